Source: an optimization exercise on an open RTL-to-GDS flow (aim: small area, a short achievable clock period and few clock cycles per item). Production flows keep margins and buffers that such runs may drop.
Where RTL was checked, it was by simulation tests only, not by an equivalence proof against the original.
Order is by start time. A run may have started before the one above it ended, and the first run may already hold edits.
Not every run is shown, and edits may drop behaviour that the tests do not exercise.
No functional check of the RTL was part of runs 4, 6, 10, 11, 13 and 27.
Power figures rest on the tool's default switching activity, not on a simulated workload.

File: design/flow/run.sh
#!/bin/bash
# synth_recipe.tcl (not shown) runs the flow's synth.tcl, then flattens the netlist and writes it again
# the make line also repeats each setting of config.mk as NAME=value (left out here)
make -C /OpenROAD-flow-scripts/flow DESIGN_CONFIG=/design/flow/config.mk WORK_HOME=/design/flow/orfs CLKGATE_MAP_FILE= SYNTH_SCRIPT=/design/flow/synth_recipe.tcl finish
File: design/flow/config.mk
export PLATFORM = sky130hd
export DESIGN_NAME = matrix2x2_mult
export DESIGN_NICKNAME = matrix2x2_mult
export VERILOG_FILES = /design/flow/design.v
export SDC_FILE = /design/flow/constraint.sdc
export NUM_CORES = 4
export LEC_CHECK = 0
export CAP_MARGIN = 20
export CORE_MARGIN = 2
export CORE_UTILIZATION = 40
export SLEW_MARGIN = 20
File: design/flow/constraint.sdc
create_clock -name core_clock -period 7.0 [get_ports {clk}]
set_input_delay 1.4000 -clock core_clock [delete_from_list [all_inputs] [get_ports {clk}]]
set_output_delay 1.4000 -clock core_clock [all_outputs]
set_load 0.01 [all_outputs]
File: design/flow/design.v
`timescale 1ns / 1ps
module matrix2x2_mult (
    input       clk,
    input       rst,
    input       start,
    input [7:0]  a00, a01,
    input [7:0]  a10, a11,
    input [7:0]  b00, b01,
    input [7:0]  b10, b11,
    output reg [16:0] c00, c01,
    output reg [16:0] c10, c11,
    output reg done
);
always@(posedge clk, posedge rst)
begin
    if(rst) begin
        c00 <= 0;
        c01 <= 0;
        c10 <= 0;
        c11 <= 0;
        done <= 0;
    end
    else    begin
        if(start)   begin
            c00 <= (a00 * b00) + (a01 * b10);
            c01 <= (a00 * b01) + (a01 * b11);
            c10 <= (a10 * b00) + (a11 * b10);
            c11 <= (a10 * b01) + (a11 * b11);
            done <= 1'b1;
        end
        else    begin
            c00 <= 0;
            c01 <= 0;
            c10 <= 0;
            c11 <= 0;
            done <= 0;    
        end
    end
end
endmodule
==> results of run 1 <==
[critical path: cells and delay by family]
family                     cells  cell delay, ns
adders and majority gates      7            3.33
and+or+nand+nor                6            1.05
buffers and inverters          7            0.94
AOI/OAI and AO/OA              1            0.25
[metrics by stage]
stage	worst slack [ns]	hold slack (ns)	cell area, sq um	std cells	setup TNS [ns]
CTS	0.304	1.52	23600	3049	0
global placement	0.00123	1.93	23300	3033	0
finish	0.309	1.52	23600	3052	0
floorplan	0.611	1.43	19800	2167	0
detailed placement	-0.0848	1.93	23300	3033	-0.265
global route	0.0260	1.55	23600	3049	0
[worst min-delay path by stage]
stage	startpoint	end	slack [ns]	cells after the start
2_1_floorplan	start	done$_DFF_PP0_	1.43	0
4_1_cts	start	done$_DFF_PP0_	1.52	2
3_5_place_dp	start	done$_DFF_PP0_	1.93	2
6_report	rst	c00[1]$_DFF_PP0_	1.52	3
3_3_place_gp	start	done$_DFF_PP0_	1.93	2
5_1_grt	start	done$_DFF_PP0_	1.55	2
[logic make-up after synthesis]
logic type,count (synthesis),share of synthesized area [%]
AOI/OAI and AO/OA,137,4.57
adders and majority gates,648,55.5
DFF,69,8.70
xor gates and xnor gates,30,1.32
and+or+nand+nor,677,18.1
muxes,8,0.404
buffers and inverters,598,11.3
[cells in the mapped netlist (2+ instances only)]
cell type  count  area share (%)
a41oi_1        2           0.088
ha_1         260              16
a211oi_1      11            0.42
mux2i_1        8            0.40
and2_1       357              11
nor2_1        50            0.95
o31ai_1        5            0.19
and3_4         2            0.11
buf_1          2           0.038
nand2b_1      10            0.32
nand2_1      200             3.8
or2_2          3           0.095
a21o_1        11            0.42
a31oi_1        2           0.063
or3_1          4            0.13
and3_1         6            0.19
nor2b_1       12            0.38
fa_1         388              39
xor2_1        15            0.66
a31o_2         2           0.088
nand3_1       11            0.28
dfrtp_1       69             8.7
o21ai_1        4            0.10
o21a_1        12            0.45
xnor2_1       15            0.66
o21bai_1       5            0.19
nor4_1         2           0.063
nor3_1        10            0.25
clkbuf_1      71             1.3
o21ai_0       25            0.63
inv_1        524             9.9
o31a_1         3            0.13
a21oi_1       40             1.0
nand4_1        6            0.19
[cells in the final DEF, fill, tap and decap left out, types with 11 or more instances in the layout]
cell type,n
nor2b_1,12
clkdlybuf4s50_1,133
o21ai_0,25
xor2_1,15
a211oi_1,11
a21oi_1,40
buf_4,101
nand3_1,11
nor2_1,50
xnor2_1,15
o21a_1,12
nand2_1,200
buf_12,39
inv_1,522
a21o_1,11
fa_1,388
and2_1,357
ha_1,260
dfrtp_1,69
[final cells by class]
class / instances / area, sq um / share of cell area, %
repair buffers: 276 / 2900 / 12.3
well taps: 664 / 831 / 3.52
diodes: 3 / 7.51 / 0.0318
flip-flops and latches: 69 / 1730 / 7.32
clock buffers: 9 / 225 / 0.955
multi-input cells: 1500 / 15900 / 67.3
clock inverters: 7 / 51.3 / 0.218
inverters: 524 / 1970 / 8.35
[where the power goes]
| part | total (mW) | switching (mW) | internal (mW) |
|---|---|---|---|
| Sequential | 0.649 | 0.0433 | 0.606 |
| Clock | 0.453 | 0.213 | 0.241 |
| Combinational | 10.6 | 5.52 | 5.13 |
[flip-flops by register name, indices dropped and copies added (netlist names)]
| name | flops |
|---|---|
| done | 1 |
| c10 | 17 |
| c00 | 17 |
| c01 | 17 |
| c11 | 17 |
[layer usage]
| metal | global-route usage (%) | wire (um) | vias up | share of wire, % |
|---|---|---|---|---|
| li1 | - | - | 6864 | - |
| met3 | 2.67 | 2220 | 56 | 4.6 |
| met1 | 26.1 | 20700 | 7662 | 43 |
| met2 | 36.7 | 24500 | 317 | 51 |
| met4 | 6.01 | 1120 | 0 | 2.3 |
| met5 | 0 | 0 | - | 0 |
==> flow_metrics.tcl, run 1 <==
set metrics [dict create \
    ys_seq_area_share_pct 8.70 \
    grt_remaining_overflow 0 \
    rsz0062_at_grt "no" \
    synth_edf_count 0 \
    antenna_left 0 \
    path_common_cell "fa_1" \
    ir_drop_mv 0.438 \
    crit_path_max_incr_delay_ns 0.54 \
    hp-class "in2async" \
    port_buffers 135 \
    clk_path_buf_depth 2 \
    netlist_area_sq_um 19800 \
    ys_warn_count 1 \
    track_usage_pct 20.6 \
    period_share_pct 95.6 \
    cts_tree "done" \
    core_sq_um 49000 \
    drc_errors 0 \
    rows 81 \
    cpMaxStageDelayCell "fa_1" \
    synth-async-reset-ratio_pct 100 \
    path_class "in2reg" \
    critical_path.cell_chain "clkdlybuf4s50_1, buf_4, buf_4, and2_1, fa_1, inv_1, fa_1, inv_1, fa_1, fa_1, fa_1, inv_1, fa_1, inv_1, ha_1, nand4_1, nor4_1, nor2_1, a21oi_1, nor3_1, nor3_1" \
    fill_cells 4755 \
    critPathLaunch "b11[5]" \
    post_cts_buffers 0 \
    wl_um 48500 \
    hold_viol_final 0 \
    cts_made_buffers 9 \
    worstPathRequired_ns 7.28 \
    avgSynthCellArea_sq_um 9.16 \
    cts_resized 0 \
    layout.nets 3095 \
    ys_seq_elements 69 \
    root_buffer "clkbuf_16" \
    max_slew_margin_pct 40.7 \
    die_w_um 227 \
    cp-endpoint "c01[15]$_DFF_PP0_" \
    p_leak_nw 12.3 \
    critPathLaunchType "primary input" \
    clk_pin_slew_ns 0.06 \
    status "timing/DRC/antenna clean" \
    dieArea_sq_um 51400 \
    dieHeight_um 227 \
    fin_crit_ns 6.69 \
    power_density_nw_per_um2 498 \
    grt_pass1_vias 16900 \
    ios 136 \
    setup_violations 0 \
    antenna_found_initial 0 \
    gp_congestion 0.864 \
    slew_viol_final 0 \
    power.total_mw 11.8 \
    synth_cells 2167 \
    routed_via_density 4.88 \
    initial_core_util_pct 40.5 \
    crit_fanout 10 \
    synth_nets 2882 \
    tightestPinTransition_ns 0.889 \
    areaGrowthSynthToFinish_pct 18.8 \
    drive_above_1_share_pct 7.34 \
    ys.flop_type "dfrtp_1" \
    utilization_pct 48.2 \
    crit_arrival_ns 6.97 \
    grt_pass1_wl_um 82500 \
    grt_max_degree 70 \
    cts.sinks 69 \
    htree_levels 3 \
    dp_hpwl_um 40400 \
    vias 14900 \
    clock.fmax_mhz 149 \
    synth_cell_type_count 54 \
    end_kind "register" \
    maxCapViolations 0 \
    drtPass1Iterations 5 \
    wl_per_cell_um 15.9 \
    ctsHoldBuffers 0 \
    first_iter_violations 651 \
]
Testbench counts, summed over its fixed seeds: cycles 16,000, items 16,000.
==> inputs of run 2 (changes only) <==
==> design/flow/design.v (replaced) <==
`timescale 1ns / 1ps
module matrix2x2_mult (
    input       clk,
    input       rst,
    input       start,
    input [7:0]  a00, a01,
    input [7:0]  a10, a11,
    input [7:0]  b00, b01,
    input [7:0]  b10, b11,
    output [16:0] c00, c01,
    output [16:0] c10, c11,
    output done
);
reg [7:0] ra00, ra01, ra10, ra11, rb00, rb01, rb10, rb11;
reg v1, v2;
always @(posedge clk) begin
    ra00 <= a00; ra01 <= a01; ra10 <= a10; ra11 <= a11;
    rb00 <= b00; rb01 <= b01; rb10 <= b10; rb11 <= b11;
end
always @(posedge clk, posedge rst) begin
    if (rst) begin
        v1 <= 1'b0;
        v2 <= 1'b0;
    end else begin
        v1 <= start;
        v2 <= v1;
    end
end
wire [26:0] s00, s01, s10, s11;
mm_dot_s1 d00 (.x0(ra00), .y0(rb00), .x1(ra01), .y1(rb10), .s(s00));
mm_dot_s1 d01 (.x0(ra00), .y0(rb01), .x1(ra01), .y1(rb11), .s(s01));
mm_dot_s1 d10 (.x0(ra10), .y0(rb00), .x1(ra11), .y1(rb10), .s(s10));
mm_dot_s1 d11 (.x0(ra10), .y0(rb01), .x1(ra11), .y1(rb11), .s(s11));
reg [26:0] q00, q01, q10, q11;
always @(posedge clk) begin
    q00 <= s00; q01 <= s01; q10 <= s10; q11 <= s11;
end
mm_dot_s2 e00 (.s(q00), .c(c00));
mm_dot_s2 e01 (.s(q01), .c(c01));
mm_dot_s2 e10 (.s(q10), .c(c10));
mm_dot_s2 e11 (.s(q11), .c(c11));
assign done = v2;
endmodule
module mm_dot_s1 (
  input  [7:0] x0, y0, x1, y1,
  output [26:0] s
);
  wire p_x0_0_0;
  mm_nand n_x0_0_0 (.a(x0[0]), .b(y0[0]), .y(p_x0_0_0));
  wire p_x0_0_1;
  mm_nand n_x0_0_1 (.a(x0[0]), .b(y0[1]), .y(p_x0_0_1));
  wire p_x0_0_2;
  mm_nand n_x0_0_2 (.a(x0[0]), .b(y0[2]), .y(p_x0_0_2));
  wire p_x0_0_3;
  mm_nand n_x0_0_3 (.a(x0[0]), .b(y0[3]), .y(p_x0_0_3));
  wire p_x0_0_4;
  mm_nand n_x0_0_4 (.a(x0[0]), .b(y0[4]), .y(p_x0_0_4));
  wire p_x0_0_5;
  mm_nand n_x0_0_5 (.a(x0[0]), .b(y0[5]), .y(p_x0_0_5));
  wire p_x0_0_6;
  mm_nand n_x0_0_6 (.a(x0[0]), .b(y0[6]), .y(p_x0_0_6));
  wire p_x0_0_7;
  mm_nand n_x0_0_7 (.a(x0[0]), .b(y0[7]), .y(p_x0_0_7));
  wire p_x0_1_0;
  mm_nand n_x0_1_0 (.a(x0[1]), .b(y0[0]), .y(p_x0_1_0));
  wire p_x0_1_1;
  mm_nand n_x0_1_1 (.a(x0[1]), .b(y0[1]), .y(p_x0_1_1));
  wire p_x0_1_2;
  mm_nand n_x0_1_2 (.a(x0[1]), .b(y0[2]), .y(p_x0_1_2));
  wire p_x0_1_3;
  mm_nand n_x0_1_3 (.a(x0[1]), .b(y0[3]), .y(p_x0_1_3));
  wire p_x0_1_4;
  mm_nand n_x0_1_4 (.a(x0[1]), .b(y0[4]), .y(p_x0_1_4));
  wire p_x0_1_5;
  mm_nand n_x0_1_5 (.a(x0[1]), .b(y0[5]), .y(p_x0_1_5));
  wire p_x0_1_6;
  mm_nand n_x0_1_6 (.a(x0[1]), .b(y0[6]), .y(p_x0_1_6));
  wire p_x0_1_7;
  mm_nand n_x0_1_7 (.a(x0[1]), .b(y0[7]), .y(p_x0_1_7));
  wire p_x0_2_0;
  mm_nand n_x0_2_0 (.a(x0[2]), .b(y0[0]), .y(p_x0_2_0));
  wire p_x0_2_1;
  mm_nand n_x0_2_1 (.a(x0[2]), .b(y0[1]), .y(p_x0_2_1));
  wire p_x0_2_2;
  mm_nand n_x0_2_2 (.a(x0[2]), .b(y0[2]), .y(p_x0_2_2));
  wire p_x0_2_3;
  mm_nand n_x0_2_3 (.a(x0[2]), .b(y0[3]), .y(p_x0_2_3));
  wire p_x0_2_4;
  mm_nand n_x0_2_4 (.a(x0[2]), .b(y0[4]), .y(p_x0_2_4));
  wire p_x0_2_5;
  mm_nand n_x0_2_5 (.a(x0[2]), .b(y0[5]), .y(p_x0_2_5));
  wire p_x0_2_6;
  mm_nand n_x0_2_6 (.a(x0[2]), .b(y0[6]), .y(p_x0_2_6));
  wire p_x0_2_7;
  mm_nand n_x0_2_7 (.a(x0[2]), .b(y0[7]), .y(p_x0_2_7));
  wire p_x0_3_0;
  mm_nand n_x0_3_0 (.a(x0[3]), .b(y0[0]), .y(p_x0_3_0));
  wire p_x0_3_1;
  mm_nand n_x0_3_1 (.a(x0[3]), .b(y0[1]), .y(p_x0_3_1));
  wire p_x0_3_2;
  mm_nand n_x0_3_2 (.a(x0[3]), .b(y0[2]), .y(p_x0_3_2));
  wire p_x0_3_3;
  mm_nand n_x0_3_3 (.a(x0[3]), .b(y0[3]), .y(p_x0_3_3));
  wire p_x0_3_4;
  mm_nand n_x0_3_4 (.a(x0[3]), .b(y0[4]), .y(p_x0_3_4));
  wire p_x0_3_5;
  mm_nand n_x0_3_5 (.a(x0[3]), .b(y0[5]), .y(p_x0_3_5));
  wire p_x0_3_6;
  mm_nand n_x0_3_6 (.a(x0[3]), .b(y0[6]), .y(p_x0_3_6));
  wire p_x0_3_7;
  mm_nand n_x0_3_7 (.a(x0[3]), .b(y0[7]), .y(p_x0_3_7));
  wire p_x0_4_0;
  mm_nand n_x0_4_0 (.a(x0[4]), .b(y0[0]), .y(p_x0_4_0));
  wire p_x0_4_1;
  mm_nand n_x0_4_1 (.a(x0[4]), .b(y0[1]), .y(p_x0_4_1));
  wire p_x0_4_2;
  mm_nand n_x0_4_2 (.a(x0[4]), .b(y0[2]), .y(p_x0_4_2));
  wire p_x0_4_3;
  mm_nand n_x0_4_3 (.a(x0[4]), .b(y0[3]), .y(p_x0_4_3));
  wire p_x0_4_4;
  mm_nand n_x0_4_4 (.a(x0[4]), .b(y0[4]), .y(p_x0_4_4));
  wire p_x0_4_5;
  mm_nand n_x0_4_5 (.a(x0[4]), .b(y0[5]), .y(p_x0_4_5));
  wire p_x0_4_6;
  mm_nand n_x0_4_6 (.a(x0[4]), .b(y0[6]), .y(p_x0_4_6));
  wire p_x0_4_7;
  mm_nand n_x0_4_7 (.a(x0[4]), .b(y0[7]), .y(p_x0_4_7));
  wire p_x0_5_0;
  mm_nand n_x0_5_0 (.a(x0[5]), .b(y0[0]), .y(p_x0_5_0));
  wire p_x0_5_1;
  mm_nand n_x0_5_1 (.a(x0[5]), .b(y0[1]), .y(p_x0_5_1));
  wire p_x0_5_2;
  mm_nand n_x0_5_2 (.a(x0[5]), .b(y0[2]), .y(p_x0_5_2));
  wire p_x0_5_3;
  mm_nand n_x0_5_3 (.a(x0[5]), .b(y0[3]), .y(p_x0_5_3));
  wire p_x0_5_4;
  mm_nand n_x0_5_4 (.a(x0[5]), .b(y0[4]), .y(p_x0_5_4));
  wire p_x0_5_5;
  mm_nand n_x0_5_5 (.a(x0[5]), .b(y0[5]), .y(p_x0_5_5));
  wire p_x0_5_6;
  mm_nand n_x0_5_6 (.a(x0[5]), .b(y0[6]), .y(p_x0_5_6));
  wire p_x0_5_7;
  mm_nand n_x0_5_7 (.a(x0[5]), .b(y0[7]), .y(p_x0_5_7));
  wire p_x0_6_0;
  mm_nand n_x0_6_0 (.a(x0[6]), .b(y0[0]), .y(p_x0_6_0));
  wire p_x0_6_1;
  mm_nand n_x0_6_1 (.a(x0[6]), .b(y0[1]), .y(p_x0_6_1));
  wire p_x0_6_2;
  mm_nand n_x0_6_2 (.a(x0[6]), .b(y0[2]), .y(p_x0_6_2));
  wire p_x0_6_3;
  mm_nand n_x0_6_3 (.a(x0[6]), .b(y0[3]), .y(p_x0_6_3));
  wire p_x0_6_4;
  mm_nand n_x0_6_4 (.a(x0[6]), .b(y0[4]), .y(p_x0_6_4));
  wire p_x0_6_5;
  mm_nand n_x0_6_5 (.a(x0[6]), .b(y0[5]), .y(p_x0_6_5));
  wire p_x0_6_6;
  mm_nand n_x0_6_6 (.a(x0[6]), .b(y0[6]), .y(p_x0_6_6));
  wire p_x0_6_7;
  mm_nand n_x0_6_7 (.a(x0[6]), .b(y0[7]), .y(p_x0_6_7));
  wire p_x0_7_0;
  mm_nand n_x0_7_0 (.a(x0[7]), .b(y0[0]), .y(p_x0_7_0));
  wire p_x0_7_1;
  mm_nand n_x0_7_1 (.a(x0[7]), .b(y0[1]), .y(p_x0_7_1));
  wire p_x0_7_2;
  mm_nand n_x0_7_2 (.a(x0[7]), .b(y0[2]), .y(p_x0_7_2));
  wire p_x0_7_3;
  mm_nand n_x0_7_3 (.a(x0[7]), .b(y0[3]), .y(p_x0_7_3));
  wire p_x0_7_4;
  mm_nand n_x0_7_4 (.a(x0[7]), .b(y0[4]), .y(p_x0_7_4));
  wire p_x0_7_5;
  mm_nand n_x0_7_5 (.a(x0[7]), .b(y0[5]), .y(p_x0_7_5));
  wire p_x0_7_6;
  mm_nand n_x0_7_6 (.a(x0[7]), .b(y0[6]), .y(p_x0_7_6));
  wire p_x0_7_7;
  mm_nand n_x0_7_7 (.a(x0[7]), .b(y0[7]), .y(p_x0_7_7));
  wire p_x1_0_0;
  mm_nand n_x1_0_0 (.a(x1[0]), .b(y1[0]), .y(p_x1_0_0));
  wire p_x1_0_1;
  mm_nand n_x1_0_1 (.a(x1[0]), .b(y1[1]), .y(p_x1_0_1));
  wire p_x1_0_2;
  mm_nand n_x1_0_2 (.a(x1[0]), .b(y1[2]), .y(p_x1_0_2));
  wire p_x1_0_3;
  mm_nand n_x1_0_3 (.a(x1[0]), .b(y1[3]), .y(p_x1_0_3));
  wire p_x1_0_4;
  mm_nand n_x1_0_4 (.a(x1[0]), .b(y1[4]), .y(p_x1_0_4));
  wire p_x1_0_5;
  mm_nand n_x1_0_5 (.a(x1[0]), .b(y1[5]), .y(p_x1_0_5));
  wire p_x1_0_6;
  mm_nand n_x1_0_6 (.a(x1[0]), .b(y1[6]), .y(p_x1_0_6));
  wire p_x1_0_7;
  mm_nand n_x1_0_7 (.a(x1[0]), .b(y1[7]), .y(p_x1_0_7));
  wire p_x1_1_0;
  mm_nand n_x1_1_0 (.a(x1[1]), .b(y1[0]), .y(p_x1_1_0));
  wire p_x1_1_1;
  mm_nand n_x1_1_1 (.a(x1[1]), .b(y1[1]), .y(p_x1_1_1));
  wire p_x1_1_2;
  mm_nand n_x1_1_2 (.a(x1[1]), .b(y1[2]), .y(p_x1_1_2));
  wire p_x1_1_3;
  mm_nand n_x1_1_3 (.a(x1[1]), .b(y1[3]), .y(p_x1_1_3));
  wire p_x1_1_4;
  mm_nand n_x1_1_4 (.a(x1[1]), .b(y1[4]), .y(p_x1_1_4));
  wire p_x1_1_5;
  mm_nand n_x1_1_5 (.a(x1[1]), .b(y1[5]), .y(p_x1_1_5));
  wire p_x1_1_6;
  mm_nand n_x1_1_6 (.a(x1[1]), .b(y1[6]), .y(p_x1_1_6));
  wire p_x1_1_7;
  mm_nand n_x1_1_7 (.a(x1[1]), .b(y1[7]), .y(p_x1_1_7));
  wire p_x1_2_0;
  mm_nand n_x1_2_0 (.a(x1[2]), .b(y1[0]), .y(p_x1_2_0));
  wire p_x1_2_1;
  mm_nand n_x1_2_1 (.a(x1[2]), .b(y1[1]), .y(p_x1_2_1));
  wire p_x1_2_2;
  mm_nand n_x1_2_2 (.a(x1[2]), .b(y1[2]), .y(p_x1_2_2));
  wire p_x1_2_3;
  mm_nand n_x1_2_3 (.a(x1[2]), .b(y1[3]), .y(p_x1_2_3));
  wire p_x1_2_4;
  mm_nand n_x1_2_4 (.a(x1[2]), .b(y1[4]), .y(p_x1_2_4));
  wire p_x1_2_5;
  mm_nand n_x1_2_5 (.a(x1[2]), .b(y1[5]), .y(p_x1_2_5));
  wire p_x1_2_6;
  mm_nand n_x1_2_6 (.a(x1[2]), .b(y1[6]), .y(p_x1_2_6));
  wire p_x1_2_7;
  mm_nand n_x1_2_7 (.a(x1[2]), .b(y1[7]), .y(p_x1_2_7));
  wire p_x1_3_0;
  mm_nand n_x1_3_0 (.a(x1[3]), .b(y1[0]), .y(p_x1_3_0));
  wire p_x1_3_1;
  mm_nand n_x1_3_1 (.a(x1[3]), .b(y1[1]), .y(p_x1_3_1));
  wire p_x1_3_2;
  mm_nand n_x1_3_2 (.a(x1[3]), .b(y1[2]), .y(p_x1_3_2));
  wire p_x1_3_3;
  mm_nand n_x1_3_3 (.a(x1[3]), .b(y1[3]), .y(p_x1_3_3));
  wire p_x1_3_4;
  mm_nand n_x1_3_4 (.a(x1[3]), .b(y1[4]), .y(p_x1_3_4));
  wire p_x1_3_5;
  mm_nand n_x1_3_5 (.a(x1[3]), .b(y1[5]), .y(p_x1_3_5));
  wire p_x1_3_6;
  mm_nand n_x1_3_6 (.a(x1[3]), .b(y1[6]), .y(p_x1_3_6));
  wire p_x1_3_7;
  mm_nand n_x1_3_7 (.a(x1[3]), .b(y1[7]), .y(p_x1_3_7));
  wire p_x1_4_0;
  mm_nand n_x1_4_0 (.a(x1[4]), .b(y1[0]), .y(p_x1_4_0));
  wire p_x1_4_1;
  mm_nand n_x1_4_1 (.a(x1[4]), .b(y1[1]), .y(p_x1_4_1));
  wire p_x1_4_2;
  mm_nand n_x1_4_2 (.a(x1[4]), .b(y1[2]), .y(p_x1_4_2));
  wire p_x1_4_3;
  mm_nand n_x1_4_3 (.a(x1[4]), .b(y1[3]), .y(p_x1_4_3));
  wire p_x1_4_4;
  mm_nand n_x1_4_4 (.a(x1[4]), .b(y1[4]), .y(p_x1_4_4));
  wire p_x1_4_5;
  mm_nand n_x1_4_5 (.a(x1[4]), .b(y1[5]), .y(p_x1_4_5));
  wire p_x1_4_6;
  mm_nand n_x1_4_6 (.a(x1[4]), .b(y1[6]), .y(p_x1_4_6));
  wire p_x1_4_7;
  mm_nand n_x1_4_7 (.a(x1[4]), .b(y1[7]), .y(p_x1_4_7));
  wire p_x1_5_0;
  mm_nand n_x1_5_0 (.a(x1[5]), .b(y1[0]), .y(p_x1_5_0));
  wire p_x1_5_1;
  mm_nand n_x1_5_1 (.a(x1[5]), .b(y1[1]), .y(p_x1_5_1));
  wire p_x1_5_2;
  mm_nand n_x1_5_2 (.a(x1[5]), .b(y1[2]), .y(p_x1_5_2));
  wire p_x1_5_3;
  mm_nand n_x1_5_3 (.a(x1[5]), .b(y1[3]), .y(p_x1_5_3));
  wire p_x1_5_4;
  mm_nand n_x1_5_4 (.a(x1[5]), .b(y1[4]), .y(p_x1_5_4));
  wire p_x1_5_5;
  mm_nand n_x1_5_5 (.a(x1[5]), .b(y1[5]), .y(p_x1_5_5));
  wire p_x1_5_6;
  mm_nand n_x1_5_6 (.a(x1[5]), .b(y1[6]), .y(p_x1_5_6));
  wire p_x1_5_7;
  mm_nand n_x1_5_7 (.a(x1[5]), .b(y1[7]), .y(p_x1_5_7));
  wire p_x1_6_0;
  mm_nand n_x1_6_0 (.a(x1[6]), .b(y1[0]), .y(p_x1_6_0));
  wire p_x1_6_1;
  mm_nand n_x1_6_1 (.a(x1[6]), .b(y1[1]), .y(p_x1_6_1));
  wire p_x1_6_2;
  mm_nand n_x1_6_2 (.a(x1[6]), .b(y1[2]), .y(p_x1_6_2));
  wire p_x1_6_3;
  mm_nand n_x1_6_3 (.a(x1[6]), .b(y1[3]), .y(p_x1_6_3));
  wire p_x1_6_4;
  mm_nand n_x1_6_4 (.a(x1[6]), .b(y1[4]), .y(p_x1_6_4));
  wire p_x1_6_5;
  mm_nand n_x1_6_5 (.a(x1[6]), .b(y1[5]), .y(p_x1_6_5));
  wire p_x1_6_6;
  mm_nand n_x1_6_6 (.a(x1[6]), .b(y1[6]), .y(p_x1_6_6));
  wire p_x1_6_7;
  mm_nand n_x1_6_7 (.a(x1[6]), .b(y1[7]), .y(p_x1_6_7));
  wire p_x1_7_0;
  mm_nand n_x1_7_0 (.a(x1[7]), .b(y1[0]), .y(p_x1_7_0));
  wire p_x1_7_1;
  mm_nand n_x1_7_1 (.a(x1[7]), .b(y1[1]), .y(p_x1_7_1));
  wire p_x1_7_2;
  mm_nand n_x1_7_2 (.a(x1[7]), .b(y1[2]), .y(p_x1_7_2));
  wire p_x1_7_3;
  mm_nand n_x1_7_3 (.a(x1[7]), .b(y1[3]), .y(p_x1_7_3));
  wire p_x1_7_4;
  mm_nand n_x1_7_4 (.a(x1[7]), .b(y1[4]), .y(p_x1_7_4));
  wire p_x1_7_5;
  mm_nand n_x1_7_5 (.a(x1[7]), .b(y1[5]), .y(p_x1_7_5));
  wire p_x1_7_6;
  mm_nand n_x1_7_6 (.a(x1[7]), .b(y1[6]), .y(p_x1_7_6));
  wire p_x1_7_7;
  mm_nand n_x1_7_7 (.a(x1[7]), .b(y1[7]), .y(p_x1_7_7));
  wire c2;
  mm_xnor xn1 (.a(p_x0_0_0), .b(p_x1_0_0), .y(s[0]));
  mm_or or1 (.a(p_x0_0_0), .b(p_x1_0_0), .y(c2));
  wire s3, c4;
  mm_fa fa3 (.a(p_x0_0_1), .b(p_x0_1_0), .c(p_x1_0_1), .s(s3), .co(c4));
  wire c6;
  mm_fa fa5 (.a(p_x1_1_0), .b(c2), .c(s3), .s(s[1]), .co(c6));
  wire s7, c8;
  mm_fa fa7 (.a(p_x0_0_2), .b(p_x0_1_1), .c(p_x0_2_0), .s(s7), .co(c8));
  wire s9, c10;
  mm_fa fa9 (.a(p_x1_0_2), .b(p_x1_1_1), .c(p_x1_2_0), .s(s9), .co(c10));
  wire s11, c12;
  mm_fa fa11 (.a(c4), .b(s7), .c(s9), .s(s11), .co(c12));
  wire c14;
  mm_xnor xn13 (.a(c6), .b(s11), .y(s[2]));
  mm_or or13 (.a(c6), .b(s11), .y(c14));
  wire s15, c16;
  mm_fa fa15 (.a(p_x0_0_3), .b(p_x0_1_2), .c(p_x0_2_1), .s(s15), .co(c16));
  wire s17, c18;
  mm_fa fa17 (.a(p_x0_3_0), .b(p_x1_0_3), .c(p_x1_1_2), .s(s17), .co(c18));
  wire s19, c20;
  mm_fa fa19 (.a(p_x1_2_1), .b(p_x1_3_0), .c(c10), .s(s19), .co(c20));
  wire s21, c22;
  mm_fa fa21 (.a(c8), .b(s15), .c(s17), .s(s21), .co(c22));
  wire s23, c24;
  mm_fa fa23 (.a(s19), .b(c12), .c(s21), .s(s23), .co(c24));
  wire c26;
  mm_xnor xn25 (.a(c14), .b(s23), .y(s[3]));
  mm_or or25 (.a(c14), .b(s23), .y(c26));
  wire s27, c28;
  mm_fa fa27 (.a(p_x0_0_4), .b(p_x0_1_3), .c(p_x0_2_2), .s(s27), .co(c28));
  wire s29, c30;
  mm_fa fa29 (.a(p_x0_3_1), .b(p_x0_4_0), .c(p_x1_0_4), .s(s29), .co(c30));
  wire s31, c32;
  mm_fa fa31 (.a(p_x1_1_3), .b(p_x1_2_2), .c(p_x1_3_1), .s(s31), .co(c32));
  wire s33, c34;
  mm_fa fa33 (.a(p_x1_4_0), .b(c16), .c(c18), .s(s33), .co(c34));
  wire s35, c36;
  mm_fa fa35 (.a(s27), .b(s29), .c(s31), .s(s35), .co(c36));
  wire s37, c38;
  mm_fa fa37 (.a(c20), .b(s33), .c(c22), .s(s37), .co(c38));
  wire s39, c40;
  mm_fa fa39 (.a(s35), .b(c24), .c(s37), .s(s39), .co(c40));
  mm_xnor xn41 (.a(c26), .b(s39), .y(s[4]));
  mm_or or41 (.a(c26), .b(s39), .y(s[5]));
  wire s43, c44;
  mm_fa fa43 (.a(p_x0_0_5), .b(p_x0_1_4), .c(p_x0_2_3), .s(s43), .co(c44));
  wire s45, c46;
  mm_fa fa45 (.a(p_x0_3_2), .b(p_x0_4_1), .c(p_x0_5_0), .s(s45), .co(c46));
  wire s47, c48;
  mm_fa fa47 (.a(p_x1_0_5), .b(p_x1_1_4), .c(p_x1_2_3), .s(s47), .co(c48));
  wire s49, c50;
  mm_fa fa49 (.a(p_x1_3_2), .b(p_x1_4_1), .c(p_x1_5_0), .s(s49), .co(c50));
  wire s51, c52;
  mm_fa fa51 (.a(c28), .b(c30), .c(c32), .s(s51), .co(c52));
  wire s53, c54;
  mm_fa fa53 (.a(s43), .b(s45), .c(s47), .s(s53), .co(c54));
  wire s55, c56;
  mm_fa fa55 (.a(s49), .b(c34), .c(s51), .s(s55), .co(c56));
  wire s57, c58;
  mm_fa fa57 (.a(c36), .b(s53), .c(c38), .s(s57), .co(c58));
  mm_fa fa59 (.a(s55), .b(c40), .c(s57), .s(s[6]), .co(s[8]));
  wire s61, c62;
  mm_fa fa61 (.a(p_x0_0_6), .b(p_x0_1_5), .c(p_x0_2_4), .s(s61), .co(c62));
  wire s63, c64;
  mm_fa fa63 (.a(p_x0_3_3), .b(p_x0_4_2), .c(p_x0_5_1), .s(s63), .co(c64));
  wire s65, c66;
  mm_fa fa65 (.a(p_x0_6_0), .b(p_x1_0_6), .c(p_x1_1_5), .s(s65), .co(c66));
  wire s67, c68;
  mm_fa fa67 (.a(p_x1_2_4), .b(p_x1_3_3), .c(p_x1_4_2), .s(s67), .co(c68));
  wire s69, c70;
  mm_fa fa69 (.a(p_x1_5_1), .b(p_x1_6_0), .c(c44), .s(s69), .co(c70));
  wire s71, c72;
  mm_fa fa71 (.a(c46), .b(c48), .c(c50), .s(s71), .co(c72));
  wire s73, c74;
  mm_fa fa73 (.a(s61), .b(s63), .c(s65), .s(s73), .co(c74));
  wire s75, c76;
  mm_fa fa75 (.a(s67), .b(c52), .c(s69), .s(s75), .co(c76));
  wire s77, c78;
  mm_fa fa77 (.a(s71), .b(c54), .c(s73), .s(s77), .co(c78));
  wire s79, c80;
  mm_fa fa79 (.a(c56), .b(s75), .c(s77), .s(s79), .co(c80));
  wire c82;
  mm_xnor xn81 (.a(c58), .b(s79), .y(s[7]));
  mm_or or81 (.a(c58), .b(s79), .y(c82));
  wire s83, c84;
  mm_fa fa83 (.a(p_x0_0_7), .b(p_x0_1_6), .c(p_x0_2_5), .s(s83), .co(c84));
  wire s85, c86;
  mm_fa fa85 (.a(p_x0_3_4), .b(p_x0_4_3), .c(p_x0_5_2), .s(s85), .co(c86));
  wire s87, c88;
  mm_fa fa87 (.a(p_x0_6_1), .b(p_x0_7_0), .c(p_x1_0_7), .s(s87), .co(c88));
  wire s89, c90;
  mm_fa fa89 (.a(p_x1_1_6), .b(p_x1_2_5), .c(p_x1_3_4), .s(s89), .co(c90));
  wire s91, c92;
  mm_fa fa91 (.a(p_x1_4_3), .b(p_x1_5_2), .c(p_x1_6_1), .s(s91), .co(c92));
  wire s93, c94;
  mm_fa fa93 (.a(p_x1_7_0), .b(c62), .c(c64), .s(s93), .co(c94));
  wire s95, c96;
  mm_fa fa95 (.a(c66), .b(c68), .c(s83), .s(s95), .co(c96));
  wire s97, c98;
  mm_fa fa97 (.a(s85), .b(s87), .c(s89), .s(s97), .co(c98));
  wire s99, c100;
  mm_fa fa99 (.a(s91), .b(c70), .c(c72), .s(s99), .co(c100));
  wire s101, c102;
  mm_fa fa101 (.a(s93), .b(c74), .c(s95), .s(s101), .co(c102));
  wire s103, c104;
  mm_fa fa103 (.a(s97), .b(c76), .c(s99), .s(s103), .co(c104));
  wire c106;
  mm_fa fa105 (.a(c78), .b(s101), .c(s103), .s(s[9]), .co(c106));
  mm_xnor xn107 (.a(c80), .b(c82), .y(s[10]));
  mm_or or107 (.a(c80), .b(c82), .y(s[11]));
  wire s109, c110;
  mm_fa fa109 (.a(p_x0_1_7), .b(p_x0_2_6), .c(p_x0_3_5), .s(s109), .co(c110));
  wire s111, c112;
  mm_fa fa111 (.a(p_x0_4_4), .b(p_x0_5_3), .c(p_x0_6_2), .s(s111), .co(c112));
  wire s113, c114;
  mm_fa fa113 (.a(p_x0_7_1), .b(p_x1_1_7), .c(p_x1_2_6), .s(s113), .co(c114));
  wire s115, c116;
  mm_fa fa115 (.a(p_x1_3_5), .b(p_x1_4_4), .c(p_x1_5_3), .s(s115), .co(c116));
  wire s117, c118;
  mm_fa fa117 (.a(p_x1_6_2), .b(p_x1_7_1), .c(c84), .s(s117), .co(c118));
  wire s119, c120;
  mm_fa fa119 (.a(c86), .b(c88), .c(c90), .s(s119), .co(c120));
  wire s121, c122;
  mm_fa fa121 (.a(c92), .b(s109), .c(s111), .s(s121), .co(c122));
  wire s123, c124;
  mm_fa fa123 (.a(s113), .b(s115), .c(c94), .s(s123), .co(c124));
  wire s125, c126;
  mm_fa fa125 (.a(s117), .b(s119), .c(c96), .s(s125), .co(c126));
  wire s127, c128;
  mm_fa fa127 (.a(c98), .b(s121), .c(c100), .s(s127), .co(c128));
  wire s129, c130;
  mm_fa fa129 (.a(s123), .b(c102), .c(s125), .s(s129), .co(c130));
  wire s131, c132;
  mm_fa fa131 (.a(c104), .b(s127), .c(s129), .s(s131), .co(c132));
  wire c134;
  mm_xnor xn133 (.a(c106), .b(s131), .y(s[12]));
  mm_or or133 (.a(c106), .b(s131), .y(c134));
  wire s135, c136;
  mm_fa fa135 (.a(p_x0_2_7), .b(p_x0_3_6), .c(p_x0_4_5), .s(s135), .co(c136));
  wire s137, c138;
  mm_fa fa137 (.a(p_x0_5_4), .b(p_x0_6_3), .c(p_x0_7_2), .s(s137), .co(c138));
  wire s139, c140;
  mm_fa fa139 (.a(p_x1_2_7), .b(p_x1_3_6), .c(p_x1_4_5), .s(s139), .co(c140));
  wire s141, c142;
  mm_fa fa141 (.a(p_x1_5_4), .b(p_x1_6_3), .c(p_x1_7_2), .s(s141), .co(c142));
  wire s143, c144;
  mm_fa fa143 (.a(c110), .b(c112), .c(c114), .s(s143), .co(c144));
  wire s145, c146;
  mm_fa fa145 (.a(c116), .b(s135), .c(s137), .s(s145), .co(c146));
  wire s147, c148;
  mm_fa fa147 (.a(s139), .b(s141), .c(c118), .s(s147), .co(c148));
  wire s149, c150;
  mm_fa fa149 (.a(c120), .b(s143), .c(c122), .s(s149), .co(c150));
  wire s151, c152;
  mm_fa fa151 (.a(s145), .b(c124), .c(c126), .s(s151), .co(c152));
  wire s153, c154;
  mm_fa fa153 (.a(s147), .b(s149), .c(c128), .s(s153), .co(c154));
  wire c156;
  mm_fa fa155 (.a(c130), .b(s151), .c(s153), .s(s[13]), .co(c156));
  mm_xnor xn157 (.a(c132), .b(c134), .y(s[14]));
  mm_or or157 (.a(c132), .b(c134), .y(s[15]));
  wire s159, c160;
  mm_fa fa159 (.a(p_x0_3_7), .b(p_x0_4_6), .c(p_x0_5_5), .s(s159), .co(c160));
  wire s161, c162;
  mm_fa fa161 (.a(p_x0_6_4), .b(p_x0_7_3), .c(p_x1_3_7), .s(s161), .co(c162));
  wire s163, c164;
  mm_fa fa163 (.a(p_x1_4_6), .b(p_x1_5_5), .c(p_x1_6_4), .s(s163), .co(c164));
  wire s165, c166;
  mm_fa fa165 (.a(p_x1_7_3), .b(c136), .c(c138), .s(s165), .co(c166));
  wire s167, c168;
  mm_fa fa167 (.a(c140), .b(c142), .c(s159), .s(s167), .co(c168));
  wire s169, c170;
  mm_fa fa169 (.a(s161), .b(s163), .c(c144), .s(s169), .co(c170));
  wire s171, c172;
  mm_fa fa171 (.a(s165), .b(c146), .c(s167), .s(s171), .co(c172));
  wire s173, c174;
  mm_fa fa173 (.a(c148), .b(c150), .c(s169), .s(s173), .co(c174));
  wire s175, c176;
  mm_fa fa175 (.a(s171), .b(c152), .c(s173), .s(s175), .co(c176));
  mm_fa fa177 (.a(c154), .b(s175), .c(c156), .s(s[16]), .co(s[18]));
  wire s179, c180;
  mm_fa fa179 (.a(p_x0_4_7), .b(p_x0_5_6), .c(p_x0_6_5), .s(s179), .co(c180));
  wire s181, c182;
  mm_fa fa181 (.a(p_x0_7_4), .b(p_x1_4_7), .c(p_x1_5_6), .s(s181), .co(c182));
  wire s183, c184;
  mm_fa fa183 (.a(p_x1_6_5), .b(p_x1_7_4), .c(c160), .s(s183), .co(c184));
  wire s185, c186;
  mm_fa fa185 (.a(c162), .b(c164), .c(s179), .s(s185), .co(c186));
  wire s187, c188;
  mm_fa fa187 (.a(s181), .b(c166), .c(s183), .s(s187), .co(c188));
  wire s189, c190;
  mm_fa fa189 (.a(c168), .b(s185), .c(c170), .s(s189), .co(c190));
  wire s191, c192;
  mm_fa fa191 (.a(s187), .b(c172), .c(c174), .s(s191), .co(c192));
  mm_fa fa193 (.a(s189), .b(c176), .c(s191), .s(s[17]), .co(s[19]));
  wire s195, c196;
  mm_fa fa195 (.a(p_x0_5_7), .b(p_x0_6_6), .c(p_x0_7_5), .s(s195), .co(c196));
  wire s197, c198;
  mm_fa fa197 (.a(p_x1_5_7), .b(p_x1_6_6), .c(p_x1_7_5), .s(s197), .co(c198));
  wire s199, c200;
  mm_fa fa199 (.a(c180), .b(c182), .c(s195), .s(s199), .co(c200));
  wire s201, c202;
  mm_fa fa201 (.a(s197), .b(c184), .c(c186), .s(s201), .co(c202));
  wire s203, c204;
  mm_fa fa203 (.a(s199), .b(c188), .c(s201), .s(s203), .co(c204));
  mm_fa fa205 (.a(c190), .b(s203), .c(c192), .s(s[20]), .co(s[22]));
  wire s207, c208;
  mm_fa fa207 (.a(p_x0_6_7), .b(p_x0_7_6), .c(p_x1_6_7), .s(s207), .co(c208));
  wire s209, c210;
  mm_fa fa209 (.a(p_x1_7_6), .b(c196), .c(c198), .s(s209), .co(c210));
  wire s211, c212;
  mm_fa fa211 (.a(s207), .b(s209), .c(c200), .s(s211), .co(c212));
  mm_fa fa213 (.a(c202), .b(s211), .c(c204), .s(s[21]), .co(s[24]));
  wire s215;
  mm_fa fa215 (.a(p_x0_7_7), .b(p_x1_7_7), .c(c208), .s(s215), .co(s[25]));
  mm_fa fa217 (.a(c210), .b(s215), .c(c212), .s(s[23]), .co(s[26]));
endmodule
module mm_dot_s2 (
  input  [26:0] s,
  output [16:0] c
);
  mm_inv u1 (.a(s[0]), .y(c[0]));
  mm_inv u2 (.a(s[1]), .y(c[1]));
  mm_inv u3 (.a(s[2]), .y(c[2]));
  mm_inv u4 (.a(s[3]), .y(c[3]));
  mm_inv u5 (.a(s[4]), .y(c[4]));
  wire g6;
  mm_nor u6 (.a(s[5]), .b(s[6]), .y(g6));
  mm_xor u7 (.a(s[5]), .b(s[6]), .y(c[5]));
  wire g8;
  mm_nor u8 (.a(s[7]), .b(s[8]), .y(g8));
  wire g9;
  mm_xor u9 (.a(s[7]), .b(s[8]), .y(g9));
  wire g10;
  mm_nor u10 (.a(s[9]), .b(s[10]), .y(g10));
  wire g11;
  mm_xor u11 (.a(s[9]), .b(s[10]), .y(g11));
  wire g12;
  mm_nor u12 (.a(s[11]), .b(s[12]), .y(g12));
  wire g13;
  mm_xor u13 (.a(s[11]), .b(s[12]), .y(g13));
  wire g14;
  mm_nor u14 (.a(s[13]), .b(s[14]), .y(g14));
  wire g15;
  mm_xor u15 (.a(s[13]), .b(s[14]), .y(g15));
  wire g16;
  mm_nor u16 (.a(s[15]), .b(s[16]), .y(g16));
  wire g17;
  mm_xor u17 (.a(s[15]), .b(s[16]), .y(g17));
  wire g18;
  mm_nor u18 (.a(s[17]), .b(s[18]), .y(g18));
  wire g19;
  mm_xor u19 (.a(s[17]), .b(s[18]), .y(g19));
  wire g20;
  mm_nor u20 (.a(s[19]), .b(s[20]), .y(g20));
  wire g21;
  mm_xor u21 (.a(s[19]), .b(s[20]), .y(g21));
  wire g22;
  mm_nor u22 (.a(s[21]), .b(s[22]), .y(g22));
  wire g23;
  mm_xor u23 (.a(s[21]), .b(s[22]), .y(g23));
  wire g24;
  mm_nor u24 (.a(s[23]), .b(s[24]), .y(g24));
  wire g25;
  mm_xor u25 (.a(s[23]), .b(s[24]), .y(g25));
  wire g26;
  mm_nor u26 (.a(s[25]), .b(s[26]), .y(g26));
  wire g27;
  mm_xor u27 (.a(s[25]), .b(s[26]), .y(g27));
  wire g28;
  mm_a21oi u28 (.a(g9), .b(g6), .c(g8), .y(g28));
  wire g29;
  mm_a21oi u29 (.a(g13), .b(g10), .c(g12), .y(g29));
  wire g30;
  mm_nand u30 (.a(g13), .b(g11), .y(g30));
  wire g31;
  mm_a21oi u31 (.a(g17), .b(g14), .c(g16), .y(g31));
  wire g32;
  mm_nand u32 (.a(g17), .b(g15), .y(g32));
  wire g33;
  mm_a21oi u33 (.a(g21), .b(g18), .c(g20), .y(g33));
  wire g34;
  mm_nand u34 (.a(g21), .b(g19), .y(g34));
  wire g35;
  mm_a21oi u35 (.a(g25), .b(g22), .c(g24), .y(g35));
  wire g36;
  mm_nand u36 (.a(g25), .b(g23), .y(g36));
  wire g37;
  mm_inv u37 (.a(g10), .y(g37));
  wire g38;
  mm_inv u38 (.a(g11), .y(g38));
  wire g39;
  mm_o21ai u39 (.a(g38), .b(g28), .c(g37), .y(g39));
  wire g40;
  mm_o21ai u40 (.a(g30), .b(g28), .c(g29), .y(g40));
  wire g41;
  mm_inv u41 (.a(g18), .y(g41));
  wire g42;
  mm_inv u42 (.a(g19), .y(g42));
  wire g43;
  mm_o21ai u43 (.a(g42), .b(g31), .c(g41), .y(g43));
  wire g44;
  mm_inv u44 (.a(g19), .y(g44));
  wire g45;
  mm_nor u45 (.a(g44), .b(g32), .y(g45));
  wire g46;
  mm_o21ai u46 (.a(g34), .b(g31), .c(g33), .y(g46));
  wire g47;
  mm_nor u47 (.a(g34), .b(g32), .y(g47));
  wire g48;
  mm_inv u48 (.a(g26), .y(g48));
  wire g49;
  mm_inv u49 (.a(g27), .y(g49));
  wire g50;
  mm_o21ai u50 (.a(g49), .b(g35), .c(g48), .y(g50));
  wire g51;
  mm_inv u51 (.a(g27), .y(g51));
  wire g52;
  mm_nor u52 (.a(g51), .b(g36), .y(g52));
  wire g53;
  mm_a21oi u53 (.a(g15), .b(g40), .c(g14), .y(g53));
  wire g54;
  mm_inv u54 (.a(g31), .y(g54));
  wire g55;
  mm_inv u55 (.a(g32), .y(g55));
  wire g56;
  mm_a21oi u56 (.a(g55), .b(g40), .c(g54), .y(g56));
  wire g57;
  mm_a21oi u57 (.a(g45), .b(g40), .c(g43), .y(g57));
  wire g58;
  mm_a21oi u58 (.a(g47), .b(g40), .c(g46), .y(g58));
  wire g59;
  mm_inv u59 (.a(g22), .y(g59));
  wire g60;
  mm_inv u60 (.a(g23), .y(g60));
  wire g61;
  mm_o21ai u61 (.a(g60), .b(g58), .c(g59), .y(g61));
  wire g62;
  mm_o21ai u62 (.a(g36), .b(g58), .c(g35), .y(g62));
  wire g63;
  mm_inv u63 (.a(g50), .y(g63));
  wire g64;
  mm_inv u64 (.a(g52), .y(g64));
  mm_o21ai u65 (.a(g64), .b(g58), .c(g63), .y(c[16]));
  mm_xor u66 (.a(g9), .b(g6), .y(c[6]));
  mm_xnor u67 (.a(g11), .b(g28), .y(c[7]));
  mm_xor u68 (.a(g13), .b(g39), .y(c[8]));
  mm_xor u69 (.a(g15), .b(g40), .y(c[9]));
  mm_xnor u70 (.a(g17), .b(g53), .y(c[10]));
  mm_xnor u71 (.a(g19), .b(g56), .y(c[11]));
  mm_xnor u72 (.a(g21), .b(g57), .y(c[12]));
  mm_xnor u73 (.a(g23), .b(g58), .y(c[13]));
  mm_xor u74 (.a(g25), .b(g61), .y(c[14]));
  mm_xor u75 (.a(g27), .b(g62), .y(c[15]));
endmodule
module mm_nand (input a, b, output y); assign y = ~(a & b); endmodule
module mm_nor (input a, b, output y); assign y = ~(a | b); endmodule
module mm_xor (input a, b, output y); assign y = a ^ b; endmodule
module mm_inv (input a, output y); assign y = ~a; endmodule
module mm_a21oi (input a, b, c, output y); assign y = ~((a & b) | c); endmodule
module mm_o21ai (input a, b, c, output y); assign y = ~((a | b) & c); endmodule
module mm_fa (
  input  a, b, c,
  output s, co
);
  assign s = a ^ b ^ c;
  assign co = (a & b) | (a & c) | (b & c);
endmodule
module mm_xnor (
  input  a, b,
  output y
);
  assign y = ~(a ^ b);
endmodule
module mm_or (
  input  a, b,
  output y
);
  assign y = a | b;
endmodule
--- a/design/flow/config.mk
+++ b/design/flow/config.mk
@@ -11 +11,3 @@
 export SLEW_MARGIN = 20
+export SYNTH_HIERARCHICAL = 1
+export SYNTH_MINIMUM_KEEP_SIZE = 0
==> run 2 against run 1 <==
Against the previous run:
- still clean on timing, DRC and antenna
- power fell by 42%
- hold slack got worse by 1.2 ns
- via count fell by 28%
- fmax rose by 50%
- critical path depth fell by 14
- critical endpoint is now c11[14]
==> flow_metrics.tcl, run 2 <==
set metrics [dict create \
    utilization_pct 47.4 \
    comb_power_share_pct 62.1 \
    path_buf_inv 1 \
    ir_drop_mv 0.398 \
    dp_hpwl_um 28500 \
    cts_resized 0 \
    wl_per_cell_um 18.2 \
    critPathLaunchType "register" \
    synth_common_cells "528 x nand2_1, 404 x fa_1, 172 x dfxtp_1" \
    period_share_pct 63.9 \
    ys_seq_area_share_pct 22.2 \
    synth_top_area_share_pct 51.3 \
    layout.nets 2083 \
    grt_max_degree 19 \
    ctsHoldBuffers 0 \
    die_w_um 202 \
    drtPass1Iterations 7 \
    cts.sinks 174 \
    netlist_area_sq_um 15800 \
    worstPathRequired_ns 5.60 \
    synth_cell_type_count 11 \
    hp-class "reg2reg" \
    final_cell_mix "528 x nand2_1, 404 x fa_1, 172 x dfxtp_1" \
    intPower_mw 3.96 \
    synth_nets 1926 \
    setup_tns_ns 0 \
    cts_tree "done" \
    initial_core_util_pct 40.7 \
    antenna_found_initial 1 \
    ys.flop_type "dfxtp_1" \
    clk_pin_slew_ns 0.08 \
    synth_cells 1455 \
    post_cts_buffers 0 \
    critical-path-top-delay-family "compound AO/OA/AOI/OAI gates" \
    slew_viol_final 0 \
    ys_warn_count 7 \
    clock.fmax_mhz 224 \
    end_kind "output pin" \
    routed_via_density 4.98 \
    clkLatencyLatePin_ns 0.46 \
    hold_viol_final 0 \
    rsz0062_at_grt "no" \
    synthTopCellsByArea "fa_1 51%, dfxtp_1 22%, nand2_1 13%" \
    avgSynthCellArea_sq_um 10.8 \
    power.share.clock_pct 14.3 \
    gp_congestion 0.857 \
    ys_seq_elements 174 \
    yosysMostFrequentCell "nand2_1" \
    areaGrowthSynthToFinish_pct 16.6 \
    dieHeight_um 202 \
    antenna_left 0 \
    crit_fanout 5 \
    fin_crit_ns 4.47 \
    first_iter_violations 834 \
    drc_errors 0 \
    p_leak_nw 6.59 \
    path_class "reg2out" \
    grt_remaining_overflow 0 \
    clk_path_buf_depth 2 \
    track_usage_pct 20.5 \
    cpMaxStageDelayCell "o21ai_1" \
    power_density_nw_per_um2 369 \
    grt_pass1_wl_um 64600 \
    antenna_cells 0 \
    tightestPinTransition_ns 0.929 \
    rows 72 \
    vias 10700 \
    synth_edf_count 0 \
    status "timing/DRC/antenna clean" \
    crit_path_max_incr_delay_ns 0.68 \
    root_buffer "clkbuf_16" \
    netSwitchingFraction_pct 41.6 \
    htree_levels 4 \
    seq_power_share_pct 23.6 \
    critical_path.cell_chain "xor2_1, a21oi_2, o21ai_1, a21oi_2, o21ai_1, xor2_1, clkdlybuf4s50_1" \
    port_buffers 135 \
    core_sq_um 38700 \
    max_slew_margin_pct 38.0 \
    drive_above_1_share_pct 4.37 \
    dieArea_sq_um 41000 \
    fin_skew_ns 0.0120 \
    grt_pass1_vias 12000 \
    setup_violations 0 \
    cts_made_buffers 17 \
    synth-async-reset-ratio_pct 1.15 \
    fill_cells 3621 \
    yosys.area.top_type "fa_1" \
    maxCapViolations 0 \
    power_switching_mw 2.82 \
    wl_um 39000 \
    ios 136 \
    final_common_cell "nand2_1" \
    crit_arrival_ns 3.07 \
]
run 2: worst register-to-register path: cells and delay by family (launching register included):
| family | cells | cell delay, ns |
|---|---|---|
| fa+ha+maj | 7 | 3.01 |
| flops | 1 | 0.90 |
| simple gates | 1 | 0.17 |
run 2: stage by stage:
step / total power, mW / cell area [sq um] / instances / hold WS (ns) / setup WS, ns
CTS: 6.91 / 18400 / 2143 / 0.361 / 2.56
floorplan: 4.29 / 15800 / 1455 / 0.331 / 3.32
finish: 6.78 / 18400 / 2143 / 0.358 / 2.53
global placement: 5.83 / 17800 / 2111 / 0.341 / 2.91
detailed placement: 5.91 / 17800 / 2111 / 0.338 / 2.83
global route: 7.45 / 18400 / 2143 / 0.373 / 2.35
run 2: cells by family (layout without fill, tap and decap cells):
family | count (synthesis) | count (layout) | synth area share [%]
fa+ha+maj | 404 | 404 | 51.3
xor+xnor | 116 | 116 | 6.45
simple gates | 616 | 616 | 15.2
flops | 174 | 174 | 22.2
buf+inv | 77 | 247 | 1.83
compound gates | 68 | 68 | 3.02
run 2: final timing paths:
kind / startpoint / end / slack, ns / cells after the start
max in group asynchronous: rst / v2$_DFF_PP0_ / 5.80 / 2
worst min-delay path: v1$_DFF_PP0_ / v2$_DFF_PP0_ / 0.36 / 0
worst min register to register: v1$_DFF_PP0_ / v2$_DFF_PP0_ / 0.36 / 0
worst max-delay path: q11[8]$_DFF_P_ / c11[14] / 2.53 / 7
min in group asynchronous: rst / v1$_DFF_PP0_ / 1.09 / 2
worst max register to register: rb01[4]$_DFF_P_ / q11[16]$_DFF_P_ / 2.80 / 8
run 2: final cells by class:
cell class	instances	area (sq um)	share of cell area, %
Clock buffer	19	453	2.47
Clock inverter	13	134	0.729
Inverter	77	289	1.57
Multi-Input combinational cell	1204	12000	65.2
Sequential cell	174	3490	19.0
Tap cell	518	648	3.53
Timing Repair Buffer	138	1370	7.48
run 2: power groups by stage:
stage | logic (mW) | registers, mW | clock network [mW]
floorplan | 2.76 | 1.53 | 0
global placement | 4.22 | 1.61 | 0
detailed placement | 4.30 | 1.62 | 0
CTS | 4.32 | 1.60 | 1.00
global route | 4.77 | 1.64 | 1.04
finish | 4.21 | 1.60 | 0.970
run 2: routing by layer:
metal,share of wire (%),track usage (%)
met1,46,30.5
met2,43,30.1
met3,9.1,4.94
met4,1.4,5.16
met5,0,0.357
run 2: modules after synthesis, one instance, submodules excluded, a selection:
module / copies in the design / cells / flops+latches
matrix2x2_mult: 1 / 175 / 174
mm_a21oi: 36 / 1 / 0
mm_fa: 404 / 1 / 0
mm_inv: 76 / 1 / 0
mm_nand: 528 / 1 / 0
mm_nor: 56 / 1 / 0
mm_o21ai: 32 / 1 / 0
mm_or: 32 / 1 / 0
mm_xnor: 52 / 1 / 0
mm_xor: 64 / 1 / 0
Testbench counts for the RTL of run 2, summed over its fixed seeds: cycles 16,008, items 16,000.
==> inputs of run 3 (changes only) <==
--- a/design/flow/config.mk
+++ b/design/flow/config.mk
@@ -10,2 +10,3 @@
 export CORE_UTILIZATION = 40
+export SETUP_SLACK_MARGIN = 3.3
 export SLEW_MARGIN = 20
==> run 3 against run 2 <==
Against the previous run:
- still clean on timing, DRC and antenna
- via count is 9.4% higher
- die area stayed put
- cell area is 12% higher
- hold slack hardly changed
- global-route usage is 1.8 points higher
- power is 6.6% higher
- routed wire length is 13% higher
- register-to-register slack better by 0.51 ns
- largest cell class unchanged
- largest power group unchanged
==> flow_metrics.tcl, run 3 <==
set metrics [dict create \
    status "timing/DRC/antenna clean" \
    critical-path-top-delay-family "adder cells" \
    clkLatencyLatePin_ns 0.46 \
    netlist_area_sq_um 15800 \
    wl_per_cell_um 18.9 \
    synth_cell_type_count 11 \
    synth_xor_area_share_pct 6.45 \
    ys_seq_elements 174 \
    wl_um 44100 \
    synth_common_cells "528 x nand2_1, 404 x fa_1, 172 x dfxtp_1" \
    rows 72 \
    place_ws_ns 2.83 \
    vias 11700 \
    root_buffer "clkbuf_16" \
    dieArea_sq_um 41000 \
    clock.fmax_mhz 271 \
    synth_cells 1455 \
    gp_congestion 0.857 \
    critical_path.cell_chain "clkbuf_4, buf_4, nand2_1, fa_1, fa_1, fa_1, fa_1, fa_1, or2_1, or2_1" \
    synth_nets 1926 \
    timing.final.ws_setup_ns 3.31 \
    period_share_pct 52.7 \
    crit_fanout 6 \
    tightestPinTransition_ns 0.467 \
    p_leak_nw 7.79 \
    track_usage_pct 22.2 \
    antenna_cells 0 \
    hp-class "reg2reg" \
    grt_pass1_vias 12800 \
    ys_warn_count 7 \
    dieHeight_um 202 \
    placed_cells 2111 \
    worstHoldStart "v1$_DFF_PP0_" \
    avgSynthCellArea_sq_um 10.8 \
    clk_path_buf_depth 2 \
    cts_tree "done" \
    power.total_mw 7.23 \
    areaGrowthSynthToFinish_pct 30.9 \
    hold_viol_final 0 \
    path_common_cell "fa_1" \
    maxCapViolations 0 \
    layout.nets 2269 \
    setup_violations 0 \
    synth_top_family_by_area "adder cells" \
    place_area_sq_um 17800 \
    stdcell_count 2329 \
    drtPass1Iterations 5 \
    rsz0062_at_grt "yes" \
    initial_core_util_pct 40.7 \
    utilization_pct 53.2 \
    critPathLaunchType "register" \
    grt_max_degree 19 \
    core_sq_um 38700 \
    antenna_found_initial 1 \
    dp_hpwl_um 28500 \
    die_w_um 202 \
    power_density_nw_per_um2 351 \
    worstPathRequired_ns 7.34 \
    ir_drop_mv 0.274 \
    path_buf_inv 2 \
    slew_viol_final 0 \
    critPathLaunch "ra00[4]$_DFF_P_" \
    grt_remaining_overflow 0 \
    synth-compound-area-share_pct 3.02 \
    fin_area_sq_um 20600 \
    antenna_left 0 \
    yosysMostFrequentCell "nand2_1" \
    cpMaxStageDelayCell "fa_1" \
    first_iter_violations 855 \
    ys_seq_area_share_pct 22.2 \
    final_cell_mix "524 x nand2_1, 383 x fa_1, 157 x buf_4" \
    crit_arrival_ns 4.03 \
    synthMuxAreaShare_pct 0 \
    routed_via_density 5.02 \
    synth_edf_count 0 \
    max_slew_margin_pct 68.9 \
    fin_skew_ns 0.0143 \
    final_common_cell "nand2_1" \
    htree_levels 4 \
    hold_ws_ns 0.358 \
    worst_r2r_startpoint "ra00[4]$_DFF_P_" \
    synth_top_area_share_pct 51.3 \
    ys.flop_type "dfxtp_1" \
    synth_fa_ha_area_share_pct 51.3 \
    yosys.area.top_type "fa_1" \
    grt_pass1_wl_um 69400 \
    drc_errors 0 \
    drive_above_1_share_pct 22.0 \
    ios 136 \
    synth-async-reset-ratio_pct 1.15 \
    port_buffers 135 \
    fin_crit_ns 3.69 \
    crit_path_max_incr_delay_ns 0.57 \
    end_kind "register" \
    setup_tns_ns 0 \
    cts_made_buffers 17 \
    path_class "reg2reg" \
    synth-simple-area-share_pct 15.2 \
    cts.sinks 174 \
    synthTopCellsByArea "fa_1 51%, dfxtp_1 22%, nand2_1 13%" \
    clk_pin_slew_ns 0.08 \
]
-- run 3: cells by family (layout without fill, tap and decap cells) --
logic type / after synthesis / count (layout)
AND/OR/NAND/NOR: 616 / 616
flip-flops: 174 / 174
AO/OA/AOI/OAI: 68 / 68
buffers and inverters: 77 / 433
adder cells (fa/ha/maj): 404 / 404
XOR/XNOR: 116 / 116
-- run 3: final timing paths --
kind	endpoint	slack [ns]	depth (start not counted)
setup / recovery	q01[15]$_DFF_P_	3.31	10
hold / removal	v2$_DFF_PP0_	0.36	0
setup reg to reg	q01[15]$_DFF_P_	3.31	10
hold reg to reg	v2$_DFF_PP0_	0.36	0
max in group asynchronous	v2$_DFF_PP0_	5.80	2
min in group asynchronous	v1$_DFF_PP0_	1.09	2
-- run 3: area by class of cell --
cell class | count | area [sq um]
inverter | 77 | 289
sequential | 174 | 3720
clock inverter | 13 | 134
multi-input combinational | 1204 | 12400
fill | 3419 | 18100
clock buffer | 19 | 453
tap | 518 | 648
timing repair buffer | 324 | 2970
-- run 3: layer usage --
metal	track usage (%)	part of all wire [%]	up-vias	wire, um
met5	0.714	0	-	0
met4	5.55	1.7	0	766
met3	7.19	11	47	4980
met2	32.6	44	613	19300
met1	32.0	43	5962	19000
li1	-	-	5060	-
-- run 3: power by group --
group	switching (mW)	leakage [nW]	internal, mW	total (mW)
Sequential	0.300	1.49	1.32	1.62
Clock	0.479	0.292	0.496	0.975
Combinational	2.30	6.01	2.33	4.63
Total	3.08	7.79	4.15	7.23
-- run 3: what timing repair did --
action | in CTS | in global routing
gates resized for setup | 193 | 74
setup endpoints to repair | 73 | 34
setup buffers | 114 | 72
pin swaps | 16 | 31
hold buffers | 0 | 0
-- run 3: Yosys stat by module, one instance, submodules excluded, a selection --
module / cell area (sq um) / flops+latches / cells / copies in the design
mm_xnor: 8.76 / 0 / 1 / 52
mm_o21ai: 5.00 / 0 / 1 / 32
mm_nor: 3.75 / 0 / 1 / 56
mm_inv: 3.75 / 0 / 1 / 76
mm_fa: 20.0 / 0 / 1 / 404
mm_xor: 8.76 / 0 / 1 / 64
matrix2x2_mult: 3500 / 174 / 175 / 1
mm_nand: 3.75 / 0 / 1 / 528
mm_a21oi: 8.76 / 0 / 1 / 36
mm_or: 6.26 / 0 / 1 / 32
==> inputs of run 4 (changes only) <==
==> design/flow/design.v (replaced) <==
`timescale 1ns / 1ps
module matrix2x2_mult (
    input       clk,
    input       rst,
    input       start,
    input [7:0]  a00, a01,
    input [7:0]  a10, a11,
    input [7:0]  b00, b01,
    input [7:0]  b10, b11,
    output [16:0] c00, c01,
    output [16:0] c10, c11,
    output done
);
reg [7:0] ra00, ra01, ra10, ra11, rb00, rb01, rb10, rb11;
always @(posedge clk) begin
    ra00 <= a00; ra01 <= a01; ra10 <= a10; ra11 <= a11;
    rb00 <= b00; rb01 <= b01; rb10 <= b10; rb11 <= b11;
end
reg [3:0] v;
always @(posedge clk, posedge rst) begin
    if (rst)
        v <= 4'd0;
    else
        v <= {v[2:0], start};
end
assign done = v[3];
wire [38:0] t1_00;
mm_t1 s1_00 (.x0(ra00), .y0(rb00), .x1(ra01), .y1(rb10), .o(t1_00));
wire [38:0] t1_01;
mm_t1 s1_01 (.x0(ra00), .y0(rb01), .x1(ra01), .y1(rb11), .o(t1_01));
wire [38:0] t1_10;
mm_t1 s1_10 (.x0(ra10), .y0(rb00), .x1(ra11), .y1(rb10), .o(t1_10));
wire [38:0] t1_11;
mm_t1 s1_11 (.x0(ra10), .y0(rb01), .x1(ra11), .y1(rb11), .o(t1_11));
reg [38:0] q1_00, q1_01, q1_10, q1_11;
always @(posedge clk) begin
    q1_00 <= t1_00;
    q1_01 <= t1_01;
    q1_10 <= t1_10;
    q1_11 <= t1_11;
end
wire [22:0] t2_00;
mm_t2 s2_00 (.i(q1_00), .o(t2_00));
wire [22:0] t2_01;
mm_t2 s2_01 (.i(q1_01), .o(t2_01));
wire [22:0] t2_10;
mm_t2 s2_10 (.i(q1_10), .o(t2_10));
wire [22:0] t2_11;
mm_t2 s2_11 (.i(q1_11), .o(t2_11));
reg [22:0] q2_00, q2_01, q2_10, q2_11;
always @(posedge clk) begin
    q2_00 <= t2_00;
    q2_01 <= t2_01;
    q2_10 <= t2_10;
    q2_11 <= t2_11;
end
wire [16:0] s_00;
mm_cpa a_00 (.i(q2_00), .c(s_00));
wire [16:0] s_01;
mm_cpa a_01 (.i(q2_01), .c(s_01));
wire [16:0] s_10;
mm_cpa a_10 (.i(q2_10), .c(s_10));
wire [16:0] s_11;
mm_cpa a_11 (.i(q2_11), .c(s_11));
reg [16:0] r00, r01, r10, r11;
always @(posedge clk) begin
    r00 <= s_00;
    r01 <= s_01;
    r10 <= s_10;
    r11 <= s_11;
end
assign c00 = r00;
assign c01 = r01;
assign c10 = r10;
assign c11 = r11;
endmodule
module mm_t1 (
  input  [7:0] x0, y0, x1, y1,
  output [38:0] o
);
  mm_nand u1 (.a(x0[0]), .b(y0[0]), .y(o[0]));
  wire w2_0;
  mm_nand u2 (.a(x0[0]), .b(y0[1]), .y(w2_0));
  wire w3_0;
  mm_nand u3 (.a(x0[0]), .b(y0[2]), .y(w3_0));
  wire w4_0;
  mm_nand u4 (.a(x0[0]), .b(y0[3]), .y(w4_0));
  wire w5_0;
  mm_nand u5 (.a(x0[0]), .b(y0[4]), .y(w5_0));
  wire w6_0;
  mm_nand u6 (.a(x0[0]), .b(y0[5]), .y(w6_0));
  wire w7_0;
  mm_nand u7 (.a(x0[0]), .b(y0[6]), .y(w7_0));
  wire w8_0;
  mm_nand u8 (.a(x0[0]), .b(y0[7]), .y(w8_0));
  mm_nand u9 (.a(x0[1]), .b(y0[0]), .y(o[2]));
  wire w10_0;
  mm_nand u10 (.a(x0[1]), .b(y0[1]), .y(w10_0));
  wire w11_0;
  mm_nand u11 (.a(x0[1]), .b(y0[2]), .y(w11_0));
  wire w12_0;
  mm_nand u12 (.a(x0[1]), .b(y0[3]), .y(w12_0));
  wire w13_0;
  mm_nand u13 (.a(x0[1]), .b(y0[4]), .y(w13_0));
  wire w14_0;
  mm_nand u14 (.a(x0[1]), .b(y0[5]), .y(w14_0));
  wire w15_0;
  mm_nand u15 (.a(x0[1]), .b(y0[6]), .y(w15_0));
  wire w16_0;
  mm_nand u16 (.a(x0[1]), .b(y0[7]), .y(w16_0));
  wire w17_0;
  mm_nand u17 (.a(x0[2]), .b(y0[0]), .y(w17_0));
  wire w18_0;
  mm_nand u18 (.a(x0[2]), .b(y0[1]), .y(w18_0));
  wire w19_0;
  mm_nand u19 (.a(x0[2]), .b(y0[2]), .y(w19_0));
  wire w20_0;
  mm_nand u20 (.a(x0[2]), .b(y0[3]), .y(w20_0));
  wire w21_0;
  mm_nand u21 (.a(x0[2]), .b(y0[4]), .y(w21_0));
  wire w22_0;
  mm_nand u22 (.a(x0[2]), .b(y0[5]), .y(w22_0));
  wire w23_0;
  mm_nand u23 (.a(x0[2]), .b(y0[6]), .y(w23_0));
  wire w24_0;
  mm_nand u24 (.a(x0[2]), .b(y0[7]), .y(w24_0));
  wire w25_0;
  mm_nand u25 (.a(x0[3]), .b(y0[0]), .y(w25_0));
  wire w26_0;
  mm_nand u26 (.a(x0[3]), .b(y0[1]), .y(w26_0));
  wire w27_0;
  mm_nand u27 (.a(x0[3]), .b(y0[2]), .y(w27_0));
  wire w28_0;
  mm_nand u28 (.a(x0[3]), .b(y0[3]), .y(w28_0));
  wire w29_0;
  mm_nand u29 (.a(x0[3]), .b(y0[4]), .y(w29_0));
  wire w30_0;
  mm_nand u30 (.a(x0[3]), .b(y0[5]), .y(w30_0));
  wire w31_0;
  mm_nand u31 (.a(x0[3]), .b(y0[6]), .y(w31_0));
  wire w32_0;
  mm_nand u32 (.a(x0[3]), .b(y0[7]), .y(w32_0));
  wire w33_0;
  mm_nand u33 (.a(x0[4]), .b(y0[0]), .y(w33_0));
  wire w34_0;
  mm_nand u34 (.a(x0[4]), .b(y0[1]), .y(w34_0));
  wire w35_0;
  mm_nand u35 (.a(x0[4]), .b(y0[2]), .y(w35_0));
  wire w36_0;
  mm_nand u36 (.a(x0[4]), .b(y0[3]), .y(w36_0));
  wire w37_0;
  mm_nand u37 (.a(x0[4]), .b(y0[4]), .y(w37_0));
  wire w38_0;
  mm_nand u38 (.a(x0[4]), .b(y0[5]), .y(w38_0));
  wire w39_0;
  mm_nand u39 (.a(x0[4]), .b(y0[6]), .y(w39_0));
  wire w40_0;
  mm_nand u40 (.a(x0[4]), .b(y0[7]), .y(w40_0));
  wire w41_0;
  mm_nand u41 (.a(x0[5]), .b(y0[0]), .y(w41_0));
  wire w42_0;
  mm_nand u42 (.a(x0[5]), .b(y0[1]), .y(w42_0));
  wire w43_0;
  mm_nand u43 (.a(x0[5]), .b(y0[2]), .y(w43_0));
  wire w44_0;
  mm_nand u44 (.a(x0[5]), .b(y0[3]), .y(w44_0));
  wire w45_0;
  mm_nand u45 (.a(x0[5]), .b(y0[4]), .y(w45_0));
  wire w46_0;
  mm_nand u46 (.a(x0[5]), .b(y0[5]), .y(w46_0));
  wire w47_0;
  mm_nand u47 (.a(x0[5]), .b(y0[6]), .y(w47_0));
  wire w48_0;
  mm_nand u48 (.a(x0[5]), .b(y0[7]), .y(w48_0));
  wire w49_0;
  mm_nand u49 (.a(x0[6]), .b(y0[0]), .y(w49_0));
  wire w50_0;
  mm_nand u50 (.a(x0[6]), .b(y0[1]), .y(w50_0));
  wire w51_0;
  mm_nand u51 (.a(x0[6]), .b(y0[2]), .y(w51_0));
  wire w52_0;
  mm_nand u52 (.a(x0[6]), .b(y0[3]), .y(w52_0));
  wire w53_0;
  mm_nand u53 (.a(x0[6]), .b(y0[4]), .y(w53_0));
  wire w54_0;
  mm_nand u54 (.a(x0[6]), .b(y0[5]), .y(w54_0));
  wire w55_0;
  mm_nand u55 (.a(x0[6]), .b(y0[6]), .y(w55_0));
  wire w56_0;
  mm_nand u56 (.a(x0[6]), .b(y0[7]), .y(w56_0));
  wire w57_0;
  mm_nand u57 (.a(x0[7]), .b(y0[0]), .y(w57_0));
  wire w58_0;
  mm_nand u58 (.a(x0[7]), .b(y0[1]), .y(w58_0));
  wire w59_0;
  mm_nand u59 (.a(x0[7]), .b(y0[2]), .y(w59_0));
  wire w60_0;
  mm_nand u60 (.a(x0[7]), .b(y0[3]), .y(w60_0));
  wire w61_0;
  mm_nand u61 (.a(x0[7]), .b(y0[4]), .y(w61_0));
  wire w62_0;
  mm_nand u62 (.a(x0[7]), .b(y0[5]), .y(w62_0));
  wire w63_0;
  mm_nand u63 (.a(x0[7]), .b(y0[6]), .y(w63_0));
  wire w64_0;
  mm_nand u64 (.a(x0[7]), .b(y0[7]), .y(w64_0));
  mm_nand u65 (.a(x1[0]), .b(y1[0]), .y(o[1]));
  wire w66_0;
  mm_nand u66 (.a(x1[0]), .b(y1[1]), .y(w66_0));
  wire w67_0;
  mm_nand u67 (.a(x1[0]), .b(y1[2]), .y(w67_0));
  wire w68_0;
  mm_nand u68 (.a(x1[0]), .b(y1[3]), .y(w68_0));
  wire w69_0;
  mm_nand u69 (.a(x1[0]), .b(y1[4]), .y(w69_0));
  wire w70_0;
  mm_nand u70 (.a(x1[0]), .b(y1[5]), .y(w70_0));
  wire w71_0;
  mm_nand u71 (.a(x1[0]), .b(y1[6]), .y(w71_0));
  wire w72_0;
  mm_nand u72 (.a(x1[0]), .b(y1[7]), .y(w72_0));
  wire w73_0;
  mm_nand u73 (.a(x1[1]), .b(y1[0]), .y(w73_0));
  wire w74_0;
  mm_nand u74 (.a(x1[1]), .b(y1[1]), .y(w74_0));
  wire w75_0;
  mm_nand u75 (.a(x1[1]), .b(y1[2]), .y(w75_0));
  wire w76_0;
  mm_nand u76 (.a(x1[1]), .b(y1[3]), .y(w76_0));
  wire w77_0;
  mm_nand u77 (.a(x1[1]), .b(y1[4]), .y(w77_0));
  wire w78_0;
  mm_nand u78 (.a(x1[1]), .b(y1[5]), .y(w78_0));
  wire w79_0;
  mm_nand u79 (.a(x1[1]), .b(y1[6]), .y(w79_0));
  wire w80_0;
  mm_nand u80 (.a(x1[1]), .b(y1[7]), .y(w80_0));
  wire w81_0;
  mm_nand u81 (.a(x1[2]), .b(y1[0]), .y(w81_0));
  wire w82_0;
  mm_nand u82 (.a(x1[2]), .b(y1[1]), .y(w82_0));
  wire w83_0;
  mm_nand u83 (.a(x1[2]), .b(y1[2]), .y(w83_0));
  wire w84_0;
  mm_nand u84 (.a(x1[2]), .b(y1[3]), .y(w84_0));
  wire w85_0;
  mm_nand u85 (.a(x1[2]), .b(y1[4]), .y(w85_0));
  wire w86_0;
  mm_nand u86 (.a(x1[2]), .b(y1[5]), .y(w86_0));
  wire w87_0;
  mm_nand u87 (.a(x1[2]), .b(y1[6]), .y(w87_0));
  wire w88_0;
  mm_nand u88 (.a(x1[2]), .b(y1[7]), .y(w88_0));
  wire w89_0;
  mm_nand u89 (.a(x1[3]), .b(y1[0]), .y(w89_0));
  wire w90_0;
  mm_nand u90 (.a(x1[3]), .b(y1[1]), .y(w90_0));
  wire w91_0;
  mm_nand u91 (.a(x1[3]), .b(y1[2]), .y(w91_0));
  wire w92_0;
  mm_nand u92 (.a(x1[3]), .b(y1[3]), .y(w92_0));
  wire w93_0;
  mm_nand u93 (.a(x1[3]), .b(y1[4]), .y(w93_0));
  wire w94_0;
  mm_nand u94 (.a(x1[3]), .b(y1[5]), .y(w94_0));
  wire w95_0;
  mm_nand u95 (.a(x1[3]), .b(y1[6]), .y(w95_0));
  wire w96_0;
  mm_nand u96 (.a(x1[3]), .b(y1[7]), .y(w96_0));
  wire w97_0;
  mm_nand u97 (.a(x1[4]), .b(y1[0]), .y(w97_0));
  wire w98_0;
  mm_nand u98 (.a(x1[4]), .b(y1[1]), .y(w98_0));
  wire w99_0;
  mm_nand u99 (.a(x1[4]), .b(y1[2]), .y(w99_0));
  wire w100_0;
  mm_nand u100 (.a(x1[4]), .b(y1[3]), .y(w100_0));
  wire w101_0;
  mm_nand u101 (.a(x1[4]), .b(y1[4]), .y(w101_0));
  wire w102_0;
  mm_nand u102 (.a(x1[4]), .b(y1[5]), .y(w102_0));
  wire w103_0;
  mm_nand u103 (.a(x1[4]), .b(y1[6]), .y(w103_0));
  wire w104_0;
  mm_nand u104 (.a(x1[4]), .b(y1[7]), .y(w104_0));
  wire w105_0;
  mm_nand u105 (.a(x1[5]), .b(y1[0]), .y(w105_0));
  wire w106_0;
  mm_nand u106 (.a(x1[5]), .b(y1[1]), .y(w106_0));
  wire w107_0;
  mm_nand u107 (.a(x1[5]), .b(y1[2]), .y(w107_0));
  wire w108_0;
  mm_nand u108 (.a(x1[5]), .b(y1[3]), .y(w108_0));
  wire w109_0;
  mm_nand u109 (.a(x1[5]), .b(y1[4]), .y(w109_0));
  wire w110_0;
  mm_nand u110 (.a(x1[5]), .b(y1[5]), .y(w110_0));
  wire w111_0;
  mm_nand u111 (.a(x1[5]), .b(y1[6]), .y(w111_0));
  wire w112_0;
  mm_nand u112 (.a(x1[5]), .b(y1[7]), .y(w112_0));
  wire w113_0;
  mm_nand u113 (.a(x1[6]), .b(y1[0]), .y(w113_0));
  wire w114_0;
  mm_nand u114 (.a(x1[6]), .b(y1[1]), .y(w114_0));
  wire w115_0;
  mm_nand u115 (.a(x1[6]), .b(y1[2]), .y(w115_0));
  wire w116_0;
  mm_nand u116 (.a(x1[6]), .b(y1[3]), .y(w116_0));
  wire w117_0;
  mm_nand u117 (.a(x1[6]), .b(y1[4]), .y(w117_0));
  wire w118_0;
  mm_nand u118 (.a(x1[6]), .b(y1[5]), .y(w118_0));
  wire w119_0;
  mm_nand u119 (.a(x1[6]), .b(y1[6]), .y(w119_0));
  wire w120_0;
  mm_nand u120 (.a(x1[6]), .b(y1[7]), .y(w120_0));
  wire w121_0;
  mm_nand u121 (.a(x1[7]), .b(y1[0]), .y(w121_0));
  wire w122_0;
  mm_nand u122 (.a(x1[7]), .b(y1[1]), .y(w122_0));
  wire w123_0;
  mm_nand u123 (.a(x1[7]), .b(y1[2]), .y(w123_0));
  wire w124_0;
  mm_nand u124 (.a(x1[7]), .b(y1[3]), .y(w124_0));
  wire w125_0;
  mm_nand u125 (.a(x1[7]), .b(y1[4]), .y(w125_0));
  wire w126_0;
  mm_nand u126 (.a(x1[7]), .b(y1[5]), .y(w126_0));
  wire w127_0;
  mm_nand u127 (.a(x1[7]), .b(y1[6]), .y(w127_0));
  wire w128_0;
  mm_nand u128 (.a(x1[7]), .b(y1[7]), .y(w128_0));
  wire w129_1;
  mm_fa u129 (.a(w2_0), .b(w66_0), .c(w73_0), .s(o[3]), .co(w129_1));
  wire w130_0, w130_1;
  mm_fa u130 (.a(w10_0), .b(w17_0), .c(w3_0), .s(w130_0), .co(w130_1));
  wire w131_0, w131_1;
  mm_fa u131 (.a(w67_0), .b(w74_0), .c(w81_0), .s(w131_0), .co(w131_1));
  wire w132_1;
  mm_fa u132 (.a(w129_1), .b(w130_0), .c(w131_0), .s(o[4]), .co(w132_1));
  wire w133_0, w133_1;
  mm_fa u133 (.a(w11_0), .b(w18_0), .c(w25_0), .s(w133_0), .co(w133_1));
  wire w134_0, w134_1;
  mm_fa u134 (.a(w4_0), .b(w68_0), .c(w75_0), .s(w134_0), .co(w134_1));
  wire w135_0, w135_1;
  mm_fa u135 (.a(w82_0), .b(w89_0), .c(w130_1), .s(w135_0), .co(w135_1));
  wire w136_0, w136_1;
  mm_fa u136 (.a(w131_1), .b(w133_0), .c(w134_0), .s(w136_0), .co(w136_1));
  wire w137_1;
  mm_fa u137 (.a(w132_1), .b(w135_0), .c(w136_0), .s(o[5]), .co(w137_1));
  wire w138_0, w138_1;
  mm_fa u138 (.a(w12_0), .b(w19_0), .c(w26_0), .s(w138_0), .co(w138_1));
  wire w139_0, w139_1;
  mm_fa u139 (.a(w33_0), .b(w5_0), .c(w69_0), .s(w139_0), .co(w139_1));
  wire w140_0, w140_1;
  mm_fa u140 (.a(w76_0), .b(w83_0), .c(w90_0), .s(w140_0), .co(w140_1));
  wire w141_0, w141_1;
  mm_fa u141 (.a(w97_0), .b(w133_1), .c(w134_1), .s(w141_0), .co(w141_1));
  wire w142_0, w142_1;
  mm_fa u142 (.a(w138_0), .b(w139_0), .c(w140_0), .s(w142_0), .co(w142_1));
  wire w143_0, w143_1;
  mm_fa u143 (.a(w135_1), .b(w136_1), .c(w141_0), .s(w143_0), .co(w143_1));
  mm_fa u144 (.a(w142_0), .b(w137_1), .c(w143_0), .s(o[6]), .co(o[8]));
  wire w145_0, w145_1;
  mm_fa u145 (.a(w105_0), .b(w13_0), .c(w20_0), .s(w145_0), .co(w145_1));
  wire w146_0, w146_1;
  mm_fa u146 (.a(w27_0), .b(w34_0), .c(w41_0), .s(w146_0), .co(w146_1));
  wire w147_0, w147_1;
  mm_fa u147 (.a(w6_0), .b(w70_0), .c(w77_0), .s(w147_0), .co(w147_1));
  wire w148_0, w148_1;
  mm_fa u148 (.a(w84_0), .b(w91_0), .c(w98_0), .s(w148_0), .co(w148_1));
  wire w149_0, w149_1;
  mm_fa u149 (.a(w138_1), .b(w139_1), .c(w140_1), .s(w149_0), .co(w149_1));
  wire w150_0, w150_1;
  mm_fa u150 (.a(w145_0), .b(w146_0), .c(w147_0), .s(w150_0), .co(w150_1));
  wire w151_1;
  mm_fa u151 (.a(w148_0), .b(w141_1), .c(w142_1), .s(o[7]), .co(w151_1));
  mm_fa u152 (.a(w149_0), .b(w150_0), .c(w143_1), .s(o[9]), .co(o[10]));
  wire w153_0, w153_1;
  mm_fa u153 (.a(w106_0), .b(w113_0), .c(w14_0), .s(w153_0), .co(w153_1));
  wire w154_0, w154_1;
  mm_fa u154 (.a(w21_0), .b(w28_0), .c(w35_0), .s(w154_0), .co(w154_1));
  wire w155_0, w155_1;
  mm_fa u155 (.a(w42_0), .b(w49_0), .c(w71_0), .s(w155_0), .co(w155_1));
  wire w156_0, w156_1;
  mm_fa u156 (.a(w78_0), .b(w7_0), .c(w85_0), .s(w156_0), .co(w156_1));
  wire w157_0, w157_1;
  mm_fa u157 (.a(w92_0), .b(w99_0), .c(w145_1), .s(w157_0), .co(w157_1));
  wire w158_0, w158_1;
  mm_fa u158 (.a(w146_1), .b(w147_1), .c(w148_1), .s(w158_0), .co(w158_1));
  wire w159_0, w159_1;
  mm_fa u159 (.a(w153_0), .b(w154_0), .c(w155_0), .s(w159_0), .co(w159_1));
  wire w160_0, w160_1;
  mm_fa u160 (.a(w156_0), .b(w149_1), .c(w150_1), .s(w160_0), .co(w160_1));
  wire w161_0;
  mm_fa u161 (.a(w157_0), .b(w158_0), .c(w159_0), .s(w161_0), .co(o[12]));
  mm_fa u162 (.a(w151_1), .b(w160_0), .c(w161_0), .s(o[11]), .co(o[15]));
  wire w163_0, w163_1;
  mm_fa u163 (.a(w100_0), .b(w107_0), .c(w114_0), .s(w163_0), .co(w163_1));
  wire w164_0, w164_1;
  mm_fa u164 (.a(w121_0), .b(w15_0), .c(w22_0), .s(w164_0), .co(w164_1));
  wire w165_0, w165_1;
  mm_fa u165 (.a(w29_0), .b(w36_0), .c(w43_0), .s(w165_0), .co(w165_1));
  wire w166_0, w166_1;
  mm_fa u166 (.a(w50_0), .b(w57_0), .c(w72_0), .s(w166_0), .co(w166_1));
  wire w167_0, w167_1;
  mm_fa u167 (.a(w79_0), .b(w86_0), .c(w8_0), .s(w167_0), .co(w167_1));
  wire w168_0, w168_1;
  mm_fa u168 (.a(w93_0), .b(w153_1), .c(w154_1), .s(w168_0), .co(w168_1));
  wire w169_0, w169_1;
  mm_fa u169 (.a(w155_1), .b(w156_1), .c(w163_0), .s(w169_0), .co(w169_1));
  wire w170_0, w170_1;
  mm_fa u170 (.a(w164_0), .b(w165_0), .c(w166_0), .s(w170_0), .co(w170_1));
  wire w171_0, w171_1;
  mm_fa u171 (.a(w167_0), .b(w157_1), .c(w158_1), .s(w171_0), .co(w171_1));
  wire w172_1;
  mm_fa u172 (.a(w159_1), .b(w168_0), .c(w169_0), .s(o[13]), .co(w172_1));
  mm_fa u173 (.a(w170_0), .b(w160_1), .c(w171_0), .s(o[14]), .co(o[16]));
  wire w174_0, w174_1;
  mm_fa u174 (.a(w101_0), .b(w108_0), .c(w115_0), .s(w174_0), .co(w174_1));
  wire w175_0, w175_1;
  mm_fa u175 (.a(w122_0), .b(w16_0), .c(w23_0), .s(w175_0), .co(w175_1));
  wire w176_0, w176_1;
  mm_fa u176 (.a(w30_0), .b(w37_0), .c(w44_0), .s(w176_0), .co(w176_1));
  wire w177_0, w177_1;
  mm_fa u177 (.a(w51_0), .b(w58_0), .c(w80_0), .s(w177_0), .co(w177_1));
  wire w178_0, w178_1;
  mm_fa u178 (.a(w87_0), .b(w94_0), .c(w163_1), .s(w178_0), .co(w178_1));
  wire w179_0, w179_1;
  mm_fa u179 (.a(w164_1), .b(w165_1), .c(w166_1), .s(w179_0), .co(w179_1));
  wire w180_0, w180_1;
  mm_fa u180 (.a(w167_1), .b(w174_0), .c(w175_0), .s(w180_0), .co(w180_1));
  wire w181_0, w181_1;
  mm_fa u181 (.a(w176_0), .b(w177_0), .c(w168_1), .s(w181_0), .co(w181_1));
  wire w182_0, w182_1;
  mm_fa u182 (.a(w169_1), .b(w170_1), .c(w178_0), .s(w182_0), .co(w182_1));
  mm_fa u183 (.a(w179_0), .b(w180_0), .c(w171_1), .s(o[17]), .co(o[21]));
  mm_fa u184 (.a(w181_0), .b(w172_1), .c(w182_0), .s(o[18]), .co(o[22]));
  wire w185_0, w185_1;
  mm_fa u185 (.a(w102_0), .b(w109_0), .c(w116_0), .s(w185_0), .co(w185_1));
  wire w186_0, w186_1;
  mm_fa u186 (.a(w123_0), .b(w24_0), .c(w31_0), .s(w186_0), .co(w186_1));
  wire w187_0, w187_1;
  mm_fa u187 (.a(w38_0), .b(w45_0), .c(w52_0), .s(w187_0), .co(w187_1));
  wire w188_0, w188_1;
  mm_fa u188 (.a(w59_0), .b(w88_0), .c(w95_0), .s(w188_0), .co(w188_1));
  wire w189_0, w189_1;
  mm_fa u189 (.a(w174_1), .b(w175_1), .c(w176_1), .s(w189_0), .co(w189_1));
  wire w190_0, w190_1;
  mm_fa u190 (.a(w177_1), .b(w185_0), .c(w186_0), .s(w190_0), .co(w190_1));
  wire w191_1;
  mm_fa u191 (.a(w187_0), .b(w188_0), .c(w178_1), .s(o[19]), .co(w191_1));
  wire w192_1;
  mm_fa u192 (.a(w179_1), .b(w180_1), .c(w189_0), .s(o[20]), .co(w192_1));
  mm_fa u193 (.a(w190_0), .b(w181_1), .c(w182_1), .s(o[23]), .co(o[25]));
  wire w194_0, w194_1;
  mm_fa u194 (.a(w103_0), .b(w110_0), .c(w117_0), .s(w194_0), .co(w194_1));
  wire w195_0, w195_1;
  mm_fa u195 (.a(w124_0), .b(w32_0), .c(w39_0), .s(w195_0), .co(w195_1));
  wire w196_0, w196_1;
  mm_fa u196 (.a(w46_0), .b(w53_0), .c(w60_0), .s(w196_0), .co(w196_1));
  wire w197_0, w197_1;
  mm_fa u197 (.a(w96_0), .b(w185_1), .c(w186_1), .s(w197_0), .co(w197_1));
  wire w198_0, w198_1;
  mm_fa u198 (.a(w187_1), .b(w188_1), .c(w194_0), .s(w198_0), .co(w198_1));
  wire w199_0, w199_1;
  mm_fa u199 (.a(w195_0), .b(w196_0), .c(w189_1), .s(w199_0), .co(w199_1));
  mm_fa u200 (.a(w190_1), .b(w197_0), .c(w198_0), .s(o[24]), .co(o[27]));
  mm_fa u201 (.a(w191_1), .b(w192_1), .c(w199_0), .s(o[26]), .co(o[29]));
  wire w202_0, w202_1;
  mm_fa u202 (.a(w104_0), .b(w111_0), .c(w118_0), .s(w202_0), .co(w202_1));
  wire w203_0, w203_1;
  mm_fa u203 (.a(w125_0), .b(w40_0), .c(w47_0), .s(w203_0), .co(w203_1));
  wire w204_0, w204_1;
  mm_fa u204 (.a(w54_0), .b(w61_0), .c(w194_1), .s(w204_0), .co(w204_1));
  wire w205_0, w205_1;
  mm_fa u205 (.a(w195_1), .b(w196_1), .c(w202_0), .s(w205_0), .co(w205_1));
  wire w206_1;
  mm_fa u206 (.a(w203_0), .b(w197_1), .c(w198_1), .s(o[28]), .co(w206_1));
  mm_fa u207 (.a(w204_0), .b(w205_0), .c(w199_1), .s(o[30]), .co(o[31]));
  wire w208_0, w208_1;
  mm_fa u208 (.a(w112_0), .b(w119_0), .c(w126_0), .s(w208_0), .co(w208_1));
  wire w209_0, w209_1;
  mm_fa u209 (.a(w48_0), .b(w55_0), .c(w62_0), .s(w209_0), .co(w209_1));
  wire w210_0, w210_1;
  mm_fa u210 (.a(w202_1), .b(w203_1), .c(w208_0), .s(w210_0), .co(w210_1));
  wire w211_0;
  mm_fa u211 (.a(w209_0), .b(w204_1), .c(w205_1), .s(w211_0), .co(o[33]));
  mm_fa u212 (.a(w210_0), .b(w206_1), .c(w211_0), .s(o[32]), .co(o[35]));
  wire w213_0, w213_1;
  mm_fa u213 (.a(w120_0), .b(w127_0), .c(w56_0), .s(w213_0), .co(w213_1));
  wire w214_0, w214_1;
  mm_fa u214 (.a(w63_0), .b(w208_1), .c(w209_1), .s(w214_0), .co(w214_1));
  wire w215_1;
  mm_fa u215 (.a(w213_0), .b(w210_1), .c(w214_0), .s(o[34]), .co(w215_1));
  wire w216_0;
  mm_fa u216 (.a(w128_0), .b(w64_0), .c(w213_1), .s(w216_0), .co(o[37]));
  mm_fa u217 (.a(w214_1), .b(w216_0), .c(w215_1), .s(o[36]), .co(o[38]));
endmodule
module mm_t2 (
  input  [38:0] i,
  output [22:0] o
);
  mm_xnor u1 (.a(i[0]), .b(i[1]), .y(o[0]));
  wire w2_0;
  mm_or u2 (.a(i[0]), .b(i[1]), .y(w2_0));
  wire w3_1;
  mm_fa u3 (.a(i[2]), .b(i[3]), .c(w2_0), .s(o[1]), .co(w3_1));
  mm_xnor u4 (.a(i[4]), .b(w3_1), .y(o[2]));
  wire w5_0;
  mm_or u5 (.a(i[4]), .b(w3_1), .y(w5_0));
  mm_xnor u6 (.a(i[5]), .b(w5_0), .y(o[3]));
  wire w7_0;
  mm_or u7 (.a(i[5]), .b(w5_0), .y(w7_0));
  mm_xnor u8 (.a(i[6]), .b(w7_0), .y(o[4]));
  wire w9_0;
  mm_or u9 (.a(i[6]), .b(w7_0), .y(w9_0));
  wire w10_0, w10_1;
  mm_fa u10 (.a(i[7]), .b(i[8]), .c(i[9]), .s(w10_0), .co(w10_1));
  mm_xnor u11 (.a(w10_0), .b(w9_0), .y(o[5]));
  wire w12_0;
  mm_or u12 (.a(w10_0), .b(w9_0), .y(w12_0));
  wire w13_0, w13_1;
  mm_fa u13 (.a(i[10]), .b(i[11]), .c(w10_1), .s(w13_0), .co(w13_1));
  mm_xnor u14 (.a(w13_0), .b(w12_0), .y(o[6]));
  wire w15_0;
  mm_or u15 (.a(w13_0), .b(w12_0), .y(w15_0));
  wire w16_0, w16_1;
  mm_fa u16 (.a(i[12]), .b(i[13]), .c(i[14]), .s(w16_0), .co(w16_1));
  wire w17_0, w17_1;
  mm_fa u17 (.a(i[15]), .b(w16_0), .c(w13_1), .s(w17_0), .co(w17_1));
  mm_xnor u18 (.a(w17_0), .b(w15_0), .y(o[7]));
  wire w19_0;
  mm_or u19 (.a(w17_0), .b(w15_0), .y(w19_0));
  wire w20_0, w20_1;
  mm_fa u20 (.a(i[16]), .b(i[17]), .c(i[18]), .s(w20_0), .co(w20_1));
  wire w21_0, w21_1;
  mm_fa u21 (.a(w16_1), .b(w20_0), .c(w17_1), .s(w21_0), .co(w21_1));
  mm_xnor u22 (.a(w21_0), .b(w19_0), .y(o[8]));
  mm_or u23 (.a(w21_0), .b(w19_0), .y(o[10]));
  wire w24_0, w24_1;
  mm_fa u24 (.a(i[19]), .b(i[20]), .c(i[21]), .s(w24_0), .co(w24_1));
  wire w25_0, w25_1;
  mm_fa u25 (.a(i[22]), .b(i[23]), .c(w20_1), .s(w25_0), .co(w25_1));
  mm_fa u26 (.a(w24_0), .b(w25_0), .c(w21_1), .s(o[9]), .co(o[12]));
  wire w27_0, w27_1;
  mm_fa u27 (.a(i[24]), .b(i[25]), .c(i[26]), .s(w27_0), .co(w27_1));
  mm_fa u28 (.a(w24_1), .b(w27_0), .c(w25_1), .s(o[11]), .co(o[14]));
  wire w29_0, w29_1;
  mm_fa u29 (.a(i[27]), .b(i[28]), .c(i[29]), .s(w29_0), .co(w29_1));
  mm_fa u30 (.a(i[30]), .b(w27_1), .c(w29_0), .s(o[13]), .co(o[15]));
  mm_fa u31 (.a(i[31]), .b(i[32]), .c(w29_1), .s(o[16]), .co(o[18]));
  mm_fa u32 (.a(i[33]), .b(i[34]), .c(i[35]), .s(o[17]), .co(o[20]));
  assign o[19] = i[36];
  assign o[21] = i[37];
  assign o[22] = i[38];
endmodule
module mm_cpa (
  input  [22:0] i,
  output [16:0] c
);
  mm_inv u1 (.a(i[0]), .y(c[0]));
  mm_inv u2 (.a(i[1]), .y(c[1]));
  mm_inv u3 (.a(i[2]), .y(c[2]));
  mm_inv u4 (.a(i[3]), .y(c[3]));
  mm_inv u5 (.a(i[4]), .y(c[4]));
  mm_inv u6 (.a(i[5]), .y(c[5]));
  mm_inv u7 (.a(i[6]), .y(c[6]));
  mm_inv u8 (.a(i[7]), .y(c[7]));
  mm_inv u9 (.a(i[8]), .y(c[8]));
  wire w10_0;
  mm_nor u10 (.a(i[9]), .b(i[10]), .y(w10_0));
  mm_xor u11 (.a(i[9]), .b(i[10]), .y(c[9]));
  wire w12_0;
  mm_nor u12 (.a(i[11]), .b(i[12]), .y(w12_0));
  wire w13_0;
  mm_xor u13 (.a(i[11]), .b(i[12]), .y(w13_0));
  wire w14_0;
  mm_nor u14 (.a(i[13]), .b(i[14]), .y(w14_0));
  wire w15_0;
  mm_xor u15 (.a(i[13]), .b(i[14]), .y(w15_0));
  wire w16_0;
  mm_nor u16 (.a(i[15]), .b(i[16]), .y(w16_0));
  wire w17_0;
  mm_xor u17 (.a(i[15]), .b(i[16]), .y(w17_0));
  wire w18_0;
  mm_nor u18 (.a(i[17]), .b(i[18]), .y(w18_0));
  wire w19_0;
  mm_xor u19 (.a(i[17]), .b(i[18]), .y(w19_0));
  wire w20_0;
  mm_nor u20 (.a(i[19]), .b(i[20]), .y(w20_0));
  wire w21_0;
  mm_xor u21 (.a(i[19]), .b(i[20]), .y(w21_0));
  wire w22_0;
  mm_nor u22 (.a(i[21]), .b(i[22]), .y(w22_0));
  wire w23_0;
  mm_xor u23 (.a(i[21]), .b(i[22]), .y(w23_0));
  wire w24_0;
  mm_a21oi u24 (.a(w13_0), .b(w10_0), .c(w12_0), .y(w24_0));
  wire w25_0;
  mm_a21oi u25 (.a(w17_0), .b(w14_0), .c(w16_0), .y(w25_0));
  wire w26_0;
  mm_nand u26 (.a(w17_0), .b(w15_0), .y(w26_0));
  wire w27_0;
  mm_a21oi u27 (.a(w21_0), .b(w18_0), .c(w20_0), .y(w27_0));
  wire w28_0;
  mm_nand u28 (.a(w21_0), .b(w19_0), .y(w28_0));
  wire w29_0;
  mm_inv u29 (.a(w14_0), .y(w29_0));
  wire w30_0;
  mm_inv u30 (.a(w15_0), .y(w30_0));
  wire w31_0;
  mm_o21ai u31 (.a(w30_0), .b(w24_0), .c(w29_0), .y(w31_0));
  wire w32_0;
  mm_o21ai u32 (.a(w26_0), .b(w24_0), .c(w25_0), .y(w32_0));
  wire w33_0;
  mm_inv u33 (.a(w22_0), .y(w33_0));
  wire w34_0;
  mm_inv u34 (.a(w23_0), .y(w34_0));
  wire w35_0;
  mm_o21ai u35 (.a(w34_0), .b(w27_0), .c(w33_0), .y(w35_0));
  wire w36_0;
  mm_inv u36 (.a(w23_0), .y(w36_0));
  wire w37_0;
  mm_nor u37 (.a(w36_0), .b(w28_0), .y(w37_0));
  wire w38_0;
  mm_a21oi u38 (.a(w19_0), .b(w32_0), .c(w18_0), .y(w38_0));
  wire w39_0;
  mm_inv u39 (.a(w27_0), .y(w39_0));
  wire w40_0;
  mm_inv u40 (.a(w28_0), .y(w40_0));
  wire w41_0;
  mm_a21oi u41 (.a(w40_0), .b(w32_0), .c(w39_0), .y(w41_0));
  wire w42_0;
  mm_a21oi u42 (.a(w37_0), .b(w32_0), .c(w35_0), .y(w42_0));
  mm_xor u43 (.a(w13_0), .b(w10_0), .y(c[10]));
  mm_xnor u44 (.a(w15_0), .b(w24_0), .y(c[11]));
  mm_xor u45 (.a(w17_0), .b(w31_0), .y(c[12]));
  mm_xor u46 (.a(w19_0), .b(w32_0), .y(c[13]));
  mm_xnor u47 (.a(w21_0), .b(w38_0), .y(c[14]));
  mm_xnor u48 (.a(w23_0), .b(w41_0), .y(c[15]));
  mm_inv u49 (.a(w42_0), .y(c[16]));
endmodule
module mm_nand (input a, b, output y); assign y = ~(a & b); endmodule
module mm_nor (input a, b, output y); assign y = ~(a | b); endmodule
module mm_or (input a, b, output y); assign y = a | b; endmodule
module mm_xor (input a, b, output y); assign y = a ^ b; endmodule
module mm_xnor (input a, b, output y); assign y = ~(a ^ b); endmodule
module mm_inv (input a, output y); assign y = ~a; endmodule
module mm_a21oi (input a, b, c, output y); assign y = ~((a & b) | c); endmodule
module mm_o21ai (input a, b, c, output y); assign y = ~((a | b) & c); endmodule
module mm_fa (
  input  a, b, c,
  output s, co
);
  assign s = a ^ b ^ c;
  assign co = (a & b) | (a & c) | (b & c);
endmodule
--- a/design/flow/config.mk
+++ b/design/flow/config.mk
@@ -10,3 +10,3 @@
 export CORE_UTILIZATION = 40
-export SETUP_SLACK_MARGIN = 3.3
+export SETUP_SLACK_MARGIN = 4.1
 export SLEW_MARGIN = 20
==> run 4 against run 3 <==
Against the previous run:
- area after synthesis increased by 25%
- routed wire length increased by 2.7%
- utilization decreased by 4.9 points
- largest cell class unchanged
==> flow_metrics.tcl, run 4 <==
set metrics [dict create \
    status "timing/DRC/antenna clean" \
    tightestPinTransition_ns 0.733 \
    utilization_pct 48.3 \
    hold_viol_final 0 \
    ys_warn_count 7 \
    core_sq_um 48800 \
    hp-class "reg2reg" \
    drtPass1Iterations 5 \
    die_w_um 226 \
    clkLatencyLatePin_ns 0.57 \
    ir_drop_mv 0.199 \
    clk_pin_slew_ns 0.07 \
    ys.flop_type "dfxtp_1" \
    path_class "reg2reg" \
    end_kind "register" \
    synth_nets 2076 \
    grt_max_degree 17 \
    slew_viol_final 0 \
    antenna_found_initial 1 \
    track_usage_pct 18.9 \
    max_slew_margin_pct 50.8 \
    netlist_area_sq_um 19700 \
    crit_fanout 16 \
    synth_cells 1589 \
    clk_path_buf_depth 3 \
    maxCapViolations 0 \
    fin_area_sq_um 23600 \
    yosys.area.top_type "fa_1" \
    synth_cell_type_count 12 \
    gp_congestion 0.822 \
    wl_um 45300 \
    ios 136 \
    grt_pass1_wl_um 73100 \
    synthTopCellsByArea "fa_1 43%, dfxtp_1 39%, nand2_1 9.9%" \
    yosysMostFrequentCell "nand2_1" \
    period_share_pct 40.6 \
    port_buffers 135 \
    avgSynthCellArea_sq_um 12.4 \
    first_iter_violations 927 \
    wl_per_cell_um 18.4 \
    power_density_nw_per_um2 383 \
    fin_skew_ns 0.0222 \
    setup_violations 0 \
    power.total_mw 9.05 \
    p_leak_nw 8.74 \
    routed_via_density 4.83 \
    critPathLaunchType "register" \
    cts_made_buffers 44 \
    cts.sinks 384 \
    dieArea_sq_um 51200 \
    grt_remaining_overflow 0 \
    synth_top_area_share_pct 42.6 \
    final_common_cell "nand2_1" \
    ys_seq_elements 384 \
    vias 11900 \
    initial_core_util_pct 40.4 \
    antenna_cells 0 \
    crit_arrival_ns 3.29 \
    dp_hpwl_um 31700 \
    ys_seq_area_share_pct 39.0 \
    layout.nets 2247 \
    cts_tree "done" \
    ctsHoldBuffers 0 \
    synth_common_cells "520 x nand2_1, 420 x fa_1, 380 x dfxtp_1" \
    final_cell_mix "520 x nand2_1, 417 x fa_1, 317 x dfxtp_1" \
    synth_edf_count 0 \
    dieHeight_um 226 \
    rows 81 \
    worstPathRequired_ns 7.45 \
    antenna_left 0 \
    grt_pass1_vias 13800 \
    rsz0062_at_grt "yes" \
    htree_levels 2 \
    root_buffer "clkbuf_16" \
    areaGrowthSynthToFinish_pct 19.5 \
    setup_tns_ns 0 \
    drc_errors 0 \
    place_area_sq_um 21800 \
    drive_above_1_share_pct 9.69 \
    clock.fmax_mhz 352 \
    fin_crit_ns 2.84 \
    synth-async-reset-ratio_pct 1.04 \
]
-- run 4: cell count changes in the layout (fill, tap and decap cells not counted), moves of 16 or more --
cell and delta:
buf_12 -16, buf_4 -155, clkbuf_16 +29, clkdlybuf4s50_1 +33, dfxtp_1 +212, dfxtp_2 +20, dfxtp_4 -24, dlygate4sd2_1 -21
fa_1 +34, fa_2 -18, nor2_1 -21, xor2_2 -28
-- run 4: timing repair --
item	CTS	global route
endpoints found under the setup margin	89	26
pin swaps	1	5
resized for setup	64	42
setup buffers	0	1
-- run 4: critical path: stages (launching register included) --
cell	delay [ns]
dfxtp_2	0.58
nand2_1	0.16
fa_1	0.60
fa_1	0.44
fa_1	0.51
fa_1	0.42
-- run 4: area by class of cell --
type,instances,area (sq um)
fillers,4426,25300
multi-input cells,1124,11700
flip-flops and latches,384,7870
repair buffers,137,1370
clock buffers,60,1280
well taps,664,831
clock inverters,21,278
inverters,69,259
-- run 4: layer usage --
| layer | up-vias | part of all wire (%) | global-route usage [%] |
|---|---|---|---|
| li1 | 5116 | - | - |
| met1 | 6112 | 40 | 24.1 |
| met2 | 536 | 48 | 30.6 |
| met3 | 107 | 8.9 | 4.87 |
| met4 | 2 | 3.6 | 7.70 |
| met5 | - | 0.024 | 0 |
-- run 4: cells by family after synthesis --
logic type	synth area share, %
AO/OA/AOI/OAI	1.37
XOR/XNOR	3.73
adder cells (fa/ha/maj)	42.6
buffers and inverters	1.77
flip-flops	39.0
AND/OR/NAND/NOR	11.5
-- run 4: where the power goes --
part / total (mW) / switching (mW) / internal, mW
Combinational: 3.10 / 1.51 / 1.59
Sequential: 3.51 / 0.466 / 3.04
Clock: 2.44 / 0.931 / 1.51
Total: 9.05 / 2.91 / 6.14
-- run 4: Yosys stat by module (local to each module, per instance), excerpt --
module	flops+latches	cell area (sq um)	times used
mm_o21ai	0	5.00	12
matrix2x2_mult	384	7710	1
mm_xnor	0	8.76	44
mm_nand	0	3.75	520
mm_t2	0	22.5	4
mm_or	0	6.26	32
mm_xor	0	8.76	40
mm_inv	0	3.75	68
mm_a21oi	0	8.76	24
mm_fa	0	20.0	420
mm_nor	0	3.75	32
-- run 4: worst paths after layout --
| check | start | end | slack [ns] | cells past startpoint |
|---|---|---|---|---|
| max | rb00[4]$_DFF_P_ | q1_00[11]$_DFF_P_ | 4.16 | 5 |
| min reg2reg | q1_10[38]$_DFF_P_ | q2_10[22]$_DFF_P_ | 0.32 | 0 |
| min in group asynchronous | rst | v[3]$_DFF_PP0_ | 1.01 | 2 |
| min | q1_10[38]$_DFF_P_ | q2_10[22]$_DFF_P_ | 0.32 | 0 |
| max reg2reg | rb00[4]$_DFF_P_ | q1_00[11]$_DFF_P_ | 4.16 | 5 |
| max in group asynchronous | rst | v[0]$_DFF_PP0_ | 5.85 | 2 |
-- run 4: through the flow --
step           worst slack (ns)  std cells  hold slack (ns)
3_3_place_gp               3.80       2377            0.315
6_report                   4.16       2459            0.322
5_1_grt                    4.08       2459            0.334
4_1_cts                    4.10       2458            0.323
2_1_floorplan              4.28       1589            0.331
3_5_place_dp               3.77       2377            0.312
==> inputs of run 5 (changes only) <==
--- a/design/flow/design.v
+++ b/design/flow/design.v
@@ -18,10 +18,10 @@
 end
-reg [3:0] v;
+reg [2:0] v;
 always @(posedge clk, posedge rst) begin
     if (rst)
-        v <= 4'd0;
+        v <= 3'd0;
     else
-        v <= {v[2:0], start};
+        v <= {v[1:0], start};
 end
-assign done = v[3];
+assign done = v[2];
 wire [38:0] t1_00;
@@ -41,25 +41,10 @@
 end
-wire [22:0] t2_00;
-mm_t2 s2_00 (.i(q1_00), .o(t2_00));
-wire [22:0] t2_01;
-mm_t2 s2_01 (.i(q1_01), .o(t2_01));
-wire [22:0] t2_10;
-mm_t2 s2_10 (.i(q1_10), .o(t2_10));
-wire [22:0] t2_11;
-mm_t2 s2_11 (.i(q1_11), .o(t2_11));
-reg [22:0] q2_00, q2_01, q2_10, q2_11;
-always @(posedge clk) begin
-    q2_00 <= t2_00;
-    q2_01 <= t2_01;
-    q2_10 <= t2_10;
-    q2_11 <= t2_11;
-end
 wire [16:0] s_00;
-mm_cpa a_00 (.i(q2_00), .c(s_00));
+mm_cpa a_00 (.i(q1_00), .c(s_00));
 wire [16:0] s_01;
-mm_cpa a_01 (.i(q2_01), .c(s_01));
+mm_cpa a_01 (.i(q1_01), .c(s_01));
 wire [16:0] s_10;
-mm_cpa a_10 (.i(q2_10), .c(s_10));
+mm_cpa a_10 (.i(q1_10), .c(s_10));
 wire [16:0] s_11;
-mm_cpa a_11 (.i(q2_11), .c(s_11));
+mm_cpa a_11 (.i(q1_11), .c(s_11));
 reg [16:0] r00, r01, r10, r11;
@@ -500,145 +485,217 @@
 endmodule
-module mm_t2 (
+module mm_cpa (
   input  [38:0] i,
-  output [22:0] o
+  output [16:0] c
 );
-  mm_xnor u1 (.a(i[0]), .b(i[1]), .y(o[0]));
+  wire w1_0;
+  mm_xnor u1 (.a(i[0]), .b(i[1]), .y(w1_0));
   wire w2_0;
   mm_or u2 (.a(i[0]), .b(i[1]), .y(w2_0));
-  wire w3_1;
-  mm_fa u3 (.a(i[2]), .b(i[3]), .c(w2_0), .s(o[1]), .co(w3_1));
-  mm_xnor u4 (.a(i[4]), .b(w3_1), .y(o[2]));
+  wire w3_0, w3_1;
+  mm_fa u3 (.a(i[2]), .b(i[3]), .c(w2_0), .s(w3_0), .co(w3_1));
+  wire w4_0, w4_1;
+  mm_fa u4 (.a(i[7]), .b(i[8]), .c(i[9]), .s(w4_0), .co(w4_1));
   wire w5_0;
-  mm_or u5 (.a(i[4]), .b(w3_1), .y(w5_0));
-  mm_xnor u6 (.a(i[5]), .b(w5_0), .y(o[3]));
-  wire w7_0;
-  mm_or u7 (.a(i[5]), .b(w5_0), .y(w7_0));
-  mm_xnor u8 (.a(i[6]), .b(w7_0), .y(o[4]));
+  mm_xnor u5 (.a(i[10]), .b(i[11]), .y(w5_0));
+  wire w6_0;
+  mm_or u6 (.a(i[10]), .b(i[11]), .y(w6_0));
+  wire w7_0, w7_1;
+  mm_fa u7 (.a(i[12]), .b(i[13]), .c(i[14]), .s(w7_0), .co(w7_1));
+  wire w8_0;
+  mm_xnor u8 (.a(i[15]), .b(w6_0), .y(w8_0));
   wire w9_0;
-  mm_or u9 (.a(i[6]), .b(w7_0), .y(w9_0));
+  mm_or u9 (.a(i[15]), .b(w6_0), .y(w9_0));
   wire w10_0, w10_1;
-  mm_fa u10 (.a(i[7]), .b(i[8]), .c(i[9]), .s(w10_0), .co(w10_1));
-  mm_xnor u11 (.a(w10_0), .b(w9_0), .y(o[5]));
+  mm_fa u10 (.a(i[16]), .b(i[17]), .c(i[18]), .s(w10_0), .co(w10_1));
+  wire w11_0;
+  mm_xnor u11 (.a(w7_1), .b(w9_0), .y(w11_0));
   wire w12_0;
-  mm_or u12 (.a(w10_0), .b(w9_0), .y(w12_0));
+  mm_or u12 (.a(w7_1), .b(w9_0), .y(w12_0));
   wire w13_0, w13_1;
-  mm_fa u13 (.a(i[10]), .b(i[11]), .c(w10_1), .s(w13_0), .co(w13_1));
-  mm_xnor u14 (.a(w13_0), .b(w12_0), .y(o[6]));
+  mm_fa u13 (.a(i[19]), .b(i[20]), .c(i[21]), .s(w13_0), .co(w13_1));
+  wire w14_0, w14_1;
+  mm_fa u14 (.a(i[22]), .b(i[23]), .c(w10_1), .s(w14_0), .co(w14_1));
   wire w15_0;
-  mm_or u15 (.a(w13_0), .b(w12_0), .y(w15_0));
-  wire w16_0, w16_1;
-  mm_fa u16 (.a(i[12]), .b(i[13]), .c(i[14]), .s(w16_0), .co(w16_1));
+  mm_xnor u15 (.a(w13_0), .b(w12_0), .y(w15_0));
+  wire w16_0;
+  mm_or u16 (.a(w13_0), .b(w12_0), .y(w16_0));
   wire w17_0, w17_1;
-  mm_fa u17 (.a(i[15]), .b(w16_0), .c(w13_1), .s(w17_0), .co(w17_1));
-  mm_xnor u18 (.a(w17_0), .b(w15_0), .y(o[7]));
-  wire w19_0;
-  mm_or u19 (.a(w17_0), .b(w15_0), .y(w19_0));
+  mm_fa u17 (.a(i[24]), .b(i[25]), .c(i[26]), .s(w17_0), .co(w17_1));
+  wire w18_0, w18_1;
+  mm_fa u18 (.a(w13_1), .b(w17_0), .c(w14_1), .s(w18_0), .co(w18_1));
+  wire w19_0, w19_1;
+  mm_fa u19 (.a(i[27]), .b(i[28]), .c(i[29]), .s(w19_0), .co(w19_1));
   wire w20_0, w20_1;
-  mm_fa u20 (.a(i[16]), .b(i[17]), .c(i[18]), .s(w20_0), .co(w20_1));
+  mm_fa u20 (.a(i[30]), .b(w17_1), .c(w19_0), .s(w20_0), .co(w20_1));
   wire w21_0, w21_1;
-  mm_fa u21 (.a(w16_1), .b(w20_0), .c(w17_1), .s(w21_0), .co(w21_1));
-  mm_xnor u22 (.a(w21_0), .b(w19_0), .y(o[8]));
-  mm_or u23 (.a(w21_0), .b(w19_0), .y(o[10]));
-  wire w24_0, w24_1;
-  mm_fa u24 (.a(i[19]), .b(i[20]), .c(i[21]), .s(w24_0), .co(w24_1));
-  wire w25_0, w25_1;
-  mm_fa u25 (.a(i[22]), .b(i[23]), .c(w20_1), .s(w25_0), .co(w25_1));
-  mm_fa u26 (.a(w24_0), .b(w25_0), .c(w21_1), .s(o[9]), .co(o[12]));
-  wire w27_0, w27_1;
-  mm_fa u27 (.a(i[24]), .b(i[25]), .c(i[26]), .s(w27_0), .co(w27_1));
-  mm_fa u28 (.a(w24_1), .b(w27_0), .c(w25_1), .s(o[11]), .co(o[14]));
-  wire w29_0, w29_1;
-  mm_fa u29 (.a(i[27]), .b(i[28]), .c(i[29]), .s(w29_0), .co(w29_1));
-  mm_fa u30 (.a(i[30]), .b(w27_1), .c(w29_0), .s(o[13]), .co(o[15]));
-  mm_fa u31 (.a(i[31]), .b(i[32]), .c(w29_1), .s(o[16]), .co(o[18]));
-  mm_fa u32 (.a(i[33]), .b(i[34]), .c(i[35]), .s(o[17]), .co(o[20]));
-  assign o[19] = i[36];
-  assign o[21] = i[37];
-  assign o[22] = i[38];
-endmodule
-module mm_cpa (
-  input  [22:0] i,
-  output [16:0] c
-);
-  mm_inv u1 (.a(i[0]), .y(c[0]));
-  mm_inv u2 (.a(i[1]), .y(c[1]));
-  mm_inv u3 (.a(i[2]), .y(c[2]));
-  mm_inv u4 (.a(i[3]), .y(c[3]));
-  mm_inv u5 (.a(i[4]), .y(c[4]));
-  mm_inv u6 (.a(i[5]), .y(c[5]));
-  mm_inv u7 (.a(i[6]), .y(c[6]));
-  mm_inv u8 (.a(i[7]), .y(c[7]));
-  mm_inv u9 (.a(i[8]), .y(c[8]));
-  wire w10_0;
-  mm_nor u10 (.a(i[9]), .b(i[10]), .y(w10_0));
-  mm_xor u11 (.a(i[9]), .b(i[10]), .y(c[9]));
-  wire w12_0;
-  mm_nor u12 (.a(i[11]), .b(i[12]), .y(w12_0));
-  wire w13_0;
-  mm_xor u13 (.a(i[11]), .b(i[12]), .y(w13_0));
-  wire w14_0;
-  mm_nor u14 (.a(i[13]), .b(i[14]), .y(w14_0));
-  wire w15_0;
-  mm_xor u15 (.a(i[13]), .b(i[14]), .y(w15_0));
-  wire w16_0;
-  mm_nor u16 (.a(i[15]), .b(i[16]), .y(w16_0));
-  wire w17_0;
-  mm_xor u17 (.a(i[15]), .b(i[16]), .y(w17_0));
-  wire w18_0;
-  mm_nor u18 (.a(i[17]), .b(i[18]), .y(w18_0));
-  wire w19_0;
-  mm_xor u19 (.a(i[17]), .b(i[18]), .y(w19_0));
-  wire w20_0;
-  mm_nor u20 (.a(i[19]), .b(i[20]), .y(w20_0));
-  wire w21_0;
-  mm_xor u21 (.a(i[19]), .b(i[20]), .y(w21_0));
-  wire w22_0;
-  mm_nor u22 (.a(i[21]), .b(i[22]), .y(w22_0));
-  wire w23_0;
-  mm_xor u23 (.a(i[21]), .b(i[22]), .y(w23_0));
-  wire w24_0;
-  mm_a21oi u24 (.a(w13_0), .b(w10_0), .c(w12_0), .y(w24_0));
+  mm_fa u21 (.a(i[31]), .b(i[32]), .c(w19_1), .s(w21_0), .co(w21_1));
+  wire w22_0, w22_1;
+  mm_fa u22 (.a(i[33]), .b(i[34]), .c(i[35]), .s(w22_0), .co(w22_1));
+  mm_inv u23 (.a(w1_0), .y(c[0]));
+  mm_inv u24 (.a(w3_0), .y(c[1]));
   wire w25_0;
-  mm_a21oi u25 (.a(w17_0), .b(w14_0), .c(w16_0), .y(w25_0));
-  wire w26_0;
-  mm_nand u26 (.a(w17_0), .b(w15_0), .y(w26_0));
+  mm_nor u25 (.a(i[4]), .b(w3_1), .y(w25_0));
+  mm_xor u26 (.a(i[4]), .b(w3_1), .y(c[2]));
   wire w27_0;
-  mm_a21oi u27 (.a(w21_0), .b(w18_0), .c(w20_0), .y(w27_0));
+  mm_nor u27 (.a(w5_0), .b(w4_1), .y(w27_0));
   wire w28_0;
-  mm_nand u28 (.a(w21_0), .b(w19_0), .y(w28_0));
+  mm_xor u28 (.a(w5_0), .b(w4_1), .y(w28_0));
   wire w29_0;
-  mm_inv u29 (.a(w14_0), .y(w29_0));
+  mm_nor u29 (.a(w8_0), .b(w7_0), .y(w29_0));
   wire w30_0;
-  mm_inv u30 (.a(w15_0), .y(w30_0));
+  mm_xor u30 (.a(w8_0), .b(w7_0), .y(w30_0));
   wire w31_0;
-  mm_o21ai u31 (.a(w30_0), .b(w24_0), .c(w29_0), .y(w31_0));
+  mm_nor u31 (.a(w10_0), .b(w11_0), .y(w31_0));
   wire w32_0;
-  mm_o21ai u32 (.a(w26_0), .b(w24_0), .c(w25_0), .y(w32_0));
+  mm_xor u32 (.a(w10_0), .b(w11_0), .y(w32_0));
   wire w33_0;
-  mm_inv u33 (.a(w22_0), .y(w33_0));
+  mm_nor u33 (.a(w15_0), .b(w14_0), .y(w33_0));
   wire w34_0;
-  mm_inv u34 (.a(w23_0), .y(w34_0));
+  mm_xor u34 (.a(w15_0), .b(w14_0), .y(w34_0));
   wire w35_0;
-  mm_o21ai u35 (.a(w34_0), .b(w27_0), .c(w33_0), .y(w35_0));
+  mm_nor u35 (.a(w16_0), .b(w18_0), .y(w35_0));
   wire w36_0;
-  mm_inv u36 (.a(w23_0), .y(w36_0));
+  mm_xor u36 (.a(w16_0), .b(w18_0), .y(w36_0));
   wire w37_0;
-  mm_nor u37 (.a(w36_0), .b(w28_0), .y(w37_0));
+  mm_nor u37 (.a(w20_0), .b(w18_1), .y(w37_0));
   wire w38_0;
-  mm_a21oi u38 (.a(w19_0), .b(w32_0), .c(w18_0), .y(w38_0));
+  mm_xor u38 (.a(w20_0), .b(w18_1), .y(w38_0));
   wire w39_0;
-  mm_inv u39 (.a(w27_0), .y(w39_0));
+  mm_nor u39 (.a(w20_1), .b(w21_0), .y(w39_0));
   wire w40_0;
-  mm_inv u40 (.a(w28_0), .y(w40_0));
+  mm_xor u40 (.a(w20_1), .b(w21_0), .y(w40_0));
   wire w41_0;
-  mm_a21oi u41 (.a(w40_0), .b(w32_0), .c(w39_0), .y(w41_0));
+  mm_nor u41 (.a(w22_0), .b(w21_1), .y(w41_0));
   wire w42_0;
-  mm_a21oi u42 (.a(w37_0), .b(w32_0), .c(w35_0), .y(w42_0));
-  mm_xor u43 (.a(w13_0), .b(w10_0), .y(c[10]));
-  mm_xnor u44 (.a(w15_0), .b(w24_0), .y(c[11]));
-  mm_xor u45 (.a(w17_0), .b(w31_0), .y(c[12]));
-  mm_xor u46 (.a(w19_0), .b(w32_0), .y(c[13]));
-  mm_xnor u47 (.a(w21_0), .b(w38_0), .y(c[14]));
-  mm_xnor u48 (.a(w23_0), .b(w41_0), .y(c[15]));
-  mm_inv u49 (.a(w42_0), .y(c[16]));
+  mm_xor u42 (.a(w22_0), .b(w21_1), .y(w42_0));
+  wire w43_0;
+  mm_nor u43 (.a(i[36]), .b(w22_1), .y(w43_0));
+  wire w44_0;
+  mm_xor u44 (.a(i[36]), .b(w22_1), .y(w44_0));
+  wire w45_0;
+  mm_nor u45 (.a(i[37]), .b(i[38]), .y(w45_0));
+  wire w46_0;
+  mm_xor u46 (.a(i[37]), .b(i[38]), .y(w46_0));
+  wire w47_0;
+  mm_inv u47 (.a(i[5]), .y(w47_0));
+  wire w48_0;
+  mm_nand u48 (.a(w47_0), .b(w25_0), .y(w48_0));
+  wire w49_0;
+  mm_nor u49 (.a(w4_0), .b(i[6]), .y(w49_0));
+  wire w50_0;
+  mm_a21oi u50 (.a(w30_0), .b(w27_0), .c(w29_0), .y(w50_0));
+  wire w51_0;
+  mm_nand u51 (.a(w30_0), .b(w28_0), .y(w51_0));
+  wire w52_0;
+  mm_a21oi u52 (.a(w34_0), .b(w31_0), .c(w33_0), .y(w52_0));
+  wire w53_0;
+  mm_nand u53 (.a(w34_0), .b(w32_0), .y(w53_0));
+  wire w54_0;
+  mm_a21oi u54 (.a(w38_0), .b(w35_0), .c(w37_0), .y(w54_0));
+  wire w55_0;
+  mm_nand u55 (.a(w38_0), .b(w36_0), .y(w55_0));
+  wire w56_0;
+  mm_a21oi u56 (.a(w42_0), .b(w39_0), .c(w41_0), .y(w56_0));
+  wire w57_0;
+  mm_nand u57 (.a(w42_0), .b(w40_0), .y(w57_0));
+  wire w58_0;
+  mm_a21oi u58 (.a(w46_0), .b(w43_0), .c(w45_0), .y(w58_0));
+  wire w59_0;
+  mm_nand u59 (.a(w46_0), .b(w44_0), .y(w59_0));
+  wire w60_0;
+  mm_nor u60 (.a(i[6]), .b(w48_0), .y(w60_0));
+  wire w61_0;
+  mm_inv u61 (.a(w49_0), .y(w61_0));
+  wire w62_0;
+  mm_nor u62 (.a(w61_0), .b(w48_0), .y(w62_0));
+  wire w63_0;
+  mm_inv u63 (.a(w31_0), .y(w63_0));
+  wire w64_0;
+  mm_inv u64 (.a(w32_0), .y(w64_0));
+  wire w65_0;
+  mm_o21ai u65 (.a(w64_0), .b(w50_0), .c(w63_0), .y(w65_0));
+  wire w66_0;
+  mm_inv u66 (.a(w32_0), .y(w66_0));
+  wire w67_0;
+  mm_nor u67 (.a(w66_0), .b(w51_0), .y(w67_0));
+  wire w68_0;
+  mm_o21ai u68 (.a(w53_0), .b(w50_0), .c(w52_0), .y(w68_0));
+  wire w69_0;
+  mm_nor u69 (.a(w53_0), .b(w51_0), .y(w69_0));
+  wire w70_0;
+  mm_inv u70 (.a(w39_0), .y(w70_0));
+  wire w71_0;
+  mm_inv u71 (.a(w40_0), .y(w71_0));
+  wire w72_0;
+  mm_o21ai u72 (.a(w71_0), .b(w54_0), .c(w70_0), .y(w72_0));
+  wire w73_0;
+  mm_inv u73 (.a(w40_0), .y(w73_0));
+  wire w74_0;
+  mm_nor u74 (.a(w73_0), .b(w55_0), .y(w74_0));
+  wire w75_0;
+  mm_o21ai u75 (.a(w57_0), .b(w54_0), .c(w56_0), .y(w75_0));
+  wire w76_0;
+  mm_nor u76 (.a(w57_0), .b(w55_0), .y(w76_0));
+  wire w77_0;
+  mm_a21oi u77 (.a(w28_0), .b(w62_0), .c(w27_0), .y(w77_0));
+  wire w78_0;
+  mm_inv u78 (.a(w50_0), .y(w78_0));
+  wire w79_0;
+  mm_inv u79 (.a(w51_0), .y(w79_0));
+  wire w80_0;
+  mm_a21oi u80 (.a(w79_0), .b(w62_0), .c(w78_0), .y(w80_0));
+  wire w81_0;
+  mm_a21oi u81 (.a(w67_0), .b(w62_0), .c(w65_0), .y(w81_0));
+  wire w82_0;
+  mm_a21oi u82 (.a(w69_0), .b(w62_0), .c(w68_0), .y(w82_0));
+  wire w83_0;
+  mm_a21oi u83 (.a(w44_0), .b(w75_0), .c(w43_0), .y(w83_0));
+  wire w84_0;
+  mm_nand u84 (.a(w44_0), .b(w76_0), .y(w84_0));
+  wire w85_0;
+  mm_inv u85 (.a(w58_0), .y(w85_0));
+  wire w86_0;
+  mm_inv u86 (.a(w59_0), .y(w86_0));
+  wire w87_0;
+  mm_a21oi u87 (.a(w86_0), .b(w75_0), .c(w85_0), .y(w87_0));
+  wire w88_0;
+  mm_inv u88 (.a(w59_0), .y(w88_0));
+  wire w89_0;
+  mm_nand u89 (.a(w88_0), .b(w76_0), .y(w89_0));
+  wire w90_0;
+  mm_inv u90 (.a(w35_0), .y(w90_0));
+  wire w91_0;
+  mm_inv u91 (.a(w36_0), .y(w91_0));
+  wire w92_0;
+  mm_o21ai u92 (.a(w91_0), .b(w82_0), .c(w90_0), .y(w92_0));
+  wire w93_0;
+  mm_o21ai u93 (.a(w55_0), .b(w82_0), .c(w54_0), .y(w93_0));
+  wire w94_0;
+  mm_inv u94 (.a(w72_0), .y(w94_0));
+  wire w95_0;
+  mm_inv u95 (.a(w74_0), .y(w95_0));
+  wire w96_0;
+  mm_o21ai u96 (.a(w95_0), .b(w82_0), .c(w94_0), .y(w96_0));
+  wire w97_0;
+  mm_inv u97 (.a(w75_0), .y(w97_0));
+  wire w98_0;
+  mm_inv u98 (.a(w76_0), .y(w98_0));
+  wire w99_0;
+  mm_o21ai u99 (.a(w98_0), .b(w82_0), .c(w97_0), .y(w99_0));
+  wire w100_0;
+  mm_o21ai u100 (.a(w84_0), .b(w82_0), .c(w83_0), .y(w100_0));
+  mm_o21ai u101 (.a(w89_0), .b(w82_0), .c(w87_0), .y(c[16]));
+  mm_xnor u102 (.a(i[5]), .b(w25_0), .y(c[3]));
+  mm_xor u103 (.a(i[6]), .b(w48_0), .y(c[4]));
+  mm_xnor u104 (.a(w4_0), .b(w60_0), .y(c[5]));
+  mm_xor u105 (.a(w28_0), .b(w62_0), .y(c[6]));
+  mm_xnor u106 (.a(w30_0), .b(w77_0), .y(c[7]));
+  mm_xnor u107 (.a(w32_0), .b(w80_0), .y(c[8]));
+  mm_xnor u108 (.a(w34_0), .b(w81_0), .y(c[9]));
+  mm_xnor u109 (.a(w36_0), .b(w82_0), .y(c[10]));
+  mm_xor u110 (.a(w38_0), .b(w92_0), .y(c[11]));
+  mm_xor u111 (.a(w40_0), .b(w93_0), .y(c[12]));
+  mm_xor u112 (.a(w42_0), .b(w96_0), .y(c[13]));
+  mm_xor u113 (.a(w44_0), .b(w99_0), .y(c[14]));
+  mm_xor u114 (.a(w46_0), .b(w100_0), .y(c[15]));
 endmodule
--- a/design/flow/config.mk
+++ b/design/flow/config.mk
@@ -9,3 +9,4 @@
 export CORE_MARGIN = 2
-export CORE_UTILIZATION = 40
+export CORE_UTILIZATION = 60
+export CTS_BUF_LIST = sky130_fd_sc_hd__clkbuf_4 sky130_fd_sc_hd__clkbuf_8
 export SETUP_SLACK_MARGIN = 4.1
==> run 5 against run 4 <==
Against the previous run:
- critical endpoint unchanged
- largest cell class unchanged
- clock-buffer cell count rose by 15
- die area decreased by 38%
- routed wire length is 6.6% lower
- sequential power fell by 24%
- synthesized cell count increased by 1.7%
- combinational power up 76%
- flip-flop and latch count down 93
- first-iteration DRC count down 4.9%
- still clean
- clock skew shrank 0.0030 ns
==> flow_metrics.tcl, run 5 <==
set metrics [dict create \
    cpMaxStageDelayCell "dfxtp_2" \
    rsz0062_at_grt "yes" \
    synthMuxAreaShare_pct 0 \
    synth_top_family_by_area "adder cells" \
    clkLatencyLatePin_ns 0.57 \
    grt_max_degree 17 \
    synth_cell_type_count 11 \
    track_usage_pct 28.4 \
    ios 136 \
    cts_tree "done" \
    hp-class "reg2reg" \
    setup_tns_ns 0 \
    fin_crit_ns 2.87 \
    cts.sinks 291 \
    end_kind "register" \
    stdcell_count 2225 \
    max_slew_margin_pct 63.5 \
    final_common_cell "nand2_1" \
    maxCapViolations 0 \
    grt_pass1_vias 13400 \
    yosysMostFrequentCell "nand2_1" \
    critical-path-top-delay-family "adder cells" \
    htree_levels 2 \
    core_sq_um 29800 \
    slew_viol_final 0 \
    p_leak_nw 7.99 \
    ys.flop_type "dfxtp_1" \
    hold_viol_final 0 \
    initial_core_util_pct 61.4 \
    period_share_pct 41.0 \
    grt_pass1_wl_um 68800 \
    hold_ws_ns 0.354 \
    synth_cells 1616 \
    dp_hpwl_um 28800 \
    path_buf_inv 0 \
    cts_made_buffers 49 \
    clk_pin_slew_ns 0.06 \
    critical_path.cell_chain "nand2_1, fa_1, fa_1, fa_1, fa_1" \
    utilization_pct 71.8 \
    synth-compound-area-share_pct 3.20 \
    drive_above_1_share_pct 11.3 \
    avgSynthCellArea_sq_um 11.3 \
    worstHoldStart "v[1]$_DFF_PP0_" \
    wl_um 42300 \
    die_w_um 179 \
    tightestPinTransition_ns 0.548 \
    r2r_setup_slack_ns 4.13 \
    first_iter_violations 882 \
    areaGrowthSynthToFinish_pct 17.0 \
    layout.nets 2276 \
    ys_seq_area_share_pct 31.9 \
    power_density_nw_per_um2 453 \
    r2r_end "q1_00[11]$_DFF_P_" \
    root_buffer "clkbuf_8" \
    drc_errors 0 \
    final_cell_mix "543 x nand2_1, 404 x fa_1, 224 x dfxtp_1" \
    place_area_sq_um 20100 \
    clk_path_buf_depth 3 \
    crit_fanout 16 \
    ys_seq_elements 291 \
    clock.fmax_mhz 349 \
    rows 63 \
    antenna_found_initial 0 \
    ir_drop_mv 0.352 \
    port_buffers 135 \
    path_class "reg2reg" \
    ff2ff_path_depth 5 \
    placed_cells 2141 \
    critPathLaunchType "register" \
    gp_congestion 0.846 \
    crit_arrival_ns 3.30 \
    synth_top_area_share_pct 44.2 \
    antenna_cells 0 \
    wl_per_cell_um 19.0 \
    whs_path_depth 0 \
    dieArea_sq_um 31900 \
    crit_path_max_incr_delay_ns 0.58 \
    fin_area_sq_um 21400 \
    grt_remaining_overflow 0 \
    synthTopCellsByArea "fa_1 44%, dfxtp_1 32%, nand2_1 11%" \
    worstPathRequired_ns 7.44 \
    drtPass1Iterations 5 \
    antenna_left 0 \
    vias 12200 \
    ctsHoldBuffers 0 \
    synth-async-reset-ratio_pct 1.03 \
    dieHeight_um 179 \
    setup_violations 0 \
    ys_warn_count 7 \
    synth_common_cells "544 x nand2_1, 404 x fa_1, 288 x dfxtp_1" \
    routed_via_density 5.48 \
    synth_xor_area_share_pct 5.56 \
    path_common_cell "fa_1" \
    yosys.area.top_type "fa_1" \
    synth_nets 2087 \
    holdPathEnd "v[2]$_DFF_PP0_" \
    synth_edf_count 0 \
    netlist_area_sq_um 18300 \
    worst_r2r_startpoint "ra01[5]$_DFF_P_" \
    fin_skew_ns 0.0192 \
    synth-simple-area-share_pct 13.3 \
    synth_fa_ha_area_share_pct 44.2 \
    status "timing/DRC/antenna clean" \
]
## run 5: cell count changes after synthesis, sizes merged, moves of 20 or more
| cell | previous run | this run |
|---|---|---|
| dfxtp | 380 | 288 |
| nor2 | 32 | 72 |
| nand2 | 520 | 544 |
| a21oi | 24 | 44 |
| o21ai | 12 | 40 |
| xor2 | 40 | 72 |
## run 5: worst max path at each step
stage                       from           endpoint  cells past startpoint
5_1_grt        q1_11[16]$_DFF_P_    r11[15]$_DFF_P_                      9
2_1_floorplan    ra01[5]$_DFF_P_  q1_00[11]$_DFF_P_                      5
4_1_cts        q1_01[16]$_DFF_P_    r01[15]$_DFF_P_                      9
3_5_place_dp     rb10[1]$_DFF_P_  q1_00[11]$_DFF_P_                      5
6_report         ra01[5]$_DFF_P_  q1_00[11]$_DFF_P_                      5
3_3_place_gp     rb10[1]$_DFF_P_  q1_00[11]$_DFF_P_                      5
## run 5: modules after synthesis (local to each module, per instance), excerpt
module | flip-flops and latches | copies in the design | area [sq um] | cells inside
mm_a21oi | 0 | 44 | 8.76 | 1
mm_fa | 0 | 404 | 20.0 | 1
mm_xor | 0 | 72 | 8.76 | 1
mm_inv | 0 | 84 | 3.75 | 1
mm_nand | 0 | 544 | 3.75 | 1
mm_o21ai | 0 | 40 | 5.00 | 1
mm_or | 0 | 20 | 6.26 | 1
matrix2x2_mult | 291 | 1 | 5840 | 292
mm_nor | 0 | 72 | 3.75 | 1
mm_xnor | 0 | 44 | 8.76 | 1
## run 5: metal layers
metal	routed length, um	global-route usage [%]
met3	5110	8.91
met2	18700	42.0
met5	0	0
met4	936	7.83
met1	17500	41.0
## run 5: repair_timing
item	4_1_cts	5_1_grt
pin swaps	0	3
setup buffers	0	3
endpoints found under the setup margin	79	24
gates resized for setup	64	45
## run 5: layout make-up
type | count | area (sq um)
Tap cell | 390 | 488
Clock buffer | 75 | 951
Inverter | 85 | 319
Fill cell | 2139 | 8410
Clock inverter | 6 | 57.6
Timing Repair Buffer | 138 | 1370
Multi-Input combinational cell | 1240 | 12200
Sequential cell | 291 | 6000
## run 5: logic make-up after synthesis
group	after synthesis
AO/OA/AOI/OAI	84
XOR/XNOR	116
adder cells (fa/ha/maj)	404
buffers and inverters	85
flip-flops	291
AND/OR/NAND/NOR	636
## run 5: worst register-to-register path: stages, from the launching register on
cell and delay, ns:
dfxtp_2 0.58, nand2_1 0.17, fa_1 0.54, fa_1 0.59, fa_1 0.45, fa_1 0.43
## run 5: stage by stage
stage               setup slack [ns]  total power, mW
detailed placement              3.83             7.97
global placement                3.87             7.79
CTS                             4.11             9.59
finish                          4.13             9.68
global route                    4.05             10.6
floorplan                       4.31             6.48
## run 5: where the power goes
part           switching, mW  leakage [nW]  internal (mW)  total (mW)
combinational           3.07          4.98           2.38        5.45
clock                  0.655         0.536          0.892        1.55
sequential             0.370          2.47           2.31        2.68
total                   4.10          7.99           5.59        9.68
Testbench counts for the RTL of run 5, summed over its fixed seeds: cycles 16,016, items 16,000.
==> inputs of run 6 (changes only) <==
--- a/design/flow/design.v
+++ b/design/flow/design.v
@@ -26,11 +26,11 @@
 assign done = v[2];
-wire [38:0] t1_00;
+wire [37:0] t1_00;
 mm_t1 s1_00 (.x0(ra00), .y0(rb00), .x1(ra01), .y1(rb10), .o(t1_00));
-wire [38:0] t1_01;
+wire [37:0] t1_01;
 mm_t1 s1_01 (.x0(ra00), .y0(rb01), .x1(ra01), .y1(rb11), .o(t1_01));
-wire [38:0] t1_10;
+wire [37:0] t1_10;
 mm_t1 s1_10 (.x0(ra10), .y0(rb00), .x1(ra11), .y1(rb10), .o(t1_10));
-wire [38:0] t1_11;
+wire [37:0] t1_11;
 mm_t1 s1_11 (.x0(ra10), .y0(rb01), .x1(ra11), .y1(rb11), .o(t1_11));
-reg [38:0] q1_00, q1_01, q1_10, q1_11;
+reg [37:0] q1_00, q1_01, q1_10, q1_11;
 always @(posedge clk) begin
@@ -63,3 +63,3 @@
   input  [7:0] x0, y0, x1, y1,
-  output [38:0] o
+  output [37:0] o
 );
@@ -422,4 +422,5 @@
   mm_fa u182 (.a(w169_1), .b(w170_1), .c(w178_0), .s(w182_0), .co(w182_1));
-  mm_fa u183 (.a(w179_0), .b(w180_0), .c(w171_1), .s(o[17]), .co(o[21]));
-  mm_fa u184 (.a(w181_0), .b(w172_1), .c(w182_0), .s(o[18]), .co(o[22]));
+  wire w183_1;
+  mm_fa u183 (.a(w179_0), .b(w180_0), .c(w171_1), .s(o[17]), .co(w183_1));
+  mm_fa u184 (.a(w181_0), .b(w172_1), .c(w182_0), .s(o[18]), .co(o[19]));
   wire w185_0, w185_1;
@@ -436,53 +437,54 @@
   mm_fa u190 (.a(w177_1), .b(w185_0), .c(w186_0), .s(w190_0), .co(w190_1));
-  wire w191_1;
-  mm_fa u191 (.a(w187_0), .b(w188_0), .c(w178_1), .s(o[19]), .co(w191_1));
-  wire w192_1;
-  mm_fa u192 (.a(w179_1), .b(w180_1), .c(w189_0), .s(o[20]), .co(w192_1));
-  mm_fa u193 (.a(w190_0), .b(w181_1), .c(w182_1), .s(o[23]), .co(o[25]));
-  wire w194_0, w194_1;
-  mm_fa u194 (.a(w103_0), .b(w110_0), .c(w117_0), .s(w194_0), .co(w194_1));
+  wire w191_0, w191_1;
+  mm_fa u191 (.a(w187_0), .b(w188_0), .c(w178_1), .s(w191_0), .co(w191_1));
+  wire w192_0, w192_1;
+  mm_fa u192 (.a(w179_1), .b(w180_1), .c(w189_0), .s(w192_0), .co(w192_1));
+  mm_fa u193 (.a(w190_0), .b(w181_1), .c(w182_1), .s(o[20]), .co(o[23]));
+  mm_fa u194 (.a(w191_0), .b(w192_0), .c(w183_1), .s(o[21]), .co(o[25]));
   wire w195_0, w195_1;
-  mm_fa u195 (.a(w124_0), .b(w32_0), .c(w39_0), .s(w195_0), .co(w195_1));
+  mm_fa u195 (.a(w103_0), .b(w110_0), .c(w117_0), .s(w195_0), .co(w195_1));
   wire w196_0, w196_1;
-  mm_fa u196 (.a(w46_0), .b(w53_0), .c(w60_0), .s(w196_0), .co(w196_1));
+  mm_fa u196 (.a(w124_0), .b(w32_0), .c(w39_0), .s(w196_0), .co(w196_1));
   wire w197_0, w197_1;
-  mm_fa u197 (.a(w96_0), .b(w185_1), .c(w186_1), .s(w197_0), .co(w197_1));
+  mm_fa u197 (.a(w46_0), .b(w53_0), .c(w60_0), .s(w197_0), .co(w197_1));
   wire w198_0, w198_1;
-  mm_fa u198 (.a(w187_1), .b(w188_1), .c(w194_0), .s(w198_0), .co(w198_1));
+  mm_fa u198 (.a(w96_0), .b(w185_1), .c(w186_1), .s(w198_0), .co(w198_1));
   wire w199_0, w199_1;
-  mm_fa u199 (.a(w195_0), .b(w196_0), .c(w189_1), .s(w199_0), .co(w199_1));
-  mm_fa u200 (.a(w190_1), .b(w197_0), .c(w198_0), .s(o[24]), .co(o[27]));
-  mm_fa u201 (.a(w191_1), .b(w192_1), .c(w199_0), .s(o[26]), .co(o[29]));
-  wire w202_0, w202_1;
-  mm_fa u202 (.a(w104_0), .b(w111_0), .c(w118_0), .s(w202_0), .co(w202_1));
+  mm_fa u199 (.a(w187_1), .b(w188_1), .c(w195_0), .s(w199_0), .co(w199_1));
+  wire w200_0, w200_1;
+  mm_fa u200 (.a(w196_0), .b(w197_0), .c(w189_1), .s(w200_0), .co(w200_1));
+  mm_fa u201 (.a(w190_1), .b(w198_0), .c(w199_0), .s(o[22]), .co(o[26]));
+  mm_fa u202 (.a(w191_1), .b(w192_1), .c(w200_0), .s(o[24]), .co(o[28]));
   wire w203_0, w203_1;
-  mm_fa u203 (.a(w125_0), .b(w40_0), .c(w47_0), .s(w203_0), .co(w203_1));
+  mm_fa u203 (.a(w104_0), .b(w111_0), .c(w118_0), .s(w203_0), .co(w203_1));
   wire w204_0, w204_1;
-  mm_fa u204 (.a(w54_0), .b(w61_0), .c(w194_1), .s(w204_0), .co(w204_1));
+  mm_fa u204 (.a(w125_0), .b(w40_0), .c(w47_0), .s(w204_0), .co(w204_1));
   wire w205_0, w205_1;
-  mm_fa u205 (.a(w195_1), .b(w196_1), .c(w202_0), .s(w205_0), .co(w205_1));
-  wire w206_1;
-  mm_fa u206 (.a(w203_0), .b(w197_1), .c(w198_1), .s(o[28]), .co(w206_1));
-  mm_fa u207 (.a(w204_0), .b(w205_0), .c(w199_1), .s(o[30]), .co(o[31]));
-  wire w208_0, w208_1;
-  mm_fa u208 (.a(w112_0), .b(w119_0), .c(w126_0), .s(w208_0), .co(w208_1));
+  mm_fa u205 (.a(w54_0), .b(w61_0), .c(w195_1), .s(w205_0), .co(w205_1));
+  wire w206_0, w206_1;
+  mm_fa u206 (.a(w196_1), .b(w197_1), .c(w203_0), .s(w206_0), .co(w206_1));
+  wire w207_1;
+  mm_fa u207 (.a(w204_0), .b(w198_1), .c(w199_1), .s(o[27]), .co(w207_1));
+  mm_fa u208 (.a(w205_0), .b(w206_0), .c(w200_1), .s(o[29]), .co(o[30]));
   wire w209_0, w209_1;
-  mm_fa u209 (.a(w48_0), .b(w55_0), .c(w62_0), .s(w209_0), .co(w209_1));
+  mm_fa u209 (.a(w112_0), .b(w119_0), .c(w126_0), .s(w209_0), .co(w209_1));
   wire w210_0, w210_1;
-  mm_fa u210 (.a(w202_1), .b(w203_1), .c(w208_0), .s(w210_0), .co(w210_1));
-  wire w211_0;
-  mm_fa u211 (.a(w209_0), .b(w204_1), .c(w205_1), .s(w211_0), .co(o[33]));
-  mm_fa u212 (.a(w210_0), .b(w206_1), .c(w211_0), .s(o[32]), .co(o[35]));
-  wire w213_0, w213_1;
-  mm_fa u213 (.a(w120_0), .b(w127_0), .c(w56_0), .s(w213_0), .co(w213_1));
+  mm_fa u210 (.a(w48_0), .b(w55_0), .c(w62_0), .s(w210_0), .co(w210_1));
+  wire w211_0, w211_1;
+  mm_fa u211 (.a(w203_1), .b(w204_1), .c(w209_0), .s(w211_0), .co(w211_1));
+  wire w212_0;
+  mm_fa u212 (.a(w210_0), .b(w205_1), .c(w206_1), .s(w212_0), .co(o[32]));
+  mm_fa u213 (.a(w211_0), .b(w207_1), .c(w212_0), .s(o[31]), .co(o[34]));
   wire w214_0, w214_1;
-  mm_fa u214 (.a(w63_0), .b(w208_1), .c(w209_1), .s(w214_0), .co(w214_1));
-  wire w215_1;
-  mm_fa u215 (.a(w213_0), .b(w210_1), .c(w214_0), .s(o[34]), .co(w215_1));
-  wire w216_0;
-  mm_fa u216 (.a(w128_0), .b(w64_0), .c(w213_1), .s(w216_0), .co(o[37]));
-  mm_fa u217 (.a(w214_1), .b(w216_0), .c(w215_1), .s(o[36]), .co(o[38]));
+  mm_fa u214 (.a(w120_0), .b(w127_0), .c(w56_0), .s(w214_0), .co(w214_1));
+  wire w215_0, w215_1;
+  mm_fa u215 (.a(w63_0), .b(w209_1), .c(w210_1), .s(w215_0), .co(w215_1));
+  wire w216_1;
+  mm_fa u216 (.a(w214_0), .b(w211_1), .c(w215_0), .s(o[33]), .co(w216_1));
+  wire w217_0;
+  mm_fa u217 (.a(w128_0), .b(w64_0), .c(w214_1), .s(w217_0), .co(o[36]));
+  mm_fa u218 (.a(w215_1), .b(w217_0), .c(w216_1), .s(o[35]), .co(o[37]));
 endmodule
 module mm_cpa (
-  input  [38:0] i,
+  input  [37:0] i,
   output [16:0] c
@@ -515,97 +517,97 @@
   mm_fa u13 (.a(i[19]), .b(i[20]), .c(i[21]), .s(w13_0), .co(w13_1));
-  wire w14_0, w14_1;
-  mm_fa u14 (.a(i[22]), .b(i[23]), .c(w10_1), .s(w14_0), .co(w14_1));
+  wire w14_0;
+  mm_xnor u14 (.a(w10_1), .b(w13_0), .y(w14_0));
   wire w15_0;
-  mm_xnor u15 (.a(w13_0), .b(w12_0), .y(w15_0));
-  wire w16_0;
-  mm_or u16 (.a(w13_0), .b(w12_0), .y(w16_0));
+  mm_or u15 (.a(w10_1), .b(w13_0), .y(w15_0));
+  wire w16_0, w16_1;
+  mm_fa u16 (.a(i[22]), .b(i[23]), .c(i[24]), .s(w16_0), .co(w16_1));
   wire w17_0, w17_1;
-  mm_fa u17 (.a(i[24]), .b(i[25]), .c(i[26]), .s(w17_0), .co(w17_1));
+  mm_fa u17 (.a(i[25]), .b(w13_1), .c(w16_0), .s(w17_0), .co(w17_1));
   wire w18_0, w18_1;
-  mm_fa u18 (.a(w13_1), .b(w17_0), .c(w14_1), .s(w18_0), .co(w18_1));
+  mm_fa u18 (.a(i[26]), .b(i[27]), .c(i[28]), .s(w18_0), .co(w18_1));
   wire w19_0, w19_1;
-  mm_fa u19 (.a(i[27]), .b(i[28]), .c(i[29]), .s(w19_0), .co(w19_1));
+  mm_fa u19 (.a(i[29]), .b(w16_1), .c(w18_0), .s(w19_0), .co(w19_1));
   wire w20_0, w20_1;
-  mm_fa u20 (.a(i[30]), .b(w17_1), .c(w19_0), .s(w20_0), .co(w20_1));
+  mm_fa u20 (.a(i[30]), .b(i[31]), .c(w18_1), .s(w20_0), .co(w20_1));
   wire w21_0, w21_1;
-  mm_fa u21 (.a(i[31]), .b(i[32]), .c(w19_1), .s(w21_0), .co(w21_1));
-  wire w22_0, w22_1;
-  mm_fa u22 (.a(i[33]), .b(i[34]), .c(i[35]), .s(w22_0), .co(w22_1));
-  mm_inv u23 (.a(w1_0), .y(c[0]));
-  mm_inv u24 (.a(w3_0), .y(c[1]));
-  wire w25_0;
-  mm_nor u25 (.a(i[4]), .b(w3_1), .y(w25_0));
-  mm_xor u26 (.a(i[4]), .b(w3_1), .y(c[2]));
+  mm_fa u21 (.a(i[32]), .b(i[33]), .c(i[34]), .s(w21_0), .co(w21_1));
+  mm_inv u22 (.a(w1_0), .y(c[0]));
+  mm_inv u23 (.a(w3_0), .y(c[1]));
+  wire w24_0;
+  mm_nor u24 (.a(i[4]), .b(w3_1), .y(w24_0));
+  mm_xor u25 (.a(i[4]), .b(w3_1), .y(c[2]));
+  wire w26_0;
+  mm_nor u26 (.a(w5_0), .b(w4_1), .y(w26_0));
   wire w27_0;
-  mm_nor u27 (.a(w5_0), .b(w4_1), .y(w27_0));
+  mm_xor u27 (.a(w5_0), .b(w4_1), .y(w27_0));
   wire w28_0;
-  mm_xor u28 (.a(w5_0), .b(w4_1), .y(w28_0));
+  mm_nor u28 (.a(w8_0), .b(w7_0), .y(w28_0));
   wire w29_0;
-  mm_nor u29 (.a(w8_0), .b(w7_0), .y(w29_0));
+  mm_xor u29 (.a(w8_0), .b(w7_0), .y(w29_0));
   wire w30_0;
-  mm_xor u30 (.a(w8_0), .b(w7_0), .y(w30_0));
+  mm_nor u30 (.a(w10_0), .b(w11_0), .y(w30_0));
   wire w31_0;
-  mm_nor u31 (.a(w10_0), .b(w11_0), .y(w31_0));
+  mm_xor u31 (.a(w10_0), .b(w11_0), .y(w31_0));
   wire w32_0;
-  mm_xor u32 (.a(w10_0), .b(w11_0), .y(w32_0));
+  mm_nor u32 (.a(w12_0), .b(w14_0), .y(w32_0));
   wire w33_0;
-  mm_nor u33 (.a(w15_0), .b(w14_0), .y(w33_0));
+  mm_xor u33 (.a(w12_0), .b(w14_0), .y(w33_0));
   wire w34_0;
-  mm_xor u34 (.a(w15_0), .b(w14_0), .y(w34_0));
+  mm_nor u34 (.a(w15_0), .b(w17_0), .y(w34_0));
   wire w35_0;
-  mm_nor u35 (.a(w16_0), .b(w18_0), .y(w35_0));
+  mm_xor u35 (.a(w15_0), .b(w17_0), .y(w35_0));
   wire w36_0;
-  mm_xor u36 (.a(w16_0), .b(w18_0), .y(w36_0));
+  mm_nor u36 (.a(w17_1), .b(w19_0), .y(w36_0));
   wire w37_0;
-  mm_nor u37 (.a(w20_0), .b(w18_1), .y(w37_0));
+  mm_xor u37 (.a(w17_1), .b(w19_0), .y(w37_0));
   wire w38_0;
-  mm_xor u38 (.a(w20_0), .b(w18_1), .y(w38_0));
+  mm_nor u38 (.a(w19_1), .b(w20_0), .y(w38_0));
   wire w39_0;
-  mm_nor u39 (.a(w20_1), .b(w21_0), .y(w39_0));
+  mm_xor u39 (.a(w19_1), .b(w20_0), .y(w39_0));
   wire w40_0;
-  mm_xor u40 (.a(w20_1), .b(w21_0), .y(w40_0));
+  mm_nor u40 (.a(w21_0), .b(w20_1), .y(w40_0));
   wire w41_0;
-  mm_nor u41 (.a(w22_0), .b(w21_1), .y(w41_0));
+  mm_xor u41 (.a(w21_0), .b(w20_1), .y(w41_0));
   wire w42_0;
-  mm_xor u42 (.a(w22_0), .b(w21_1), .y(w42_0));
+  mm_nor u42 (.a(i[35]), .b(w21_1), .y(w42_0));
   wire w43_0;
-  mm_nor u43 (.a(i[36]), .b(w22_1), .y(w43_0));
+  mm_xor u43 (.a(i[35]), .b(w21_1), .y(w43_0));
   wire w44_0;
-  mm_xor u44 (.a(i[36]), .b(w22_1), .y(w44_0));
+  mm_nor u44 (.a(i[36]), .b(i[37]), .y(w44_0));
   wire w45_0;
-  mm_nor u45 (.a(i[37]), .b(i[38]), .y(w45_0));
+  mm_xor u45 (.a(i[36]), .b(i[37]), .y(w45_0));
   wire w46_0;
-  mm_xor u46 (.a(i[37]), .b(i[38]), .y(w46_0));
+  mm_inv u46 (.a(i[5]), .y(w46_0));
   wire w47_0;
-  mm_inv u47 (.a(i[5]), .y(w47_0));
+  mm_nand u47 (.a(w46_0), .b(w24_0), .y(w47_0));
   wire w48_0;
-  mm_nand u48 (.a(w47_0), .b(w25_0), .y(w48_0));
+  mm_nor u48 (.a(w4_0), .b(i[6]), .y(w48_0));
   wire w49_0;
-  mm_nor u49 (.a(w4_0), .b(i[6]), .y(w49_0));
+  mm_a21oi u49 (.a(w29_0), .b(w26_0), .c(w28_0), .y(w49_0));
   wire w50_0;
-  mm_a21oi u50 (.a(w30_0), .b(w27_0), .c(w29_0), .y(w50_0));
+  mm_nand u50 (.a(w29_0), .b(w27_0), .y(w50_0));
   wire w51_0;
-  mm_nand u51 (.a(w30_0), .b(w28_0), .y(w51_0));
+  mm_a21oi u51 (.a(w33_0), .b(w30_0), .c(w32_0), .y(w51_0));
   wire w52_0;
-  mm_a21oi u52 (.a(w34_0), .b(w31_0), .c(w33_0), .y(w52_0));
+  mm_nand u52 (.a(w33_0), .b(w31_0), .y(w52_0));
   wire w53_0;
-  mm_nand u53 (.a(w34_0), .b(w32_0), .y(w53_0));
+  mm_a21oi u53 (.a(w37_0), .b(w34_0), .c(w36_0), .y(w53_0));
   wire w54_0;
-  mm_a21oi u54 (.a(w38_0), .b(w35_0), .c(w37_0), .y(w54_0));
+  mm_nand u54 (.a(w37_0), .b(w35_0), .y(w54_0));
   wire w55_0;
-  mm_nand u55 (.a(w38_0), .b(w36_0), .y(w55_0));
+  mm_a21oi u55 (.a(w41_0), .b(w38_0), .c(w40_0), .y(w55_0));
   wire w56_0;
-  mm_a21oi u56 (.a(w42_0), .b(w39_0), .c(w41_0), .y(w56_0));
+  mm_nand u56 (.a(w41_0), .b(w39_0), .y(w56_0));
   wire w57_0;
-  mm_nand u57 (.a(w42_0), .b(w40_0), .y(w57_0));
+  mm_a21oi u57 (.a(w45_0), .b(w42_0), .c(w44_0), .y(w57_0));
   wire w58_0;
-  mm_a21oi u58 (.a(w46_0), .b(w43_0), .c(w45_0), .y(w58_0));
+  mm_nand u58 (.a(w45_0), .b(w43_0), .y(w58_0));
   wire w59_0;
-  mm_nand u59 (.a(w46_0), .b(w44_0), .y(w59_0));
+  mm_nor u59 (.a(i[6]), .b(w47_0), .y(w59_0));
   wire w60_0;
-  mm_nor u60 (.a(i[6]), .b(w48_0), .y(w60_0));
+  mm_inv u60 (.a(w48_0), .y(w60_0));
   wire w61_0;
-  mm_inv u61 (.a(w49_0), .y(w61_0));
+  mm_nor u61 (.a(w60_0), .b(w47_0), .y(w61_0));
   wire w62_0;
-  mm_nor u62 (.a(w61_0), .b(w48_0), .y(w62_0));
+  mm_inv u62 (.a(w30_0), .y(w62_0));
   wire w63_0;
@@ -613,13 +615,13 @@
   wire w64_0;
-  mm_inv u64 (.a(w32_0), .y(w64_0));
+  mm_o21ai u64 (.a(w63_0), .b(w49_0), .c(w62_0), .y(w64_0));
   wire w65_0;
-  mm_o21ai u65 (.a(w64_0), .b(w50_0), .c(w63_0), .y(w65_0));
+  mm_inv u65 (.a(w31_0), .y(w65_0));
   wire w66_0;
-  mm_inv u66 (.a(w32_0), .y(w66_0));
+  mm_nor u66 (.a(w65_0), .b(w50_0), .y(w66_0));
   wire w67_0;
-  mm_nor u67 (.a(w66_0), .b(w51_0), .y(w67_0));
+  mm_o21ai u67 (.a(w52_0), .b(w49_0), .c(w51_0), .y(w67_0));
   wire w68_0;
-  mm_o21ai u68 (.a(w53_0), .b(w50_0), .c(w52_0), .y(w68_0));
+  mm_nor u68 (.a(w52_0), .b(w50_0), .y(w68_0));
   wire w69_0;
-  mm_nor u69 (.a(w53_0), .b(w51_0), .y(w69_0));
+  mm_inv u69 (.a(w38_0), .y(w69_0));
   wire w70_0;
@@ -627,15 +629,15 @@
   wire w71_0;
-  mm_inv u71 (.a(w40_0), .y(w71_0));
+  mm_o21ai u71 (.a(w70_0), .b(w53_0), .c(w69_0), .y(w71_0));
   wire w72_0;
-  mm_o21ai u72 (.a(w71_0), .b(w54_0), .c(w70_0), .y(w72_0));
+  mm_inv u72 (.a(w39_0), .y(w72_0));
   wire w73_0;
-  mm_inv u73 (.a(w40_0), .y(w73_0));
+  mm_nor u73 (.a(w72_0), .b(w54_0), .y(w73_0));
   wire w74_0;
-  mm_nor u74 (.a(w73_0), .b(w55_0), .y(w74_0));
+  mm_o21ai u74 (.a(w56_0), .b(w53_0), .c(w55_0), .y(w74_0));
   wire w75_0;
-  mm_o21ai u75 (.a(w57_0), .b(w54_0), .c(w56_0), .y(w75_0));
+  mm_nor u75 (.a(w56_0), .b(w54_0), .y(w75_0));
   wire w76_0;
-  mm_nor u76 (.a(w57_0), .b(w55_0), .y(w76_0));
+  mm_a21oi u76 (.a(w27_0), .b(w61_0), .c(w26_0), .y(w76_0));
   wire w77_0;
-  mm_a21oi u77 (.a(w28_0), .b(w62_0), .c(w27_0), .y(w77_0));
+  mm_inv u77 (.a(w49_0), .y(w77_0));
   wire w78_0;
@@ -643,13 +645,13 @@
   wire w79_0;
-  mm_inv u79 (.a(w51_0), .y(w79_0));
+  mm_a21oi u79 (.a(w78_0), .b(w61_0), .c(w77_0), .y(w79_0));
   wire w80_0;
-  mm_a21oi u80 (.a(w79_0), .b(w62_0), .c(w78_0), .y(w80_0));
+  mm_a21oi u80 (.a(w66_0), .b(w61_0), .c(w64_0), .y(w80_0));
   wire w81_0;
-  mm_a21oi u81 (.a(w67_0), .b(w62_0), .c(w65_0), .y(w81_0));
+  mm_a21oi u81 (.a(w68_0), .b(w61_0), .c(w67_0), .y(w81_0));
   wire w82_0;
-  mm_a21oi u82 (.a(w69_0), .b(w62_0), .c(w68_0), .y(w82_0));
+  mm_a21oi u82 (.a(w43_0), .b(w74_0), .c(w42_0), .y(w82_0));
   wire w83_0;
-  mm_a21oi u83 (.a(w44_0), .b(w75_0), .c(w43_0), .y(w83_0));
+  mm_nand u83 (.a(w43_0), .b(w75_0), .y(w83_0));
   wire w84_0;
-  mm_nand u84 (.a(w44_0), .b(w76_0), .y(w84_0));
+  mm_inv u84 (.a(w57_0), .y(w84_0));
   wire w85_0;
@@ -657,9 +659,9 @@
   wire w86_0;
-  mm_inv u86 (.a(w59_0), .y(w86_0));
+  mm_a21oi u86 (.a(w85_0), .b(w74_0), .c(w84_0), .y(w86_0));
   wire w87_0;
-  mm_a21oi u87 (.a(w86_0), .b(w75_0), .c(w85_0), .y(w87_0));
+  mm_inv u87 (.a(w58_0), .y(w87_0));
   wire w88_0;
-  mm_inv u88 (.a(w59_0), .y(w88_0));
+  mm_nand u88 (.a(w87_0), .b(w75_0), .y(w88_0));
   wire w89_0;
-  mm_nand u89 (.a(w88_0), .b(w76_0), .y(w89_0));
+  mm_inv u89 (.a(w34_0), .y(w89_0));
   wire w90_0;
@@ -667,13 +669,13 @@
   wire w91_0;
-  mm_inv u91 (.a(w36_0), .y(w91_0));
+  mm_o21ai u91 (.a(w90_0), .b(w81_0), .c(w89_0), .y(w91_0));
   wire w92_0;
-  mm_o21ai u92 (.a(w91_0), .b(w82_0), .c(w90_0), .y(w92_0));
+  mm_o21ai u92 (.a(w54_0), .b(w81_0), .c(w53_0), .y(w92_0));
   wire w93_0;
-  mm_o21ai u93 (.a(w55_0), .b(w82_0), .c(w54_0), .y(w93_0));
+  mm_inv u93 (.a(w71_0), .y(w93_0));
   wire w94_0;
-  mm_inv u94 (.a(w72_0), .y(w94_0));
+  mm_inv u94 (.a(w73_0), .y(w94_0));
   wire w95_0;
-  mm_inv u95 (.a(w74_0), .y(w95_0));
+  mm_o21ai u95 (.a(w94_0), .b(w81_0), .c(w93_0), .y(w95_0));
   wire w96_0;
-  mm_o21ai u96 (.a(w95_0), .b(w82_0), .c(w94_0), .y(w96_0));
+  mm_inv u96 (.a(w74_0), .y(w96_0));
   wire w97_0;
@@ -681,21 +683,19 @@
   wire w98_0;
-  mm_inv u98 (.a(w76_0), .y(w98_0));
+  mm_o21ai u98 (.a(w97_0), .b(w81_0), .c(w96_0), .y(w98_0));
   wire w99_0;
-  mm_o21ai u99 (.a(w98_0), .b(w82_0), .c(w97_0), .y(w99_0));
-  wire w100_0;
-  mm_o21ai u100 (.a(w84_0), .b(w82_0), .c(w83_0), .y(w100_0));
-  mm_o21ai u101 (.a(w89_0), .b(w82_0), .c(w87_0), .y(c[16]));
-  mm_xnor u102 (.a(i[5]), .b(w25_0), .y(c[3]));
-  mm_xor u103 (.a(i[6]), .b(w48_0), .y(c[4]));
-  mm_xnor u104 (.a(w4_0), .b(w60_0), .y(c[5]));
-  mm_xor u105 (.a(w28_0), .b(w62_0), .y(c[6]));
-  mm_xnor u106 (.a(w30_0), .b(w77_0), .y(c[7]));
-  mm_xnor u107 (.a(w32_0), .b(w80_0), .y(c[8]));
-  mm_xnor u108 (.a(w34_0), .b(w81_0), .y(c[9]));
-  mm_xnor u109 (.a(w36_0), .b(w82_0), .y(c[10]));
-  mm_xor u110 (.a(w38_0), .b(w92_0), .y(c[11]));
-  mm_xor u111 (.a(w40_0), .b(w93_0), .y(c[12]));
-  mm_xor u112 (.a(w42_0), .b(w96_0), .y(c[13]));
-  mm_xor u113 (.a(w44_0), .b(w99_0), .y(c[14]));
-  mm_xor u114 (.a(w46_0), .b(w100_0), .y(c[15]));
+  mm_o21ai u99 (.a(w83_0), .b(w81_0), .c(w82_0), .y(w99_0));
+  mm_o21ai u100 (.a(w88_0), .b(w81_0), .c(w86_0), .y(c[16]));
+  mm_xnor u101 (.a(i[5]), .b(w24_0), .y(c[3]));
+  mm_xor u102 (.a(i[6]), .b(w47_0), .y(c[4]));
+  mm_xnor u103 (.a(w4_0), .b(w59_0), .y(c[5]));
+  mm_xor u104 (.a(w27_0), .b(w61_0), .y(c[6]));
+  mm_xnor u105 (.a(w29_0), .b(w76_0), .y(c[7]));
+  mm_xnor u106 (.a(w31_0), .b(w79_0), .y(c[8]));
+  mm_xnor u107 (.a(w33_0), .b(w80_0), .y(c[9]));
+  mm_xnor u108 (.a(w35_0), .b(w81_0), .y(c[10]));
+  mm_xor u109 (.a(w37_0), .b(w91_0), .y(c[11]));
+  mm_xor u110 (.a(w39_0), .b(w92_0), .y(c[12]));
+  mm_xor u111 (.a(w41_0), .b(w95_0), .y(c[13]));
+  mm_xor u112 (.a(w43_0), .b(w98_0), .y(c[14]));
+  mm_xor u113 (.a(w45_0), .b(w99_0), .y(c[15]));
 endmodule
==> run 6 against run 5 <==
Against the previous run:
- global-route usage grew 0.64 points
- cell area rose by 2.1%
- utilization up 1.5 points
- power hardly changed
- critical path type unchanged
- still clean on timing, DRC and antenna
==> flow_metrics.tcl, run 6 <==
set metrics [dict create \
    layout.nets 2322 \
    place_ws_ns 3.71 \
    met3_usage_pct 7.97 \
    avgSynthCellArea_sq_um 11.3 \
    yosysMostFrequentCell "nand2_1" \
    hold_viol_final 0 \
    rsz0062_at_grt "yes" \
    worstPathRequired_ns 7.45 \
    track_usage_pct 29.0 \
    grt_pass1_wl_um 69700 \
    max_slew_margin_pct 57.5 \
    power.total_mw 9.68 \
    synth-async-reset-ratio_pct 1.05 \
    netlist_area_sq_um 18200 \
    final_cell_mix "544 x nand2_1, 400 x fa_1, 225 x dfxtp_1" \
    rows 63 \
    antenna_found_initial 0 \
    whs_path_depth 0 \
    first_iter_violations 929 \
    yosys.area.top_type "fa_1" \
    critPathLaunchType "register" \
    grtUsageMet1_pct 42.1 \
    die_w_um 178 \
    cts.sinks 287 \
    crit_arrival_ns 3.34 \
    wl_um 43400 \
    initial_core_util_pct 61.1 \
    routed_via_density 5.43 \
    slew_viol_final 0 \
    core_sq_um 29800 \
    root_buffer "clkbuf_8" \
    fin_skew_ns 0.0231 \
    ir_drop_mv 0.353 \
    synth_edf_count 0 \
    areaGrowthSynthToFinish_pct 20.0 \
    ff_latch_area_sq_um 5960 \
    hp-class "reg2reg" \
    clk_pin_slew_ns 0.06 \
    p_leak_nw 8.28 \
    gr-usage-met2_pct 43.6 \
    final_common_cell "nand2_1" \
    synthTopCellsByArea "fa_1 44%, dfxtp_1 31%, nand2_1 11%" \
    clk_path_buf_depth 3 \
    ios 136 \
    tightestPinTransition_ns 0.638 \
    period_share_pct 41.2 \
    vias 12400 \
    path_class "reg2reg" \
    synth_common_cells "544 x nand2_1, 404 x fa_1, 284 x dfxtp_1" \
    htree_levels 2 \
    cts_made_buffers 49 \
    synth_cells 1612 \
    grt_pass1_vias 13400 \
    setup_violations 0 \
    cts_tree "done" \
    gp_congestion 0.865 \
    clock.fmax_mhz 346 \
    antenna_cells 0 \
    drtPass1Iterations 7 \
    drc_errors 0 \
    antenna_left 0 \
    ff2ff_path_depth 6 \
    synth_cell_type_count 11 \
    clkLatencyLatePin_ns 0.58 \
    multi_input_area_sq_um 12100 \
    wl_per_cell_um 19.0 \
    fin_crit_ns 2.89 \
    dp_hpwl_um 29300 \
    grt_busiest_layer "met2" \
    status "timing/DRC/antenna clean" \
    drive_above_1_share_pct 13.3 \
    timing.final.ws_setup_ns 4.11 \
    crit_fanout 16 \
    setup_tns_ns 0 \
    dieArea_sq_um 31800 \
    synth_top_area_share_pct 44.4 \
    end_kind "register" \
    fill_cells 2168 \
    dieHeight_um 178 \
    power_density_nw_per_um2 443 \
    grt_max_degree 17 \
    ys_seq_area_share_pct 31.6 \
    synth_nets 2083 \
    ys_seq_elements 287 \
    grt_remaining_overflow 0 \
    ys_warn_count 7 \
    port_buffers 135 \
    maxCapViolations 0 \
    ys.flop_type "dfxtp_1" \
]
==> run 6: logic make-up after synthesis <==
| group | Yosys count | synth area share (%) |
|---|---|---|
| buffers and inverters | 85 | 1.75 |
| XOR/XNOR | 116 | 5.58 |
| flip-flops | 287 | 31.6 |
| AND/OR/NAND/NOR | 636 | 13.4 |
| adder cells (fa/ha/maj) | 404 | 44.4 |
| AO/OA/AOI/OAI | 84 | 3.22 |
==> run 6: where the power goes <==
group | switching (mW) | internal (mW) | leakage, nW
registers | 0.356 | 2.29 | 2.44
logic | 3.04 | 2.30 | 5.24
clock network | 0.699 | 0.993 | 0.597
==> run 6: timing repair <==
item | in CTS | in global routing
pin swaps | 0 | 0
setup endpoints to repair | 85 | 22
gates resized for setup | 92 | 34
hold buffers | 0 | 0
cloned | 0 | 0
buffers inserted | 0 | 47
endpoints found under the hold margin | 0 | 0
==> run 6: through the flow <==
stage / std cells / instance area (sq um) / util [%] / hold WS [ns]
floorplan: 1612 / 18200 / - / 0.331
global placement: 2143 / 20100 / 67.4 / 0.336
detailed placement: 2143 / 20100 / 67.4 / 0.358
CTS: 2234 / 21400 / 71.7 / 0.379
global route: 2281 / 21800 / 73.3 / 0.385
finish: 2281 / 21800 / 73.3 / 0.367
==> run 6: worst paths after layout <==
kind | from | end | slack, ns
setup / recovery | rb11[3]$_DFF_P_ | q1_01[21]$_DFF_P_ | 4.11
hold / removal | v[1]$_DFF_PP0_ | v[2]$_DFF_PP0_ | 0.37
setup reg to reg | rb11[3]$_DFF_P_ | q1_01[21]$_DFF_P_ | 4.11
hold reg to reg | v[1]$_DFF_PP0_ | v[2]$_DFF_PP0_ | 0.37
max in group asynchronous | rst | v[0]$_DFF_PP0_ | 5.87
min in group asynchronous | rst | v[1]$_DFF_PP0_ | 1.00
==> run 6: worst max-delay path, stage by stage, from the launching register on <==
cell and delay, ns:
dfxtp_4 0.50, nand2_1 0.14, fa_1 0.45, fa_1 0.40, fa_1 0.40, fa_1 0.42
fa_1 0.45
==> run 6: per-layer routing <==
metal	part of all wire (%)	up-vias
met5	0	-
met4	2.7	0
met3	11	103
met2	44	726
met1	42	6167
li1	-	5383
==> run 6: final cells by class <==
class                      instances  share of cell area, %
inverter                          85                   1.46
multi-input combinational       1240                   55.6
tap                              390                   2.23
clock inverter                    20                  0.957
timing repair buffer             188                   8.31
clock buffer                      71                   4.19
sequential                       287                   27.3
==> run 6: per-module statistics from Yosys, one instance, submodules excluded, a selection <==
module | times used | cells
mm_or | 20 | 1
mm_nor | 72 | 1
mm_nand | 544 | 1
mm_xnor | 44 | 1
mm_inv | 84 | 1
mm_fa | 404 | 1
mm_xor | 72 | 1
matrix2x2_mult | 1 | 288
mm_a21oi | 44 | 1
mm_o21ai | 40 | 1
==> inputs of run 7 (changes only) <==
==> design/flow/design.v: back to that of run 5 <==
==> design/flow/flow/run.sh (new file) <==
#!/bin/bash
# The standard layout, with plain buffers (buf_2) on the ports instead of the
# delay buffer buffer_ports picks by default.
set -euo pipefail
bash standard.sh "BUFFER_PORTS_ARGS=-buffer_cell sky130_fd_sc_hd__buf_2" finish > standard_flow.log 2>&1
==> design/flow/standard.sh (new file) <==
#!/bin/bash
# synth_recipe.tcl (not shown) runs the flow's synth.tcl, then flattens the netlist and writes it again
# the make line also repeats each setting of config.mk as NAME=value (left out here)
make -C /OpenROAD-flow-scripts/flow DESIGN_CONFIG=/design/flow/config.mk WORK_HOME=/design/flow/orfs CLKGATE_MAP_FILE= SYNTH_SCRIPT=/design/flow/synth_recipe.tcl "${@:-finish}"
--- a/design/flow/config.mk
+++ b/design/flow/config.mk
@@ -9,5 +9,7 @@
 export CORE_MARGIN = 2
-export CORE_UTILIZATION = 60
-export CTS_BUF_LIST = sky130_fd_sc_hd__clkbuf_4 sky130_fd_sc_hd__clkbuf_8
-export SETUP_SLACK_MARGIN = 4.1
+export CORE_UTILIZATION = 65
+export CTS_BUF_LIST = sky130_fd_sc_hd__clkbuf_8
+export CTS_CLUSTER_DIAMETER = 100
+export CTS_CLUSTER_SIZE = 16
+export SETUP_SLACK_MARGIN = 4.3
 export SLEW_MARGIN = 20
removed: design/flow/run.sh
==> run 7 against run 6 <==
Against the previous run:
- fmax rose by 6.7%
- synthesized cell count grew 0.25%
- power is 2.2% higher
- highest routed layer unchanged
- hold slack got worse by 0.0037 ns
- die area shrank 7.1%
- area after synthesis grew 0.44%
- first-iteration DRC count up 50%
- largest power group unchanged
==> flow_metrics.tcl, run 7 <==
set metrics [dict create \
    ys.flop_type "dfxtp_1" \
    grtUsageMet1_pct 44.0 \
    cts_tree "done" \
    max_slew_margin_pct 55.3 \
    antenna_found_initial 1 \
    synth_top_area_share_pct 44.2 \
    worstHoldStart "v[0]$_DFF_PP0_" \
    crit_arrival_ns 3.18 \
    ff2ff_path_depth 6 \
    utilization_pct 78.8 \
    met3_usage_pct 8.19 \
    p_leak_nw 8.51 \
    fin_skew_ns 0.0442 \
    ys_warn_count 7 \
    ys_seq_elements 291 \
    rsz0062_at_grt "yes" \
    power.total_mw 9.89 \
    drive_above_1_share_pct 24.3 \
    rows 61 \
    netlist_area_sq_um 18300 \
    initial_core_util_pct 66.0 \
    final_cell_mix "540 x nand2_1, 383 x fa_1, 221 x dfxtp_1" \
    ios 136 \
    port_buffers 135 \
    clock.fmax_mhz 369 \
    drc_errors 0 \
    grt_pass1_wl_um 67700 \
    crit_fanout 4 \
    setup_tns_ns 0 \
    antenna_cells 0 \
    whs_path_depth 0 \
    yosysMostFrequentCell "nand2_1" \
    placed_cells 2129 \
    dp_hpwl_um 28500 \
    worstPathRequired_ns 7.48 \
    slew_viol_final 0 \
    routed_via_density 5.70 \
    fin_crit_ns 2.71 \
    cts.sinks 291 \
    areaGrowthSynthToFinish_pct 19.3 \
    dieHeight_um 172 \
    maxCapViolations 0 \
    stdcell_count 2292 \
    status "timing/DRC/antenna clean" \
    antenna_left 0 \
    synth-async-reset-ratio_pct 1.03 \
    synth_cell_type_count 11 \
    critPathLaunch "rb11[0]$_DFF_P_" \
    grt_remaining_overflow 0 \
    r2r_setup_slack_ns 4.29 \
    timing.final.ws_setup_ns 4.29 \
    end_kind "register" \
    final_common_cell "nand2_1" \
    clk_path_buf_depth 3 \
    root_buffer "clkbuf_8" \
    clkLatencyLatePin_ns 0.60 \
    place_ws_ns 3.84 \
    cts_made_buffers 22 \
    period_share_pct 38.7 \
    core_sq_um 27700 \
    die_w_um 172 \
    wl_per_cell_um 21.5 \
    gr-usage-met2_pct 46.0 \
    yosys.area.top_type "fa_1" \
    critPathLaunchType "register" \
    track_usage_pct 30.1 \
    hp-class "reg2reg" \
    hold_viol_final 0 \
    worst_r2r_startpoint "rb11[0]$_DFF_P_" \
    ir_drop_mv 0.388 \
    synthTopCellsByArea "fa_1 44%, dfxtp_1 32%, nand2_1 11%" \
    synth_cells 1616 \
    path_class "reg2reg" \
    layout.nets 2384 \
    gp_congestion 0.864 \
    ys_seq_area_share_pct 31.9 \
    grt_max_degree 18 \
    vias 13100 \
    setup_violations 0 \
    grt_busiest_layer "met2" \
    first_iter_violations 1398 \
    dieArea_sq_um 29500 \
    wl_um 49400 \
    drtPass1Iterations 8 \
    power_density_nw_per_um2 453 \
    htree_levels 1 \
    synth_edf_count 0 \
    grt_pass1_vias 13200 \
    synth_common_cells "544 x nand2_1, 404 x fa_1, 288 x dfxtp_1" \
    clk_pin_slew_ns 0.11 \
    avgSynthCellArea_sq_um 11.3 \
    synth_nets 2087 \
    tightestPinTransition_ns 0.668 \
]
-- run 7: cell count changes in the layout (fill, tap and decap cells not counted), sizes merged --
| cell | change |
|---|---|
| buf | +216 |
| clkdlybuf4s50 | -135 |
| clkbuf | -44 |
| clkinv | -12 |
| bufinv | -4 |
| dfxtp | +4 |
| clkinvlp | -2 |
-- run 7: metrics by stage --
stage,hold slack (ns),area [sq um]
floorplan,0.331,18300
global placement,0.335,19400
detailed placement,0.338,19400
CTS,0.368,20200
global route,0.372,21800
finish,0.364,21800
-- run 7: area by class of cell --
class                           instances  area (sq um)
Multi-Input combinational cell       1240         12400
Sequential cell                       291          6080
Inverter                               85           319
Fill cell                            1756          5890
Clock inverter                          2          20.0
Tap cell                              378           473
Clock buffer                           23           317
Timing Repair Buffer                  273          2160
-- run 7: worst max-delay path: stages (launching register included) --
cell and delay [ns]:
dfxtp_4 0.38, buf_4 0.18, nand2_1 0.09, fa_1 0.51
fa_1 0.46, fa_1 0.53, fa_1 0.43
-- run 7: Yosys stat by module (local to each module, per instance), excerpt --
| module | area (sq um) | cells inside |
|---|---|---|
| matrix2x2_mult | 5840 | 292 |
| mm_a21oi | 8.76 | 1 |
| mm_fa | 20.0 | 1 |
| mm_inv | 3.75 | 1 |
| mm_nand | 3.75 | 1 |
| mm_nor | 3.75 | 1 |
| mm_o21ai | 5.00 | 1 |
| mm_or | 6.26 | 1 |
| mm_xnor | 8.76 | 1 |
| mm_xor | 8.76 | 1 |
-- run 7: what timing repair did --
item,4_1_cts,5_1_grt
pin swaps,14,29
resized for setup,154,62
buffers inserted,10,128
hold buffers,0,0
endpoints found under the setup margin,103,67
cloned,0,0
-- run 7: power by group --
group          leakage, nW  total (mW)  internal, mW  switching [mW]
clock network        0.178       0.838         0.299           0.539
logic                 5.85        6.43          2.81            3.62
registers             2.48        2.63          2.30           0.324
-- run 7: per-layer routing --
metal / part of all wire, % / routed length (um)
met5: 0 / 0
met4: 4.3 / 2150
met3: 13 / 6550
met2: 45 / 22300
met1: 37 / 18400
-- run 7: final timing paths --
path	to
max in group asynchronous	v[0]$_DFF_PP0_
min in group asynchronous	v[1]$_DFF_PP0_
setup reg to reg	q1_11[11]$_DFF_P_
hold reg to reg	v[1]$_DFF_PP0_
setup / recovery	q1_11[11]$_DFF_P_
hold / removal	v[1]$_DFF_PP0_
-- run 7: logic make-up after synthesis --
| kind of cell | Yosys count | synth area share (%) |
|---|---|---|
| buffers and inverters | 85 | 1.74 |
| AOI/OAI and AO/OA | 84 | 3.20 |
| DFF | 291 | 31.9 |
| and+or+nand+nor | 636 | 13.3 |
| adders and majority gates | 404 | 44.2 |
| xor gates and xnor gates | 116 | 5.56 |
Testbench counts for the RTL of run 7, summed over its fixed seeds: cycles 16,016, items 16,000.
==> inputs of run 8 (changes only) <==
--- a/design/flow/config.mk
+++ b/design/flow/config.mk
@@ -10,5 +10,5 @@
 export CORE_UTILIZATION = 65
-export CTS_BUF_LIST = sky130_fd_sc_hd__clkbuf_8
-export CTS_CLUSTER_DIAMETER = 100
-export CTS_CLUSTER_SIZE = 16
+export CTS_BUF_LIST = sky130_fd_sc_hd__clkbuf_16
+export CTS_CLUSTER_DIAMETER = 150
+export CTS_CLUSTER_SIZE = 30
 export SETUP_SLACK_MARGIN = 4.3
==> run 8 against run 7 <==
Against the previous run:
- still clean
- fmax decreased by 1.2%
- register-to-register slack got worse by 0.03 ns
- cell count fell by 1.6%
- routed wire length decreased by 5.2%
- clock-buffer cell count is 10 lower
- highest routed layer is now met5
==> flow_metrics.tcl, run 8 <==
set metrics [dict create \
    status "timing/DRC/antenna clean" \
    layout.nets 2349 \
    grt_remaining_overflow 0 \
    critPathLaunchType "register" \
    drive_above_1_share_pct 22.7 \
    worstPathRequired_ns 7.39 \
    drtPass1Iterations 6 \
    grt_pass1_wl_um 67700 \
    antenna_cells 0 \
    ctsHoldBuffers 0 \
    antenna_found_initial 0 \
    synth-async-reset-ratio_pct 1.03 \
    hp-class "reg2reg" \
    hold_viol_final 0 \
    fill_cells 1826 \
    path_class "reg2reg" \
    synth_edf_count 0 \
    synthTopCellsByArea "fa_1 44%, dfxtp_1 32%, nand2_1 11%" \
    synth_nets 2087 \
    netlist_area_sq_um 18300 \
    slew_viol_final 0 \
    p_leak_nw 8.33 \
    ys_warn_count 7 \
    areaGrowthSynthToFinish_pct 17.4 \
    rows 61 \
    fin_crit_ns 2.74 \
    ys.flop_type "dfxtp_1" \
    yosys.area.top_type "fa_1" \
    yosysMostFrequentCell "nand2_1" \
    initial_core_util_pct 66.0 \
    grt_pass1_vias 13200 \
    dieArea_sq_um 29500 \
    cts_made_buffers 13 \
    final_common_cell "nand2_1" \
    drc_errors 0 \
    placed_cells 2129 \
    avgSynthCellArea_sq_um 11.3 \
    maxCapViolations 0 \
    first_iter_violations 1369 \
    setup_violations 0 \
    port_buffers 135 \
    ios 136 \
    track_usage_pct 30.2 \
    synth_cell_type_count 11 \
    rsz0062_at_grt "yes" \
    synth_cells 1616 \
    cts_tree "done" \
    wl_per_cell_um 20.8 \
    die_w_um 172 \
    grt_max_degree 32 \
    routed_via_density 5.67 \
    max_slew_margin_pct 53.9 \
    final_cell_mix "540 x nand2_1, 391 x fa_1, 219 x dfxtp_1" \
    clk_path_buf_depth 3 \
    synth_common_cells "544 x nand2_1, 404 x fa_1, 288 x dfxtp_1" \
    setup_tns_ns 0 \
    root_buffer "clkbuf_16" \
    tightestPinTransition_ns 0.690 \
    dieHeight_um 172 \
    power_density_nw_per_um2 447 \
    htree_levels 1 \
    antenna_left 0 \
    crit_arrival_ns 3.13 \
    end_kind "register" \
    core_sq_um 27700 \
    period_share_pct 39.1 \
    clk_pin_slew_ns 0.11 \
    ys_seq_area_share_pct 31.9 \
    cts.sinks 291 \
    hold_ws_ns 0.367 \
    crit_fanout 9 \
    ys_seq_elements 291 \
    gp_congestion 0.864 \
    fin_skew_ns 0.0179 \
    ir_drop_mv 0.363 \
    synth_top_area_share_pct 44.2 \
    stdcell_count 2256 \
    wl_um 46800 \
    clock.fmax_mhz 365 \
    clkLatencyLatePin_ns 0.51 \
    vias 12800 \
    dp_hpwl_um 28500 \
]
==> run 8: layer usage <==
layer | wire [um] | vias up | global-route usage (%)
li1 | - | 5394 | -
met1 | 18100 | 6379 | 44.3
met2 | 21200 | 888 | 45.9
met3 | 5830 | 134 | 8.03
met4 | 1590 | 2 | 6.98
met5 | 40 | - | 0
==> run 8: area by class of cell <==
type	count	area (sq um)	share of cell area [%]
clock buffers	13	325	1.52
well taps	378	473	2.20
flip-flops and latches	291	6090	28.4
clock inverters	2	15.0	0.0700
inverters	85	319	1.49
multi-input cells	1240	12400	58.0
repair buffers	247	1800	8.40
==> run 8: final timing paths <==
| kind | startpoint | endpoint | slack [ns] | cells after the start |
|---|---|---|---|---|
| max | rb11[6]$_DFF_P_ | q1_11[32]$_DFF_P_ | 4.26 | 6 |
| min reg2reg | v[0]$_DFF_PP0_ | v[1]$_DFF_PP0_ | 0.37 | 0 |
| max in group asynchronous | rst | v[0]$_DFF_PP0_ | 6.15 | 2 |
| min in group asynchronous | rst | v[1]$_DFF_PP0_ | 0.73 | 2 |
| max reg2reg | rb11[6]$_DFF_P_ | q1_11[32]$_DFF_P_ | 4.26 | 6 |
| min | v[0]$_DFF_PP0_ | v[1]$_DFF_PP0_ | 0.37 | 0 |
==> run 8: stage by stage <==
step,util [%],worst slack [ns],power [mW],area [sq um]
6_report,77.5,4.26,9.60,21500
5_1_grt,77.5,4.20,10.4,21500
4_1_cts,73.2,4.16,9.02,20300
3_5_place_dp,70.1,3.84,7.77,19400
3_3_place_gp,70.1,3.91,7.55,19400
2_1_floorplan,-,4.31,6.48,18300
==> run 8: modules after synthesis, one instance, submodules excluded, excerpt <==
module / cell area (sq um) / cells
mm_fa: 20.0 / 1
mm_xnor: 8.76 / 1
mm_xor: 8.76 / 1
mm_o21ai: 5.00 / 1
mm_nor: 3.75 / 1
mm_inv: 3.75 / 1
==> run 8: critical path, stage by stage, from the launching register on <==
cell	delay (ns)
dfxtp_4	0.50
buf_6	0.21
nand2_1	0.10
fa_1	0.44
fa_1	0.42
fa_1	0.54
fa_1	0.42
==> run 8: repair_timing <==
item / 4_1_cts / 5_1_grt
setup endpoints to repair: 100 / 73
pin swaps: 9 / 26
setup buffers: 23 / 89
gates resized for setup: 146 / 60
==> run 8: logic make-up after synthesis <==
family / Yosys count / share of synthesized area (%)
AO/OA/AOI/OAI: 84 / 3.20
XOR/XNOR: 116 / 5.56
adder cells (fa/ha/maj): 404 / 44.2
buffers and inverters: 85 / 1.74
flip-flops: 291 / 31.9
AND/OR/NAND/NOR: 636 / 13.3
==> run 8: where the power goes <==
group / internal, mW / switching, mW
clock: 0.343 / 0.512
sequential: 2.30 / 0.334
combinational: 2.59 / 3.52
==> inputs of run 9 (changes only) <==
--- a/design/flow/config.mk
+++ b/design/flow/config.mk
@@ -13,3 +13,3 @@
 export CTS_CLUSTER_SIZE = 30
-export SETUP_SLACK_MARGIN = 4.3
+export SETUP_SLACK_MARGIN = 4.0
 export SLEW_MARGIN = 20
==> run 9 against run 8 <==
Against the previous run:
- non-clock buffer count down 112
- largest cell class unchanged
- highest routed layer is now met4
- clock-buffer cell count unchanged
- critical endpoint is now q1_11[11]$_DFF_P_
- register-to-register slack worse by 0.17 ns
- first-iteration DRC count down 25%
- clock skew about the same
==> flow_metrics.tcl, run 9 <==
set metrics [dict create \
    power_density_nw_per_um2 434 \
    antenna_left 0 \
    layout.nets 2237 \
    synth_common_cells "544 x nand2_1, 404 x fa_1, 288 x dfxtp_1" \
    post_cts_buffers 0 \
    power_switching_mw 3.88 \
    dieArea_sq_um 29500 \
    clkLatencyLatePin_ns 0.51 \
    grt_remaining_overflow 0 \
    critical-path-top-delay-family "adder cells" \
    cts_made_buffers 13 \
    htree_levels 1 \
    yosysMostFrequentCell "nand2_1" \
    vias 12000 \
    wl_um 41000 \
    critical_path.cell_chain "nand2_1, fa_1, fa_1, fa_1, fa_1" \
    worst_r2r_startpoint "rb11[1]$_DFF_P_" \
    worstPathRequired_ns 7.39 \
    final_cell_mix "544 x nand2_1, 404 x fa_1, 224 x dfxtp_1" \
    hold_viol_final 0 \
    path_common_cell "fa_1" \
    grt_pass1_wl_um 66500 \
    ios 136 \
    gr-usage-met2_pct 45.4 \
    dieHeight_um 172 \
    end_kind "register" \
    avgSynthCellArea_sq_um 11.3 \
    tightestPinTransition_ns 0.562 \
    hp-class "reg2reg" \
    holdPathEnd "v[1]$_DFF_PP0_" \
    first_iter_violations 1029 \
    clk_path_buf_depth 3 \
    root_buffer "clkbuf_16" \
    netlist_area_sq_um 18300 \
    setup_tns_ns 0 \
    areaGrowthSynthToFinish_pct 8.74 \
    crit_arrival_ns 3.30 \
    port_buffers 135 \
    final_common_cell "nand2_1" \
    ys_seq_elements 291 \
    core_sq_um 27700 \
    ys.flop_type "dfxtp_1" \
    ys_warn_count 7 \
    ff2ff_path_depth 5 \
    dp_hpwl_um 28500 \
    utilization_pct 71.8 \
    ir_drop_mv 0.309 \
    place_ws_ns 3.84 \
    comb_power_share_pct 59.2 \
    cts_tree "done" \
    grtUsageMet1_pct 43.5 \
    drc_errors 0 \
    worstHoldStart "v[0]$_DFF_PP0_" \
    drtPass1Iterations 6 \
    drive_above_1_share_pct 14.8 \
    netSwitchingFraction_pct 44.9 \
    intPower_mw 4.76 \
    path_class "reg2reg" \
    fill_cells 2061 \
    synth_cell_type_count 11 \
    timing.final.ws_setup_ns 4.09 \
    crit_path_max_incr_delay_ns 0.64 \
    synth_edf_count 0 \
    slew_viol_final 0 \
    grt_busiest_layer "met2" \
    maxCapViolations 0 \
    clk_pin_slew_ns 0.11 \
    track_usage_pct 29.5 \
    setup_violations 0 \
    whs_path_depth 0 \
    antenna_cells 0 \
    die_w_um 172 \
    status "timing/DRC/antenna clean" \
    cpMaxStageDelayCell "dfxtp_2" \
    synth-async-reset-ratio_pct 1.03 \
    routed_via_density 5.58 \
    path_buf_inv 0 \
    ys_seq_area_share_pct 31.9 \
    clock.fmax_mhz 343 \
    grt_pass1_vias 13000 \
    met3_usage_pct 7.87 \
    rows 61 \
    fin_skew_ns 0.0179 \
    antenna_found_initial 0 \
    max_slew_margin_pct 62.6 \
    yosys.area.top_type "fa_1" \
    fin_area_sq_um 19900 \
    gp_congestion 0.864 \
    place_area_sq_um 19400 \
    p_leak_nw 7.61 \
    r2r_end "q1_11[11]$_DFF_P_" \
    r2r_setup_slack_ns 4.09 \
    wl_per_cell_um 19.1 \
    initial_core_util_pct 66.0 \
    critPathLaunchType "register" \
    synth_top_area_share_pct 44.2 \
    grt_max_degree 32 \
    cts.sinks 291 \
    synth_cells 1616 \
    synth_nets 2087 \
    rsz0062_at_grt "yes" \
    seq_power_share_pct 31.0 \
    fin_crit_ns 2.91 \
    crit_fanout 16 \
    synthTopCellsByArea "fa_1 44%, dfxtp_1 32%, nand2_1 11%" \
    period_share_pct 41.6 \
    power.share.clock_pct 9.8 \
]
run 9: timing repair:
| item | CTS | global route |
|---|---|---|
| endpoints found under the setup margin | 42 | 37 |
| gates resized for setup | 59 | 9 |
| hold buffers | 0 | 0 |
run 9: Yosys stat by module, one instance, submodules excluded, a selection:
| module | copies in the design | cell area, sq um | cells inside |
|---|---|---|---|
| matrix2x2_mult | 1 | 5840 | 292 |
| mm_nand | 544 | 3.75 | 1 |
| mm_a21oi | 44 | 8.76 | 1 |
| mm_xnor | 44 | 8.76 | 1 |
| mm_or | 20 | 6.26 | 1 |
| mm_nor | 72 | 3.75 | 1 |
| mm_inv | 84 | 3.75 | 1 |
| mm_o21ai | 40 | 5.00 | 1 |
| mm_xor | 72 | 8.76 | 1 |
| mm_fa | 404 | 20.0 | 1 |
run 9: cell type report:
cell class | count | area (sq um) | area share [%]
inverter | 85 | 319 | 1.60
tap | 378 | 473 | 2.38
sequential | 291 | 5920 | 29.8
timing repair buffer | 135 | 676 | 3.40
multi-input combinational | 1240 | 12200 | 61.1
clock inverter | 2 | 15.0 | 0.0755
clock buffer | 13 | 325 | 1.64
run 9: worst reg2reg max path: stages (launching register included):
cell and delay [ns]:
dfxtp_2 0.64, nand2_1 0.15, fa_1 0.54, fa_1 0.57
fa_1 0.45, fa_1 0.45
run 9: metal layers:
layer | vias up | wire, um | part of all wire [%]
li1 | 5169 | - | -
met4 | 0 | 585 | 1.4
met1 | 6046 | 16900 | 41
met3 | 60 | 4780 | 12
met5 | - | 0 | 0
met2 | 698 | 18700 | 46
run 9: worst max path at each step:
stage	from	end	slack, ns	depth (start not counted)
after floorplan	ra01[5]$_DFF_P_	q1_00[11]$_DFF_P_	4.31	5
after CTS	ra01[0]$_DFF_P_	q1_01[11]$_DFF_P_	4.01	5
after global routing	q1_01[16]$_DFF_P_	r01[15]$_DFF_P_	3.92	9
final	rb11[1]$_DFF_P_	q1_11[11]$_DFF_P_	4.09	5
after detailed placement	rb11[1]$_DFF_P_	q1_11[11]$_DFF_P_	3.84	5
after global placement	rb10[1]$_DFF_P_	q1_00[11]$_DFF_P_	3.91	5
run 9: logic make-up after synthesis:
logic type	Yosys count	synth area share [%]
AO/OA/AOI/OAI	84	3.20
XOR/XNOR	116	5.56
adder cells (fa/ha/maj)	404	44.2
buffers and inverters	85	1.74
flip-flops	291	31.9
AND/OR/NAND/NOR	636	13.3
run 9: per-stage QoR:
| step | instances | hold WS (ns) | power (mW) |
|---|---|---|---|
| floorplan | 1616 | 0.331 | 6.48 |
| global placement | 2129 | 0.335 | 7.55 |
| detailed placement | 2129 | 0.338 | 7.77 |
| CTS | 2144 | 0.371 | 8.64 |
| global route | 2144 | 0.375 | 9.47 |
| finish | 2144 | 0.367 | 8.64 |
run 9: power groups by stage:
stage	Sequential (mW)	Clock [mW]	Combinational, mW
after floorplan	2.71	0	3.77
final	2.68	0.848	5.11
after global routing	2.74	0.927	5.80
after global placement	2.69	0	4.86
after detailed placement	2.71	0	5.06
after CTS	2.68	0.869	5.10
--- run 10: outline of the changes from run 9 ---
design/flow/design.v: 716 -> 1353 lines; modules unchanged: 9
  matrix2x2_mult: edited, 60 -> 67 lines
  mm_t1i: new, 424 lines, shown in part
  mm_addi: new, 210 lines
  mm_t1t: new, 424 lines, not shown
  mm_addt: new, 211 lines, not shown
  mm_and: new, 1 line
  removed: mm_t1, mm_cpa
==> module matrix2x2_mult as of run 10 <==
module matrix2x2_mult (
    input       clk,
    input       rst,
    input       start,
    input [7:0]  a00, a01,
    input [7:0]  a10, a11,
    input [7:0]  b00, b01,
    input [7:0]  b10, b11,
    output [16:0] c00, c01,
    output [16:0] c10, c11,
    output done
);
reg [7:0] ta00, ta01, ta10, ta11, tb00, tb01, tb10, tb11;
reg [7:0] na00, na01, na10, na11, nb00, nb01, nb10, nb11;
always @(posedge clk) begin
    ta00 <= a00; ta01 <= a01; ta10 <= a10; ta11 <= a11;
    tb00 <= b00; tb01 <= b01; tb10 <= b10; tb11 <= b11;
    na00 <= ~a00; na01 <= ~a01; na10 <= ~a10; na11 <= ~a11;
    nb00 <= ~b00; nb01 <= ~b01; nb10 <= ~b10; nb11 <= ~b11;
end
reg [2:0] v;
always @(posedge clk, posedge rst) begin
    if (rst)
        v <= 3'd0;
    else
        v <= {v[1:0], start};
end
assign done = v[2];
wire [38:0] t_00;
mm_t1i m1_00 (.x0(ta00), .y0(tb00), .x1(ta01), .y1(tb10), .o(t_00));
wire [38:0] t_01;
mm_t1t m1_01 (.x0(na00), .y0(nb01), .x1(na01), .y1(nb11), .o(t_01));
wire [38:0] t_10;
mm_t1t m1_10 (.x0(na10), .y0(nb00), .x1(na11), .y1(nb10), .o(t_10));
wire [38:0] t_11;
mm_t1i m1_11 (.x0(ta10), .y0(tb01), .x1(ta11), .y1(tb11), .o(t_11));
reg [38:0] q_00, q_01, q_10, q_11;
always @(posedge clk) begin
    q_00 <= t_00;
    q_01 <= t_01;
    q_10 <= t_10;
    q_11 <= t_11;
end
wire [16:0] p_00;
mm_addi m2_00 (.i(q_00), .c(p_00));
wire [16:0] s_00 = {p_00[16], p_00[15], p_00[14], p_00[13], p_00[12], p_00[11], p_00[10], p_00[9], p_00[8], p_00[7], p_00[6], p_00[5], p_00[4], p_00[3], p_00[2], p_00[1], p_00[0]};
wire [16:0] p_01;
mm_addt m2_01 (.i(q_01), .c(p_01));
wire [16:0] s_01 = {p_01[16], p_01[15], p_01[14], p_01[13], p_01[12], p_01[11], p_01[10], p_01[9], p_01[8], p_01[7], p_01[6], p_01[5], p_01[4], p_01[3], p_01[2], p_01[1], p_01[0]};
wire [16:0] p_10;
mm_addt m2_10 (.i(q_10), .c(p_10));
wire [16:0] s_10 = {p_10[16], p_10[15], p_10[14], p_10[13], p_10[12], p_10[11], p_10[10], p_10[9], p_10[8], p_10[7], p_10[6], p_10[5], p_10[4], p_10[3], p_10[2], p_10[1], p_10[0]};
wire [16:0] p_11;
mm_addi m2_11 (.i(q_11), .c(p_11));
wire [16:0] s_11 = {p_11[16], p_11[15], p_11[14], p_11[13], p_11[12], p_11[11], p_11[10], p_11[9], p_11[8], p_11[7], p_11[6], p_11[5], p_11[4], p_11[3], p_11[2], p_11[1], p_11[0]};
reg [16:0] r00, r01, r10, r11;
always @(posedge clk) begin
    r00 <= s_00;
    r01 <= s_01;
    r10 <= s_10;
    r11 <= s_11;
end
assign c00 = r00;
assign c01 = r01;
assign c10 = r10;
assign c11 = r11;
endmodule
==> module mm_t1i as of run 10, first 59 of 424 lines <==
module mm_t1i (
  input  [7:0] x0, y0, x1, y1,
  output [38:0] o
);
  mm_nand u1 (.a(x0[0]), .b(y0[0]), .y(o[0]));
  wire w2_0;
  mm_nand u2 (.a(x0[0]), .b(y0[1]), .y(w2_0));
  wire w3_0;
  mm_nand u3 (.a(x0[0]), .b(y0[2]), .y(w3_0));
  wire w4_0;
  mm_nand u4 (.a(x0[0]), .b(y0[3]), .y(w4_0));
  wire w5_0;
  mm_nand u5 (.a(x0[0]), .b(y0[4]), .y(w5_0));
  wire w6_0;
  mm_nand u6 (.a(x0[0]), .b(y0[5]), .y(w6_0));
  wire w7_0;
  mm_nand u7 (.a(x0[0]), .b(y0[6]), .y(w7_0));
  wire w8_0;
  mm_nand u8 (.a(x0[0]), .b(y0[7]), .y(w8_0));
  mm_nand u9 (.a(x0[1]), .b(y0[0]), .y(o[2]));
  wire w10_0;
  mm_nand u10 (.a(x0[1]), .b(y0[1]), .y(w10_0));
  wire w11_0;
  mm_nand u11 (.a(x0[1]), .b(y0[2]), .y(w11_0));
  wire w12_0;
  mm_nand u12 (.a(x0[1]), .b(y0[3]), .y(w12_0));
  wire w13_0;
  mm_nand u13 (.a(x0[1]), .b(y0[4]), .y(w13_0));
  wire w14_0;
  mm_nand u14 (.a(x0[1]), .b(y0[5]), .y(w14_0));
  wire w15_0;
  mm_nand u15 (.a(x0[1]), .b(y0[6]), .y(w15_0));
  wire w16_0;
  mm_nand u16 (.a(x0[1]), .b(y0[7]), .y(w16_0));
  wire w17_0;
  mm_nand u17 (.a(x0[2]), .b(y0[0]), .y(w17_0));
  wire w18_0;
  mm_nand u18 (.a(x0[2]), .b(y0[1]), .y(w18_0));
  wire w19_0;
  mm_nand u19 (.a(x0[2]), .b(y0[2]), .y(w19_0));
  wire w20_0;
  mm_nand u20 (.a(x0[2]), .b(y0[3]), .y(w20_0));
  wire w21_0;
  mm_nand u21 (.a(x0[2]), .b(y0[4]), .y(w21_0));
  wire w22_0;
  mm_nand u22 (.a(x0[2]), .b(y0[5]), .y(w22_0));
  wire w23_0;
  mm_nand u23 (.a(x0[2]), .b(y0[6]), .y(w23_0));
  wire w24_0;
  mm_nand u24 (.a(x0[2]), .b(y0[7]), .y(w24_0));
  wire w25_0;
  mm_nand u25 (.a(x0[3]), .b(y0[0]), .y(w25_0));
  wire w26_0;
  mm_nand u26 (.a(x0[3]), .b(y0[1]), .y(w26_0));
  wire w27_0;
  mm_nand u27 (.a(x0[3]), .b(y0[2]), .y(w27_0));
  wire w28_0;
  mm_nand u28 (.a(x0[3]), .b(y0[3]), .y(w28_0));
  wire w29_0;
==> module mm_addi as of run 10 <==
module mm_addi (
  input  [38:0] i,
  output [16:0] c
);
  wire w1_0;
  mm_xnor u1 (.a(i[0]), .b(i[1]), .y(w1_0));
  wire w2_0;
  mm_or u2 (.a(i[0]), .b(i[1]), .y(w2_0));
  wire w3_0, w3_1;
  mm_fa u3 (.a(i[2]), .b(i[3]), .c(w2_0), .s(w3_0), .co(w3_1));
  wire w4_0, w4_1;
  mm_fa u4 (.a(i[7]), .b(i[8]), .c(i[9]), .s(w4_0), .co(w4_1));
  wire w5_0;
  mm_xnor u5 (.a(i[10]), .b(i[11]), .y(w5_0));
  wire w6_0;
  mm_or u6 (.a(i[10]), .b(i[11]), .y(w6_0));
  wire w7_0, w7_1;
  mm_fa u7 (.a(i[12]), .b(i[13]), .c(i[14]), .s(w7_0), .co(w7_1));
  wire w8_0;
  mm_xnor u8 (.a(i[15]), .b(w6_0), .y(w8_0));
  wire w9_0;
  mm_or u9 (.a(i[15]), .b(w6_0), .y(w9_0));
  wire w10_0, w10_1;
  mm_fa u10 (.a(i[16]), .b(i[17]), .c(i[18]), .s(w10_0), .co(w10_1));
  wire w11_0;
  mm_xnor u11 (.a(w7_1), .b(w9_0), .y(w11_0));
  wire w12_0;
  mm_or u12 (.a(w7_1), .b(w9_0), .y(w12_0));
  wire w13_0, w13_1;
  mm_fa u13 (.a(i[19]), .b(i[20]), .c(i[21]), .s(w13_0), .co(w13_1));
  wire w14_0, w14_1;
  mm_fa u14 (.a(i[22]), .b(i[23]), .c(w10_1), .s(w14_0), .co(w14_1));
  wire w15_0;
  mm_xnor u15 (.a(w13_0), .b(w12_0), .y(w15_0));
  wire w16_0;
  mm_or u16 (.a(w13_0), .b(w12_0), .y(w16_0));
  wire w17_0, w17_1;
  mm_fa u17 (.a(i[24]), .b(i[25]), .c(i[26]), .s(w17_0), .co(w17_1));
  wire w18_0, w18_1;
  mm_fa u18 (.a(w13_1), .b(w17_0), .c(w14_1), .s(w18_0), .co(w18_1));
  wire w19_0, w19_1;
  mm_fa u19 (.a(i[27]), .b(i[28]), .c(i[29]), .s(w19_0), .co(w19_1));
  wire w20_0, w20_1;
  mm_fa u20 (.a(i[30]), .b(w17_1), .c(w19_0), .s(w20_0), .co(w20_1));
  wire w21_0, w21_1;
  mm_fa u21 (.a(i[31]), .b(i[32]), .c(w19_1), .s(w21_0), .co(w21_1));
  wire w22_0, w22_1;
  mm_fa u22 (.a(i[33]), .b(i[34]), .c(i[35]), .s(w22_0), .co(w22_1));
  wire w23_0;
  mm_nor u23 (.a(i[4]), .b(w3_1), .y(w23_0));
  mm_xor u24 (.a(i[4]), .b(w3_1), .y(c[2]));
  wire w25_0;
  mm_nor u25 (.a(w5_0), .b(w4_1), .y(w25_0));
  wire w26_0;
  mm_xor u26 (.a(w5_0), .b(w4_1), .y(w26_0));
  wire w27_0;
  mm_nor u27 (.a(w8_0), .b(w7_0), .y(w27_0));
  wire w28_0;
  mm_xor u28 (.a(w8_0), .b(w7_0), .y(w28_0));
  wire w29_0;
  mm_nor u29 (.a(w10_0), .b(w11_0), .y(w29_0));
  wire w30_0;
  mm_xor u30 (.a(w10_0), .b(w11_0), .y(w30_0));
  wire w31_0;
  mm_nor u31 (.a(w15_0), .b(w14_0), .y(w31_0));
  wire w32_0;
  mm_xor u32 (.a(w15_0), .b(w14_0), .y(w32_0));
  wire w33_0;
  mm_nor u33 (.a(w16_0), .b(w18_0), .y(w33_0));
  wire w34_0;
  mm_xor u34 (.a(w16_0), .b(w18_0), .y(w34_0));
  wire w35_0;
  mm_nor u35 (.a(w20_0), .b(w18_1), .y(w35_0));
  wire w36_0;
  mm_xor u36 (.a(w20_0), .b(w18_1), .y(w36_0));
  wire w37_0;
  mm_nor u37 (.a(w20_1), .b(w21_0), .y(w37_0));
  wire w38_0;
  mm_xor u38 (.a(w20_1), .b(w21_0), .y(w38_0));
  wire w39_0;
  mm_nor u39 (.a(w22_0), .b(w21_1), .y(w39_0));
  wire w40_0;
  mm_xor u40 (.a(w22_0), .b(w21_1), .y(w40_0));
  wire w41_0;
  mm_nor u41 (.a(i[36]), .b(w22_1), .y(w41_0));
  wire w42_0;
  mm_xor u42 (.a(i[36]), .b(w22_1), .y(w42_0));
  wire w43_0;
  mm_nor u43 (.a(i[37]), .b(i[38]), .y(w43_0));
  wire w44_0;
  mm_xor u44 (.a(i[37]), .b(i[38]), .y(w44_0));
  wire w45_0;
  mm_inv u45 (.a(i[5]), .y(w45_0));
  wire w46_0;
  mm_nand u46 (.a(w45_0), .b(w23_0), .y(w46_0));
  wire w47_0;
  mm_nor u47 (.a(w4_0), .b(i[6]), .y(w47_0));
  wire w48_0;
  mm_a21oi u48 (.a(w28_0), .b(w25_0), .c(w27_0), .y(w48_0));
  wire w49_0;
  mm_nand u49 (.a(w28_0), .b(w26_0), .y(w49_0));
  wire w50_0;
  mm_a21oi u50 (.a(w32_0), .b(w29_0), .c(w31_0), .y(w50_0));
  wire w51_0;
  mm_nand u51 (.a(w32_0), .b(w30_0), .y(w51_0));
  wire w52_0;
  mm_a21oi u52 (.a(w36_0), .b(w33_0), .c(w35_0), .y(w52_0));
  wire w53_0;
  mm_nand u53 (.a(w36_0), .b(w34_0), .y(w53_0));
  wire w54_0;
  mm_a21oi u54 (.a(w40_0), .b(w37_0), .c(w39_0), .y(w54_0));
  wire w55_0;
  mm_nand u55 (.a(w40_0), .b(w38_0), .y(w55_0));
  wire w56_0;
  mm_a21oi u56 (.a(w44_0), .b(w41_0), .c(w43_0), .y(w56_0));
  wire w57_0;
  mm_nand u57 (.a(w44_0), .b(w42_0), .y(w57_0));
  wire w58_0;
  mm_nor u58 (.a(i[6]), .b(w46_0), .y(w58_0));
  wire w59_0;
  mm_inv u59 (.a(w47_0), .y(w59_0));
  wire w60_0;
  mm_nor u60 (.a(w59_0), .b(w46_0), .y(w60_0));
  wire w61_0;
  mm_inv u61 (.a(w29_0), .y(w61_0));
  wire w62_0;
  mm_inv u62 (.a(w30_0), .y(w62_0));
  wire w63_0;
  mm_o21ai u63 (.a(w62_0), .b(w48_0), .c(w61_0), .y(w63_0));
  wire w64_0;
  mm_nor u64 (.a(w62_0), .b(w49_0), .y(w64_0));
  wire w65_0;
  mm_o21ai u65 (.a(w51_0), .b(w48_0), .c(w50_0), .y(w65_0));
  wire w66_0;
  mm_nor u66 (.a(w51_0), .b(w49_0), .y(w66_0));
  wire w67_0;
  mm_inv u67 (.a(w37_0), .y(w67_0));
  wire w68_0;
  mm_inv u68 (.a(w38_0), .y(w68_0));
  wire w69_0;
  mm_o21ai u69 (.a(w68_0), .b(w52_0), .c(w67_0), .y(w69_0));
  wire w70_0;
  mm_nor u70 (.a(w68_0), .b(w53_0), .y(w70_0));
  wire w71_0;
  mm_o21ai u71 (.a(w55_0), .b(w52_0), .c(w54_0), .y(w71_0));
  wire w72_0;
  mm_nor u72 (.a(w55_0), .b(w53_0), .y(w72_0));
  wire w73_0;
  mm_a21oi u73 (.a(w26_0), .b(w60_0), .c(w25_0), .y(w73_0));
  wire w74_0;
  mm_inv u74 (.a(w48_0), .y(w74_0));
  wire w75_0;
  mm_inv u75 (.a(w49_0), .y(w75_0));
  wire w76_0;
  mm_a21oi u76 (.a(w75_0), .b(w60_0), .c(w74_0), .y(w76_0));
  wire w77_0;
  mm_a21oi u77 (.a(w64_0), .b(w60_0), .c(w63_0), .y(w77_0));
  wire w78_0;
  mm_a21oi u78 (.a(w66_0), .b(w60_0), .c(w65_0), .y(w78_0));
  wire w79_0;
  mm_a21oi u79 (.a(w42_0), .b(w71_0), .c(w41_0), .y(w79_0));
  wire w80_0;
  mm_nand u80 (.a(w42_0), .b(w72_0), .y(w80_0));
  wire w81_0;
  mm_inv u81 (.a(w56_0), .y(w81_0));
  wire w82_0;
  mm_inv u82 (.a(w57_0), .y(w82_0));
  wire w83_0;
  mm_a21oi u83 (.a(w82_0), .b(w71_0), .c(w81_0), .y(w83_0));
  wire w84_0;
  mm_nand u84 (.a(w82_0), .b(w72_0), .y(w84_0));
  wire w85_0;
  mm_inv u85 (.a(w33_0), .y(w85_0));
  wire w86_0;
  mm_inv u86 (.a(w34_0), .y(w86_0));
  wire w87_0;
  mm_o21ai u87 (.a(w86_0), .b(w78_0), .c(w85_0), .y(w87_0));
  wire w88_0;
  mm_o21ai u88 (.a(w53_0), .b(w78_0), .c(w52_0), .y(w88_0));
  wire w89_0;
  mm_inv u89 (.a(w69_0), .y(w89_0));
  wire w90_0;
  mm_inv u90 (.a(w70_0), .y(w90_0));
  wire w91_0;
  mm_o21ai u91 (.a(w90_0), .b(w78_0), .c(w89_0), .y(w91_0));
  wire w92_0;
  mm_inv u92 (.a(w71_0), .y(w92_0));
  wire w93_0;
  mm_inv u93 (.a(w72_0), .y(w93_0));
  wire w94_0;
  mm_o21ai u94 (.a(w93_0), .b(w78_0), .c(w92_0), .y(w94_0));
  wire w95_0;
  mm_o21ai u95 (.a(w80_0), .b(w78_0), .c(w79_0), .y(w95_0));
  mm_o21ai u96 (.a(w84_0), .b(w78_0), .c(w83_0), .y(c[16]));
  mm_xnor u97 (.a(i[5]), .b(w23_0), .y(c[3]));
  mm_xor u98 (.a(i[6]), .b(w46_0), .y(c[4]));
  mm_xnor u99 (.a(w4_0), .b(w58_0), .y(c[5]));
  mm_xor u100 (.a(w26_0), .b(w60_0), .y(c[6]));
  mm_xnor u101 (.a(w28_0), .b(w73_0), .y(c[7]));
  mm_xnor u102 (.a(w30_0), .b(w76_0), .y(c[8]));
  mm_xnor u103 (.a(w32_0), .b(w77_0), .y(c[9]));
  mm_xnor u104 (.a(w34_0), .b(w78_0), .y(c[10]));
  mm_xor u105 (.a(w36_0), .b(w87_0), .y(c[11]));
  mm_xor u106 (.a(w38_0), .b(w88_0), .y(c[12]));
  mm_xor u107 (.a(w40_0), .b(w91_0), .y(c[13]));
  mm_xor u108 (.a(w42_0), .b(w94_0), .y(c[14]));
  mm_xor u109 (.a(w44_0), .b(w95_0), .y(c[15]));
  mm_inv u110 (.a(w1_0), .y(c[0]));
  mm_inv u111 (.a(w3_0), .y(c[1]));
endmodule
==> module mm_and as of run 10 <==
module mm_and (input a, b, output y); assign y = a & b; endmodule
==> run 10 against run 9 <==
Against the previous run:
- still clean
- clock-buffer cell count is 2 higher
- cell count is 6.1% higher
- first-iteration DRC count is 21% lower
- area after synthesis is 8.0% higher
- sequential share of layout area is 3.6 points higher
==> flow_metrics.tcl, run 10 <==
set metrics [dict create \
    grt_pass1_wl_um 68700 \
    critPathLaunchType "register" \
    synth_xor_area_share_pct 5.14 \
    antenna_found_initial 0 \
    clk_path_buf_depth 3 \
    ys_seq_area_share_pct 36.1 \
    fin_area_sq_um 21300 \
    dp_hpwl_um 34400 \
    die_w_um 178 \
    hp-class "reg2reg" \
    track_usage_pct 28.8 \
    grt_pass1_vias 13600 \
    drive_above_1_share_pct 10.4 \
    drc_errors 0 \
    post_cts_buffers 0 \
    areaGrowthSynthToFinish_pct 7.90 \
    root_buffer "clkbuf_16" \
    place_area_sq_um 20900 \
    gp_congestion 0.937 \
    synth_cell_type_count 12 \
    fin_crit_ns 2.82 \
    multi_input_area_sq_um 12100 \
    ys_seq_elements 355 \
    antenna_left 0 \
    cts_made_buffers 15 \
    end_kind "register" \
    synth_top_area_share_pct 40.9 \
    dieHeight_um 178 \
    avgSynthCellArea_sq_um 11.4 \
    synthMuxAreaShare_pct 0 \
    clk_pin_slew_ns 0.11 \
    max_slew_margin_pct 45.9 \
    path_class "reg2reg" \
    final_cell_mix "404 x fa_1, 352 x dfxtp_1, 308 x nand2_1, 308 x nor2_1, 138 x inv_1" \
    wl_um 43000 \
    power.total_mw 8.97 \
    wl_per_cell_um 18.9 \
    ys.flop_type "dfxtp_1" \
    final_common_cell "fa_1" \
    fin_skew_ns 0.0129 \
    drtPass1Iterations 8 \
    synth_edf_count 0 \
    p_leak_nw 9.14 \
    grt_max_degree 32 \
    vias 12400 \
    rows 63 \
    cts.sinks 355 \
    synth_top_family_by_area "adder cells" \
    ios 136 \
    hold_ws_ns 0.388 \
    synth-simple-area-share_pct 12.3 \
    status "timing/DRC/antenna clean" \
    synth_fa_ha_area_share_pct 40.9 \
    grt_remaining_overflow 0 \
    slew_viol_final 0 \
    period_share_pct 40.3 \
    hold_viol_final 0 \
    initial_core_util_pct 66.3 \
    setup_violations 0 \
    core_sq_um 29800 \
    crit_path_max_incr_delay_ns 0.63 \
    critical_path.cell_chain "nor2_1, fa_1, fa_1, fa_1, fa_1" \
    synth_cells 1732 \
    netlist_area_sq_um 19800 \
    synth_common_cells "404 x fa_1, 352 x dfxtp_1, 308 x nand2_1, 308 x nor2_1, 137 x inv_1" \
    cpMaxStageDelayCell "dfxtp_1" \
    crit_fanout 8 \
    port_buffers 135 \
    path_buf_inv 0 \
    setup_tns_ns 0 \
    yosysMostFrequentCell "fa_1" \
    first_iter_violations 813 \
    ff_latch_area_sq_um 7120 \
    cts_tree "done" \
    ir_drop_mv 0.478 \
    ys_warn_count 7 \
    dieArea_sq_um 31800 \
    synth-async-reset-ratio_pct 0.845 \
    layout.nets 2355 \
    path_common_cell "fa_1" \
    power_density_nw_per_um2 421 \
    antenna_cells 0 \
    clock.fmax_mhz 354 \
    rsz0062_at_grt "no" \
    maxCapViolations 0 \
    routed_via_density 5.47 \
    synthTopCellsByArea "fa_1 41%, dfxtp_1 36%, nand2_1 5.9%" \
    synth_nets 2203 \
    clkLatencyLatePin_ns 0.51 \
    ctsHoldBuffers 0 \
    yosys.area.top_type "fa_1" \
    htree_levels 1 \
    worstPathRequired_ns 7.41 \
    synth-compound-area-share_pct 2.93 \
    fill_cells 2204 \
    crit_arrival_ns 3.23 \
    tightestPinTransition_ns 0.806 \
    critical-path-top-delay-family "adder cells" \
]
## run 10: per-layer routing
| metal | global-route usage, % | vias up | part of all wire [%] |
|---|---|---|---|
| li1 | - | 5469 | - |
| met1 | 35.9 | 6254 | 37 |
| met2 | 49.8 | 600 | 51 |
| met3 | 6.46 | 123 | 8.8 |
| met4 | 10.3 | 0 | 3.9 |
| met5 | 0 | - | 0 |
## run 10: worst register-to-register path, cell delays in order, from the launching register on
cell and delay (ns):
dfxtp_1 0.63, nor2_1 0.14, fa_1 0.59, fa_1 0.44, fa_1 0.51, fa_1 0.40
## run 10: power by group
part / internal [mW] / switching [mW]
Sequential: 2.69 / 0.346
Clock: 0.392 / 0.600
Combinational: 2.14 / 2.80
Total: 5.23 / 3.75
## run 10: timing repair
item                                   4_1_cts  5_1_grt
gates resized for setup                      0        2
endpoints found under the hold margin        0        0
setup endpoints to repair                    0        5
## run 10: final timing paths
check / start / to / slack (ns) / cells past startpoint
worst max-delay path: nb01[4]$_DFF_P_ / q_01[11]$_DFF_P_ / 4.18 / 5
worst min-delay path: v[0]$_DFF_PP0_ / v[1]$_DFF_PP0_ / 0.39 / 0
worst max register to register: nb01[4]$_DFF_P_ / q_01[11]$_DFF_P_ / 4.18 / 5
worst min register to register: v[0]$_DFF_PP0_ / v[1]$_DFF_PP0_ / 0.39 / 0
max in group asynchronous: rst / v[0]$_DFF_PP0_ / 6.13 / 2
min in group asynchronous: rst / v[1]$_DFF_PP0_ / 0.74 / 2
## run 10: cells by family (layout without fill, tap and decap cells)
| group | Yosys count | after routing |
|---|---|---|
| compound gates | 84 | 84 |
| xor+xnor | 116 | 116 |
| fa+ha+maj | 404 | 404 |
| buf+inv | 137 | 289 |
| simple gates | 636 | 636 |
| flops | 355 | 355 |
## run 10: final cells by class
class / instances / share of cell area, %
Multi-Input combinational cell: 1240 / 56.9
Sequential cell: 355 / 33.4
Timing Repair Buffer: 135 / 3.17
Inverter: 137 / 2.41
Tap cell: 390 / 2.29
Clock buffer: 15 / 1.76
Clock inverter: 2 / 0.0528
## run 10: modules after synthesis (local to each module, per instance), a selection
module	cell area, sq um	times used	cells	flops+latches
mm_fa	20.0	404	1	0
mm_a21oi	8.76	42	1	0
mm_nand	3.75	308	1	0
mm_xnor	8.76	56	1	0
mm_and	6.26	10	1	0
matrix2x2_mult	7370	1	420	355
mm_or	6.26	10	1	0
mm_inv	3.75	72	1	0
mm_nor	3.75	308	1	0
mm_o21ai	5.00	42	1	0
mm_xor	8.76	60	1	0
## run 10: per-stage QoR
stage / cells / setup WS, ns / utilization [%]
after floorplan: 1732 / 4.43 / -
after global placement: 2257 / 4.24 / 70.2
after detailed placement: 2257 / 4.21 / 70.2
after CTS: 2274 / 4.17 / 71.5
after global routing: 2274 / 4.02 / 71.5
final: 2274 / 4.18 / 71.5
==> inputs of run 11 (changes only) <==
--- a/design/flow/config.mk
+++ b/design/flow/config.mk
@@ -13,3 +13,3 @@
 export CTS_CLUSTER_SIZE = 30
-export SETUP_SLACK_MARGIN = 4.0
+export SETUP_SLACK_MARGIN = 4.3
 export SLEW_MARGIN = 20
==> run 11 against run 10 <==
Against the previous run:
- die area unchanged
- critical path depth unchanged
- largest power group unchanged
- via count up 0.30%
- area after synthesis unchanged
- combinational power up 15%
- highest routed layer unchanged
- clock skew up 0.0019 ns
- non-clock buffer count up 9
- first-iteration DRC count down 1.1%
- still clean on timing, DRC and antenna
- global-route usage up 0.16 points
==> flow_metrics.tcl, run 11 <==
set metrics [dict create \
    comb_power_share_pct 58.5 \
    top_layer "met4" \
    dieHeight_um 178 \
    dp_hpwl_um 34400 \
    fin_crit_ns 2.65 \
    die_w_um 178 \
    synth_fa_ha_area_share_pct 40.9 \
    worstPathRequired_ns 7.40 \
    power_switching_mw 4.09 \
    root_buffer "clkbuf_16" \
    grt_pass1_wl_um 69100 \
    maxCapViolations 0 \
    synth-compound-area-share_pct 2.93 \
    intPower_mw 5.64 \
    yosysMostFrequentCell "fa_1" \
    final_common_cell "fa_1" \
    status "timing/DRC/antenna clean" \
    synth_nets 2203 \
    synthTopCellsByArea "fa_1 41%, dfxtp_1 36%, nand2_1 5.9%" \
    avgSynthCellArea_sq_um 11.4 \
    crit_arrival_ns 3.05 \
    wl_met3_um 3630 \
    final_cell_mix "396 x fa_1, 303 x nand2_1, 302 x nor2_1" \
    seq_power_share_pct 31.3 \
    dieArea_sq_um 31800 \
    first_iter_violations 804 \
    rows 63 \
    gp_congestion 0.937 \
    grt_max_degree 32 \
    clkLatencyLatePin_ns 0.52 \
    path_common_cell "fa_1" \
    synth_top_area_share_pct 40.9 \
    clk_path_buf_depth 3 \
    clock.fmax_mhz 377 \
    drtPass1Iterations 5 \
    synth-simple-area-share_pct 12.3 \
    synth_cells 1732 \
    power.share.clock_pct 10.2 \
    synth-async-reset-ratio_pct 0.845 \
    route.met2.wl_um 22300 \
    track_usage_pct 29.0 \
    layout.nets 2364 \
    initial_core_util_pct 66.3 \
    hold_viol_final 0 \
    clk_pin_slew_ns 0.11 \
    cts_made_buffers 15 \
    yosys.area.top_type "fa_1" \
    setup_violations 0 \
    max_slew_margin_pct 60.7 \
    ys_warn_count 7 \
    netSwitchingFraction_pct 42.1 \
    areaGrowthSynthToFinish_pct 10.2 \
    fill_cells 2120 \
    tightestPinTransition_ns 0.587 \
    synth_common_cells "404 x fa_1, 352 x dfxtp_1, 308 x nand2_1, 308 x nor2_1, 137 x inv_1" \
    ys_seq_area_share_pct 36.1 \
    synth_top_family_by_area "adder cells" \
    grt_remaining_overflow 0 \
    utilization_pct 73.1 \
    cpMaxStageDelayCell "fa_1" \
    critical-path-top-delay-family "adder cells" \
    path_class "reg2reg" \
    p_leak_nw 9.23 \
    period_share_pct 37.9 \
    synth_cell_type_count 12 \
    slew_viol_final 0 \
    hp-class "reg2reg" \
    critical_path.cell_chain "nand2_1, fa_1, fa_1, fa_1, fa_1" \
    critPathLaunchType "register" \
    grt_pass1_vias 13600 \
    antenna_cells 0 \
    wl_per_cell_um 19.1 \
    drive_above_1_share_pct 19.1 \
    ir_drop_mv 0.480 \
    hold_ws_ns 0.388 \
    power_density_nw_per_um2 447 \
    netlist_area_sq_um 19800 \
    drc_errors 0 \
    port_buffers 135 \
    crit_fanout 8 \
    synth_xor_area_share_pct 5.14 \
    end_kind "register" \
    path_buf_inv 0 \
    cts_tree "done" \
    rsz0062_at_grt "yes" \
    setup_tns_ns 0 \
    core_sq_um 29800 \
    wl_um 43500 \
    ff_latch_area_sq_um 7290 \
    htree_levels 1 \
    vias 12500 \
    synth_edf_count 0 \
    cts.sinks 355 \
    ys_seq_elements 355 \
    ios 136 \
    crit_path_max_incr_delay_ns 0.58 \
    ys.flop_type "dfxtp_1" \
    multi_input_area_sq_um 12300 \
    fin_skew_ns 0.0148 \
    antenna_found_initial 0 \
    wl_met1_um 16000 \
    routed_via_density 5.47 \
    synthMuxAreaShare_pct 0 \
    antenna_left 0 \
]
-- run 11: what timing repair did --
action,CTS,global route
buffers inserted,1,8
gates resized for setup,75,100
hold buffers,0,0
pin swaps,2,16
endpoints found under the setup margin,34,58
-- run 11: per-module statistics from Yosys, one instance, submodules excluded, excerpt --
| module | cells inside | flops+latches | copies in the design |
|---|---|---|---|
| mm_xnor | 1 | 0 | 56 |
| matrix2x2_mult | 420 | 355 | 1 |
| mm_xor | 1 | 0 | 60 |
| mm_and | 1 | 0 | 10 |
| mm_fa | 1 | 0 | 404 |
| mm_nor | 1 | 0 | 308 |
| mm_a21oi | 1 | 0 | 42 |
| mm_or | 1 | 0 | 10 |
| mm_inv | 1 | 0 | 72 |
| mm_o21ai | 1 | 0 | 42 |
| mm_nand | 1 | 0 | 308 |
-- run 11: stage by stage --
stage	area, sq um	power [mW]	setup slack [ns]	instances
4_1_cts	21500	9.25	4.29	2275
3_5_place_dp	20900	8.06	4.21	2257
2_1_floorplan	19800	6.95	4.43	1732
6_report	21800	9.73	4.35	2283
3_3_place_gp	20900	7.88	4.24	2257
5_1_grt	21800	10.6	4.28	2283
-- run 11: cell type report --
type | instances | share of cell area [%]
Multi-Input combinational cell | 1240 | 56.7
Sequential cell | 355 | 33.5
Timing Repair Buffer | 144 | 3.41
Inverter | 137 | 2.36
Tap cell | 390 | 2.24
Clock buffer | 15 | 1.72
Clock inverter | 2 | 0.0517
-- run 11: final timing paths --
| path | from | end | slack (ns) | depth (start not counted) |
|---|---|---|---|---|
| setup reg to reg | tb10[1]$_DFF_P_ | q_00[11]$_DFF_P_ | 4.35 | 5 |
| min in group asynchronous | rst | v[1]$_DFF_PP0_ | 0.73 | 2 |
| hold / removal | v[0]$_DFF_PP0_ | v[1]$_DFF_PP0_ | 0.39 | 0 |
| hold reg to reg | v[0]$_DFF_PP0_ | v[1]$_DFF_PP0_ | 0.39 | 0 |
| max in group asynchronous | rst | v[0]$_DFF_PP0_ | 6.13 | 2 |
| setup / recovery | tb10[1]$_DFF_P_ | q_00[11]$_DFF_P_ | 4.35 | 5 |
-- run 11: cell families after synthesis --
family / count (synthesis)
simple gates: 636
fa+ha+maj: 404
flops: 355
buf+inv: 137
xor+xnor: 116
compound gates: 84
-- run 11: worst register-to-register path, stage by stage, from the launching register on --
cell	delay, ns
dfxtp_2	0.46
nand2_1	0.12
fa_1	0.51
fa_1	0.58
fa_1	0.44
fa_1	0.44
-- run 11: routing by layer --
layer,track usage [%],up-vias
met5,0,-
met4,9.76,0
met3,5.78,122
met2,50.5,546
met1,36.4,6331
li1,-,5484
-- run 11: power by group through the flow --
stage | combinational (mW) | sequential [mW] | clock (mW)
2_1_floorplan | 3.85 | 3.11 | 0
3_3_place_gp | 4.81 | 3.07 | 0
3_5_place_dp | 4.97 | 3.09 | 0
4_1_cts | 5.18 | 3.05 | 1.02
5_1_grt | 6.42 | 3.12 | 1.08
6_report | 5.69 | 3.05 | 0.994
==> inputs of run 12 (changes only) <==
==> design/flow/design.v: back to that of run 5 <==
==> design/flow/flow/run.sh (replaced) <==
#!/bin/bash
# The standard layout, with plain buffers (buf_1) on the ports instead of the
# delay buffer buffer_ports picks by default.
set -euo pipefail
bash standard.sh "BUFFER_PORTS_ARGS=-buffer_cell sky130_fd_sc_hd__buf_1" finish > standard_flow.log 2>&1
--- a/design/flow/config.mk
+++ b/design/flow/config.mk
@@ -13,3 +13,3 @@
 export CTS_CLUSTER_SIZE = 30
-export SETUP_SLACK_MARGIN = 4.3
+export SETUP_SLACK_MARGIN = 4.0
 export SLEW_MARGIN = 20
==> run 12 against run 11 <==
Against the previous run:
- die area fell by 7.3%
- routed wire length fell by 6.7%
- clock skew rose by 0.0043 ns
- via count fell by 5.0%
- register-to-register slack got worse by 0.27 ns
- synthesized cell count fell by 6.7%
- largest power group unchanged
==> flow_metrics.tcl, run 12 <==
set metrics [dict create \
    status "timing/DRC/antenna clean" \
    synth_top_area_share_pct 44.2 \
    wl_um 40600 \
    grt_pass1_vias 13100 \
    max_slew_margin_pct 59.9 \
    netSwitchingFraction_pct 45.1 \
    ys.flop_type "dfxtp_1" \
    rows 61 \
    clk_pin_slew_ns 0.11 \
    first_iter_violations 1032 \
    dp_hpwl_um 28300 \
    path_buf_inv 0 \
    ys_seq_elements 291 \
    cts_tree "done" \
    drc_errors 0 \
    fin_crit_ns 2.92 \
    power_switching_mw 3.86 \
    root_buffer "clkbuf_16" \
    wl_met3_um 4420 \
    synth_nets 2087 \
    gp_congestion 0.866 \
    worstPathRequired_ns 7.40 \
    power.total_mw 8.56 \
    crit_fanout 16 \
    critical_path.cell_chain "nand2_1, fa_1, fa_1, fa_1, fa_1" \
    dieArea_sq_um 29500 \
    dieHeight_um 172 \
    cts.sinks 291 \
    cpMaxStageDelayCell "dfxtp_2" \
    clkLatencyLatePin_ns 0.51 \
    drive_above_1_share_pct 7.19 \
    timing.final.ws_setup_ns 4.08 \
    wl_per_cell_um 18.9 \
    period_share_pct 41.7 \
    yosys.area.top_type "fa_1" \
    path_class "reg2reg" \
    clk_path_buf_depth 3 \
    port_buffers 135 \
    antenna_left 0 \
    top_layer "met4" \
    netlist_area_sq_um 18300 \
    end_kind "register" \
    crit_arrival_ns 3.31 \
    ys_seq_area_share_pct 31.9 \
    place_ws_ns 3.86 \
    final_cell_mix "544 x nand2_1, 404 x fa_1, 224 x dfxtp_1" \
    cts_resized 56 \
    power_density_nw_per_um2 434 \
    crit_path_max_incr_delay_ns 0.67 \
    track_usage_pct 29.6 \
    synth_cell_type_count 11 \
    hold_viol_final 0 \
    setup_tns_ns 0 \
    cts_made_buffers 13 \
    fin_skew_ns 0.0191 \
    routed_via_density 5.53 \
    areaGrowthSynthToFinish_pct 7.86 \
    synth_cells 1616 \
    critPathLaunchType "register" \
    ys_warn_count 7 \
    setup_violations 0 \
    tightestPinTransition_ns 0.602 \
    antenna_cells 0 \
    place_area_sq_um 19300 \
    critical-path-top-delay-family "adder cells" \
    maxCapViolations 0 \
    post_cts_buffers 0 \
    yosysMostFrequentCell "nand2_1" \
    path_common_cell "fa_1" \
    utilization_pct 71.2 \
    ios 136 \
    synth_common_cells "544 x nand2_1, 404 x fa_1, 288 x dfxtp_1" \
    vias 11900 \
    p_leak_nw 7.23 \
    rsz0062_at_grt "yes" \
    synth_edf_count 0 \
    fin_area_sq_um 19700 \
    die_w_um 172 \
    route.met2.wl_um 18300 \
    synthTopCellsByArea "fa_1 44%, dfxtp_1 32%, nand2_1 11%" \
    comb_power_share_pct 58.8 \
    avgSynthCellArea_sq_um 11.3 \
    synth-async-reset-ratio_pct 1.03 \
    intPower_mw 4.70 \
    clock.fmax_mhz 343 \
    final_common_cell "nand2_1" \
    seq_power_share_pct 31.3 \
    htree_levels 1 \
    grt_remaining_overflow 0 \
    antenna_found_initial 0 \
    layout.nets 2237 \
    grt_pass1_wl_um 66900 \
    power.share.clock_pct 9.9 \
    slew_viol_final 0 \
    initial_core_util_pct 66.0 \
    drtPass1Iterations 5 \
    core_sq_um 27700 \
    hp-class "reg2reg" \
    grt_max_degree 32 \
    wl_met1_um 17100 \
    ir_drop_mv 0.371 \
    ctsHoldBuffers 0 \
]
run 12: changes by cell type in the layout (fill, tap and decap cells not counted), sizes merged:
cell / delta
and2: -10
dfxtp: -64
nand2: +236
xnor2: -12
nor2: -236
inv: -51
clkinvlp: -1
a21oi: +2
buf: -9
o21ai: -2
xor2: +12
clkbuf: -2
or2: +10
run 12: worst paths after layout:
check                                startpoint           endpoint  slack (ns)  depth (start not counted)
worst min-delay path             v[1]$_DFF_PP0_     v[2]$_DFF_PP0_        0.37                          0
worst min register to register   v[1]$_DFF_PP0_     v[2]$_DFF_PP0_        0.37                          0
max in group asynchronous                   rst     v[1]$_DFF_PP0_        6.16                          2
worst max-delay path            ra10[5]$_DFF_P_  q1_10[11]$_DFF_P_        4.08                          5
worst max register to register  ra10[5]$_DFF_P_  q1_10[11]$_DFF_P_        4.08                          5
min in group asynchronous                   rst     v[2]$_DFF_PP0_        0.71                          2
run 12: metal layers:
layer | global-route usage (%) | vias up
met5 | 0 | -
met1 | 43.7 | 5969
li1 | - | 5159
met2 | 45.2 | 673
met3 | 7.46 | 57
met4 | 6.32 | 0
run 12: per-stage QoR:
step           hold slack [ns]  instances
2_1_floorplan            0.331       1616
3_3_place_gp             0.338       2129
3_5_place_dp             0.348       2129
4_1_cts                  0.371       2144
5_1_grt                  0.374       2144
6_report                 0.365       2144
run 12: power by group through the flow:
stage	sequential, mW	combinational [mW]	clock (mW)
global route	2.75	5.72	0.937
finish	2.68	5.04	0.850
global placement	2.70	4.81	0
floorplan	2.71	3.77	0
CTS	2.68	5.00	0.883
detailed placement	2.71	4.97	0
run 12: logic make-up (layout without fill, tap and decap cells):
kind of cell,Yosys count,after routing,share of synthesized area (%)
flops,291,291,31.9
simple gates,636,636,13.3
buf+inv,85,235,1.74
compound gates,84,84,3.20
fa+ha+maj,404,404,44.2
xor+xnor,116,116,5.56
run 12: final cells by class:
cell class | count | area, sq um
Sequential cell | 291 | 5920
Timing Repair Buffer | 135 | 507
Fill cell | 2109 | 7980
Inverter | 85 | 319
Tap cell | 378 | 473
Clock buffer | 13 | 325
Multi-Input combinational cell | 1240 | 12200
Clock inverter | 2 | 15.0
run 12: modules after synthesis, one instance, submodules excluded, a selection:
module   flops+latches  cells inside
mm_fa                0             1
mm_inv               0             1
mm_nand              0             1
mm_nor               0             1
mm_or                0             1
mm_xnor              0             1
Testbench counts for the RTL of run 12, summed over its fixed seeds: cycles 16,016, items 16,000.
==> inputs of run 13 (changes only) <==
==> design/flow/design.v: back to that of run 10 <==
==> design/flow/flow/run.sh (replaced) <==
#!/bin/bash
# The standard layout, with plain buffers (buf_2) on the ports instead of the
# delay buffer buffer_ports picks by default.
set -euo pipefail
bash standard.sh "BUFFER_PORTS_ARGS=-buffer_cell sky130_fd_sc_hd__buf_2" finish > standard_flow.log 2>&1
--- a/design/flow/config.mk
+++ b/design/flow/config.mk
@@ -13,3 +13,3 @@
 export CTS_CLUSTER_SIZE = 30
-export SETUP_SLACK_MARGIN = 4.0
+export SETUP_SLACK_MARGIN = 4.6
 export SLEW_MARGIN = 20
==> run 13 against run 12 <==
Against the previous run:
- clock skew about the same
- clock-buffer cell count is 2 higher
- die area up 7.8%
- highest routed layer is now met5
- non-clock buffer count rose by 182
- synthesized cell count grew 7.2%
- area after synthesis rose by 8.0%
- critical path depth stayed put
- power grew 33%
- sequential power rose by 14%
- fmax grew 11%
- first-iteration DRC count increased by 4.6%
==> flow_metrics.tcl, run 13 <==
set metrics [dict create \
    status "timing/DRC/antenna clean" \
    max_slew_margin_pct 62.7 \
    clkLatencyLatePin_ns 0.52 \
    cp-endpoint "q_11[11]$_DFF_P_" \
    initial_core_util_pct 66.3 \
    grt_max_degree 32 \
    timing.final.ws_setup_ns 4.37 \
    rsz0062_at_grt "yes" \
    cpMaxStageDelayCell "fa_1" \
    r2r_end "q_11[11]$_DFF_P_" \
    drtPass1Iterations 7 \
    ys_seq_area_share_pct 36.1 \
    grt_pass1_wl_um 74200 \
    ys.flop_type "dfxtp_1" \
    drive_above_1_share_pct 44.6 \
    first_iter_violations 1079 \
    crit_fanout 5 \
    synth_cell_type_count 12 \
    tightestPinTransition_ns 0.555 \
    dieHeight_um 178 \
    synth_xor_area_share_pct 5.14 \
    ys_warn_count 7 \
    synthTopCellsByArea "fa_1 41%, dfxtp_1 36%, nand2_1 5.9%" \
    ctsHoldBuffers 0 \
    period_share_pct 37.5 \
    crit_path_max_incr_delay_ns 0.58 \
    synth_cells 1732 \
    synth_common_cells "404 x fa_1, 352 x dfxtp_1, 308 x nand2_1, 308 x nor2_1, 137 x inv_1" \
    clk_pin_slew_ns 0.12 \
    hold_viol_final 0 \
    synth_top_area_share_pct 40.9 \
    netlist_area_sq_um 19800 \
    wl_um 49900 \
    critPathLaunch "tb01[2]$_DFF_P_" \
    port_buffers 135 \
    clk_path_buf_depth 3 \
    grt_pass1_vias 14700 \
    rows 63 \
    final_common_cell "nand2_1" \
    avgSynthCellArea_sq_um 11.4 \
    ir_drop_mv 0.593 \
    yosys.area.top_type "fa_1" \
    path_class "reg2reg" \
    setup_tns_ns 0 \
    fin_area_sq_um 25000 \
    layout.nets 2537 \
    areaGrowthSynthToFinish_pct 26.7 \
    cts_made_buffers 15 \
    slew_viol_final 0 \
    dp_hpwl_um 34600 \
    worstPathRequired_ns 7.39 \
    antenna_left 0 \
    synth-async-reset-ratio_pct 0.845 \
    grt_remaining_overflow 0 \
    dieArea_sq_um 31800 \
    synth-compound-area-share_pct 2.93 \
    ys_seq_elements 355 \
    synth_fa_ha_area_share_pct 40.9 \
    fin_crit_ns 2.63 \
    power_density_nw_per_um2 454 \
    crit_arrival_ns 3.02 \
    final_cell_mix "266 x nand2_1, 215 x nor2_1, 213 x fa_2" \
    p_leak_nw 10.3 \
    path_buf_inv 0 \
    synth_edf_count 0 \
    critical_path.cell_chain "nand2_2, fa_1, fa_2, fa_1, fa_2" \
    critical-path-top-delay-family "adder cells" \
    critPathLaunchType "register" \
    synth_top_family_by_area "adder cells" \
    setup_violations 0 \
    antenna_found_initial 4 \
    cts.sinks 355 \
    synthMuxAreaShare_pct 0 \
    core_sq_um 29800 \
    vias 13700 \
    fin_skew_ns 0.0195 \
    die_w_um 178 \
    antenna_cells 0 \
    wl_per_cell_um 20.3 \
    ios 136 \
    htree_levels 1 \
    power.total_mw 11.4 \
    maxCapViolations 0 \
    track_usage_pct 31.2 \
    crit_cells 5 \
    clock.fmax_mhz 381 \
    cts_tree "done" \
    routed_via_density 5.55 \
    place_ws_ns 4.33 \
    worst_r2r_startpoint "tb01[2]$_DFF_P_" \
    gp_congestion 0.902 \
    root_buffer "clkbuf_16" \
    synth-simple-area-share_pct 12.3 \
    yosysMostFrequentCell "fa_1" \
    drc_errors 0 \
    end_kind "register" \
    ff2ff_path_depth 5 \
    hp-class "reg2reg" \
    utilization_pct 84.0 \
    synth_nets 2203 \
    place_area_sq_um 21200 \
    r2r_setup_slack_ns 4.37 \
]
run 13: changes by cell type after synthesis:
cell	delta
a21oi_2	-2
nor2_1	+236
xor2_1	-12
or2_1	-10
nand2_1	-236
dfxtp_1	+64
and2_1	+10
inv_1	+52
o21ai_1	+2
xnor2_1	+12
run 13: cell families (layout without fill, tap and decap cells):
kind of cell,after synthesis,count (layout)
flip-flops,355,355
AO/OA/AOI/OAI,84,84
XOR/XNOR,116,116
adder cells (fa/ha/maj),404,404
AND/OR/NAND/NOR,636,636
buffers and inverters,137,477
run 13: stage by stage:
| step | hold WS [ns] | cells |
|---|---|---|
| floorplan | 0.331 | 1732 |
| global placement | 0.340 | 2257 |
| detailed placement | 0.353 | 2257 |
| CTS | 0.385 | 2395 |
| global route | 0.391 | 2462 |
| finish | 0.375 | 2462 |
run 13: timing repair:
item,4_1_cts,5_1_grt
pin swaps,142,109
setup endpoints to repair,111,120
setup buffers,115,67
gates resized for setup,378,237
run 13: report_power, final:
group          internal (mW)  switching [mW]
clock                  0.397           0.615
sequential              2.70           0.367
combinational           3.52            3.76
run 13: cell type report:
cell class | instances | area (sq um)
Clock inverter | 8 | 33.8
Multi-Input combinational cell | 1240 | 13500
Inverter | 137 | 514
Fill cell | 1585 | 4770
Tap cell | 390 | 488
Timing Repair Buffer | 317 | 2470
Clock buffer | 15 | 375
Sequential cell | 355 | 7620
run 13: worst min path at each step:
stage | from | to | slack (ns) | cells past startpoint
CTS | v[0]$_DFF_PP0_ | v[1]$_DFF_PP0_ | 0.39 | 0
global route | v[1]$_DFF_PP0_ | v[2]$_DFF_PP0_ | 0.39 | 0
detailed placement | v[0]$_DFF_PP0_ | v[1]$_DFF_PP0_ | 0.35 | 0
finish | v[0]$_DFF_PP0_ | v[1]$_DFF_PP0_ | 0.38 | 0
global placement | v[0]$_DFF_PP0_ | v[1]$_DFF_PP0_ | 0.34 | 0
floorplan | v[0]$_DFF_PP0_ | v[1]$_DFF_PP0_ | 0.33 | 0
run 13: per-module statistics from Yosys, one instance, submodules excluded, a selection:
| module | cells inside | flip-flops and latches | area, sq um | times used |
|---|---|---|---|---|
| mm_a21oi | 1 | 0 | 8.76 | 42 |
| matrix2x2_mult | 420 | 355 | 7370 | 1 |
| mm_inv | 1 | 0 | 3.75 | 72 |
| mm_xor | 1 | 0 | 8.76 | 60 |
| mm_nand | 1 | 0 | 3.75 | 308 |
| mm_xnor | 1 | 0 | 8.76 | 56 |
| mm_and | 1 | 0 | 6.26 | 10 |
| mm_fa | 1 | 0 | 20.0 | 404 |
| mm_o21ai | 1 | 0 | 5.00 | 42 |
| mm_or | 1 | 0 | 6.26 | 10 |
| mm_nor | 1 | 0 | 3.75 | 308 |
run 13: per-layer routing:
metal	vias to the layer above	routed length [um]	track usage [%]
met4	6	2690	15.7
met2	724	26100	54.1
met3	204	4050	5.07
met5	-	62	0
li1	5853	-	-
met1	6883	17100	38.1
run 13: worst register-to-register path: cells and delay by family, from the launching register on:
kind          cells  cell delay [ns]
fa+ha+maj         4             1.99
flops             1             0.43
simple gates      1             0.08
==> inputs of run 14 (changes only) <==
==> design/flow/design.v (replaced) <==
`timescale 1ns / 1ps
module matrix2x2_mult (
    input       clk,
    input       rst,
    input       start,
    input [7:0]  a00, a01,
    input [7:0]  a10, a11,
    input [7:0]  b00, b01,
    input [7:0]  b10, b11,
    output [16:0] c00, c01,
    output [16:0] c10, c11,
    output done
);
reg [7:0] ra00, ra01, ra10, ra11, rb00, rb01, rb10, rb11;
always @(posedge clk) begin
    ra00 <= a00; ra01 <= a01; ra10 <= a10; ra11 <= a11;
    rb00 <= b00; rb01 <= b01; rb10 <= b10; rb11 <= b11;
end
reg [2:0] v;
always @(posedge clk, posedge rst) begin
    if (rst)
        v <= 3'd0;
    else
        v <= {v[1:0], start};
end
assign done = v[2];
wire [38:0] t1_00;
mm_t1 s1_00 (.x0(ra00), .y0(rb00), .x1(ra01), .y1(rb10), .o(t1_00));
wire [38:0] t1_01;
mm_t1 s1_01 (.x0(ra00), .y0(rb01), .x1(ra01), .y1(rb11), .o(t1_01));
wire [38:0] t1_10;
mm_t1 s1_10 (.x0(ra10), .y0(rb00), .x1(ra11), .y1(rb10), .o(t1_10));
wire [38:0] t1_11;
mm_t1 s1_11 (.x0(ra10), .y0(rb01), .x1(ra11), .y1(rb11), .o(t1_11));
reg [38:0] q1_00, q1_01, q1_10, q1_11;
always @(posedge clk) begin
    q1_00 <= t1_00;
    q1_01 <= t1_01;
    q1_10 <= t1_10;
    q1_11 <= t1_11;
end
wire [16:0] s_00;
mm_cpa a_00 (.i(q1_00), .c(s_00));
wire [16:0] s_01;
mm_cpa a_01 (.i(q1_01), .c(s_01));
wire [16:0] s_10;
mm_cpa a_10 (.i(q1_10), .c(s_10));
wire [16:0] s_11;
mm_cpa a_11 (.i(q1_11), .c(s_11));
reg [16:0] r00, r01, r10, r11;
always @(posedge clk) begin
    r00 <= s_00;
    r01 <= s_01;
    r10 <= s_10;
    r11 <= s_11;
end
assign c00 = r00;
assign c01 = r01;
assign c10 = r10;
assign c11 = r11;
endmodule
module mm_t1 (
  input  [7:0] x0, y0, x1, y1,
  output [38:0] o
);
  mm_nand u1 (.a(x0[0]), .b(y0[0]), .y(o[0]));
  wire w2_0;
  mm_nand u2 (.a(x0[0]), .b(y0[1]), .y(w2_0));
  wire w3_0;
  mm_nand u3 (.a(x0[0]), .b(y0[2]), .y(w3_0));
  wire w4_0;
  mm_nand u4 (.a(x0[0]), .b(y0[3]), .y(w4_0));
  wire w5_0;
  mm_nand u5 (.a(x0[0]), .b(y0[4]), .y(w5_0));
  wire w6_0;
  mm_nand u6 (.a(x0[0]), .b(y0[5]), .y(w6_0));
  wire w7_0;
  mm_nand u7 (.a(x0[0]), .b(y0[6]), .y(w7_0));
  wire w8_0;
  mm_nand u8 (.a(x0[0]), .b(y0[7]), .y(w8_0));
  mm_nand u9 (.a(x0[1]), .b(y0[0]), .y(o[2]));
  wire w10_0;
  mm_nand u10 (.a(x0[1]), .b(y0[1]), .y(w10_0));
  wire w11_0;
  mm_nand u11 (.a(x0[1]), .b(y0[2]), .y(w11_0));
  wire w12_0;
  mm_nand u12 (.a(x0[1]), .b(y0[3]), .y(w12_0));
  wire w13_0;
  mm_nand u13 (.a(x0[1]), .b(y0[4]), .y(w13_0));
  wire w14_0;
  mm_nand u14 (.a(x0[1]), .b(y0[5]), .y(w14_0));
  wire w15_0;
  mm_nand u15 (.a(x0[1]), .b(y0[6]), .y(w15_0));
  wire w16_0;
  mm_nand u16 (.a(x0[1]), .b(y0[7]), .y(w16_0));
  wire w17_0;
  mm_nand u17 (.a(x0[2]), .b(y0[0]), .y(w17_0));
  wire w18_0;
  mm_nand u18 (.a(x0[2]), .b(y0[1]), .y(w18_0));
  wire w19_0;
  mm_nand u19 (.a(x0[2]), .b(y0[2]), .y(w19_0));
  wire w20_0;
  mm_nand u20 (.a(x0[2]), .b(y0[3]), .y(w20_0));
  wire w21_0;
  mm_nand u21 (.a(x0[2]), .b(y0[4]), .y(w21_0));
  wire w22_0;
  mm_nand u22 (.a(x0[2]), .b(y0[5]), .y(w22_0));
  wire w23_0;
  mm_nand u23 (.a(x0[2]), .b(y0[6]), .y(w23_0));
  wire w24_0;
  mm_nand u24 (.a(x0[2]), .b(y0[7]), .y(w24_0));
  wire w25_0;
  mm_nand u25 (.a(x0[3]), .b(y0[0]), .y(w25_0));
  wire w26_0;
  mm_nand u26 (.a(x0[3]), .b(y0[1]), .y(w26_0));
  wire w27_0;
  mm_nand u27 (.a(x0[3]), .b(y0[2]), .y(w27_0));
  wire w28_0;
  mm_nand u28 (.a(x0[3]), .b(y0[3]), .y(w28_0));
  wire w29_0;
  mm_nand u29 (.a(x0[3]), .b(y0[4]), .y(w29_0));
  wire w30_0;
  mm_nand u30 (.a(x0[3]), .b(y0[5]), .y(w30_0));
  wire w31_0;
  mm_nand u31 (.a(x0[3]), .b(y0[6]), .y(w31_0));
  wire w32_0;
  mm_nand u32 (.a(x0[3]), .b(y0[7]), .y(w32_0));
  wire w33_0;
  mm_nand u33 (.a(x0[4]), .b(y0[0]), .y(w33_0));
  wire w34_0;
  mm_nand u34 (.a(x0[4]), .b(y0[1]), .y(w34_0));
  wire w35_0;
  mm_nand u35 (.a(x0[4]), .b(y0[2]), .y(w35_0));
  wire w36_0;
  mm_nand u36 (.a(x0[4]), .b(y0[3]), .y(w36_0));
  wire w37_0;
  mm_nand u37 (.a(x0[4]), .b(y0[4]), .y(w37_0));
  wire w38_0;
  mm_nand u38 (.a(x0[4]), .b(y0[5]), .y(w38_0));
  wire w39_0;
  mm_nand u39 (.a(x0[4]), .b(y0[6]), .y(w39_0));
  wire w40_0;
  mm_nand u40 (.a(x0[4]), .b(y0[7]), .y(w40_0));
  wire w41_0;
  mm_nand u41 (.a(x0[5]), .b(y0[0]), .y(w41_0));
  wire w42_0;
  mm_nand u42 (.a(x0[5]), .b(y0[1]), .y(w42_0));
  wire w43_0;
  mm_nand u43 (.a(x0[5]), .b(y0[2]), .y(w43_0));
  wire w44_0;
  mm_nand u44 (.a(x0[5]), .b(y0[3]), .y(w44_0));
  wire w45_0;
  mm_nand u45 (.a(x0[5]), .b(y0[4]), .y(w45_0));
  wire w46_0;
  mm_nand u46 (.a(x0[5]), .b(y0[5]), .y(w46_0));
  wire w47_0;
  mm_nand u47 (.a(x0[5]), .b(y0[6]), .y(w47_0));
  wire w48_0;
  mm_nand u48 (.a(x0[5]), .b(y0[7]), .y(w48_0));
  wire w49_0;
  mm_nand u49 (.a(x0[6]), .b(y0[0]), .y(w49_0));
  wire w50_0;
  mm_nand u50 (.a(x0[6]), .b(y0[1]), .y(w50_0));
  wire w51_0;
  mm_nand u51 (.a(x0[6]), .b(y0[2]), .y(w51_0));
  wire w52_0;
  mm_nand u52 (.a(x0[6]), .b(y0[3]), .y(w52_0));
  wire w53_0;
  mm_nand u53 (.a(x0[6]), .b(y0[4]), .y(w53_0));
  wire w54_0;
  mm_nand u54 (.a(x0[6]), .b(y0[5]), .y(w54_0));
  wire w55_0;
  mm_nand u55 (.a(x0[6]), .b(y0[6]), .y(w55_0));
  wire w56_0;
  mm_nand u56 (.a(x0[6]), .b(y0[7]), .y(w56_0));
  wire w57_0;
  mm_nand u57 (.a(x0[7]), .b(y0[0]), .y(w57_0));
  wire w58_0;
  mm_nand u58 (.a(x0[7]), .b(y0[1]), .y(w58_0));
  wire w59_0;
  mm_nand u59 (.a(x0[7]), .b(y0[2]), .y(w59_0));
  wire w60_0;
  mm_nand u60 (.a(x0[7]), .b(y0[3]), .y(w60_0));
  wire w61_0;
  mm_nand u61 (.a(x0[7]), .b(y0[4]), .y(w61_0));
  wire w62_0;
  mm_nand u62 (.a(x0[7]), .b(y0[5]), .y(w62_0));
  wire w63_0;
  mm_nand u63 (.a(x0[7]), .b(y0[6]), .y(w63_0));
  wire w64_0;
  mm_nand u64 (.a(x0[7]), .b(y0[7]), .y(w64_0));
  mm_nand u65 (.a(x1[0]), .b(y1[0]), .y(o[1]));
  wire w66_0;
  mm_nand u66 (.a(x1[0]), .b(y1[1]), .y(w66_0));
  wire w67_0;
  mm_nand u67 (.a(x1[0]), .b(y1[2]), .y(w67_0));
  wire w68_0;
  mm_nand u68 (.a(x1[0]), .b(y1[3]), .y(w68_0));
  wire w69_0;
  mm_nand u69 (.a(x1[0]), .b(y1[4]), .y(w69_0));
  wire w70_0;
  mm_nand u70 (.a(x1[0]), .b(y1[5]), .y(w70_0));
  wire w71_0;
  mm_nand u71 (.a(x1[0]), .b(y1[6]), .y(w71_0));
  wire w72_0;
  mm_nand u72 (.a(x1[0]), .b(y1[7]), .y(w72_0));
  wire w73_0;
  mm_nand u73 (.a(x1[1]), .b(y1[0]), .y(w73_0));
  wire w74_0;
  mm_nand u74 (.a(x1[1]), .b(y1[1]), .y(w74_0));
  wire w75_0;
  mm_nand u75 (.a(x1[1]), .b(y1[2]), .y(w75_0));
  wire w76_0;
  mm_nand u76 (.a(x1[1]), .b(y1[3]), .y(w76_0));
  wire w77_0;
  mm_nand u77 (.a(x1[1]), .b(y1[4]), .y(w77_0));
  wire w78_0;
  mm_nand u78 (.a(x1[1]), .b(y1[5]), .y(w78_0));
  wire w79_0;
  mm_nand u79 (.a(x1[1]), .b(y1[6]), .y(w79_0));
  wire w80_0;
  mm_nand u80 (.a(x1[1]), .b(y1[7]), .y(w80_0));
  wire w81_0;
  mm_nand u81 (.a(x1[2]), .b(y1[0]), .y(w81_0));
  wire w82_0;
  mm_nand u82 (.a(x1[2]), .b(y1[1]), .y(w82_0));
  wire w83_0;
  mm_nand u83 (.a(x1[2]), .b(y1[2]), .y(w83_0));
  wire w84_0;
  mm_nand u84 (.a(x1[2]), .b(y1[3]), .y(w84_0));
  wire w85_0;
  mm_nand u85 (.a(x1[2]), .b(y1[4]), .y(w85_0));
  wire w86_0;
  mm_nand u86 (.a(x1[2]), .b(y1[5]), .y(w86_0));
  wire w87_0;
  mm_nand u87 (.a(x1[2]), .b(y1[6]), .y(w87_0));
  wire w88_0;
  mm_nand u88 (.a(x1[2]), .b(y1[7]), .y(w88_0));
  wire w89_0;
  mm_nand u89 (.a(x1[3]), .b(y1[0]), .y(w89_0));
  wire w90_0;
  mm_nand u90 (.a(x1[3]), .b(y1[1]), .y(w90_0));
  wire w91_0;
  mm_nand u91 (.a(x1[3]), .b(y1[2]), .y(w91_0));
  wire w92_0;
  mm_nand u92 (.a(x1[3]), .b(y1[3]), .y(w92_0));
  wire w93_0;
  mm_nand u93 (.a(x1[3]), .b(y1[4]), .y(w93_0));
  wire w94_0;
  mm_nand u94 (.a(x1[3]), .b(y1[5]), .y(w94_0));
  wire w95_0;
  mm_nand u95 (.a(x1[3]), .b(y1[6]), .y(w95_0));
  wire w96_0;
  mm_nand u96 (.a(x1[3]), .b(y1[7]), .y(w96_0));
  wire w97_0;
  mm_nand u97 (.a(x1[4]), .b(y1[0]), .y(w97_0));
  wire w98_0;
  mm_nand u98 (.a(x1[4]), .b(y1[1]), .y(w98_0));
  wire w99_0;
  mm_nand u99 (.a(x1[4]), .b(y1[2]), .y(w99_0));
  wire w100_0;
  mm_nand u100 (.a(x1[4]), .b(y1[3]), .y(w100_0));
  wire w101_0;
  mm_nand u101 (.a(x1[4]), .b(y1[4]), .y(w101_0));
  wire w102_0;
  mm_nand u102 (.a(x1[4]), .b(y1[5]), .y(w102_0));
  wire w103_0;
  mm_nand u103 (.a(x1[4]), .b(y1[6]), .y(w103_0));
  wire w104_0;
  mm_nand u104 (.a(x1[4]), .b(y1[7]), .y(w104_0));
  wire w105_0;
  mm_nand u105 (.a(x1[5]), .b(y1[0]), .y(w105_0));
  wire w106_0;
  mm_nand u106 (.a(x1[5]), .b(y1[1]), .y(w106_0));
  wire w107_0;
  mm_nand u107 (.a(x1[5]), .b(y1[2]), .y(w107_0));
  wire w108_0;
  mm_nand u108 (.a(x1[5]), .b(y1[3]), .y(w108_0));
  wire w109_0;
  mm_nand u109 (.a(x1[5]), .b(y1[4]), .y(w109_0));
  wire w110_0;
  mm_nand u110 (.a(x1[5]), .b(y1[5]), .y(w110_0));
  wire w111_0;
  mm_nand u111 (.a(x1[5]), .b(y1[6]), .y(w111_0));
  wire w112_0;
  mm_nand u112 (.a(x1[5]), .b(y1[7]), .y(w112_0));
  wire w113_0;
  mm_nand u113 (.a(x1[6]), .b(y1[0]), .y(w113_0));
  wire w114_0;
  mm_nand u114 (.a(x1[6]), .b(y1[1]), .y(w114_0));
  wire w115_0;
  mm_nand u115 (.a(x1[6]), .b(y1[2]), .y(w115_0));
  wire w116_0;
  mm_nand u116 (.a(x1[6]), .b(y1[3]), .y(w116_0));
  wire w117_0;
  mm_nand u117 (.a(x1[6]), .b(y1[4]), .y(w117_0));
  wire w118_0;
  mm_nand u118 (.a(x1[6]), .b(y1[5]), .y(w118_0));
  wire w119_0;
  mm_nand u119 (.a(x1[6]), .b(y1[6]), .y(w119_0));
  wire w120_0;
  mm_nand u120 (.a(x1[6]), .b(y1[7]), .y(w120_0));
  wire w121_0;
  mm_nand u121 (.a(x1[7]), .b(y1[0]), .y(w121_0));
  wire w122_0;
  mm_nand u122 (.a(x1[7]), .b(y1[1]), .y(w122_0));
  wire w123_0;
  mm_nand u123 (.a(x1[7]), .b(y1[2]), .y(w123_0));
  wire w124_0;
  mm_nand u124 (.a(x1[7]), .b(y1[3]), .y(w124_0));
  wire w125_0;
  mm_nand u125 (.a(x1[7]), .b(y1[4]), .y(w125_0));
  wire w126_0;
  mm_nand u126 (.a(x1[7]), .b(y1[5]), .y(w126_0));
  wire w127_0;
  mm_nand u127 (.a(x1[7]), .b(y1[6]), .y(w127_0));
  wire w128_0;
  mm_nand u128 (.a(x1[7]), .b(y1[7]), .y(w128_0));
  wire w129_1;
  mm_fa u129 (.a(w2_0), .b(w66_0), .c(w73_0), .s(o[3]), .co(w129_1));
  wire w130_0, w130_1;
  mm_fa u130 (.a(w10_0), .b(w17_0), .c(w3_0), .s(w130_0), .co(w130_1));
  wire w131_0, w131_1;
  mm_fa u131 (.a(w67_0), .b(w74_0), .c(w81_0), .s(w131_0), .co(w131_1));
  wire w132_1;
  mm_fa u132 (.a(w129_1), .b(w130_0), .c(w131_0), .s(o[4]), .co(w132_1));
  wire w133_0, w133_1;
  mm_fa u133 (.a(w11_0), .b(w18_0), .c(w25_0), .s(w133_0), .co(w133_1));
  wire w134_0, w134_1;
  mm_fa u134 (.a(w4_0), .b(w68_0), .c(w75_0), .s(w134_0), .co(w134_1));
  wire w135_0, w135_1;
  mm_fa u135 (.a(w82_0), .b(w89_0), .c(w130_1), .s(w135_0), .co(w135_1));
  wire w136_0, w136_1;
  mm_fa u136 (.a(w131_1), .b(w133_0), .c(w134_0), .s(w136_0), .co(w136_1));
  wire w137_1;
  mm_fa u137 (.a(w132_1), .b(w135_0), .c(w136_0), .s(o[5]), .co(w137_1));
  wire w138_0, w138_1;
  mm_fa u138 (.a(w12_0), .b(w19_0), .c(w26_0), .s(w138_0), .co(w138_1));
  wire w139_0, w139_1;
  mm_fa u139 (.a(w33_0), .b(w5_0), .c(w69_0), .s(w139_0), .co(w139_1));
  wire w140_0, w140_1;
  mm_fa u140 (.a(w76_0), .b(w83_0), .c(w90_0), .s(w140_0), .co(w140_1));
  wire w141_0, w141_1;
  mm_fa u141 (.a(w97_0), .b(w133_1), .c(w134_1), .s(w141_0), .co(w141_1));
  wire w142_0, w142_1;
  mm_fa u142 (.a(w138_0), .b(w139_0), .c(w140_0), .s(w142_0), .co(w142_1));
  wire w143_0, w143_1;
  mm_fa u143 (.a(w135_1), .b(w136_1), .c(w141_0), .s(w143_0), .co(w143_1));
  mm_fa u144 (.a(w142_0), .b(w137_1), .c(w143_0), .s(o[6]), .co(o[8]));
  wire w145_0, w145_1;
  mm_fa u145 (.a(w105_0), .b(w13_0), .c(w20_0), .s(w145_0), .co(w145_1));
  wire w146_0, w146_1;
  mm_fa u146 (.a(w27_0), .b(w34_0), .c(w41_0), .s(w146_0), .co(w146_1));
  wire w147_0, w147_1;
  mm_fa u147 (.a(w6_0), .b(w70_0), .c(w77_0), .s(w147_0), .co(w147_1));
  wire w148_0, w148_1;
  mm_fa u148 (.a(w84_0), .b(w91_0), .c(w98_0), .s(w148_0), .co(w148_1));
  wire w149_0, w149_1;
  mm_fa u149 (.a(w138_1), .b(w139_1), .c(w140_1), .s(w149_0), .co(w149_1));
  wire w150_0, w150_1;
  mm_fa u150 (.a(w145_0), .b(w146_0), .c(w147_0), .s(w150_0), .co(w150_1));
  wire w151_1;
  mm_fa u151 (.a(w148_0), .b(w141_1), .c(w142_1), .s(o[7]), .co(w151_1));
  mm_fa u152 (.a(w149_0), .b(w150_0), .c(w143_1), .s(o[9]), .co(o[10]));
  wire w153_0, w153_1;
  mm_fa u153 (.a(w106_0), .b(w113_0), .c(w14_0), .s(w153_0), .co(w153_1));
  wire w154_0, w154_1;
  mm_fa u154 (.a(w21_0), .b(w28_0), .c(w35_0), .s(w154_0), .co(w154_1));
  wire w155_0, w155_1;
  mm_fa u155 (.a(w42_0), .b(w49_0), .c(w71_0), .s(w155_0), .co(w155_1));
  wire w156_0, w156_1;
  mm_fa u156 (.a(w78_0), .b(w7_0), .c(w85_0), .s(w156_0), .co(w156_1));
  wire w157_0, w157_1;
  mm_fa u157 (.a(w92_0), .b(w99_0), .c(w145_1), .s(w157_0), .co(w157_1));
  wire w158_0, w158_1;
  mm_fa u158 (.a(w146_1), .b(w147_1), .c(w148_1), .s(w158_0), .co(w158_1));
  wire w159_0, w159_1;
  mm_fa u159 (.a(w153_0), .b(w154_0), .c(w155_0), .s(w159_0), .co(w159_1));
  wire w160_0, w160_1;
  mm_fa u160 (.a(w156_0), .b(w149_1), .c(w150_1), .s(w160_0), .co(w160_1));
  wire w161_0;
  mm_fa u161 (.a(w157_0), .b(w158_0), .c(w159_0), .s(w161_0), .co(o[12]));
  mm_fa u162 (.a(w151_1), .b(w160_0), .c(w161_0), .s(o[11]), .co(o[15]));
  wire w163_0, w163_1;
  mm_fa u163 (.a(w100_0), .b(w107_0), .c(w114_0), .s(w163_0), .co(w163_1));
  wire w164_0, w164_1;
  mm_fa u164 (.a(w121_0), .b(w15_0), .c(w22_0), .s(w164_0), .co(w164_1));
  wire w165_0, w165_1;
  mm_fa u165 (.a(w29_0), .b(w36_0), .c(w43_0), .s(w165_0), .co(w165_1));
  wire w166_0, w166_1;
  mm_fa u166 (.a(w50_0), .b(w57_0), .c(w72_0), .s(w166_0), .co(w166_1));
  wire w167_0, w167_1;
  mm_fa u167 (.a(w79_0), .b(w86_0), .c(w8_0), .s(w167_0), .co(w167_1));
  wire w168_0, w168_1;
  mm_fa u168 (.a(w93_0), .b(w153_1), .c(w154_1), .s(w168_0), .co(w168_1));
  wire w169_0, w169_1;
  mm_fa u169 (.a(w155_1), .b(w156_1), .c(w163_0), .s(w169_0), .co(w169_1));
  wire w170_0, w170_1;
  mm_fa u170 (.a(w164_0), .b(w165_0), .c(w166_0), .s(w170_0), .co(w170_1));
  wire w171_0, w171_1;
  mm_fa u171 (.a(w167_0), .b(w157_1), .c(w158_1), .s(w171_0), .co(w171_1));
  wire w172_1;
  mm_fa u172 (.a(w159_1), .b(w168_0), .c(w169_0), .s(o[13]), .co(w172_1));
  mm_fa u173 (.a(w170_0), .b(w160_1), .c(w171_0), .s(o[14]), .co(o[16]));
  wire w174_0, w174_1;
  mm_fa u174 (.a(w101_0), .b(w108_0), .c(w115_0), .s(w174_0), .co(w174_1));
  wire w175_0, w175_1;
  mm_fa u175 (.a(w122_0), .b(w16_0), .c(w23_0), .s(w175_0), .co(w175_1));
  wire w176_0, w176_1;
  mm_fa u176 (.a(w30_0), .b(w37_0), .c(w44_0), .s(w176_0), .co(w176_1));
  wire w177_0, w177_1;
  mm_fa u177 (.a(w51_0), .b(w58_0), .c(w80_0), .s(w177_0), .co(w177_1));
  wire w178_0, w178_1;
  mm_fa u178 (.a(w87_0), .b(w94_0), .c(w163_1), .s(w178_0), .co(w178_1));
  wire w179_0, w179_1;
  mm_fa u179 (.a(w164_1), .b(w165_1), .c(w166_1), .s(w179_0), .co(w179_1));
  wire w180_0, w180_1;
  mm_fa u180 (.a(w167_1), .b(w174_0), .c(w175_0), .s(w180_0), .co(w180_1));
  wire w181_0, w181_1;
  mm_fa u181 (.a(w176_0), .b(w177_0), .c(w168_1), .s(w181_0), .co(w181_1));
  wire w182_0, w182_1;
  mm_fa u182 (.a(w169_1), .b(w170_1), .c(w178_0), .s(w182_0), .co(w182_1));
  mm_fa u183 (.a(w179_0), .b(w180_0), .c(w171_1), .s(o[17]), .co(o[21]));
  mm_fa u184 (.a(w181_0), .b(w172_1), .c(w182_0), .s(o[18]), .co(o[22]));
  wire w185_0, w185_1;
  mm_fa u185 (.a(w102_0), .b(w109_0), .c(w116_0), .s(w185_0), .co(w185_1));
  wire w186_0, w186_1;
  mm_fa u186 (.a(w123_0), .b(w24_0), .c(w31_0), .s(w186_0), .co(w186_1));
  wire w187_0, w187_1;
  mm_fa u187 (.a(w38_0), .b(w45_0), .c(w52_0), .s(w187_0), .co(w187_1));
  wire w188_0, w188_1;
  mm_fa u188 (.a(w59_0), .b(w88_0), .c(w95_0), .s(w188_0), .co(w188_1));
  wire w189_0, w189_1;
  mm_fa u189 (.a(w174_1), .b(w175_1), .c(w176_1), .s(w189_0), .co(w189_1));
  wire w190_0, w190_1;
  mm_fa u190 (.a(w177_1), .b(w185_0), .c(w186_0), .s(w190_0), .co(w190_1));
  wire w191_1;
  mm_fa u191 (.a(w187_0), .b(w188_0), .c(w178_1), .s(o[19]), .co(w191_1));
  wire w192_1;
  mm_fa u192 (.a(w179_1), .b(w180_1), .c(w189_0), .s(o[20]), .co(w192_1));
  mm_fa u193 (.a(w190_0), .b(w181_1), .c(w182_1), .s(o[23]), .co(o[25]));
  wire w194_0, w194_1;
  mm_fa u194 (.a(w103_0), .b(w110_0), .c(w117_0), .s(w194_0), .co(w194_1));
  wire w195_0, w195_1;
  mm_fa u195 (.a(w124_0), .b(w32_0), .c(w39_0), .s(w195_0), .co(w195_1));
  wire w196_0, w196_1;
  mm_fa u196 (.a(w46_0), .b(w53_0), .c(w60_0), .s(w196_0), .co(w196_1));
  wire w197_0, w197_1;
  mm_fa u197 (.a(w96_0), .b(w185_1), .c(w186_1), .s(w197_0), .co(w197_1));
  wire w198_0, w198_1;
  mm_fa u198 (.a(w187_1), .b(w188_1), .c(w194_0), .s(w198_0), .co(w198_1));
  wire w199_0, w199_1;
  mm_fa u199 (.a(w195_0), .b(w196_0), .c(w189_1), .s(w199_0), .co(w199_1));
  mm_fa u200 (.a(w190_1), .b(w197_0), .c(w198_0), .s(o[24]), .co(o[27]));
  mm_fa u201 (.a(w191_1), .b(w192_1), .c(w199_0), .s(o[26]), .co(o[29]));
  wire w202_0, w202_1;
  mm_fa u202 (.a(w104_0), .b(w111_0), .c(w118_0), .s(w202_0), .co(w202_1));
  wire w203_0, w203_1;
  mm_fa u203 (.a(w125_0), .b(w40_0), .c(w47_0), .s(w203_0), .co(w203_1));
  wire w204_0, w204_1;
  mm_fa u204 (.a(w54_0), .b(w61_0), .c(w194_1), .s(w204_0), .co(w204_1));
  wire w205_0, w205_1;
  mm_fa u205 (.a(w195_1), .b(w196_1), .c(w202_0), .s(w205_0), .co(w205_1));
  wire w206_1;
  mm_fa u206 (.a(w203_0), .b(w197_1), .c(w198_1), .s(o[28]), .co(w206_1));
  mm_fa u207 (.a(w204_0), .b(w205_0), .c(w199_1), .s(o[30]), .co(o[31]));
  wire w208_0, w208_1;
  mm_fa u208 (.a(w112_0), .b(w119_0), .c(w126_0), .s(w208_0), .co(w208_1));
  wire w209_0, w209_1;
  mm_fa u209 (.a(w48_0), .b(w55_0), .c(w62_0), .s(w209_0), .co(w209_1));
  wire w210_0, w210_1;
  mm_fa u210 (.a(w202_1), .b(w203_1), .c(w208_0), .s(w210_0), .co(w210_1));
  wire w211_0;
  mm_fa u211 (.a(w209_0), .b(w204_1), .c(w205_1), .s(w211_0), .co(o[33]));
  mm_fa u212 (.a(w210_0), .b(w206_1), .c(w211_0), .s(o[32]), .co(o[35]));
  wire w213_0, w213_1;
  mm_fa u213 (.a(w120_0), .b(w127_0), .c(w56_0), .s(w213_0), .co(w213_1));
  wire w214_0, w214_1;
  mm_fa u214 (.a(w63_0), .b(w208_1), .c(w209_1), .s(w214_0), .co(w214_1));
  wire w215_1;
  mm_fa u215 (.a(w213_0), .b(w210_1), .c(w214_0), .s(o[34]), .co(w215_1));
  wire w216_0;
  mm_fa u216 (.a(w128_0), .b(w64_0), .c(w213_1), .s(w216_0), .co(o[37]));
  mm_fa u217 (.a(w214_1), .b(w216_0), .c(w215_1), .s(o[36]), .co(o[38]));
endmodule
module mm_cpa (
  input  [38:0] i,
  output [16:0] c
);
  wire w1_0;
  mm_xnor u1 (.a(i[0]), .b(i[1]), .y(w1_0));
  wire w2_0;
  mm_or u2 (.a(i[0]), .b(i[1]), .y(w2_0));
  wire w3_0, w3_1;
  mm_fa u3 (.a(i[2]), .b(i[3]), .c(w2_0), .s(w3_0), .co(w3_1));
  wire w4_0, w4_1;
  mm_fa u4 (.a(i[7]), .b(i[8]), .c(i[9]), .s(w4_0), .co(w4_1));
  wire w5_0;
  mm_xnor u5 (.a(i[10]), .b(i[11]), .y(w5_0));
  wire w6_0;
  mm_or u6 (.a(i[10]), .b(i[11]), .y(w6_0));
  wire w7_0, w7_1;
  mm_fa u7 (.a(i[12]), .b(i[13]), .c(i[14]), .s(w7_0), .co(w7_1));
  wire w8_0;
  mm_xnor u8 (.a(i[15]), .b(w6_0), .y(w8_0));
  wire w9_0;
  mm_or u9 (.a(i[15]), .b(w6_0), .y(w9_0));
  wire w10_0, w10_1;
  mm_fa u10 (.a(i[16]), .b(i[17]), .c(i[18]), .s(w10_0), .co(w10_1));
  wire w11_0;
  mm_xnor u11 (.a(w7_1), .b(w9_0), .y(w11_0));
  wire w12_0;
  mm_or u12 (.a(w7_1), .b(w9_0), .y(w12_0));
  wire w13_0, w13_1;
  mm_fa u13 (.a(i[19]), .b(i[20]), .c(i[21]), .s(w13_0), .co(w13_1));
  wire w14_0, w14_1;
  mm_fa u14 (.a(i[22]), .b(i[23]), .c(w10_1), .s(w14_0), .co(w14_1));
  wire w15_0;
  mm_xnor u15 (.a(w13_0), .b(w12_0), .y(w15_0));
  wire w16_0;
  mm_or u16 (.a(w13_0), .b(w12_0), .y(w16_0));
  wire w17_0, w17_1;
  mm_fa u17 (.a(i[24]), .b(i[25]), .c(i[26]), .s(w17_0), .co(w17_1));
  wire w18_0, w18_1;
  mm_fa u18 (.a(w13_1), .b(w17_0), .c(w14_1), .s(w18_0), .co(w18_1));
  wire w19_0, w19_1;
  mm_fa u19 (.a(i[27]), .b(i[28]), .c(i[29]), .s(w19_0), .co(w19_1));
  wire w20_0, w20_1;
  mm_fa u20 (.a(i[30]), .b(w17_1), .c(w19_0), .s(w20_0), .co(w20_1));
  wire w21_0, w21_1;
  mm_fa u21 (.a(i[31]), .b(i[32]), .c(w19_1), .s(w21_0), .co(w21_1));
  wire w22_0, w22_1;
  mm_fa u22 (.a(i[33]), .b(i[34]), .c(i[35]), .s(w22_0), .co(w22_1));
  mm_inv u23 (.a(w1_0), .y(c[0]));
  mm_inv u24 (.a(w3_0), .y(c[1]));
  wire w25_0;
  mm_nor u25 (.a(i[4]), .b(w3_1), .y(w25_0));
  mm_xor u26 (.a(i[4]), .b(w3_1), .y(c[2]));
  wire w27_0;
  mm_nor u27 (.a(w5_0), .b(w4_1), .y(w27_0));
  wire w28_0;
  mm_xor u28 (.a(w5_0), .b(w4_1), .y(w28_0));
  wire w29_0;
  mm_nor u29 (.a(w8_0), .b(w7_0), .y(w29_0));
  wire w30_0;
  mm_xor u30 (.a(w8_0), .b(w7_0), .y(w30_0));
  wire w31_0;
  mm_nor u31 (.a(w10_0), .b(w11_0), .y(w31_0));
  wire w32_0;
  mm_xor u32 (.a(w10_0), .b(w11_0), .y(w32_0));
  wire w33_0;
  mm_nor u33 (.a(w15_0), .b(w14_0), .y(w33_0));
  wire w34_0;
  mm_xor u34 (.a(w15_0), .b(w14_0), .y(w34_0));
  wire w35_0;
  mm_nor u35 (.a(w16_0), .b(w18_0), .y(w35_0));
  wire w36_0;
  mm_xor u36 (.a(w16_0), .b(w18_0), .y(w36_0));
  wire w37_0;
  mm_nor u37 (.a(w20_0), .b(w18_1), .y(w37_0));
  wire w38_0;
  mm_xor u38 (.a(w20_0), .b(w18_1), .y(w38_0));
  wire w39_0;
  mm_nor u39 (.a(w20_1), .b(w21_0), .y(w39_0));
  wire w40_0;
  mm_xor u40 (.a(w20_1), .b(w21_0), .y(w40_0));
  wire w41_0;
  mm_nor u41 (.a(w22_0), .b(w21_1), .y(w41_0));
  wire w42_0;
  mm_xor u42 (.a(w22_0), .b(w21_1), .y(w42_0));
  wire w43_0;
  mm_nor u43 (.a(i[36]), .b(w22_1), .y(w43_0));
  wire w44_0;
  mm_xor u44 (.a(i[36]), .b(w22_1), .y(w44_0));
  wire w45_0;
  mm_nor u45 (.a(i[37]), .b(i[38]), .y(w45_0));
  wire w46_0;
  mm_xor u46 (.a(i[37]), .b(i[38]), .y(w46_0));
  wire w47_0;
  mm_inv u47 (.a(i[5]), .y(w47_0));
  wire w48_0;
  mm_nand u48 (.a(w47_0), .b(w25_0), .y(w48_0));
  wire w49_0;
  mm_nor u49 (.a(w4_0), .b(i[6]), .y(w49_0));
  wire w50_0;
  mm_a21oi u50 (.a(w30_0), .b(w27_0), .c(w29_0), .y(w50_0));
  wire w51_0;
  mm_nand u51 (.a(w30_0), .b(w28_0), .y(w51_0));
  wire w52_0;
  mm_a21oi u52 (.a(w34_0), .b(w31_0), .c(w33_0), .y(w52_0));
  wire w53_0;
  mm_nand u53 (.a(w34_0), .b(w32_0), .y(w53_0));
  wire w54_0;
  mm_a21oi u54 (.a(w38_0), .b(w35_0), .c(w37_0), .y(w54_0));
  wire w55_0;
  mm_nand u55 (.a(w38_0), .b(w36_0), .y(w55_0));
  wire w56_0;
  mm_a21oi u56 (.a(w42_0), .b(w39_0), .c(w41_0), .y(w56_0));
  wire w57_0;
  mm_nand u57 (.a(w42_0), .b(w40_0), .y(w57_0));
  wire w58_0;
  mm_a21oi u58 (.a(w46_0), .b(w43_0), .c(w45_0), .y(w58_0));
  wire w59_0;
  mm_nand u59 (.a(w46_0), .b(w44_0), .y(w59_0));
  wire w60_0;
  mm_nor u60 (.a(i[6]), .b(w48_0), .y(w60_0));
  wire w61_0;
  mm_inv u61 (.a(w49_0), .y(w61_0));
  wire w62_0;
  mm_nor u62 (.a(w61_0), .b(w48_0), .y(w62_0));
  wire w63_0;
  mm_inv u63 (.a(w32_0), .y(w63_0));
  wire w64_0;
  mm_o21bai u64 (.a(w63_0), .b(w50_0), .c(w31_0), .y(w64_0));
  wire w65_0;
  mm_nor u65 (.a(w63_0), .b(w51_0), .y(w65_0));
  wire w66_0;
  mm_o21ai u66 (.a(w53_0), .b(w50_0), .c(w52_0), .y(w66_0));
  wire w67_0;
  mm_nor u67 (.a(w53_0), .b(w51_0), .y(w67_0));
  wire w68_0;
  mm_inv u68 (.a(w40_0), .y(w68_0));
  wire w69_0;
  mm_o21bai u69 (.a(w68_0), .b(w54_0), .c(w39_0), .y(w69_0));
  wire w70_0;
  mm_nor u70 (.a(w68_0), .b(w55_0), .y(w70_0));
  wire w71_0;
  mm_o21ai u71 (.a(w57_0), .b(w54_0), .c(w56_0), .y(w71_0));
  wire w72_0;
  mm_nor u72 (.a(w57_0), .b(w55_0), .y(w72_0));
  wire w73_0;
  mm_a21oi u73 (.a(w28_0), .b(w62_0), .c(w27_0), .y(w73_0));
  wire w74_0;
  mm_inv u74 (.a(w51_0), .y(w74_0));
  wire w75_0;
  mm_a21boi u75 (.a(w74_0), .b(w62_0), .c(w50_0), .y(w75_0));
  wire w76_0;
  mm_a21oi u76 (.a(w65_0), .b(w62_0), .c(w64_0), .y(w76_0));
  wire w77_0;
  mm_a21oi u77 (.a(w67_0), .b(w62_0), .c(w66_0), .y(w77_0));
  wire w78_0;
  mm_a21oi u78 (.a(w44_0), .b(w71_0), .c(w43_0), .y(w78_0));
  wire w79_0;
  mm_nand u79 (.a(w44_0), .b(w72_0), .y(w79_0));
  wire w80_0;
  mm_inv u80 (.a(w59_0), .y(w80_0));
  wire w81_0;
  mm_a21boi u81 (.a(w80_0), .b(w71_0), .c(w58_0), .y(w81_0));
  wire w82_0;
  mm_nand u82 (.a(w80_0), .b(w72_0), .y(w82_0));
  wire w83_0;
  mm_inv u83 (.a(w36_0), .y(w83_0));
  wire w84_0;
  mm_o21bai u84 (.a(w83_0), .b(w77_0), .c(w35_0), .y(w84_0));
  wire w85_0;
  mm_o21ai u85 (.a(w55_0), .b(w77_0), .c(w54_0), .y(w85_0));
  wire w86_0;
  mm_inv u86 (.a(w70_0), .y(w86_0));
  wire w87_0;
  mm_o21bai u87 (.a(w86_0), .b(w77_0), .c(w69_0), .y(w87_0));
  wire w88_0;
  mm_inv u88 (.a(w72_0), .y(w88_0));
  wire w89_0;
  mm_o21bai u89 (.a(w88_0), .b(w77_0), .c(w71_0), .y(w89_0));
  wire w90_0;
  mm_o21ai u90 (.a(w79_0), .b(w77_0), .c(w78_0), .y(w90_0));
  mm_o21ai u91 (.a(w82_0), .b(w77_0), .c(w81_0), .y(c[16]));
  mm_xnor u92 (.a(i[5]), .b(w25_0), .y(c[3]));
  mm_xor u93 (.a(i[6]), .b(w48_0), .y(c[4]));
  mm_xnor u94 (.a(w4_0), .b(w60_0), .y(c[5]));
  mm_xor u95 (.a(w28_0), .b(w62_0), .y(c[6]));
  mm_xnor u96 (.a(w30_0), .b(w73_0), .y(c[7]));
  mm_xnor u97 (.a(w32_0), .b(w75_0), .y(c[8]));
  mm_xnor u98 (.a(w34_0), .b(w76_0), .y(c[9]));
  mm_xnor u99 (.a(w36_0), .b(w77_0), .y(c[10]));
  mm_xor u100 (.a(w38_0), .b(w84_0), .y(c[11]));
  mm_xor u101 (.a(w40_0), .b(w85_0), .y(c[12]));
  mm_xor u102 (.a(w42_0), .b(w87_0), .y(c[13]));
  mm_xor u103 (.a(w44_0), .b(w89_0), .y(c[14]));
  mm_xor u104 (.a(w46_0), .b(w90_0), .y(c[15]));
endmodule
module mm_nand (input a, b, output y); assign y = ~(a & b); endmodule
module mm_nor (input a, b, output y); assign y = ~(a | b); endmodule
module mm_or (input a, b, output y); assign y = a | b; endmodule
module mm_xor (input a, b, output y); assign y = a ^ b; endmodule
module mm_xnor (input a, b, output y); assign y = ~(a ^ b); endmodule
module mm_inv (input a, output y); assign y = ~a; endmodule
module mm_a21oi (input a, b, c, output y); assign y = ~((a & b) | c); endmodule
module mm_o21ai (input a, b, c, output y); assign y = ~((a | b) & c); endmodule
module mm_a21boi (input a, b, c, output y); assign y = ~((a & b) | ~c); endmodule
module mm_o21bai (input a, b, c, output y); assign y = ~((a | b) & ~c); endmodule
module mm_nor2b (input a, b, output y); assign y = ~(a | ~b); endmodule
module mm_fa (
  input  a, b, c,
  output s, co
);
  assign s = a ^ b ^ c;
  assign co = (a & b) | (a & c) | (b & c);
endmodule
==> design/flow/flow/run.sh (replaced) <==
#!/bin/bash
# The standard layout, with plain buffers (buf_1) on the ports instead of the
# delay buffer buffer_ports picks by default.
set -euo pipefail
bash standard.sh "BUFFER_PORTS_ARGS=-buffer_cell sky130_fd_sc_hd__buf_1" finish > standard_flow.log 2>&1
--- a/design/flow/config.mk
+++ b/design/flow/config.mk
@@ -13,3 +13,3 @@
 export CTS_CLUSTER_SIZE = 30
-export SETUP_SLACK_MARGIN = 4.6
+export SETUP_SLACK_MARGIN = 4.0
 export SLEW_MARGIN = 20
==> run 14 against run 13 <==
Against the previous run:
- area after synthesis is 7.8% lower
- power is 25% lower
- critical endpoint is now q1_10[11]$_DFF_P_
- combinational power is 32% lower
- via count is 13% lower
- utilization is 13 points lower
==> flow_metrics.tcl, run 14 <==
set metrics [dict create \
    crit_path_max_incr_delay_ns 0.68 \
    synth-async-reset-ratio_pct 1.03 \
    critical-path-top-delay-family "adder cells" \
    tightestPinTransition_ns 0.593 \
    die_w_um 171 \
    period_share_pct 41.6 \
    final_common_cell "nand2_1" \
    setup_tns_ns 0 \
    cts.sinks 291 \
    antenna_left 0 \
    ys_seq_elements 291 \
    dieHeight_um 171 \
    worstPathRequired_ns 7.39 \
    routed_via_density 5.63 \
    synth_edf_count 0 \
    cpMaxStageDelayCell "dfxtp_2" \
    antenna_cells 0 \
    first_iter_violations 1077 \
    antenna_found_initial 0 \
    synth_top_area_share_pct 44.4 \
    synth-simple-area-share_pct 13.4 \
    place_area_sq_um 19200 \
    final_cell_mix "544 x nand2_1, 404 x fa_1, 224 x dfxtp_1" \
    synth_cells 1576 \
    synth_xor_area_share_pct 5.58 \
    ys_seq_area_share_pct 32.1 \
    fin_skew_ns 0.0175 \
    setup_violations 0 \
    cts_made_buffers 13 \
    ys.flop_type "dfxtp_1" \
    hold_viol_final 0 \
    drc_errors 0 \
    rsz0062_at_grt "yes" \
    synth_nets 2047 \
    avgSynthCellArea_sq_um 11.6 \
    clkLatencyLatePin_ns 0.51 \
    netlist_area_sq_um 18200 \
    end_kind "register" \
    synthMuxAreaShare_pct 0 \
    crit_fanout 16 \
    ios 136 \
    vias 11800 \
    dieArea_sq_um 29400 \
    initial_core_util_pct 65.7 \
    grt_pass1_vias 12900 \
    port_buffers 135 \
    timing.final.ws_setup_ns 4.09 \
    maxCapViolations 0 \
    areaGrowthSynthToFinish_pct 7.85 \
    track_usage_pct 29.7 \
    ir_drop_mv 0.321 \
    ys_warn_count 7 \
    path_buf_inv 0 \
    status "timing/DRC/antenna clean" \
    clk_pin_slew_ns 0.11 \
    critPathLaunchType "register" \
    yosysMostFrequentCell "nand2_1" \
    grt_remaining_overflow 0 \
    placed_cells 2089 \
    cts_tree "done" \
    synth_top_family_by_area "adder cells" \
    fill_cells 2098 \
    wl_per_cell_um 19.6 \
    clk_path_buf_depth 3 \
    grt_pass1_wl_um 66700 \
    grt_max_degree 32 \
    fin_crit_ns 2.91 \
    layout.nets 2197 \
    drive_above_1_share_pct 7.30 \
    stdcell_count 2104 \
    gp_congestion 0.846 \
    place_ws_ns 3.83 \
    max_slew_margin_pct 60.5 \
    slew_viol_final 0 \
    synth_common_cells "544 x nand2_1, 404 x fa_1, 288 x dfxtp_1" \
    drtPass1Iterations 7 \
    dp_hpwl_um 28600 \
    fin_area_sq_um 19600 \
    hp-class "reg2reg" \
    p_leak_nw 7.06 \
    rows 61 \
    path_class "reg2reg" \
    wl_um 41200 \
    synthTopCellsByArea "fa_1 44%, dfxtp_1 32%, nand2_1 11%" \
    htree_levels 1 \
    yosys.area.top_type "fa_1" \
    synth_cell_type_count 13 \
    path_common_cell "fa_1" \
    power_density_nw_per_um2 433 \
    crit_arrival_ns 3.31 \
    clock.fmax_mhz 343 \
    ctsHoldBuffers 0 \
    root_buffer "clkbuf_16" \
    synth_fa_ha_area_share_pct 44.4 \
    post_cts_buffers 0 \
    core_sq_um 27700 \
    power.total_mw 8.50 \
    critical_path.cell_chain "nand2_1, fa_1, fa_1, fa_1, fa_1" \
    synth-compound-area-share_pct 3.60 \
]
==> run 14: path summary, 6_finish.rpt <==
kind	from	end	slack (ns)	cells past startpoint
max	ra10[2]$_DFF_P_	q1_10[11]$_DFF_P_	4.09	5
min	v[0]$_DFF_PP0_	v[1]$_DFF_PP0_	0.36	0
max reg2reg	ra10[2]$_DFF_P_	q1_10[11]$_DFF_P_	4.09	5
min reg2reg	v[0]$_DFF_PP0_	v[1]$_DFF_PP0_	0.36	0
max in group asynchronous	rst	v[1]$_DFF_PP0_	6.17	2
min in group asynchronous	rst	v[2]$_DFF_PP0_	0.71	2
==> run 14: area by class of cell <==
type                            instances  area [sq um]  share of cell area, %
Inverter                               45           169                  0.860
Clock inverter                          2          15.0                 0.0765
Sequential cell                       291          5920                   30.2
Tap cell                              378           473                   2.41
Clock buffer                           13           325                   1.66
Timing Repair Buffer                  135           507                   2.58
Multi-Input combinational cell       1240         12200                   62.3
==> run 14: cells by family (layout without fill, tap and decap cells) <==
family / count (synthesis) / after routing
simple gates: 636 / 636
fa+ha+maj: 404 / 404
flops: 291 / 291
xor+xnor: 116 / 116
compound gates: 84 / 84
buf+inv: 45 / 195
==> run 14: power breakdown <==
group | total, mW | leakage (nW) | switching (mW) | internal (mW)
clock network | 0.854 | 0.172 | 0.511 | 0.343
logic | 4.96 | 4.43 | 2.91 | 2.06
registers | 2.68 | 2.46 | 0.370 | 2.31
==> run 14: timing repair <==
| item | 4_1_cts | 5_1_grt |
|---|---|---|
| resized for setup | 57 | 11 |
| endpoints found under the setup margin | 50 | 43 |
| hold endpoints to repair | 0 | 0 |
==> run 14: metrics by stage <==
step                      utilization, %  hold WS [ns]
after floorplan                        -         0.331
after detailed placement            69.2         0.339
after global routing                70.9         0.371
after global placement              69.2         0.335
final                               70.9         0.364
after CTS                           70.7         0.368
==> run 14: layer usage <==
metal | track usage (%) | vias up | wire length (um)
li1 | - | 5091 | -
met1 | 44.2 | 5967 | 17000
met2 | 45.2 | 730 | 18400
met3 | 7.32 | 61 | 4900
met4 | 6.37 | 0 | 940
met5 | 0 | - | 0
==> run 14: per-module statistics from Yosys, one instance, submodules excluded, a selection <==
module | cells | times used
matrix2x2_mult | 292 | 1
mm_fa | 1 | 404
mm_a21boi | 1 | 8
mm_xnor | 1 | 44
mm_xor | 1 | 72
mm_or | 1 | 20
mm_o21ai | 1 | 20
mm_inv | 1 | 44
mm_nand | 1 | 544
Testbench counts for the RTL of run 14, summed over its fixed seeds: cycles 16,016, items 16,000.
==> inputs of run 15 (changes only) <==
--- a/design/flow/design.v
+++ b/design/flow/design.v
@@ -13,6 +13,9 @@
 );
-reg [7:0] ra00, ra01, ra10, ra11, rb00, rb01, rb10, rb11;
+reg [7:0] ta00, ta01, ta10, ta11, tb00, tb01, tb10, tb11;
+reg [7:0] na00, na01, na10, na11, nb00, nb01, nb10, nb11;
 always @(posedge clk) begin
-    ra00 <= a00; ra01 <= a01; ra10 <= a10; ra11 <= a11;
-    rb00 <= b00; rb01 <= b01; rb10 <= b10; rb11 <= b11;
+    ta00 <= a00; ta01 <= a01; ta10 <= a10; ta11 <= a11;
+    tb00 <= b00; tb01 <= b01; tb10 <= b10; tb11 <= b11;
+    na00 <= ~a00; na01 <= ~a01; na10 <= ~a10; na11 <= ~a11;
+    nb00 <= ~b00; nb01 <= ~b01; nb10 <= ~b10; nb11 <= ~b11;
 end
@@ -26,25 +29,29 @@
 assign done = v[2];
-wire [38:0] t1_00;
-mm_t1 s1_00 (.x0(ra00), .y0(rb00), .x1(ra01), .y1(rb10), .o(t1_00));
-wire [38:0] t1_01;
-mm_t1 s1_01 (.x0(ra00), .y0(rb01), .x1(ra01), .y1(rb11), .o(t1_01));
-wire [38:0] t1_10;
-mm_t1 s1_10 (.x0(ra10), .y0(rb00), .x1(ra11), .y1(rb10), .o(t1_10));
-wire [38:0] t1_11;
-mm_t1 s1_11 (.x0(ra10), .y0(rb01), .x1(ra11), .y1(rb11), .o(t1_11));
-reg [38:0] q1_00, q1_01, q1_10, q1_11;
+wire [38:0] t_00;
+mm_t1i m1_00 (.x0(ta00), .y0(tb00), .x1(ta01), .y1(tb10), .o(t_00));
+wire [38:0] t_01;
+mm_t1t m1_01 (.x0(na00), .y0(nb01), .x1(na01), .y1(nb11), .o(t_01));
+wire [38:0] t_10;
+mm_t1t m1_10 (.x0(na10), .y0(nb00), .x1(na11), .y1(nb10), .o(t_10));
+wire [38:0] t_11;
+mm_t1i m1_11 (.x0(ta10), .y0(tb01), .x1(ta11), .y1(tb11), .o(t_11));
+reg [38:0] q_00, q_01, q_10, q_11;
 always @(posedge clk) begin
-    q1_00 <= t1_00;
-    q1_01 <= t1_01;
-    q1_10 <= t1_10;
-    q1_11 <= t1_11;
+    q_00 <= t_00;
+    q_01 <= t_01;
+    q_10 <= t_10;
+    q_11 <= t_11;
 end
-wire [16:0] s_00;
-mm_cpa a_00 (.i(q1_00), .c(s_00));
-wire [16:0] s_01;
-mm_cpa a_01 (.i(q1_01), .c(s_01));
-wire [16:0] s_10;
-mm_cpa a_10 (.i(q1_10), .c(s_10));
-wire [16:0] s_11;
-mm_cpa a_11 (.i(q1_11), .c(s_11));
+wire [16:0] p_00;
+mm_addi m2_00 (.i(q_00), .c(p_00));
+wire [16:0] s_00 = {p_00[16], p_00[15], p_00[14], p_00[13], p_00[12], p_00[11], p_00[10], p_00[9], p_00[8], p_00[7], p_00[6], p_00[5], p_00[4], p_00[3], p_00[2], p_00[1], p_00[0]};
+wire [16:0] p_01;
+mm_addt m2_01 (.i(q_01), .c(p_01));
+wire [16:0] s_01 = {p_01[16], p_01[15], p_01[14], p_01[13], p_01[12], p_01[11], p_01[10], p_01[9], p_01[8], p_01[7], p_01[6], p_01[5], p_01[4], p_01[3], p_01[2], p_01[1], p_01[0]};
+wire [16:0] p_10;
+mm_addt m2_10 (.i(q_10), .c(p_10));
+wire [16:0] s_10 = {p_10[16], p_10[15], p_10[14], p_10[13], p_10[12], p_10[11], p_10[10], p_10[9], p_10[8], p_10[7], p_10[6], p_10[5], p_10[4], p_10[3], p_10[2], p_10[1], p_10[0]};
+wire [16:0] p_11;
+mm_addi m2_11 (.i(q_11), .c(p_11));
+wire [16:0] s_11 = {p_11[16], p_11[15], p_11[14], p_11[13], p_11[12], p_11[11], p_11[10], p_11[9], p_11[8], p_11[7], p_11[6], p_11[5], p_11[4], p_11[3], p_11[2], p_11[1], p_11[0]};
 reg [16:0] r00, r01, r10, r11;
@@ -61,3 +68,3 @@
 endmodule
-module mm_t1 (
+module mm_t1i (
   input  [7:0] x0, y0, x1, y1,
@@ -348,3 +355,3 @@
   mm_fa u143 (.a(w135_1), .b(w136_1), .c(w141_0), .s(w143_0), .co(w143_1));
-  mm_fa u144 (.a(w142_0), .b(w137_1), .c(w143_0), .s(o[6]), .co(o[8]));
+  mm_fa u144 (.a(w142_0), .b(w137_1), .c(w143_0), .s(o[6]), .co(o[9]));
   wire w145_0, w145_1;
@@ -363,3 +370,3 @@
   mm_fa u151 (.a(w148_0), .b(w141_1), .c(w142_1), .s(o[7]), .co(w151_1));
-  mm_fa u152 (.a(w149_0), .b(w150_0), .c(w143_1), .s(o[9]), .co(o[10]));
+  mm_fa u152 (.a(w149_0), .b(w150_0), .c(w143_1), .s(o[8]), .co(o[10]));
   wire w153_0, w153_1;
@@ -423,3 +430,3 @@
   mm_fa u183 (.a(w179_0), .b(w180_0), .c(w171_1), .s(o[17]), .co(o[21]));
-  mm_fa u184 (.a(w181_0), .b(w172_1), .c(w182_0), .s(o[18]), .co(o[22]));
+  mm_fa u184 (.a(w181_0), .b(w172_1), .c(w182_0), .s(o[18]), .co(o[23]));
   wire w185_0, w185_1;
@@ -440,3 +447,3 @@
   mm_fa u192 (.a(w179_1), .b(w180_1), .c(w189_0), .s(o[20]), .co(w192_1));
-  mm_fa u193 (.a(w190_0), .b(w181_1), .c(w182_1), .s(o[23]), .co(o[25]));
+  mm_fa u193 (.a(w190_0), .b(w181_1), .c(w182_1), .s(o[22]), .co(o[25]));
   wire w194_0, w194_1;
@@ -485,3 +492,3 @@
 endmodule
-module mm_cpa (
+module mm_addi (
   input  [38:0] i,
@@ -533,125 +540,127 @@
   mm_fa u22 (.a(i[33]), .b(i[34]), .c(i[35]), .s(w22_0), .co(w22_1));
-  mm_inv u23 (.a(w1_0), .y(c[0]));
-  mm_inv u24 (.a(w3_0), .y(c[1]));
+  wire w23_0;
+  mm_nor u23 (.a(i[4]), .b(w3_1), .y(w23_0));
+  mm_xor u24 (.a(i[4]), .b(w3_1), .y(c[2]));
   wire w25_0;
-  mm_nor u25 (.a(i[4]), .b(w3_1), .y(w25_0));
-  mm_xor u26 (.a(i[4]), .b(w3_1), .y(c[2]));
+  mm_nor u25 (.a(w5_0), .b(w4_1), .y(w25_0));
+  wire w26_0;
+  mm_xor u26 (.a(w5_0), .b(w4_1), .y(w26_0));
   wire w27_0;
-  mm_nor u27 (.a(w5_0), .b(w4_1), .y(w27_0));
+  mm_nor u27 (.a(w8_0), .b(w7_0), .y(w27_0));
   wire w28_0;
-  mm_xor u28 (.a(w5_0), .b(w4_1), .y(w28_0));
+  mm_xor u28 (.a(w8_0), .b(w7_0), .y(w28_0));
   wire w29_0;
-  mm_nor u29 (.a(w8_0), .b(w7_0), .y(w29_0));
+  mm_nor u29 (.a(w10_0), .b(w11_0), .y(w29_0));
   wire w30_0;
-  mm_xor u30 (.a(w8_0), .b(w7_0), .y(w30_0));
+  mm_xor u30 (.a(w10_0), .b(w11_0), .y(w30_0));
   wire w31_0;
-  mm_nor u31 (.a(w10_0), .b(w11_0), .y(w31_0));
+  mm_nor u31 (.a(w15_0), .b(w14_0), .y(w31_0));
   wire w32_0;
-  mm_xor u32 (.a(w10_0), .b(w11_0), .y(w32_0));
+  mm_xor u32 (.a(w15_0), .b(w14_0), .y(w32_0));
   wire w33_0;
-  mm_nor u33 (.a(w15_0), .b(w14_0), .y(w33_0));
+  mm_nor u33 (.a(w16_0), .b(w18_0), .y(w33_0));
   wire w34_0;
-  mm_xor u34 (.a(w15_0), .b(w14_0), .y(w34_0));
+  mm_xor u34 (.a(w16_0), .b(w18_0), .y(w34_0));
   wire w35_0;
-  mm_nor u35 (.a(w16_0), .b(w18_0), .y(w35_0));
+  mm_nor u35 (.a(w20_0), .b(w18_1), .y(w35_0));
   wire w36_0;
-  mm_xor u36 (.a(w16_0), .b(w18_0), .y(w36_0));
+  mm_xor u36 (.a(w20_0), .b(w18_1), .y(w36_0));
   wire w37_0;
-  mm_nor u37 (.a(w20_0), .b(w18_1), .y(w37_0));
+  mm_nor u37 (.a(w20_1), .b(w21_0), .y(w37_0));
   wire w38_0;
-  mm_xor u38 (.a(w20_0), .b(w18_1), .y(w38_0));
+  mm_xor u38 (.a(w20_1), .b(w21_0), .y(w38_0));
   wire w39_0;
-  mm_nor u39 (.a(w20_1), .b(w21_0), .y(w39_0));
+  mm_nor u39 (.a(w22_0), .b(w21_1), .y(w39_0));
   wire w40_0;
-  mm_xor u40 (.a(w20_1), .b(w21_0), .y(w40_0));
+  mm_xor u40 (.a(w22_0), .b(w21_1), .y(w40_0));
   wire w41_0;
-  mm_nor u41 (.a(w22_0), .b(w21_1), .y(w41_0));
+  mm_nor u41 (.a(i[36]), .b(w22_1), .y(w41_0));
   wire w42_0;
-  mm_xor u42 (.a(w22_0), .b(w21_1), .y(w42_0));
+  mm_xor u42 (.a(i[36]), .b(w22_1), .y(w42_0));
   wire w43_0;
-  mm_nor u43 (.a(i[36]), .b(w22_1), .y(w43_0));
+  mm_nor u43 (.a(i[37]), .b(i[38]), .y(w43_0));
   wire w44_0;
-  mm_xor u44 (.a(i[36]), .b(w22_1), .y(w44_0));
+  mm_xor u44 (.a(i[37]), .b(i[38]), .y(w44_0));
   wire w45_0;
-  mm_nor u45 (.a(i[37]), .b(i[38]), .y(w45_0));
+  mm_inv u45 (.a(i[5]), .y(w45_0));
   wire w46_0;
-  mm_xor u46 (.a(i[37]), .b(i[38]), .y(w46_0));
+  mm_nand u46 (.a(w45_0), .b(w23_0), .y(w46_0));
   wire w47_0;
-  mm_inv u47 (.a(i[5]), .y(w47_0));
+  mm_nor u47 (.a(w4_0), .b(i[6]), .y(w47_0));
   wire w48_0;
-  mm_nand u48 (.a(w47_0), .b(w25_0), .y(w48_0));
+  mm_a21oi u48 (.a(w28_0), .b(w25_0), .c(w27_0), .y(w48_0));
   wire w49_0;
-  mm_nor u49 (.a(w4_0), .b(i[6]), .y(w49_0));
+  mm_nand u49 (.a(w28_0), .b(w26_0), .y(w49_0));
   wire w50_0;
-  mm_a21oi u50 (.a(w30_0), .b(w27_0), .c(w29_0), .y(w50_0));
+  mm_a21oi u50 (.a(w32_0), .b(w29_0), .c(w31_0), .y(w50_0));
   wire w51_0;
-  mm_nand u51 (.a(w30_0), .b(w28_0), .y(w51_0));
+  mm_nand u51 (.a(w32_0), .b(w30_0), .y(w51_0));
   wire w52_0;
-  mm_a21oi u52 (.a(w34_0), .b(w31_0), .c(w33_0), .y(w52_0));
+  mm_a21oi u52 (.a(w36_0), .b(w33_0), .c(w35_0), .y(w52_0));
   wire w53_0;
-  mm_nand u53 (.a(w34_0), .b(w32_0), .y(w53_0));
+  mm_nand u53 (.a(w36_0), .b(w34_0), .y(w53_0));
   wire w54_0;
-  mm_a21oi u54 (.a(w38_0), .b(w35_0), .c(w37_0), .y(w54_0));
+  mm_a21oi u54 (.a(w40_0), .b(w37_0), .c(w39_0), .y(w54_0));
   wire w55_0;
-  mm_nand u55 (.a(w38_0), .b(w36_0), .y(w55_0));
+  mm_nand u55 (.a(w40_0), .b(w38_0), .y(w55_0));
   wire w56_0;
-  mm_a21oi u56 (.a(w42_0), .b(w39_0), .c(w41_0), .y(w56_0));
+  mm_a21oi u56 (.a(w44_0), .b(w41_0), .c(w43_0), .y(w56_0));
   wire w57_0;
-  mm_nand u57 (.a(w42_0), .b(w40_0), .y(w57_0));
+  mm_nand u57 (.a(w44_0), .b(w42_0), .y(w57_0));
   wire w58_0;
-  mm_a21oi u58 (.a(w46_0), .b(w43_0), .c(w45_0), .y(w58_0));
+  mm_nor u58 (.a(i[6]), .b(w46_0), .y(w58_0));
   wire w59_0;
-  mm_nand u59 (.a(w46_0), .b(w44_0), .y(w59_0));
+  mm_inv u59 (.a(w47_0), .y(w59_0));
   wire w60_0;
-  mm_nor u60 (.a(i[6]), .b(w48_0), .y(w60_0));
+  mm_nor u60 (.a(w59_0), .b(w46_0), .y(w60_0));
   wire w61_0;
-  mm_inv u61 (.a(w49_0), .y(w61_0));
+  mm_inv u61 (.a(w30_0), .y(w61_0));
   wire w62_0;
-  mm_nor u62 (.a(w61_0), .b(w48_0), .y(w62_0));
+  mm_o21bai u62 (.a(w61_0), .b(w48_0), .c(w29_0), .y(w62_0));
   wire w63_0;
-  mm_inv u63 (.a(w32_0), .y(w63_0));
+  mm_nor u63 (.a(w61_0), .b(w49_0), .y(w63_0));
   wire w64_0;
-  mm_o21bai u64 (.a(w63_0), .b(w50_0), .c(w31_0), .y(w64_0));
+  mm_o21ai u64 (.a(w51_0), .b(w48_0), .c(w50_0), .y(w64_0));
   wire w65_0;
-  mm_nor u65 (.a(w63_0), .b(w51_0), .y(w65_0));
+  mm_nor u65 (.a(w51_0), .b(w49_0), .y(w65_0));
   wire w66_0;
-  mm_o21ai u66 (.a(w53_0), .b(w50_0), .c(w52_0), .y(w66_0));
+  mm_inv u66 (.a(w38_0), .y(w66_0));
   wire w67_0;
-  mm_nor u67 (.a(w53_0), .b(w51_0), .y(w67_0));
+  mm_o21bai u67 (.a(w66_0), .b(w52_0), .c(w37_0), .y(w67_0));
   wire w68_0;
-  mm_inv u68 (.a(w40_0), .y(w68_0));
+  mm_nor u68 (.a(w66_0), .b(w53_0), .y(w68_0));
   wire w69_0;
-  mm_o21bai u69 (.a(w68_0), .b(w54_0), .c(w39_0), .y(w69_0));
+  mm_o21ai u69 (.a(w55_0), .b(w52_0), .c(w54_0), .y(w69_0));
   wire w70_0;
-  mm_nor u70 (.a(w68_0), .b(w55_0), .y(w70_0));
+  mm_nor u70 (.a(w55_0), .b(w53_0), .y(w70_0));
   wire w71_0;
-  mm_o21ai u71 (.a(w57_0), .b(w54_0), .c(w56_0), .y(w71_0));
+  mm_a21oi u71 (.a(w26_0), .b(w60_0), .c(w25_0), .y(w71_0));
   wire w72_0;
-  mm_nor u72 (.a(w57_0), .b(w55_0), .y(w72_0));
+  mm_inv u72 (.a(w49_0), .y(w72_0));
   wire w73_0;
-  mm_a21oi u73 (.a(w28_0), .b(w62_0), .c(w27_0), .y(w73_0));
+  mm_a21boi u73 (.a(w72_0), .b(w60_0), .c(w48_0), .y(w73_0));
   wire w74_0;
-  mm_inv u74 (.a(w51_0), .y(w74_0));
+  mm_a21oi u74 (.a(w63_0), .b(w60_0), .c(w62_0), .y(w74_0));
   wire w75_0;
-  mm_a21boi u75 (.a(w74_0), .b(w62_0), .c(w50_0), .y(w75_0));
+  mm_a21oi u75 (.a(w65_0), .b(w60_0), .c(w64_0), .y(w75_0));
   wire w76_0;
-  mm_a21oi u76 (.a(w65_0), .b(w62_0), .c(w64_0), .y(w76_0));
+  mm_a21oi u76 (.a(w42_0), .b(w69_0), .c(w41_0), .y(w76_0));
   wire w77_0;
-  mm_a21oi u77 (.a(w67_0), .b(w62_0), .c(w66_0), .y(w77_0));
+  mm_nand u77 (.a(w42_0), .b(w70_0), .y(w77_0));
   wire w78_0;
-  mm_a21oi u78 (.a(w44_0), .b(w71_0), .c(w43_0), .y(w78_0));
+  mm_inv u78 (.a(w57_0), .y(w78_0));
   wire w79_0;
-  mm_nand u79 (.a(w44_0), .b(w72_0), .y(w79_0));
+  mm_a21boi u79 (.a(w78_0), .b(w69_0), .c(w56_0), .y(w79_0));
   wire w80_0;
-  mm_inv u80 (.a(w59_0), .y(w80_0));
+  mm_nand u80 (.a(w78_0), .b(w70_0), .y(w80_0));
   wire w81_0;
-  mm_a21boi u81 (.a(w80_0), .b(w71_0), .c(w58_0), .y(w81_0));
+  mm_inv u81 (.a(w34_0), .y(w81_0));
   wire w82_0;
-  mm_nand u82 (.a(w80_0), .b(w72_0), .y(w82_0));
+  mm_o21bai u82 (.a(w81_0), .b(w75_0), .c(w33_0), .y(w82_0));
   wire w83_0;
-  mm_inv u83 (.a(w36_0), .y(w83_0));
+  mm_o21ai u83 (.a(w53_0), .b(w75_0), .c(w52_0), .y(w83_0));
   wire w84_0;
-  mm_o21bai u84 (.a(w83_0), .b(w77_0), .c(w35_0), .y(w84_0));
+  mm_inv u84 (.a(w68_0), .y(w84_0));
   wire w85_0;
-  mm_o21ai u85 (.a(w55_0), .b(w77_0), .c(w54_0), .y(w85_0));
+  mm_o21bai u85 (.a(w84_0), .b(w75_0), .c(w67_0), .y(w85_0));
   wire w86_0;
@@ -659,23 +668,642 @@
   wire w87_0;
-  mm_o21bai u87 (.a(w86_0), .b(w77_0), .c(w69_0), .y(w87_0));
+  mm_o21bai u87 (.a(w86_0), .b(w75_0), .c(w69_0), .y(w87_0));
   wire w88_0;
-  mm_inv u88 (.a(w72_0), .y(w88_0));
+  mm_o21ai u88 (.a(w77_0), .b(w75_0), .c(w76_0), .y(w88_0));
+  mm_o21ai u89 (.a(w80_0), .b(w75_0), .c(w79_0), .y(c[16]));
+  mm_xnor u90 (.a(i[5]), .b(w23_0), .y(c[3]));
+  mm_xor u91 (.a(i[6]), .b(w46_0), .y(c[4]));
+  mm_xnor u92 (.a(w4_0), .b(w58_0), .y(c[5]));
+  mm_xor u93 (.a(w26_0), .b(w60_0), .y(c[6]));
+  mm_xnor u94 (.a(w28_0), .b(w71_0), .y(c[7]));
+  mm_xnor u95 (.a(w30_0), .b(w73_0), .y(c[8]));
+  mm_xnor u96 (.a(w32_0), .b(w74_0), .y(c[9]));
+  mm_xnor u97 (.a(w34_0), .b(w75_0), .y(c[10]));
+  mm_xor u98 (.a(w36_0), .b(w82_0), .y(c[11]));
+  mm_xor u99 (.a(w38_0), .b(w83_0), .y(c[12]));
+  mm_xor u100 (.a(w40_0), .b(w85_0), .y(c[13]));
+  mm_xor u101 (.a(w42_0), .b(w87_0), .y(c[14]));
+  mm_xor u102 (.a(w44_0), .b(w88_0), .y(c[15]));
+  mm_inv u103 (.a(w1_0), .y(c[0]));
+  mm_inv u104 (.a(w3_0), .y(c[1]));
+endmodule
+module mm_t1t (
+  input  [7:0] x0, y0, x1, y1,
+  output [38:0] o
+);
+  mm_nor u1 (.a(x0[0]), .b(y0[0]), .y(o[0]));
+  wire w2_0;
+  mm_nor u2 (.a(x0[0]), .b(y0[1]), .y(w2_0));
+  wire w3_0;
+  mm_nor u3 (.a(x0[0]), .b(y0[2]), .y(w3_0));
+  wire w4_0;
+  mm_nor u4 (.a(x0[0]), .b(y0[3]), .y(w4_0));
+  wire w5_0;
+  mm_nor u5 (.a(x0[0]), .b(y0[4]), .y(w5_0));
+  wire w6_0;
+  mm_nor u6 (.a(x0[0]), .b(y0[5]), .y(w6_0));
+  wire w7_0;
+  mm_nor u7 (.a(x0[0]), .b(y0[6]), .y(w7_0));
+  wire w8_0;
+  mm_nor u8 (.a(x0[0]), .b(y0[7]), .y(w8_0));
+  mm_nor u9 (.a(x0[1]), .b(y0[0]), .y(o[2]));
+  wire w10_0;
+  mm_nor u10 (.a(x0[1]), .b(y0[1]), .y(w10_0));
+  wire w11_0;
+  mm_nor u11 (.a(x0[1]), .b(y0[2]), .y(w11_0));
+  wire w12_0;
+  mm_nor u12 (.a(x0[1]), .b(y0[3]), .y(w12_0));
+  wire w13_0;
+  mm_nor u13 (.a(x0[1]), .b(y0[4]), .y(w13_0));
+  wire w14_0;
+  mm_nor u14 (.a(x0[1]), .b(y0[5]), .y(w14_0));
+  wire w15_0;
+  mm_nor u15 (.a(x0[1]), .b(y0[6]), .y(w15_0));
+  wire w16_0;
+  mm_nor u16 (.a(x0[1]), .b(y0[7]), .y(w16_0));
+  wire w17_0;
+  mm_nor u17 (.a(x0[2]), .b(y0[0]), .y(w17_0));
+  wire w18_0;
+  mm_nor u18 (.a(x0[2]), .b(y0[1]), .y(w18_0));
+  wire w19_0;
+  mm_nor u19 (.a(x0[2]), .b(y0[2]), .y(w19_0));
+  wire w20_0;
+  mm_nor u20 (.a(x0[2]), .b(y0[3]), .y(w20_0));
+  wire w21_0;
+  mm_nor u21 (.a(x0[2]), .b(y0[4]), .y(w21_0));
+  wire w22_0;
+  mm_nor u22 (.a(x0[2]), .b(y0[5]), .y(w22_0));
+  wire w23_0;
+  mm_nor u23 (.a(x0[2]), .b(y0[6]), .y(w23_0));
+  wire w24_0;
+  mm_nor u24 (.a(x0[2]), .b(y0[7]), .y(w24_0));
+  wire w25_0;
+  mm_nor u25 (.a(x0[3]), .b(y0[0]), .y(w25_0));
+  wire w26_0;
+  mm_nor u26 (.a(x0[3]), .b(y0[1]), .y(w26_0));
+  wire w27_0;
+  mm_nor u27 (.a(x0[3]), .b(y0[2]), .y(w27_0));
+  wire w28_0;
+  mm_nor u28 (.a(x0[3]), .b(y0[3]), .y(w28_0));
+  wire w29_0;
+  mm_nor u29 (.a(x0[3]), .b(y0[4]), .y(w29_0));
+  wire w30_0;
+  mm_nor u30 (.a(x0[3]), .b(y0[5]), .y(w30_0));
+  wire w31_0;
+  mm_nor u31 (.a(x0[3]), .b(y0[6]), .y(w31_0));
+  wire w32_0;
+  mm_nor u32 (.a(x0[3]), .b(y0[7]), .y(w32_0));
+  wire w33_0;
+  mm_nor u33 (.a(x0[4]), .b(y0[0]), .y(w33_0));
+  wire w34_0;
+  mm_nor u34 (.a(x0[4]), .b(y0[1]), .y(w34_0));
+  wire w35_0;
+  mm_nor u35 (.a(x0[4]), .b(y0[2]), .y(w35_0));
+  wire w36_0;
+  mm_nor u36 (.a(x0[4]), .b(y0[3]), .y(w36_0));
+  wire w37_0;
+  mm_nor u37 (.a(x0[4]), .b(y0[4]), .y(w37_0));
+  wire w38_0;
+  mm_nor u38 (.a(x0[4]), .b(y0[5]), .y(w38_0));
+  wire w39_0;
+  mm_nor u39 (.a(x0[4]), .b(y0[6]), .y(w39_0));
+  wire w40_0;
+  mm_nor u40 (.a(x0[4]), .b(y0[7]), .y(w40_0));
+  wire w41_0;
+  mm_nor u41 (.a(x0[5]), .b(y0[0]), .y(w41_0));
+  wire w42_0;
+  mm_nor u42 (.a(x0[5]), .b(y0[1]), .y(w42_0));
+  wire w43_0;
+  mm_nor u43 (.a(x0[5]), .b(y0[2]), .y(w43_0));
+  wire w44_0;
+  mm_nor u44 (.a(x0[5]), .b(y0[3]), .y(w44_0));
+  wire w45_0;
+  mm_nor u45 (.a(x0[5]), .b(y0[4]), .y(w45_0));
+  wire w46_0;
+  mm_nor u46 (.a(x0[5]), .b(y0[5]), .y(w46_0));
+  wire w47_0;
+  mm_nor u47 (.a(x0[5]), .b(y0[6]), .y(w47_0));
+  wire w48_0;
+  mm_nor u48 (.a(x0[5]), .b(y0[7]), .y(w48_0));
+  wire w49_0;
+  mm_nor u49 (.a(x0[6]), .b(y0[0]), .y(w49_0));
+  wire w50_0;
+  mm_nor u50 (.a(x0[6]), .b(y0[1]), .y(w50_0));
+  wire w51_0;
+  mm_nor u51 (.a(x0[6]), .b(y0[2]), .y(w51_0));
+  wire w52_0;
+  mm_nor u52 (.a(x0[6]), .b(y0[3]), .y(w52_0));
+  wire w53_0;
+  mm_nor u53 (.a(x0[6]), .b(y0[4]), .y(w53_0));
+  wire w54_0;
+  mm_nor u54 (.a(x0[6]), .b(y0[5]), .y(w54_0));
+  wire w55_0;
+  mm_nor u55 (.a(x0[6]), .b(y0[6]), .y(w55_0));
+  wire w56_0;
+  mm_nor u56 (.a(x0[6]), .b(y0[7]), .y(w56_0));
+  wire w57_0;
+  mm_nor u57 (.a(x0[7]), .b(y0[0]), .y(w57_0));
+  wire w58_0;
+  mm_nor u58 (.a(x0[7]), .b(y0[1]), .y(w58_0));
+  wire w59_0;
+  mm_nor u59 (.a(x0[7]), .b(y0[2]), .y(w59_0));
+  wire w60_0;
+  mm_nor u60 (.a(x0[7]), .b(y0[3]), .y(w60_0));
+  wire w61_0;
+  mm_nor u61 (.a(x0[7]), .b(y0[4]), .y(w61_0));
+  wire w62_0;
+  mm_nor u62 (.a(x0[7]), .b(y0[5]), .y(w62_0));
+  wire w63_0;
+  mm_nor u63 (.a(x0[7]), .b(y0[6]), .y(w63_0));
+  wire w64_0;
+  mm_nor u64 (.a(x0[7]), .b(y0[7]), .y(w64_0));
+  mm_nor u65 (.a(x1[0]), .b(y1[0]), .y(o[1]));
+  wire w66_0;
+  mm_nor u66 (.a(x1[0]), .b(y1[1]), .y(w66_0));
+  wire w67_0;
+  mm_nor u67 (.a(x1[0]), .b(y1[2]), .y(w67_0));
+  wire w68_0;
+  mm_nor u68 (.a(x1[0]), .b(y1[3]), .y(w68_0));
+  wire w69_0;
+  mm_nor u69 (.a(x1[0]), .b(y1[4]), .y(w69_0));
+  wire w70_0;
+  mm_nor u70 (.a(x1[0]), .b(y1[5]), .y(w70_0));
+  wire w71_0;
+  mm_nor u71 (.a(x1[0]), .b(y1[6]), .y(w71_0));
+  wire w72_0;
+  mm_nor u72 (.a(x1[0]), .b(y1[7]), .y(w72_0));
+  wire w73_0;
+  mm_nor u73 (.a(x1[1]), .b(y1[0]), .y(w73_0));
+  wire w74_0;
+  mm_nor u74 (.a(x1[1]), .b(y1[1]), .y(w74_0));
+  wire w75_0;
+  mm_nor u75 (.a(x1[1]), .b(y1[2]), .y(w75_0));
+  wire w76_0;
+  mm_nor u76 (.a(x1[1]), .b(y1[3]), .y(w76_0));
+  wire w77_0;
+  mm_nor u77 (.a(x1[1]), .b(y1[4]), .y(w77_0));
+  wire w78_0;
+  mm_nor u78 (.a(x1[1]), .b(y1[5]), .y(w78_0));
+  wire w79_0;
+  mm_nor u79 (.a(x1[1]), .b(y1[6]), .y(w79_0));
+  wire w80_0;
+  mm_nor u80 (.a(x1[1]), .b(y1[7]), .y(w80_0));
+  wire w81_0;
+  mm_nor u81 (.a(x1[2]), .b(y1[0]), .y(w81_0));
+  wire w82_0;
+  mm_nor u82 (.a(x1[2]), .b(y1[1]), .y(w82_0));
+  wire w83_0;
+  mm_nor u83 (.a(x1[2]), .b(y1[2]), .y(w83_0));
+  wire w84_0;
+  mm_nor u84 (.a(x1[2]), .b(y1[3]), .y(w84_0));
+  wire w85_0;
+  mm_nor u85 (.a(x1[2]), .b(y1[4]), .y(w85_0));
+  wire w86_0;
+  mm_nor u86 (.a(x1[2]), .b(y1[5]), .y(w86_0));
+  wire w87_0;
+  mm_nor u87 (.a(x1[2]), .b(y1[6]), .y(w87_0));
+  wire w88_0;
+  mm_nor u88 (.a(x1[2]), .b(y1[7]), .y(w88_0));
   wire w89_0;
-  mm_o21bai u89 (.a(w88_0), .b(w77_0), .c(w71_0), .y(w89_0));
+  mm_nor u89 (.a(x1[3]), .b(y1[0]), .y(w89_0));
   wire w90_0;
-  mm_o21ai u90 (.a(w79_0), .b(w77_0), .c(w78_0), .y(w90_0));
-  mm_o21ai u91 (.a(w82_0), .b(w77_0), .c(w81_0), .y(c[16]));
-  mm_xnor u92 (.a(i[5]), .b(w25_0), .y(c[3]));
-  mm_xor u93 (.a(i[6]), .b(w48_0), .y(c[4]));
-  mm_xnor u94 (.a(w4_0), .b(w60_0), .y(c[5]));
-  mm_xor u95 (.a(w28_0), .b(w62_0), .y(c[6]));
-  mm_xnor u96 (.a(w30_0), .b(w73_0), .y(c[7]));
-  mm_xnor u97 (.a(w32_0), .b(w75_0), .y(c[8]));
-  mm_xnor u98 (.a(w34_0), .b(w76_0), .y(c[9]));
-  mm_xnor u99 (.a(w36_0), .b(w77_0), .y(c[10]));
-  mm_xor u100 (.a(w38_0), .b(w84_0), .y(c[11]));
-  mm_xor u101 (.a(w40_0), .b(w85_0), .y(c[12]));
-  mm_xor u102 (.a(w42_0), .b(w87_0), .y(c[13]));
-  mm_xor u103 (.a(w44_0), .b(w89_0), .y(c[14]));
-  mm_xor u104 (.a(w46_0), .b(w90_0), .y(c[15]));
+  mm_nor u90 (.a(x1[3]), .b(y1[1]), .y(w90_0));
+  wire w91_0;
+  mm_nor u91 (.a(x1[3]), .b(y1[2]), .y(w91_0));
+  wire w92_0;
+  mm_nor u92 (.a(x1[3]), .b(y1[3]), .y(w92_0));
+  wire w93_0;
+  mm_nor u93 (.a(x1[3]), .b(y1[4]), .y(w93_0));
+  wire w94_0;
+  mm_nor u94 (.a(x1[3]), .b(y1[5]), .y(w94_0));
+  wire w95_0;
+  mm_nor u95 (.a(x1[3]), .b(y1[6]), .y(w95_0));
+  wire w96_0;
+  mm_nor u96 (.a(x1[3]), .b(y1[7]), .y(w96_0));
+  wire w97_0;
+  mm_nor u97 (.a(x1[4]), .b(y1[0]), .y(w97_0));
+  wire w98_0;
+  mm_nor u98 (.a(x1[4]), .b(y1[1]), .y(w98_0));
+  wire w99_0;
+  mm_nor u99 (.a(x1[4]), .b(y1[2]), .y(w99_0));
+  wire w100_0;
+  mm_nor u100 (.a(x1[4]), .b(y1[3]), .y(w100_0));
+  wire w101_0;
+  mm_nor u101 (.a(x1[4]), .b(y1[4]), .y(w101_0));
+  wire w102_0;
+  mm_nor u102 (.a(x1[4]), .b(y1[5]), .y(w102_0));
+  wire w103_0;
+  mm_nor u103 (.a(x1[4]), .b(y1[6]), .y(w103_0));
+  wire w104_0;
+  mm_nor u104 (.a(x1[4]), .b(y1[7]), .y(w104_0));
+  wire w105_0;
+  mm_nor u105 (.a(x1[5]), .b(y1[0]), .y(w105_0));
+  wire w106_0;
+  mm_nor u106 (.a(x1[5]), .b(y1[1]), .y(w106_0));
+  wire w107_0;
+  mm_nor u107 (.a(x1[5]), .b(y1[2]), .y(w107_0));
+  wire w108_0;
+  mm_nor u108 (.a(x1[5]), .b(y1[3]), .y(w108_0));
+  wire w109_0;
+  mm_nor u109 (.a(x1[5]), .b(y1[4]), .y(w109_0));
+  wire w110_0;
+  mm_nor u110 (.a(x1[5]), .b(y1[5]), .y(w110_0));
+  wire w111_0;
+  mm_nor u111 (.a(x1[5]), .b(y1[6]), .y(w111_0));
+  wire w112_0;
+  mm_nor u112 (.a(x1[5]), .b(y1[7]), .y(w112_0));
+  wire w113_0;
+  mm_nor u113 (.a(x1[6]), .b(y1[0]), .y(w113_0));
+  wire w114_0;
+  mm_nor u114 (.a(x1[6]), .b(y1[1]), .y(w114_0));
+  wire w115_0;
+  mm_nor u115 (.a(x1[6]), .b(y1[2]), .y(w115_0));
+  wire w116_0;
+  mm_nor u116 (.a(x1[6]), .b(y1[3]), .y(w116_0));
+  wire w117_0;
+  mm_nor u117 (.a(x1[6]), .b(y1[4]), .y(w117_0));
+  wire w118_0;
+  mm_nor u118 (.a(x1[6]), .b(y1[5]), .y(w118_0));
+  wire w119_0;
+  mm_nor u119 (.a(x1[6]), .b(y1[6]), .y(w119_0));
+  wire w120_0;
+  mm_nor u120 (.a(x1[6]), .b(y1[7]), .y(w120_0));
+  wire w121_0;
+  mm_nor u121 (.a(x1[7]), .b(y1[0]), .y(w121_0));
+  wire w122_0;
+  mm_nor u122 (.a(x1[7]), .b(y1[1]), .y(w122_0));
+  wire w123_0;
+  mm_nor u123 (.a(x1[7]), .b(y1[2]), .y(w123_0));
+  wire w124_0;
+  mm_nor u124 (.a(x1[7]), .b(y1[3]), .y(w124_0));
+  wire w125_0;
+  mm_nor u125 (.a(x1[7]), .b(y1[4]), .y(w125_0));
+  wire w126_0;
+  mm_nor u126 (.a(x1[7]), .b(y1[5]), .y(w126_0));
+  wire w127_0;
+  mm_nor u127 (.a(x1[7]), .b(y1[6]), .y(w127_0));
+  wire w128_0;
+  mm_nor u128 (.a(x1[7]), .b(y1[7]), .y(w128_0));
+  wire w129_1;
+  mm_fa u129 (.a(w2_0), .b(w66_0), .c(w73_0), .s(o[3]), .co(w129_1));
+  wire w130_0, w130_1;
+  mm_fa u130 (.a(w10_0), .b(w17_0), .c(w3_0), .s(w130_0), .co(w130_1));
+  wire w131_0, w131_1;
+  mm_fa u131 (.a(w67_0), .b(w74_0), .c(w81_0), .s(w131_0), .co(w131_1));
+  wire w132_1;
+  mm_fa u132 (.a(w129_1), .b(w130_0), .c(w131_0), .s(o[4]), .co(w132_1));
+  wire w133_0, w133_1;
+  mm_fa u133 (.a(w11_0), .b(w18_0), .c(w25_0), .s(w133_0), .co(w133_1));
+  wire w134_0, w134_1;
+  mm_fa u134 (.a(w4_0), .b(w68_0), .c(w75_0), .s(w134_0), .co(w134_1));
+  wire w135_0, w135_1;
+  mm_fa u135 (.a(w82_0), .b(w89_0), .c(w130_1), .s(w135_0), .co(w135_1));
+  wire w136_0, w136_1;
+  mm_fa u136 (.a(w131_1), .b(w133_0), .c(w134_0), .s(w136_0), .co(w136_1));
+  wire w137_1;
+  mm_fa u137 (.a(w132_1), .b(w135_0), .c(w136_0), .s(o[5]), .co(w137_1));
+  wire w138_0, w138_1;
+  mm_fa u138 (.a(w12_0), .b(w19_0), .c(w26_0), .s(w138_0), .co(w138_1));
+  wire w139_0, w139_1;
+  mm_fa u139 (.a(w33_0), .b(w5_0), .c(w69_0), .s(w139_0), .co(w139_1));
+  wire w140_0, w140_1;
+  mm_fa u140 (.a(w76_0), .b(w83_0), .c(w90_0), .s(w140_0), .co(w140_1));
+  wire w141_0, w141_1;
+  mm_fa u141 (.a(w97_0), .b(w133_1), .c(w134_1), .s(w141_0), .co(w141_1));
+  wire w142_0, w142_1;
+  mm_fa u142 (.a(w138_0), .b(w139_0), .c(w140_0), .s(w142_0), .co(w142_1));
+  wire w143_0, w143_1;
+  mm_fa u143 (.a(w135_1), .b(w136_1), .c(w141_0), .s(w143_0), .co(w143_1));
+  mm_fa u144 (.a(w142_0), .b(w137_1), .c(w143_0), .s(o[6]), .co(o[9]));
+  wire w145_0, w145_1;
+  mm_fa u145 (.a(w105_0), .b(w13_0), .c(w20_0), .s(w145_0), .co(w145_1));
+  wire w146_0, w146_1;
+  mm_fa u146 (.a(w27_0), .b(w34_0), .c(w41_0), .s(w146_0), .co(w146_1));
+  wire w147_0, w147_1;
+  mm_fa u147 (.a(w6_0), .b(w70_0), .c(w77_0), .s(w147_0), .co(w147_1));
+  wire w148_0, w148_1;
+  mm_fa u148 (.a(w84_0), .b(w91_0), .c(w98_0), .s(w148_0), .co(w148_1));
+  wire w149_0, w149_1;
+  mm_fa u149 (.a(w138_1), .b(w139_1), .c(w140_1), .s(w149_0), .co(w149_1));
+  wire w150_0, w150_1;
+  mm_fa u150 (.a(w145_0), .b(w146_0), .c(w147_0), .s(w150_0), .co(w150_1));
+  wire w151_1;
+  mm_fa u151 (.a(w148_0), .b(w141_1), .c(w142_1), .s(o[7]), .co(w151_1));
+  mm_fa u152 (.a(w149_0), .b(w150_0), .c(w143_1), .s(o[8]), .co(o[10]));
+  wire w153_0, w153_1;
+  mm_fa u153 (.a(w106_0), .b(w113_0), .c(w14_0), .s(w153_0), .co(w153_1));
+  wire w154_0, w154_1;
+  mm_fa u154 (.a(w21_0), .b(w28_0), .c(w35_0), .s(w154_0), .co(w154_1));
+  wire w155_0, w155_1;
+  mm_fa u155 (.a(w42_0), .b(w49_0), .c(w71_0), .s(w155_0), .co(w155_1));
+  wire w156_0, w156_1;
+  mm_fa u156 (.a(w78_0), .b(w7_0), .c(w85_0), .s(w156_0), .co(w156_1));
+  wire w157_0, w157_1;
+  mm_fa u157 (.a(w92_0), .b(w99_0), .c(w145_1), .s(w157_0), .co(w157_1));
+  wire w158_0, w158_1;
+  mm_fa u158 (.a(w146_1), .b(w147_1), .c(w148_1), .s(w158_0), .co(w158_1));
+  wire w159_0, w159_1;
+  mm_fa u159 (.a(w153_0), .b(w154_0), .c(w155_0), .s(w159_0), .co(w159_1));
+  wire w160_0, w160_1;
+  mm_fa u160 (.a(w156_0), .b(w149_1), .c(w150_1), .s(w160_0), .co(w160_1));
+  wire w161_0;
+  mm_fa u161 (.a(w157_0), .b(w158_0), .c(w159_0), .s(w161_0), .co(o[12]));
+  mm_fa u162 (.a(w151_1), .b(w160_0), .c(w161_0), .s(o[11]), .co(o[15]));
+  wire w163_0, w163_1;
+  mm_fa u163 (.a(w100_0), .b(w107_0), .c(w114_0), .s(w163_0), .co(w163_1));
+  wire w164_0, w164_1;
+  mm_fa u164 (.a(w121_0), .b(w15_0), .c(w22_0), .s(w164_0), .co(w164_1));
+  wire w165_0, w165_1;
+  mm_fa u165 (.a(w29_0), .b(w36_0), .c(w43_0), .s(w165_0), .co(w165_1));
+  wire w166_0, w166_1;
+  mm_fa u166 (.a(w50_0), .b(w57_0), .c(w72_0), .s(w166_0), .co(w166_1));
+  wire w167_0, w167_1;
+  mm_fa u167 (.a(w79_0), .b(w86_0), .c(w8_0), .s(w167_0), .co(w167_1));
+  wire w168_0, w168_1;
+  mm_fa u168 (.a(w93_0), .b(w153_1), .c(w154_1), .s(w168_0), .co(w168_1));
+  wire w169_0, w169_1;
+  mm_fa u169 (.a(w155_1), .b(w156_1), .c(w163_0), .s(w169_0), .co(w169_1));
+  wire w170_0, w170_1;
+  mm_fa u170 (.a(w164_0), .b(w165_0), .c(w166_0), .s(w170_0), .co(w170_1));
+  wire w171_0, w171_1;
+  mm_fa u171 (.a(w167_0), .b(w157_1), .c(w158_1), .s(w171_0), .co(w171_1));
+  wire w172_1;
+  mm_fa u172 (.a(w159_1), .b(w168_0), .c(w169_0), .s(o[13]), .co(w172_1));
+  mm_fa u173 (.a(w170_0), .b(w160_1), .c(w171_0), .s(o[14]), .co(o[16]));
+  wire w174_0, w174_1;
+  mm_fa u174 (.a(w101_0), .b(w108_0), .c(w115_0), .s(w174_0), .co(w174_1));
+  wire w175_0, w175_1;
+  mm_fa u175 (.a(w122_0), .b(w16_0), .c(w23_0), .s(w175_0), .co(w175_1));
+  wire w176_0, w176_1;
+  mm_fa u176 (.a(w30_0), .b(w37_0), .c(w44_0), .s(w176_0), .co(w176_1));
+  wire w177_0, w177_1;
+  mm_fa u177 (.a(w51_0), .b(w58_0), .c(w80_0), .s(w177_0), .co(w177_1));
+  wire w178_0, w178_1;
+  mm_fa u178 (.a(w87_0), .b(w94_0), .c(w163_1), .s(w178_0), .co(w178_1));
+  wire w179_0, w179_1;
+  mm_fa u179 (.a(w164_1), .b(w165_1), .c(w166_1), .s(w179_0), .co(w179_1));
+  wire w180_0, w180_1;
+  mm_fa u180 (.a(w167_1), .b(w174_0), .c(w175_0), .s(w180_0), .co(w180_1));
+  wire w181_0, w181_1;
+  mm_fa u181 (.a(w176_0), .b(w177_0), .c(w168_1), .s(w181_0), .co(w181_1));
+  wire w182_0, w182_1;
+  mm_fa u182 (.a(w169_1), .b(w170_1), .c(w178_0), .s(w182_0), .co(w182_1));
+  mm_fa u183 (.a(w179_0), .b(w180_0), .c(w171_1), .s(o[17]), .co(o[21]));
+  mm_fa u184 (.a(w181_0), .b(w172_1), .c(w182_0), .s(o[18]), .co(o[23]));
+  wire w185_0, w185_1;
+  mm_fa u185 (.a(w102_0), .b(w109_0), .c(w116_0), .s(w185_0), .co(w185_1));
+  wire w186_0, w186_1;
+  mm_fa u186 (.a(w123_0), .b(w24_0), .c(w31_0), .s(w186_0), .co(w186_1));
+  wire w187_0, w187_1;
+  mm_fa u187 (.a(w38_0), .b(w45_0), .c(w52_0), .s(w187_0), .co(w187_1));
+  wire w188_0, w188_1;
+  mm_fa u188 (.a(w59_0), .b(w88_0), .c(w95_0), .s(w188_0), .co(w188_1));
+  wire w189_0, w189_1;
+  mm_fa u189 (.a(w174_1), .b(w175_1), .c(w176_1), .s(w189_0), .co(w189_1));
+  wire w190_0, w190_1;
+  mm_fa u190 (.a(w177_1), .b(w185_0), .c(w186_0), .s(w190_0), .co(w190_1));
+  wire w191_1;
+  mm_fa u191 (.a(w187_0), .b(w188_0), .c(w178_1), .s(o[19]), .co(w191_1));
+  wire w192_1;
+  mm_fa u192 (.a(w179_1), .b(w180_1), .c(w189_0), .s(o[20]), .co(w192_1));
+  mm_fa u193 (.a(w190_0), .b(w181_1), .c(w182_1), .s(o[22]), .co(o[25]));
+  wire w194_0, w194_1;
+  mm_fa u194 (.a(w103_0), .b(w110_0), .c(w117_0), .s(w194_0), .co(w194_1));
+  wire w195_0, w195_1;
+  mm_fa u195 (.a(w124_0), .b(w32_0), .c(w39_0), .s(w195_0), .co(w195_1));
+  wire w196_0, w196_1;
+  mm_fa u196 (.a(w46_0), .b(w53_0), .c(w60_0), .s(w196_0), .co(w196_1));
+  wire w197_0, w197_1;
+  mm_fa u197 (.a(w96_0), .b(w185_1), .c(w186_1), .s(w197_0), .co(w197_1));
+  wire w198_0, w198_1;
+  mm_fa u198 (.a(w187_1), .b(w188_1), .c(w194_0), .s(w198_0), .co(w198_1));
+  wire w199_0, w199_1;
+  mm_fa u199 (.a(w195_0), .b(w196_0), .c(w189_1), .s(w199_0), .co(w199_1));
+  mm_fa u200 (.a(w190_1), .b(w197_0), .c(w198_0), .s(o[24]), .co(o[27]));
+  mm_fa u201 (.a(w191_1), .b(w192_1), .c(w199_0), .s(o[26]), .co(o[29]));
+  wire w202_0, w202_1;
+  mm_fa u202 (.a(w104_0), .b(w111_0), .c(w118_0), .s(w202_0), .co(w202_1));
+  wire w203_0, w203_1;
+  mm_fa u203 (.a(w125_0), .b(w40_0), .c(w47_0), .s(w203_0), .co(w203_1));
+  wire w204_0, w204_1;
+  mm_fa u204 (.a(w54_0), .b(w61_0), .c(w194_1), .s(w204_0), .co(w204_1));
+  wire w205_0, w205_1;
+  mm_fa u205 (.a(w195_1), .b(w196_1), .c(w202_0), .s(w205_0), .co(w205_1));
+  wire w206_1;
+  mm_fa u206 (.a(w203_0), .b(w197_1), .c(w198_1), .s(o[28]), .co(w206_1));
+  mm_fa u207 (.a(w204_0), .b(w205_0), .c(w199_1), .s(o[30]), .co(o[31]));
+  wire w208_0, w208_1;
+  mm_fa u208 (.a(w112_0), .b(w119_0), .c(w126_0), .s(w208_0), .co(w208_1));
+  wire w209_0, w209_1;
+  mm_fa u209 (.a(w48_0), .b(w55_0), .c(w62_0), .s(w209_0), .co(w209_1));
+  wire w210_0, w210_1;
+  mm_fa u210 (.a(w202_1), .b(w203_1), .c(w208_0), .s(w210_0), .co(w210_1));
+  wire w211_0;
+  mm_fa u211 (.a(w209_0), .b(w204_1), .c(w205_1), .s(w211_0), .co(o[33]));
+  mm_fa u212 (.a(w210_0), .b(w206_1), .c(w211_0), .s(o[32]), .co(o[35]));
+  wire w213_0, w213_1;
+  mm_fa u213 (.a(w120_0), .b(w127_0), .c(w56_0), .s(w213_0), .co(w213_1));
+  wire w214_0, w214_1;
+  mm_fa u214 (.a(w63_0), .b(w208_1), .c(w209_1), .s(w214_0), .co(w214_1));
+  wire w215_1;
+  mm_fa u215 (.a(w213_0), .b(w210_1), .c(w214_0), .s(o[34]), .co(w215_1));
+  wire w216_0;
+  mm_fa u216 (.a(w128_0), .b(w64_0), .c(w213_1), .s(w216_0), .co(o[37]));
+  mm_fa u217 (.a(w214_1), .b(w216_0), .c(w215_1), .s(o[36]), .co(o[38]));
+endmodule
+module mm_addt (
+  input  [38:0] i,
+  output [16:0] c
+);
+  mm_xor u1 (.a(i[0]), .b(i[1]), .y(c[0]));
+  wire w2_0;
+  mm_and u2 (.a(i[0]), .b(i[1]), .y(w2_0));
+  wire w3_1;
+  mm_fa u3 (.a(i[2]), .b(i[3]), .c(w2_0), .s(c[1]), .co(w3_1));
+  wire w4_0, w4_1;
+  mm_fa u4 (.a(i[7]), .b(i[8]), .c(i[9]), .s(w4_0), .co(w4_1));
+  wire w5_0;
+  mm_xor u5 (.a(i[10]), .b(i[11]), .y(w5_0));
+  wire w6_0;
+  mm_and u6 (.a(i[10]), .b(i[11]), .y(w6_0));
+  wire w7_0, w7_1;
+  mm_fa u7 (.a(i[12]), .b(i[13]), .c(i[14]), .s(w7_0), .co(w7_1));
+  wire w8_0;
+  mm_xor u8 (.a(i[15]), .b(w6_0), .y(w8_0));
+  wire w9_0;
+  mm_and u9 (.a(i[15]), .b(w6_0), .y(w9_0));
+  wire w10_0, w10_1;
+  mm_fa u10 (.a(i[16]), .b(i[17]), .c(i[18]), .s(w10_0), .co(w10_1));
+  wire w11_0;
+  mm_xor u11 (.a(w7_1), .b(w9_0), .y(w11_0));
+  wire w12_0;
+  mm_and u12 (.a(w7_1), .b(w9_0), .y(w12_0));
+  wire w13_0, w13_1;
+  mm_fa u13 (.a(i[19]), .b(i[20]), .c(i[21]), .s(w13_0), .co(w13_1));
+  wire w14_0, w14_1;
+  mm_fa u14 (.a(i[22]), .b(i[23]), .c(w10_1), .s(w14_0), .co(w14_1));
+  wire w15_0;
+  mm_xor u15 (.a(w13_0), .b(w12_0), .y(w15_0));
+  wire w16_0;
+  mm_and u16 (.a(w13_0), .b(w12_0), .y(w16_0));
+  wire w17_0, w17_1;
+  mm_fa u17 (.a(i[24]), .b(i[25]), .c(i[26]), .s(w17_0), .co(w17_1));
+  wire w18_0, w18_1;
+  mm_fa u18 (.a(w13_1), .b(w17_0), .c(w14_1), .s(w18_0), .co(w18_1));
+  wire w19_0, w19_1;
+  mm_fa u19 (.a(i[27]), .b(i[28]), .c(i[29]), .s(w19_0), .co(w19_1));
+  wire w20_0, w20_1;
+  mm_fa u20 (.a(i[30]), .b(w17_1), .c(w19_0), .s(w20_0), .co(w20_1));
+  wire w21_0, w21_1;
+  mm_fa u21 (.a(i[31]), .b(i[32]), .c(w19_1), .s(w21_0), .co(w21_1));
+  wire w22_0, w22_1;
+  mm_fa u22 (.a(i[33]), .b(i[34]), .c(i[35]), .s(w22_0), .co(w22_1));
+  wire w23_0;
+  mm_nand u23 (.a(i[4]), .b(w3_1), .y(w23_0));
+  wire w24_0;
+  mm_xnor u24 (.a(i[4]), .b(w3_1), .y(w24_0));
+  wire w25_0;
+  mm_nand u25 (.a(w5_0), .b(w4_1), .y(w25_0));
+  wire w26_0;
+  mm_xnor u26 (.a(w5_0), .b(w4_1), .y(w26_0));
+  wire w27_0;
+  mm_nand u27 (.a(w8_0), .b(w7_0), .y(w27_0));
+  wire w28_0;
+  mm_xnor u28 (.a(w8_0), .b(w7_0), .y(w28_0));
+  wire w29_0;
+  mm_nand u29 (.a(w10_0), .b(w11_0), .y(w29_0));
+  wire w30_0;
+  mm_xnor u30 (.a(w10_0), .b(w11_0), .y(w30_0));
+  wire w31_0;
+  mm_nand u31 (.a(w15_0), .b(w14_0), .y(w31_0));
+  wire w32_0;
+  mm_xnor u32 (.a(w15_0), .b(w14_0), .y(w32_0));
+  wire w33_0;
+  mm_nand u33 (.a(w16_0), .b(w18_0), .y(w33_0));
+  wire w34_0;
+  mm_xnor u34 (.a(w16_0), .b(w18_0), .y(w34_0));
+  wire w35_0;
+  mm_nand u35 (.a(w20_0), .b(w18_1), .y(w35_0));
+  wire w36_0;
+  mm_xnor u36 (.a(w20_0), .b(w18_1), .y(w36_0));
+  wire w37_0;
+  mm_nand u37 (.a(w20_1), .b(w21_0), .y(w37_0));
+  wire w38_0;
+  mm_xnor u38 (.a(w20_1), .b(w21_0), .y(w38_0));
+  wire w39_0;
+  mm_nand u39 (.a(w22_0), .b(w21_1), .y(w39_0));
+  wire w40_0;
+  mm_xnor u40 (.a(w22_0), .b(w21_1), .y(w40_0));
+  wire w41_0;
+  mm_nand u41 (.a(i[36]), .b(w22_1), .y(w41_0));
+  wire w42_0;
+  mm_xnor u42 (.a(i[36]), .b(w22_1), .y(w42_0));
+  wire w43_0;
+  mm_nand u43 (.a(i[37]), .b(i[38]), .y(w43_0));
+  wire w44_0;
+  mm_xnor u44 (.a(i[37]), .b(i[38]), .y(w44_0));
+  wire w45_0;
+  mm_inv u45 (.a(i[5]), .y(w45_0));
+  wire w46_0;
+  mm_nor u46 (.a(w45_0), .b(w23_0), .y(w46_0));
+  wire w47_0;
+  mm_nand u47 (.a(w4_0), .b(i[6]), .y(w47_0));
+  wire w48_0;
+  mm_o21ai u48 (.a(w28_0), .b(w25_0), .c(w27_0), .y(w48_0));
+  wire w49_0;
+  mm_nor u49 (.a(w28_0), .b(w26_0), .y(w49_0));
+  wire w50_0;
+  mm_o21ai u50 (.a(w32_0), .b(w29_0), .c(w31_0), .y(w50_0));
+  wire w51_0;
+  mm_nor u51 (.a(w32_0), .b(w30_0), .y(w51_0));
+  wire w52_0;
+  mm_o21ai u52 (.a(w36_0), .b(w33_0), .c(w35_0), .y(w52_0));
+  wire w53_0;
+  mm_nor u53 (.a(w36_0), .b(w34_0), .y(w53_0));
+  wire w54_0;
+  mm_o21ai u54 (.a(w40_0), .b(w37_0), .c(w39_0), .y(w54_0));
+  wire w55_0;
+  mm_nor u55 (.a(w40_0), .b(w38_0), .y(w55_0));
+  wire w56_0;
+  mm_o21ai u56 (.a(w44_0), .b(w41_0), .c(w43_0), .y(w56_0));
+  wire w57_0;
+  mm_nor u57 (.a(w44_0), .b(w42_0), .y(w57_0));
+  wire w58_0;
+  mm_nand u58 (.a(i[6]), .b(w46_0), .y(w58_0));
+  wire w59_0;
+  mm_inv u59 (.a(w47_0), .y(w59_0));
+  wire w60_0;
+  mm_nand u60 (.a(w59_0), .b(w46_0), .y(w60_0));
+  wire w61_0;
+  mm_inv u61 (.a(w30_0), .y(w61_0));
+  wire w62_0;
+  mm_a21boi u62 (.a(w61_0), .b(w48_0), .c(w29_0), .y(w62_0));
+  wire w63_0;
+  mm_nand u63 (.a(w61_0), .b(w49_0), .y(w63_0));
+  wire w64_0;
+  mm_a21oi u64 (.a(w51_0), .b(w48_0), .c(w50_0), .y(w64_0));
+  wire w65_0;
+  mm_nand u65 (.a(w51_0), .b(w49_0), .y(w65_0));
+  wire w66_0;
+  mm_inv u66 (.a(w38_0), .y(w66_0));
+  wire w67_0;
+  mm_a21boi u67 (.a(w66_0), .b(w52_0), .c(w37_0), .y(w67_0));
+  wire w68_0;
+  mm_nand u68 (.a(w66_0), .b(w53_0), .y(w68_0));
+  wire w69_0;
+  mm_a21oi u69 (.a(w55_0), .b(w52_0), .c(w54_0), .y(w69_0));
+  wire w70_0;
+  mm_nand u70 (.a(w55_0), .b(w53_0), .y(w70_0));
+  wire w71_0;
+  mm_o21ai u71 (.a(w26_0), .b(w60_0), .c(w25_0), .y(w71_0));
+  wire w72_0;
+  mm_inv u72 (.a(w49_0), .y(w72_0));
+  wire w73_0;
+  mm_o21bai u73 (.a(w72_0), .b(w60_0), .c(w48_0), .y(w73_0));
+  wire w74_0;
+  mm_o21ai u74 (.a(w63_0), .b(w60_0), .c(w62_0), .y(w74_0));
+  wire w75_0;
+  mm_o21ai u75 (.a(w65_0), .b(w60_0), .c(w64_0), .y(w75_0));
+  wire w76_0;
+  mm_o21ai u76 (.a(w42_0), .b(w69_0), .c(w41_0), .y(w76_0));
+  wire w77_0;
+  mm_nor u77 (.a(w42_0), .b(w70_0), .y(w77_0));
+  wire w78_0;
+  mm_inv u78 (.a(w57_0), .y(w78_0));
+  wire w79_0;
+  mm_o21bai u79 (.a(w78_0), .b(w69_0), .c(w56_0), .y(w79_0));
+  wire w80_0;
+  mm_nor u80 (.a(w78_0), .b(w70_0), .y(w80_0));
+  wire w81_0;
+  mm_inv u81 (.a(w34_0), .y(w81_0));
+  wire w82_0;
+  mm_a21boi u82 (.a(w81_0), .b(w75_0), .c(w33_0), .y(w82_0));
+  wire w83_0;
+  mm_a21oi u83 (.a(w53_0), .b(w75_0), .c(w52_0), .y(w83_0));
+  wire w84_0;
+  mm_inv u84 (.a(w68_0), .y(w84_0));
+  wire w85_0;
+  mm_a21boi u85 (.a(w84_0), .b(w75_0), .c(w67_0), .y(w85_0));
+  wire w86_0;
+  mm_inv u86 (.a(w70_0), .y(w86_0));
+  wire w87_0;
+  mm_a21boi u87 (.a(w86_0), .b(w75_0), .c(w69_0), .y(w87_0));
+  wire w88_0;
+  mm_a21oi u88 (.a(w77_0), .b(w75_0), .c(w76_0), .y(w88_0));
+  wire w89_0;
+  mm_a21oi u89 (.a(w80_0), .b(w75_0), .c(w79_0), .y(w89_0));
+  mm_xnor u90 (.a(i[5]), .b(w23_0), .y(c[3]));
+  mm_xor u91 (.a(i[6]), .b(w46_0), .y(c[4]));
+  mm_xnor u92 (.a(w4_0), .b(w58_0), .y(c[5]));
+  mm_xor u93 (.a(w26_0), .b(w60_0), .y(c[6]));
+  mm_xnor u94 (.a(w28_0), .b(w71_0), .y(c[7]));
+  mm_xnor u95 (.a(w30_0), .b(w73_0), .y(c[8]));
+  mm_xnor u96 (.a(w32_0), .b(w74_0), .y(c[9]));
+  mm_xnor u97 (.a(w34_0), .b(w75_0), .y(c[10]));
+  mm_xor u98 (.a(w36_0), .b(w82_0), .y(c[11]));
+  mm_xor u99 (.a(w38_0), .b(w83_0), .y(c[12]));
+  mm_xor u100 (.a(w40_0), .b(w85_0), .y(c[13]));
+  mm_xor u101 (.a(w42_0), .b(w87_0), .y(c[14]));
+  mm_xor u102 (.a(w44_0), .b(w88_0), .y(c[15]));
+  mm_inv u103 (.a(w24_0), .y(c[2]));
+  mm_inv u104 (.a(w89_0), .y(c[16]));
 endmodule
@@ -683,2 +1311,3 @@
 module mm_nor (input a, b, output y); assign y = ~(a | b); endmodule
+module mm_and (input a, b, output y); assign y = a & b; endmodule
 module mm_or (input a, b, output y); assign y = a | b; endmodule
--- a/design/flow/config.mk
+++ b/design/flow/config.mk
@@ -13,3 +13,3 @@
 export CTS_CLUSTER_SIZE = 30
-export SETUP_SLACK_MARGIN = 4.0
+export SETUP_SLACK_MARGIN = 4.3
 export SLEW_MARGIN = 20
==> run 15 against run 14 <==
Against the previous run:
- critical path depth is the same
- area after synthesis grew 8.3%
- register-to-register slack gained 0.25 ns
- cell count grew 7.4%
- via count grew 3.2%
==> flow_metrics.tcl, run 15 <==
set metrics [dict create \
    hold_viol_final 0 \
    synth_common_cells "404 x fa_1, 352 x dfxtp_1, 308 x nand2_1, 308 x nor2_1, 109 x inv_1" \
    yosysMostFrequentCell "fa_1" \
    fill_cells 2185 \
    synth_top_area_share_pct 41.0 \
    slew_viol_final 0 \
    wl_um 42600 \
    synth-simple-area-share_pct 12.4 \
    avgSynthCellArea_sq_um 11.6 \
    initial_core_util_pct 66.2 \
    grt_max_degree 32 \
    ys.flop_type "dfxtp_1" \
    synth-async-reset-ratio_pct 0.845 \
    synth_cell_type_count 14 \
    power_density_nw_per_um2 442 \
    clk_path_buf_depth 3 \
    synth_xor_area_share_pct 5.15 \
    netlist_area_sq_um 19700 \
    first_iter_violations 658 \
    ys_warn_count 7 \
    fin_crit_ns 2.66 \
    wl_per_cell_um 18.9 \
    grt_pass1_vias 13500 \
    clk_pin_slew_ns 0.11 \
    ys_seq_elements 355 \
    htree_levels 1 \
    maxCapViolations 0 \
    dp_hpwl_um 34000 \
    period_share_pct 38.0 \
    synth_fa_ha_area_share_pct 41.0 \
    routed_via_density 5.41 \
    status "timing/DRC/antenna clean" \
    setup_tns_ns 0 \
    p_leak_nw 8.76 \
    path_common_cell "fa_1" \
    grt_pass1_wl_um 68400 \
    rows 63 \
    ys_seq_area_share_pct 36.1 \
    synthMuxAreaShare_pct 0 \
    layout.nets 2339 \
    vias 12200 \
    core_sq_um 29800 \
    synth_nets 2175 \
    r2r_setup_slack_ns 4.34 \
    synth_cells 1704 \
    worstPathRequired_ns 7.40 \
    synth-compound-area-share_pct 3.29 \
    fin_skew_ns 0.0111 \
    ctsHoldBuffers 0 \
    drtPass1Iterations 5 \
    die_w_um 178 \
    cts_tree "done" \
    crit_arrival_ns 3.06 \
    clkLatencyLatePin_ns 0.51 \
    yosys.area.top_type "fa_1" \
    dieArea_sq_um 31700 \
    areaGrowthSynthToFinish_pct 9.46 \
    crit_fanout 8 \
    track_usage_pct 28.4 \
    cpMaxStageDelayCell "fa_1" \
    ios 136 \
    cts_made_buffers 15 \
    ir_drop_mv 0.494 \
    antenna_left 0 \
    cts.sinks 355 \
    setup_violations 0 \
    rsz0062_at_grt "no" \
    hp-class "reg2reg" \
    grt_remaining_overflow 0 \
    drc_errors 0 \
    gp_congestion 0.923 \
    path_class "reg2reg" \
    tightestPinTransition_ns 0.607 \
    drive_above_1_share_pct 12.7 \
    root_buffer "clkbuf_16" \
    end_kind "register" \
    dieHeight_um 178 \
    timing.final.ws_setup_ns 4.34 \
    max_slew_margin_pct 59.4 \
    final_cell_mix "394 x fa_1, 304 x nand2_1, 301 x nor2_1" \
    synth_top_family_by_area "adder cells" \
    critPathLaunchType "register" \
    antenna_found_initial 1 \
    place_ws_ns 4.17 \
    port_buffers 135 \
    synth_edf_count 0 \
    crit_path_max_incr_delay_ns 0.56 \
    clock.fmax_mhz 376 \
    critical_path.cell_chain "nor2_1, fa_1, fa_1, fa_1, fa_1" \
    synthTopCellsByArea "fa_1 41%, dfxtp_1 36%, nand2_1 5.9%" \
    final_common_cell "fa_1" \
]
[run 15: changes by cell type in the layout (fill, tap and decap cells not counted), moves of 10 or more]
cell     previous run  this run
nand2_1           544       304
nor2_1             72       301
inv_1              46       110
dfxtp_2            64       114
dfxtp_4             0        13
xor2_1             68        55
buf_4               0        12
a21oi_2            36        26
and2_1              0        10
fa_1              404       394
fa_2                0        10
or2_1              20        10
[run 15: what timing repair did]
| action | 4_1_cts | 5_1_grt |
|---|---|---|
| gates resized for setup | 74 | 111 |
| setup buffers | 0 | 12 |
| pin swaps | 2 | 16 |
| setup endpoints to repair | 43 | 54 |
[run 15: final cells by class]
| cell class | count | area [sq um] | share of cell area, % |
|---|---|---|---|
| Multi-Input combinational cell | 1240 | 12400 | 57.4 |
| Sequential cell | 355 | 7310 | 33.9 |
| Timing Repair Buffer | 147 | 597 | 2.76 |
| Tap cell | 390 | 488 | 2.26 |
| Inverter | 109 | 409 | 1.90 |
| Clock buffer | 15 | 375 | 1.74 |
| Clock inverter | 2 | 11.3 | 0.0522 |
| Antenna cell | 1 | 2.50 | 0.0116 |
[run 15: per-module statistics from Yosys, one instance, submodules excluded, excerpt]
module     cells  flops+latches
mm_xor         1              0
mm_o21bai      1              0
mm_and         1              0
mm_o21ai       1              0
mm_inv         1              0
mm_nor         1              0
[run 15: kinds of logic after synthesis]
logic type                 Yosys count
and+or+nand+nor                    636
AOI/OAI and AO/OA                   84
DFF                                355
xor gates and xnor gates           116
buffers and inverters              109
adders and majority gates          404
[run 15: final timing paths]
check	startpoint	endpoint	cells after the start
setup / recovery	nb11[4]$_DFF_P_	q_01[26]$_DFF_P_	5
hold / removal	v[0]$_DFF_PP0_	v[1]$_DFF_PP0_	0
setup reg to reg	nb11[4]$_DFF_P_	q_01[26]$_DFF_P_	5
hold reg to reg	v[0]$_DFF_PP0_	v[1]$_DFF_PP0_	0
max in group asynchronous	rst	v[0]$_DFF_PP0_	2
min in group asynchronous	rst	v[2]$_DFF_PP0_	2
[run 15: critical path, delay by kind of cell, from the launching register on]
kind          cells  cell delay, ns
simple gates      1            0.11
fa+ha+maj         4            1.92
flops             1            0.50
[run 15: report_power, final]
group	switching (mW)	internal [mW]	leakage [nW]	total, mW
clock	0.594	0.392	0.190	0.986
sequential	0.354	2.70	3.00	3.05
combinational	3.01	2.49	5.56	5.51
[run 15: layer usage]
layer	global-route usage [%]	part of all wire (%)
met4	9.32	3.1
met5	0	0.031
met1	37.1	38
met3	5.26	7.4
met2	48.5	51
[run 15: stage by stage]
step	utilization, %	area, sq um	cells	total power, mW	hold WS, ns
floorplan	-	19700	1704	6.93	0.331
global placement	69.5	20700	2229	7.79	0.336
detailed placement	69.5	20700	2229	7.99	0.343
CTS	71.3	21200	2246	9.12	0.367
global route	72.4	21600	2258	10.4	0.374
finish	72.4	21600	2259	9.55	0.361
Testbench counts for the RTL of run 15, summed over its fixed seeds: cycles 16,016, items 16,000.
==> inputs of run 16 (changes only) <==
--- a/design/flow/config.mk
+++ b/design/flow/config.mk
@@ -9,3 +9,3 @@
 export CORE_MARGIN = 2
-export CORE_UTILIZATION = 65
+export CORE_UTILIZATION = 75
 export CTS_BUF_LIST = sky130_fd_sc_hd__clkbuf_16
==> run 16 against run 15 <==
Against the previous run:
- critical endpoint is now r01[15]$_DFF_P_
- utilization increased by 11 points
- critical path depth increased by 4
- register-to-register slack got worse by 0.06 ns
- via count increased by 7.0%
- largest power group unchanged
- cell count decreased by 2.3%
- die area decreased by 13%
- still clean
==> flow_metrics.tcl, run 16 <==
set metrics [dict create \
    status "timing/DRC/antenna clean" \
    synth_common_cells "404 x fa_1, 352 x dfxtp_1, 308 x nand2_1, 308 x nor2_1, 109 x inv_1" \
    ff2ff_path_depth 9 \
    worst_r2r_startpoint "q_01[16]$_DFF_P_" \
    utilization_pct 83.7 \
    crit_path_max_incr_delay_ns 0.64 \
    path_buf_inv 0 \
    grt_pass1_vias 14900 \
    yosys.area.top_type "fa_1" \
    layout.nets 2344 \
    synth_nets 2175 \
    ios 136 \
    placed_cells 2174 \
    period_share_pct 38.8 \
    clock.fmax_mhz 368 \
    critical-path-top-delay-family "adder cells" \
    cts_made_buffers 15 \
    fin_crit_ns 2.72 \
    rsz0062_at_grt "yes" \
    netlist_area_sq_um 19700 \
    dp_hpwl_um 35300 \
    final_common_cell "fa_1" \
    ys_warn_count 7 \
    worstPathRequired_ns 7.40 \
    ys.flop_type "dfxtp_1" \
    routed_via_density 5.93 \
    critPathLaunchType "register" \
    avgSynthCellArea_sq_um 11.6 \
    ys_seq_area_share_pct 36.1 \
    antenna_left 0 \
    fin_skew_ns 0.0162 \
    fill_cells 1441 \
    rows 59 \
    synth_cells 1704 \
    dieArea_sq_um 27600 \
    r2r_setup_slack_ns 4.28 \
    cpMaxStageDelayCell "fa_2" \
    whs_path_depth 0 \
    synth_top_area_share_pct 41.0 \
    first_iter_violations 1020 \
    dieHeight_um 166 \
    power_density_nw_per_um2 469 \
    max_slew_margin_pct 62.0 \
    setup_violations 0 \
    tightestPinTransition_ns 0.567 \
    drc_errors 0 \
    ir_drop_mv 0.742 \
    crit_arrival_ns 3.12 \
    antenna_found_initial 0 \
    clkLatencyLatePin_ns 0.52 \
    synth-async-reset-ratio_pct 0.845 \
    gp_congestion 1.01 \
    root_buffer "clkbuf_16" \
    grt_pass1_wl_um 75200 \
    critical_path.cell_chain "fa_1, fa_2, fa_2, nand2_2, o21ai_4, a21oi_2, o21ai_2, a21oi_2, xor2_1" \
    wl_per_cell_um 21.6 \
    synthTopCellsByArea "fa_1 41%, dfxtp_1 36%, nand2_1 5.9%" \
    place_ws_ns 4.09 \
    crit_fanout 3 \
    r2r_end "r01[15]$_DFF_P_" \
    yosysMostFrequentCell "fa_1" \
    maxCapViolations 0 \
    ys_seq_elements 355 \
    wl_um 47700 \
    cts_tree "done" \
    cts.sinks 355 \
    die_w_um 166 \
    final_cell_mix "395 x fa_1, 303 x nand2_1, 294 x nor2_1" \
    slew_viol_final 0 \
    track_usage_pct 35.7 \
    p_leak_nw 8.80 \
    setup_tns_ns 0 \
    synth_cell_type_count 14 \
    vias 13100 \
    drive_above_1_share_pct 13.2 \
    hold_viol_final 0 \
    end_kind "register" \
    ctsHoldBuffers 0 \
    antenna_cells 0 \
    grt_remaining_overflow 0 \
    power.total_mw 10.2 \
    timing.final.ws_setup_ns 4.28 \
    path_class "reg2reg" \
    holdPathEnd "v[1]$_DFF_PP0_" \
    grt_max_degree 32 \
    hp-class "reg2reg" \
    core_sq_um 25900 \
    clk_path_buf_depth 3 \
    initial_core_util_pct 76.1 \
    stdcell_count 2208 \
    drtPass1Iterations 6 \
    synth_edf_count 0 \
    port_buffers 135 \
    worstHoldStart "v[0]$_DFF_PP0_" \
    htree_levels 1 \
    clk_pin_slew_ns 0.11 \
    areaGrowthSynthToFinish_pct 10.0 \
]
## run 16: how the worst max path moves through the flow
stage                                   to  cells after the start             start
final                      r01[15]$_DFF_P_                      9  q_01[16]$_DFF_P_
after global routing       r11[14]$_DFF_P_                      9  q_11[16]$_DFF_P_
after CTS                 q_00[11]$_DFF_P_                      5   tb00[1]$_DFF_P_
after detailed placement   r10[14]$_DFF_P_                      8  q_10[16]$_DFF_P_
after global placement    q_01[11]$_DFF_P_                      5   na01[5]$_DFF_P_
after floorplan            r01[15]$_DFF_P_                      9  q_01[16]$_DFF_P_
## run 16: worst register-to-register path, delay by kind of cell, from the launching register on
kind	cells	cell delay, ns
fa+ha+maj	3	1.43
compound gates	4	0.57
flops	1	0.33
xor+xnor	1	0.17
simple gates	1	0.11
## run 16: logic make-up (layout without fill, tap and decap cells)
logic type                 after synthesis  count (layout)  synth area share (%)
AOI/OAI and AO/OA                       84              84                  3.29
xor gates and xnor gates               116             116                  5.15
adders and majority gates              404             404                  41.0
buffers and inverters                  109             278                  2.07
DFF                                    355             355                  36.1
and+or+nand+nor                        636             636                  12.4
## run 16: timing repair
action,CTS,global route
pin swaps,4,22
gates resized for setup,97,124
setup buffers,4,13
hold endpoints to repair,0,0
setup endpoints to repair,42,63
## run 16: per-module statistics from Yosys (local to each module, per instance), a selection
module / copies in the design / cell area [sq um] / flip-flops and latches
matrix2x2_mult: 1 / 7370 / 355
mm_a21boi: 14 / 11.3 / 0
mm_a21oi: 28 / 8.76 / 0
mm_and: 10 / 6.26 / 0
mm_fa: 404 / 20.0 / 0
mm_inv: 44 / 3.75 / 0
mm_nand: 308 / 3.75 / 0
mm_nor: 308 / 3.75 / 0
mm_o21ai: 28 / 5.00 / 0
mm_o21bai: 14 / 7.51 / 0
mm_or: 10 / 6.26 / 0
mm_xnor: 56 / 8.76 / 0
mm_xor: 60 / 8.76 / 0
## run 16: through the flow
step | hold WS [ns] | instance area [sq um]
6_report | 0.367 | 21700
5_1_grt | 0.379 | 21700
4_1_cts | 0.373 | 21200
3_5_place_dp | 0.338 | 20600
3_3_place_gp | 0.344 | 20600
2_1_floorplan | 0.331 | 19700
## run 16: final cells by class
| type | instances | area (sq um) | area share [%] |
|---|---|---|---|
| Clock inverter | 2 | 11.3 | 0.0519 |
| Inverter | 109 | 409 | 1.89 |
| Timing Repair Buffer | 152 | 634 | 2.92 |
| Clock buffer | 15 | 375 | 1.73 |
| Multi-Input combinational cell | 1240 | 12500 | 57.5 |
| Sequential cell | 355 | 7370 | 34.0 |
| Tap cell | 335 | 419 | 1.93 |
## run 16: layer usage
layer / global-route usage [%] / wire length [um] / share of wire, % / vias up
li1: - / - / - / 5452
met1: 41.4 / 15800 / 33 / 6587
met2: 62.3 / 24300 / 51 / 827
met3: 9.41 / 4790 / 10 / 225
met4: 16.7 / 2880 / 6.0 / 0
met5: 0 / 0 / 0 / -
## run 16: power by group
group	leakage (nW)	switching, mW	internal, mW
clock network	0.190	0.613	0.393
registers	3.01	0.366	2.70
logic	5.60	3.41	2.69
total	8.80	4.38	5.78
==> inputs of run 17 (changes only) <==
==> design/flow/design.v: back to that of run 14 <==
--- a/design/flow/config.mk
+++ b/design/flow/config.mk
@@ -9,3 +9,3 @@
 export CORE_MARGIN = 2
-export CORE_UTILIZATION = 75
+export CORE_UTILIZATION = 65
 export CTS_BUF_LIST = sky130_fd_sc_hd__clkbuf_16
@@ -13,3 +13,3 @@
 export CTS_CLUSTER_SIZE = 30
-export SETUP_SLACK_MARGIN = 4.3
+export SETUP_SLACK_MARGIN = 4.1
 export SLEW_MARGIN = 20
==> run 17 against run 16 <==
Against the previous run:
- non-clock buffer count down 14
- cell area down 8.9%
- critical endpoint is now q1_10[11]$_DFF_P_
- sequential share of layout area down 3.7 points
- first-iteration DRC count up 15%
==> flow_metrics.tcl, run 17 <==
set metrics [dict create \
    ff2ff_path_depth 5 \
    dieHeight_um 171 \
    hp-class "reg2reg" \
    fin_crit_ns 2.86 \
    wl_um 41300 \
    yosys.area.top_type "fa_1" \
    cpMaxStageDelayCell "dfxtp_2" \
    critPathLaunchType "register" \
    initial_core_util_pct 65.7 \
    clkLatencyLatePin_ns 0.51 \
    setup_tns_ns 0 \
    synthMuxAreaShare_pct 0 \
    synthTopCellsByArea "fa_1 44%, dfxtp_1 32%, nand2_1 11%" \
    core_sq_um 27700 \
    synth-async-reset-ratio_pct 1.03 \
    ys_seq_area_share_pct 32.1 \
    netlist_area_sq_um 18200 \
    die_w_um 171 \
    routed_via_density 5.63 \
    place_ws_ns 3.83 \
    synth_edf_count 0 \
    ys_warn_count 7 \
    grt_remaining_overflow 0 \
    crit_path_max_incr_delay_ns 0.64 \
    layout.nets 2200 \
    synth_nets 2047 \
    final_common_cell "nand2_1" \
    ios 136 \
    drtPass1Iterations 7 \
    worstPathRequired_ns 7.39 \
    synth_cell_type_count 13 \
    dieArea_sq_um 29400 \
    synth_cells 1576 \
    max_slew_margin_pct 60.8 \
    synth-simple-area-share_pct 13.4 \
    port_buffers 135 \
    ys_seq_elements 291 \
    gp_congestion 0.846 \
    whs_path_depth 0 \
    period_share_pct 40.8 \
    synth_common_cells "544 x nand2_1, 404 x fa_1, 288 x dfxtp_1" \
    synth_fa_ha_area_share_pct 44.4 \
    crit_arrival_ns 3.25 \
    r2r_setup_slack_ns 4.14 \
    worstHoldStart "v[0]$_DFF_PP0_" \
    worst_r2r_startpoint "rb00[5]$_DFF_P_" \
    clk_path_buf_depth 3 \
    path_common_cell "fa_1" \
    cts.sinks 291 \
    clk_pin_slew_ns 0.11 \
    grt_pass1_wl_um 66700 \
    holdPathEnd "v[1]$_DFF_PP0_" \
    yosysMostFrequentCell "nand2_1" \
    grt_pass1_vias 12900 \
    ys.flop_type "dfxtp_1" \
    stdcell_count 2107 \
    rsz0062_at_grt "yes" \
    ir_drop_mv 0.322 \
    vias 11900 \
    rows 61 \
    synth_xor_area_share_pct 5.58 \
    timing.final.ws_setup_ns 4.14 \
    crit_fanout 16 \
    end_kind "register" \
    placed_cells 2089 \
    cts_tree "done" \
    r2r_end "q1_10[11]$_DFF_P_" \
    critical_path.cell_chain "nand2_1, fa_1, fa_1, fa_1, fa_1" \
    maxCapViolations 0 \
    tightestPinTransition_ns 0.586 \
    final_cell_mix "543 x nand2_1, 404 x fa_1, 224 x dfxtp_1" \
    setup_violations 0 \
    antenna_left 0 \
    htree_levels 1 \
    root_buffer "clkbuf_16" \
    fin_skew_ns 0.0188 \
    synth_top_area_share_pct 44.4 \
    slew_viol_final 0 \
    wl_per_cell_um 19.6 \
    drc_errors 0 \
    synth-compound-area-share_pct 3.60 \
    power_density_nw_per_um2 438 \
    avgSynthCellArea_sq_um 11.6 \
    drive_above_1_share_pct 7.98 \
    hold_viol_final 0 \
    path_class "reg2reg" \
    grt_max_degree 32 \
    first_iter_violations 1170 \
    status "timing/DRC/antenna clean" \
    areaGrowthSynthToFinish_pct 8.53 \
    utilization_pct 71.3 \
    cts_made_buffers 13 \
    antenna_cells 0 \
    clock.fmax_mhz 350 \
    hold_ws_ns 0.364 \
    track_usage_pct 29.7 \
    synth_top_family_by_area "adder cells" \
    dp_hpwl_um 28600 \
    p_leak_nw 7.09 \
    antenna_found_initial 0 \
]
[run 17: changes by cell type in the layout (fill, tap and decap cells not counted), sizes merged, moves of 10 or more]
cell,delta
dfxtp,-64
nor2,-236
xnor2,-12
inv,-63
nand2,+236
xor2,+12
and2,-10
or2,+10
buf,-14
[run 17: final cells by class]
type / count / area [sq um]
multi-input cells: 1240 / 12300
fillers: 2086 / 7950
flip-flops and latches: 291 / 5980
repair buffers: 138 / 529
well taps: 378 / 473
clock buffers: 13 / 325
inverters: 45 / 169
clock inverters: 2 / 15.0
[run 17: worst max path at each step]
| stage | end | cells past startpoint | start | slack, ns |
|---|---|---|---|---|
| finish | q1_10[11]$_DFF_P_ | 5 | rb00[5]$_DFF_P_ | 4.14 |
| global placement | q1_11[11]$_DFF_P_ | 5 | ra10[2]$_DFF_P_ | 3.88 |
| detailed placement | q1_10[11]$_DFF_P_ | 5 | ra10[2]$_DFF_P_ | 3.83 |
| floorplan | q1_00[11]$_DFF_P_ | 5 | ra01[5]$_DFF_P_ | 4.31 |
| CTS | r00[15]$_DFF_P_ | 9 | q1_00[16]$_DFF_P_ | 4.11 |
| global route | r00[15]$_DFF_P_ | 9 | q1_00[16]$_DFF_P_ | 4.07 |
[run 17: cells by family after synthesis]
group                      count (synthesis)
DFF                                      291
AOI/OAI and AO/OA                         84
adders and majority gates                404
buffers and inverters                     45
xor gates and xnor gates                 116
and+or+nand+nor                          636
[run 17: report_power, final]
group	switching, mW	internal [mW]
Sequential	0.370	2.31
Clock	0.509	0.343
Combinational	2.98	2.15
Total	3.86	4.80
[run 17: routing by layer]
metal / vias up / wire length, um / global-route usage [%]
met2: 718 / 18600 / 45.2
met5: - / 0 / 0
met3: 57 / 4660 / 7.32
met1: 5991 / 17200 / 44.2
met4: 0 / 859 / 6.37
li1: 5097 / - / -
[run 17: what timing repair did]
item / 4_1_cts / 5_1_grt
endpoints found under the hold margin: 0 / 0
endpoints found under the setup margin: 82 / 25
setup buffers: 0 / 3
cloned: 0 / 0
resized for setup: 64 / 36
hold buffers: 0 / 0
pin swaps: 0 / 5
[run 17: per-stage QoR]
step / area (sq um) / power (mW)
after floorplan: 18200 / 6.44
after CTS: 19600 / 8.50
after detailed placement: 19200 / 7.62
after global routing: 19800 / 9.46
final: 19800 / 8.66
after global placement: 19200 / 7.44
[run 17: critical path, delay by kind of cell (launching register included)]
| family | cells | cell delay, ns |
|---|---|---|
| adders and majority gates | 4 | 1.94 |
| and+or+nand+nor | 1 | 0.18 |
| DFF | 1 | 0.64 |
[run 17: modules after synthesis (local to each module, per instance), a selection]
module          flip-flops and latches  cells inside  times used
mm_fa                                0             1         404
mm_xor                               0             1          72
mm_nor                               0             1          72
mm_o21ai                             0             1          20
mm_a21oi                             0             1          36
mm_inv                               0             1          44
mm_nand                              0             1         544
mm_or                                0             1          20
matrix2x2_mult                     291           292           1
mm_xnor                              0             1          44
Testbench counts for the RTL of run 17, summed over its fixed seeds: cycles 16,016, items 16,000.
==> inputs of run 18 (changes only) <==
==> design/flow/flow/run.sh (replaced) <==
#!/bin/bash
# The standard layout with two changes: plain buf_1 port buffers instead of
# the delay buffer buffer_ports picks by default, and the AOI cells that
# ABC upsized to drive strength 2 during synthesis put back at drive
# strength 1 before placement (timing repair upsizes any that need it).
set -euo pipefail
PB="BUFFER_PORTS_ARGS=-buffer_cell sky130_fd_sc_hd__buf_1"
NET="$PWD/orfs/results/sky130hd/matrix2x2_mult/base/1_2_yosys.v"
bash standard.sh "$PB" "$NET" > synth_flow.log 2>&1
python3 flow/downsize.py "$NET" > downsize.log 2>&1
bash standard.sh "$PB" finish > layout_flow.log 2>&1
==> design/flow/flow/downsize.py (new file) <==
#!/usr/bin/env python3
"""Put the AOI cells that ABC's upsizing left at drive strength 2 back at
drive strength 1 in the synthesized netlist (same function and pins; timing
repair later upsizes any that need it)."""
import re
import sys

path = sys.argv[1]
text = open(path).read()
swaps = {'sky130_fd_sc_hd__a21oi_2': 'sky130_fd_sc_hd__a21oi_1',
         'sky130_fd_sc_hd__a21boi_2': 'sky130_fd_sc_hd__a21boi_1'}
for old, new in swaps.items():
    n = len(re.findall(r'\b%s\b' % old, text))
    text = re.sub(r'\b%s\b' % old, new, text)
    print('%s -> %s: %d' % (old, new, n))
open(path, 'w').write(text)
--- a/design/flow/config.mk
+++ b/design/flow/config.mk
@@ -13,3 +13,3 @@
 export CTS_CLUSTER_SIZE = 30
-export SETUP_SLACK_MARGIN = 4.1
+export SETUP_SLACK_MARGIN = 4.0
 export SLEW_MARGIN = 20
==> run 18 against run 17 <==
Against the previous run:
- clock skew is 0.0012 ns lower
- register-to-register slack worse by 0.08 ns
- routed wire length is 1.8% lower
- critical path depth stayed put
- via count is 0.42% lower
- combinational power is 6.4% lower
- cell area is 1.4% lower
- critical path type unchanged
- largest cell class unchanged
==> flow_metrics.tcl, run 18 <==
set metrics [dict create \
    status "timing/DRC/antenna clean" \
    ys_warn_count 7 \
    crit_path_max_incr_delay_ns 0.66 \
    critical-path-top-delay-family "adder cells" \
    grt_pass1_wl_um 65800 \
    grt_remaining_overflow 0 \
    synth-async-reset-ratio_pct 1.03 \
    track_usage_pct 29.6 \
    path_buf_inv 0 \
    synth_cell_type_count 13 \
    rsz0062_at_grt "no" \
    hold_ws_ns 0.362 \
    synth_cells 1576 \
    antenna_found_initial 0 \
    wl_um 40500 \
    antenna_cells 0 \
    fin_skew_ns 0.0175 \
    initial_core_util_pct 66.6 \
    dp_hpwl_um 28300 \
    grt_max_degree 32 \
    path_class "reg2reg" \
    clk_path_buf_depth 3 \
    gp_congestion 0.833 \
    clk_pin_slew_ns 0.11 \
    crit_fanout 16 \
    slew_viol_final 0 \
    cpMaxStageDelayCell "dfxtp_2" \
    root_buffer "clkbuf_16" \
    stdcell_count 2098 \
    critPathLaunchType "register" \
    worstPathRequired_ns 7.39 \
    grt_pass1_vias 12900 \
    ctsHoldBuffers 0 \
    end_kind "register" \
    ir_drop_mv 0.306 \
    tightestPinTransition_ns 0.569 \
    rows 60 \
    htree_levels 1 \
    final_cell_mix "544 x nand2_1, 404 x fa_1, 224 x dfxtp_1" \
    power_density_nw_per_um2 427 \
    crit_arrival_ns 3.32 \
    vias 11800 \
    ios 136 \
    clock.fmax_mhz 340 \
    synth_nets 2047 \
    wl_per_cell_um 19.3 \
    placed_cells 2083 \
    critical_path.cell_chain "nand2_1, fa_1, fa_1, fa_1, fa_1" \
    synth_top_area_share_pct 44.4 \
    synth_edf_count 0 \
    hold_viol_final 0 \
    p_leak_nw 7.04 \
    fin_crit_ns 2.94 \
    maxCapViolations 0 \
    synth_common_cells "544 x nand2_1, 404 x fa_1, 288 x dfxtp_1" \
    port_buffers 135 \
    drive_above_1_share_pct 5.10 \
    yosys.area.top_type "fa_1" \
    drc_errors 0 \
    routed_via_density 5.63 \
    cts_tree "done" \
    dieHeight_um 171 \
    yosysMostFrequentCell "nand2_1" \
    layout.nets 2197 \
    antenna_left 0 \
    period_share_pct 42.0 \
    setup_violations 0 \
    post_cts_buffers 0 \
    setup_tns_ns 0 \
    yosys_area_sq_um 18200 \
    ys_seq_elements 291 \
    drtPass1Iterations 7 \
    ys_seq_area_share_pct 32.1 \
    dieArea_sq_um 29100 \
    clkLatencyLatePin_ns 0.50 \
    areaGrowthSynthToFinish_pct 8.00 \
    hp-class "reg2reg" \
    cts.sinks 291 \
    core_sq_um 27100 \
    first_iter_violations 931 \
    final_common_cell "nand2_1" \
    max_slew_margin_pct 62.0 \
    netlist_area_sq_um 18000 \
    synthTopCellsByArea "fa_1 44%, dfxtp_1 32%, nand2_1 11%" \
    ys.flop_type "dfxtp_1" \
    die_w_um 171 \
    avgSynthCellArea_sq_um 11.4 \
    path_common_cell "fa_1" \
    cts_made_buffers 13 \
]
==> run 18: cell counts after synthesis <==
No cell type changed its count.
==> run 18: cell type report <==
type | count | area [sq um]
Inverter | 45 | 169
Timing Repair Buffer | 135 | 507
Fill cell | 1935 | 7620
Multi-Input combinational cell | 1240 | 12100
Clock buffer | 13 | 325
Sequential cell | 291 | 5920
Tap cell | 372 | 465
Clock inverter | 2 | 15.0
==> run 18: report_power, final <==
group          internal [mW]  switching (mW)
registers               2.31           0.365
clock network          0.343           0.507
logic                   2.00            2.79
total                   4.65            3.66
==> run 18: per-module statistics from Yosys (local to each module, per instance), a selection <==
module	copies in the design	cell area (sq um)	cells inside
mm_nand	544	3.75	1
mm_o21ai	20	5.00	1
mm_or	20	6.26	1
mm_nor	72	3.75	1
matrix2x2_mult	1	5840	292
mm_xor	72	8.76	1
mm_o21bai	20	7.51	1
mm_a21boi	8	11.3	1
mm_xnor	44	8.76	1
mm_inv	44	3.75	1
==> run 18: routing by layer <==
metal / part of all wire (%) / wire length, um / up-vias / GRT usage [%]
li1: - / - / 5080 / -
met1: 41 / 16800 / 5941 / 43.9
met2: 45 / 18100 / 732 / 44.5
met3: 12 / 4860 / 60 / 7.59
met4: 2.0 / 822 / 0 / 6.80
met5: 0 / 0 / - / 0
==> run 18: cell families after synthesis <==
family | share of synthesized area (%)
simple gates | 13.4
fa+ha+maj | 44.4
buf+inv | 0.928
flops | 32.1
xor+xnor | 5.58
compound gates | 3.60
==> run 18: what timing repair did <==
item | 4_1_cts | 5_1_grt
cloned | 0 | 0
gates resized for setup | 60 | 14
endpoints found under the setup margin | 49 | 45
==> run 18: worst reg2reg max path: cells and delay by family (launching register included) <==
kind / cells / cell delay [ns]
and+or+nand+nor: 1 / 0.19
adders and majority gates: 4 / 1.97
DFF: 1 / 0.66
==> run 18: final timing paths <==
| path | slack [ns] | end | from | cells past startpoint |
|---|---|---|---|---|
| worst max-delay path | 4.06 | q1_10[11]$_DFF_P_ | rb10[1]$_DFF_P_ | 5 |
| worst min-delay path | 0.36 | v[1]$_DFF_PP0_ | v[0]$_DFF_PP0_ | 0 |
| worst max register to register | 4.06 | q1_10[11]$_DFF_P_ | rb10[1]$_DFF_P_ | 5 |
| worst min register to register | 0.36 | v[1]$_DFF_PP0_ | v[0]$_DFF_PP0_ | 0 |
| max in group asynchronous | 6.16 | v[0]$_DFF_PP0_ | rst | 2 |
| min in group asynchronous | 0.72 | v[1]$_DFF_PP0_ | rst | 2 |
==> run 18: through the flow <==
stage               instance area, sq um  util (%)  setup slack [ns]  total power [mW]
CTS                                19400      71.7              3.98              8.26
detailed placement                 19000      70.2              3.85              7.41
global placement                   19000      70.2              3.88              7.22
finish                             19500      71.9              4.06              8.32
global route                       19500      71.9              4.00              9.12
floorplan                          18000         -              4.31              6.21
==> inputs of run 19 (changes only) <==
==> design/flow/flow/run.sh (replaced) <==
#!/bin/bash
# The standard layout, with plain buffers (buf_1) on the ports instead of the
# delay buffer buffer_ports picks by default.
set -euo pipefail
bash standard.sh "BUFFER_PORTS_ARGS=-buffer_cell sky130_fd_sc_hd__buf_1" finish > standard_flow.log 2>&1
--- a/design/flow/config.mk
+++ b/design/flow/config.mk
@@ -13,3 +13,3 @@
 export CTS_CLUSTER_SIZE = 30
-export SETUP_SLACK_MARGIN = 4.0
+export SETUP_SLACK_MARGIN = 4.25
 export SLEW_MARGIN = 20
removed: design/flow/flow/downsize.py
==> run 19 against run 18 <==
Against the previous run:
- utilization rose by 1.9 points
- cell area rose by 5.0%
- non-clock buffer count rose by 45
- via count rose by 2.0%
- clock skew rose by 0.0015 ns
- critical path depth did not move
- still clean on timing, DRC and antenna
- hold slack improved by 0.0020 ns
- register-to-register slack improved by 0.21 ns
- clock-buffer cell count did not move
- critical path type unchanged
- die area rose by 0.89%
- sequential power barely moved
==> flow_metrics.tcl, run 19 <==
set metrics [dict create \
    status "timing/DRC/antenna clean" \
    synth_edf_count 0 \
    power_switching_mw 4.14 \
    synthMuxAreaShare_pct 0 \
    htree_levels 1 \
    grt_pass1_vias 13000 \
    ir_drop_mv 0.328 \
    netlist_area_sq_um 18200 \
    ys.flop_type "dfxtp_1" \
    rsz0062_at_grt "yes" \
    synth_fa_ha_area_share_pct 44.4 \
    gp_congestion 0.846 \
    whs_path_depth 0 \
    crit_arrival_ns 3.13 \
    core_sq_um 27700 \
    root_buffer "clkbuf_16" \
    intPower_mw 5.03 \
    seq_power_share_pct 29.1 \
    power_density_nw_per_um2 448 \
    ys_seq_area_share_pct 32.1 \
    synth_cell_type_count 13 \
    utilization_pct 73.8 \
    period_share_pct 39.0 \
    worstPathRequired_ns 7.40 \
    cts.sinks 291 \
    p_leak_nw 7.37 \
    ctsHoldBuffers 0 \
    synth-compound-area-share_pct 3.60 \
    grt_max_degree 32 \
    drc_errors 0 \
    dp_hpwl_um 28600 \
    antenna_cells 0 \
    track_usage_pct 30.0 \
    dieHeight_um 171 \
    crit_fanout 15 \
    hold_viol_final 0 \
    placed_cells 2089 \
    synth_top_family_by_area "adder cells" \
    yosys.area.top_type "fa_1" \
    layout.nets 2242 \
    ff2ff_path_depth 5 \
    setup_violations 0 \
    hp-class "reg2reg" \
    yosysMostFrequentCell "nand2_1" \
    dieArea_sq_um 29400 \
    die_w_um 171 \
    synth-async-reset-ratio_pct 1.03 \
    port_buffers 135 \
    synth_cells 1576 \
    antenna_found_initial 0 \
    place_area_sq_um 19200 \
    drtPass1Iterations 6 \
    netSwitchingFraction_pct 45.2 \
    power.total_mw 9.17 \
    routed_via_density 5.61 \
    synth_common_cells "544 x nand2_1, 404 x fa_1, 288 x dfxtp_1" \
    grt_remaining_overflow 0 \
    rows 61 \
    vias 12100 \
    fin_skew_ns 0.0190 \
    grt_pass1_wl_um 67100 \
    avgSynthCellArea_sq_um 11.6 \
    final_common_cell "nand2_1" \
    path_class "reg2reg" \
    maxCapViolations 0 \
    fin_area_sq_um 20500 \
    critPathLaunchType "register" \
    tightestPinTransition_ns 0.649 \
    synth_xor_area_share_pct 5.58 \
    first_iter_violations 1194 \
    power.share.clock_pct 9.3 \
    wl_um 43000 \
    synthTopCellsByArea "fa_1 44%, dfxtp_1 32%, nand2_1 11%" \
    synth_top_area_share_pct 44.4 \
    slew_viol_final 0 \
    areaGrowthSynthToFinish_pct 12.4 \
    drive_above_1_share_pct 12.3 \
    ys_seq_elements 291 \
    clkLatencyLatePin_ns 0.51 \
    stdcell_count 2149 \
    comb_power_share_pct 61.6 \
    fin_crit_ns 2.73 \
    setup_tns_ns 0 \
    antenna_left 0 \
    ys_warn_count 7 \
    synth-simple-area-share_pct 13.4 \
    wl_per_cell_um 20.0 \
    initial_core_util_pct 65.7 \
    end_kind "register" \
    clk_pin_slew_ns 0.11 \
    synth_nets 2047 \
    ios 136 \
    final_cell_mix "539 x nand2_1, 393 x fa_1, 220 x dfxtp_1" \
    max_slew_margin_pct 56.5 \
    cts_tree "done" \
    cts_made_buffers 13 \
    clock.fmax_mhz 366 \
    clk_path_buf_depth 3 \
]
-- run 19: path summary, 6_finish.rpt --
path,from,endpoint,slack (ns)
max in group asynchronous,rst,v[1]$_DFF_PP0_,6.17
min in group asynchronous,rst,v[2]$_DFF_PP0_,0.71
worst max-delay path,rb10[1]$_DFF_P_,q1_10[11]$_DFF_P_,4.27
worst min-delay path,v[0]$_DFF_PP0_,v[1]$_DFF_PP0_,0.36
worst min register to register,v[0]$_DFF_PP0_,v[1]$_DFF_PP0_,0.36
worst max register to register,rb10[1]$_DFF_P_,q1_10[11]$_DFF_P_,4.27
-- run 19: cells by family after synthesis --
| logic type | count (synthesis) |
|---|---|
| xor gates and xnor gates | 116 |
| adders and majority gates | 404 |
| and+or+nand+nor | 636 |
| AOI/OAI and AO/OA | 84 |
| DFF | 291 |
| buffers and inverters | 45 |
-- run 19: metrics by stage --
step                      setup slack, ns  hold slack [ns]
after detailed placement             3.83            0.339
final                                4.27            0.364
after global placement               3.88            0.335
after CTS                            4.20            0.368
after global routing                 4.18            0.371
after floorplan                      4.31            0.331
-- run 19: power by group through the flow --
stage          Clock [mW]  Sequential [mW]  Combinational (mW)
2_1_floorplan           0             2.71                3.72
3_3_place_gp            0             2.70                4.74
3_5_place_dp            0             2.72                4.90
4_1_cts             0.880             2.68                5.20
5_1_grt             0.934             2.73                6.32
6_report            0.857             2.67                5.64
-- run 19: layout make-up --
cell class,instances,area (sq um)
Clock buffer,13,325
Clock inverter,2,15.0
Fill cell,1983,7250
Inverter,45,169
Multi-Input combinational cell,1240,12500
Sequential cell,291,6090
Tap cell,378,473
Timing Repair Buffer,180,901
-- run 19: critical path, cell delays in order (launching register included) --
cell	delay, ns
dfxtp_4	0.51
nand2_1	0.13
fa_1	0.53
fa_1	0.58
fa_1	0.44
fa_1	0.43
-- run 19: layer usage --
metal	wire [um]	vias up	part of all wire (%)	global-route usage [%]
met5	0	-	0	0
met4	1160	0	2.7	5.71
met3	4950	81	12	7.11
met2	19400	759	45	46.0
met1	17600	6038	41	44.7
li1	-	5177	-	-
-- run 19: timing repair --
item / in CTS / in global routing
setup buffers: 3 / 42
gates resized for setup: 132 / 64
endpoints found under the setup margin: 98 / 66
pin swaps: 6 / 21
-- run 19: Yosys stat by module (local to each module, per instance), excerpt --
module | times used | area (sq um) | cells
matrix2x2_mult | 1 | 5840 | 292
mm_fa | 404 | 20.0 | 1
mm_a21boi | 8 | 11.3 | 1
mm_a21oi | 36 | 8.76 | 1
mm_xnor | 44 | 8.76 | 1
mm_xor | 72 | 8.76 | 1
mm_o21bai | 20 | 7.51 | 1
mm_or | 20 | 6.26 | 1
mm_o21ai | 20 | 5.00 | 1
mm_inv | 44 | 3.75 | 1
mm_nand | 544 | 3.75 | 1
mm_nor | 72 | 3.75 | 1
==> inputs of run 20 (changes only) <==
--- a/design/flow/config.mk
+++ b/design/flow/config.mk
@@ -13,3 +13,3 @@
 export CTS_CLUSTER_SIZE = 30
-export SETUP_SLACK_MARGIN = 4.25
+export SETUP_SLACK_MARGIN = 4.3
 export SLEW_MARGIN = 20
==> run 20 against run 19 <==
Against the previous run:
- still clean
- utilization up 3.3 points
- non-clock buffer count up 76
- die area unchanged
- routed wire length up 9.1%
- clock power about the same
- register-to-register slack about the same
- setup slack better by 0.0072 ns
- largest power group unchanged
==> flow_metrics.tcl, run 20 <==
set metrics [dict create \
    status "timing/DRC/antenna clean" \
    ff2ff_path_depth 7 \
    antenna_found_initial 1 \
    die_w_um 171 \
    cts.sinks 291 \
    worstPathRequired_ns 7.40 \
    hold_ws_ns 0.364 \
    dieHeight_um 171 \
    slew_viol_final 0 \
    grt_pass1_wl_um 67900 \
    worst_r2r_startpoint "ra10[2]$_DFF_P_" \
    root_buffer "clkbuf_16" \
    r2r_setup_slack_ns 4.28 \
    fin_area_sq_um 21400 \
    period_share_pct 38.9 \
    synth_cells 1576 \
    htree_levels 1 \
    final_cell_mix "539 x nand2_1, 380 x fa_1, 218 x dfxtp_1" \
    ios 136 \
    crit_fanout 7 \
    ys_seq_elements 291 \
    track_usage_pct 30.3 \
    clock.fmax_mhz 367 \
    drtPass1Iterations 5 \
    core_sq_um 27700 \
    drive_above_1_share_pct 16.9 \
    rsz0062_at_grt "yes" \
    holdPathEnd "v[1]$_DFF_PP0_" \
    gp_congestion 0.846 \
    final_common_cell "nand2_1" \
    routed_via_density 5.70 \
    ys.flop_type "dfxtp_1" \
    critical-path-top-delay-family "adder cells" \
    first_iter_violations 1347 \
    path_buf_inv 2 \
    antenna_cells 0 \
    avgSynthCellArea_sq_um 11.6 \
    end_kind "register" \
    synth-async-reset-ratio_pct 1.03 \
    clk_pin_slew_ns 0.12 \
    ir_drop_mv 0.347 \
    worstHoldStart "v[0]$_DFF_PP0_" \
    drc_errors 0 \
    cts_made_buffers 13 \
    ys_warn_count 7 \
    netlist_area_sq_um 18200 \
    dp_hpwl_um 28600 \
    path_common_cell "fa_1" \
    grt_remaining_overflow 0 \
    tightestPinTransition_ns 0.646 \
    utilization_pct 77.2 \
    max_slew_margin_pct 56.8 \
    grt_max_degree 32 \
    areaGrowthSynthToFinish_pct 17.4 \
    grt_pass1_vias 13200 \
    yosysMostFrequentCell "nand2_1" \
    port_buffers 135 \
    clk_path_buf_depth 3 \
    antenna_left 0 \
    clkLatencyLatePin_ns 0.51 \
    ys_seq_area_share_pct 32.1 \
    wl_per_cell_um 21.1 \
    hold_viol_final 0 \
    path_class "reg2reg" \
    cts_tree "done" \
    synth_nets 2047 \
    crit_arrival_ns 3.12 \
    synth_cell_type_count 13 \
    fin_crit_ns 2.72 \
    dieArea_sq_um 29400 \
    rows 61 \
    fin_skew_ns 0.0189 \
    crit_path_max_incr_delay_ns 0.53 \
    wl_um 46900 \
    layout.nets 2318 \
    setup_violations 0 \
    place_area_sq_um 19200 \
    initial_core_util_pct 65.7 \
    maxCapViolations 0 \
    critical_path.cell_chain "buf_4, buf_4, nand2_1, fa_1, fa_1, fa_1, fa_1" \
    whs_path_depth 0 \
    hp-class "reg2reg" \
    r2r_end "q1_10[26]$_DFF_P_" \
    synth_edf_count 0 \
    cpMaxStageDelayCell "fa_1" \
    critPathLaunchType "register" \
    synthTopCellsByArea "fa_1 44%, dfxtp_1 32%, nand2_1 11%" \
    p_leak_nw 7.84 \
    setup_tns_ns 0 \
    yosys.area.top_type "fa_1" \
    vias 12700 \
    power_density_nw_per_um2 443 \
    power.total_mw 9.46 \
    synth_top_area_share_pct 44.4 \
    synth_common_cells "544 x nand2_1, 404 x fa_1, 288 x dfxtp_1" \
]
run 20: layer usage:
metal	up-vias	GRT usage, %	share of wire, %
met5	-	0	0.028
met4	2	6.41	3.5
met3	124	7.46	13
met2	856	46.4	45
met1	6367	44.9	38
li1	5328	-	-
run 20: how the worst max path moves through the flow:
stage / start / end / slack [ns] / depth (start not counted)
final: ra10[2]$_DFF_P_ / q1_10[26]$_DFF_P_ / 4.28 / 7
after CTS: ra10[3]$_DFF_P_ / q1_10[11]$_DFF_P_ / 4.29 / 5
after global routing: q1_01[1]$_DFF_P_ / r01[13]$_DFF_P_ / 4.23 / 8
after floorplan: ra01[5]$_DFF_P_ / q1_00[11]$_DFF_P_ / 4.31 / 5
after detailed placement: ra10[2]$_DFF_P_ / q1_10[11]$_DFF_P_ / 3.83 / 5
after global placement: ra10[2]$_DFF_P_ / q1_11[11]$_DFF_P_ / 3.88 / 5
run 20: timing repair:
item                                    CTS  global route
hold buffers                              0             0
pin swaps                                15            30
resized for setup                       158            63
endpoints found under the setup margin  103            59
buffers inserted                         16           105
run 20: per-module statistics from Yosys (local to each module, per instance), excerpt:
| module | cell area (sq um) | copies in the design |
|---|---|---|
| mm_nand | 3.75 | 544 |
| mm_xor | 8.76 | 72 |
| mm_or | 6.26 | 20 |
| mm_o21ai | 5.00 | 20 |
| mm_o21bai | 7.51 | 20 |
| mm_fa | 20.0 | 404 |
| mm_xnor | 8.76 | 44 |
| mm_a21boi | 11.3 | 8 |
| mm_inv | 3.75 | 44 |
| matrix2x2_mult | 5840 | 1 |
| mm_a21oi | 8.76 | 36 |
| mm_nor | 3.75 | 72 |
run 20: final cells by class:
class | instances | area [sq um]
Timing Repair Buffer | 256 | 1780
Fill cell | 1822 | 6330
Tap cell | 378 | 473
Clock inverter | 2 | 15.0
Clock buffer | 13 | 325
Multi-Input combinational cell | 1240 | 12500
Sequential cell | 291 | 6090
Inverter | 45 | 169
run 20: where the power goes:
| group | internal (mW) | leakage [nW] | switching, mW | total (mW) |
|---|---|---|---|---|
| Clock | 0.343 | 0.172 | 0.514 | 0.857 |
| Combinational | 2.55 | 5.19 | 3.41 | 5.96 |
| Sequential | 2.30 | 2.48 | 0.339 | 2.64 |
run 20: kinds of logic (layout without fill, tap and decap cells):
kind of cell	count (synthesis)	in the layout	share of synthesized area (%)
xor+xnor	116	116	5.58
fa+ha+maj	404	404	44.4
simple gates	636	636	13.4
flops	291	291	32.1
buf+inv	45	316	0.928
compound gates	84	84	3.60
run 20: per-stage QoR:
stage / setup slack, ns / cells
floorplan: 4.31 / 1576
global placement: 3.88 / 2089
detailed placement: 3.83 / 2089
CTS: 4.29 / 2120
global route: 4.23 / 2225
finish: 4.28 / 2225
run 20: worst register-to-register path, cell delays in order, from the launching register on:
cell	delay [ns]
dfxtp_4	0.39
buf_4	0.21
buf_4	0.15
nand2_1	0.07
fa_1	0.41
fa_1	0.44
fa_1	0.53
fa_1	0.42
==> inputs of run 21 (changes only) <==
--- a/design/flow/config.mk
+++ b/design/flow/config.mk
@@ -13,3 +13,3 @@
 export CTS_CLUSTER_SIZE = 30
-export SETUP_SLACK_MARGIN = 4.3
+export SETUP_SLACK_MARGIN = 4.2
 export SLEW_MARGIN = 20
==> run 21 against run 20 <==
Against the previous run:
- still clean
- cell count decreased by 5.0%
- register-to-register slack worse by 0.02 ns
- global-route usage fell by 0.50 points
- first-iteration DRC count shrank 13%
- cell area fell by 6.3%
- critical endpoint is now q1_10[18]$_DFF_P_
- largest power group unchanged
- highest routed layer is now met4
==> flow_metrics.tcl, run 21 <==
set metrics [dict create \
    status "timing/DRC/antenna clean" \
    slew_viol_final 0 \
    fill_cells 2025 \
    areaGrowthSynthToFinish_pct 10.0 \
    clkLatencyLatePin_ns 0.51 \
    dieHeight_um 171 \
    critical_path.cell_chain "nand2_1, fa_1, fa_1, fa_1, fa_1" \
    multi_input_area_sq_um 12400 \
    utilization_pct 72.3 \
    p_leak_nw 7.15 \
    wl_per_cell_um 19.7 \
    synthTopCellsByArea "fa_1 44%, dfxtp_1 32%, nand2_1 11%" \
    power_density_nw_per_um2 447 \
    ios 136 \
    final_common_cell "nand2_1" \
    root_buffer "clkbuf_16" \
    die_w_um 171 \
    antenna_found_initial 0 \
    final_cell_mix "540 x nand2_1, 394 x fa_1, 224 x dfxtp_1" \
    routed_via_density 5.62 \
    fin_skew_ns 0.0198 \
    cts_tree "done" \
    synth_top_area_share_pct 44.4 \
    synth_edf_count 0 \
    crit_fanout 16 \
    cts_made_buffers 13 \
    dp_hpwl_um 28600 \
    antenna_cells 0 \
    grt_max_degree 32 \
    clk_path_buf_depth 3 \
    dieArea_sq_um 29400 \
    initial_core_util_pct 65.7 \
    synth-async-reset-ratio_pct 1.03 \
    cpMaxStageDelayCell "dfxtp_2" \
    antenna_left 0 \
    route.met2.wl_um 18900 \
    fin_crit_ns 2.74 \
    ys_seq_elements 291 \
    ys_seq_area_share_pct 32.1 \
    path_class "reg2reg" \
    worstPathRequired_ns 7.39 \
    ff_latch_area_sq_um 6080 \
    hold_viol_final 0 \
    drive_above_1_share_pct 9.57 \
    ys.flop_type "dfxtp_1" \
    maxCapViolations 0 \
    ctsHoldBuffers 0 \
    grt_remaining_overflow 0 \
    grt_pass1_wl_um 66800 \
    setup_violations 0 \
    synth_nets 2047 \
    hp-class "reg2reg" \
    tightestPinTransition_ns 0.649 \
    wl_met3_um 4390 \
    drc_errors 0 \
    crit_path_max_incr_delay_ns 0.62 \
    grt_pass1_vias 13000 \
    setup_tns_ns 0 \
    clock.fmax_mhz 365 \
    synth_cells 1576 \
    clk_pin_slew_ns 0.12 \
    ir_drop_mv 0.322 \
    yosysMostFrequentCell "nand2_1" \
    critPathLaunchType "register" \
    wl_met1_um 17400 \
    avgSynthCellArea_sq_um 11.6 \
    period_share_pct 39.2 \
    synth_common_cells "544 x nand2_1, 404 x fa_1, 288 x dfxtp_1" \
    core_sq_um 27700 \
    layout.nets 2206 \
    crit_arrival_ns 3.13 \
    ys_warn_count 7 \
    synth_cell_type_count 13 \
    gp_congestion 0.846 \
    end_kind "register" \
    first_iter_violations 1174 \
    htree_levels 1 \
    rows 61 \
    drtPass1Iterations 6 \
    track_usage_pct 29.8 \
    port_buffers 135 \
    top_layer "met4" \
    vias 11900 \
    rsz0062_at_grt "no" \
    critical-path-top-delay-family "adder cells" \
    cts.sinks 291 \
    wl_um 41500 \
    path_buf_inv 0 \
    netlist_area_sq_um 18200 \
    max_slew_margin_pct 56.5 \
    path_common_cell "fa_1" \
    yosys.area.top_type "fa_1" \
]
-- run 21: cell counts after synthesis --
No cell type changed its count.
-- run 21: modules after synthesis, one instance, submodules excluded, excerpt --
module          flip-flops and latches  times used
mm_or                                0          20
mm_nor                               0          72
mm_fa                                0         404
mm_xor                               0          72
matrix2x2_mult                     291           1
mm_nand                              0         544
mm_a21boi                            0           8
mm_o21bai                            0          20
-- run 21: path summary, 6_finish.rpt --
| check | startpoint | endpoint | slack [ns] | cells past startpoint |
|---|---|---|---|---|
| worst min register to register | v[0]$_DFF_PP0_ | v[1]$_DFF_PP0_ | 0.36 | 0 |
| worst min-delay path | v[0]$_DFF_PP0_ | v[1]$_DFF_PP0_ | 0.36 | 0 |
| worst max-delay path | ra10[7]$_DFF_P_ | q1_10[18]$_DFF_P_ | 4.26 | 5 |
| min in group asynchronous | rst | v[2]$_DFF_PP0_ | 0.71 | 2 |
| worst max register to register | ra10[7]$_DFF_P_ | q1_10[18]$_DFF_P_ | 4.26 | 5 |
| max in group asynchronous | rst | v[1]$_DFF_PP0_ | 6.17 | 2 |
-- run 21: through the flow --
stage / std cells / power (mW) / setup WS (ns) / hold slack (ns) / instance area (sq um)
after floorplan: 1576 / 6.44 / 4.31 / 0.331 / 18200
after global placement: 2089 / 7.44 / 3.88 / 0.335 / 19200
after detailed placement: 2089 / 7.62 / 3.83 / 0.339 / 19200
after CTS: 2104 / 8.60 / 4.19 / 0.368 / 19700
after global routing: 2113 / 9.76 / 4.18 / 0.371 / 20000
final: 2113 / 8.95 / 4.26 / 0.364 / 20000
-- run 21: worst register-to-register path: stages (launching register included) --
cell,delay (ns)
dfxtp_2,0.62
nand2_1,0.16
fa_1,0.51
fa_1,0.40
fa_1,0.54
fa_1,0.41
-- run 21: power by group --
part | leakage, nW | internal (mW) | switching [mW] | total, mW
clock network | 0.172 | 0.343 | 0.510 | 0.853
registers | 2.48 | 2.30 | 0.373 | 2.67
logic | 4.50 | 2.32 | 3.11 | 5.42
-- run 21: timing repair --
item | CTS | global route
hold endpoints to repair | 0 | 0
buffers inserted | 0 | 9
pin swaps | 0 | 18
gates resized for setup | 92 | 75
setup endpoints to repair | 95 | 61
-- run 21: kinds of logic (layout without fill, tap and decap cells) --
group           Yosys count  after routing  share of synthesized area, %
simple gates            636            636                          13.4
fa+ha+maj               404            404                          44.4
flops                   291            291                          32.1
xor+xnor                116            116                          5.58
compound gates           84             84                          3.60
buf+inv                  45            204                         0.928
-- run 21: per-layer routing --
metal	vias up	track usage, %
met1	5992	44.4
met5	-	0
met3	59	7.18
met4	0	6.26
li1	5109	-
met2	714	45.5
-- run 21: layout make-up --
| cell class | instances | area share, % |
|---|---|---|
| Inverter | 45 | 0.843 |
| Tap cell | 378 | 2.36 |
| Sequential cell | 291 | 30.3 |
| Multi-Input combinational cell | 1240 | 61.9 |
| Clock inverter | 2 | 0.0750 |
| Clock buffer | 13 | 1.62 |
| Timing Repair Buffer | 144 | 2.87 |
==> inputs of run 22 (changes only) <==
==> design/flow/design.v: back to that of run 15 <==
==> run 22 against run 21 <==
Against the previous run:
- sequential share of layout area grew 3.4 points
- utilization shrank 0.87 points
- synthesized cell count grew 8.1%
- still clean on timing, DRC and antenna
- critical endpoint is now q_01[11]$_DFF_P_
- clock skew shrank 0.0068 ns
- cell count grew 6.4%
==> flow_metrics.tcl, run 22 <==
set metrics [dict create \
    status "timing/DRC/antenna clean" \
    gp_congestion 0.923 \
    p_leak_nw 8.68 \
    synth_edf_count 0 \
    rsz0062_at_grt "no" \
    cts_made_buffers 15 \
    synth_nets 2175 \
    antenna_left 0 \
    synth_cells 1704 \
    hold_viol_final 0 \
    drive_above_1_share_pct 6.89 \
    slew_viol_final 0 \
    synth_cell_type_count 14 \
    worst_r2r_startpoint "na01[3]$_DFF_P_" \
    areaGrowthSynthToFinish_pct 7.91 \
    clk_pin_slew_ns 0.11 \
    dieHeight_um 178 \
    synthTopCellsByArea "fa_1 41%, dfxtp_1 36%, nand2_1 5.9%" \
    crit_path_max_incr_delay_ns 0.63 \
    end_kind "register" \
    track_usage_pct 28.3 \
    drtPass1Iterations 7 \
    first_iter_violations 645 \
    fin_skew_ns 0.0129 \
    ys.flop_type "dfxtp_1" \
    die_w_um 178 \
    drc_errors 0 \
    r2r_setup_slack_ns 4.24 \
    clkLatencyLatePin_ns 0.52 \
    final_cell_mix "400 x fa_1, 307 x nand2_1, 306 x dfxtp_1" \
    netlist_area_sq_um 19700 \
    fin_crit_ns 2.76 \
    antenna_cells 0 \
    dp_hpwl_um 34000 \
    period_share_pct 39.4 \
    ir_drop_mv 0.499 \
    final_common_cell "fa_1" \
    max_slew_margin_pct 66.5 \
    utilization_pct 71.4 \
    ff2ff_path_depth 5 \
    ys_seq_area_share_pct 36.1 \
    ys_warn_count 7 \
    tightestPinTransition_ns 0.501 \
    avgSynthCellArea_sq_um 11.6 \
    ctsHoldBuffers 0 \
    critPathLaunchType "register" \
    cts_tree "done" \
    rows 63 \
    setup_tns_ns 0 \
    worstHoldStart "v[0]$_DFF_PP0_" \
    clock.fmax_mhz 362 \
    synth_top_area_share_pct 41.0 \
    holdPathEnd "v[1]$_DFF_PP0_" \
    path_class "reg2reg" \
    critical_path.cell_chain "nor2_1, fa_1, fa_1, fa_1, fa_1" \
    clk_path_buf_depth 3 \
    whs_path_depth 0 \
    yosys.area.top_type "fa_1" \
    dieArea_sq_um 31700 \
    vias 12200 \
    synth-async-reset-ratio_pct 0.845 \
    maxCapViolations 0 \
    yosysMostFrequentCell "fa_1" \
    grt_pass1_vias 13400 \
    port_buffers 135 \
    cpMaxStageDelayCell "dfxtp_1" \
    ios 136 \
    htree_levels 1 \
    path_common_cell "fa_1" \
    routed_via_density 5.42 \
    layout.nets 2330 \
    grt_max_degree 32 \
    antenna_found_initial 1 \
    hp-class "reg2reg" \
    core_sq_um 29800 \
    worstPathRequired_ns 7.41 \
    root_buffer "clkbuf_16" \
    power_density_nw_per_um2 431 \
    initial_core_util_pct 66.2 \
    crit_arrival_ns 3.17 \
    crit_fanout 8 \
    r2r_end "q_01[11]$_DFF_P_" \
    grt_pass1_wl_um 68100 \
    synth_common_cells "404 x fa_1, 352 x dfxtp_1, 308 x nand2_1, 308 x nor2_1, 109 x inv_1" \
    ys_seq_elements 355 \
    wl_per_cell_um 18.7 \
    cts.sinks 355 \
    fill_cells 2224 \
    setup_violations 0 \
    grt_remaining_overflow 0 \
    wl_um 42000 \
]
==> run 22: cell types whose count changed in the layout (fill, tap and decap cells not counted), moves of 10 or more <==
cell / delta
nor2_1: +236
nand2_1: -233
dfxtp_1: +82
inv_1: +64
dfxtp_4: -62
dfxtp_2: +44
and2_1: +10
or2_1: -10
xnor2_1: +10
==> run 22: worst max path at each step <==
stage | start | cells after the start | end | slack [ns]
3_5_place_dp | ta10[1]$_DFF_P_ | 5 | q_11[6]$_DFF_P_ | 4.17
3_3_place_gp | ta10[1]$_DFF_P_ | 5 | q_11[6]$_DFF_P_ | 4.24
5_1_grt | q_00[16]$_DFF_P_ | 9 | r00[14]$_DFF_P_ | 4.18
2_1_floorplan | q_01[16]$_DFF_P_ | 9 | r01[15]$_DFF_P_ | 4.44
4_1_cts | ta10[2]$_DFF_P_ | 5 | q_11[11]$_DFF_P_ | 4.21
6_report | na01[3]$_DFF_P_ | 5 | q_01[11]$_DFF_P_ | 4.24
==> run 22: report_power, final <==
part	switching (mW)	internal, mW
logic	2.86	2.29
clock network	0.595	0.392
registers	0.350	2.70
total	3.80	5.38
==> run 22: critical path, delay by kind of cell (launching register included) <==
kind / cells / cell delay (ns)
AND/OR/NAND/NOR: 1 / 0.13
adder cells (fa/ha/maj): 4 / 1.89
flip-flops: 1 / 0.63
==> run 22: logic make-up after synthesis <==
| family | share of synthesized area (%) |
|---|---|
| AO/OA/AOI/OAI | 3.29 |
| XOR/XNOR | 5.15 |
| adder cells (fa/ha/maj) | 41.0 |
| buffers and inverters | 2.07 |
| flip-flops | 36.1 |
| AND/OR/NAND/NOR | 12.4 |
==> run 22: Yosys stat by module (local to each module, per instance), a selection <==
module     times used  cells
mm_a21boi          14      1
mm_a21oi           28      1
mm_and             10      1
mm_fa             404      1
mm_nand           308      1
mm_o21ai           28      1
mm_o21bai          14      1
mm_xor             60      1
==> run 22: stage by stage <==
stage	cell area (sq um)	power, mW	hold WS (ns)	worst slack (ns)	instances
after global placement	20700	7.79	0.336	4.24	2229
after global routing	21300	10.0	0.374	4.18	2249
final	21300	9.18	0.361	4.24	2249
after CTS	21100	8.99	0.367	4.21	2246
after detailed placement	20700	7.99	0.343	4.17	2229
after floorplan	19700	6.93	0.331	4.44	1704
==> run 22: final cells by class <==
| type | count | area (sq um) | share of cell area (%) |
|---|---|---|---|
| Clock buffer | 15 | 375 | 1.76 |
| Timing Repair Buffer | 138 | 529 | 2.49 |
| Sequential cell | 355 | 7180 | 33.7 |
| Tap cell | 390 | 488 | 2.29 |
| Inverter | 109 | 409 | 1.92 |
| Multi-Input combinational cell | 1240 | 12300 | 57.7 |
| Clock inverter | 2 | 11.3 | 0.0529 |
==> run 22: per-layer routing <==
metal  global-route usage [%]  share of wire, %  up-vias
li1                         -                 -     5417
met1                     37.0                38     6186
met2                     48.3                50      501
met3                     5.24               8.3       84
met4                     9.01               3.3        2
met5                        0             0.031        -
==> run 22: repair_timing <==
action | 4_1_cts | 5_1_grt
setup buffers | 0 | 3
setup endpoints to repair | 2 | 36
resized for setup | 2 | 66
pin swaps | 0 | 6
Testbench counts for the RTL of run 22, summed over its fixed seeds: cycles 16,016, items 16,000.
==> inputs of run 23 (changes only) <==
==> design/flow/design.v: back to that of run 14 <==
--- a/design/flow/config.mk
+++ b/design/flow/config.mk
@@ -9,3 +9,3 @@
 export CORE_MARGIN = 2
-export CORE_UTILIZATION = 65
+export CORE_UTILIZATION = 70
 export CTS_BUF_LIST = sky130_fd_sc_hd__clkbuf_16
==> run 23 against run 22 <==
Against the previous run:
- utilization up 6.2 points
- highest routed layer is now met4
- critical path depth unchanged
- sequential power decreased by 12%
==> flow_metrics.tcl, run 23 <==
set metrics [dict create \
    ys_seq_area_share_pct 32.1 \
    ir_drop_mv 0.353 \
    drc_errors 0 \
    die_w_um 165 \
    hold_viol_final 0 \
    path_class "reg2reg" \
    port_buffers 135 \
    synth_common_cells "544 x nand2_1, 404 x fa_1, 288 x dfxtp_1" \
    ios 136 \
    final_cell_mix "540 x nand2_1, 396 x fa_1, 222 x dfxtp_1" \
    clock.fmax_mhz 365 \
    maxCapViolations 0 \
    antenna_cells 0 \
    drive_above_1_share_pct 9.61 \
    clkLatencyLatePin_ns 0.51 \
    placed_cells 2046 \
    synth_nets 2047 \
    clk_pin_slew_ns 0.11 \
    layout.nets 2209 \
    rsz0062_at_grt "yes" \
    yosys.area.top_type "fa_1" \
    utilization_pct 77.6 \
    dp_hpwl_um 28200 \
    fin_skew_ns 0.0337 \
    gp_congestion 0.831 \
    routed_via_density 5.82 \
    max_slew_margin_pct 56.4 \
    hp-class "reg2reg" \
    clk_path_buf_depth 3 \
    end_kind "register" \
    cts_made_buffers 13 \
    vias 12100 \
    wl_um 41400 \
    final_common_cell "nand2_1" \
    rows 59 \
    netlist_area_sq_um 18200 \
    power_density_nw_per_um2 449 \
    period_share_pct 39.1 \
    wl_per_cell_um 20.0 \
    crit_fanout 16 \
    synth_cells 1576 \
    initial_core_util_pct 70.7 \
    status "timing/DRC/antenna clean" \
    avgSynthCellArea_sq_um 11.6 \
    grt_pass1_vias 13100 \
    track_usage_pct 31.8 \
    areaGrowthSynthToFinish_pct 9.86 \
    synthTopCellsByArea "fa_1 44%, dfxtp_1 32%, nand2_1 11%" \
    drtPass1Iterations 7 \
    setup_tns_ns 0 \
    antenna_left 0 \
    ys_seq_elements 291 \
    dieHeight_um 165 \
    p_leak_nw 7.17 \
    first_iter_violations 1171 \
    cts.sinks 291 \
    grt_max_degree 32 \
    grt_remaining_overflow 0 \
    synth_edf_count 0 \
    antenna_found_initial 0 \
    yosysMostFrequentCell "nand2_1" \
    synth-async-reset-ratio_pct 1.03 \
    ys_warn_count 7 \
    stdcell_count 2073 \
    slew_viol_final 0 \
    root_buffer "clkbuf_16" \
    core_sq_um 25800 \
    crit_arrival_ns 3.14 \
    fin_crit_ns 2.74 \
    critPathLaunchType "register" \
    tightestPinTransition_ns 0.651 \
    worstPathRequired_ns 7.40 \
    setup_violations 0 \
    dieArea_sq_um 27300 \
    synth_top_area_share_pct 44.4 \
    cts_tree "done" \
    grt_pass1_wl_um 65900 \
    synth_cell_type_count 13 \
    ys.flop_type "dfxtp_1" \
    htree_levels 1 \
]
run 23: area by class of cell:
cell class / instances / area [sq um]
Clock buffer: 13 / 325
Fill cell: 1686 / 5760
Tap cell: 335 / 419
Inverter: 45 / 169
Sequential cell: 291 / 6080
Timing Repair Buffer: 147 / 609
Clock inverter: 2 / 15.0
Multi-Input combinational cell: 1240 / 12400
run 23: layer usage:
layer	vias up	share of wire, %	GRT usage (%)
met4	0	2.3	7.63
met2	826	47	50.3
li1	5108	-	-
met5	-	0	0
met1	6038	39	45.5
met3	99	12	7.87
run 23: through the flow:
| step | total power, mW | setup slack (ns) | hold slack, ns | cell area (sq um) |
|---|---|---|---|---|
| final | 8.98 | 4.26 | 0.361 | 20000 |
| after global routing | 9.76 | 4.18 | 0.377 | 20000 |
| after CTS | 8.64 | 4.18 | 0.363 | 19700 |
| after detailed placement | 7.66 | 3.87 | 0.338 | 19100 |
| after global placement | 7.43 | 3.91 | 0.335 | 19100 |
| after floorplan | 6.44 | 4.31 | 0.331 | 18200 |
run 23: modules after synthesis (local to each module, per instance), a selection:
module | copies in the design | area (sq um)
mm_o21bai | 20 | 7.51
mm_o21ai | 20 | 5.00
mm_fa | 404 | 20.0
mm_inv | 44 | 3.75
mm_a21oi | 36 | 8.76
mm_nor | 72 | 3.75
mm_xnor | 44 | 8.76
mm_a21boi | 8 | 11.3
matrix2x2_mult | 1 | 5840
mm_nand | 544 | 3.75
run 23: cell families after synthesis:
kind of cell / share of synthesized area [%]
adders and majority gates: 44.4
DFF: 32.1
xor gates and xnor gates: 5.58
and+or+nand+nor: 13.4
AOI/OAI and AO/OA: 3.60
buffers and inverters: 0.928
run 23: where the power goes:
group / leakage [nW] / total, mW / internal, mW / switching, mW
sequential: 2.48 / 2.67 / 2.30 / 0.371
combinational: 4.52 / 5.46 / 2.33 / 3.13
clock: 0.172 / 0.853 / 0.343 / 0.510
total: 7.17 / 8.98 / 4.97 / 4.01
run 23: critical path, cell delays in order (launching register included):
cell     delay, ns
dfxtp_4       0.52
nand2_1       0.13
fa_1          0.58
fa_1          0.46
fa_1          0.52
fa_1          0.40
run 23: worst paths after layout:
| kind | start | to | slack (ns) | depth (start not counted) |
|---|---|---|---|---|
| worst max-delay path | rb01[4]$_DFF_P_ | q1_11[11]$_DFF_P_ | 4.26 | 5 |
| worst min-delay path | v[1]$_DFF_PP0_ | v[2]$_DFF_PP0_ | 0.36 | 0 |
| worst max register to register | rb01[4]$_DFF_P_ | q1_11[11]$_DFF_P_ | 4.26 | 5 |
| worst min register to register | v[1]$_DFF_PP0_ | v[2]$_DFF_PP0_ | 0.36 | 0 |
| max in group asynchronous | rst | v[0]$_DFF_PP0_ | 6.16 | 2 |
| min in group asynchronous | rst | v[1]$_DFF_PP0_ | 0.71 | 2 |
run 23: timing repair:
| item | CTS | global route |
|---|---|---|
| gates resized for setup | 93 | 73 |
| pin swaps | 1 | 18 |
| setup buffers | 1 | 11 |
| hold buffers | 0 | 0 |
| setup endpoints to repair | 97 | 55 |
Testbench counts for the RTL of run 23, summed over its fixed seeds: cycles 16,016, items 16,000.
==> inputs of run 24 (changes only) <==
--- a/design/flow/config.mk
+++ b/design/flow/config.mk
@@ -9,3 +9,3 @@
 export CORE_MARGIN = 2
-export CORE_UTILIZATION = 70
+export CORE_UTILIZATION = 60
 export CTS_BUF_LIST = sky130_fd_sc_hd__clkbuf_16
==> run 24 against run 23 <==
Against the previous run:
- critical path type unchanged
- flip-flop and latch count stayed put
- first-iteration DRC count down 27%
- utilization decreased by 10 points
- global-route usage down 4.3 points
- clock-buffer cell count stayed put
- cell area grew 0.43%
- critical path depth up 1
- clock power is 0.8% higher
- routed wire length grew 0.30%
- fmax down 0.46%
- combinational power hardly changed
- largest power group unchanged
- largest cell class unchanged
==> flow_metrics.tcl, run 24 <==
set metrics [dict create \
    synth_fa_ha_area_share_pct 44.4 \
    layout.nets 2209 \
    yosysMostFrequentCell "nand2_1" \
    ff_latch_area_sq_um 6080 \
    hp-class "reg2reg" \
    crit_arrival_ns 3.14 \
    place_ws_ns 3.83 \
    dieArea_sq_um 31800 \
    grt_remaining_overflow 0 \
    final_cell_mix "540 x nand2_1, 396 x fa_1, 222 x dfxtp_1" \
    end_kind "register" \
    ir_drop_mv 0.324 \
    drc_errors 0 \
    clkLatencyLatePin_ns 0.51 \
    yosys.area.top_type "fa_1" \
    core_sq_um 29800 \
    clk_pin_slew_ns 0.11 \
    setup_tns_ns 0 \
    rows 63 \
    initial_core_util_pct 61.1 \
    synth_xor_area_share_pct 5.58 \
    synth-compound-area-share_pct 3.60 \
    cts_tree "done" \
    synth_common_cells "544 x nand2_1, 404 x fa_1, 288 x dfxtp_1" \
    crit_fanout 9 \
    track_usage_pct 27.5 \
    ys_seq_elements 291 \
    synth-simple-area-share_pct 13.4 \
    wl_um 41500 \
    cts.sinks 291 \
    hold_ws_ns 0.364 \
    synth_top_area_share_pct 44.4 \
    p_leak_nw 7.17 \
    synthTopCellsByArea "fa_1 44%, dfxtp_1 32%, nand2_1 11%" \
    gp_congestion 0.843 \
    worstPathRequired_ns 7.39 \
    netlist_area_sq_um 18200 \
    fin_skew_ns 0.0138 \
    ff2ff_path_depth 6 \
    synth_top_family_by_area "adder cells" \
    status "timing/DRC/antenna clean" \
    fin_crit_ns 2.75 \
    dieHeight_um 178 \
    synth_nets 2047 \
    critPathLaunchType "register" \
    drtPass1Iterations 5 \
    synth_cell_type_count 13 \
    drive_above_1_share_pct 9.67 \
    grt_max_degree 32 \
    ys_warn_count 7 \
    wl_per_cell_um 19.5 \
    ys_seq_area_share_pct 32.1 \
    grt_pass1_wl_um 66500 \
    grt_pass1_vias 12700 \
    synth-async-reset-ratio_pct 1.03 \
    whs_path_depth 0 \
    cts_made_buffers 13 \
    ios 136 \
    power.total_mw 9.02 \
    routed_via_density 5.54 \
    tightestPinTransition_ns 0.614 \
    fill_cells 2293 \
    r2r_setup_slack_ns 4.25 \
    synthMuxAreaShare_pct 0 \
    hold_viol_final 0 \
    antenna_left 0 \
    max_slew_margin_pct 58.9 \
    clock.fmax_mhz 363 \
    period_share_pct 39.3 \
    first_iter_violations 853 \
    clk_path_buf_depth 3 \
    ys.flop_type "dfxtp_1" \
    dp_hpwl_um 28400 \
    synth_edf_count 0 \
    antenna_found_initial 0 \
    areaGrowthSynthToFinish_pct 10.3 \
    synth_cells 1576 \
    path_class "reg2reg" \
    multi_input_area_sq_um 12400 \
    setup_violations 0 \
    root_buffer "clkbuf_16" \
    htree_levels 1 \
    vias 11800 \
    final_common_cell "nand2_1" \
    utilization_pct 67.4 \
    ctsHoldBuffers 0 \
    antenna_cells 0 \
    slew_viol_final 0 \
    port_buffers 135 \
    timing.final.ws_setup_ns 4.25 \
    maxCapViolations 0 \
    avgSynthCellArea_sq_um 11.6 \
    rsz0062_at_grt "yes" \
    die_w_um 178 \
    power_density_nw_per_um2 449 \
]
-- run 24: final timing paths --
path                                 startpoint                end
worst max-delay path            ra01[5]$_DFF_P_  q1_00[26]$_DFF_P_
worst min-delay path             v[0]$_DFF_PP0_     v[1]$_DFF_PP0_
worst max register to register  ra01[5]$_DFF_P_  q1_00[26]$_DFF_P_
worst min register to register   v[0]$_DFF_PP0_     v[1]$_DFF_PP0_
max in group asynchronous                   rst     v[0]$_DFF_PP0_
min in group asynchronous                   rst     v[1]$_DFF_PP0_
-- run 24: power breakdown --
group	leakage, nW	switching (mW)	internal (mW)	total [mW]
Combinational	4.52	3.16	2.33	5.49
Clock	0.172	0.517	0.343	0.860
Sequential	2.48	0.368	2.30	2.67
-- run 24: cells by family (layout without fill, tap and decap cells) --
| family | after synthesis | in the layout |
|---|---|---|
| buffers and inverters | 45 | 207 |
| DFF | 291 | 291 |
| adders and majority gates | 404 | 404 |
| AOI/OAI and AO/OA | 84 | 84 |
| and+or+nand+nor | 636 | 636 |
| xor gates and xnor gates | 116 | 116 |
-- run 24: metrics by stage --
stage	cell area, sq um	instances
floorplan	18200	1576
global placement	19200	2101
detailed placement	19200	2101
CTS	19700	2116
global route	20100	2128
finish	20100	2128
-- run 24: routing by layer --
metal | global-route usage (%) | wire, um | up-vias
li1 | - | - | 5116
met4 | 5.59 | 731 | 0
met2 | 40.5 | 18500 | 684
met5 | 0 | 0 | -
met3 | 7.27 | 4550 | 46
met1 | 41.9 | 17800 | 5935
-- run 24: worst max-delay path, stage by stage (launching register included) --
cell and delay (ns):
dfxtp_4 0.47, buf_4 0.23, nand2_1 0.10, fa_1 0.44, fa_1 0.53, fa_1 0.41
fa_1 0.46
-- run 24: what timing repair did --
action,in CTS,in global routing
gates resized for setup,91,81
buffers inserted,0,12
pin swaps,0,20
endpoints found under the setup margin,95,63
endpoints found under the hold margin,0,0
-- run 24: cell type report --
type	count	area share, %
Tap cell	390	2.43
Clock inverter	2	0.0747
Inverter	45	0.841
Timing Repair Buffer	147	2.97
Sequential cell	291	30.3
Multi-Input combinational cell	1240	61.8
Clock buffer	13	1.62
-- run 24: modules after synthesis, one instance, submodules excluded, excerpt --
module | times used | flops+latches
mm_inv | 44 | 0
matrix2x2_mult | 1 | 291
mm_nand | 544 | 0
mm_fa | 404 | 0
mm_a21oi | 36 | 0
mm_o21bai | 20 | 0
mm_xnor | 44 | 0
mm_a21boi | 8 | 0
mm_nor | 72 | 0
mm_o21ai | 20 | 0
mm_xor | 72 | 0
mm_or | 20 | 0
==> inputs of run 25 (changes only) <==
--- a/design/flow/config.mk
+++ b/design/flow/config.mk
@@ -9,3 +9,3 @@
 export CORE_MARGIN = 2
-export CORE_UTILIZATION = 60
+export CORE_UTILIZATION = 65
 export CTS_BUF_LIST = sky130_fd_sc_hd__clkbuf_16
@@ -13,3 +13,3 @@
 export CTS_CLUSTER_SIZE = 30
-export SETUP_SLACK_MARGIN = 4.2
+export SETUP_SLACK_MARGIN = 4.15
 export SLEW_MARGIN = 20
==> run 25 against run 24 <==
Against the previous run:
- still clean on timing, DRC and antenna
- flip-flop and latch count unchanged
- register-to-register slack got worse by 0.06 ns
- clock-buffer cell count unchanged
- critical path type unchanged
- largest power group unchanged
==> flow_metrics.tcl, run 25 <==
set metrics [dict create \
    power_density_nw_per_um2 443 \
    port_buffers 135 \
    dp_hpwl_um 28600 \
    synth_edf_count 0 \
    clkLatencyLatePin_ns 0.51 \
    final_cell_mix "540 x nand2_1, 400 x fa_1, 224 x dfxtp_1" \
    netSwitchingFraction_pct 44.6 \
    maxCapViolations 0 \
    rsz0062_at_grt "yes" \
    htree_levels 1 \
    synth_cell_type_count 13 \
    die_w_um 171 \
    seq_power_share_pct 30.3 \
    antenna_left 0 \
    synth-async-reset-ratio_pct 1.03 \
    wl_um 41400 \
    ir_drop_mv 0.320 \
    routed_via_density 5.65 \
    crit_arrival_ns 3.20 \
    antenna_cells 0 \
    final_common_cell "nand2_1" \
    areaGrowthSynthToFinish_pct 9.39 \
    drtPass1Iterations 5 \
    cts.sinks 291 \
    ys.flop_type "dfxtp_1" \
    cts_tree "done" \
    ys_seq_area_share_pct 32.1 \
    end_kind "register" \
    cts_made_buffers 13 \
    netlist_area_sq_um 18200 \
    status "timing/DRC/antenna clean" \
    tightestPinTransition_ns 0.649 \
    fin_skew_ns 0.0238 \
    path_class "reg2reg" \
    clk_pin_slew_ns 0.12 \
    drc_errors 0 \
    worstPathRequired_ns 7.39 \
    root_buffer "clkbuf_16" \
    yosysMostFrequentCell "nand2_1" \
    slew_viol_final 0 \
    synthTopCellsByArea "fa_1 44%, dfxtp_1 32%, nand2_1 11%" \
    layout.nets 2203 \
    ctsHoldBuffers 0 \
    hp-class "reg2reg" \
    intPower_mw 4.89 \
    ys_warn_count 7 \
    drive_above_1_share_pct 8.83 \
    avgSynthCellArea_sq_um 11.6 \
    ys_seq_elements 291 \
    core_sq_um 27700 \
    power_switching_mw 3.94 \
    hold_viol_final 0 \
    critPathLaunchType "register" \
    synth_top_area_share_pct 44.4 \
    max_slew_margin_pct 56.5 \
    power.share.clock_pct 9.7 \
    antenna_found_initial 0 \
    synth_common_cells "544 x nand2_1, 404 x fa_1, 288 x dfxtp_1" \
    grt_pass1_vias 12900 \
    setup_tns_ns 0 \
    rows 61 \
    crit_fanout 16 \
    p_leak_nw 7.12 \
    synth_cells 1576 \
    ios 136 \
    clock.fmax_mhz 356 \
    dieHeight_um 171 \
    grt_remaining_overflow 0 \
    initial_core_util_pct 65.7 \
    gp_congestion 0.846 \
    setup_violations 0 \
    grt_pass1_wl_um 66700 \
    period_share_pct 40.1 \
    clk_path_buf_depth 3 \
    synth_nets 2047 \
    track_usage_pct 29.8 \
    dieArea_sq_um 29400 \
    stdcell_count 2110 \
    comb_power_share_pct 60.0 \
    placed_cells 2089 \
    wl_per_cell_um 19.6 \
    vias 11900 \
    grt_max_degree 32 \
    fin_crit_ns 2.81 \
    first_iter_violations 1295 \
    yosys.area.top_type "fa_1" \
]
==> run 25: power groups by stage <==
stage	Sequential, mW	Combinational (mW)	Clock [mW]
finish	2.68	5.29	0.858
global route	2.74	5.96	0.935
CTS	2.68	4.98	0.881
detailed placement	2.72	4.90	0
global placement	2.70	4.74	0
floorplan	2.71	3.72	0
==> run 25: cell families (layout without fill, tap and decap cells) <==
group / count (synthesis) / count (layout) / share of synthesized area [%]
buf+inv: 45 / 201 / 0.928
xor+xnor: 116 / 116 / 5.58
simple gates: 636 / 636 / 13.4
flops: 291 / 291 / 32.1
compound gates: 84 / 84 / 3.60
fa+ha+maj: 404 / 404 / 44.4
==> run 25: Yosys stat by module, one instance, submodules excluded, a selection <==
| module | flops+latches | copies in the design |
|---|---|---|
| mm_nand | 0 | 544 |
| mm_or | 0 | 20 |
| mm_xnor | 0 | 44 |
| mm_o21ai | 0 | 20 |
| mm_o21bai | 0 | 20 |
| mm_a21oi | 0 | 36 |
| mm_a21boi | 0 | 8 |
| mm_inv | 0 | 44 |
==> run 25: cell type report <==
type / instances / area, sq um
clock buffer: 13 / 325
clock inverter: 2 / 15.0
fill: 2059 / 7790
inverter: 45 / 169
multi-input combinational: 1240 / 12300
sequential: 291 / 6040
tap: 378 / 473
timing repair buffer: 141 / 552
==> run 25: repair_timing <==
action | CTS | global route
setup buffers | 0 | 6
pin swaps | 0 | 12
cloned | 0 | 0
endpoints found under the setup margin | 92 | 39
gates resized for setup | 68 | 73
==> run 25: per-layer routing <==
| metal | track usage [%] | up-vias | wire [um] |
|---|---|---|---|
| met5 | 0 | - | 0 |
| met4 | 6.37 | 0 | 840 |
| met3 | 7.23 | 62 | 4770 |
| met2 | 45.3 | 735 | 18800 |
| met1 | 44.3 | 6034 | 17000 |
| li1 | - | 5092 | - |
==> run 25: final timing paths <==
check / startpoint / slack, ns / cells past startpoint / endpoint
max: ra11[4]$_DFF_P_ / 4.19 / 5 / q1_10[18]$_DFF_P_
max in group asynchronous: rst / 6.17 / 2 / v[1]$_DFF_PP0_
min reg2reg: v[0]$_DFF_PP0_ / 0.36 / 0 / v[1]$_DFF_PP0_
min in group asynchronous: rst / 0.71 / 2 / v[2]$_DFF_PP0_
min: v[0]$_DFF_PP0_ / 0.36 / 0 / v[1]$_DFF_PP0_
max reg2reg: ra11[4]$_DFF_P_ / 4.19 / 5 / q1_10[18]$_DFF_P_
==> run 25: through the flow <==
| step | util, % | hold slack [ns] | cell area (sq um) | setup WS [ns] | power, mW |
|---|---|---|---|---|---|
| 2_1_floorplan | - | 0.331 | 18200 | 4.31 | 6.44 |
| 3_3_place_gp | 69.2 | 0.335 | 19200 | 3.88 | 7.44 |
| 4_1_cts | 70.9 | 0.368 | 19600 | 4.15 | 8.54 |
| 3_5_place_dp | 69.2 | 0.339 | 19200 | 3.83 | 7.62 |
| 5_1_grt | 71.9 | 0.371 | 19900 | 4.09 | 9.64 |
| 6_report | 71.9 | 0.364 | 19900 | 4.19 | 8.83 |
==> run 25: critical path, stage by stage (launching register included) <==
cell and delay (ns):
dfxtp_2 0.63, nand2_1 0.15, fa_1 0.52, fa_1 0.41, fa_1 0.57, fa_1 0.41
==> inputs of run 26 (changes only) <==
==> design/flow/flow/run.sh (replaced) <==
#!/bin/bash
# The standard layout with two changes: plain buf_1 port buffers instead of
# the delay buffer buffer_ports picks by default, and the AOI cells that
# ABC upsized to drive strength 2 during synthesis put back at drive
# strength 1 before placement (timing repair upsizes any that need it).
set -euo pipefail
PB="BUFFER_PORTS_ARGS=-buffer_cell sky130_fd_sc_hd__buf_1"
NET="$PWD/orfs/results/sky130hd/matrix2x2_mult/base/1_2_yosys.v"
bash standard.sh "$PB" "$NET" > synth_flow.log 2>&1
python3 flow/downsize.py "$NET" > downsize.log 2>&1
bash standard.sh "$PB" finish > layout_flow.log 2>&1
==> design/flow/flow/downsize.py (new file) <==
#!/usr/bin/env python3
"""Put the AOI cells that ABC's upsizing left at drive strength 2 back at
drive strength 1 in the synthesized netlist (same function and pins; timing
repair later upsizes any that need it)."""
import re
import sys

path = sys.argv[1]
text = open(path).read()
swaps = {'sky130_fd_sc_hd__a21oi_2': 'sky130_fd_sc_hd__a21oi_1',
         'sky130_fd_sc_hd__a21boi_2': 'sky130_fd_sc_hd__a21boi_1'}
for old, new in swaps.items():
    n = len(re.findall(r'\b%s\b' % old, text))
    text = re.sub(r'\b%s\b' % old, new, text)
    print('%s -> %s: %d' % (old, new, n))
open(path, 'w').write(text)
--- a/design/flow/config.mk
+++ b/design/flow/config.mk
@@ -13,3 +13,3 @@
 export CTS_CLUSTER_SIZE = 30
-export SETUP_SLACK_MARGIN = 4.15
+export SETUP_SLACK_MARGIN = 4.2
 export SLEW_MARGIN = 20
==> run 26 against run 25 <==
Against the previous run:
- critical path depth increased by 4
- register-to-register slack improved by 0.05 ns
- die area decreased by 0.88%
- clock-buffer cell count did not move
- sequential share of layout area rose by 0.14 points
- combinational power is essentially flat
- clock power down 0.6%
- critical endpoint is now r11[13]$_DFF_P_
- largest power group unchanged
==> flow_metrics.tcl, run 26 <==
set metrics [dict create \
    met3_usage_pct 7.70 \
    final_cell_mix "540 x nand2_1, 394 x fa_1, 223 x dfxtp_1" \
    synth_top_area_share_pct 44.4 \
    setup_violations 0 \
    synth_cell_type_count 13 \
    antenna_cells 0 \
    cts_tree "done" \
    ctsHoldBuffers 0 \
    comb_power_share_pct 60.1 \
    seq_power_share_pct 30.3 \
    power_density_nw_per_um2 443 \
    maxCapViolations 0 \
    port_buffers 135 \
    path_class "reg2reg" \
    path_buf_inv 1 \
    slew_viol_final 0 \
    critPathLaunch "q1_11[16]$_DFF_P_" \
    power_switching_mw 3.91 \
    synth_edf_count 0 \
    netlist_area_sq_um 18000 \
    htree_levels 1 \
    drc_errors 0 \
    synth-async-reset-ratio_pct 1.03 \
    first_iter_violations 931 \
    ios 136 \
    ys_seq_area_share_pct 32.1 \
    track_usage_pct 29.7 \
    rsz0062_at_grt "yes" \
    worst_r2r_startpoint "q1_11[16]$_DFF_P_" \
    grt_remaining_overflow 0 \
    critPathLaunchType "register" \
    gr-usage-met2_pct 44.9 \
    rows 60 \
    drtPass1Iterations 5 \
    initial_core_util_pct 66.6 \
    dieHeight_um 171 \
    intPower_mw 4.92 \
    synth_nets 2047 \
    synth_cells 1576 \
    synth_common_cells "544 x nand2_1, 404 x fa_1, 288 x dfxtp_1" \
    wl_per_cell_um 19.6 \
    clk_pin_slew_ns 0.12 \
    routed_via_density 5.64 \
    crit_arrival_ns 3.15 \
    drive_above_1_share_pct 7.86 \
    grt_pass1_wl_um 66000 \
    grtUsageMet1_pct 43.9 \
    grt_max_degree 32 \
    max_slew_margin_pct 60.7 \
    power.total_mw 8.83 \
    antenna_left 0 \
    crit_path_max_incr_delay_ns 0.63 \
    cts_made_buffers 13 \
    ys_warn_count 7 \
    fill_cells 1880 \
    wl_um 41500 \
    path_common_cell "fa_2" \
    critical_path.cell_chain "fa_2, fa_2, fa_2, nor2_2, a21oi_2, buf_4, o21bai_1, o21bai_1, xor2_1" \
    antenna_found_initial 0 \
    dieArea_sq_um 29100 \
    setup_tns_ns 0 \
    gp_congestion 0.833 \
    root_buffer "clkbuf_16" \
    worstPathRequired_ns 7.39 \
    clock.fmax_mhz 362 \
    ir_drop_mv 0.317 \
    netSwitchingFraction_pct 44.3 \
    cpMaxStageDelayCell "fa_2" \
    grt_pass1_vias 12900 \
    layout.nets 2214 \
    die_w_um 171 \
    p_leak_nw 7.16 \
    power.share.clock_pct 9.7 \
    crit_fanout 3 \
    ys_seq_elements 291 \
    worstHoldStart "v[0]$_DFF_PP0_" \
    cts.sinks 291 \
    hold_viol_final 0 \
    end_kind "register" \
    tightestPinTransition_ns 0.587 \
    avgSynthCellArea_sq_um 11.4 \
    final_common_cell "nand2_1" \
    yosys.area.top_type "fa_1" \
    yosysMostFrequentCell "nand2_1" \
    clk_path_buf_depth 3 \
    fin_crit_ns 2.76 \
    clkLatencyLatePin_ns 0.51 \
    vias 11900 \
    status "timing/DRC/antenna clean" \
    period_share_pct 39.4 \
    critical-path-top-delay-family "adder cells" \
    grt_busiest_layer "met2" \
    fin_skew_ns 0.0214 \
    areaGrowthSynthToFinish_pct 10.5 \
    core_sq_um 27100 \
    dp_hpwl_um 28300 \
    hp-class "reg2reg" \
    synthTopCellsByArea "fa_1 44%, dfxtp_1 32%, nand2_1 11%" \
    ys.flop_type "dfxtp_1" \
    yosys_area_sq_um 18200 \
]
run 26: cell types whose count changed in the layout (fill, tap and decap cells not counted), moves of 6 or more:
cell / change
a21oi_2: -29
a21oi_1: +27
dfxtp_4: +13
dfxtp_2: -12
buf_4: +11
a21boi_1: +8
a21boi_2: -8
fa_1: -6
fa_2: +6
run 26: routing by layer:
layer	up-vias	part of all wire [%]
li1	5113	-
met1	6008	41
met2	749	46
met3	59	12
met4	0	1.9
met5	-	0
run 26: cells by family (layout without fill, tap and decap cells):
| group | count (synthesis) | in the layout | share of synthesized area, % |
|---|---|---|---|
| AOI/OAI and AO/OA | 84 | 84 | 3.60 |
| xor gates and xnor gates | 116 | 116 | 5.58 |
| buffers and inverters | 45 | 212 | 0.928 |
| adders and majority gates | 404 | 404 | 44.4 |
| DFF | 291 | 291 | 32.1 |
| and+or+nand+nor | 636 | 636 | 13.4 |
run 26: per-stage QoR:
step	instance area (sq um)	hold slack, ns	cells	worst slack (ns)	util [%]
floorplan	18000	0.331	1576	4.31	-
global placement	19000	0.335	2083	3.88	70.2
detailed placement	19000	0.340	2083	3.85	70.2
CTS	19500	0.365	2098	4.18	72.0
global route	19900	0.381	2115	4.11	73.6
finish	19900	0.362	2115	4.24	73.6
run 26: worst paths after layout:
path                       slack [ns]  cells past startpoint              end
setup / recovery                 4.24                      9  r11[13]$_DFF_P_
hold reg to reg                  0.36                      0   v[1]$_DFF_PP0_
hold / removal                   0.36                      0   v[1]$_DFF_PP0_
min in group asynchronous        0.71                      2   v[1]$_DFF_PP0_
max in group asynchronous        6.16                      2   v[0]$_DFF_PP0_
setup reg to reg                 4.24                      9  r11[13]$_DFF_P_
run 26: worst reg2reg max path: cells and delay by family (launching register included):
kind                       cells  cell delay, ns
adders and majority gates      3            1.41
AOI/OAI and AO/OA              3            0.49
DFF                            1            0.35
xor gates and xnor gates       1            0.18
buffers and inverters          1            0.14
and+or+nand+nor                1            0.08
run 26: cell type report:
| cell class | instances | area [sq um] | area share, % |
|---|---|---|---|
| clock buffer | 13 | 325 | 1.63 |
| clock inverter | 2 | 15.0 | 0.0753 |
| inverter | 45 | 169 | 0.847 |
| multi-input combinational | 1240 | 12300 | 61.5 |
| sequential | 291 | 6080 | 30.5 |
| tap | 372 | 465 | 2.33 |
| timing repair buffer | 152 | 634 | 3.18 |
run 26: modules after synthesis, one instance, submodules excluded, a selection:
module,copies in the design,area [sq um],flip-flops and latches,cells inside
mm_or,20,6.26,0,1
mm_fa,404,20.0,0,1
mm_xnor,44,8.76,0,1
mm_nand,544,3.75,0,1
mm_nor,72,3.75,0,1
mm_a21oi,36,8.76,0,1
matrix2x2_mult,1,5840,291,292
mm_a21boi,8,11.3,0,1
mm_inv,44,3.75,0,1
mm_xor,72,8.76,0,1
mm_o21bai,20,7.51,0,1
mm_o21ai,20,5.00,0,1
run 26: power groups by stage:
| stage | Clock, mW | Sequential, mW | Combinational [mW] |
|---|---|---|---|
| 6_report | 0.853 | 2.67 | 5.30 |
| 5_1_grt | 0.932 | 2.74 | 5.96 |
| 4_1_cts | 0.872 | 2.68 | 4.83 |
| 3_5_place_dp | 0 | 2.71 | 4.69 |
| 3_3_place_gp | 0 | 2.70 | 4.52 |
| 2_1_floorplan | 0 | 2.72 | 3.50 |
run 26: repair_timing:
| action | 4_1_cts | 5_1_grt |
|---|---|---|
| endpoints found under the setup margin | 108 | 68 |
| gates resized for setup | 83 | 92 |
| buffers inserted | 0 | 17 |
| pin swaps | 0 | 17 |
==> inputs of run 27 (changes only) <==
--- a/design/flow/design.v
+++ b/design/flow/design.v
@@ -26,11 +26,11 @@
 assign done = v[2];
-wire [38:0] t1_00;
+wire [39:0] t1_00;
 mm_t1 s1_00 (.x0(ra00), .y0(rb00), .x1(ra01), .y1(rb10), .o(t1_00));
-wire [38:0] t1_01;
+wire [39:0] t1_01;
 mm_t1 s1_01 (.x0(ra00), .y0(rb01), .x1(ra01), .y1(rb11), .o(t1_01));
-wire [38:0] t1_10;
+wire [39:0] t1_10;
 mm_t1 s1_10 (.x0(ra10), .y0(rb00), .x1(ra11), .y1(rb10), .o(t1_10));
-wire [38:0] t1_11;
+wire [39:0] t1_11;
 mm_t1 s1_11 (.x0(ra10), .y0(rb01), .x1(ra11), .y1(rb11), .o(t1_11));
-reg [38:0] q1_00, q1_01, q1_10, q1_11;
+reg [39:0] q1_00, q1_01, q1_10, q1_11;
 always @(posedge clk) begin
@@ -63,3 +63,3 @@
   input  [7:0] x0, y0, x1, y1,
-  output [38:0] o
+  output [39:0] o
 );
@@ -361,5 +361,4 @@
   mm_fa u150 (.a(w145_0), .b(w146_0), .c(w147_0), .s(w150_0), .co(w150_1));
-  wire w151_1;
-  mm_fa u151 (.a(w148_0), .b(w141_1), .c(w142_1), .s(o[7]), .co(w151_1));
-  mm_fa u152 (.a(w149_0), .b(w150_0), .c(w143_1), .s(o[9]), .co(o[10]));
+  mm_fa u151 (.a(w148_0), .b(w141_1), .c(w142_1), .s(o[7]), .co(o[10]));
+  mm_fa u152 (.a(w149_0), .b(w150_0), .c(w143_1), .s(o[9]), .co(o[13]));
   wire w153_0, w153_1;
@@ -378,111 +377,109 @@
   mm_fa u159 (.a(w153_0), .b(w154_0), .c(w155_0), .s(w159_0), .co(w159_1));
-  wire w160_0, w160_1;
-  mm_fa u160 (.a(w156_0), .b(w149_1), .c(w150_1), .s(w160_0), .co(w160_1));
-  wire w161_0;
-  mm_fa u161 (.a(w157_0), .b(w158_0), .c(w159_0), .s(w161_0), .co(o[12]));
-  mm_fa u162 (.a(w151_1), .b(w160_0), .c(w161_0), .s(o[11]), .co(o[15]));
+  wire w160_1;
+  mm_fa u160 (.a(w156_0), .b(w149_1), .c(w150_1), .s(o[11]), .co(w160_1));
+  mm_fa u161 (.a(w157_0), .b(w158_0), .c(w159_0), .s(o[12]), .co(o[14]));
+  wire w162_0, w162_1;
+  mm_fa u162 (.a(w100_0), .b(w107_0), .c(w114_0), .s(w162_0), .co(w162_1));
   wire w163_0, w163_1;
-  mm_fa u163 (.a(w100_0), .b(w107_0), .c(w114_0), .s(w163_0), .co(w163_1));
+  mm_fa u163 (.a(w121_0), .b(w15_0), .c(w22_0), .s(w163_0), .co(w163_1));
   wire w164_0, w164_1;
-  mm_fa u164 (.a(w121_0), .b(w15_0), .c(w22_0), .s(w164_0), .co(w164_1));
+  mm_fa u164 (.a(w29_0), .b(w36_0), .c(w43_0), .s(w164_0), .co(w164_1));
   wire w165_0, w165_1;
-  mm_fa u165 (.a(w29_0), .b(w36_0), .c(w43_0), .s(w165_0), .co(w165_1));
+  mm_fa u165 (.a(w50_0), .b(w57_0), .c(w72_0), .s(w165_0), .co(w165_1));
   wire w166_0, w166_1;
-  mm_fa u166 (.a(w50_0), .b(w57_0), .c(w72_0), .s(w166_0), .co(w166_1));
+  mm_fa u166 (.a(w79_0), .b(w86_0), .c(w8_0), .s(w166_0), .co(w166_1));
   wire w167_0, w167_1;
-  mm_fa u167 (.a(w79_0), .b(w86_0), .c(w8_0), .s(w167_0), .co(w167_1));
+  mm_fa u167 (.a(w93_0), .b(w153_1), .c(w154_1), .s(w167_0), .co(w167_1));
   wire w168_0, w168_1;
-  mm_fa u168 (.a(w93_0), .b(w153_1), .c(w154_1), .s(w168_0), .co(w168_1));
+  mm_fa u168 (.a(w155_1), .b(w156_1), .c(w162_0), .s(w168_0), .co(w168_1));
   wire w169_0, w169_1;
-  mm_fa u169 (.a(w155_1), .b(w156_1), .c(w163_0), .s(w169_0), .co(w169_1));
+  mm_fa u169 (.a(w163_0), .b(w164_0), .c(w165_0), .s(w169_0), .co(w169_1));
   wire w170_0, w170_1;
-  mm_fa u170 (.a(w164_0), .b(w165_0), .c(w166_0), .s(w170_0), .co(w170_1));
-  wire w171_0, w171_1;
-  mm_fa u171 (.a(w167_0), .b(w157_1), .c(w158_1), .s(w171_0), .co(w171_1));
-  wire w172_1;
-  mm_fa u172 (.a(w159_1), .b(w168_0), .c(w169_0), .s(o[13]), .co(w172_1));
-  mm_fa u173 (.a(w170_0), .b(w160_1), .c(w171_0), .s(o[14]), .co(o[16]));
+  mm_fa u170 (.a(w166_0), .b(w157_1), .c(w158_1), .s(w170_0), .co(w170_1));
+  wire w171_1;
+  mm_fa u171 (.a(w159_1), .b(w167_0), .c(w168_0), .s(o[15]), .co(w171_1));
+  mm_fa u172 (.a(w169_0), .b(w160_1), .c(w170_0), .s(o[16]), .co(o[17]));
+  wire w173_0, w173_1;
+  mm_fa u173 (.a(w101_0), .b(w108_0), .c(w115_0), .s(w173_0), .co(w173_1));
   wire w174_0, w174_1;
-  mm_fa u174 (.a(w101_0), .b(w108_0), .c(w115_0), .s(w174_0), .co(w174_1));
+  mm_fa u174 (.a(w122_0), .b(w16_0), .c(w23_0), .s(w174_0), .co(w174_1));
   wire w175_0, w175_1;
-  mm_fa u175 (.a(w122_0), .b(w16_0), .c(w23_0), .s(w175_0), .co(w175_1));
+  mm_fa u175 (.a(w30_0), .b(w37_0), .c(w44_0), .s(w175_0), .co(w175_1));
   wire w176_0, w176_1;
-  mm_fa u176 (.a(w30_0), .b(w37_0), .c(w44_0), .s(w176_0), .co(w176_1));
+  mm_fa u176 (.a(w51_0), .b(w58_0), .c(w80_0), .s(w176_0), .co(w176_1));
   wire w177_0, w177_1;
-  mm_fa u177 (.a(w51_0), .b(w58_0), .c(w80_0), .s(w177_0), .co(w177_1));
+  mm_fa u177 (.a(w87_0), .b(w94_0), .c(w162_1), .s(w177_0), .co(w177_1));
   wire w178_0, w178_1;
-  mm_fa u178 (.a(w87_0), .b(w94_0), .c(w163_1), .s(w178_0), .co(w178_1));
+  mm_fa u178 (.a(w163_1), .b(w164_1), .c(w165_1), .s(w178_0), .co(w178_1));
   wire w179_0, w179_1;
-  mm_fa u179 (.a(w164_1), .b(w165_1), .c(w166_1), .s(w179_0), .co(w179_1));
+  mm_fa u179 (.a(w166_1), .b(w173_0), .c(w174_0), .s(w179_0), .co(w179_1));
   wire w180_0, w180_1;
-  mm_fa u180 (.a(w167_1), .b(w174_0), .c(w175_0), .s(w180_0), .co(w180_1));
+  mm_fa u180 (.a(w175_0), .b(w176_0), .c(w167_1), .s(w180_0), .co(w180_1));
   wire w181_0, w181_1;
-  mm_fa u181 (.a(w176_0), .b(w177_0), .c(w168_1), .s(w181_0), .co(w181_1));
-  wire w182_0, w182_1;
-  mm_fa u182 (.a(w169_1), .b(w170_1), .c(w178_0), .s(w182_0), .co(w182_1));
-  mm_fa u183 (.a(w179_0), .b(w180_0), .c(w171_1), .s(o[17]), .co(o[21]));
-  mm_fa u184 (.a(w181_0), .b(w172_1), .c(w182_0), .s(o[18]), .co(o[22]));
+  mm_fa u181 (.a(w168_1), .b(w169_1), .c(w177_0), .s(w181_0), .co(w181_1));
+  mm_fa u182 (.a(w178_0), .b(w179_0), .c(w170_1), .s(o[18]), .co(o[22]));
+  mm_fa u183 (.a(w180_0), .b(w171_1), .c(w181_0), .s(o[19]), .co(o[23]));
+  wire w184_0, w184_1;
+  mm_fa u184 (.a(w102_0), .b(w109_0), .c(w116_0), .s(w184_0), .co(w184_1));
   wire w185_0, w185_1;
-  mm_fa u185 (.a(w102_0), .b(w109_0), .c(w116_0), .s(w185_0), .co(w185_1));
+  mm_fa u185 (.a(w123_0), .b(w24_0), .c(w31_0), .s(w185_0), .co(w185_1));
   wire w186_0, w186_1;
-  mm_fa u186 (.a(w123_0), .b(w24_0), .c(w31_0), .s(w186_0), .co(w186_1));
+  mm_fa u186 (.a(w38_0), .b(w45_0), .c(w52_0), .s(w186_0), .co(w186_1));
   wire w187_0, w187_1;
-  mm_fa u187 (.a(w38_0), .b(w45_0), .c(w52_0), .s(w187_0), .co(w187_1));
+  mm_fa u187 (.a(w59_0), .b(w88_0), .c(w95_0), .s(w187_0), .co(w187_1));
   wire w188_0, w188_1;
-  mm_fa u188 (.a(w59_0), .b(w88_0), .c(w95_0), .s(w188_0), .co(w188_1));
+  mm_fa u188 (.a(w173_1), .b(w174_1), .c(w175_1), .s(w188_0), .co(w188_1));
   wire w189_0, w189_1;
-  mm_fa u189 (.a(w174_1), .b(w175_1), .c(w176_1), .s(w189_0), .co(w189_1));
-  wire w190_0, w190_1;
-  mm_fa u190 (.a(w177_1), .b(w185_0), .c(w186_0), .s(w190_0), .co(w190_1));
+  mm_fa u189 (.a(w176_1), .b(w184_0), .c(w185_0), .s(w189_0), .co(w189_1));
+  wire w190_1;
+  mm_fa u190 (.a(w186_0), .b(w187_0), .c(w177_1), .s(o[20]), .co(w190_1));
   wire w191_1;
-  mm_fa u191 (.a(w187_0), .b(w188_0), .c(w178_1), .s(o[19]), .co(w191_1));
-  wire w192_1;
-  mm_fa u192 (.a(w179_1), .b(w180_1), .c(w189_0), .s(o[20]), .co(w192_1));
-  mm_fa u193 (.a(w190_0), .b(w181_1), .c(w182_1), .s(o[23]), .co(o[25]));
+  mm_fa u191 (.a(w178_1), .b(w179_1), .c(w188_0), .s(o[21]), .co(w191_1));
+  mm_fa u192 (.a(w189_0), .b(w180_1), .c(w181_1), .s(o[24]), .co(o[26]));
+  wire w193_0, w193_1;
+  mm_fa u193 (.a(w103_0), .b(w110_0), .c(w117_0), .s(w193_0), .co(w193_1));
   wire w194_0, w194_1;
-  mm_fa u194 (.a(w103_0), .b(w110_0), .c(w117_0), .s(w194_0), .co(w194_1));
+  mm_fa u194 (.a(w124_0), .b(w32_0), .c(w39_0), .s(w194_0), .co(w194_1));
   wire w195_0, w195_1;
-  mm_fa u195 (.a(w124_0), .b(w32_0), .c(w39_0), .s(w195_0), .co(w195_1));
+  mm_fa u195 (.a(w46_0), .b(w53_0), .c(w60_0), .s(w195_0), .co(w195_1));
   wire w196_0, w196_1;
-  mm_fa u196 (.a(w46_0), .b(w53_0), .c(w60_0), .s(w196_0), .co(w196_1));
+  mm_fa u196 (.a(w96_0), .b(w184_1), .c(w185_1), .s(w196_0), .co(w196_1));
   wire w197_0, w197_1;
-  mm_fa u197 (.a(w96_0), .b(w185_1), .c(w186_1), .s(w197_0), .co(w197_1));
+  mm_fa u197 (.a(w186_1), .b(w187_1), .c(w193_0), .s(w197_0), .co(w197_1));
   wire w198_0, w198_1;
-  mm_fa u198 (.a(w187_1), .b(w188_1), .c(w194_0), .s(w198_0), .co(w198_1));
-  wire w199_0, w199_1;
-  mm_fa u199 (.a(w195_0), .b(w196_0), .c(w189_1), .s(w199_0), .co(w199_1));
-  mm_fa u200 (.a(w190_1), .b(w197_0), .c(w198_0), .s(o[24]), .co(o[27]));
-  mm_fa u201 (.a(w191_1), .b(w192_1), .c(w199_0), .s(o[26]), .co(o[29]));
+  mm_fa u198 (.a(w194_0), .b(w195_0), .c(w188_1), .s(w198_0), .co(w198_1));
+  mm_fa u199 (.a(w189_1), .b(w196_0), .c(w197_0), .s(o[25]), .co(o[28]));
+  mm_fa u200 (.a(w190_1), .b(w191_1), .c(w198_0), .s(o[27]), .co(o[30]));
+  wire w201_0, w201_1;
+  mm_fa u201 (.a(w104_0), .b(w111_0), .c(w118_0), .s(w201_0), .co(w201_1));
   wire w202_0, w202_1;
-  mm_fa u202 (.a(w104_0), .b(w111_0), .c(w118_0), .s(w202_0), .co(w202_1));
+  mm_fa u202 (.a(w125_0), .b(w40_0), .c(w47_0), .s(w202_0), .co(w202_1));
   wire w203_0, w203_1;
-  mm_fa u203 (.a(w125_0), .b(w40_0), .c(w47_0), .s(w203_0), .co(w203_1));
+  mm_fa u203 (.a(w54_0), .b(w61_0), .c(w193_1), .s(w203_0), .co(w203_1));
   wire w204_0, w204_1;
-  mm_fa u204 (.a(w54_0), .b(w61_0), .c(w194_1), .s(w204_0), .co(w204_1));
-  wire w205_0, w205_1;
-  mm_fa u205 (.a(w195_1), .b(w196_1), .c(w202_0), .s(w205_0), .co(w205_1));
-  wire w206_1;
-  mm_fa u206 (.a(w203_0), .b(w197_1), .c(w198_1), .s(o[28]), .co(w206_1));
-  mm_fa u207 (.a(w204_0), .b(w205_0), .c(w199_1), .s(o[30]), .co(o[31]));
+  mm_fa u204 (.a(w194_1), .b(w195_1), .c(w201_0), .s(w204_0), .co(w204_1));
+  wire w205_1;
+  mm_fa u205 (.a(w202_0), .b(w196_1), .c(w197_1), .s(o[29]), .co(w205_1));
+  mm_fa u206 (.a(w203_0), .b(w204_0), .c(w198_1), .s(o[31]), .co(o[32]));
+  wire w207_0, w207_1;
+  mm_fa u207 (.a(w112_0), .b(w119_0), .c(w126_0), .s(w207_0), .co(w207_1));
   wire w208_0, w208_1;
-  mm_fa u208 (.a(w112_0), .b(w119_0), .c(w126_0), .s(w208_0), .co(w208_1));
+  mm_fa u208 (.a(w48_0), .b(w55_0), .c(w62_0), .s(w208_0), .co(w208_1));
   wire w209_0, w209_1;
-  mm_fa u209 (.a(w48_0), .b(w55_0), .c(w62_0), .s(w209_0), .co(w209_1));
-  wire w210_0, w210_1;
-  mm_fa u210 (.a(w202_1), .b(w203_1), .c(w208_0), .s(w210_0), .co(w210_1));
-  wire w211_0;
-  mm_fa u211 (.a(w209_0), .b(w204_1), .c(w205_1), .s(w211_0), .co(o[33]));
-  mm_fa u212 (.a(w210_0), .b(w206_1), .c(w211_0), .s(o[32]), .co(o[35]));
+  mm_fa u209 (.a(w201_1), .b(w202_1), .c(w207_0), .s(w209_0), .co(w209_1));
+  wire w210_0;
+  mm_fa u210 (.a(w208_0), .b(w203_1), .c(w204_1), .s(w210_0), .co(o[34]));
+  mm_fa u211 (.a(w209_0), .b(w205_1), .c(w210_0), .s(o[33]), .co(o[36]));
+  wire w212_0, w212_1;
+  mm_fa u212 (.a(w120_0), .b(w127_0), .c(w56_0), .s(w212_0), .co(w212_1));
   wire w213_0, w213_1;
-  mm_fa u213 (.a(w120_0), .b(w127_0), .c(w56_0), .s(w213_0), .co(w213_1));
-  wire w214_0, w214_1;
-  mm_fa u214 (.a(w63_0), .b(w208_1), .c(w209_1), .s(w214_0), .co(w214_1));
-  wire w215_1;
-  mm_fa u215 (.a(w213_0), .b(w210_1), .c(w214_0), .s(o[34]), .co(w215_1));
-  wire w216_0;
-  mm_fa u216 (.a(w128_0), .b(w64_0), .c(w213_1), .s(w216_0), .co(o[37]));
-  mm_fa u217 (.a(w214_1), .b(w216_0), .c(w215_1), .s(o[36]), .co(o[38]));
+  mm_fa u213 (.a(w63_0), .b(w207_1), .c(w208_1), .s(w213_0), .co(w213_1));
+  wire w214_1;
+  mm_fa u214 (.a(w212_0), .b(w209_1), .c(w213_0), .s(o[35]), .co(w214_1));
+  wire w215_0;
+  mm_fa u215 (.a(w128_0), .b(w64_0), .c(w212_1), .s(w215_0), .co(o[38]));
+  mm_fa u216 (.a(w213_1), .b(w215_0), .c(w214_1), .s(o[37]), .co(o[39]));
 endmodule
 module mm_cpa (
-  input  [38:0] i,
+  input  [39:0] i,
   output [16:0] c
@@ -497,185 +494,187 @@
   mm_fa u4 (.a(i[7]), .b(i[8]), .c(i[9]), .s(w4_0), .co(w4_1));
-  wire w5_0;
-  mm_xnor u5 (.a(i[10]), .b(i[11]), .y(w5_0));
+  wire w5_0, w5_1;
+  mm_fa u5 (.a(i[10]), .b(i[11]), .c(i[12]), .s(w5_0), .co(w5_1));
   wire w6_0;
-  mm_or u6 (.a(i[10]), .b(i[11]), .y(w6_0));
-  wire w7_0, w7_1;
-  mm_fa u7 (.a(i[12]), .b(i[13]), .c(i[14]), .s(w7_0), .co(w7_1));
-  wire w8_0;
-  mm_xnor u8 (.a(i[15]), .b(w6_0), .y(w8_0));
+  mm_xnor u6 (.a(i[13]), .b(w4_1), .y(w6_0));
+  wire w7_0;
+  mm_or u7 (.a(i[13]), .b(w4_1), .y(w7_0));
+  wire w8_0, w8_1;
+  mm_fa u8 (.a(i[14]), .b(i[15]), .c(i[16]), .s(w8_0), .co(w8_1));
   wire w9_0;
-  mm_or u9 (.a(i[15]), .b(w6_0), .y(w9_0));
-  wire w10_0, w10_1;
-  mm_fa u10 (.a(i[16]), .b(i[17]), .c(i[18]), .s(w10_0), .co(w10_1));
-  wire w11_0;
-  mm_xnor u11 (.a(w7_1), .b(w9_0), .y(w11_0));
+  mm_xnor u9 (.a(w5_1), .b(w8_0), .y(w9_0));
+  wire w10_0;
+  mm_or u10 (.a(w5_1), .b(w8_0), .y(w10_0));
+  wire w11_0, w11_1;
+  mm_fa u11 (.a(i[17]), .b(i[18]), .c(i[19]), .s(w11_0), .co(w11_1));
   wire w12_0;
-  mm_or u12 (.a(w7_1), .b(w9_0), .y(w12_0));
-  wire w13_0, w13_1;
-  mm_fa u13 (.a(i[19]), .b(i[20]), .c(i[21]), .s(w13_0), .co(w13_1));
+  mm_xnor u12 (.a(w8_1), .b(w11_0), .y(w12_0));
+  wire w13_0;
+  mm_or u13 (.a(w8_1), .b(w11_0), .y(w13_0));
   wire w14_0, w14_1;
-  mm_fa u14 (.a(i[22]), .b(i[23]), .c(w10_1), .s(w14_0), .co(w14_1));
-  wire w15_0;
-  mm_xnor u15 (.a(w13_0), .b(w12_0), .y(w15_0));
+  mm_fa u14 (.a(i[20]), .b(i[21]), .c(i[22]), .s(w14_0), .co(w14_1));
+  wire w15_0, w15_1;
+  mm_fa u15 (.a(i[23]), .b(i[24]), .c(w11_1), .s(w15_0), .co(w15_1));
   wire w16_0;
-  mm_or u16 (.a(w13_0), .b(w12_0), .y(w16_0));
-  wire w17_0, w17_1;
-  mm_fa u17 (.a(i[24]), .b(i[25]), .c(i[26]), .s(w17_0), .co(w17_1));
+  mm_xnor u16 (.a(w14_0), .b(w13_0), .y(w16_0));
+  wire w17_0;
+  mm_or u17 (.a(w14_0), .b(w13_0), .y(w17_0));
   wire w18_0, w18_1;
-  mm_fa u18 (.a(w13_1), .b(w17_0), .c(w14_1), .s(w18_0), .co(w18_1));
+  mm_fa u18 (.a(i[25]), .b(i[26]), .c(i[27]), .s(w18_0), .co(w18_1));
   wire w19_0, w19_1;
-  mm_fa u19 (.a(i[27]), .b(i[28]), .c(i[29]), .s(w19_0), .co(w19_1));
+  mm_fa u19 (.a(w14_1), .b(w18_0), .c(w15_1), .s(w19_0), .co(w19_1));
   wire w20_0, w20_1;
-  mm_fa u20 (.a(i[30]), .b(w17_1), .c(w19_0), .s(w20_0), .co(w20_1));
+  mm_fa u20 (.a(i[28]), .b(i[29]), .c(i[30]), .s(w20_0), .co(w20_1));
   wire w21_0, w21_1;
-  mm_fa u21 (.a(i[31]), .b(i[32]), .c(w19_1), .s(w21_0), .co(w21_1));
+  mm_fa u21 (.a(i[31]), .b(w18_1), .c(w20_0), .s(w21_0), .co(w21_1));
   wire w22_0, w22_1;
-  mm_fa u22 (.a(i[33]), .b(i[34]), .c(i[35]), .s(w22_0), .co(w22_1));
-  mm_inv u23 (.a(w1_0), .y(c[0]));
-  mm_inv u24 (.a(w3_0), .y(c[1]));
-  wire w25_0;
-  mm_nor u25 (.a(i[4]), .b(w3_1), .y(w25_0));
-  mm_xor u26 (.a(i[4]), .b(w3_1), .y(c[2]));
-  wire w27_0;
-  mm_nor u27 (.a(w5_0), .b(w4_1), .y(w27_0));
+  mm_fa u22 (.a(i[32]), .b(i[33]), .c(w20_1), .s(w22_0), .co(w22_1));
+  wire w23_0, w23_1;
+  mm_fa u23 (.a(i[34]), .b(i[35]), .c(i[36]), .s(w23_0), .co(w23_1));
+  mm_inv u24 (.a(w1_0), .y(c[0]));
+  mm_inv u25 (.a(w3_0), .y(c[1]));
+  wire w26_0;
+  mm_nor u26 (.a(i[4]), .b(w3_1), .y(w26_0));
+  mm_xor u27 (.a(i[4]), .b(w3_1), .y(c[2]));
   wire w28_0;
-  mm_xor u28 (.a(w5_0), .b(w4_1), .y(w28_0));
+  mm_nor u28 (.a(w5_0), .b(w6_0), .y(w28_0));
   wire w29_0;
-  mm_nor u29 (.a(w8_0), .b(w7_0), .y(w29_0));
+  mm_xor u29 (.a(w5_0), .b(w6_0), .y(w29_0));
   wire w30_0;
-  mm_xor u30 (.a(w8_0), .b(w7_0), .y(w30_0));
+  mm_nor u30 (.a(w7_0), .b(w9_0), .y(w30_0));
   wire w31_0;
-  mm_nor u31 (.a(w10_0), .b(w11_0), .y(w31_0));
+  mm_xor u31 (.a(w7_0), .b(w9_0), .y(w31_0));
   wire w32_0;
-  mm_xor u32 (.a(w10_0), .b(w11_0), .y(w32_0));
+  mm_nor u32 (.a(w10_0), .b(w12_0), .y(w32_0));
   wire w33_0;
-  mm_nor u33 (.a(w15_0), .b(w14_0), .y(w33_0));
+  mm_xor u33 (.a(w10_0), .b(w12_0), .y(w33_0));
   wire w34_0;
-  mm_xor u34 (.a(w15_0), .b(w14_0), .y(w34_0));
+  mm_nor u34 (.a(w15_0), .b(w16_0), .y(w34_0));
   wire w35_0;
-  mm_nor u35 (.a(w16_0), .b(w18_0), .y(w35_0));
+  mm_xor u35 (.a(w15_0), .b(w16_0), .y(w35_0));
   wire w36_0;
-  mm_xor u36 (.a(w16_0), .b(w18_0), .y(w36_0));
+  mm_nor u36 (.a(w17_0), .b(w19_0), .y(w36_0));
   wire w37_0;
-  mm_nor u37 (.a(w20_0), .b(w18_1), .y(w37_0));
+  mm_xor u37 (.a(w17_0), .b(w19_0), .y(w37_0));
   wire w38_0;
-  mm_xor u38 (.a(w20_0), .b(w18_1), .y(w38_0));
+  mm_nor u38 (.a(w21_0), .b(w19_1), .y(w38_0));
   wire w39_0;
-  mm_nor u39 (.a(w20_1), .b(w21_0), .y(w39_0));
+  mm_xor u39 (.a(w21_0), .b(w19_1), .y(w39_0));
   wire w40_0;
-  mm_xor u40 (.a(w20_1), .b(w21_0), .y(w40_0));
+  mm_nor u40 (.a(w21_1), .b(w22_0), .y(w40_0));
   wire w41_0;
-  mm_nor u41 (.a(w22_0), .b(w21_1), .y(w41_0));
+  mm_xor u41 (.a(w21_1), .b(w22_0), .y(w41_0));
   wire w42_0;
-  mm_xor u42 (.a(w22_0), .b(w21_1), .y(w42_0));
+  mm_nor u42 (.a(w23_0), .b(w22_1), .y(w42_0));
   wire w43_0;
-  mm_nor u43 (.a(i[36]), .b(w22_1), .y(w43_0));
+  mm_xor u43 (.a(w23_0), .b(w22_1), .y(w43_0));
   wire w44_0;
-  mm_xor u44 (.a(i[36]), .b(w22_1), .y(w44_0));
+  mm_nor u44 (.a(i[37]), .b(w23_1), .y(w44_0));
   wire w45_0;
-  mm_nor u45 (.a(i[37]), .b(i[38]), .y(w45_0));
+  mm_xor u45 (.a(i[37]), .b(w23_1), .y(w45_0));
   wire w46_0;
-  mm_xor u46 (.a(i[37]), .b(i[38]), .y(w46_0));
+  mm_nor u46 (.a(i[38]), .b(i[39]), .y(w46_0));
   wire w47_0;
-  mm_inv u47 (.a(i[5]), .y(w47_0));
+  mm_xor u47 (.a(i[38]), .b(i[39]), .y(w47_0));
   wire w48_0;
-  mm_nand u48 (.a(w47_0), .b(w25_0), .y(w48_0));
+  mm_inv u48 (.a(i[5]), .y(w48_0));
   wire w49_0;
-  mm_nor u49 (.a(w4_0), .b(i[6]), .y(w49_0));
+  mm_nand u49 (.a(w48_0), .b(w26_0), .y(w49_0));
   wire w50_0;
-  mm_a21oi u50 (.a(w30_0), .b(w27_0), .c(w29_0), .y(w50_0));
+  mm_nor u50 (.a(w4_0), .b(i[6]), .y(w50_0));
   wire w51_0;
-  mm_nand u51 (.a(w30_0), .b(w28_0), .y(w51_0));
+  mm_a21oi u51 (.a(w31_0), .b(w28_0), .c(w30_0), .y(w51_0));
   wire w52_0;
-  mm_a21oi u52 (.a(w34_0), .b(w31_0), .c(w33_0), .y(w52_0));
+  mm_nand u52 (.a(w31_0), .b(w29_0), .y(w52_0));
   wire w53_0;
-  mm_nand u53 (.a(w34_0), .b(w32_0), .y(w53_0));
+  mm_a21oi u53 (.a(w35_0), .b(w32_0), .c(w34_0), .y(w53_0));
   wire w54_0;
-  mm_a21oi u54 (.a(w38_0), .b(w35_0), .c(w37_0), .y(w54_0));
+  mm_nand u54 (.a(w35_0), .b(w33_0), .y(w54_0));
   wire w55_0;
-  mm_nand u55 (.a(w38_0), .b(w36_0), .y(w55_0));
+  mm_a21oi u55 (.a(w39_0), .b(w36_0), .c(w38_0), .y(w55_0));
   wire w56_0;
-  mm_a21oi u56 (.a(w42_0), .b(w39_0), .c(w41_0), .y(w56_0));
+  mm_nand u56 (.a(w39_0), .b(w37_0), .y(w56_0));
   wire w57_0;
-  mm_nand u57 (.a(w42_0), .b(w40_0), .y(w57_0));
+  mm_a21oi u57 (.a(w43_0), .b(w40_0), .c(w42_0), .y(w57_0));
   wire w58_0;
-  mm_a21oi u58 (.a(w46_0), .b(w43_0), .c(w45_0), .y(w58_0));
+  mm_nand u58 (.a(w43_0), .b(w41_0), .y(w58_0));
   wire w59_0;
-  mm_nand u59 (.a(w46_0), .b(w44_0), .y(w59_0));
+  mm_a21oi u59 (.a(w47_0), .b(w44_0), .c(w46_0), .y(w59_0));
   wire w60_0;
-  mm_nor u60 (.a(i[6]), .b(w48_0), .y(w60_0));
+  mm_nand u60 (.a(w47_0), .b(w45_0), .y(w60_0));
   wire w61_0;
-  mm_inv u61 (.a(w49_0), .y(w61_0));
+  mm_nor u61 (.a(i[6]), .b(w49_0), .y(w61_0));
   wire w62_0;
-  mm_nor u62 (.a(w61_0), .b(w48_0), .y(w62_0));
+  mm_inv u62 (.a(w50_0), .y(w62_0));
   wire w63_0;
-  mm_inv u63 (.a(w32_0), .y(w63_0));
+  mm_nor u63 (.a(w62_0), .b(w49_0), .y(w63_0));
   wire w64_0;
-  mm_o21bai u64 (.a(w63_0), .b(w50_0), .c(w31_0), .y(w64_0));
+  mm_inv u64 (.a(w33_0), .y(w64_0));
   wire w65_0;
-  mm_nor u65 (.a(w63_0), .b(w51_0), .y(w65_0));
+  mm_o21bai u65 (.a(w64_0), .b(w51_0), .c(w32_0), .y(w65_0));
   wire w66_0;
-  mm_o21ai u66 (.a(w53_0), .b(w50_0), .c(w52_0), .y(w66_0));
+  mm_nor u66 (.a(w64_0), .b(w52_0), .y(w66_0));
   wire w67_0;
-  mm_nor u67 (.a(w53_0), .b(w51_0), .y(w67_0));
+  mm_o21ai u67 (.a(w54_0), .b(w51_0), .c(w53_0), .y(w67_0));
   wire w68_0;
-  mm_inv u68 (.a(w40_0), .y(w68_0));
+  mm_nor u68 (.a(w54_0), .b(w52_0), .y(w68_0));
   wire w69_0;
-  mm_o21bai u69 (.a(w68_0), .b(w54_0), .c(w39_0), .y(w69_0));
+  mm_inv u69 (.a(w41_0), .y(w69_0));
   wire w70_0;
-  mm_nor u70 (.a(w68_0), .b(w55_0), .y(w70_0));
+  mm_o21bai u70 (.a(w69_0), .b(w55_0), .c(w40_0), .y(w70_0));
   wire w71_0;
-  mm_o21ai u71 (.a(w57_0), .b(w54_0), .c(w56_0), .y(w71_0));
+  mm_nor u71 (.a(w69_0), .b(w56_0), .y(w71_0));
   wire w72_0;
-  mm_nor u72 (.a(w57_0), .b(w55_0), .y(w72_0));
+  mm_o21ai u72 (.a(w58_0), .b(w55_0), .c(w57_0), .y(w72_0));
   wire w73_0;
-  mm_a21oi u73 (.a(w28_0), .b(w62_0), .c(w27_0), .y(w73_0));
+  mm_nor u73 (.a(w58_0), .b(w56_0), .y(w73_0));
   wire w74_0;
-  mm_inv u74 (.a(w51_0), .y(w74_0));
+  mm_a21oi u74 (.a(w29_0), .b(w63_0), .c(w28_0), .y(w74_0));
   wire w75_0;
-  mm_a21boi u75 (.a(w74_0), .b(w62_0), .c(w50_0), .y(w75_0));
+  mm_inv u75 (.a(w52_0), .y(w75_0));
   wire w76_0;
-  mm_a21oi u76 (.a(w65_0), .b(w62_0), .c(w64_0), .y(w76_0));
+  mm_a21boi u76 (.a(w75_0), .b(w63_0), .c(w51_0), .y(w76_0));
   wire w77_0;
-  mm_a21oi u77 (.a(w67_0), .b(w62_0), .c(w66_0), .y(w77_0));
+  mm_a21oi u77 (.a(w66_0), .b(w63_0), .c(w65_0), .y(w77_0));
   wire w78_0;
-  mm_a21oi u78 (.a(w44_0), .b(w71_0), .c(w43_0), .y(w78_0));
+  mm_a21oi u78 (.a(w68_0), .b(w63_0), .c(w67_0), .y(w78_0));
   wire w79_0;
-  mm_nand u79 (.a(w44_0), .b(w72_0), .y(w79_0));
+  mm_a21oi u79 (.a(w45_0), .b(w72_0), .c(w44_0), .y(w79_0));
   wire w80_0;
-  mm_inv u80 (.a(w59_0), .y(w80_0));
+  mm_nand u80 (.a(w45_0), .b(w73_0), .y(w80_0));
   wire w81_0;
-  mm_a21boi u81 (.a(w80_0), .b(w71_0), .c(w58_0), .y(w81_0));
+  mm_inv u81 (.a(w60_0), .y(w81_0));
   wire w82_0;
-  mm_nand u82 (.a(w80_0), .b(w72_0), .y(w82_0));
+  mm_a21boi u82 (.a(w81_0), .b(w72_0), .c(w59_0), .y(w82_0));
   wire w83_0;
-  mm_inv u83 (.a(w36_0), .y(w83_0));
+  mm_nand u83 (.a(w81_0), .b(w73_0), .y(w83_0));
   wire w84_0;
-  mm_o21bai u84 (.a(w83_0), .b(w77_0), .c(w35_0), .y(w84_0));
+  mm_inv u84 (.a(w37_0), .y(w84_0));
   wire w85_0;
-  mm_o21ai u85 (.a(w55_0), .b(w77_0), .c(w54_0), .y(w85_0));
+  mm_o21bai u85 (.a(w84_0), .b(w78_0), .c(w36_0), .y(w85_0));
   wire w86_0;
-  mm_inv u86 (.a(w70_0), .y(w86_0));
+  mm_o21ai u86 (.a(w56_0), .b(w78_0), .c(w55_0), .y(w86_0));
   wire w87_0;
-  mm_o21bai u87 (.a(w86_0), .b(w77_0), .c(w69_0), .y(w87_0));
+  mm_inv u87 (.a(w71_0), .y(w87_0));
   wire w88_0;
-  mm_inv u88 (.a(w72_0), .y(w88_0));
+  mm_o21bai u88 (.a(w87_0), .b(w78_0), .c(w70_0), .y(w88_0));
   wire w89_0;
-  mm_o21bai u89 (.a(w88_0), .b(w77_0), .c(w71_0), .y(w89_0));
+  mm_inv u89 (.a(w73_0), .y(w89_0));
   wire w90_0;
-  mm_o21ai u90 (.a(w79_0), .b(w77_0), .c(w78_0), .y(w90_0));
-  mm_o21ai u91 (.a(w82_0), .b(w77_0), .c(w81_0), .y(c[16]));
-  mm_xnor u92 (.a(i[5]), .b(w25_0), .y(c[3]));
-  mm_xor u93 (.a(i[6]), .b(w48_0), .y(c[4]));
-  mm_xnor u94 (.a(w4_0), .b(w60_0), .y(c[5]));
-  mm_xor u95 (.a(w28_0), .b(w62_0), .y(c[6]));
-  mm_xnor u96 (.a(w30_0), .b(w73_0), .y(c[7]));
-  mm_xnor u97 (.a(w32_0), .b(w75_0), .y(c[8]));
-  mm_xnor u98 (.a(w34_0), .b(w76_0), .y(c[9]));
-  mm_xnor u99 (.a(w36_0), .b(w77_0), .y(c[10]));
-  mm_xor u100 (.a(w38_0), .b(w84_0), .y(c[11]));
-  mm_xor u101 (.a(w40_0), .b(w85_0), .y(c[12]));
-  mm_xor u102 (.a(w42_0), .b(w87_0), .y(c[13]));
-  mm_xor u103 (.a(w44_0), .b(w89_0), .y(c[14]));
-  mm_xor u104 (.a(w46_0), .b(w90_0), .y(c[15]));
+  mm_o21bai u90 (.a(w89_0), .b(w78_0), .c(w72_0), .y(w90_0));
+  wire w91_0;
+  mm_o21ai u91 (.a(w80_0), .b(w78_0), .c(w79_0), .y(w91_0));
+  mm_o21ai u92 (.a(w83_0), .b(w78_0), .c(w82_0), .y(c[16]));
+  mm_xnor u93 (.a(i[5]), .b(w26_0), .y(c[3]));
+  mm_xor u94 (.a(i[6]), .b(w49_0), .y(c[4]));
+  mm_xnor u95 (.a(w4_0), .b(w61_0), .y(c[5]));
+  mm_xor u96 (.a(w29_0), .b(w63_0), .y(c[6]));
+  mm_xnor u97 (.a(w31_0), .b(w74_0), .y(c[7]));
+  mm_xnor u98 (.a(w33_0), .b(w76_0), .y(c[8]));
+  mm_xnor u99 (.a(w35_0), .b(w77_0), .y(c[9]));
+  mm_xnor u100 (.a(w37_0), .b(w78_0), .y(c[10]));
+  mm_xor u101 (.a(w39_0), .b(w85_0), .y(c[11]));
+  mm_xor u102 (.a(w41_0), .b(w86_0), .y(c[12]));
+  mm_xor u103 (.a(w43_0), .b(w88_0), .y(c[13]));
+  mm_xor u104 (.a(w45_0), .b(w90_0), .y(c[14]));
+  mm_xor u105 (.a(w47_0), .b(w91_0), .y(c[15]));
 endmodule
==> design/flow/flow/run.sh (replaced) <==
#!/bin/bash
# The standard layout, with plain buffers (buf_1) on the ports instead of the
# delay buffer buffer_ports picks by default.
set -euo pipefail
bash standard.sh "BUFFER_PORTS_ARGS=-buffer_cell sky130_fd_sc_hd__buf_1" finish > standard_flow.log 2>&1
removed: design/flow/flow/downsize.py
==> run 27 against run 26 <==
Against the previous run:
- still clean on timing, DRC and antenna
- highest routed layer unchanged
- clock-buffer cell count did not move
- hold slack got worse by 0.0032 ns
- first-iteration DRC count rose by 17%
- area after synthesis rose by 1.4%
- combinational power rose by 13%
- utilization fell by 1.1 points
- global-route usage rose by 0.24 points
- critical endpoint is now r10[15]$_DFF_P_
- cell count barely moved
- fmax rose by 0.66%
- power rose by 8.1%
- non-clock buffer count fell by 12
==> flow_metrics.tcl, run 27 <==
set metrics [dict create \
    power_density_nw_per_um2 475 \
    path_class "reg2reg" \
    dieHeight_um 172 \
    synth_edf_count 0 \
    ys_warn_count 7 \
    antenna_cells 0 \
    end_kind "register" \
    grt_remaining_overflow 0 \
    worstPathRequired_ns 7.38 \
    fin_crit_ns 2.74 \
    status "timing/DRC/antenna clean" \
    root_buffer "clkbuf_16" \
    grt_max_degree 32 \
    wl_met3_um 5040 \
    wl_met1_um 16700 \
    drc_errors 0 \
    top_layer "met4" \
    final_common_cell "nand2_1" \
    vias 11900 \
    dieArea_sq_um 29500 \
    cts.sinks 295 \
    final_cell_mix "540 x nand2_1, 395 x fa_1, 228 x dfxtp_1" \
    netlist_area_sq_um 18300 \
    place_area_sq_um 19300 \
    ys_seq_elements 295 \
    p_leak_nw 7.16 \
    ys.flop_type "dfxtp_1" \
    synth_common_cells "544 x nand2_1, 404 x fa_1, 292 x dfxtp_1" \
    drive_above_1_share_pct 9.45 \
    grt_pass1_wl_um 67000 \
    cts_made_buffers 13 \
    grt_pass1_vias 13100 \
    crit_fanout 3 \
    die_w_um 172 \
    rsz0062_at_grt "yes" \
    wl_um 41300 \
    ys_seq_area_share_pct 32.4 \
    antenna_found_initial 0 \
    cts_tree "done" \
    power.share.clock_pct 8.9 \
    antenna_left 0 \
    clk_pin_slew_ns 0.12 \
    max_slew_margin_pct 58.6 \
    netSwitchingFraction_pct 45.5 \
    yosysMostFrequentCell "nand2_1" \
    routed_via_density 5.62 \
    clk_path_buf_depth 3 \
    fin_skew_ns 0.0241 \
    seq_power_share_pct 28.4 \
    ios 136 \
    clkLatencyLatePin_ns 0.50 \
    synth_nets 2051 \
    setup_tns_ns 0 \
    hold_viol_final 0 \
    route.met2.wl_um 18600 \
    slew_viol_final 0 \
    first_iter_violations 1088 \
    intPower_mw 5.20 \
    gp_congestion 0.859 \
    synth_top_area_share_pct 44.2 \
    synth-async-reset-ratio_pct 1.02 \
    initial_core_util_pct 66.0 \
    dp_hpwl_um 28400 \
    critPathLaunchType "register" \
    layout.nets 2206 \
    comb_power_share_pct 62.7 \
    ctsHoldBuffers 0 \
    fin_area_sq_um 20100 \
    tightestPinTransition_ns 0.619 \
    yosys.area.top_type "fa_1" \
    wl_per_cell_um 19.5 \
    rows 61 \
    synth_cells 1580 \
    avgSynthCellArea_sq_um 11.6 \
    hold_ws_ns 0.359 \
    synthTopCellsByArea "fa_1 44%, dfxtp_1 32%, nand2_1 11%" \
    crit_arrival_ns 3.12 \
    drtPass1Iterations 6 \
    maxCapViolations 0 \
    clock.fmax_mhz 365 \
    track_usage_pct 29.9 \
    areaGrowthSynthToFinish_pct 9.85 \
    htree_levels 1 \
    setup_violations 0 \
    ir_drop_mv 0.366 \
    power_switching_mw 4.35 \
    port_buffers 135 \
    core_sq_um 27700 \
    fill_cells 1981 \
    period_share_pct 39.2 \
    synth_cell_type_count 13 \
    hp-class "reg2reg" \
]
run 27: changes by cell type in the layout (fill, tap and decap cells not counted), sizes merged:
cell,before,now
buf,152,140
inv,47,46
dfxtp,288,292
clkinvlp,0,1
run 27: cell type report:
cell class | count | area, sq um | area share (%)
tap | 378 | 473 | 2.35
clock buffer | 13 | 325 | 1.62
clock inverter | 2 | 11.3 | 0.0561
inverter | 45 | 169 | 0.841
multi-input combinational | 1240 | 12400 | 61.8
sequential | 295 | 6150 | 30.6
timing repair buffer | 140 | 544 | 2.71
run 27: power groups by stage:
stage          clock network [mW]  logic, mW  registers [mW]
2_1_floorplan                   0       4.10            2.75
3_3_place_gp                    0       5.22            2.73
3_5_place_dp                    0       5.38            2.75
4_1_cts                     0.881       5.47            2.72
5_1_grt                     0.932       6.70            2.78
6_report                    0.846       5.98            2.71
run 27: per-module statistics from Yosys (local to each module, per instance), a selection:
module | flops+latches | cells
mm_o21ai | 0 | 1
mm_nor | 0 | 1
mm_fa | 0 | 1
matrix2x2_mult | 295 | 296
mm_inv | 0 | 1
mm_o21bai | 0 | 1
mm_a21boi | 0 | 1
mm_or | 0 | 1
mm_a21oi | 0 | 1
mm_xor | 0 | 1
mm_xnor | 0 | 1
mm_nand | 0 | 1
run 27: path summary, 6_finish.rpt:
path | start | to | slack (ns) | cells past startpoint
max reg2reg | q1_10[17]$_DFF_P_ | r10[15]$_DFF_P_ | 4.26 | 9
max | q1_10[17]$_DFF_P_ | r10[15]$_DFF_P_ | 4.26 | 9
min | v[1]$_DFF_PP0_ | v[2]$_DFF_PP0_ | 0.36 | 0
min reg2reg | v[1]$_DFF_PP0_ | v[2]$_DFF_PP0_ | 0.36 | 0
max in group asynchronous | rst | v[0]$_DFF_PP0_ | 6.14 | 2
min in group asynchronous | rst | v[2]$_DFF_PP0_ | 0.73 | 2
run 27: what timing repair did:
item,in CTS,in global routing
endpoints found under the setup margin,85,62
cloned,0,0
buffers inserted,0,4
resized for setup,71,98
pin swaps,0,19
run 27: kinds of logic (layout without fill, tap and decap cells):
family                   after synthesis  in the layout  share of synthesized area [%]
XOR/XNOR                             116            116                           5.56
AO/OA/AOI/OAI                         84             84                           3.59
buffers and inverters                 45            200                          0.924
flip-flops                           295            295                           32.4
adder cells (fa/ha/maj)              404            404                           44.2
AND/OR/NAND/NOR                      636            636                           13.3
run 27: layer usage:
layer | up-vias | track usage [%]
met4 | 0 | 6.72
met2 | 723 | 46.3
li1 | 5105 | -
met3 | 85 | 9.18
met1 | 5964 | 42.3
met5 | - | 0.696
run 27: stage by stage:
| step | setup WS, ns | total power, mW | instances | utilization [%] |
|---|---|---|---|---|
| 2_1_floorplan | 4.34 | 6.85 | 1580 | - |
| 3_3_place_gp | 3.88 | 7.95 | 2094 | 69.6 |
| 3_5_place_dp | 3.85 | 8.13 | 2094 | 69.6 |
| 4_1_cts | 4.19 | 9.06 | 2109 | 71.2 |
| 5_1_grt | 4.14 | 10.4 | 2113 | 72.5 |
| 6_report | 4.26 | 9.54 | 2113 | 72.5 |
run 27: critical path: stages, from the launching register on:
cell and delay [ns]:
dfxtp_2 0.35, fa_2 0.39, fa_2 0.41, fa_2 0.63
nor2_2 0.07, a21oi_2 0.24, o21ai_2 0.12, a21oi_2 0.16
o21ai_2 0.07, xor2_1 0.17

-- separate check: timing with driven ports --
In the flow no input, the clock included, has a driving cell. The finished layouts below were timed again as built, in two steps.
Step 1 assumes that a clkbuf_16 drives the clock port and a buf_2 every other input.
Step 2 times the ports against the registers' clock, not the clock port: input delays grow and output delays shrink by t, the midpoint of the rising clock arrivals with the driver on.
Slacks: no drivers / after step 1 / after step 2; pairs: no drivers / after step 1.
run	shift t [ns]	slack for setup (ns)	worst setup path at the end
run 1	0.429	0.309 / 0.342 / -0.088	input to register
run 2	0.504	2.526 / 2.474 / 2.796	register to register
run 3	0.506	3.311 / 3.311 / 3.311	register to register
run 4	0.620	4.155 / 4.108 / 4.155	register to register
run 5	0.608	4.131 / 4.117 / 4.131	register to register
run 6	0.617	4.113 / 4.104 / 4.113	register to register
run 7	0.624	4.293 / 4.293 / 4.293	register to register
run 8	0.553	4.260 / 4.260 / 4.260	register to register
run 9	0.548	4.086 / 4.086 / 4.086	register to register
run 10	0.557	4.176 / 4.176 / 4.176	register to register
run 11	0.559	4.350 / 4.350 / 4.350	register to register
run 12	0.548	4.083 / 4.083 / 4.083	register to register
run 13	0.560	4.373 / 4.373 / 4.373	register to register
run 14	0.548	4.086 / 4.086 / 4.086	register to register
run 15	0.559	4.341 / 4.341 / 4.341	register to register
run 16	0.561	4.282 / 4.282 / 4.282	register to register
run 17	0.550	4.142 / 4.142 / 4.142	register to register
run 18	0.548	4.061 / 4.061 / 4.061	register to register
run 19	0.552	4.270 / 4.270 / 4.270	register to register
run 20	0.552	4.277 / 4.277 / 4.277	register to register
run 21	0.550	4.258 / 4.258 / 4.258	register to register
run 22	0.561	4.241 / 4.241 / 4.241	register to register
run 23	0.545	4.260 / 4.260 / 4.260	register to register
run 24	0.549	4.247 / 4.247 / 4.247	register to register
run 25	0.552	4.191 / 4.191 / 4.191	register to register
run 26	0.551	4.239 / 4.239 / 4.239	register to register
run 27	0.543	4.258 / 4.258 / 4.258	register to register
Met with ideal ports but missed after step 2: setup timing in run 1. The setup slack of run 1, which loses most, moves by +0.033 ns with the drivers and by -0.397 ns with both steps.
